This is an optimization exercise on Yosys and OpenROAD, whose aim is small area and a short achievable clock period, not a production implementation.
RTL that was checked went through simulation tests only; none was proved equivalent to the original.
The runs stand in the order in which they began. Some may have run side by side, so a run need not build on the results above it, and the first need not be the original design.
Some runs may be left out. An edit can pass the tests and still lose a function that they never use.
No functional check of the RTL was part of runs 2 to 5, 10, 12 to 16, 18 to 22, 25 to 32, 34, 47 and 48.

## flow/config.mk

```make
export PLATFORM = sky130hd
export DESIGN_NAME = lab4_2
export DESIGN_NICKNAME = lab4_2
export VERILOG_FILES = /design/flow/design.v
export SDC_FILE = /design/flow/constraint.sdc
export NUM_CORES = 4
export LEC_CHECK = 0
export CAP_MARGIN = 20
export CORE_MARGIN = 2
export CORE_UTILIZATION = 40
export SLEW_MARGIN = 20
```

## flow/design.v

```verilog
`timescale 1ns / 1ps
module lab4_2( 
              input wire      mode,
              input wire[2:0] opCode,
              input wire[3:0] value,
              input clk,
              input reset,
              output reg[9:0] result,
              output reg cacheFull,
              output reg invalidOp,
              output reg overflow);
		reg[9:0] p0;
		reg[9:0] p1;
		reg[5:0] i;
		reg[5:0] j;
		reg[5:0] size;
		reg[3:0] bits;
		reg[5:0] offset;
		reg[2:0] ops [0:31];
		reg[3:0] vals [0:31];
		always @(posedge clk or posedge reset) begin
			if (reset == 1) begin
				for (j = 0; j < 32; j = j + 1) begin
					ops[j] = 0; vals[j] = 0; i=0; cacheFull = 0;
					size = 0; offset = 0; p0 = 0; p1 = 0; result = 0;
				end
				invalidOp = 0; overflow = 0;
			end else begin
				if (mode == 0) begin  
					overflow = 0;
					if (opCode == 3'b011 || opCode == 3'b111) begin
						invalidOp = 1;
					end else begin
						invalidOp = 0;
						if (size == 32) begin
							cacheFull = 1;
						end else begin
							ops[size[4:0]] = opCode;
							vals[size[4:0]] = value;
							size = size + 1;
						end
					end
				end else begin  
					invalidOp = 0;
					if (ops[i[4:0]] == 3'b000) begin  
						result = p0 + vals[i[4:0]];
						if (p0 + vals[i[4:0]] >= 1024) overflow = 1;
						else overflow = 0;
					end else if (ops[i[4:0]] == 3'b001) begin  
						result = p0 + p1 + vals[i[4:0]];
						if (p0 + p1 + vals[i[4:0]] >= 1024) overflow = 1;
						else overflow = 0;
					end else if (ops[i[4:0]] == 3'b010) begin  
						result = p0 * p1 + vals[i[4:0]];
						if (p0 * p1 + vals[i[4:0]] >= 1024) overflow = 1;
						else overflow = 0;
					end else if (ops[i[4:0]] == 3'b100) begin  
						bits = 0;
						for (j = 0; j < 10; j = j + 1) begin
							if (p0[j] == 1) bits = bits + 1;
						end
						result = bits;
						overflow = 0;
					end else if (ops[i[4:0]] == 3'b101) begin  
						for (j = 0; j < 10; j = j + 1) begin
							result[j] = p0[9 - j];
						end
						overflow = 0;
					end else if (ops[i[4:0]] == 3'b110) begin  
						offset = vals[i[4:0]];
					end else begin  
					end
					if (ops[i[4:0]] != 3'b110) begin 
						p1 = p0;
						p0 = result;
					end
					i = i + 1; 
					if (i == size) i = offset;
				end
			end
		end
endmodule
```

## flow/constraint.sdc

```tcl
create_clock -name core_clock -period 8.0 [get_ports {clk}]
set_input_delay 1.6000 -clock core_clock [delete_from_list [all_inputs] [get_ports {clk}]]
set_output_delay 1.6000 -clock core_clock [all_outputs]
set_load 0.01 [all_outputs]
```

## flow/run.sh

```bash
#!/bin/bash
# synth_recipe.tcl (not shown) runs the flow's synth.tcl, then flattens the netlist and writes it again
# the make line also repeats each setting of config.mk as NAME=value (left out here)
make -C /OpenROAD-flow-scripts/flow DESIGN_CONFIG=/design/flow/config.mk WORK_HOME=/design/flow/orfs CLKGATE_MAP_FILE= SYNTH_SCRIPT=/design/flow/synth_recipe.tcl finish
```

==> summary.txt, run 1 <==
Run status:
- The flow ran to the end and the layout has no timing, DRC or antenna violations.

Final layout:
- The final non-filler cell area is between 20000 and 25000 um2.
- Summing all flip-flop and latch instances after layout gives a little under 7000 um2.
- The area growth from synthesis to layout is 9.37%.
- The final-stage net count is around 2000.
- In the final layout, the share of cells above drive strength 1 is 0.193.
- Leaving out filler cells and counting taps, the final layout contains between 2000 and 2500.
- In the final layout, the multi-input gates occupy between 10000 and 15000 um2.
- The fill cell instance count of the final layout is about 4500.

STA:
- For the final database, setup skew stands at roughly 23 ps.
- The total count of hold-check failures in the final report is 0.
- The worst hold-check slack is 484 ps.
- Derived from the worst setup path, the maximum achievable clock frequency is approximately 150 MHz.
- The number of max-slew violations in the final report is 0.
- Dividing the final minimum period by the clock period gives 0.855.
- In this run the tightest slew margin relative to its limit is 0.227.
- Setup violations remaining at the end of the flow were counted as 0.
- The clock period could shrink to 6840 ps.
- The actual slew at the worst max-slew pin is 1150 ps.
- The summed negative setup slack over all endpoints is 0 ps.
- Setup repair after global routing left no endpoint under its margin.

Synth:
- In this run, synthesis inferred 0 flip-flops with an integrated enable.
- In this run the cell area of the synthesized design comes to 19400 um2.
- The synthesized design spends more area on one cell type than any other, namely sky130_fd_sc_hd__dfrtp_1.
- Synthesis instantiated 97 different standard cells from the library.
- After synthesis, the cell types taking the most area are sky130_fd_sc_hd__dfrtp_1 35%, sky130_fd_sc_hd__mux2_2 14%, sky130_fd_sc_hd__fa_1 7.5%, sky130_fd_sc_hd__ha_1 7.2%, sky130_fd_sc_hd__nand2_1 2.9%.
- In the synthesized netlist the dominant register cell turns out to be sky130_fd_sc_hd__dfrtp_1.
- The instance count of the mapped netlist is approximately 1900.
- Yosys printed 3 warnings.
- In this run, synthesis produced a sequential element count of ~280.
- The sequential area share after synthesis is 0.355.
- The share of Yosys cell area claimed by the top area cell type is 0.355.
- The per-instance average area after synthesis is between 10 and 15 um2.
- Counting flops with an async set or reset pin after synthesis yields a share of 1.00.

Flow run:
- The number of max-capacitance violations reported is 0.

Critical path:
- The worst setup path is of the flop to flop kind.
- For the worst flop-to-flop path, the logic depth is 22.
- The endpoint of the most critical register-to-register path is overflow.
- The worst setup path is launched from a flop.
- At the worst endpoint, the arrival time is roughly 7300 ps.
- The setup slack of the worst register-to-register path is between 1000 and 1500 ps.
- The reg-to-reg startpoint is i[4].
- STA classifies the critical path endpoint as a flop.
- The slowest stage of the critical path is the sky130_fd_sc_hd__dfrtp_2 cell.
- Traced cell by cell, the critical path runs through buf_4 > nor2b_1 > a22o_1 > a22oi_1 > o21ai_0 > nor4_1 > a41oi_1 > ha_1 > ha_1 > fa_1 > ha_1 > inv_1 > fa_1 > nor2b_1 > o31a_1 > o2111ai_1 > nand3b_1 > nand2_1 > a311oi_1 > nand3_1 > nor4b_2 > a311oi_1.
- Of all nets on the critical path, the largest fanout is 47.
- At the worst endpoint, the required time is 8490 ps.
- The biggest cell delay along the critical path is around 790 ps.
- The most frequent cell on the critical path is sky130_fd_sc_hd__ha_1.

Floorplanning:
- The core footprint is roughly 48000 um2.
- The number of top-level pins is 23.
- The floorplan step set the die height to 224 um.
- The floorplan step defined a die boundary enclosing about 50000 um2.
- The number of rows in the core area is 80.
- The starting utilization of the core area is 0.405.
- The overall die width is around 220 um.

Global routing:
- The via count of the first global-routing pass is about 15000.
- The wire length of the first global-routing pass is around 94000 um.
- Across every metal layer, demand over resource in global routing totals 0.243.
- Entering global routing, the biggest net connects between 150 and 200 pins.
- The final global-route overflow total is 0.
- The number of antenna violations at the first check in global routing was 0.

Route:
- The routed wire length per instance is roughly 24 um.
- The first routing iteration left 1532 violations.
- Summing over every cut layer, the via total after detailed routing is about 15000.
- The count of unresolved DRC violations after routing is 0.
- In this run the remaining antenna-violating nets after routing total 0.
- The routed design has between 60000 and 70000 um of wire.
- Before antenna repair, the detailed router went through 5 iterations.
- The per-cell via count in the routed design is slightly above 6.

Placed design:
- In this run the tool buffered the top-level ports with 22 buffer cells.
- The post-place instance area is 20100 um2.
- The number of cells after detailed placement is 2436.
- The detailed placement HPWL is around 43000 um.
- The congestion estimate from routability-driven global placement came to 0.934.

Clock tree:
- Counting along the longest clock path gives a buffer depth of 3.
- The number of buffers inserted for hold repair after clock tree synthesis is 0.
- The post-cts repair resize count is 0.
- The clock sink count is 275.
- In this run the clock root is driven by a sky130_fd_sc_hd__clkbuf_16.
- The maximum level of the CTS H-tree is 1.
- The post-CTS setup-driven buffer insertion count is 0.
- TritonCTS created 31 clock buffers.
- The later pin in the worst-skew pair is clocked with a latency of approximately 600 ps.
- TritonCTS built the clock tree.
- After clock tree synthesis, the clock-pin slew on the worst setup and hold paths is around 60 ps.

Worst hold path:
- The class of the tightest hold or removal check is flop to flop.
- The end of the worst hold path is offset[3].
- The start point of the worst min-delay path is offset[3].
- The worst hold path passes through 2 cells.
==> cells by family after synthesis <==
group,after synthesis,share of synthesized area
and+or+nand+nor,459,0.120
buffers and inverters,285,0.0590
xor gates and xnor gates,52,0.0254
DFF,275,0.355
adders and majority gates,184,0.147
muxes,270,0.157
AOI/OAI and AO/OA,380,0.137
==> registers in the layout (all words and copies together), names as in the netlist, 6 cells and up <==
| register | cells |
|---|---|
| i | 6 |
| vals | 128 |
| result | 10 |
| ops | 96 |
| p1 | 10 |
| p0 | 10 |
| offset | 6 |
| size | 6 |
==> cell usage after synthesis, drive strengths merged (8+ instances only) <==
| library cell | instances |
|---|---|
| a211oi | 13 |
| a21o | 17 |
| a21oi | 71 |
| a221oi | 10 |
| a22o | 12 |
| a22oi | 29 |
| a31oi | 22 |
| a32oi | 13 |
| and2 | 52 |
| and3 | 16 |
| buf | 41 |
| clkbuf | 97 |
| dfrtp | 275 |
| fa | 73 |
| ha | 111 |
| inv | 146 |
| mux2 | 247 |
| mux2i | 22 |
| nand2 | 152 |
| nand2b | 8 |
| nand3 | 37 |
| nand4 | 17 |
| nor2 | 81 |
| nor2b | 17 |
| nor3 | 21 |
| nor3b | 8 |
| nor4 | 10 |
| o2111ai | 10 |
| o211ai | 11 |
| o21ai | 80 |
| o22ai | 8 |
| o31a | 8 |
| xnor2 | 32 |
| xor2 | 18 |
==> worst max-delay path, delay by kind of cell, from the launching register on <==
kind	cells	cell delay, ps
buffers and inverters	2	640
AO/OA/AOI/OAI	8	2190
adder cells (fa/ha/maj)	5	1680
AND/OR/NAND/NOR	7	1430
flip-flops	1	790
==> cells in the final DEF (no fill, tap or decap), types with 31 or more instances in the layout <==
cell	Yosys	routed
sky130_fd_sc_hd__mux2_2	241	241
sky130_fd_sc_hd__nand2_1	152	152
sky130_fd_sc_hd__dfrtp_1	275	272
sky130_fd_sc_hd__fa_1	73	73
sky130_fd_sc_hd__buf_4	5	31
sky130_fd_sc_hd__inv_1	145	144
sky130_fd_sc_hd__o21ai_0	60	60
sky130_fd_sc_hd__ha_1	111	111
sky130_fd_sc_hd__xnor2_1	31	31
sky130_fd_sc_hd__nand3_1	37	37
sky130_fd_sc_hd__a21oi_1	67	67
sky130_fd_sc_hd__clkbuf_16	0	31
sky130_fd_sc_hd__and2_1	52	52
sky130_fd_sc_hd__nor2_1	79	78
==> cell type report <==
cell class	count	share of cell area
antenna	1	0.000118
clock buffer	44	0.0422
clock inverter	13	0.00991
inverter	147	0.0262
multi-input combinational	1345	0.537
sequential	275	0.325
tap	615	0.0363
timing repair buffer	55	0.0236
==> how the worst max path moves through the flow <==
stage / start / endpoint / slack (ps) / cells past startpoint
after floorplan: i[0] / overflow / 1950 / 27
after global placement: i[4] / overflow / 1480 / 21
after detailed placement: i[4] / overflow / 1320 / 21
after CTS: i[4] / overflow / 1270 / 21
after global routing: i[4] / overflow / 700 / 21
final: i[4] / overflow / 1160 / 22
==> per-layer routing <==
layer,vias up,track usage,wire length [um]
met4,0,0.0699,1760
met1,7790,0.360,28000
li1,6654,-,-
met2,563,0.368,26600
met3,113,0.0388,4230
met5,-,0,0
==> per-stage QoR <==
stage | worst slack, ps | util
floorplan | 1950 | -
global placement | 1480 | 0.419
global route | 697 | 0.443
finish | 1160 | 0.443
detailed placement | 1320 | 0.419
CTS | 1270 | 0.443
Power of run 1 is not shown: default switching activity piles up to over one toggle a cycle in this logic, so the estimate is an artifact.
==> run 2, diff against run 1 <==
==> flow/design.v (replaced) <==
`timescale 1ns / 1ps
module lab4_2( 
              input wire      mode,
              input wire[2:0] opCode,
              input wire[3:0] value,
              input clk,
              input reset,
              output reg[9:0] result,
              output reg cacheFull,
              output reg invalidOp,
              output reg overflow);
	reg [9:0] p1;
	reg [5:0] i;
	reg [5:0] size;
	reg [3:0] offset;
	reg [2:0] ops  [0:31];
	reg [3:0] vals [0:31];
	wire load_ok = ~mode & ~(opCode[1] & opCode[0]) & ~size[5];
	always @(posedge clk) begin
		if (load_ok) begin
			ops[size[4:0]]  <= opCode;
			vals[size[4:0]] <= value;
		end
	end
	wire       valid = size[5] | (i[4:0] < size[4:0]);
	wire [2:0] op = valid ? ops[i[4:0]]  : 3'b000;
	wire [3:0] v  = valid ? vals[i[4:0]] : 4'b0000;
	wire is_add2 = (op == 3'b001);
	wire is_fma  = (op == 3'b010);
	wire is_setr = (op == 3'b110);
	wire [19:0] prod = result * p1;
	wire [11:0] addend = is_fma ? prod[11:0] : ({2'b00, result} + (is_add2 ? {2'b00, p1} : 12'd0));
	wire [12:0] sum = {1'b0, addend} + {9'd0, v};
	wire        ovf = sum[12] | sum[11] | sum[10] | (is_fma & (|prod[19:12]));
	reg [3:0] popc;
	integer k;
	always @(*) begin
		popc = 4'd0;
		for (k = 0; k < 10; k = k + 1) popc = popc + result[k];
	end
	wire [9:0] brev = {result[0], result[1], result[2], result[3], result[4],
	                   result[5], result[6], result[7], result[8], result[9]};
	wire [9:0] res_new = op[2] ? (op[0] ? brev : {6'd0, popc}) : sum[9:0];
	wire       ovf_new = op[2] ? 1'b0 : ovf;
	wire [3:0] off_new = is_setr ? v : offset;
	wire [5:0] i_inc = i + 6'd1;
	wire [5:0] i_new = (i_inc == size) ? {2'b00, off_new} : i_inc;
	always @(posedge clk or posedge reset) begin
		if (reset) begin
			result <= 10'd0; p1 <= 10'd0; i <= 6'd0; size <= 6'd0; offset <= 4'd0;
			cacheFull <= 1'b0; invalidOp <= 1'b0; overflow <= 1'b0;
		end else if (~mode) begin
			overflow <= 1'b0;
			invalidOp <= opCode[1] & opCode[0];
			if (~(opCode[1] & opCode[0])) begin
				if (size[5]) cacheFull <= 1'b1;
				else size <= size + 6'd1;
			end
		end else begin
			invalidOp <= 1'b0;
			offset <= off_new;
			i <= i_new;
			if (!is_setr) begin
				result <= res_new;
				overflow <= ovf_new;
				p1 <= result;
			end
		end
	end
endmodule
==> run 2 against run 1 <==
  * Sequential share of layout area increased by 13 points
  * Count of clock-buffer cells in the layout decreased by 14
  * Clock skew shrank 6.7 ps
  * Die area is 20% lower
  * Sequential cell count decreased by 12
  * Critical endpoint unchanged
  * Largest cell class is now registers
==> summary.txt, run 2 <==
Critical path:
- The critical path launch point type is a flop.
- The cell count of the worst reg-to-reg path is 20.
- Setup slack on the worst reg-to-reg path comes out at between 1000 and 1500 ps.
- At the worst endpoint, the required time is approximately 8500 ps.
- For this run, the slowest stage of the critical path takes between 800 and 900 ps.
- Traced cell by cell, the critical path runs through buf_4 > nor2_1 > a22oi_1 > nand3b_1 > a21oi_1 > o21ai_1 > nor3_1 > and2_1 > ha_1 > inv_1 > fa_1 > nand2b_1 > a211oi_1 > o21ai_0 > a21oi_1 > xor2_1 > nand3_1 > mux2_4 > o21a_1 > o31ai_2.
- The buffering stage count on the worst path with inverters included is 2.
- The arrival time at the worst endpoint is 7370 ps.
- The most numerous cell type found on the critical path is sky130_fd_sc_hd__a21oi_1.
- The critical path is of the flop to flop type.
- The peak fanout along the critical path is 27.
- The critical path runs through a total of 20 cells.
- STA classifies the critical path endpoint as a flop.
- The reg-to-reg startpoint is i[0].
- The endpoint identified for the worst register-to-register timing path is overflow.
- The master of the slowest instance on the critical path is sky130_fd_sc_hd__dfrtp_2.
- The kind of cell adding the most delay to the critical path is compound AO/OA/AOI/OAI gates.

STA:
- Setup violations remaining at the end of the flow were counted as 0.
- The post-route fraction of the period consumed by the critical path is 0.864.
- Setup total negative slack on the finished layout was measured at 0 ps.
- Subtracting the final worst setup slack from the clock period gives between 6000 and 7000 ps.
- The total count of hold-check failures in the final report is 0.
- Derived from the worst setup path, the maximum achievable clock frequency is roughly 140 MHz.
- Setup repair after global routing left no endpoint under its margin.
- The number of max-slew violations in the final report is 0.
- The actual slew at the worst max-slew pin is between 1000 and 1500 ps.
- The clock tree skew after final layout is ~17 ps.
- The worst slew margin relative to its limit is 0.277.

Clock tree:
- The clock insertion delay at the later pin of the skew report is 550 ps.
- TritonCTS created 27 clock buffers.
- The TritonCTS clock tree is yes.
- Once the clock tree was built, the resizer swapped 0 gates to a different size.
- Buffers inserted to repair hold after CTS numbered 0.
- In this run the number of H-tree levels came out at 1.
- The clock sink count is approximately 260.
- The CTS clock-pin slew for the worst setup and hold paths is about 60 ps.
- The clock root buffer is sky130_fd_sc_hd__clkbuf_16.
- Post-CTS timing repair inserted 0 buffers for setup.
- The buffer levels on the longest clock path is 3.

Synth:
- Counting instances in the post-synthesis netlist gives the leading cell types as 224 x sky130_fd_sc_hd__edfxtp_1, 112 x sky130_fd_sc_hd__inv_1, 103 x sky130_fd_sc_hd__nand2_1.
- The cell with the most instances after synthesis is sky130_fd_sc_hd__edfxtp_1.
- The share of the Yosys chip area taken by registers is 0.498.
- Of all cell types, the one taking the most synthesized area is sky130_fd_sc_hd__edfxtp_1.
- Each instance of the synthesized netlist takes up on average ~13 um2.
- Of the post-synthesis cell area, the dominant cell type holds 0.434.
- In the post-synthesis netlist, the biggest area contributors are sky130_fd_sc_hd__edfxtp_1 43%, sky130_fd_sc_hd__fa_1 9.1%, sky130_fd_sc_hd__mux4_2 7.7%, sky130_fd_sc_hd__ha_1 6.5%, sky130_fd_sc_hd__dfrtp_1 6.3%.
- The post-synth design cell area is 15500 um2.
- After synthesis, the netlist uses approximately 70 different library cells.
- Synthesis produced 1212 cells.
- The flop and latch count out of synthesis is 263.
- In this run, synthesis inferred 224 flip-flops with an integrated enable.
- In the synthesized netlist the dominant register cell turns out to be sky130_fd_sc_hd__edfxtp_1.
- The yosys synthesis warning count is 1.
- The async set or reset register ratio after synthesis is 0.148.

Route:
- After detailed routing, the number of vias per cell comes to approximately 5.4.
- The pre-antenna-repair detailed-routing pass consisted of 5 iterations.
- The routed design has 37000 um of wire.
- The number of routed nets with antenna violations is 0.
- The count of unresolved DRC violations after routing is 0.
- For this block, the via count after detailed routing is about 9500.
- The routed wire length per instance is 21.1 um.
- The initial detailed-routing violation count is 671.

Worst hold path:
- The end of the worst hold path is cacheFull.
- In this run the worst hold path is classified as flop to flop.
- The start point of the worst min-delay path is cacheFull.
- The number of cells traversed by the worst hold path is 1.

Placed design:
- The number of buffers inserted by port buffering is 22.
- The global placer's final weighted congestion is approximately 0.87.
- The detailed placement HPWL is roughly 26000 um.

Final layout:
- Leaving out fill and tap cells, the most frequent cells in the layout are 224 x sky130_fd_sc_hd__edfxtp_1, 111 x sky130_fd_sc_hd__inv_1, 103 x sky130_fd_sc_hd__nand2_1, 81 x sky130_fd_sc_hd__ha_1, 73 x sky130_fd_sc_hd__nor2_1.
- 0 antenna diodes ended up in the layout.
- The final-stage net count is roughly 1400.
- The area taken by flip-flops and latches is roughly 7700 um2.
- The most common cell after layout, fill and taps aside is sky130_fd_sc_hd__edfxtp_1.
- Of the cells placed in the final design, the portion with a size suffix greater than 1 is 0.105.
- The multi-input combinational cell area is roughly 7100 um2.
- The register with the most flip-flops in the layout has about 130 of them.
- Counting the fill cells in the layout gives roughly 3500.
- From synthesis to final layout, the design area changed by 9.75%.

Floorplanning:
- The initial utilization of the core area, before any placement, comes to 0.402.
- The overall die width is about 200 um.
- Pin placement for this block handled 23 I/O pins.
- The floorplan has 72 rows.
- The floorplan step set the die height to between 200 and 250 um.
- The area of the die is between 40000 and 50000 um2.
- The core footprint is between 30000 and 40000 um2.

Global routing:
- The via count of the first global-routing pass is 9764.
- The number of antenna violations at the first check in global routing was 0.
- The wire length of the first global-routing pass is 57900 um.
- Entering global routing, the biggest net connects 47 pins.
- The global router's overall resource usage is 0.186.
- The final global-route overflow total is 0.

Run status:
- The run finished with no timing, DRC or antenna violations.

Flow run:
- The tool flagged a number of max-cap violations equal to 0.
[run 2: cell count changes after synthesis, sizes merged, moves of 30 or more]
cell | before | now
mux2 | 247 | 4
dfrtp | 275 | 39
edfxtp | 0 | 224
clkbuf | 97 | 34
mux4 | 1 | 53
nand2 | 152 | 104
o21ai | 80 | 44
inv | 146 | 113
ha | 111 | 81
[run 2: worst max path at each step]
| stage | start | slack, ps | end |
|---|---|---|---|
| 2_1_floorplan | result[0] | 2490 | overflow |
| 3_3_place_gp | i[0] | 1150 | overflow |
| 3_5_place_dp | i[0] | 1090 | result[5] |
| 4_1_cts | i[0] | 1070 | result[5] |
| 5_1_grt | i[0] | 480 | overflow |
| 6_report | i[0] | 1090 | overflow |
[run 2: worst register-to-register path, delay by kind of cell (launching register included)]
kind                       cells  cell delay [ps]
adders and majority gates      2              620
muxes                          1              310
AOI/OAI and AO/OA              8             2340
xor gates and xnor gates       1              340
buffers and inverters          2              580
and+or+nand+nor                6             1760
DFF                            1              890
[run 2: cells by family after synthesis]
| group | share of synthesized area |
|---|---|
| flops | 0.498 |
| simple gates | 0.104 |
| compound gates | 0.0722 |
| buf+inv | 0.0441 |
| xor+xnor | 0.0158 |
| mux | 0.110 |
| fa+ha+maj | 0.156 |
[run 2: area by class of cell]
class	instances	share of cell area
Timing Repair Buffer	32	0.0165
Sequential cell	263	0.454
Multi-Input combinational cell	781	0.418
Clock inverter	16	0.00869
Tap cell	518	0.0381
Clock buffer	30	0.0404
Inverter	113	0.0250
[run 2: per-stage QoR]
stage          instance area, um2  cells  setup WS, ps  utilization  hold WS [ps]
6_report                    17000   1753          1090        0.442           457
5_1_grt                     17000   1753           477        0.442           490
4_1_cts                     17000   1753          1070        0.442           466
3_5_place_dp                16200   1707          1090        0.420           454
3_3_place_gp                16200   1707          1150        0.420           448
2_1_floorplan               15500   1212          2490            -           475
[run 2: metal layers]
metal / up-vias / share of wire / GRT usage
li1: 4356 / - / -
met1: 4834 / 0.44 / 0.250
met2: 239 / 0.49 / 0.314
met3: 57 / 0.045 / 0.0268
met4: 0 / 0.028 / 0.0579
met5: - / 0 / 0
Power of run 2 is left out for the same reason.
==> run 3, diff against run 2 <==
--- a/flow/config.mk
+++ b/flow/config.mk
@@ -5,7 +5,9 @@
 export SDC_FILE = /design/flow/constraint.sdc
 export NUM_CORES = 4
 export LEC_CHECK = 0
+export ABC_CLOCK_PERIOD_IN_PS = 3500
 export CAP_MARGIN = 20
 export CORE_MARGIN = 2
 export CORE_UTILIZATION = 40
+export SETUP_SLACK_MARGIN = 4.5
 export SLEW_MARGIN = 20
==> run 3 against run 2 <==
  * Register-to-register slack improved by 1500 ps
  * Design area increased by 7.7%
  * Count of clock-buffer cells in the layout up 3
  * Maximum frequency up 28%
  * Non-clock buffer count grew 57
  * Largest cell class is now multi-input gates
  * Area after synthesis unchanged
  * Highest routed layer unchanged
  * Critical path depth stayed put
  * Hold slack gained 25 ps
  * Via count is 2.4% higher
  * Utilization up 3.4 points
  * Sequential cell count stayed put
==> summary.txt, run 3 <==
Run status:
- The run finished with no timing, DRC or antenna violations.

Global routing:
- The via count of the first global-routing pass came to between 10000 and 15000.
- Entering global routing, the biggest net connects 40 pins.
- The first global-routing pass estimated 59100 um of wire.
- The number of antenna violations at the first check in global routing is 0.
- The final global-route overflow total is 0.
- Across every metal layer, demand over resource in global routing totals 0.189.

STA:
- The post-route fraction of the period consumed by the critical path is 0.674.
- The final critical path time including I/O delays and setup is around 5400 ps.
- After layout, the worst setup slack is about 2600 ps.
- Based on the critical path, the design can be clocked at up to 185 MHz.
- The number of max-slew violations in the final report is 0.
- The worst slew margin relative to its limit is 0.383.
- The total count of hold-check failures in the final report is 0.
- Setup repair after global routing could not meet its margin everywhere.
- The actual slew at the worst max-slew pin is a little over 900 ps.
- In the final timing run, aggregate negative setup slack is 0 ps.
- Setup violations remaining at the end of the flow were counted as 0.
- The clock tree skew after final layout is roughly 24 ps.
- The tightest hold path in the finished design has a slack of ~480 ps.

Floorplanning:
- In this run the vertical extent of the chip is around 200 um.
- The starting utilization of the core area is 0.402.
- The number of top-level pins is 23.
- The total area inside the core boundary comes to roughly 38000 um2.
- From left edge to right edge, the die measures approximately 200 um.
- The die covers approximately 40000 um2.
- The floorplan has a little over 70 rows.

Clock tree:
- In this run the number of H-tree levels came out at 1.
- The CTS clock-pin slew for the worst setup and hold paths is approximately 60 ps.
- After clock tree synthesis, the flow added hold-fix buffers numbering 0.
- The TritonCTS clock tree is yes.
- The clock root buffer is sky130_fd_sc_hd__clkbuf_16.
- The clock sink count is approximately 260.
- The clock buffer count from CTS is 28.
- The buffer levels on the longest clock path is 3.
- The clock reaches the later pin of the worst-skew pair after 540 ps.

Synth:
- The per-instance average area after synthesis is ~13 um2.
- The number of distinct library cells after synthesis is 72.
- Of all flip-flops after synthesis, the portion carrying an async set or reset was 0.148.
- The share of Yosys cell area claimed by the top area cell type is 0.434.
- In the synthesized netlist, the number of instances is 1212.
- The count of flip-flops with a built-in enable after synthesis is between 200 and 250.
- The post-synth design cell area is ~15000 um2.
- For this run, the register share of the synthesized area comes to 0.498.
- The commonest cells after synthesis are 224 x sky130_fd_sc_hd__edfxtp_1, 112 x sky130_fd_sc_hd__inv_1, 103 x sky130_fd_sc_hd__nand2_1.
- In the post-synthesis netlist, the cell with the most instances is sky130_fd_sc_hd__edfxtp_1.
- By area the synthesized netlist is led by sky130_fd_sc_hd__edfxtp_1 43%, sky130_fd_sc_hd__fa_1 9.1%, sky130_fd_sc_hd__mux4_2 7.7%, sky130_fd_sc_hd__ha_1 6.5%, sky130_fd_sc_hd__dfrtp_1 6.3%.
- The flip-flop cell with the highest count after synthesis is sky130_fd_sc_hd__edfxtp_1.
- The yosys synthesis warning count is 1.
- The cell type contributing the most total cell area after synthesis is sky130_fd_sc_hd__edfxtp_1.
- The flop and latch count out of synthesis is approximately 260.

Route:
- Across all layers, the routed design uses just under 10000 vias.
- The per-cell via count in the routed design is between 5 and 6.
- The number of routed nets with antenna violations is 0.
- The initial detailed-routing violation count is between 700 and 800.
- In the routed design, unresolved DRC markers number 0.
- The total detailed-routing wirelength is ~38000 um.
- Dividing the detail-routed wire length by the instance count gives around 21 um.
- The number of detailed-routing iterations run before antenna repair is 5.

Final layout:
- The multi-input combinational cell area is ~7800 um2.
- The library cell used most frequently in the layout, excluding fill and tap cells, is sky130_fd_sc_hd__edfxtp_1.
- The repair_antennas step left the layout with diodes totalling 0.
- Fill cells in the final layout number between 3000 and 4000.
- The library cells used most frequently in the layout, excluding fill and tap cells, are 224 x sky130_fd_sc_hd__edfxtp_1, 108 x sky130_fd_sc_hd__inv_1, 95 x sky130_fd_sc_hd__nand2_1, 69 x sky130_fd_sc_hd__ha_1.
- In the final layout, the share of cells above drive strength 1 is 0.238.
- After routing the design area is between 15000 and 20000 um2.
- The area growth from synthesis to layout is 18.1%.
- The flip-flop count of the largest register after layout is 128.
- In the final design database the tool counted 1437 nets.
- The area taken by flip-flops and latches is between 7000 and 8000 um2.

Critical path:
- For the worst setup path, the data required time is between 8000 and 9000 ps.
- In this design, the stage delay of the slowest critical-path cell is 530 ps.
- The most frequent cell on the critical path is sky130_fd_sc_hd__fa_1.
- The worst setup path is launched from a flop.
- The setup slack of the worst register-to-register path is between 2000 and 3000 ps.
- The worst register-to-register path has a depth of 20.
- The type of destination of the critical path is a flop.
- The worst setup path is of the flop to flop kind.
- Among cell families on the critical path, the largest total delay comes from adder cells.
- Traced cell by cell, the critical path runs through and2_4 > fa_1 > inv_1 > fa_1 > inv_1 > fa_1 > fa_1 > inv_1 > fa_1 > inv_1 > ha_2 > a21o_1 > and2_4 > a221oi_2 > o22ai_1 > or3_1 > nor2_1 > o211ai_1 > o311ai_2 > o31ai_2.
- Of all nets on the critical path, the largest fanout is 11.
- The endpoint of the most critical register-to-register path is overflow.
- The reg-to-reg startpoint is p1[6].
- The arrival time at the worst endpoint is approximately 5800 ps.
- The buffering stage count on the worst path with inverters included is 4.
- The master of the slowest instance on the critical path is sky130_fd_sc_hd__fa_1.

Placed design:
- The placed instances occupy a cell area of approximately 16000 um2.
- OpenSTA, run right after detailed placement, puts the worst setup slack at approximately 2400 ps.
- The detailed placement HPWL is ~25000 um.
- The global placer's final weighted congestion is between 0.8 and 0.9.
- In this run the tool buffered the top-level ports with 22 buffer cells.

Worst hold path:
- Counting instances, the worst hold path has a depth of 1.
- In this run the most critical hold path is launched from cacheFull.
- The class of the tightest hold or removal check is flop to flop.
- The end of the worst hold path is cacheFull.

Flow run:
- The number of max-capacitance violations reported is 0.
run 3: cell counts after synthesis:
Identical to the previous run, type by type.
run 3: metal layers:
metal	GRT usage	vias up	part of all wire
met5	0	-	0
li1	-	4482	-
met3	0.0227	42	0.042
met2	0.322	211	0.50
met4	0.0426	0	0.015
met1	0.260	4974	0.45
run 3: area by class of cell:
| class | instances | area share |
|---|---|---|
| flip-flops and latches | 263 | 0.424 |
| clock inverters | 17 | 0.00513 |
| well taps | 518 | 0.0354 |
| clock buffers | 33 | 0.0405 |
| repair buffers | 89 | 0.0454 |
| multi-input cells | 781 | 0.426 |
| inverters | 113 | 0.0232 |
run 3: worst max path at each step:
stage,start,to,slack (ps),cells past startpoint
2_1_floorplan,result[5],overflow,2970,21
3_3_place_gp,p1[6],overflow,2480,20
3_5_place_dp,i[1],overflow,2360,20
4_1_cts,result[3],overflow,2630,20
5_1_grt,result[3],overflow,2430,20
6_report,p1[6],overflow,2600,20
run 3: timing repair:
item | in CTS | in global routing
gates resized for setup | 107 | 59
gates cloned | 0 | 0
buffers inserted | 27 | 32
setup endpoints to repair | 257 | 212
pin swaps | 8 | 18
run 3: stage by stage:
| stage | instances | util |
|---|---|---|
| CTS | 1782 | 0.462 |
| global placement | 1705 | 0.424 |
| global route | 1814 | 0.475 |
| detailed placement | 1705 | 0.424 |
| floorplan | 1212 | - |
| finish | 1814 | 0.475 |
run 3: kinds of logic after synthesis:
logic type / after synthesis / synth area share
adders and majority gates: 151 / 0.156
xor gates and xnor gates: 28 / 0.0158
DFF: 263 / 0.498
buffers and inverters: 168 / 0.0441
and+or+nand+nor: 328 / 0.104
muxes: 103 / 0.110
AOI/OAI and AO/OA: 171 / 0.0722
Power of run 3 is left out for the same reason.
==> run 4, diff against run 3 <==
--- a/flow/design.v
+++ b/flow/design.v
@@ -28,15 +28,42 @@
 	wire is_add2 = (op == 3'b001);
 	wire is_fma  = (op == 3'b010);
 	wire is_setr = (op == 3'b110);
-	wire [19:0] prod = result * p1;
-	wire [11:0] addend = is_fma ? prod[11:0] : ({2'b00, result} + (is_add2 ? {2'b00, p1} : 12'd0));
-	wire [12:0] sum = {1'b0, addend} + {9'd0, v};
-	wire        ovf = sum[12] | sum[11] | sum[10] | (is_fma & (|prod[19:12]));
+	wire [10:0] a11 = {1'b0, result};
+	wire [11:0] b12 = {2'b00, p1};
+	reg  [10:0] rows [0:5];
+	reg  [10:0] negs;
+	integer k, w;
+	reg one, two, neg, bm;
+	reg [10:0] mg;
+	always @(*) begin
+		negs = 11'd0;
+		for (k = 0; k < 6; k = k + 1) begin
+			bm = (k == 0) ? 1'b0 : b12[2*k-1];
+			one = b12[2*k] ^ bm;
+			two = (b12[2*k+1] & ~b12[2*k] & ~bm) | (~b12[2*k+1] & b12[2*k] & bm);
+			neg = b12[2*k+1];
+			mg = one ? a11 : two ? {a11[9:0], 1'b0} : 11'd0;
+			mg = (mg ^ {11{neg}}) << (2*k);
+			rows[k] = mg;
+			negs[2*k] = neg;
+		end
+	end
+	wire [10:0] tf = rows[0] + rows[1] + rows[2] + rows[3] + rows[4] + rows[5] + negs + {7'd0, v};
+	reg big;
+	integer m;
+	always @(*) begin
+		big = 1'b0;
+		for (m = 1; m < 10; m = m + 1)
+			big = big | ((|(result >> m)) & (|(p1 >> (10 - m))));
+	end
+	wire [11:0] sadd = {2'b00, result} + (is_add2 ? {2'b00, p1} : 12'd0) + {8'd0, v};
+	wire [9:0]  sum = is_fma ? tf[9:0] : sadd[9:0];
+	wire        ovf = is_fma ? (big | tf[10]) : (sadd[11] | sadd[10]);
 	reg [3:0] popc;
-	integer k;
+	integer q;
 	always @(*) begin
 		popc = 4'd0;
-		for (k = 0; k < 10; k = k + 1) popc = popc + result[k];
+		for (q = 0; q < 10; q = q + 1) popc = popc + result[q];
 	end
 	wire [9:0] brev = {result[0], result[1], result[2], result[3], result[4],
 	                   result[5], result[6], result[7], result[8], result[9]};
==> flow/config.mk (replaced) <==
export PLATFORM = sky130hd
export DESIGN_NAME = lab4_2
export DESIGN_NICKNAME = lab4_2
export VERILOG_FILES = /design/flow/design.v
export SDC_FILE = /design/flow/constraint.sdc
export NUM_CORES = 4
export LEC_CHECK = 0
export CAP_MARGIN = 20
export CORE_MARGIN = 2
export CORE_UTILIZATION = 40
export SETUP_SLACK_MARGIN = 5
export SLEW_MARGIN = 20
==> run 4 against run 3 <==
  * Still clean
  * Routed wire length decreased by 1.4%
  * First-iteration DRC count increased by 16%
  * Count of clock-buffer cells in the layout unchanged
  * Critical endpoint unchanged
==> summary.txt, run 4 <==
Run status:
- The flow ran to the end and the layout has no timing, DRC or antenna violations.

Synth:
- The yosys synthesis warning count is 2.
- The commonest cells after synthesis are 224 x sky130_fd_sc_hd__edfxtp_1, 79 x sky130_fd_sc_hd__nand2_1, 73 x sky130_fd_sc_hd__nor2_1.
- sky130_fd_sc_hd__edfxtp_1 takes more of the synthesized area than any other cell.
- sky130_fd_sc_hd__edfxtp_1 is the most common cell in the netlist.
- The synthesized design contains 263 register bits.
- The per-instance average area after synthesis is about 13 um2.
- The count of flip-flops with a built-in enable after synthesis is 224.
- Synthesis instantiated 62 different standard cells from the library.
- The cell area that synthesis handed to floorplanning was between 10000 and 15000 um2.
- Of the post-synthesis cell area, the dominant cell type holds 0.487.
- By area the synthesized netlist is led by sky130_fd_sc_hd__edfxtp_1 49%, sky130_fd_sc_hd__mux4_2 8.3%, sky130_fd_sc_hd__dfrtp_1 7.1%, sky130_fd_sc_hd__ha_1 4.5%, sky130_fd_sc_hd__fa_1 4.2%.
- The most used flip-flop cell after synthesis is sky130_fd_sc_hd__edfxtp_1.
- The async set or reset register ratio after synthesis is 0.148.
- Synthesis produced a netlist whose cell count is 1047.
- The sequential area share after synthesis is 0.558.

Final layout:
- The proportion of layout cells with a drive suffix above 1 is 0.293.
- The register with the most flip-flops in the layout has roughly 130 of them.
- After the last flow step, the layout net total stands at around 1200.
- The most common cell after layout, fill and taps aside is sky130_fd_sc_hd__edfxtp_1.
- 0 antenna diodes ended up in the layout.
- Relative to the synthesized area, the layout overhead comes to 24.1%.
- The library cells used most frequently in the layout, excluding fill and tap cells, are 224 x sky130_fd_sc_hd__edfxtp_1, 74 x sky130_fd_sc_hd__nand2_1, 66 x sky130_fd_sc_hd__buf_4, 53 x sky130_fd_sc_hd__inv_1.
- The final standard cell count with taps included and fillers excluded is between 1500 and 2000.

Floorplanning:
- For this design the top-level I/O count stands at 23.
- The area of the die is 36000 um2.
- From left edge to right edge, the die measures roughly 190 um.
- The core footprint is 34300 um2.
- The starting utilization of the core area is 0.403.
- The number of rows in the core area is slightly below 70.
- The y dimension of the die is approximately 190 um.

Clock tree:
- The later pin in the worst-skew pair is clocked with a latency of 560 ps.
- The TritonCTS clock tree is yes.
- The maximum level of the CTS H-tree is 1.
- The clock buffer count from CTS is 29.
- The clock passes through at most 3 buffers.
- The CTS clock-pin slew for the worst setup and hold paths is 70 ps.
- In this run, post-CTS hold repair placed 0 buffers.
- The cell sitting at the root of the clock tree is a sky130_fd_sc_hd__clkbuf_16.
- Counting every sink on the clock net gives ~260.

Global routing:
- The global router's overall resource usage is 0.209.
- The first global-routing pass estimated 56100 um of wire.
- The largest net degree at the start of global routing is 40.
- The via count of the first global-routing pass is 8935.
- The number of antenna violations at the first check in global routing came to 0.
- Global routing finished with a remaining overflow of 0.

Critical path:
- The most critical setup path has its startpoint at i[0].
- The critical path launch point type is a flop.
- Counting buffers and inverters, the worst setup path is 20 cells deep.
- The slowest stage of the critical path belongs to the cell sky130_fd_sc_hd__mux4_2.
- The capture point of the critical path is overflow.
- The category of the most critical setup path is flop to flop.
- The buffering stage count on the worst path with inverters included is 5.
- The required arrival time at the worst endpoint is around 8400 ps.
- The setup slack of the worst register-to-register path is between 3000 and 4000 ps.
- The reg-to-reg startpoint is i[0].
- For the worst setup path, the data arrival time is 5350 ps.
- Among cell families on the critical path, the largest total delay comes from adder cells.
- Walking the worst path, the cells encountered are buf_12 > buf_12 > mux4_2 > mux4_2 > a22o_4 > fa_1 > inv_1 > fa_1 > inv_2 > ha_4 > ha_4 > a21o_1 > a211oi_2 > nor2_2 > o41ai_2 > buf_4 > nor3b_2 > o21ai_1 > nand4_1 > o211ai_1.
- In this run the worst path has a maximum fanout of 5.
- The endpoint identified for the worst register-to-register timing path is overflow.
- The worst register-to-register path has a depth of 20.
- The worst setup path is captured at a flop.
- In this design, the stage delay of the slowest critical-path cell is between 500 and 600 ps.

STA:
- The actual slew at the worst max-slew pin is around 900 ps.
- The summed negative setup slack over all endpoints is 0 ps.
- Counting I/O delays and the setup requirement, the final critical path takes 4920 ps.
- Setup violations remaining at the end of the flow were counted as 0.
- The number of max-slew violations in the final report is 0.
- The clock tree skew after final layout is between 20 and 25 ps.
- Final hold analysis gives a worst-case slack of roughly 450 ps.
- Dividing the final minimum period by the clock period gives 0.615.
- The total count of hold-check failures in the final report is 0.
- The worst pin sits at a relative slew slack of 0.402.
- Setup repair after global routing could not meet its margin everywhere.
- The upper clock frequency limit is roughly 200 MHz.

Route:
- The pre-antenna-repair detailed-routing pass consisted of 8 iterations.
- Dividing the detail-routed wire length by the instance count gives between 20 and 25 um.
- In this run the remaining antenna-violating nets after routing total 0.
- Detailed routing inserted a total of 9128 vias.
- The count of unresolved DRC violations after routing is 0.
- In the routed layout, each cell is associated on average with a via count of about 5.6.
- The total detailed-routing wirelength is roughly 38000 um.
- After the first detailed-routing iteration, the DRC count stood at 834.

Worst hold path:
- In this run the worst hold path is classified as flop to flop.

Placed design:
- Detailed placement ended at an HPWL of 22200 um.
- The number of cells after detailed placement is 1469.
- The number of buffers inserted by port buffering is 22.
- The global placer's final weighted congestion is about 0.86.

Flow run:
- The number of max-capacitance violations reported is 0.
-- run 4: changes by cell type after synthesis, sizes merged, moves of 10 or more --
cell	previous run	this run
ha	81	50
fa	70	29
o21ai	44	57
nand2	104	80
clkbuf	34	44
mux2i	46	31
a21oi	45	56
nand3	25	14
inv	113	62
a22oi	10	20
xor2	10	35
and2	73	2
-- run 4: final cells by class --
type	count	area (um2)
fill	2897	17100
sequential	263	7730
multi-input combinational	656	6200
timing repair buffer	136	1440
clock buffer	33	741
tap	455	569
inverter	62	241
clock inverter	21	216
-- run 4: stage by stage --
step                      worst slack [ps]  instance area (um2)   util
final                                 3080                17100  0.500
after global routing                  2960                17100  0.500
after CTS                             3110                16800  0.489
after detailed placement              2130                14500  0.423
after global placement                2280                14500  0.423
after floorplan                       3110                14000      -
-- run 4: cells by family (layout without fill, tap and decap cells) --
group                      after synthesis  in the layout  synth area share
xor gates and xnor gates                58             58            0.0378
muxes                                   86             86             0.109
AOI/OAI and AO/OA                      196            196            0.0888
DFF                                    263            263             0.558
buffers and inverters                  130            252            0.0407
adders and majority gates               79             79            0.0873
and+or+nand+nor                        235            237            0.0791
-- run 4: worst min-delay path by stage --
stage,from,to,slack (ps),depth (start not counted)
floorplan,offset[3],offset[3],450,2
detailed placement,cacheFull,cacheFull,450,1
global route,cacheFull,cacheFull,490,1
global placement,cacheFull,cacheFull,450,1
CTS,cacheFull,cacheFull,450,1
finish,cacheFull,cacheFull,450,1
-- run 4: worst reg2reg max path, delay by kind of cell (launching register included) --
family	cells	cell delay, ps
AOI/OAI and AO/OA	6	1060
adders and majority gates	4	1340
buffers and inverters	5	560
DFF	1	470
muxes	2	1040
and+or+nand+nor	3	320
-- run 4: what timing repair did --
action                                  4_1_cts  5_1_grt
endpoints found under the setup margin      270      257
gates resized for setup                     195       46
gates cloned                                  5        0
pin swaps                                    35       30
setup buffers                                70       28
-- run 4: metal layers --
layer / wire [um] / vias up / global-route usage
met3: 2040 / 86 / 0.0295
met5: 0 / - / 0
met4: 1440 / 0 / 0.0799
li1: - / 4125 / -
met1: 15800 / 4629 / 0.278
met2: 18400 / 288 / 0.349
Power of run 4 is left out for the same reason.
==> run 5, diff against run 4 <==
--- a/flow/config.mk
+++ b/flow/config.mk
@@ -5,6 +5,7 @@
 export SDC_FILE = /design/flow/constraint.sdc
 export NUM_CORES = 4
 export LEC_CHECK = 0
+export ABC_CLOCK_PERIOD_IN_PS = 2500
 export CAP_MARGIN = 20
 export CORE_MARGIN = 2
 export CORE_UTILIZATION = 40
==> run 5 against run 4 <==
  * Still clean on timing, DRC and antenna
  * Clock skew is the same
  * Hold slack is the same
  * Critical path depth did not move
  * Maximum frequency stayed put
  * Synthesized cell count stayed put
  * Routed wire length unchanged
  * First-iteration DRC count stayed put
  * Sequential cell count unchanged
  * Critical endpoint unchanged
==> summary.txt, run 5 <==
Synth:
- The synthesized design contains ~220 enable-type register cells.
- The cell type contributing the most total cell area after synthesis is sky130_fd_sc_hd__edfxtp_1.
- The post-synth design cell area is roughly 14000 um2.
- Synthesis inferred about 260 register bits.
- The per-instance average area after synthesis is ~13 um2.
- For this run, the number of Yosys warnings is 2.
- For this run, asynchronously set or reset flops after synthesis account for 0.148.
- By area the synthesized netlist is led by sky130_fd_sc_hd__edfxtp_1 49%, sky130_fd_sc_hd__mux4_2 8.3%, sky130_fd_sc_hd__dfrtp_1 7.1%, sky130_fd_sc_hd__ha_1 4.5%, sky130_fd_sc_hd__fa_1 4.2%.
- The cell with the most instances after synthesis is sky130_fd_sc_hd__edfxtp_1.
- Of the synthesized area, sequential elements account for 0.558.
- The instance count of the mapped netlist is between 1000 and 1500.
- The flip-flop cell with the highest count after synthesis is sky130_fd_sc_hd__edfxtp_1.
- Sorting the synthesized cells by how often they occur yields 224 x sky130_fd_sc_hd__edfxtp_1, 79 x sky130_fd_sc_hd__nand2_1, 73 x sky130_fd_sc_hd__nor2_1.
- Of the post-synthesis cell area, the dominant cell type holds 0.487.
- The number of distinct library cells after synthesis is 62.

STA:
- The actual slew at the worst max-slew pin is between 800 and 900 ps.
- The clock tree skew after final layout is around 22 ps.
- Setup repair after global routing could not meet its margin everywhere.
- Final hold analysis gives a worst-case slack of roughly 450 ps.
- The summed negative setup slack over all endpoints is 0 ps.
- The upper clock frequency limit is 203 MHz.
- The number of max-slew violations in the final report is 0.
- The worst slew margin relative to its limit is 0.402.
- Setup violations remaining at the end of the flow were counted as 0.
- The worst path in the final design needs a cycle of slightly below 5000 ps, including I/O delays and setup.
- The total count of hold-check failures in the final report is 0.
- The post-route fraction of the period consumed by the critical path is 0.615.

Clock tree:
- The clock net in this run drives a total of 263 sinks.
- Clock latency on the worst-skew pair, taken at its later pin, is about 560 ps.
- TritonCTS built the clock tree.
- The cell sitting at the root of the clock tree is a sky130_fd_sc_hd__clkbuf_16.
- The CTS clock-pin slew for the worst setup and hold paths is roughly 70 ps.
- The clock buffer count from CTS is 29.
- In this run the deepest clock path goes through 3 buffers.
- The maximum level of the CTS H-tree is 1.

Flow run:
- The tool flagged a number of max-cap violations equal to 0.

Final layout:
- The area growth from synthesis to layout is 24.1%.
- The fill cell instance count of the final layout is around 2900.
- Leaving out fill and tap cells, the most frequent cell in the layout is sky130_fd_sc_hd__edfxtp_1.
- At the end of the flow, the number of nets in the layout was ~1200.
- The library cells used most frequently in the layout, excluding fill and tap cells, are 224 x sky130_fd_sc_hd__edfxtp_1, 74 x sky130_fd_sc_hd__nand2_1, 66 x sky130_fd_sc_hd__buf_4, 53 x sky130_fd_sc_hd__inv_1.
- 0 antenna diodes ended up in the layout.
- The flip-flop count of the largest register after layout is approximately 130.
- In the final layout, the share of cells above drive strength 1 is 0.293.
- After the flow finishes, the layout carries non-filler instances totaling 1626.

Global routing:
- The total overflow left after global routing is 0.
- The first global-routing pass estimated roughly 56000 um of wire.
- The largest net degree at the start of global routing is 40.
- The number of antenna violations at the first check in global routing is 0.
- The via count of the first global-routing pass was between 8000 and 9000.
- The global router's overall resource usage is 0.209.

Critical path:
- The startpoint of the worst setup timing path is i[0].
- The critical path is of the flop to flop type.
- The peak fanout along the critical path is 5.
- In this run the register-to-register setup slack is roughly 3100 ps.
- In this design, the largest share of critical-path delay is due to adder cells.
- On the critical path, the stage with the largest delay is an instance of sky130_fd_sc_hd__mux4_2.
- The arrival time at the worst endpoint is between 5000 and 6000 ps.
- The buffering stage count on the worst path with inverters included is 5.
- STA classifies the critical path endpoint as a flop.
- The cell count of the worst reg-to-reg path is 20.
- STA classifies the critical path startpoint as a flop.
- In this design, the stage delay of the slowest critical-path cell is about 540 ps.
- The endpoint of the most critical register-to-register path is overflow.
- Walking the worst path, the cells encountered are buf_12 > buf_12 > mux4_2 > mux4_2 > a22o_4 > fa_1 > inv_1 > fa_1 > inv_2 > ha_4 > ha_4 > a21o_1 > a211oi_2 > nor2_2 > o41ai_2 > buf_4 > nor3b_2 > o21ai_1 > nand4_1 > o211ai_1.
- The startpoint identified for the worst register-to-register timing path is i[0].
- Data on the critical path is required at its endpoint by 8430 ps.

Route:
- For this run, design rule violations remaining after detail routing come to 0.
- The total detailed-routing wirelength is 37600 um.
- The number of routed nets with antenna violations is 0.
- The initial detailed-routing violation count is 834.
- Using the TritonRoute via totals, the vias-per-cell ratio works out to 5.61.
- The number of detailed-routing iterations run before antenna repair is 8.
- The routed via count is 9128.
- Dividing the detail-routed wire length by the instance count gives ~23 um.

Floorplanning:
- The overall die width is about 190 um.
- The die is 190 um tall.
- The floorplan step defined a die boundary enclosing 36000 um2.
- The number of top-level pins is 23.
- The initial utilization of the core area, before any placement, comes to 0.403.
- After floorplanning, the core was divided into between 60 and 70 placement rows.
- The core footprint is 34300 um2.

Worst hold path:
- The tightest min-delay check is of the flop to flop type.
- Counting instances, the worst hold path has a depth of 1.
- The end of the worst hold path is cacheFull.
- The start point of the worst min-delay path is cacheFull.

Placed design:
- The number of buffers inserted by port buffering is 22.
- Detailed placement ended at an HPWL of roughly 22000 um.
- Routability-driven placement finished with a final weighted congestion of between 0.8 and 0.9.
- After detailed placement, the design holds a cell count of 1469.

Run status:
- The flow ran to the end and the layout has no timing, DRC or antenna violations.
[run 5: cell counts in the layout (fill, tap and decap cells not counted)]
Identical to the previous run, type by type.
[run 5: layer usage]
| metal | up-vias | wire length, um | global-route usage |
|---|---|---|---|
| met3 | 86 | 2040 | 0.0295 |
| met2 | 288 | 18400 | 0.349 |
| met4 | 0 | 1440 | 0.0799 |
| li1 | 4125 | - | - |
| met5 | - | 0 | 0 |
| met1 | 4629 | 15800 | 0.278 |
[run 5: how the worst max path moves through the flow]
stage | cells after the start | end | slack, ps
4_1_cts | 20 | overflow | 3110
5_1_grt | 20 | overflow | 2960
3_3_place_gp | 21 | overflow | 2280
3_5_place_dp | 21 | overflow | 2130
6_report | 20 | overflow | 3080
2_1_floorplan | 21 | overflow | 3110
[run 5: kinds of logic after synthesis]
kind of cell	synth area share
fa+ha+maj	0.0873
simple gates	0.0791
mux	0.109
flops	0.558
buf+inv	0.0407
xor+xnor	0.0378
compound gates	0.0888
[run 5: stage by stage]
step	worst slack, ps	util	cell area [um2]
CTS	3110	0.489	16800
global placement	2280	0.423	14500
floorplan	3110	-	14000
detailed placement	2130	0.423	14500
global route	2960	0.500	17100
finish	3080	0.500	17100
[run 5: cell type report]
type | instances | area [um2] | share of cell area
clock buffer | 33 | 741 | 0.0432
clock inverter | 21 | 216 | 0.0126
inverter | 62 | 241 | 0.0141
multi-input combinational | 656 | 6200 | 0.362
sequential | 263 | 7730 | 0.451
tap | 455 | 569 | 0.0332
timing repair buffer | 136 | 1440 | 0.0837
[run 5: worst reg2reg max path, cell delays in order (launching register included)]
cell and delay [ps]:
sky130_fd_sc_hd__dfrtp_4 470, sky130_fd_sc_hd__buf_12 150, sky130_fd_sc_hd__buf_12 130, sky130_fd_sc_hd__mux4_2 500, sky130_fd_sc_hd__mux4_2 540, sky130_fd_sc_hd__a22o_4 280
sky130_fd_sc_hd__fa_1 500, sky130_fd_sc_hd__inv_1 50, sky130_fd_sc_hd__fa_1 540, sky130_fd_sc_hd__inv_2 40, sky130_fd_sc_hd__ha_4 150, sky130_fd_sc_hd__ha_4 150
sky130_fd_sc_hd__a21o_1 180, sky130_fd_sc_hd__a211oi_2 200, sky130_fd_sc_hd__nor2_2 70, sky130_fd_sc_hd__o41ai_2 220, sky130_fd_sc_hd__buf_4 190, sky130_fd_sc_hd__nor3b_2 160
sky130_fd_sc_hd__o21ai_1 90, sky130_fd_sc_hd__nand4_1 90, sky130_fd_sc_hd__o211ai_1 90
[run 5: timing repair]
item | 4_1_cts | 5_1_grt
pin swaps | 35 | 30
resized for setup | 195 | 46
hold buffers | 0 | 0
setup buffers | 70 | 28
setup endpoints to repair | 270 | 257
gates cloned | 5 | 0
Power of run 5 is left out for the same reason.
==> run 6, diff against run 5 <==
==> flow/design.v (replaced) <==
`timescale 1ns / 1ps
module lab4_2( 
              input wire      mode,
              input wire[2:0] opCode,
              input wire[3:0] value,
              input clk,
              input reset,
              output reg[9:0] result,
              output reg cacheFull,
              output reg invalidOp,
              output reg overflow);
	reg [9:0] p1;
	reg [5:0] i;
	reg [5:0] size;
	reg [3:0] offset;
	reg [2:0] ops  [0:31];
	reg [3:0] vals [0:31];
	reg [2:0] op;
	reg [3:0] v;
	wire in_ok   = ~(opCode[1] & opCode[0]);
	wire load_ok = ~mode & in_ok & ~size[5];
	always @(posedge clk) begin
		if (load_ok) begin
			ops[size[4:0]]  <= opCode;
			vals[size[4:0]] <= value;
		end
	end
	wire is_add2 = ~op[2] & op[0];
	wire is_fma  = ~op[2] & op[1];
	wire is_setr = op[2] & op[1];
	wire [11:0] sadd = {2'b00, result} + (is_add2 ? {2'b00, p1} : 12'd0) + {8'd0, v};
	wire [10:0] a11 = {1'b0, result};
	wire [11:0] b12 = {2'b00, p1};
	reg  [10:0] rows [0:5];
	reg  [10:0] negs;
	integer k;
	reg one, two, neg, bm;
	reg [10:0] mg;
	always @(*) begin
		negs = 11'd0;
		for (k = 0; k < 6; k = k + 1) begin
			bm = (k == 0) ? 1'b0 : b12[2*k-1];
			one = b12[2*k] ^ bm;
			two = (b12[2*k+1] & ~b12[2*k] & ~bm) | (~b12[2*k+1] & b12[2*k] & bm);
			neg = b12[2*k+1];
			mg = one ? a11 : two ? {a11[9:0], 1'b0} : 11'd0;
			rows[k] = (mg ^ {11{neg}}) << (2*k);
			negs[2*k] = neg;
		end
	end
	wire [10:0] tf = rows[0] + rows[1] + rows[2] + rows[3] + rows[4] + rows[5] + negs + {7'd0, v};
	reg big;
	integer m;
	always @(*) begin
		big = 1'b0;
		for (m = 1; m < 10; m = m + 1)
			big = big | ((|(result >> m)) & (|(p1 >> (10 - m))));
	end
	reg [3:0] popc;
	integer q;
	always @(*) begin
		popc = 4'd0;
		for (q = 0; q < 10; q = q + 1) popc = popc + result[q];
	end
	wire [9:0] brev = {result[0], result[1], result[2], result[3], result[4],
	                   result[5], result[6], result[7], result[8], result[9]};
	wire [9:0] res_new = op[2] ? (op[0] ? brev : {6'd0, popc}) :
	                     is_fma ? tf[9:0] : sadd[9:0];
	wire       ovf_new = ~op[2] & (is_fma ? (big | tf[10]) : (sadd[11] | sadd[10]));
	wire [3:0] off_new = is_setr ? v : offset;
	wire [5:0] i_inc = i + 6'd1;
	wire [5:0] i_new = (i_inc == size) ? {2'b00, off_new} : i_inc;
	wire       f_valid = size[5] | (i_new[4:0] < size[4:0]);
	wire [2:0] f_op = f_valid ? ops[i_new[4:0]]  : 3'b000;
	wire [3:0] f_v  = f_valid ? vals[i_new[4:0]] : 4'b0000;
	always @(posedge clk or posedge reset) begin
		if (reset) begin
			result <= 10'd0; p1 <= 10'd0; i <= 6'd0; size <= 6'd0; offset <= 4'd0;
			cacheFull <= 1'b0; invalidOp <= 1'b0; overflow <= 1'b0;
			op <= 3'b000; v <= 4'b0000;
		end else if (~mode) begin
			overflow <= 1'b0;
			invalidOp <= ~in_ok;
			if (in_ok) begin
				if (size[5]) cacheFull <= 1'b1;
				else size <= size + 6'd1;
			end
			if (load_ok && i[4:0] == size[4:0]) begin
				op <= opCode;
				v <= value;
			end
		end else begin
			invalidOp <= 1'b0;
			offset <= off_new;
			i <= i_new;
			op <= f_op;
			v <= f_v;
			if (!is_setr) begin
				result <= res_new;
				overflow <= ovf_new;
				p1 <= result;
			end
		end
	end
endmodule
--- a/flow/config.mk
+++ b/flow/config.mk
@@ -5,7 +5,6 @@
 export SDC_FILE = /design/flow/constraint.sdc
 export NUM_CORES = 4
 export LEC_CHECK = 0
-export ABC_CLOCK_PERIOD_IN_PS = 2500
 export CAP_MARGIN = 20
 export CORE_MARGIN = 2
 export CORE_UTILIZATION = 40
==> run 6 against run 5 <==
  * Area after synthesis grew 6.4%
  * Die area is 6.2% higher
  * Hold slack improved by 44 ps
  * Largest cell class unchanged
==> summary.txt, run 6 <==
Global routing:
- Summed over all layers, the global routing overflow is 0.
- The via count of the first global-routing pass came to around 11000.
- The wire length of the first global-routing pass is between 60000 and 70000 um.
- Entering global routing, the biggest net connects 47 pins.
- Across every metal layer, demand over resource in global routing totals 0.234.
- The number of antenna violations at the first check in global routing is 0.

Critical path:
- The worst setup path is launched from a flop.
- The most critical setup path has its startpoint at p1[1].
- The endpoint identified for the worst register-to-register timing path is result[9].
- For this run, the slowest stage of the critical path takes approximately 530 ps.
- The arrival time at the worst endpoint is between 4000 and 5000 ps.
- The worst register-to-register path begins at p1[1].
- The type of destination of the critical path is a flop.
- The worst setup path is of the flop to flop kind.
- The setup slack of the worst register-to-register path is roughly 4000 ps.
- The buffering stage count on the worst path with inverters included is 5.
- The master of the slowest instance on the critical path is sky130_fd_sc_hd__fa_1.
- At the worst endpoint, the required time is roughly 8400 ps.
- The kind of cell adding the most delay to the critical path is adder cells.
- The cell count of the worst reg-to-reg path is 20.
- In this run the worst setup path terminates at result[9].
- Of all nets on the critical path, the largest fanout is 6.
- The signal on the critical path passes through buf_12 > clkinv_8 > ha_4 > buf_6 > o31ai_4 > fa_1 > inv_1 > fa_1 > inv_2 > ha_4 > fa_2 > a21oi_2 > o21bai_2 > a21oi_2 > nor2_1 > nor2_1 > xor2_1 > nand2_1 > o21ai_1 > o22ai_1.
- The number of cells on the critical path is 20.

Clock tree:
- CTS built an H-tree with a depth of 1.
- For the worst-skew pair, the clock arrives at the later sink with an insertion delay of about 560 ps.
- TritonCTS created 29 clock buffers.
- The tree built by TritonCTS fans out to 270 sinks.
- After clock tree synthesis, the flow added hold-fix buffers numbering 0.
- The TritonCTS clock tree is yes.
- The buffer levels on the longest clock path is 3.
- After clock tree synthesis, the clock-pin slew on the worst setup and hold paths is approximately 60 ps.
- The clock root buffer is sky130_fd_sc_hd__clkbuf_16.

STA:
- The post-route fraction of the period consumed by the critical path is 0.497.
- The final critical path time including I/O delays and setup is 3980 ps.
- The upper clock frequency limit is between 200 and 300 MHz.
- Setup repair after global routing could not meet its margin everywhere.
- The number of setup violations in the final report is 0.
- The total count of hold-check failures in the final report is 0.
- For the pin with the worst max-slew slack, the measured transition is about 750 ps.
- For the final routed database, the setup TNS stands at 0 ps.
- The number of max-slew violations in the final report was 0.
- On the final layout, the worst clock skew is between 15 and 20 ps.
- The worst slew margin relative to its limit is 0.501.

Floorplanning:
- The initialized floorplan defines 70 standard-cell rows.
- The core region is roughly 36000 um2.
- For this design the top-level I/O count stands at 23.
- The y dimension of the die is ~200 um.
- The overall die width is between 150 and 200 um.
- The die covers 38300 um2.
- For this configuration, the core starts out at a cell density of 0.403.

Synth:
- The post-synth design cell area is around 15000 um2.
- Yosys attributes the largest share of cell area to sky130_fd_sc_hd__edfxtp_1 46%, sky130_fd_sc_hd__dfrtp_1 7.8%, sky130_fd_sc_hd__ha_1 4.2%, sky130_fd_sc_hd__fa_1 4.0%, sky130_fd_sc_hd__nand2_1 3.3%.
- The count of flip-flops with a built-in enable after synthesis is approximately 220.
- Of all flip-flops after synthesis, the portion carrying an async set or reset was 0.170.
- Synthesis produced a netlist whose cell count is 1247.
- After synthesis the netlist holds a flip-flop and latch count of between 200 and 300.
- The flip-flop cell with the highest count after synthesis is sky130_fd_sc_hd__edfxtp_1.
- The share of Yosys cell area claimed by the top area cell type is 0.458.
- A synthesized cell averages ~12 um2.
- By count the netlist is led by 224 x sky130_fd_sc_hd__edfxtp_1, 129 x sky130_fd_sc_hd__nand2_1, 69 x sky130_fd_sc_hd__a21oi_1.
- The cell type contributing the most total cell area after synthesis is sky130_fd_sc_hd__edfxtp_1.
- For this run, the number of Yosys warnings is 2.
- Synthesis instantiated 75 different standard cells from the library.
- The cell with the most instances after synthesis is sky130_fd_sc_hd__edfxtp_1.
- The share of the Yosys chip area taken by registers is 0.536.

Final layout:
- The net count of the finished layout is between 1000 and 1500.
- In the final layout, the share of cells above drive strength 1 is 0.300.
- Across the whole layout, storage elements account for ~7900 um2.
- The multi-input combinational cell area is about 7200 um2.
- For this run, the share of the core covered by cells in the final layout is 0.519.
- The area growth from synthesis to layout is 28.7%.
- The top cell types in the final layout, fill and taps aside, are 224 x sky130_fd_sc_hd__edfxtp_1, 120 x sky130_fd_sc_hd__nand2_1, 108 x sky130_fd_sc_hd__buf_4, 58 x sky130_fd_sc_hd__a21oi_1, 49 x sky130_fd_sc_hd__inv_1.
- The flip-flop count of the largest register after layout is about 130.
- The fill cell instance count of the final layout is 3091.
- The number of antenna diodes in the final layout is 0.
- The library cell used most frequently in the layout, excluding fill and tap cells, is sky130_fd_sc_hd__edfxtp_1.

Placed design:
- The global placer's final weighted congestion is 0.909.
- The wire-length estimate of the detail-placed layout is 26200 um.
- The count of buffers added on input and output ports is 22.

Route:
- The first detailed-routing pass ran for 6 iterations.
- In this run, the number of DRC markers left after iteration 0 of detailed routing was approximately 1200.
- In the routed design, unresolved DRC markers number 0.
- The number of routed nets with antenna violations is 0.
- The routed wire length per instance is 24.1 um.
- The per-cell via count in the routed design is roughly 5.9.
- The routed design has 45200 um of wire.
- The routed layout has ~11000 vias.

Worst hold path:
- The class of the tightest hold or removal check is flop to flop.

Run status:
- The flow ran to the end and the layout has no timing, DRC or antenna violations.

Flow run:
- The number of max-capacitance violations reported is 0.
[run 6: cell count changes in the layout (fill, tap and decap cells not counted), moves of 20 or more]
cell                       previous run  this run
sky130_fd_sc_hd__nand2_1             74       120
sky130_fd_sc_hd__a21boi_0             0        24
sky130_fd_sc_hd__mux4_2              51         4
sky130_fd_sc_hd__mux2_2               4        24
sky130_fd_sc_hd__buf_4               66       108
[run 6: worst min path at each step]
stage / depth (start not counted) / slack (ps) / to / startpoint
2_1_floorplan: 2 / 450 / offset[0] / offset[0]
3_3_place_gp: 2 / 470 / offset[3] / offset[3]
3_5_place_dp: 2 / 480 / offset[3] / offset[3]
4_1_cts: 2 / 500 / offset[3] / offset[3]
5_1_grt: 1 / 540 / offset[2] / offset[2]
6_report: 2 / 490 / offset[3] / offset[3]
[run 6: cells by family (layout without fill, tap and decap cells)]
logic type / Yosys count / count (layout) / share of synthesized area
flip-flops: 270 / 270 / 0.536
adder cells (fa/ha/maj): 78 / 78 / 0.0812
multiplexers: 76 / 76 / 0.0581
AO/OA/AOI/OAI: 302 / 303 / 0.142
buffers and inverters: 145 / 299 / 0.0427
XOR/XNOR: 66 / 66 / 0.0419
AND/OR/NAND/NOR: 310 / 312 / 0.0984
[run 6: layout make-up]
type,count,share of cell area
Clock inverter,21,0.00979
Timing Repair Buffer,178,0.105
Multi-Input combinational cell,835,0.380
Timing Repair inverter,1,0.000463
Sequential cell,270,0.419
Inverter,67,0.0163
Tap cell,468,0.0310
Clock buffer,32,0.0390
[run 6: stage by stage]
| stage | area (um2) | hold WS, ps | instances | worst slack, ps |
|---|---|---|---|---|
| finish | 18900 | 491 | 1872 | 4020 |
| global route | 18900 | 542 | 1872 | 3830 |
| CTS | 18200 | 499 | 1829 | 4080 |
| detailed placement | 15600 | 484 | 1674 | 2970 |
| global placement | 15600 | 467 | 1674 | 3080 |
| floorplan | 15200 | 450 | 1247 | 4080 |
[run 6: timing repair]
action,4_1_cts,5_1_grt
gates cloned,12,3
setup buffers,90,40
endpoints found under the setup margin,271,140
pin swaps,45,51
endpoints found under the hold margin,0,0
gates resized for setup,212,59
[run 6: layer usage]
layer  wire length (um)  part of all wire  vias to the layer above  track usage
li1                   -                 -                     4912            -
met1              18400              0.41                     5460        0.318
met2              22000              0.49                      529        0.396
met3               3330             0.074                      106       0.0266
met4               1480             0.033                        0       0.0679
met5                  0                 0                        -            0
Power of run 6 is left out for the same reason.
==> run 7, diff against run 6 <==
--- a/flow/config.mk
+++ b/flow/config.mk
@@ -8,5 +8,5 @@
 export CAP_MARGIN = 20
 export CORE_MARGIN = 2
 export CORE_UTILIZATION = 40
-export SETUP_SLACK_MARGIN = 5
+export SETUP_SLACK_MARGIN = 3.5
 export SLEW_MARGIN = 20
==> run 7 against run 6 <==
  * Cell count fell by 6.8%
  * Maximum frequency fell by 6.1%
  * Register-to-register slack got worse by 260 ps
  * Still clean on timing, DRC and antenna
  * Area after synthesis did not move
  * Non-clock buffer count fell by 126
  * Critical path depth fell by 6
  * Sequential share of layout area rose by 5.9 points
  * Worst setup slack got worse by 260 ps
  * Clock skew rose by 36 ps
  * Utilization fell by 6.6 points
==> summary.txt, run 7 <==
Run status:
- The run finished with no timing, DRC or antenna violations.

Synth:
- After synthesis, the share of cell area in mux cells is 0.0581.
- By area the synthesized netlist is led by sky130_fd_sc_hd__edfxtp_1 46%, sky130_fd_sc_hd__dfrtp_1 7.8%, sky130_fd_sc_hd__ha_1 4.2%, sky130_fd_sc_hd__fa_1 4.0%, sky130_fd_sc_hd__nand2_1 3.3%.
- For this run, the number of Yosys warnings is 2.
- The cell type contributing the most total cell area after synthesis is sky130_fd_sc_hd__edfxtp_1.
- The instance count of the mapped netlist is 1247.
- In the synthesized netlist the dominant register cell turns out to be sky130_fd_sc_hd__edfxtp_1.
- The cell with the most instances after synthesis is sky130_fd_sc_hd__edfxtp_1.
- The flop and latch count out of synthesis is 270.
- The synthesized-area fraction occupied by xor and xnor cells is 0.0419.
- The post-synth design cell area is 14700 um2.
- The synthesized-area fraction occupied by adder cells is 0.0812.
- The compound-gate portion of the synthesized area was 0.142.
- After synthesis, the netlist uses 75 different library cells.
- For this run, asynchronously set or reset flops after synthesis account for 0.170.
- The share of the Yosys chip area taken by registers is 0.536.
- The dominant combinational cell family by area after synthesis is compound AO/OA/AOI/OAI gates.
- Of the post-synthesis cell area, the dominant cell type holds 0.458.
- Ranked by instance count, the synthesized netlist is headed by 224 x sky130_fd_sc_hd__edfxtp_1, 129 x sky130_fd_sc_hd__nand2_1, 69 x sky130_fd_sc_hd__a21oi_1.
- The simple-gate area share of the yosys netlist is 0.0984.
- The per-instance average area after synthesis is 11.8 um2.
- The count of flip-flops with a built-in enable after synthesis is 224.

Critical path:
- The kind of cell adding the most delay to the critical path is adder cells.
- The largest individual stage delay along the critical path comes from the cell sky130_fd_sc_hd__dfrtp_1.
- Data on the critical path is required at its endpoint by approximately 8500 ps.
- The critical path is of the flop to flop type.
- For this run, the slowest stage of the critical path takes approximately 650 ps.
- Data on the critical path arrives at its endpoint at around 4700 ps.
- The peak fanout along the critical path is 9.
- Walking the worst path, the cells encountered are inv_1 > o21ai_0 > a211oi_1 > a21oi_1 > fa_1 > fa_1 > fa_1 > xor2_1 > xnor2_1 > xnor2_1 > xnor2_1 > xnor2_1 > xnor2_1 > a211oi_1.
- The critical path launch point type is a flop.
- By instance count, the cell type seen most on the critical path is sky130_fd_sc_hd__xnor2_1.
- The type of destination of the critical path is a flop.
- The buffering stage count on the worst path with inverters included is 1.

Clock tree:
- TritonCTS built the clock tree.
- In this run the deepest clock path goes through 3 buffers.
- The later pin in the worst-skew pair is clocked with a latency of 600 ps.
- The clock root buffer is sky130_fd_sc_hd__clkbuf_16.
- The clock sink count is 270.
- The clock buffer count from CTS is 30.
- The maximum level of the CTS H-tree is 1.
- The CTS clock-pin slew for the worst setup and hold paths is about 70 ps.

Final layout:
- In the final layout, flip-flops and latches occupy slightly below 8000 um2.
- 0 antenna diodes ended up in the layout.
- The multi-input combinational cell area is 6260 um2.
- The final standard cell count with taps included and fillers excluded is about 1700.
- The fill cell instance count of the final layout is between 3000 and 4000.
- The top cell types in the final layout, fill and taps aside, are 224 x sky130_fd_sc_hd__edfxtp_1, 128 x sky130_fd_sc_hd__nand2_1, 67 x sky130_fd_sc_hd__a21oi_1, 61 x sky130_fd_sc_hd__inv_1, 57 x sky130_fd_sc_hd__nor2_1.
- The most common cell after layout, fill and taps aside is sky130_fd_sc_hd__edfxtp_1.
- In the final design database the tool counted approximately 1300 nets.
- From synthesis to final layout, the design area changed by 12.4%.
- The register with the most flip-flops in the layout has between 100 and 150 of them.
- The proportion of layout cells with a drive suffix above 1 is 0.116.

Floorplanning:
- For this design the top-level I/O count stands at 23.
- The core footprint is about 36000 um2.
- The die covers roughly 38000 um2.
- From bottom edge to top edge, the die measures 196 um.
- The number of rows in the core area is 70.
- The starting utilization of the core area is 0.403.
- The overall die width is 196 um.

Placed design:
- Once placement completed, the tool counted placed cells totaling 1678.
- In this run the tool buffered the top-level ports with 22 buffer cells.
- The detailed placement HPWL is ~27000 um.
- The congestion estimate from routability-driven global placement came to 0.931.

STA:
- The actual slew at the worst max-slew pin is between 900 and 1000 ps.
- Subtracting the final worst setup slack from the clock period gives approximately 4200 ps.
- The total count of hold-check failures in the final report is 0.
- The clock tree skew after final layout is approximately 53 ps.
- The number of max-slew violations in the final report is 0.
- Setup repair after global routing left no endpoint under its margin.
- On the final layout, the worst hold slack is 487 ps.
- The summed negative setup slack over all endpoints is 0 ps.
- Dividing the final minimum period by the clock period gives 0.529.
- The number of setup violations in the final report is 0.
- The worst slew margin relative to its limit is 0.380.
- The upper clock frequency limit is around 240 MHz.

Global routing:
- The final global-route overflow total is 0.
- Entering global routing, the biggest net connects 47 pins.
- The via count of the first global-routing pass came to between 9000 and 10000.
- For this run, the total global-route usage over all layers was measured as 0.208.
- The number of antenna violations at the first check in global routing is 1.
- The first global-routing pass estimated roughly 61000 um of wire.

Flow run:
- The number of max-capacitance violations reported is 0.

Worst hold path:
- The min-delay analysis places its worst path in the category flop to flop.

Route:
- The per-cell via count in the routed design is 5.79.
- The total detailed-routing wirelength is 39700 um.
- For this block, the via count after detailed routing is about 10000.
- In this run, the number of DRC markers left after iteration 0 of detailed routing was 942.
- After detailed routing, the average wire length per cell comes to roughly 23 um.
- The number of routed nets with antenna violations is 0.
- The count of unresolved DRC violations after routing is 0.
- Before antenna repair, the detailed router went through 7 iterations.
run 7: cell type report:
class | count | share of cell area
clock buffer | 31 | 0.0457
clock inverter | 23 | 0.0180
inverter | 67 | 0.0161
multi-input combinational | 833 | 0.379
sequential | 270 | 0.478
tap | 468 | 0.0355
timing repair buffer | 52 | 0.0274
run 7: kinds of logic after synthesis:
kind of cell	Yosys count
and+or+nand+nor	310
muxes	76
DFF	270
adders and majority gates	78
AOI/OAI and AO/OA	302
xor gates and xnor gates	66
buffers and inverters	145
run 7: metal layers:
metal,global-route usage,vias up,part of all wire
li1,-,4625,-
met3,0.0311,102,0.065
met2,0.336,385,0.46
met1,0.284,4979,0.43
met5,0,-,0.00018
met4,0.0859,2,0.045
run 7: stage by stage:
step / setup slack (ps) / area [um2] / util
floorplan: 3500 / 14700 / -
global placement: 2850 / 15300 / 0.419
detailed placement: 2790 / 15300 / 0.419
CTS: 3470 / 16400 / 0.450
global route: 3510 / 16500 / 0.453
finish: 3770 / 16500 / 0.453
run 7: repair_timing:
| action | in CTS | in global routing |
|---|---|---|
| hold buffers | 0 | 0 |
| cloned | 1 | 0 |
| pin swaps | 1 | 1 |
| buffers inserted | 1 | 10 |
| resized for setup | 17 | 16 |
| endpoints found under the setup margin | 13 | 11 |
run 7: final timing paths:
check	slack, ps	to	cells past startpoint	start
worst min-delay path	490	offset[0]	2	offset[0]
max in group asynchronous	5840	p1[1]	2	reset
worst min register to register	490	offset[0]	2	offset[0]
min in group asynchronous	1510	v[1]	2	reset
worst max register to register	3770	overflow	14	result[6]
worst max-delay path	3770	overflow	14	result[6]
run 7: worst register-to-register path: cells and delay by family, from the launching register on:
| family | cells | cell delay [ps] |
|---|---|---|
| DFF | 1 | 650 |
| adders and majority gates | 3 | 1460 |
| xor gates and xnor gates | 6 | 960 |
| buffers and inverters | 1 | 290 |
| AOI/OAI and AO/OA | 4 | 780 |
Power of run 7 is left out for the same reason.
==> run 8, diff against run 7 <==
--- a/flow/config.mk
+++ b/flow/config.mk
@@ -8,5 +8,6 @@
 export CAP_MARGIN = 20
 export CORE_MARGIN = 2
 export CORE_UTILIZATION = 40
+export CTS_BUF_LIST = sky130_fd_sc_hd__clkbuf_4 sky130_fd_sc_hd__clkbuf_8
 export SETUP_SLACK_MARGIN = 3.5
 export SLEW_MARGIN = 20
==> run 8 against run 7 <==
  * First-iteration DRC count is 18% higher
  * Critical endpoint unchanged
  * Via count is 0.74% higher
  * Critical path depth stayed put
  * Clock skew is 16 ps lower
  * Synthesized cell count stayed put
  * Hold slack better by 1.5 ps
  * Area after synthesis stayed put
==> summary.txt, run 8 <==
Floorplanning:
- For this configuration, the core starts out at a cell density of 0.403.
- After floorplanning, the core was divided into 70 placement rows.
- The overall die width is 196 um.
- The core footprint is about 36000 um2.
- The area of the die is about 38000 um2.
- The y dimension of the die is 196 um.
- Pin placement for this block handled 23 I/O pins.

Clock tree:
- The buffer levels on the longest clock path is 3.
- Buffers inserted during clock tree synthesis total 46.
- Clock tree synthesis selected as its root buffer the cell sky130_fd_sc_hd__clkbuf_8.
- TritonCTS built the clock tree.
- The H-tree was split into 2 levels.
- The clock reaches the later pin of the worst-skew pair after between 500 and 600 ps.
- The clock sink count is 270.
- The number of buffers inserted for hold repair after clock tree synthesis is 0.
- The CTS clock-pin slew for the worst setup and hold paths is ~60 ps.

Synth:
- The async set or reset register ratio after synthesis is 0.170.
- A synthesized cell averages between 10 and 15 um2.
- The flop and latch count out of synthesis is between 200 and 300.
- The number of distinct library cells after synthesis is 75.
- The cell type contributing the most total cell area after synthesis is sky130_fd_sc_hd__edfxtp_1.
- Yosys printed 2 warnings.
- The cell count after synthesis came out at between 1000 and 1500.
- The share of the Yosys chip area taken by registers is 0.536.
- The share of Yosys cell area claimed by the top area cell type is 0.458.
- The commonest cells after synthesis are 224 x sky130_fd_sc_hd__edfxtp_1, 129 x sky130_fd_sc_hd__nand2_1, 69 x sky130_fd_sc_hd__a21oi_1.
- Yosys mapped a number of flops with a built-in enable equal to around 220.
- The post-synth design cell area is 14700 um2.
- In the synthesized netlist the dominant register cell turns out to be sky130_fd_sc_hd__edfxtp_1.
- By instance count, the leading cell after synthesis is sky130_fd_sc_hd__edfxtp_1.
- Sorting the synthesized cells by area gives the leading types as sky130_fd_sc_hd__edfxtp_1 46%, sky130_fd_sc_hd__dfrtp_1 7.8%, sky130_fd_sc_hd__ha_1 4.2%, sky130_fd_sc_hd__fa_1 4.0%, sky130_fd_sc_hd__nand2_1 3.3%.

STA:
- The total count of hold-check failures in the final report is 0.
- Setup repair after global routing left no endpoint under its margin.
- The number of max-slew violations in the final report is 0.
- On the final layout, the worst hold slack is 489 ps.
- The worst slew margin relative to its limit is 0.395.
- The clock tree skew after final layout is approximately 37 ps.
- Setup violations remaining at the end of the flow were counted as 0.
- At the pin with the least slew margin, the transition time is 908 ps.
- The final critical path time including I/O delays and setup is 4250 ps.
- The summed negative setup slack over all endpoints is 0 ps.
- The post-route fraction of the period consumed by the critical path is 0.531.
- The upper clock frequency limit is ~240 MHz.
- The worst setup margin is ~3800 ps.

Global routing:
- The number of antenna violations at the first check in global routing is 0.
- The via count of the first global-routing pass is 10000.
- The wire length of the first global-routing pass is 61200 um.
- The final global-route overflow total is 0.
- The global router's overall resource usage is 0.211.
- The largest net degree at the start of global routing is between 40 and 50.

Final layout:
- Leaving out fill and tap cells, the most frequent cells in the layout are 224 x sky130_fd_sc_hd__edfxtp_1, 128 x sky130_fd_sc_hd__nand2_1, 68 x sky130_fd_sc_hd__a21oi_1, 61 x sky130_fd_sc_hd__inv_1, 57 x sky130_fd_sc_hd__nor2_1.
- The most common cell after layout, fill and taps aside is sky130_fd_sc_hd__edfxtp_1.
- The final-stage net count is approximately 1400.
- Relative to the synthesized area, the layout overhead comes to 11.2%.
- Of the cells placed in the final design, the portion with a size suffix greater than 1 is 0.130.
- The flip-flop count of the largest register after layout is around 130.
- The count of inserted antenna diode cells is 0.

Worst hold path:
- The worst hold path belongs to the class flop to flop.
- The number of cells traversed by the worst hold path is 2.
- The end of the worst hold path is offset[0].
- The start point of the worst min-delay path is offset[0].

Critical path:
- In this design, the critical path's most frequently occurring cell is sky130_fd_sc_hd__xnor2_1.
- On the critical path, the stage with the largest delay is an instance of sky130_fd_sc_hd__dfrtp_1.
- In this run the register-to-register setup slack is approximately 3800 ps.
- In this run the worst setup path begins at result[6].
- The worst setup path is captured at a flop.
- The startpoint identified for the worst register-to-register timing path is result[6].
- The arrival time at the worst endpoint is 4730 ps.
- Counting cells, the worst reg-to-reg path comes to 14.
- The worst setup path is of the flop to flop kind.
- The critical path launch point type is a flop.
- Traced cell by cell, the critical path runs through inv_1 > o21ai_0 > a211oi_1 > a21oi_1 > fa_1 > fa_1 > fa_1 > xor2_1 > xnor2_1 > xnor2_1 > xnor2_1 > xnor2_1 > xnor2_1 > a211oi_1.
- Of all nets on the critical path, the largest fanout is 9.
- The biggest cell delay along the critical path is approximately 640 ps.
- The endpoint of the most critical register-to-register path is overflow.
- The required arrival time at the worst endpoint is roughly 8500 ps.

Flow run:
- The number of max-capacitance violations reported is 0.

Route:
- After detailed routing, the number of vias per cell comes to 5.74.
- The routed wire length per instance is 22.6 um.
- The total detailed-routing wirelength is around 40000 um.
- The number of detailed-routing iterations run before antenna repair is 5.
- The initial detailed-routing violation count is around 1100.
- The detail route stage leaves a number of antenna-violating nets equal to 0.
- The routed via count is approximately 10000.
- The count of unresolved DRC violations after routing is 0.

Placed design:
- Input and output buffers added on the ports amount to 22.
- The detailed placement HPWL is roughly 27000 um.
- OpenSTA, run right after detailed placement, puts the worst setup slack at around 2800 ps.
- The congestion estimate from routability-driven global placement came to between 0.9 and 1.

Run status:
- The run finished with no timing, DRC or antenna violations.
run 8: per-stage QoR:
step | std cells | util | area, um2
CTS | 1765 | 0.446 | 16200
floorplan | 1247 | - | 14700
detailed placement | 1678 | 0.419 | 15300
global route | 1772 | 0.449 | 16300
finish | 1772 | 0.449 | 16300
global placement | 1678 | 0.419 | 15300
run 8: kinds of logic after synthesis:
kind of cell	after synthesis	share of synthesized area
and+or+nand+nor	310	0.0984
buffers and inverters	145	0.0427
muxes	76	0.0581
xor gates and xnor gates	66	0.0419
adders and majority gates	78	0.0812
AOI/OAI and AO/OA	302	0.142
DFF	270	0.536
run 8: repair_timing:
action / CTS / global route
resized for setup: 16 / 15
buffers inserted: 1 / 7
pin swaps: 1 / 1
endpoints found under the setup margin: 13 / 11
cloned: 1 / 0
run 8: area by class of cell:
| cell class | count | area (um2) |
|---|---|---|
| clock buffers | 58 | 723 |
| multi-input cells | 833 | 6260 |
| repair buffers | 49 | 430 |
| fillers | 3369 | 20100 |
| clock inverters | 27 | 190 |
| flip-flops and latches | 270 | 7890 |
| well taps | 468 | 586 |
| inverters | 67 | 265 |
run 8: worst max-delay path by stage:
stage	end	slack, ps	depth (start not counted)
floorplan	result[8]	3500	20
global placement	result[8]	2850	17
detailed placement	result[8]	2790	17
CTS	result[8]	3510	18
global route	overflow	3480	14
finish	overflow	3750	14
run 8: metal layers:
metal	GRT usage	wire length, um
met1	0.284	17100
met2	0.335	18500
met3	0.0344	2570
met4	0.0988	1790
met5	0	0
run 8: critical path, delay by kind of cell (launching register included):
kind / cells / cell delay, ps
flip-flops: 1 / 640
adder cells (fa/ha/maj): 3 / 1460
AO/OA/AOI/OAI: 4 / 780
buffers and inverters: 1 / 280
XOR/XNOR: 6 / 990
Power of run 8 is left out for the same reason.
==> run 9, diff against run 8 <==
--- a/flow/config.mk
+++ b/flow/config.mk
@@ -8,6 +8,5 @@
 export CAP_MARGIN = 20
 export CORE_MARGIN = 2
 export CORE_UTILIZATION = 40
-export CTS_BUF_LIST = sky130_fd_sc_hd__clkbuf_4 sky130_fd_sc_hd__clkbuf_8
-export SETUP_SLACK_MARGIN = 3.5
+export SETUP_SLACK_MARGIN = 2.5
 export SLEW_MARGIN = 20
==> run 9 against run 8 <==
  * Worst setup slack got worse by 880 ps
  * Global-route usage is 0.59 points lower
  * Register-to-register slack worse by 880 ps
  * Routed wire length decreased by 1.7%
  * Critical path depth fell by 1
  * Clock skew rose by 11 ps
  * Die area stayed put
  * Count of clock-buffer cells in the layout shrank 23
  * Cell count down 2.1%
==> summary.txt, run 9 <==
Synth:
- The instance count of the mapped netlist is approximately 1200.
- For this run, the register share of the synthesized area comes to 0.536.
- After synthesis, the cell types taking the most area are sky130_fd_sc_hd__edfxtp_1 46%, sky130_fd_sc_hd__dfrtp_1 7.8%, sky130_fd_sc_hd__ha_1 4.2%, sky130_fd_sc_hd__fa_1 4.0%, sky130_fd_sc_hd__nand2_1 3.3%.
- Yosys mapped the design onto between 70 and 80 distinct sky130hd cell types.
- The async set or reset register ratio after synthesis is 0.170.
- The share of Yosys cell area claimed by the top area cell type is 0.458.
- The post-synth design cell area is approximately 15000 um2.
- The biggest area contributor in the post-synthesis netlist is sky130_fd_sc_hd__edfxtp_1.
- After synthesis the netlist holds a flip-flop and latch count of 270.
- The yosys synthesis warning count is 2.
- The flip-flop cell with the highest count after synthesis is sky130_fd_sc_hd__edfxtp_1.
- Counting instances in the post-synthesis netlist gives the leading cell types as 224 x sky130_fd_sc_hd__edfxtp_1, 129 x sky130_fd_sc_hd__nand2_1, 69 x sky130_fd_sc_hd__a21oi_1.
- The average instance in the mapped netlist occupies ~12 um2.
- Counting flops with a built-in enable in the synthesized netlist gives around 220.
- sky130_fd_sc_hd__edfxtp_1 is the most common cell in the netlist.

STA:
- The number of setup violations in the final report is 0.
- On the final layout, the worst hold slack is 504 ps.
- The clock period could shrink to ~5100 ps.
- For the pin with the worst max-slew slack, the measured transition is between 800 and 900 ps.
- The summed negative setup slack over all endpoints is 0 ps.
- The upper clock frequency limit is 195 MHz.
- The total count of hold-check failures in the final report is 0.
- The number of max-slew violations in the final report is 0.
- The worst slew margin relative to its limit is 0.395.
- Setup repair after global routing left no endpoint under its margin.
- Clock skew on the completed layout was measured at around 48 ps.
- The post-route fraction of the period consumed by the critical path is 0.641.

Global routing:
- The largest net degree at the start of global routing is slightly below 60.
- Summed over all layers, the global routing overflow is 0.
- The first global-routing pass estimated about 60000 um of wire.
- The global router's overall resource usage is 0.205.
- The via count of the first global-routing pass is around 9800.
- The number of antenna violations at the first check in global routing is 0.

Final layout:
- The library cells used most frequently in the layout, excluding fill and tap cells, are 224 x sky130_fd_sc_hd__edfxtp_1, 128 x sky130_fd_sc_hd__nand2_1, 69 x sky130_fd_sc_hd__a21oi_1, 63 x sky130_fd_sc_hd__inv_1, 57 x sky130_fd_sc_hd__nor2_1.
- The count of inserted antenna diode cells is 0.
- After filler insertion, the fill cell instance count of the layout stands at 3341.
- The library cell used most frequently in the layout, excluding fill and tap cells, is sky130_fd_sc_hd__edfxtp_1.
- In the final layout, the share of cells above drive strength 1 is 0.0877.
- The register with the most flip-flops in the layout has between 100 and 150 of them.
- Compared with the post-synthesis result, the final layout area differs by 10.6%.
- Excluding fillers, the count of instances in the completed layout stands at between 1500 and 2000.
- The final-stage net count is around 1300.

Critical path:
- The required arrival time at the worst endpoint is ~8500 ps.
- The master of the slowest instance on the critical path is sky130_fd_sc_hd__ha_1.
- Traced cell by cell, the critical path runs through ha_1 > xor2_1 > nor3_4 > o211ai_4 > o21ai_4 > nand2_2 > inv_2 > ha_1 > and3_1 > a221oi_1 > o21ai_1 > nor2b_1 > nor4_1.
- The arrival time at the worst endpoint is approximately 5600 ps.
- Counting stages on the worst path, the most repeated cell is sky130_fd_sc_hd__ha_1.
- The critical path launch point type is a flop.
- The peak fanout along the critical path is 26.
- The type of destination of the critical path is a flop.
- The critical path is of the flop to flop type.
- For this run, the slowest stage of the critical path takes ~770 ps.

Route:
- In the routed design, unresolved DRC markers number 0.
- In the final routed layout, each cell accounts on average for 22.7 um.
- Using the TritonRoute via totals, the vias-per-cell ratio works out to 5.81.
- The initial detailed-routing violation count is around 1000.
- Once detail routing completed, the nets flagged for antenna violations numbered 0.
- The total detailed-routing wirelength is about 39000 um.
- The number of detailed-routing iterations run before antenna repair is 5.
- The routed via count is 10100.

Floorplanning:
- For this configuration, the core starts out at a cell density of 0.403.
- In this run the core area contains 70 standard-cell rows.
- The number of top-level pins is 23.
- In this run the standard cell core region covers 36400 um2.
- The floorplan step set the die height to around 200 um.
- The overall die width is 196 um.
- The area of the die is around 38000 um2.

Run status:
- The run finished with no timing, DRC or antenna violations.

Placed design:
- The number of cells after detailed placement is ~1700.
- Detailed placement finished with a half-perimeter wire length of 26800 um.
- Input and output buffers added on the ports amount to 22.
- At the end of routability-driven placement, the weighted congestion stood at 0.903.

Clock tree:
- After clock tree synthesis, the clock-pin slew on the worst setup and hold paths is 60 ps.
- At the later pin of the worst-skew pair, clock insertion delay measures about 600 ps.
- CTS saw 270 sinks.
- CTS built an H-tree with a depth of 1.
- The cell sitting at the root of the clock tree is a sky130_fd_sc_hd__clkbuf_16.
- TritonCTS built the clock tree.
- The clock passes through at most 3 buffers.
- The number of clock buffers added by TritonCTS is 30.

Worst hold path:
- The class of the tightest hold or removal check is flop to flop.

Flow run:
- Max-cap violations in this run came to 0.
-- run 9: cell count changes in the layout (fill, tap and decap cells not counted), moves of 3 or more --
| cell | delta |
|---|---|
| sky130_fd_sc_hd__dfrtp_1 | +8 |
| sky130_fd_sc_hd__clkbuf_4 | -12 |
| sky130_fd_sc_hd__clkinv_2 | -3 |
| sky130_fd_sc_hd__dfrtp_2 | -7 |
| sky130_fd_sc_hd__clkinv_1 | -4 |
| sky130_fd_sc_hd__clkbuf_16 | +30 |
| sky130_fd_sc_hd__buf_4 | -6 |
| sky130_fd_sc_hd__clkbuf_1 | +5 |
| sky130_fd_sc_hd__clkbuf_8 | -46 |
-- run 9: kinds of logic after synthesis --
kind of cell / synth area share
AO/OA/AOI/OAI: 0.142
XOR/XNOR: 0.0419
adder cells (fa/ha/maj): 0.0812
buffers and inverters: 0.0427
flip-flops: 0.536
multiplexers: 0.0581
AND/OR/NAND/NOR: 0.0984
-- run 9: area by class of cell --
cell class,count,area [um2],area share
well taps,468,586,0.0360
flip-flops and latches,270,7880,0.485
multi-input cells,832,6190,0.381
repair buffers,42,370,0.0228
inverters,67,251,0.0155
clock inverters,20,196,0.0121
clock buffers,35,769,0.0474
-- run 9: metal layers --
| metal | vias up | part of all wire | track usage |
|---|---|---|---|
| met5 | - | 0 | 0 |
| met4 | 0 | 0.040 | 0.0735 |
| met3 | 91 | 0.066 | 0.0327 |
| met2 | 381 | 0.48 | 0.338 |
| met1 | 4983 | 0.42 | 0.276 |
| li1 | 4614 | - | - |
-- run 9: what timing repair did --
item,in CTS,in global routing
hold buffers,0,0
endpoints found under the setup margin,0,3
setup buffers,0,0
endpoints found under the hold margin,0,0
gates resized for setup,0,2
-- run 9: metrics by stage --
stage               instance area [um2]  setup WS (ps)   util
finish                            16200           2870  0.446
global placement                  15300           2700  0.419
global route                      16200           2550  0.446
CTS                               16200           2580  0.446
floorplan                         14700           3320      -
detailed placement                15300           2620  0.419
-- run 9: final timing paths --
check	startpoint	endpoint	slack, ps	cells after the start
worst max-delay path	i[0]	op[0]	2870	13
worst min-delay path	offset[0]	offset[0]	500	2
worst max register to register	i[0]	op[0]	2870	13
worst min register to register	offset[0]	offset[0]	500	2
max in group asynchronous	reset	p1[1]	5950	3
min in group asynchronous	reset	v[3]	1540	3
-- run 9: worst max-delay path: cells and delay by family (launching register included) --
family	cells	cell delay [ps]
AO/OA/AOI/OAI	4	1250
XOR/XNOR	1	210
adder cells (fa/ha/maj)	2	1120
buffers and inverters	1	640
flip-flops	1	480
AND/OR/NAND/NOR	5	1340
Power of run 9 is left out for the same reason.
==> run 10, diff against run 9 <==
--- a/flow/design.v
+++ b/flow/design.v
@@ -10,7 +10,8 @@
               output reg invalidOp,
               output reg overflow);
 	reg [9:0] p1;
-	reg [5:0] i;
+	reg [5:0] j;
+	reg       w;
 	reg [5:0] size;
 	reg [3:0] offset;
 	reg [2:0] ops  [0:31];
@@ -29,8 +30,8 @@
 	wire is_fma  = ~op[2] & op[1];
 	wire is_setr = op[2] & op[1];
 	wire [11:0] sadd = {2'b00, result} + (is_add2 ? {2'b00, p1} : 12'd0) + {8'd0, v};
-	wire [10:0] a11 = {1'b0, result};
-	wire [11:0] b12 = {2'b00, p1};
+	wire [10:0] a11 = {1'b0, p1};
+	wire [11:0] b12 = {2'b00, result};
 	reg  [10:0] rows [0:5];
 	reg  [10:0] negs;
 	integer k;
@@ -68,14 +69,18 @@
 	                     is_fma ? tf[9:0] : sadd[9:0];
 	wire       ovf_new = ~op[2] & (is_fma ? (big | tf[10]) : (sadd[11] | sadd[10]));
 	wire [3:0] off_new = is_setr ? v : offset;
-	wire [5:0] i_inc = i + 6'd1;
-	wire [5:0] i_new = (i_inc == size) ? {2'b00, off_new} : i_inc;
-	wire       f_valid = size[5] | (i_new[4:0] < size[4:0]);
+	wire [5:0] i_new = w ? {2'b00, off_new} : j;
+	wire       off_lt = size[5] | ({1'b0, off_new} < size[4:0]);
+	wire       j_lt   = size[5] | (j[4:0] < size[4:0]);
+	wire       f_valid = w ? off_lt : j_lt;
 	wire [2:0] f_op = f_valid ? ops[i_new[4:0]]  : 3'b000;
 	wire [3:0] f_v  = f_valid ? vals[i_new[4:0]] : 4'b0000;
+	wire [5:0] j_new = i_new + 6'd1;
+	wire       w_new = w ? ({2'b00, off_new} + 6'd1 == size) : (j + 6'd1 == size);
+	wire [5:0] s_inc = size + 6'd1;
 	always @(posedge clk or posedge reset) begin
 		if (reset) begin
-			result <= 10'd0; p1 <= 10'd0; i <= 6'd0; size <= 6'd0; offset <= 4'd0;
+			result <= 10'd0; p1 <= 10'd0; j <= 6'd1; w <= 1'b0; size <= 6'd0; offset <= 4'd0;
 			cacheFull <= 1'b0; invalidOp <= 1'b0; overflow <= 1'b0;
 			op <= 3'b000; v <= 4'b0000;
 		end else if (~mode) begin
@@ -83,16 +88,20 @@
 			invalidOp <= ~in_ok;
 			if (in_ok) begin
 				if (size[5]) cacheFull <= 1'b1;
-				else size <= size + 6'd1;
+				else begin
+					size <= s_inc;
+					w <= (j == s_inc);
+				end
 			end
-			if (load_ok && i[4:0] == size[4:0]) begin
+			if (load_ok && j[4:0] == s_inc[4:0]) begin
 				op <= opCode;
 				v <= value;
 			end
 		end else begin
 			invalidOp <= 1'b0;
 			offset <= off_new;
-			i <= i_new;
+			j <= j_new;
+			w <= w_new;
 			op <= f_op;
 			v <= f_v;
 			if (!is_setr) begin
--- a/flow/config.mk
+++ b/flow/config.mk
@@ -8,5 +8,5 @@
 export CAP_MARGIN = 20
 export CORE_MARGIN = 2
 export CORE_UTILIZATION = 40
-export SETUP_SLACK_MARGIN = 2.5
+export SETUP_SLACK_MARGIN = 3.5
 export SLEW_MARGIN = 20
==> run 10 against run 9 <==
  * Routed wire length down 1.7%
  * Sequential cell count up 1
  * Clock skew down 40 ps
  * Still clean
  * Critical path depth up 4
  * Die area up 0.40%
  * Via count up 3.8%
==> summary.txt, run 10 <==
Clock tree:
- Clock tree synthesis selected as its root buffer the cell sky130_fd_sc_hd__clkbuf_16.
- The clock buffer count from CTS is 30.
- CTS built an H-tree with a depth of 1.
- The CTS clock-pin slew for the worst setup and hold paths is approximately 60 ps.
- At the later pin of the worst-skew pair, clock insertion delay measures roughly 580 ps.
- Counting every sink on the clock net gives approximately 270.
- TritonCTS built the clock tree.
- The buffer levels on the longest clock path is 3.
- The number of buffers inserted for hold repair after clock tree synthesis is 0.

Global routing:
- After global routing the overflow that remains totals 0.
- The via count of the first global-routing pass was just over 10000.
- The largest net degree at the start of global routing is between 70 and 80.
- The number of antenna violations at the first check in global routing is 0.
- For this run, the total global-route usage over all layers was measured as 0.201.
- The first global-routing pass estimated between 50000 and 60000 um of wire.

STA:
- After routing, the total negative slack on setup checks comes to 0 ps.
- The worst slew margin relative to its limit is 0.367.
- The actual slew at the worst max-slew pin is 950 ps.
- Derived from the worst setup path, the maximum achievable clock frequency is roughly 230 MHz.
- The worst path in the final design needs a cycle of between 4000 and 5000 ps, including I/O delays and setup.
- The post-route fraction of the period consumed by the critical path is 0.549.
- The total count of hold-check failures in the final report came to 0.
- The clock tree skew after final layout is about 7.9 ps.
- Setup repair after global routing could not meet its margin everywhere.
- The number of setup violations in the final report is 0.
- The number of max-slew violations in the final report is 0.

Floorplanning:
- In this run the core area contains 70 standard-cell rows.
- The y dimension of the die is a little under 200 um.
- After floorplanning, the core was sized to cover 36400 um2.
- The die is between 150 and 200 um wide.
- The die covers around 38000 um2.
- Pin placement for this block handled 23 I/O pins.
- The starting utilization of the core area is 0.405.

Route:
- The routed design uses 2260 um of met3 wire.
- The number of routed nets with antenna violations is 0.
- Summed over all layers, the routed wires come to just under 40000 um.
- The routed design uses about 18000 um of met2 wire.
- The first detailed-routing pass took 5 iterations.
- The first routing iteration left between 800 and 900 violations.
- Detailed routing inserted a total of ~10000 vias.
- The uppermost signal routing layer after detailed routing is met4.
- Dividing the detail-routed via count by the number of cells gives 5.58.
- The count of unresolved DRC violations after routing is 0.
- The wire length on met1 is ~17000 um.
- Dividing the detail-routed wire length by the instance count gives 20.6 um.

Critical path:
- The setup slack of the worst register-to-register path is 3610 ps.
- The arrival time at the worst endpoint is roughly 4900 ps.
- The biggest cell delay along the critical path is approximately 590 ps.
- The most frequent cell on the critical path is sky130_fd_sc_hd__fa_1.
- For the worst setup path, the data required time is 8480 ps.
- Together, buffers and inverters on the worst path number 5.
- The kind of cell with the highest combined delay along the critical path is adder cells.
- The critical path launch point type is a flop.
- The critical path goes through buf_12 > inv_4 > ha_4 > buf_4 > nand2_1 > o31ai_1 > fa_1 > inv_1 > fa_1 > inv_1 > fa_1 > ha_4 > o21a_1 > o41a_1 > xnor2_2 > nor3_2 > o32ai_2.
- STA classifies the critical path endpoint as a flop.
- The peak fanout along the critical path is 16.
- The category of the most critical setup path is flop to flop.
- The largest individual stage delay along the critical path comes from the cell sky130_fd_sc_hd__fa_1.

Final layout:
- In the final design database the tool counted between 1000 and 1500 nets.
- Of the cells placed in the final design, the portion with a size suffix greater than 1 is 0.104.
- The area taken by flip-flops and latches is 7920 um2.
- The final non-filler cell area is around 17000 um2.
- The number of antenna diodes in the final layout is 0.
- Relative to the synthesized area, the layout overhead comes to 12.7%.
- In the final layout, the multi-input gates occupy 6360 um2.
- The fill cell instance count of the final layout is 3380.
- Leaving out fill and tap cells, the most frequent cells in the layout are 244 x sky130_fd_sc_hd__nand2_1, 224 x sky130_fd_sc_hd__edfxtp_1, 100 x sky130_fd_sc_hd__a21oi_1, 76 x sky130_fd_sc_hd__nor2_1, 74 x sky130_fd_sc_hd__nand3_1.
- The most common cell after layout, fill and taps aside is sky130_fd_sc_hd__nand2_1.
- The register with the most flip-flops in the layout has about 130 of them.

Flow run:
- The number of max-capacitance violations reported is 0.

Placed design:
- The global placer's final weighted congestion is a little under 0.9.
- The detailed placement HPWL is about 25000 um.
- The post-place instance area is ~15000 um2.
- Input and output buffers added on the ports amount to 22.

Synth:
- The sequential area share after synthesis is 0.536.
- The number of distinct library cells after synthesis is 72.
- The share of synthesized area in the top cell type comes to 0.456.
- The per-instance average area after synthesis is about 11 um2.
- The instance count of the mapped netlist is around 1400.
- The cell type contributing the most total cell area after synthesis is sky130_fd_sc_hd__edfxtp_1.
- In this run, synthesis inferred ~220 flip-flops with an integrated enable.
- Among all cell types in the netlist, the one instantiated most often is sky130_fd_sc_hd__nand2_1.
- Sorting the synthesized cells by how often they occur yields 244 x sky130_fd_sc_hd__nand2_1, 224 x sky130_fd_sc_hd__edfxtp_1, 103 x sky130_fd_sc_hd__a21oi_1.
- By area the synthesized netlist is led by sky130_fd_sc_hd__edfxtp_1 46%, sky130_fd_sc_hd__dfrtp_1 7.8%, sky130_fd_sc_hd__nand2_1 6.2%, sky130_fd_sc_hd__ha_1 4.8%, sky130_fd_sc_hd__fa_1 3.9%.
- The flop and latch count out of synthesis is approximately 270.
- The yosys synthesis warning count is 2.
- The async set or reset register ratio after synthesis is 0.173.
- The most used flip-flop cell after synthesis is sky130_fd_sc_hd__edfxtp_1.
- The cell area that synthesis handed to floorplanning was between 10000 and 15000 um2.

Run status:
- The flow ran to the end and the layout has no timing, DRC or antenna violations.

Worst hold path:
- The class of the tightest hold or removal check is flop to flop.
-- run 10: final cells by class --
| cell class | count | share of cell area |
|---|---|---|
| repair buffers | 62 | 0.0340 |
| clock buffers | 41 | 0.0488 |
| inverters | 66 | 0.0160 |
| well taps | 468 | 0.0352 |
| flip-flops and latches | 271 | 0.476 |
| multi-input cells | 951 | 0.382 |
| clock inverters | 14 | 0.00722 |
-- run 10: worst paths after layout --
kind                              to      start  cells past startpoint
min in group asynchronous  result[3]      reset                      3
setup / recovery            overflow  result[3]                     17
max in group asynchronous  result[1]      reset                      3
setup reg to reg            overflow  result[3]                     17
hold / removal             cacheFull  cacheFull                      1
hold reg to reg            cacheFull  cacheFull                      1
-- run 10: cell families after synthesis --
group | Yosys count | share of synthesized area
adders and majority gates | 86 | 0.0877
AOI/OAI and AO/OA | 242 | 0.103
xor gates and xnor gates | 75 | 0.0455
and+or+nand+nor | 510 | 0.157
buffers and inverters | 152 | 0.0458
DFF | 271 | 0.536
muxes | 38 | 0.0263
-- run 10: stage by stage --
| step | std cells | setup WS, ps | utilization | hold WS [ps] |
|---|---|---|---|---|
| CTS | 1856 | 3510 | 0.448 | 476 |
| finish | 1873 | 3610 | 0.456 | 462 |
| floorplan | 1374 | 3520 | - | 441 |
| global route | 1873 | 3420 | 0.456 | 496 |
| global placement | 1797 | 2990 | 0.420 | 457 |
| detailed placement | 1797 | 2790 | 0.420 | 464 |
-- run 10: repair_timing --
item,CTS,global route
endpoints found under the setup margin,4,2
cloned,0,1
pin swaps,0,15
setup buffers,4,16
resized for setup,16,33
-- run 10: routing by layer --
| layer | track usage | vias up |
|---|---|---|
| met5 | 0 | - |
| met2 | 0.332 | 349 |
| li1 | - | 4908 |
| met3 | 0.0256 | 75 |
| met4 | 0.0626 | 0 |
| met1 | 0.277 | 5119 |
Power of run 10 is left out for the same reason.
==> run 11, diff against run 10 <==
--- a/flow/design.v
+++ b/flow/design.v
@@ -10,8 +10,7 @@
               output reg invalidOp,
               output reg overflow);
 	reg [9:0] p1;
-	reg [5:0] j;
-	reg       w;
+	reg [5:0] i;
 	reg [5:0] size;
 	reg [3:0] offset;
 	reg [2:0] ops  [0:31];
@@ -30,8 +29,8 @@
 	wire is_fma  = ~op[2] & op[1];
 	wire is_setr = op[2] & op[1];
 	wire [11:0] sadd = {2'b00, result} + (is_add2 ? {2'b00, p1} : 12'd0) + {8'd0, v};
-	wire [10:0] a11 = {1'b0, p1};
-	wire [11:0] b12 = {2'b00, result};
+	wire [10:0] a11 = {1'b0, result};
+	wire [11:0] b12 = {2'b00, p1};
 	reg  [10:0] rows [0:5];
 	reg  [10:0] negs;
 	integer k;
@@ -69,18 +68,14 @@
 	                     is_fma ? tf[9:0] : sadd[9:0];
 	wire       ovf_new = ~op[2] & (is_fma ? (big | tf[10]) : (sadd[11] | sadd[10]));
 	wire [3:0] off_new = is_setr ? v : offset;
-	wire [5:0] i_new = w ? {2'b00, off_new} : j;
-	wire       off_lt = size[5] | ({1'b0, off_new} < size[4:0]);
-	wire       j_lt   = size[5] | (j[4:0] < size[4:0]);
-	wire       f_valid = w ? off_lt : j_lt;
+	wire [5:0] i_inc = i + 6'd1;
+	wire [5:0] i_new = (i_inc == size) ? {2'b00, off_new} : i_inc;
+	wire       f_valid = size[5] | (i_new[4:0] < size[4:0]);
 	wire [2:0] f_op = f_valid ? ops[i_new[4:0]]  : 3'b000;
 	wire [3:0] f_v  = f_valid ? vals[i_new[4:0]] : 4'b0000;
-	wire [5:0] j_new = i_new + 6'd1;
-	wire       w_new = w ? ({2'b00, off_new} + 6'd1 == size) : (j + 6'd1 == size);
-	wire [5:0] s_inc = size + 6'd1;
 	always @(posedge clk or posedge reset) begin
 		if (reset) begin
-			result <= 10'd0; p1 <= 10'd0; j <= 6'd1; w <= 1'b0; size <= 6'd0; offset <= 4'd0;
+			result <= 10'd0; p1 <= 10'd0; i <= 6'd0; size <= 6'd0; offset <= 4'd0;
 			cacheFull <= 1'b0; invalidOp <= 1'b0; overflow <= 1'b0;
 			op <= 3'b000; v <= 4'b0000;
 		end else if (~mode) begin
@@ -88,20 +83,16 @@
 			invalidOp <= ~in_ok;
 			if (in_ok) begin
 				if (size[5]) cacheFull <= 1'b1;
-				else begin
-					size <= s_inc;
-					w <= (j == s_inc);
-				end
+				else size <= size + 6'd1;
 			end
-			if (load_ok && j[4:0] == s_inc[4:0]) begin
+			if (load_ok && i[4:0] == size[4:0]) begin
 				op <= opCode;
 				v <= value;
 			end
 		end else begin
 			invalidOp <= 1'b0;
 			offset <= off_new;
-			j <= j_new;
-			w <= w_new;
+			i <= i_new;
 			op <= f_op;
 			v <= f_v;
 			if (!is_setr) begin
--- a/flow/config.mk
+++ b/flow/config.mk
@@ -8,5 +8,8 @@
 export CAP_MARGIN = 20
 export CORE_MARGIN = 2
 export CORE_UTILIZATION = 40
+export CTS_BUF_LIST = sky130_fd_sc_hd__clkbuf_8
+export CTS_CLUSTER_DIAMETER = 100
+export CTS_CLUSTER_SIZE = 16
 export SETUP_SLACK_MARGIN = 3.5
 export SLEW_MARGIN = 20
==> run 11 against run 10 <==
  * Count of clock-buffer cells in the layout is 20 lower
  * Cell count fell by 7.8%
  * Synthesized cell count decreased by 9.2%
  * Hold slack improved by 36 ps
  * Die area decreased by 0.40%
  * Critical endpoint unchanged
  * Utilization decreased by 2.2 points
  * Clock skew grew 24 ps
  * First-iteration DRC count grew 12%
  * Maximum frequency up 2.7%
  * Register-to-register slack improved by 120 ps
  * Still clean on timing, DRC and antenna
  * Highest routed layer is now met5
==> summary.txt, run 11 <==
Run status:
- The flow ran to the end and the layout has no timing, DRC or antenna violations.

Clock tree:
- The root buffer cell chosen for the clock tree is sky130_fd_sc_hd__clkbuf_8.
- The clock buffer count from CTS is 21.
- The maximum level of the CTS H-tree is 1.
- The clock insertion delay at the later pin of the skew report is 560 ps.
- In this run, post-CTS hold repair placed 0 buffers.
- TritonCTS built the clock tree.
- CTS saw 270 sinks.
- In this run the deepest clock path goes through 3 buffers.
- Clock-pin slew was measured on the worst setup and hold paths at 120 ps.

Global routing:
- The global router's overall resource usage is 0.206.
- The wire length of the first global-routing pass is about 60000 um.
- Entering global routing, the biggest net connects 47 pins.
- The via count of the first global-routing pass came to 9744.
- The number of antenna violations at the first check in global routing is 1.
- Global routing finished with a remaining overflow of 0.

Route:
- In this run the remaining antenna-violating nets after routing total 0.
- Using the TritonRoute via totals, the vias-per-cell ratio works out to just under 6.
- The routed wire length per instance is around 23 um.
- The first detailed-routing pass took 5 iterations.
- The routed via count is ~10000.
- The count of unresolved DRC violations after routing is 0.
- The total detailed-routing wirelength is approximately 39000 um.
- The initial detailed-routing violation count is ~1000.

Final layout:
- Once layout is done, the placed cells without fillers occupy between 15000 and 20000 um2.
- The count of inserted antenna diode cells is 0.
- The proportion of layout cells with a drive suffix above 1 is 0.0993.
- The multi-input combinational cell area is 6260 um2.
- The most common cell after layout, fill and taps aside is sky130_fd_sc_hd__edfxtp_1.
- The layout has between 3000 and 4000 filler cells.
- The register with the most flip-flops in the layout has roughly 130 of them.
- Across the whole layout, storage elements account for around 7900 um2.
- From synthesis to final layout, the design area changed by 7.69%.
- The final-stage net count is 1333.
- The top cell types in the final layout, fill and taps aside, are 224 x sky130_fd_sc_hd__edfxtp_1, 128 x sky130_fd_sc_hd__nand2_1, 75 x sky130_fd_sc_hd__inv_1, 68 x sky130_fd_sc_hd__a21oi_1, 57 x sky130_fd_sc_hd__nor2_1.

Critical path:
- Walking the worst path, the cells encountered are inv_1 > ha_2 > a211oi_1 > a21oi_1 > fa_1 > fa_1 > fa_1 > xor2_1 > xnor2_1 > xnor2_1 > xnor2_1 > xnor2_1 > xnor2_1 > a211oi_1.
- The master of the slowest instance on the critical path is sky130_fd_sc_hd__dfrtp_1.
- At the worst endpoint, the arrival time is 4750 ps.
- For this run, the slowest stage of the critical path takes 580 ps.
- The setup slack of the worst register-to-register path is 3730 ps.
- The kind of cell with the highest combined delay along the critical path is adder cells.
- The category of the most critical setup path is flop to flop.
- STA classifies the critical path endpoint as a flop.
- STA classifies the critical path startpoint as a flop.
- The buffering stage count on the worst path with inverters included is 1.
- At the worst endpoint, the required time is 8480 ps.
- The most frequent cell on the critical path is sky130_fd_sc_hd__xnor2_1.
- The peak fanout along the critical path is 13.

Placed design:
- The number of buffers inserted by port buffering is 22.
- At the end of routability-driven placement, the weighted congestion stood at ~0.93.
- The wire-length estimate of the detail-placed layout is 26700 um.
- The post-place instance area is about 15000 um2.

STA:
- The total count of hold-check failures in the final report is 0.
- For the pin with the worst max-slew slack, the measured transition is 922 ps.
- Setup repair after global routing could not meet its margin everywhere.
- For this run, the top clock speed supported by timing is around 230 MHz.
- The number of max-slew violations in the final report is 0.
- The number of setup violations in the final report is 0.
- For the final database, setup skew stands at around 32 ps.
- Adding up every negative setup slack in the final design gives 0 ps.
- Subtracting the final worst setup slack from the clock period gives about 4300 ps.
- The post-route fraction of the period consumed by the critical path is 0.534.
- Headroom to the max-slew limit came out at 0.385.

Floorplanning:
- The core footprint is 36400 um2.
- The initialized floorplan defines 70 standard-cell rows.
- The area of the die is 38300 um2.
- The overall die width is ~200 um.
- The y dimension of the die is between 150 and 200 um.
- The starting utilization of the core area is 0.403.
- 23 I/O pins were placed.

Synth:
- The most used flip-flop cell after synthesis is sky130_fd_sc_hd__edfxtp_1.
- The async set or reset register ratio after synthesis is 0.170.
- Counting every instance in the synthesized netlist gives approximately 1200.
- By instance count, the leading cell after synthesis is sky130_fd_sc_hd__edfxtp_1.
- Dividing the synthesized area by the synthesized cell count gives 11.8 um2.
- Counting distinct cell types in the post-synthesis netlist gives 75.
- Of the post-synthesis cell area, the dominant cell type holds 0.458.
- The synthesized design contains 224 enable-type register cells.
- Yosys attributes the largest share of cell area to sky130_fd_sc_hd__edfxtp_1 46%, sky130_fd_sc_hd__dfrtp_1 7.8%, sky130_fd_sc_hd__ha_1 4.2%, sky130_fd_sc_hd__fa_1 4.0%, sky130_fd_sc_hd__nand2_1 3.3%.
- By count the netlist is led by 224 x sky130_fd_sc_hd__edfxtp_1, 129 x sky130_fd_sc_hd__nand2_1, 69 x sky130_fd_sc_hd__a21oi_1.
- The sequential area share after synthesis is 0.536.
- The yosys synthesis warning count is 2.
- The cell type contributing the most total cell area after synthesis is sky130_fd_sc_hd__edfxtp_1.
- The post-synth design cell area is around 15000 um2.
- In this run, synthesis produced a sequential element count of 270.

Flow run:
- The number of max-capacitance violations reported is 0.

Worst hold path:
- The class of the tightest hold or removal check is flop to flop.
==> run 11: changes by cell type after synthesis, moves of 10 or more <==
cell,previous run,this run
sky130_fd_sc_hd__buf_2,29,14
sky130_fd_sc_hd__mux2i_1,32,47
sky130_fd_sc_hd__o21ai_0,41,52
sky130_fd_sc_hd__nand2_1,244,129
sky130_fd_sc_hd__a211oi_1,7,30
sky130_fd_sc_hd__nand3_1,74,31
sky130_fd_sc_hd__nor2_1,76,57
sky130_fd_sc_hd__a21boi_0,1,24
sky130_fd_sc_hd__nand4_1,17,7
sky130_fd_sc_hd__mux2_2,6,24
sky130_fd_sc_hd__a21oi_1,103,69
sky130_fd_sc_hd__a311oi_1,3,17
sky130_fd_sc_hd__a21o_1,4,14
sky130_fd_sc_hd__xnor2_1,48,32
==> run 11: cell type report <==
type | count | share of cell area
Clock buffer | 21 | 0.0183
Clock inverter | 16 | 0.00467
Inverter | 67 | 0.0168
Multi-Input combinational cell | 833 | 0.396
Sequential cell | 270 | 0.499
Tap cell | 468 | 0.0370
Timing Repair Buffer | 52 | 0.0286
==> run 11: timing repair <==
item,4_1_cts,5_1_grt
gates cloned,1,0
hold endpoints to repair,0,0
gates resized for setup,17,16
pin swaps,1,1
setup buffers,1,10
setup endpoints to repair,13,11
==> run 11: metal layers <==
layer,up-vias,wire (um),track usage
li1,4608,-,-
met1,4908,16900,0.283
met2,371,18100,0.328
met3,95,2520,0.0303
met4,2,1760,0.0873
met5,-,10,0
==> run 11: stage by stage <==
stage               hold slack, ps  utilization  worst slack [ps]  std cells
finish                         498        0.434              3730       1727
floorplan                      450            -              3500       1247
global placement               469        0.419              2850       1678
global route                   533        0.434              3490       1727
CTS                            501        0.431              3520       1717
detailed placement             478        0.419              2790       1678
==> run 11: worst reg2reg max path, delay by kind of cell (launching register included) <==
kind                     cells  cell delay [ps]
adder cells (fa/ha/maj)      4             1950
XOR/XNOR                     6             1010
flip-flops                   1              580
AO/OA/AOI/OAI                3              490
buffers and inverters        1              170
==> run 11: kinds of logic after synthesis <==
group                    after synthesis  synth area share
AO/OA/AOI/OAI                        302             0.142
multiplexers                          76            0.0581
XOR/XNOR                              66            0.0419
buffers and inverters                145            0.0427
adder cells (fa/ha/maj)               78            0.0812
flip-flops                           270             0.536
AND/OR/NAND/NOR                      310            0.0984
==> run 11: final timing paths <==
| kind | end | start | cells past startpoint |
|---|---|---|---|
| min in group asynchronous | p1[2] | reset | 2 |
| worst min-delay path | offset[0] | offset[0] | 2 |
| max in group asynchronous | p1[1] | reset | 2 |
| worst min register to register | offset[0] | offset[0] | 2 |
| worst max register to register | overflow | p1[4] | 14 |
| worst max-delay path | overflow | p1[4] | 14 |
Power of run 11 is left out for the same reason.
==> run 12, diff against run 11 <==
--- a/flow/design.v
+++ b/flow/design.v
@@ -10,13 +10,15 @@
               output reg invalidOp,
               output reg overflow);
 	reg [9:0] p1;
-	reg [5:0] i;
+	reg [5:0] j;
+	reg       w;
 	reg [5:0] size;
 	reg [3:0] offset;
 	reg [2:0] ops  [0:31];
 	reg [3:0] vals [0:31];
 	reg [2:0] op;
 	reg [3:0] v;
+	reg       is_setr;	 
 	wire in_ok   = ~(opCode[1] & opCode[0]);
 	wire load_ok = ~mode & in_ok & ~size[5];
 	always @(posedge clk) begin
@@ -27,10 +29,9 @@
 	end
 	wire is_add2 = ~op[2] & op[0];
 	wire is_fma  = ~op[2] & op[1];
-	wire is_setr = op[2] & op[1];
 	wire [11:0] sadd = {2'b00, result} + (is_add2 ? {2'b00, p1} : 12'd0) + {8'd0, v};
-	wire [10:0] a11 = {1'b0, result};
-	wire [11:0] b12 = {2'b00, p1};
+	wire [10:0] a11 = {1'b0, p1};
+	wire [11:0] b12 = {2'b00, result};
 	reg  [10:0] rows [0:5];
 	reg  [10:0] negs;
 	integer k;
@@ -68,33 +69,43 @@
 	                     is_fma ? tf[9:0] : sadd[9:0];
 	wire       ovf_new = ~op[2] & (is_fma ? (big | tf[10]) : (sadd[11] | sadd[10]));
 	wire [3:0] off_new = is_setr ? v : offset;
-	wire [5:0] i_inc = i + 6'd1;
-	wire [5:0] i_new = (i_inc == size) ? {2'b00, off_new} : i_inc;
-	wire       f_valid = size[5] | (i_new[4:0] < size[4:0]);
+	wire [5:0] i_new = w ? {2'b00, off_new} : j;
+	wire       off_lt = size[5] | ({1'b0, off_new} < size[4:0]);
+	wire       j_lt   = size[5] | (j[4:0] < size[4:0]);
+	wire       f_valid = w ? off_lt : j_lt;
 	wire [2:0] f_op = f_valid ? ops[i_new[4:0]]  : 3'b000;
 	wire [3:0] f_v  = f_valid ? vals[i_new[4:0]] : 4'b0000;
+	wire [5:0] j_new = i_new + 6'd1;
+	wire       w_new = w ? ({2'b00, off_new} + 6'd1 == size) : (j + 6'd1 == size);
+	wire [5:0] s_inc = size + 6'd1;
 	always @(posedge clk or posedge reset) begin
 		if (reset) begin
-			result <= 10'd0; p1 <= 10'd0; i <= 6'd0; size <= 6'd0; offset <= 4'd0;
+			result <= 10'd0; p1 <= 10'd0; j <= 6'd1; w <= 1'b0; size <= 6'd0; offset <= 4'd0;
 			cacheFull <= 1'b0; invalidOp <= 1'b0; overflow <= 1'b0;
-			op <= 3'b000; v <= 4'b0000;
+			op <= 3'b000; v <= 4'b0000; is_setr <= 1'b0;
 		end else if (~mode) begin
 			overflow <= 1'b0;
 			invalidOp <= ~in_ok;
 			if (in_ok) begin
 				if (size[5]) cacheFull <= 1'b1;
-				else size <= size + 6'd1;
+				else begin
+					size <= s_inc;
+					w <= (j == s_inc);
+				end
 			end
-			if (load_ok && i[4:0] == size[4:0]) begin
+			if (load_ok && j[4:0] == s_inc[4:0]) begin
 				op <= opCode;
 				v <= value;
+				is_setr <= opCode[2] & opCode[1];
 			end
 		end else begin
 			invalidOp <= 1'b0;
 			offset <= off_new;
-			i <= i_new;
+			j <= j_new;
+			w <= w_new;
 			op <= f_op;
 			v <= f_v;
+			is_setr <= f_op[2] & f_op[1];
 			if (!is_setr) begin
 				result <= res_new;
 				overflow <= ovf_new;
--- a/flow/config.mk
+++ b/flow/config.mk
@@ -8,8 +8,8 @@
 export CAP_MARGIN = 20
 export CORE_MARGIN = 2
 export CORE_UTILIZATION = 40
-export CTS_BUF_LIST = sky130_fd_sc_hd__clkbuf_8
+export CTS_BUF_LIST = sky130_fd_sc_hd__clkbuf_16
 export CTS_CLUSTER_DIAMETER = 100
-export CTS_CLUSTER_SIZE = 16
+export CTS_CLUSTER_SIZE = 22
 export SETUP_SLACK_MARGIN = 3.5
 export SLEW_MARGIN = 20
==> run 12 against run 11 <==
  * Area after synthesis grew 0.47%
  * Design area is 1.7% higher
  * First-iteration DRC count is 17% lower
  * Cell count is 3.8% lower
  * Hold slack got worse by 13 ps
  * Critical path type unchanged
  * Largest cell class unchanged
  * Highest routed layer is now met4
==> summary.txt, run 12 <==
Run status:
- The flow ran to the end and the layout has no timing, DRC or antenna violations.

Floorplanning:
- The initial utilization of the core area, before any placement, comes to 0.405.
- The number of top-level pins is 23.
- The die covers 38500 um2.
- The die is about 200 um wide.
- The floorplan step defined a core boundary enclosing around 36000 um2.
- From bottom edge to top edge, the die measures 196 um.
- The floorplan has 70 rows.

Final layout:
- The most common cell after layout, fill and taps aside is sky130_fd_sc_hd__edfxtp_1.
- The flip-flop count of the largest register after layout is about 130.
- The area growth from synthesis to layout is 9.04%.
- Of the cells placed in the final design, the portion with a size suffix greater than 1 is 0.108.
- In the layout the commonest cells are 224 x sky130_fd_sc_hd__edfxtp_1, 84 x sky130_fd_sc_hd__nor2_1, 77 x sky130_fd_sc_hd__a21oi_1, 74 x sky130_fd_sc_hd__inv_1, 69 x sky130_fd_sc_hd__nand2_1.
- At the end of the flow, the number of nets in the layout was about 1300.
- The count of inserted antenna diode cells is 0.

Critical path:
- The cell that appears most often on the critical path is sky130_fd_sc_hd__xnor2_1.
- Of all nets on the critical path, the largest fanout is 20.
- The arrival time at the worst endpoint is around 4800 ps.
- The worst setup path is of the flop to flop kind.
- The master of the slowest instance on the critical path is sky130_fd_sc_hd__dfrtp_4.
- For this run, the slowest stage of the critical path takes 610 ps.
- The critical path launch point type is a flop.
- Walking the worst path, the cells encountered are inv_1 > ha_1 > o31ai_1 > ha_1 > inv_1 > fa_1 > fa_1 > xnor2_1 > xnor2_1 > xnor2_1 > xnor2_1 > xnor3_1 > nand4bb_1 > nand3_1.
- The required arrival time at the worst endpoint is between 8000 and 9000 ps.
- The type of destination of the critical path is a flop.

Synth:
- Yosys mapped a number of flops with a built-in enable equal to ~220.
- The flop and latch count out of synthesis is approximately 270.
- Ranked by instance count, the synthesized netlist is headed by 224 x sky130_fd_sc_hd__edfxtp_1, 84 x sky130_fd_sc_hd__nor2_1, 79 x sky130_fd_sc_hd__a21oi_1.
- Yosys instantiated no cell more often than sky130_fd_sc_hd__edfxtp_1.
- The async set or reset register ratio after synthesis is 0.176.
- The yosys synthesis warning count is 2.
- The post-synth design cell area is approximately 15000 um2.
- A synthesized cell averages ~12 um2.
- The number of distinct library cells after synthesis is 72.
- By area the synthesized netlist is led by sky130_fd_sc_hd__edfxtp_1 46%, sky130_fd_sc_hd__dfrtp_1 8.0%, sky130_fd_sc_hd__mux4_2 6.6%, sky130_fd_sc_hd__ha_1 4.8%, sky130_fd_sc_hd__fa_1 3.9%.
- The instance count of the mapped netlist is 1190.
- The share of synthesized area in the top cell type comes to 0.456.
- The synthesized design spends more area on one cell type than any other, namely sky130_fd_sc_hd__edfxtp_1.
- The flip-flop cell with the highest count after synthesis is sky130_fd_sc_hd__edfxtp_1.
- Of the synthesized area, sequential elements account for 0.537.

STA:
- Setup repair after global routing could not meet its margin everywhere.
- Setup violations remaining at the end of the flow were counted as 0.
- The post-route fraction of the period consumed by the critical path is 0.541.
- The actual slew at the worst max-slew pin is 898 ps.
- The worst slew margin relative to its limit is 0.402.
- The summed negative setup slack over all endpoints is 0 ps.
- The final critical path time including I/O delays and setup is approximately 4300 ps.
- The total count of hold-check failures in the final report is 0.
- The clock tree skew after final layout is about 22 ps.
- The number of max-slew violations in the final report is 0.
- The upper clock frequency limit is 231 MHz.

Worst hold path:
- The tightest min-delay check is of the flop to flop type.

Route:
- The first TritonRoute pass finished after 7 iterations.
- The detailed router placed between 9000 and 10000 vias in this run.
- In the routed design, unresolved DRC markers number 0.
- The per-cell via count in the routed design is 5.66.
- The first routing iteration left between 800 and 900 violations.
- The number of routed nets with antenna violations is 0.
- The routed design has between 30000 and 40000 um of wire.
- The routed wire length per instance is approximately 22 um.

Placed design:
- The detailed placement HPWL is about 24000 um.
- During placement, the flow inserted port buffers numbering 22.
- At the end of routability-driven placement, the weighted congestion stood at ~0.89.

Clock tree:
- The clock buffer count from CTS is 17.
- CTS built an H-tree with a depth of 1.
- In this run, post-CTS hold repair placed 0 buffers.
- The clock net in this run drives a total of 272 sinks.
- The buffer levels on the longest clock path is 3.
- After clock tree synthesis, the clock-pin slew on the worst setup and hold paths is around 90 ps.
- The clock root buffer is sky130_fd_sc_hd__clkbuf_16.
- For the worst-skew pair, the clock arrives at the later sink with an insertion delay of 520 ps.
- TritonCTS built the clock tree.

Global routing:
- For this run, the total global-route usage over all layers was measured as 0.188.
- The first global-routing pass estimated 55800 um of wire.
- The via count of the first global-routing pass is 9332.
- For this run the aggregate overflow at the end of global routing stands at 0.
- Entering global routing, the biggest net connects 49 pins.
- The number of antenna violations at the first check in global routing came to 0.

Flow run:
- Max-cap violations in this run came to 0.
[run 12: cell count changes after synthesis, sizes merged, moves of 17 or more]
cell | before | now
nor2 | 59 | 84
mux2 | 24 | 4
mux4 | 4 | 43
xnor2 | 33 | 50
a21boi | 24 | 2
nand2 | 130 | 69
[run 12: kinds of logic (layout without fill, tap and decap cells)]
family          Yosys count  after routing  synth area share
fa+ha+maj                86             86            0.0876
simple gates            267            267            0.0849
compound gates          249            249             0.107
xor+xnor                 74             74            0.0448
buf+inv                 152            155            0.0401
mux                      90             90            0.0989
flops                   272            272             0.537
[run 12: final cells by class]
class / count / area (um2)
clock buffer: 17 / 425
clock inverter: 13 / 105
fill: 3329 / 20300
inverter: 75 / 293
multi-input combinational: 766 / 6300
sequential: 272 / 7950
tap: 468 / 586
timing repair buffer: 50 / 440
[run 12: final timing paths]
kind	start	end	slack, ps	cells after the start
worst max register to register	result[7]	overflow	3670	14
worst max-delay path	result[7]	overflow	3670	14
worst min register to register	cacheFull	cacheFull	480	1
worst min-delay path	cacheFull	cacheFull	480	1
max in group asynchronous	reset	result[7]	5890	3
min in group asynchronous	reset	result[3]	1580	3
[run 12: routing by layer]
layer / wire [um] / global-route usage / part of all wire / vias up
met3: 1690 / 0.0260 / 0.047 / 63
met2: 17500 / 0.316 / 0.48 / 254
li1: - / - / - / 4364
met1: 15700 / 0.250 / 0.43 / 4716
met4: 1330 / 0.0690 / 0.037 / 0
met5: 0 / 0 / 0 / -
[run 12: worst max-delay path, delay by kind of cell, from the launching register on]
kind / cells / cell delay [ps]
XOR/XNOR: 5 / 1080
adder cells (fa/ha/maj): 4 / 1530
buffers and inverters: 2 / 430
AND/OR/NAND/NOR: 2 / 270
flip-flops: 1 / 610
AO/OA/AOI/OAI: 1 / 340
[run 12: metrics by stage]
| stage | std cells | setup slack (ps) | utilization | cell area [um2] | hold WS, ps |
|---|---|---|---|---|---|
| after detailed placement | 1620 | 3000 | 0.423 | 15400 | 466 |
| after global routing | 1661 | 3480 | 0.442 | 16100 | 502 |
| after global placement | 1620 | 3090 | 0.423 | 15400 | 469 |
| after floorplan | 1190 | 3510 | - | 14800 | 449 |
| after CTS | 1652 | 3520 | 0.439 | 16000 | 487 |
| final | 1661 | 3670 | 0.442 | 16100 | 484 |
[run 12: repair_timing]
| item | in CTS | in global routing |
|---|---|---|
| endpoints found under the setup margin | 6 | 7 |
| resized for setup | 13 | 15 |
| pin swaps | 0 | 2 |
| setup buffers | 2 | 9 |
Power of run 12 is left out for the same reason.
==> run 13, diff against run 12 <==
--- a/flow/config.mk
+++ b/flow/config.mk
@@ -11,5 +11,5 @@
 export CTS_BUF_LIST = sky130_fd_sc_hd__clkbuf_16
 export CTS_CLUSTER_DIAMETER = 100
 export CTS_CLUSTER_SIZE = 22
-export SETUP_SLACK_MARGIN = 3.5
+export SETUP_SLACK_MARGIN = 4.2
 export SLEW_MARGIN = 20
==> run 13 against run 12 <==
  * Synthesized cell count unchanged
  * Register-to-register slack gained 160 ps
  * Count of clock-buffer cells in the layout stayed put
==> summary.txt, run 13 <==
Run status:
- The flow ran to the end and the layout has no timing, DRC or antenna violations.

Placed design:
- The post-place instance area is ~15000 um2.
- The global placer's final weighted congestion is roughly 0.89.
- The number of buffers inserted by port buffering is 22.
- The detailed placement HPWL is about 24000 um.

Global routing:
- The final global-route overflow total is 0.
- The number of antenna violations at the first check in global routing is 0.
- The first global-routing pass estimated between 50000 and 60000 um of wire.
- The via count of the first global-routing pass is approximately 9200.
- For this run, the total global-route usage over all layers was measured as 0.190.
- The largest net degree at the start of global routing is 49.

STA:
- The total count of hold-check failures in the final report is 0.
- The worst slew margin relative to its limit is 0.344.
- The clock tree skew after final layout is between 15 and 20 ps.
- The actual slew at the worst max-slew pin is between 900 and 1000 ps.
- The post-route fraction of the period consumed by the critical path is 0.521.
- The summed negative setup slack over all endpoints is 0 ps.
- The number of max-slew violations in the final report is 0.
- The final critical path time including I/O delays and setup is between 4000 and 5000 ps.
- Timing would allow up to ~240 MHz.
- Setup violations remaining at the end of the flow were counted as 0.
- Setup repair after global routing could not meet its margin everywhere.

Final layout:
- The library cell used most frequently in the layout, excluding fill and tap cells, is sky130_fd_sc_hd__edfxtp_1.
- In the layout the commonest cells are 224 x sky130_fd_sc_hd__edfxtp_1, 73 x sky130_fd_sc_hd__a21oi_1, 70 x sky130_fd_sc_hd__inv_1, 66 x sky130_fd_sc_hd__nand2_1, 55 x sky130_fd_sc_hd__o21ai_0.
- The area growth from synthesis to layout is 12.5%.
- The flip-flop count of the largest register after layout is between 100 and 150.
- The utilization after layout is 0.456.
- The count of inserted antenna diode cells is 0.
- Of the cells placed in the final design, the portion with a size suffix greater than 1 is 0.173.
- The final non-filler cell area is 16600 um2.
- The final-stage net count is roughly 1300.

Route:
- The routed via count is roughly 9400.
- The per-cell via count in the routed design is approximately 5.6.
- In the routed design, unresolved DRC markers number 0.
- After detailed routing, the average wire length per cell comes to approximately 22 um.
- The initial detailed-routing violation count is a little over 700.
- The routed design has around 36000 um of wire.
- The first detailed-routing pass took 6 iterations.
- The detail route stage leaves a number of antenna-violating nets equal to 0.

Worst hold path:
- The class of the tightest hold or removal check is flop to flop.

Critical path:
- The peak fanout along the critical path is 3.
- For the worst setup path, the data required time is approximately 8400 ps.
- The master of the slowest instance on the critical path is sky130_fd_sc_hd__fa_1.
- Walking the worst path, the cells encountered are inv_8 > ha_4 > buf_6 > and3_4 > a21oi_4 > xnor2_2 > fa_1 > inv_2 > fa_1 > inv_2 > ha_4 > fa_2 > a21o_1 > a21oi_2 > o21bai_1 > a21oi_2 > xnor2_1 > mux2i_1 > o31ai_1.
- The critical path in this run is classified as flop to flop.
- The arrival time at the worst endpoint is roughly 4600 ps.
- The biggest cell delay along the critical path is 550 ps.
- The setup slack of the worst register-to-register path is 3830 ps.
- The worst setup path is launched from a flop.
- STA classifies the critical path endpoint as a flop.

Synth:
- In the synthesized netlist, the cells that appear most often are 224 x sky130_fd_sc_hd__edfxtp_1, 84 x sky130_fd_sc_hd__nor2_1, 79 x sky130_fd_sc_hd__a21oi_1.
- The synthesized design contains between 200 and 250 enable-type register cells.
- The post-synth design cell area is 14800 um2.
- The instance count of the mapped netlist is 1190.
- Among all flip-flop cells after synthesis, the most frequent one is sky130_fd_sc_hd__edfxtp_1.
- For this run, the number of Yosys warnings is 2.
- The cell type contributing the most total cell area after synthesis is sky130_fd_sc_hd__edfxtp_1.
- Synthesis inferred ~270 register bits.
- Averaged over all synthesized cells, the footprint is around 12 um2.
- The number of different library cells used by synthesis comes to 72.
- Counting flops with an async set or reset pin after synthesis yields a share of 0.176.
- The share of synthesized area in the top cell type comes to 0.456.
- After synthesis, the cell types taking the most area are sky130_fd_sc_hd__edfxtp_1 46%, sky130_fd_sc_hd__dfrtp_1 8.0%, sky130_fd_sc_hd__mux4_2 6.6%, sky130_fd_sc_hd__ha_1 4.8%, sky130_fd_sc_hd__fa_1 3.9%.
- The cell with the most instances after synthesis is sky130_fd_sc_hd__edfxtp_1.
- The share of the Yosys chip area taken by registers is 0.537.

Floorplanning:
- The y dimension of the die is 196 um.
- The floorplan step defined a die boundary enclosing 38500 um2.
- The initial utilization of the core area, before any placement, comes to 0.405.
- The overall die width is ~200 um.
- The number of top-level pins is 23.
- In this run the core area contains 70 standard-cell rows.
- The floorplan step defined a core boundary enclosing 36400 um2.

Clock tree:
- The TritonCTS clock tree is yes.
- The number of clock buffers added by TritonCTS is 17.
- The maximum level of the CTS H-tree is 1.
- The buffer levels on the longest clock path is 3.
- At the later pin of the worst-skew pair, clock insertion delay measures around 520 ps.
- CTS saw 272 sinks.
- After clock tree synthesis, the clock-pin slew on the worst setup and hold paths is about 100 ps.
- The clock root buffer is sky130_fd_sc_hd__clkbuf_16.

Flow run:
- Across the run, the number of max-cap violations was 0.
[run 13: cell counts after synthesis]
Identical to the previous run, type by type.
[run 13: path summary, 6_finish.rpt]
kind | to | startpoint | depth (start not counted)
setup reg to reg | result[9] | result[0] | 19
hold / removal | cacheFull | cacheFull | 1
max in group asynchronous | result[2] | reset | 3
min in group asynchronous | overflow | reset | 3
hold reg to reg | cacheFull | cacheFull | 1
setup / recovery | result[9] | result[0] | 19
[run 13: cell type report]
class	instances	area, um2
Multi-Input combinational cell	766	6630
Inverter	75	314
Fill cell	3277	19800
Clock buffer	17	425
Tap cell	468	586
Clock inverter	13	106
Sequential cell	272	7960
Timing Repair Buffer	63	583
[run 13: kinds of logic (layout without fill, tap and decap cells)]
| group | Yosys count | count (layout) | share of synthesized area |
|---|---|---|---|
| DFF | 272 | 272 | 0.537 |
| and+or+nand+nor | 267 | 267 | 0.0849 |
| AOI/OAI and AO/OA | 249 | 249 | 0.107 |
| buffers and inverters | 152 | 168 | 0.0401 |
| muxes | 90 | 90 | 0.0989 |
| adders and majority gates | 86 | 86 | 0.0876 |
| xor gates and xnor gates | 74 | 74 | 0.0448 |
[run 13: repair_timing]
| action | 4_1_cts | 5_1_grt |
|---|---|---|
| pin swaps | 16 | 22 |
| setup buffers | 19 | 4 |
| endpoints found under the setup margin | 110 | 238 |
| gates resized for setup | 49 | 51 |
| hold buffers | 0 | 0 |
[run 13: through the flow]
stage               setup WS (ps)  std cells  hold WS, ps
floorplan                    3930       1190          449
global placement             3380       1621          469
detailed placement           3310       1621          483
CTS                          3820       1670          502
global route                 3670       1674          518
finish                       3830       1674          494
[run 13: worst max-delay path, delay by kind of cell (launching register included)]
kind	cells	cell delay (ps)
fa+ha+maj	5	1860
compound gates	6	850
flops	1	520
xor+xnor	2	290
buf+inv	4	260
simple gates	1	190
mux	1	90
[run 13: per-layer routing]
layer / part of all wire / GRT usage / vias to the layer above / wire length [um]
met4: 0.029 / 0.0513 / 0 / 1040
met2: 0.50 / 0.325 / 265 / 18100
met5: 0 / 0 / - / 0
met1: 0.43 / 0.257 / 4671 / 15600
met3: 0.048 / 0.0232 / 60 / 1750
li1: - / - / 4398 / -
Power of run 13 is left out for the same reason.
==> run 14, diff against run 13 <==
--- a/flow/design.v
+++ b/flow/design.v
@@ -30,26 +30,8 @@
 	wire is_add2 = ~op[2] & op[0];
 	wire is_fma  = ~op[2] & op[1];
 	wire [11:0] sadd = {2'b00, result} + (is_add2 ? {2'b00, p1} : 12'd0) + {8'd0, v};
-	wire [10:0] a11 = {1'b0, p1};
-	wire [11:0] b12 = {2'b00, result};
-	reg  [10:0] rows [0:5];
-	reg  [10:0] negs;
-	integer k;
-	reg one, two, neg, bm;
-	reg [10:0] mg;
-	always @(*) begin
-		negs = 11'd0;
-		for (k = 0; k < 6; k = k + 1) begin
-			bm = (k == 0) ? 1'b0 : b12[2*k-1];
-			one = b12[2*k] ^ bm;
-			two = (b12[2*k+1] & ~b12[2*k] & ~bm) | (~b12[2*k+1] & b12[2*k] & bm);
-			neg = b12[2*k+1];
-			mg = one ? a11 : two ? {a11[9:0], 1'b0} : 11'd0;
-			rows[k] = (mg ^ {11{neg}}) << (2*k);
-			negs[2*k] = neg;
-		end
-	end
-	wire [10:0] tf = rows[0] + rows[1] + rows[2] + rows[3] + rows[4] + rows[5] + negs + {7'd0, v};
+	wire [10:0] tf;
+	l42_mac mac (.a(result), .b(p1), .v(v), .t(tf));
 	reg big;
 	integer m;
 	always @(*) begin
@@ -114,3 +96,169 @@
 		end
 	end
 endmodule
+module l42_mac(input wire [9:0] a, input wire [9:0] b, input wire [3:0] v, output wire [10:0] t);
+	wire [11:0] ae = {2'b00, a};
+	wire [10:0] bb = {1'b0, b};
+	wire one0 = ae[0] ^ 1'b0;
+	wire two0 = (ae[1] & ~ae[0] & ~1'b0) | (~ae[1] & ae[0] & 1'b0);
+	wire neg0 = ae[1];
+	wire pp0_0 = ((one0 & bb[0]) | (two0 & 1'b0)) ^ neg0;
+	wire pp0_1 = ((one0 & bb[1]) | (two0 & bb[0])) ^ neg0;
+	wire pp0_2 = ((one0 & bb[2]) | (two0 & bb[1])) ^ neg0;
+	wire pp0_3 = ((one0 & bb[3]) | (two0 & bb[2])) ^ neg0;
+	wire pp0_4 = ((one0 & bb[4]) | (two0 & bb[3])) ^ neg0;
+	wire pp0_5 = ((one0 & bb[5]) | (two0 & bb[4])) ^ neg0;
+	wire pp0_6 = ((one0 & bb[6]) | (two0 & bb[5])) ^ neg0;
+	wire pp0_7 = ((one0 & bb[7]) | (two0 & bb[6])) ^ neg0;
+	wire pp0_8 = ((one0 & bb[8]) | (two0 & bb[7])) ^ neg0;
+	wire pp0_9 = ((one0 & bb[9]) | (two0 & bb[8])) ^ neg0;
+	wire pp0_10 = ((one0 & bb[10]) | (two0 & bb[9])) ^ neg0;
+	wire one1 = ae[2] ^ ae[1];
+	wire two1 = (ae[3] & ~ae[2] & ~ae[1]) | (~ae[3] & ae[2] & ae[1]);
+	wire neg1 = ae[3];
+	wire pp1_2 = ((one1 & bb[0]) | (two1 & 1'b0)) ^ neg1;
+	wire pp1_3 = ((one1 & bb[1]) | (two1 & bb[0])) ^ neg1;
+	wire pp1_4 = ((one1 & bb[2]) | (two1 & bb[1])) ^ neg1;
+	wire pp1_5 = ((one1 & bb[3]) | (two1 & bb[2])) ^ neg1;
+	wire pp1_6 = ((one1 & bb[4]) | (two1 & bb[3])) ^ neg1;
+	wire pp1_7 = ((one1 & bb[5]) | (two1 & bb[4])) ^ neg1;
+	wire pp1_8 = ((one1 & bb[6]) | (two1 & bb[5])) ^ neg1;
+	wire pp1_9 = ((one1 & bb[7]) | (two1 & bb[6])) ^ neg1;
+	wire pp1_10 = ((one1 & bb[8]) | (two1 & bb[7])) ^ neg1;
+	wire one2 = ae[4] ^ ae[3];
+	wire two2 = (ae[5] & ~ae[4] & ~ae[3]) | (~ae[5] & ae[4] & ae[3]);
+	wire neg2 = ae[5];
+	wire pp2_4 = ((one2 & bb[0]) | (two2 & 1'b0)) ^ neg2;
+	wire pp2_5 = ((one2 & bb[1]) | (two2 & bb[0])) ^ neg2;
+	wire pp2_6 = ((one2 & bb[2]) | (two2 & bb[1])) ^ neg2;
+	wire pp2_7 = ((one2 & bb[3]) | (two2 & bb[2])) ^ neg2;
+	wire pp2_8 = ((one2 & bb[4]) | (two2 & bb[3])) ^ neg2;
+	wire pp2_9 = ((one2 & bb[5]) | (two2 & bb[4])) ^ neg2;
+	wire pp2_10 = ((one2 & bb[6]) | (two2 & bb[5])) ^ neg2;
+	wire one3 = ae[6] ^ ae[5];
+	wire two3 = (ae[7] & ~ae[6] & ~ae[5]) | (~ae[7] & ae[6] & ae[5]);
+	wire neg3 = ae[7];
+	wire pp3_6 = ((one3 & bb[0]) | (two3 & 1'b0)) ^ neg3;
+	wire pp3_7 = ((one3 & bb[1]) | (two3 & bb[0])) ^ neg3;
+	wire pp3_8 = ((one3 & bb[2]) | (two3 & bb[1])) ^ neg3;
+	wire pp3_9 = ((one3 & bb[3]) | (two3 & bb[2])) ^ neg3;
+	wire pp3_10 = ((one3 & bb[4]) | (two3 & bb[3])) ^ neg3;
+	wire one4 = ae[8] ^ ae[7];
+	wire two4 = (ae[9] & ~ae[8] & ~ae[7]) | (~ae[9] & ae[8] & ae[7]);
+	wire neg4 = ae[9];
+	wire pp4_8 = ((one4 & bb[0]) | (two4 & 1'b0)) ^ neg4;
+	wire pp4_9 = ((one4 & bb[1]) | (two4 & bb[0])) ^ neg4;
+	wire pp4_10 = ((one4 & bb[2]) | (two4 & bb[1])) ^ neg4;
+	wire one5 = ae[10] ^ ae[9];
+	wire two5 = (ae[11] & ~ae[10] & ~ae[9]) | (~ae[11] & ae[10] & ae[9]);
+	wire neg5 = ae[11];
+	wire pp5_10 = ((one5 & bb[0]) | (two5 & 1'b0)) ^ neg5;
+	wire s0 = pp0_6 ^ pp1_6;
+	wire c0 = pp0_6 & pp1_6;
+	wire s1 = pp0_7 ^ pp1_7;
+	wire c1 = pp0_7 & pp1_7;
+	wire s2 = pp0_8 ^ pp1_8 ^ pp2_8;
+	wire c2 = (pp0_8 & pp1_8) | (pp0_8 & pp2_8) | (pp1_8 & pp2_8);
+	wire s3 = pp3_8 ^ pp4_8;
+	wire c3 = pp3_8 & pp4_8;
+	wire s4 = pp0_9 ^ pp1_9 ^ pp2_9;
+	wire c4 = (pp0_9 & pp1_9) | (pp0_9 & pp2_9) | (pp1_9 & pp2_9);
+	wire s5 = pp3_9 ^ pp4_9;
+	wire c5 = pp3_9 & pp4_9;
+	wire s6 = pp0_10 ^ pp1_10 ^ pp2_10;
+	wire c6 = (pp0_10 & pp1_10) | (pp0_10 & pp2_10) | (pp1_10 & pp2_10);
+	wire s7 = pp3_10 ^ pp4_10 ^ pp5_10;
+	wire c7 = (pp3_10 & pp4_10) | (pp3_10 & pp5_10) | (pp4_10 & pp5_10);
+	wire s8 = pp0_2 ^ pp1_2;
+	wire c8 = pp0_2 & pp1_2;
+	wire s9 = pp0_3 ^ pp1_3;
+	wire c9 = pp0_3 & pp1_3;
+	wire s10 = pp0_4 ^ pp1_4 ^ pp2_4;
+	wire c10 = (pp0_4 & pp1_4) | (pp0_4 & pp2_4) | (pp1_4 & pp2_4);
+	wire s11 = pp0_5 ^ pp1_5;
+	wire c11 = pp0_5 & pp1_5;
+	wire s12 = s0 ^ pp2_6 ^ pp3_6;
+	wire c12 = (s0 & pp2_6) | (s0 & pp3_6) | (pp2_6 & pp3_6);
+	wire s13 = s1 ^ pp2_7 ^ pp3_7;
+	wire c13 = (s1 & pp2_7) | (s1 & pp3_7) | (pp2_7 & pp3_7);
+	wire s14 = s2 ^ s3 ^ neg4;
+	wire c14 = (s2 & s3) | (s2 & neg4) | (s3 & neg4);
+	wire s15 = s4 ^ s5 ^ c2;
+	wire c15 = (s4 & s5) | (s4 & c2) | (s5 & c2);
+	wire s16 = s6 ^ s7 ^ c4;
+	wire c16 = (s6 & s7) | (s6 & c4) | (s7 & c4);
+	wire s17 = pp0_0 ^ neg0;
+	wire c17 = pp0_0 & neg0;
+	wire s18 = pp0_1 ^ v[1];
+	wire c18 = pp0_1 & v[1];
+	wire s19 = s8 ^ neg1 ^ v[2];
+	wire c19 = (s8 & neg1) | (s8 & v[2]) | (neg1 & v[2]);
+	wire s20 = s9 ^ v[3] ^ c8;
+	wire c20 = (s9 & v[3]) | (s9 & c8) | (v[3] & c8);
+	wire s21 = s10 ^ neg2 ^ c9;
+	wire c21 = (s10 & neg2) | (s10 & c9) | (neg2 & c9);
+	wire s22 = s11 ^ pp2_5 ^ c10;
+	wire c22 = (s11 & pp2_5) | (s11 & c10) | (pp2_5 & c10);
+	wire s23 = s12 ^ neg3 ^ c11;
+	wire c23 = (s12 & neg3) | (s12 & c11) | (neg3 & c11);
+	wire s24 = s13 ^ c0 ^ c12;
+	wire c24 = (s13 & c0) | (s13 & c12) | (c0 & c12);
+	wire s25 = s14 ^ c1 ^ c13;
+	wire c25 = (s14 & c1) | (s14 & c13) | (c1 & c13);
+	wire s26 = s15 ^ c3 ^ c14;
+	wire c26 = (s15 & c3) | (s15 & c14) | (c3 & c14);
+	wire s27 = s16 ^ c5 ^ c15;
+	wire c27 = (s16 & c5) | (s16 & c15) | (c5 & c15);
+	wire [10:0] x = {s27, s26, s25, s24, s23, s22, s21, s20, s19, s18, s17};
+	wire [10:0] y = {c26, c25, c24, c23, c22, c21, c20, c19, c18, c17, v[0]};
+	l42_add11 add (.x(x), .y(y), .s(t));
+endmodule
+module l42_add11(input wire [10:0] x, input wire [10:0] y, output wire [10:0] s);
+	wire [10:0] g0 = x & y;
+	wire [10:0] p0 = x ^ y;
+	wire g1_1 = g0[1] | (p0[1] & g0[0]);
+	wire p1_1 = p0[1] & p0[0];
+	wire g1_3 = g0[3] | (p0[3] & g0[2]);
+	wire p1_3 = p0[3] & p0[2];
+	wire g1_5 = g0[5] | (p0[5] & g0[4]);
+	wire p1_5 = p0[5] & p0[4];
+	wire g1_7 = g0[7] | (p0[7] & g0[6]);
+	wire p1_7 = p0[7] & p0[6];
+	wire g1_9 = g0[9] | (p0[9] & g0[8]);
+	wire p1_9 = p0[9] & p0[8];
+	wire g2_2 = g0[2] | (p0[2] & g1_1);
+	wire p2_2 = p0[2] & p1_1;
+	wire g2_3 = g1_3 | (p1_3 & g1_1);
+	wire p2_3 = p1_3 & p1_1;
+	wire g2_6 = g0[6] | (p0[6] & g1_5);
+	wire p2_6 = p0[6] & p1_5;
+	wire g2_7 = g1_7 | (p1_7 & g1_5);
+	wire p2_7 = p1_7 & p1_5;
+	wire g2_10 = g0[10] | (p0[10] & g1_9);
+	wire p2_10 = p0[10] & p1_9;
+	wire g3_4 = g0[4] | (p0[4] & g2_3);
+	wire p3_4 = p0[4] & p2_3;
+	wire g3_5 = g1_5 | (p1_5 & g2_3);
+	wire p3_5 = p1_5 & p2_3;
+	wire g3_6 = g2_6 | (p2_6 & g2_3);
+	wire p3_6 = p2_6 & p2_3;
+	wire g3_7 = g2_7 | (p2_7 & g2_3);
+	wire p3_7 = p2_7 & p2_3;
+	wire g4_8 = g0[8] | (p0[8] & g3_7);
+	wire p4_8 = p0[8] & p3_7;
+	wire g4_9 = g1_9 | (p1_9 & g3_7);
+	wire p4_9 = p1_9 & p3_7;
+	wire g4_10 = g2_10 | (p2_10 & g3_7);
+	wire p4_10 = p2_10 & p3_7;
+	assign s[0] = p0[0];
+	assign s[1] = p0[1] ^ g0[0];
+	assign s[2] = p0[2] ^ g1_1;
+	assign s[3] = p0[3] ^ g2_2;
+	assign s[4] = p0[4] ^ g2_3;
+	assign s[5] = p0[5] ^ g3_4;
+	assign s[6] = p0[6] ^ g3_5;
+	assign s[7] = p0[7] ^ g3_6;
+	assign s[8] = p0[8] ^ g3_7;
+	assign s[9] = p0[9] ^ g4_8;
+	assign s[10] = p0[10] ^ g4_9;
+endmodule
--- a/flow/config.mk
+++ b/flow/config.mk
@@ -11,5 +11,5 @@
 export CTS_BUF_LIST = sky130_fd_sc_hd__clkbuf_16
 export CTS_CLUSTER_DIAMETER = 100
 export CTS_CLUSTER_SIZE = 22
-export SETUP_SLACK_MARGIN = 4.2
+export SETUP_SLACK_MARGIN = 3.5
 export SLEW_MARGIN = 20
==> run 14 against run 13 <==
  * Non-clock buffer count up 7
  * Critical path depth unchanged
  * Utilization down 0.47 points
  * Cell count up 5.1%
  * Design area down 0.32%
  * Hold slack worse by 14 ps
  * Clock skew up 26 ps
  * Critical path type unchanged
==> summary.txt, run 14 <==
Run status:
- The run finished with no timing, DRC or antenna violations.

Clock tree:
- The clock insertion delay at the later pin of the skew report is 550 ps.
- The clock root buffer is sky130_fd_sc_hd__clkbuf_16.
- The TritonCTS clock tree is yes.
- Clock-pin slew was measured on the worst setup and hold paths at approximately 80 ps.
- The buffer levels on the longest clock path is 3.
- The clock sink count is between 200 and 300.
- Clock tree synthesis inserted a total of 18 buffers.
- CTS built an H-tree with a depth of 1.

Route:
- The met3 wire length is roughly 2300 um.
- The initial detailed-routing violation count is between 800 and 900.
- The uppermost signal routing layer after detailed routing is met4.
- The routed via count is between 10000 and 15000.
- The routed design has about 39000 um of wire.
- The met2 wire length is between 15000 and 20000 um.
- In this run the remaining antenna-violating nets after routing total 0.
- The routed wire length per instance is approximately 22 um.
- The count of unresolved DRC violations after routing is 0.
- The number of detailed-routing iterations run before antenna repair is 5.
- The wire length on met1 is approximately 18000 um.
- The per-cell via count in the routed design is just under 6.

Worst hold path:
- The worst hold path begins at cacheFull.
- The worst hold path belongs to the class flop to flop.
- The number of cells traversed by the worst hold path is 1.
- The worst hold path terminates at cacheFull.

STA:
- The total count of hold-check failures in the final report is 0.
- The post-route fraction of the period consumed by the critical path is 0.549.
- In the final timing run, aggregate negative setup slack is 0 ps.
- The final critical path time including I/O delays and setup is 4390 ps.
- The number of max-slew violations in the final report is 0.
- The number of setup violations in the final report is 0.
- Setup repair after global routing could not meet its margin everywhere.
- The worst slew margin relative to its limit is 0.318.
- The upper clock frequency limit is roughly 230 MHz.
- The worst hold-check slack is between 400 and 500 ps.
- For the pin with the worst max-slew slack, the measured transition is roughly 1000 ps.
- On the final layout, the worst clock skew is roughly 45 ps.

Global routing:
- The largest net degree at the start of global routing is between 50 and 60.
- The final global-route overflow total is 0.
- The via count of the first global-routing pass was 9854.
- The number of antenna violations at the first check in global routing is 0.
- For this run, the total global-route usage over all layers was measured as 0.203.
- The wire length of the first global-routing pass is ~60000 um.

Final layout:
- The fill cell instance count of the final layout is around 3300.
- After routing the design area is 16500 um2.
- The area taken by flip-flops and latches is 7950 um2.
- Summing all multi-input logic gate instances after layout gives about 6500 um2.
- The flip-flop count of the largest register after layout is 128.
- In the layout the commonest cells are 224 x sky130_fd_sc_hd__edfxtp_1, 124 x sky130_fd_sc_hd__nand2_1, 84 x sky130_fd_sc_hd__mux2i_1, 77 x sky130_fd_sc_hd__inv_1, 76 x sky130_fd_sc_hd__nor2_1.
- Excluding fillers, the count of instances in the completed layout stands at between 1500 and 2000.
- Leaving out fill and tap cells, the most frequent cell in the layout is sky130_fd_sc_hd__edfxtp_1.
- The count of inserted antenna diode cells is 0.
- The area growth from synthesis to layout is 10.7%.
- The proportion of layout cells with a drive suffix above 1 is 0.117.
- For this run, the post-layout net count is between 1000 and 1500.

Floorplanning:
- The overall die width is 197 um.
- The y dimension of the die is just under 200 um.
- For this configuration, the core starts out at a cell density of 0.407.
- The core footprint is ~37000 um2.
- The number of top-level pins is 23.
- The die covers around 39000 um2.
- The number of rows in the core area is 70.

Placed design:
- The post-place instance area is 15600 um2.
- The number of buffers inserted by port buffering is 22.
- The detailed placement HPWL is between 20000 and 30000 um.
- After detailed placement, the design holds a cell count of about 1700.
- The global placer's final weighted congestion is ~0.90.

Synth:
- The commonest cells after synthesis are 224 x sky130_fd_sc_hd__edfxtp_1, 125 x sky130_fd_sc_hd__nand2_1, 84 x sky130_fd_sc_hd__mux2i_1.
- The biggest area contributor in the post-synthesis netlist is sky130_fd_sc_hd__edfxtp_1.
- A synthesized cell averages 11.7 um2.
- Synthesis inferred about 270 register bits.
- The count of flip-flops with a built-in enable after synthesis is approximately 220.
- The most used flip-flop cell after synthesis is sky130_fd_sc_hd__edfxtp_1.
- The cell with the most instances after synthesis is sky130_fd_sc_hd__edfxtp_1.
- The post-synth design cell area is ~15000 um2.
- The sequential area share after synthesis is 0.530.
- Of the post-synthesis cell area, the dominant cell type holds 0.450.
- The instance count of the mapped netlist is 1275.
- By area the synthesized netlist is led by sky130_fd_sc_hd__edfxtp_1 45%, sky130_fd_sc_hd__dfrtp_1 7.9%, sky130_fd_sc_hd__mux2i_1 5.6%, sky130_fd_sc_hd__ha_1 4.7%, sky130_fd_sc_hd__fa_1 4.0%.
- The netlist uses 75 different library cells.
- The yosys synthesis warning count is 1.
- Counting flops with an async set or reset pin after synthesis yields a share of 0.176.

Critical path:
- The type of destination of the critical path is a flop.
- Traced cell by cell, the critical path runs through inv_8 > ha_4 > buf_6 > buf_4 > a311oi_2 > ha_1 > inv_1 > fa_1 > inv_1 > fa_1 > ha_4 > inv_1 > a211oi_2 > or2_4 > fa_2 > nand2_1 > o31ai_1 > a21oi_1 > o21ai_1.
- The peak fanout along the critical path is 7.
- The critical path is of the flop to flop type.
- The critical path contains buffers and inverters numbering 6 combined.
- Data on the critical path arrives at its endpoint at ~4800 ps.
- The endpoint of the most critical register-to-register path is result[8].
- The master of the slowest instance on the critical path is sky130_fd_sc_hd__dfrtp_4.
- The critical path launch point type is a flop.
- The required arrival time at the worst endpoint is 8370 ps.
- Grouping stages by cell kind, the critical path spends the most delay in adder cells.
- The startpoint identified for the worst register-to-register timing path is result[1].
- Measured in cells, the most critical reg-to-reg path has a length of 19.
- Among the stages of the critical path, the cell type that occurs most often is sky130_fd_sc_hd__inv_1.
- The setup check on the worst reg-to-reg path leaves a slack of 3610 ps.
- The biggest cell delay along the critical path is 510 ps.

Flow run:
- The number of max-capacitance violations reported is 0.
[run 14: worst max path at each step]
stage / startpoint / cells after the start / endpoint
4_1_cts: result[6] / 17 / result[8]
3_5_place_dp: result[5] / 17 / result[8]
6_report: result[1] / 19 / result[8]
2_1_floorplan: result[1] / 22 / result[9]
5_1_grt: result[1] / 20 / result[8]
3_3_place_gp: result[5] / 17 / result[8]
[run 14: cells by family (layout without fill, tap and decap cells)]
kind of cell / count (synthesis) / after routing / synth area share
simple gates: 311 / 311 / 0.0933
compound gates: 277 / 277 / 0.126
flops: 272 / 272 / 0.530
buf+inv: 167 / 183 / 0.0478
mux: 103 / 103 / 0.0801
fa+ha+maj: 86 / 86 / 0.0871
xor+xnor: 59 / 59 / 0.0355
[run 14: layout make-up]
cell class / count / share of cell area
timing repair buffer: 70 / 0.0358
inverter: 81 / 0.0199
clock inverter: 14 / 0.00794
multi-input combinational: 836 / 0.393
clock buffer: 18 / 0.0272
sequential: 272 / 0.481
tap: 468 / 0.0354
[run 14: timing repair]
| item | 4_1_cts | 5_1_grt |
|---|---|---|
| buffers inserted | 11 | 22 |
| hold buffers | 0 | 0 |
| pin swaps | 1 | 12 |
| gates resized for setup | 16 | 27 |
| endpoints found under the setup margin | 6 | 3 |
[run 14: per-stage QoR]
stage               utilization  setup WS, ps
global route              0.451          3370
floorplan                     -          3500
finish                    0.451          3610
CTS                       0.443          3510
global placement          0.424          2860
detailed placement        0.424          2750
[run 14: per-layer routing]
metal	up-vias	global-route usage
met4	0	0.0663
met3	81	0.0237
met2	382	0.322
met5	-	0
met1	5047	0.290
li1	4687	-
Power of run 14 is left out for the same reason.
==> run 15, diff against run 14 <==
--- a/flow/config.mk
+++ b/flow/config.mk
@@ -13,3 +13,5 @@
 export CTS_CLUSTER_SIZE = 22
 export SETUP_SLACK_MARGIN = 3.5
 export SLEW_MARGIN = 20
+export SYNTH_HIERARCHICAL = 1
+export SYNTH_MINIMUM_KEEP_SIZE = 0
==> run 15 against run 14 <==
  * Sequential cell count did not move
  * Global-route usage fell by 2.0 points
  * Count of clock-buffer cells in the layout is the same
  * Via count down 7.5%
  * Design area decreased by 1.2%
  * Critical path depth unchanged
  * Cell count down 5.7%
  * Register-to-register slack got worse by 380 ps
  * Maximum frequency is 7.9% lower
  * Routed wire length is 11% lower
  * Non-clock buffer count decreased by 2
  * Largest cell class unchanged
==> summary.txt, run 15 <==
STA:
- Clock skew on the completed layout was measured at roughly 22 ps.
- The total count of hold-check failures in the final report is 0.
- Setup repair after global routing could not meet its margin everywhere.
- The number of setup violations in the final report is 0.
- The post-route fraction of the period consumed by the critical path is 0.596.
- In the final timing run, aggregate negative setup slack is 0 ps.
- The worst slew margin relative to its limit is 0.393.
- The number of max-slew violations in the final report was 0.
- The upper clock frequency limit is roughly 210 MHz.
- The worst path needs between 4000 and 5000 ps of the cycle, external delays included.
- At the pin with the least slew margin, the transition time is just over 900 ps.

Final layout:
- The final-stage net count is roughly 1300.
- The filler cells instantiated in the layout total 3285.
- The number of antenna diodes in the final layout is 0.
- Leaving out fill and tap cells, the most frequent cells in the layout are 224 x sky130_fd_sc_hd__edfxtp_1, 86 x sky130_fd_sc_hd__nand2_1, 76 x sky130_fd_sc_hd__nor2_1, 71 x sky130_fd_sc_hd__inv_1, 59 x sky130_fd_sc_hd__a21oi_1.
- The most common cell after layout, fill and taps aside is sky130_fd_sc_hd__edfxtp_1.
- The flip-flop count of the largest register after layout is 128.
- The proportion of layout cells with a drive suffix above 1 is 0.155.
- The area growth from synthesis to layout is 10.3%.

Synth:
- In the synthesized netlist, the cells that appear most often are 224 x sky130_fd_sc_hd__edfxtp_1, 86 x sky130_fd_sc_hd__nand2_1, 78 x sky130_fd_sc_hd__nor2_1.
- The synthesized-area fraction occupied by adder cells is 0.0910.
- In the post-synthesis netlist, the biggest area contributors are sky130_fd_sc_hd__edfxtp_1 45%, sky130_fd_sc_hd__dfrtp_1 7.9%, sky130_fd_sc_hd__mux4_2 7.0%, sky130_fd_sc_hd__ha_1 4.3%, sky130_fd_sc_hd__fa_1 4.1%.
- The synthesized netlist occupies a cell area of ~15000 um2.
- Of the total synthesized cell area, the portion taken by AND, OR, NAND and NOR gates is 0.0895.
- In the post-synthesis netlist, the cell with the most instances is sky130_fd_sc_hd__edfxtp_1.
- The compound-gate portion of the synthesized area is 0.0987.
- In this run, synthesis inferred about 220 flip-flops with an integrated enable.
- Among all flip-flop cells after synthesis, the most frequent one is sky130_fd_sc_hd__edfxtp_1.
- The flop and latch count out of synthesis is roughly 270.
- During synthesis, Yosys emitted a total of 7 warnings.
- Of the total synthesized cell area, the portion taken by XOR and XNOR cells is 0.0327.
- For this run, asynchronously set or reset flops after synthesis account for 0.176.
- The dominant combinational cell family by area after synthesis is multiplexers.
- The instance count of the mapped netlist is between 1000 and 1500.
- The per-instance average area after synthesis is 12.7 um2.
- After synthesis, the share of cell area in mux cells is 0.113.
- In this run, distinct cell masters in the synthesized netlist total between 70 and 80.
- The sequential area share after synthesis is 0.535.
- The share of synthesized area in the top cell type comes to 0.454.
- The cell type contributing the most total cell area after synthesis is sky130_fd_sc_hd__edfxtp_1.

Clock tree:
- For the worst-skew pair, the clock arrives at the later sink with an insertion delay of roughly 500 ps.
- The clock sink count is 272.
- The maximum level of the CTS H-tree is 1.
- The clock buffer count from CTS is 16.
- The clock root buffer is sky130_fd_sc_hd__clkbuf_16.
- Hold repair after CTS inserted 0 buffers.
- The buffer levels on the longest clock path is 3.
- The CTS clock-pin slew for the worst setup and hold paths is around 90 ps.
- The TritonCTS clock tree is yes.

Global routing:
- The wire length of the first global-routing pass is roughly 54000 um.
- The via count of the first global-routing pass is 9171.
- Entering global routing, the biggest net connects 60 pins.
- The layer carrying the most global-route usage is met2.
- The global router's overall resource usage is 0.182.
- The number of antenna violations at the first check in global routing was 0.
- In the global route stage, met3 resource usage came out at 0.0180.
- In the global route stage, met2 resource usage came out at 0.302.
- The final global-route overflow total is 0.
- For met1 alone, demand over resource in global routing was 0.259.

Critical path:
- The worst setup path is of the flop to flop kind.
- The critical path launch point type is a flop.
- The type of destination of the critical path is a flop.
- The peak fanout along the critical path is 4.
- The arrival time at the worst endpoint is between 5000 and 6000 ps.
- Data on the critical path is required at its endpoint by around 8400 ps.

Placed design:
- The detailed placement HPWL is ~22000 um.
- The global placer's final weighted congestion is 0.841.
- The number of buffers inserted by port buffering is 22.

Floorplanning:
- In this run the count of I/O pins placed on the die edge is 23.
- The floorplan has 70 rows.
- The y dimension of the die is roughly 200 um.
- The initial utilization of the core area, before any placement, comes to 0.406.
- After floorplanning, the core was sized to cover roughly 37000 um2.
- The overall die width is 197 um.
- The area of the die is about 39000 um2.

Route:
- The routed wire length per instance is 21.1 um.
- The initial detailed-routing violation count is about 840.
- The total detailed-routing wirelength is between 30000 and 40000 um.
- The per-cell via count in the routed design is about 5.7.
- Wire segments on met3 add up to 1870 um in the final route.
- After detailed routing, the number of remaining DRC violations is 0.
- The routed via count is between 9000 and 10000.
- The wire length on met1 is 15600 um.
- The uppermost signal routing layer after detailed routing is met4.
- The first TritonRoute pass finished after 5 iterations.
- The number of routed nets with antenna violations is 0.
- The met2 wire length is roughly 17000 um.

Worst hold path:
- The tightest min-delay check is of the flop to flop type.

Flow run:
- The number of max-capacitance violations reported is 0.

Run status:
- The flow ran to the end and the layout has no timing, DRC or antenna violations.
## run 15: worst max-delay path, cell delays in order, from the launching register on
cell and delay, ps:
sky130_fd_sc_hd__dfrtp_4 490, sky130_fd_sc_hd__buf_2 170, sky130_fd_sc_hd__and3_1 150, sky130_fd_sc_hd__o21ai_1 160, sky130_fd_sc_hd__o221ai_2 120, sky130_fd_sc_hd__fa_1 510
sky130_fd_sc_hd__inv_1 50, sky130_fd_sc_hd__fa_1 490, sky130_fd_sc_hd__inv_1 50, sky130_fd_sc_hd__fa_1 520, sky130_fd_sc_hd__inv_1 70, sky130_fd_sc_hd__ha_1 190
sky130_fd_sc_hd__or3_4 410, sky130_fd_sc_hd__nor4_4 170, sky130_fd_sc_hd__nor3_2 90, sky130_fd_sc_hd__a2111oi_2 320, sky130_fd_sc_hd__o221ai_1 180, sky130_fd_sc_hd__a211oi_2 280
sky130_fd_sc_hd__o31a_1 180, sky130_fd_sc_hd__a211oi_2 40
## run 15: kinds of logic (layout without fill, tap and decap cells)
| family | count (synthesis) | in the layout |
|---|---|---|
| compound gates | 221 | 221 |
| mux | 106 | 106 |
| xor+xnor | 53 | 53 |
| simple gates | 282 | 282 |
| flops | 272 | 272 |
| fa+ha+maj | 92 | 92 |
| buf+inv | 139 | 165 |
## run 15: path summary, 6_finish.rpt
kind	startpoint	endpoint	slack, ps	depth (start not counted)
hold / removal	cacheFull	cacheFull	480	1
max in group asynchronous	reset	result[3]	5870	3
hold reg to reg	cacheFull	cacheFull	480	1
setup / recovery	result[3]	overflow	3230	19
setup reg to reg	result[3]	overflow	3230	19
min in group asynchronous	reset	cacheFull	1600	3
## run 15: final cells by class
type                    count  area (um2)  area share
clock buffers              18         450      0.0276
clock inverters             7        31.3     0.00191
inverters                  72         275      0.0168
multi-input cells         754        6420       0.393
well taps                 468         586      0.0358
repair buffers             68         631      0.0386
flip-flops and latches    272        7960       0.487
## run 15: stage by stage
stage / instances / utilization / worst slack [ps] / instance area (um2) / hold slack, ps
after global routing: 1659 / 0.448 / 2980 / 16300 / 511
after CTS: 1638 / 0.440 / 3140 / 16100 / 495
final: 1659 / 0.448 / 3230 / 16300 / 479
after global placement: 1606 / 0.423 / 2690 / 15400 / 478
after detailed placement: 1606 / 0.423 / 2570 / 15400 / 474
after floorplan: 1165 / - / 3340 / 14800 / 469
## run 15: what timing repair did
| action | 4_1_cts | 5_1_grt |
|---|---|---|
| endpoints found under the hold margin | 0 | 0 |
| pin swaps | 0 | 21 |
| resized for setup | 10 | 38 |
| endpoints found under the setup margin | 3 | 3 |
| setup buffers | 7 | 21 |
## run 15: Yosys stat by module (local to each module, per instance)
module	flip-flops and latches	cells	cell area, um2	times used
l42_add11	0	52	418	1
l42_mac	0	269	1850	1
lab4_2	272	844	12600	1
Power of run 15 is not shown: the default activity estimate is doubtful for this run.
==> run 16, diff against run 15 <==
==> flow/design.v: back to that of run 12 <==
==> flow/flow/run.sh (new file) <==
#!/bin/bash
# Standard layout, with sizing free to change a cell's footprint (the platform
# default restricts resizing to cells of the same footprint).
set -euo pipefail
bash standard.sh MATCH_CELL_FOOTPRINT=0 finish > standard.log 2>&1
==> flow/standard.sh (new file) <==
#!/bin/bash
# synth_recipe.tcl (not shown) runs the flow's synth.tcl, then flattens the netlist and writes it again
# the make line also repeats each setting of config.mk as NAME=value (left out here)
make -C /OpenROAD-flow-scripts/flow DESIGN_CONFIG=/design/flow/config.mk WORK_HOME=/design/flow/orfs CLKGATE_MAP_FILE= SYNTH_SCRIPT=/design/flow/synth_recipe.tcl "${@:-finish}"
--- a/flow/config.mk
+++ b/flow/config.mk
@@ -13,5 +13,3 @@
 export CTS_CLUSTER_SIZE = 22
 export SETUP_SLACK_MARGIN = 3.5
 export SLEW_MARGIN = 20
-export SYNTH_HIERARCHICAL = 1
-export SYNTH_MINIMUM_KEEP_SIZE = 0
removed: flow/run.sh
==> run 16 against run 15 <==
  * Still clean
  * Routed wire length rose by 2.9%
  * Largest cell class unchanged
  * Area after synthesis fell by 0.42%
  * Die area fell by 0.42%
  * Critical path depth fell by 5
  * Utilization fell by 0.56 points
  * First-iteration DRC count fell by 11%
  * Count of clock-buffer cells in the layout fell by 1
==> summary.txt, run 16 <==
STA:
- The worst slew margin relative to its limit is 0.383.
- The summed negative setup slack over all endpoints is 0 ps.
- The number of setup violations in the final report is 0.
- Dividing the final minimum period by the clock period gives 0.546.
- The actual slew at the worst max-slew pin is a little over 900 ps.
- The number of max-slew violations in the final report is 0.
- The total count of hold-check failures in the final report came to 0.
- The upper clock frequency limit is approximately 230 MHz.
- For the finished layout, the period the worst path requires is ~4400 ps.
- The clock tree skew after final layout is around 18 ps.
- Setup repair after global routing could not meet its margin everywhere.

Final layout:
- After routing the design area is about 16000 um2.
- In the layout the commonest cells are 224 x sky130_fd_sc_hd__edfxtp_1, 84 x sky130_fd_sc_hd__nor2_1, 78 x sky130_fd_sc_hd__a21oi_1, 75 x sky130_fd_sc_hd__inv_1, 69 x sky130_fd_sc_hd__nand2_1.
- The flip-flop count of the largest register after layout is roughly 130.
- The count of inserted antenna diode cells is 0.
- The area growth from synthesis to layout is 9.10%.
- The final-stage net count is 1284.
- The fill cell instance count of the final layout is 3345.
- The most common cell after layout, fill and taps aside is sky130_fd_sc_hd__edfxtp_1.
- The proportion of layout cells with a drive suffix above 1 is 0.109.

Synth:
- The synthesized design contains 224 enable-type register cells.
- Yosys attributes the largest share of cell area to sky130_fd_sc_hd__edfxtp_1 46%, sky130_fd_sc_hd__dfrtp_1 8.0%, sky130_fd_sc_hd__mux4_2 6.6%, sky130_fd_sc_hd__ha_1 4.8%, sky130_fd_sc_hd__fa_1 3.9%.
- Of the synthesized area, sequential elements account for 0.537.
- By count the netlist is led by 224 x sky130_fd_sc_hd__edfxtp_1, 84 x sky130_fd_sc_hd__nor2_1, 79 x sky130_fd_sc_hd__a21oi_1.
- In this run the cell area of the synthesized design comes to around 15000 um2.
- Counting flops and latches in the post-synthesis netlist gives roughly 270.
- Of the post-synthesis cell area, the dominant cell type holds 0.456.
- In the post-synthesis netlist, the cell with the most instances is sky130_fd_sc_hd__edfxtp_1.
- Summed over all instances, the cell type with the most area after synthesis is sky130_fd_sc_hd__edfxtp_1.
- Among all flip-flop cells after synthesis, the most frequent one is sky130_fd_sc_hd__edfxtp_1.
- The per-instance average area after synthesis is about 12 um2.
- The number of distinct library cells after synthesis is just over 70.
- After technology mapping, the gate count stands at 1190.
- The yosys synthesis warning count is 2.
- The async set or reset register ratio after synthesis is 0.176.

Critical path:
- For this run, the slowest stage of the critical path takes approximately 650 ps.
- At the worst endpoint, the arrival time is just under 5000 ps.
- The buffering stage count on the worst path with inverters included is 2.
- The critical path launch point type is a flop.
- The category of the most critical setup path is flop to flop.
- In this run the worst path has a maximum fanout of 20.
- The critical path goes through inv_1 > ha_1 > o31ai_1 > ha_1 > inv_1 > fa_1 > fa_1 > xnor2_1 > xnor2_1 > xnor2_1 > xnor2_1 > xnor3_1 > nand4bb_1 > nand3_1.
- On the critical path, the stage with the largest delay is an instance of sky130_fd_sc_hd__dfrtp_2.
- STA puts the critical path data required time at 8440 ps.
- In this design, the largest share of critical-path delay is due to adder cells.
- The worst setup path is captured at a flop.
- Counting stages on the worst path, the most repeated cell is sky130_fd_sc_hd__xnor2_1.

Clock tree:
- The clock insertion delay at the later pin of the skew report is approximately 500 ps.
- The clock root buffer is sky130_fd_sc_hd__clkbuf_16.
- The clock sink count is roughly 270.
- Buffers inserted during clock tree synthesis total 17.
- The CTS clock-pin slew for the worst setup and hold paths is 100 ps.
- CTS built an H-tree with a depth of 1.
- The buffer levels on the longest clock path is 3.
- The TritonCTS clock tree is yes.

Floorplanning:
- The area of the die is just under 40000 um2.
- The total area inside the core boundary comes to 36400 um2.
- The starting utilization of the core area is 0.405.
- The floorplan step set the die width to between 150 and 200 um.
- The number of top-level pins is 23.
- The y dimension of the die is approximately 200 um.
- The number of rows in the core area is 70.

Placed design:
- Buffers placed on the I/O ports in this run total 22.
- At the end of routability-driven placement, the weighted congestion stood at 0.885.
- The post-place instance area is around 15000 um2.
- The detailed placement HPWL is about 24000 um.

Route:
- The per-cell via count in the routed design is roughly 5.7.
- After the first detailed-routing iteration, the DRC count stood at around 750.
- The count of nets left with antenna violations once routing finished came out at 0.
- The routed wire length per instance is 21.7 um.
- The final layout contains routed wiring with a total length of ~36000 um.
- The count of unresolved DRC violations after routing is 0.
- The first detailed-routing pass took 5 iterations.
- The routed via count is around 9500.

Global routing:
- The wire length of the first global-routing pass is between 50000 and 60000 um.
- The largest net degree at the start of global routing is 49.
- The via count of the first global-routing pass is 9305.
- For this run, the total global-route usage over all layers was measured as 0.189.
- The final global-route overflow total is 0.
- The number of antenna violations at the first check in global routing is 0.

Run status:
- The run finished with no timing, DRC or antenna violations.

Worst hold path:
- The class of the tightest hold or removal check is flop to flop.

Flow run:
- The number of max-capacitance violations reported is 0.
run 16: path summary, 6_finish.rpt:
kind	start	to	slack, ps	cells after the start
setup / recovery	result[7]	overflow	3630	14
hold / removal	cacheFull	cacheFull	480	1
setup reg to reg	result[7]	overflow	3630	14
hold reg to reg	cacheFull	cacheFull	480	1
max in group asynchronous	reset	result[4]	5880	3
min in group asynchronous	reset	p1[4]	1570	3
run 16: layer usage:
metal,track usage,wire length (um),share of wire,up-vias
met3,0.0206,1590,0.044,58
met5,0,0,0,-
li1,-,-,-,4383
met1,0.254,15700,0.44,4746
met2,0.321,17700,0.49,272
met4,0.0617,1150,0.032,0
run 16: worst register-to-register path, cell delays in order (launching register included):
cell	delay (ps)
sky130_fd_sc_hd__dfrtp_2	650
sky130_fd_sc_hd__inv_1	310
sky130_fd_sc_hd__ha_1	430
sky130_fd_sc_hd__o31ai_1	340
sky130_fd_sc_hd__ha_1	300
sky130_fd_sc_hd__inv_1	70
sky130_fd_sc_hd__fa_1	430
sky130_fd_sc_hd__fa_1	440
sky130_fd_sc_hd__xnor2_1	180
sky130_fd_sc_hd__xnor2_1	150
sky130_fd_sc_hd__xnor2_1	160
sky130_fd_sc_hd__xnor2_1	140
sky130_fd_sc_hd__xnor3_1	440
sky130_fd_sc_hd__nand4bb_1	190
sky130_fd_sc_hd__nand3_1	80
run 16: repair_timing:
item                                    in CTS  in global routing
hold buffers                                 0                  0
gates cloned                                 0                  0
endpoints found under the setup margin       7                  6
buffers inserted                             5                 11
resized for setup                           10                 12
hold endpoints to repair                     0                  0
pin swaps                                    0                  1
run 16: cell families (layout without fill, tap and decap cells):
family | Yosys count | in the layout | share of synthesized area
AOI/OAI and AO/OA | 249 | 249 | 0.107
xor gates and xnor gates | 74 | 74 | 0.0448
adders and majority gates | 86 | 86 | 0.0876
buffers and inverters | 152 | 161 | 0.0401
DFF | 272 | 272 | 0.537
muxes | 90 | 90 | 0.0989
and+or+nand+nor | 267 | 267 | 0.0849
run 16: metrics by stage:
step | setup slack (ps) | hold WS (ps) | cells | utilization
2_1_floorplan | 3500 | 449 | 1190 | -
3_3_place_gp | 2950 | 441 | 1621 | 0.423
3_5_place_dp | 2900 | 459 | 1621 | 0.423
4_1_cts | 3510 | 485 | 1656 | 0.439
5_1_grt | 3370 | 504 | 1667 | 0.442
6_report | 3630 | 485 | 1667 | 0.442
run 16: cell type report:
cell class / count / area (um2) / share of cell area
clock inverter: 13 / 83.8 / 0.00520
sequential: 272 / 7940 / 0.493
timing repair buffer: 56 / 479 / 0.0298
clock buffer: 17 / 425 / 0.0264
tap: 468 / 586 / 0.0364
multi-input combinational: 766 / 6290 / 0.391
inverter: 75 / 295 / 0.0183
Power of run 16 is not shown: default switching activity piles up to over one toggle a cycle in this logic, so the estimate is an artifact.
==> run 17, diff against run 16 <==
==> flow/design.v: back to that of run 6 <==
==> flow/run.sh (new file) <==
#!/bin/bash
# synth_recipe.tcl (not shown) runs the flow's synth.tcl, then flattens the netlist and writes it again
# the make line also repeats each setting of config.mk as NAME=value (left out here)
make -C /OpenROAD-flow-scripts/flow DESIGN_CONFIG=/design/flow/config.mk WORK_HOME=/design/flow/orfs CLKGATE_MAP_FILE= SYNTH_SCRIPT=/design/flow/synth_recipe.tcl finish
removed: flow/flow/run.sh
removed: flow/standard.sh
==> run 17 against run 16 <==
  * Still clean
  * Count of clock-buffer cells in the layout stayed put
  * Worst setup slack better by 82 ps
  * First-iteration DRC count is 26% higher
  * Global-route usage is 1.6 points higher
  * Routed wire length is 8.6% higher
  * Sequential share of layout area is 0.25 points higher
  * Largest cell class unchanged
  * Highest routed layer unchanged
==> summary.txt, run 17 <==
Run status:
- The run finished with no timing, DRC or antenna violations.

Clock tree:
- CTS saw 270 sinks.
- The number of clock buffers added by TritonCTS is 17.
- The later pin in the worst-skew pair is clocked with a latency of ~500 ps.
- The maximum level of the CTS H-tree is 1.
- TritonCTS built the clock tree.
- The clock root buffer is sky130_fd_sc_hd__clkbuf_16.
- The buffer levels on the longest clock path is 3.
- The CTS clock-pin slew for the worst setup and hold paths is 90 ps.

Placed design:
- The detailed placement HPWL is between 20000 and 30000 um.
- In this run the tool buffered the top-level ports with 22 buffer cells.
- At the end of routability-driven placement, the weighted congestion stood at 0.931.

Critical path:
- The number of buffers and inverters on the critical path is 3.
- The worst setup path is launched from a flop.
- In this run the worst setup path begins at result[1].
- The most frequent cell on the critical path is sky130_fd_sc_hd__a21oi_1.
- The type of destination of the critical path is a flop.
- The number of cells on the critical path is 18.
- For this run, the slowest stage of the critical path takes roughly 580 ps.
- The category of the most critical setup path is flop to flop.
- Measured in cells, the most critical reg-to-reg path has a length of 18.
- The setup slack of the worst register-to-register path is approximately 3700 ps.
- The peak fanout along the critical path is 11.
- Walking the worst path, the cells encountered are buf_4 > a21oi_1 > nor2_1 > o31ai_2 > fa_1 > inv_1 > fa_1 > inv_1 > ha_1 > ha_1 > a21o_1 > a21oi_1 > o21bai_1 > a21oi_2 > xnor2_1 > nor2_1 > a2111oi_1 > a21oi_1.
- The endpoint of the most critical register-to-register path is result[8].
- The required arrival time at the worst endpoint is approximately 8400 ps.
- The slowest stage of the critical path belongs to the cell sky130_fd_sc_hd__dfrtp_2.
- The reg-to-reg startpoint is result[1].
- The arrival time at the worst endpoint is 4660 ps.
- Among cell families on the critical path, the largest total delay comes from adder cells.
- The capture point of the critical path is result[8].

Synth:
- The count of flip-flops with a built-in enable after synthesis is about 220.
- Sorting the synthesized cells by how often they occur yields 224 x sky130_fd_sc_hd__edfxtp_1, 129 x sky130_fd_sc_hd__nand2_1, 69 x sky130_fd_sc_hd__a21oi_1.
- The number of distinct library cells after synthesis is 75.
- Synthesis produced between 1000 and 1500 cells.
- The compound-gate portion of the synthesized area is 0.142.
- Of the total synthesized cell area, the portion taken by AND, OR, NAND and NOR gates is 0.0984.
- The mux share of post-synthesis cell area is 0.0581.
- The Yosys step of the flow raised 2 warnings.
- After synthesis, the share of flip-flops with an asynchronous set or reset is 0.170.
- Dividing the synthesized area by the synthesized cell count gives between 10 and 15 um2.
- Yosys attributes the largest share of cell area to sky130_fd_sc_hd__edfxtp_1 46%, sky130_fd_sc_hd__dfrtp_1 7.8%, sky130_fd_sc_hd__ha_1 4.2%, sky130_fd_sc_hd__fa_1 4.0%, sky130_fd_sc_hd__nand2_1 3.3%.
- The cell with the most instances after synthesis is sky130_fd_sc_hd__edfxtp_1.
- The sequential area share after synthesis is 0.536.
- After synthesis the cells add up to ~15000 um2.
- The flip-flop cell with the highest count after synthesis is sky130_fd_sc_hd__edfxtp_1.
- The share of Yosys cell area claimed by the top area cell type is 0.458.
- Of the total synthesized cell area, the portion taken by XOR and XNOR cells is 0.0419.
- The cell type contributing the most total cell area after synthesis is sky130_fd_sc_hd__edfxtp_1.
- The flop and latch count out of synthesis is 270.
- After synthesis, the largest family of logic cells by area is compound AO/OA/AOI/OAI gates.
- Of the total synthesized cell area, the portion taken by full adders, half adders and majority gates is 0.0812.

STA:
- The worst slew margin relative to its limit is 0.384.
- The number of max-slew violations in the final report is 0.
- Setup violations remaining at the end of the flow were counted as 0.
- Dividing the final minimum period by the clock period gives 0.536.
- Based on the critical path, the design can be clocked at up to 233 MHz.
- For the final database, setup skew stands at approximately 18 ps.
- The summed negative setup slack over all endpoints is 0 ps.
- The clock period could shrink to ~4300 ps.
- Setup repair after global routing could not meet its margin everywhere.
- The total count of hold-check failures in the final report is 0.
- For the pin with the worst max-slew slack, the measured transition is between 900 and 1000 ps.

Route:
- The number of detailed-routing iterations run before antenna repair is 5.
- The total detailed-routing wirelength is ~39000 um.
- The count of unresolved DRC violations after routing is 0.
- The per-cell via count in the routed design is ~5.8.
- The number of routed nets with antenna violations is 0.
- The routed wire length per instance is 22.9 um.
- The initial detailed-routing violation count is 946.
- Summing over every cut layer, the via total after detailed routing is ~10000.

Floorplanning:
- From bottom edge to top edge, the die measures approximately 200 um.
- The overall die width is about 200 um.
- The core region is 36400 um2.
- Pin placement for this block handled 23 I/O pins.
- In this run the core area contains 70 standard-cell rows.
- The starting utilization of the core area is 0.403.
- The die covers ~38000 um2.

Global routing:
- The via count of the first global-routing pass is 9700.
- Entering global routing, the biggest net connects 47 pins.
- The wire length of the first global-routing pass is 60000 um.
- The number of antenna violations at the first check in global routing is 0.
- For this run, the total global-route usage over all layers was measured as 0.205.
- The final global-route overflow total is 0.

Final layout:
- The final-stage net count is 1324.
- Of the cells placed in the final design, the portion with a size suffix greater than 1 is 0.0939.
- The most common cell after layout, fill and taps aside is sky130_fd_sc_hd__edfxtp_1.
- The area growth from synthesis to layout is 8.36%.
- The count of inserted antenna diode cells is 0.
- The library cells used most frequently in the layout, excluding fill and tap cells, are 224 x sky130_fd_sc_hd__edfxtp_1, 128 x sky130_fd_sc_hd__nand2_1, 69 x sky130_fd_sc_hd__inv_1, 67 x sky130_fd_sc_hd__a21oi_1, 57 x sky130_fd_sc_hd__nor2_1.
- The register with the most flip-flops in the layout has about 130 of them.

Flow run:
- Across the run, the number of max-cap violations was 0.

Worst hold path:
- The min-delay analysis places its worst path in the category flop to flop.
-- run 17: layout make-up --
cell class / count / area, um2
multi-input combinational: 833 / 6270
inverter: 67 / 265
fill: 3372 / 20500
tap: 468 / 586
timing repair buffer: 47 / 415
sequential: 270 / 7890
clock buffer: 17 / 425
clock inverter: 12 / 73.8
-- run 17: how the worst min path moves through the flow --
stage                    from         to  slack (ps)  cells after the start
floorplan           offset[0]  offset[0]         450                      2
global placement    offset[3]  offset[3]         470                      2
detailed placement  offset[0]  offset[0]         480                      2
CTS                 offset[0]  offset[0]         500                      2
global route        offset[2]  offset[2]         530                      1
finish              offset[0]  offset[0]         490                      2
-- run 17: cells by family after synthesis --
logic type / Yosys count
xor gates and xnor gates: 66
DFF: 270
adders and majority gates: 78
AOI/OAI and AO/OA: 302
and+or+nand+nor: 310
buffers and inverters: 145
muxes: 76
-- run 17: tightest hold or removal path, cell delays in order, from the launching register on --
cell and delay [ps]:
sky130_fd_sc_hd__dfrtp_1 350, sky130_fd_sc_hd__nand2_1 50, sky130_fd_sc_hd__o21ai_0 60
-- run 17: metrics by stage --
step                      cells  instance area (um2)  hold slack (ps)  utilization  setup WS (ps)
after floorplan            1247                14700              450            -           3500
after global placement     1678                15300              469        0.419           2850
after detailed placement   1678                15300              478        0.419           2790
after CTS                  1708                15800              495        0.434           3450
after global routing       1714                15900              527        0.437           3420
final                      1714                15900              491        0.437           3710
-- run 17: layer usage --
layer,up-vias,wire length (um),global-route usage
met4,0,1840,0.0909
met1,4901,16900,0.281
met5,-,0,0
met3,98,2460,0.0296
met2,369,18000,0.326
li1,4595,-,-
-- run 17: what timing repair did --
action | CTS | global route
resized for setup | 13 | 19
hold buffers | 0 | 0
buffers inserted | 0 | 6
pin swaps | 1 | 1
setup endpoints to repair | 13 | 12
gates cloned | 1 | 0
Power of run 17 is left out for the same reason.
## Run 18: large edit since run 17, in outline
flow/design.v: 105 -> 276 lines; modules unchanged: 0
  lab4_2: edited, 104 -> 103 lines, not shown
  l42_fin: new, 6 lines
  l42_mac: new, 117 lines, not shown
  l42_add11: new, 49 lines, not shown
==> module l42_fin as of run 18 <==
module l42_fin(input wire sel, input wire [10:0] t, input wire big,
               input wire [9:0] o_res, input wire o_ovf,
               output wire [9:0] res, output wire ovf);
	assign res = sel ? t[9:0] : o_res;
	assign ovf = sel ? (big | t[10]) : o_ovf;
endmodule
--- a/flow/config.mk
+++ b/flow/config.mk
@@ -11,5 +11,7 @@
 export CTS_BUF_LIST = sky130_fd_sc_hd__clkbuf_16
 export CTS_CLUSTER_DIAMETER = 100
 export CTS_CLUSTER_SIZE = 22
-export SETUP_SLACK_MARGIN = 3.5
+export SETUP_SLACK_MARGIN = 4.0
 export SLEW_MARGIN = 20
+export SYNTH_HIERARCHICAL = 1
+export SYNTH_MINIMUM_KEEP_SIZE = 0
==> run 18 against run 17 <==
  * Highest routed layer is now met5
  * Synthesized cell count decreased by 6.4%
  * Die area increased by 1.5%
  * Sequential share of layout area decreased by 1.2 points
  * Global-route usage fell by 1.7 points
  * Critical path depth shrank 3
  * Sequential cell count up 2
  * Utilization is 1.2 points higher
  * Count of clock-buffer cells in the layout is 1 higher
  * Design area grew 3.4%
==> summary.txt, run 18 <==
STA:
- The upper clock frequency limit is around 240 MHz.
- The summed negative setup slack over all endpoints is 0 ps.
- The total count of hold-check failures in the final report is 0.
- Clock skew on the completed layout was measured at around 24 ps.
- Setup repair after global routing could not meet its margin everywhere.
- The actual slew at the worst max-slew pin is approximately 1000 ps.
- The number of max-slew violations in the final report is 0.
- Headroom to the max-slew limit came out at 0.331.
- The worst setup margin is a little under 4000 ps.
- The clock period could shrink to 4090 ps.
- Setup violations remaining at the end of the flow were counted as 0.
- The tightest hold path in the finished design has a slack of 521 ps.
- Of the available clock period, the critical path in the final layout requires 0.511.

Route:
- The routed wire length per instance is about 22 um.
- In the routed design, unresolved DRC markers number 0.
- The total detailed-routing wirelength is 35900 um.
- The routed via count is 9501.
- In the routed layout, each cell is associated on average with a via count of about 5.7.
- The detailed router finished its first iteration with 860 violations.
- The number of detailed-routing iterations run before antenna repair is 4.
- The count of nets left with antenna violations once routing finished came out at 0.

Final layout:
- Excluding fillers, the count of instances in the completed layout stands at roughly 1700.
- The finished cells cover 16500 um2.
- For this run, the share of the core covered by cells in the final layout is 0.449.
- The proportion of layout cells with a drive suffix above 1 is 0.162.
- The area taken by flip-flops and latches is between 7000 and 8000 um2.
- The multi-input combinational cell area is between 6000 and 7000 um2.
- The area growth from synthesis to layout is 10.4%.
- The final-stage net count is around 1300.
- The most common cell after layout, fill and taps aside is sky130_fd_sc_hd__edfxtp_1.
- In the layout the commonest cells are 224 x sky130_fd_sc_hd__edfxtp_1, 91 x sky130_fd_sc_hd__nand2_1, 69 x sky130_fd_sc_hd__inv_1, 67 x sky130_fd_sc_hd__nor2_1, 49 x sky130_fd_sc_hd__mux2i_1.
- The register with the most flip-flops in the layout has between 100 and 150 of them.
- The count of inserted antenna diode cells is 0.
- The fill cell instance count of the final layout is roughly 3300.

Critical path:
- STA classifies the critical path endpoint as a flop.
- Data on the critical path is required at its endpoint by around 8400 ps.
- The peak fanout along the critical path is 6.
- The arrival time at the worst endpoint is about 4500 ps.
- The worst setup path is launched from a flop.
- By startpoint and endpoint, the worst setup path is classified as flop to flop.
- The reg-to-reg startpoint is result[2].
- The most critical setup path has its startpoint at result[2].

Synth:
- Ranked by total cell area, the synthesized netlist is headed by sky130_fd_sc_hd__edfxtp_1 45%, sky130_fd_sc_hd__dfrtp_1 7.9%, sky130_fd_sc_hd__ha_1 4.3%, sky130_fd_sc_hd__fa_1 4.0%, sky130_fd_sc_hd__mux4_2 3.9%.
- The flop and latch count out of synthesis is ~270.
- In the post-synthesis netlist, the cell with the most instances is sky130_fd_sc_hd__edfxtp_1.
- The cell type contributing the most total cell area after synthesis is sky130_fd_sc_hd__edfxtp_1.
- The sequential area share after synthesis is 0.532.
- The instance count of the mapped netlist is roughly 1200.
- The number of distinct library cells after synthesis is 74.
- The per-instance average area after synthesis is between 10 and 15 um2.
- For this run, the number of Yosys warnings is 7.
- The synthesized design contains about 220 enable-type register cells.
- In the synthesized netlist the dominant register cell turns out to be sky130_fd_sc_hd__edfxtp_1.
- Sorting the synthesized cells by how often they occur yields 224 x sky130_fd_sc_hd__edfxtp_1, 91 x sky130_fd_sc_hd__nand2_1, 87 x sky130_fd_sc_hd__nor2_1.
- In this run the cell area of the synthesized design comes to about 15000 um2.
- The async set or reset register ratio after synthesis is 0.176.
- The share of Yosys cell area claimed by the top area cell type is 0.451.

Placed design:
- The congestion estimate from routability-driven global placement came to roughly 0.86.
- Before CTS, the worst setup slack after placement is about 3300 ps.
- Summing all placed instances gives a cell area of 15500 um2.
- Once detailed placement completed, the half-perimeter wirelength came to ~23000 um.
- The number of cells after detailed placement is approximately 1600.
- During placement, the flow inserted port buffers numbering 22.

Flow run:
- The number of max-capacitance violations reported is 0.

Global routing:
- The first global-routing pass estimated 56200 um of wire.
- The number of antenna violations at the first check in global routing came to 1.
- The final global-route overflow total is 0.
- The global router's overall resource usage is 0.188.
- Entering global routing, the biggest net connects 57 pins.
- The via count of the first global-routing pass was approximately 9000.

Worst hold path:
- The class of the tightest hold or removal check is flop to flop.
- The start point of the worst min-delay path is j[0].

Floorplanning:
- The number of rows in the core area is 70.
- The y dimension of the die is roughly 200 um.
- The overall die width is just under 200 um.
- The core footprint is around 37000 um2.
- The number of top-level pins is 23.
- The starting utilization of the core area is 0.406.
- The floorplan step defined a die boundary enclosing about 40000 um2.

Clock tree:
- TritonCTS built the clock tree.
- The clock insertion delay at the later pin of the skew report is slightly above 500 ps.
- The CTS clock-pin slew for the worst setup and hold paths is ~90 ps.
- The number of buffers inserted for hold repair after clock tree synthesis is 0.
- The clock root buffer is sky130_fd_sc_hd__clkbuf_16.
- The maximum level of the CTS H-tree is 1.
- The clock sink count is ~270.
- Clock tree synthesis inserted a total of 18 buffers.
- In this run the deepest clock path goes through 3 buffers.

Run status:
- The run finished with no timing, DRC or antenna violations.
[run 18: changes by cell type after synthesis, moves of 18 or more]
cell | before | now
sky130_fd_sc_hd__a21oi_1 | 69 | 51
sky130_fd_sc_hd__mux4_2 | 4 | 26
sky130_fd_sc_hd__nor2_1 | 57 | 87
sky130_fd_sc_hd__a21boi_0 | 24 | 2
sky130_fd_sc_hd__nand2_1 | 129 | 91
sky130_fd_sc_hd__a211oi_1 | 30 | 11
[run 18: path summary, 6_finish.rpt]
| check | endpoint | slack (ps) | depth (start not counted) |
|---|---|---|---|
| worst max-delay path | result[8] | 3910 | 15 |
| worst min-delay path | j[0] | 520 | 2 |
| worst max register to register | result[8] | 3910 | 15 |
| worst min register to register | j[0] | 520 | 2 |
| max in group asynchronous | result[7] | 5840 | 3 |
| min in group asynchronous | size[4] | 1610 | 3 |
[run 18: area by class of cell]
cell class                 instances  share of cell area
sequential                       272               0.483
tap                              468              0.0356
clock buffer                      18              0.0274
inverter                          65              0.0160
clock inverter                    14             0.00714
multi-input combinational        761               0.396
timing repair buffer              60              0.0343
[run 18: cell families after synthesis]
group,count (synthesis),share of synthesized area
DFF,272,0.532
AOI/OAI and AO/OA,220,0.0978
muxes,122,0.119
adders and majority gates,92,0.0904
xor gates and xnor gates,52,0.0315
buffers and inverters,134,0.0460
and+or+nand+nor,275,0.0836
[run 18: worst max-delay path: stages (launching register included)]
cell and delay, ps:
sky130_fd_sc_hd__dfrtp_4 530, sky130_fd_sc_hd__buf_6 150, sky130_fd_sc_hd__maj3_2 320, sky130_fd_sc_hd__o22ai_2 160, sky130_fd_sc_hd__a21oi_1 60, sky130_fd_sc_hd__ha_1 280, sky130_fd_sc_hd__inv_1 50, sky130_fd_sc_hd__fa_2 550
sky130_fd_sc_hd__inv_1 60, sky130_fd_sc_hd__fa_1 550, sky130_fd_sc_hd__ha_4 190, sky130_fd_sc_hd__nor2_2 40, sky130_fd_sc_hd__and3_4 170, sky130_fd_sc_hd__a21oi_2 140, sky130_fd_sc_hd__fa_2 450, sky130_fd_sc_hd__mux2_4 260
[run 18: per-layer routing]
| layer | global-route usage | part of all wire | vias to the layer above |
|---|---|---|---|
| met1 | 0.291 | 0.48 | 4825 |
| met2 | 0.284 | 0.45 | 279 |
| met5 | 0 | 0.00039 | - |
| met4 | 0.0382 | 0.021 | 2 |
| li1 | - | - | 4351 |
| met3 | 0.0251 | 0.048 | 44 |
[run 18: modules after synthesis, one instance, submodules excluded]
module	cells inside	times used
lab4_2	837	1
l42_add11	52	1
l42_fin	14	1
l42_mac	264	1
[run 18: repair_timing]
item | in CTS | in global routing
gates resized for setup | 26 | 43
setup endpoints to repair | 9 | 119
buffers inserted | 11 | 10
pin swaps | 5 | 10
Power of run 18 is left out for the same reason.
==> run 19, diff against run 18 <==
--- a/flow/design.v
+++ b/flow/design.v
@@ -21,12 +21,20 @@
 	reg       is_setr;	 
 	wire in_ok   = ~(opCode[1] & opCode[0]);
 	wire load_ok = ~mode & in_ok & ~size[5];
-	always @(posedge clk) begin
-		if (load_ok) begin
-			ops[size[4:0]]  <= opCode;
-			vals[size[4:0]] <= value;
-		end
-	end
+	wire [31:0] dec = 32'd1 << size[4:0];
+	wire [31:0] wen;
+	l42_wen wdec (.ld(load_ok), .dec(dec), .en(wen));
+	genvar e;
+	generate
+		for (e = 0; e < 32; e = e + 1) begin : wr
+			always @(posedge clk) begin
+				if (wen[e]) begin
+					ops[e]  <= opCode;
+					vals[e] <= value;
+				end
+			end
+		end
+	endgenerate
 	wire is_add2 = ~op[2] & op[0];
 	wire is_fma  = ~op[2] & op[1];
 	wire [11:0] sadd = {2'b00, result} + (is_add2 ? {2'b00, p1} : 12'd0) + {8'd0, v};
@@ -58,8 +66,16 @@
 	wire       off_lt = size[5] | ({1'b0, off_new} < size[4:0]);
 	wire       j_lt   = size[5] | (j[4:0] < size[4:0]);
 	wire       f_valid = w ? off_lt : j_lt;
-	wire [2:0] f_op = f_valid ? ops[i_new[4:0]]  : 3'b000;
-	wire [3:0] f_v  = f_valid ? vals[i_new[4:0]] : 4'b0000;
+	wire [223:0] flat;
+	generate
+		for (e = 0; e < 32; e = e + 1) begin : rd
+			assign flat[7*e +: 7] = {ops[e], vals[e]};
+		end
+	endgenerate
+	wire [6:0] rdq;
+	l42_rd rdm (.m(flat), .idx(i_new[4:0]), .q(rdq));
+	wire [2:0] f_op = f_valid ? rdq[6:4] : 3'b000;
+	wire [3:0] f_v  = f_valid ? rdq[3:0] : 4'b0000;
 	wire [5:0] j_new = i_new + 6'd1;
 	wire       w_new = w ? ({2'b00, off_new} + 6'd1 == size) : (j + 6'd1 == size);
 	wire [5:0] s_inc = size + 6'd1;
@@ -101,6 +117,28 @@
 			if (!is_setr) p1 <= result;
 		end
 	end
+endmodule
+module l42_wen(input wire ld, input wire [31:0] dec, output wire [31:0] en);
+	assign en = dec & {32{ld}};
+endmodule
+module l42_rd(input wire [223:0] m, input wire [4:0] idx, output wire [6:0] q);
+	genvar b, g;
+	generate
+		for (b = 0; b < 7; b = b + 1) begin : rb
+			wire [7:0] l1;
+			wire [1:0] l2;
+			for (g = 0; g < 8; g = g + 1) begin : grp
+				l42_m4 m1 (.d({m[7*(4*g+3)+b], m[7*(4*g+2)+b], m[7*(4*g+1)+b], m[7*(4*g)+b]}),
+				           .s(idx[1:0]), .y(l1[g]));
+			end
+			l42_m4 m2a (.d(l1[3:0]), .s(idx[3:2]), .y(l2[0]));
+			l42_m4 m2b (.d(l1[7:4]), .s(idx[3:2]), .y(l2[1]));
+			assign q[b] = idx[4] ? l2[1] : l2[0];
+		end
+	endgenerate
+endmodule
+module l42_m4(input wire [3:0] d, input wire [1:0] s, output wire y);
+	assign y = d[s];
 endmodule
 module l42_fin(input wire sel, input wire [10:0] t, input wire big,
                input wire [9:0] o_res, input wire o_ovf,
==> run 19 against run 18 <==
  * Maximum frequency decreased by 1.4%
  * Non-clock buffer count is 14 higher
  * Routed wire length is 3.7% lower
  * Clock skew up 13 ps
  * Synthesized cell count shrank 4.6%
  * Sequential share of layout area is 0.79 points lower
==> summary.txt, run 19 <==
Run status:
- The run finished with no timing, DRC or antenna violations.

Critical path:
- The peak fanout along the critical path is 6.
- For the worst setup path, the data required time is ~8400 ps.
- The critical path is of the flop to flop type.
- Together, buffers and inverters on the worst path number 1.
- In this run the number of cells on the critical path is 15.
- The biggest cell delay along the critical path is 530 ps.
- The worst register-to-register path ends at overflow.
- The reg-to-reg startpoint is result[3].
- Across all register-to-register paths, the minimum setup slack is between 3000 and 4000 ps.
- For the worst flop-to-flop path, the logic depth is 15.
- The signal on the critical path passes through buf_6 > maj3_2 > o221ai_4 > fa_1 > fa_2 > xor2_1 > xnor2_1 > xnor3_1 > xnor2_2 > xor2_2 > or3_4 > nor4_4 > nor3_2 > nor2_1 > a21oi_1.
- Data arrives at the worst endpoint at around 4600 ps.
- The largest individual stage delay along the critical path comes from the cell sky130_fd_sc_hd__dfrtp_4.
- The kind of cell adding the most delay to the critical path is adder cells.
- The type of destination of the critical path is a flop.
- STA classifies the critical path startpoint as a flop.

Floorplanning:
- The overall die width is approximately 200 um.
- The y dimension of the die is about 200 um.
- After floorplanning, the core was sized to cover 36700 um2.
- The floorplan has 70 rows.
- The number of top-level pins is 23.
- The die covers 38800 um2.
- The starting utilization of the core area is 0.406.

Synth:
- Of the total synthesized cell area, the portion taken by XOR and XNOR cells is 0.0309.
- The synthesized netlist contains 71 unique library cells.
- By count the netlist is led by 224 x sky130_fd_sc_hd__edfxtp_1, 89 x sky130_fd_sc_hd__nand2_1, 70 x sky130_fd_sc_hd__mux4_2.
- The dominant combinational cell family by area after synthesis is multiplexers.
- The mux share of post-synthesis cell area is 0.139.
- In this run, synthesis produced a sequential element count of between 200 and 300.
- After synthesis the cells add up to about 15000 um2.
- The share of synthesized area in the top cell type comes to 0.451.
- The simple-gate area share of the yosys netlist is 0.0968.
- Of the synthesized area, sequential elements account for 0.532.
- Yosys mapped a number of flops with a built-in enable equal to around 220.
- By area the synthesized netlist is led by sky130_fd_sc_hd__edfxtp_1 45%, sky130_fd_sc_hd__mux4_2 11%, sky130_fd_sc_hd__dfrtp_1 7.9%, sky130_fd_sc_hd__ha_1 4.4%, sky130_fd_sc_hd__fa_1 4.0%.
- After technology mapping, the gate count stands at about 1100.
- The synthesized-area fraction occupied by adder cells is 0.0922.
- A synthesized cell averages around 13 um2.
- The most used flip-flop cell after synthesis is sky130_fd_sc_hd__edfxtp_1.
- The compound-gate portion of the synthesized area is 0.0774.
- For this run, the number of Yosys warnings is 9.
- The async set or reset register ratio after synthesis is 0.176.
- The most common cell in the synthesized netlist is sky130_fd_sc_hd__edfxtp_1.
- The synthesized design spends more area on one cell type than any other, namely sky130_fd_sc_hd__edfxtp_1.

Worst hold path:
- The number of cells traversed by the worst hold path is 1.
- The end of the worst hold path is cacheFull.
- The tightest min-delay check is of the flop to flop type.
- The start point of the worst min-delay path is cacheFull.

Final layout:
- The area growth from synthesis to layout is 12.5%.
- The proportion of layout cells with a drive suffix above 1 is 0.228.
- In the layout the commonest cells are 224 x sky130_fd_sc_hd__edfxtp_1, 88 x sky130_fd_sc_hd__nand2_1, 73 x sky130_fd_sc_hd__inv_1, 70 x sky130_fd_sc_hd__mux4_2, 58 x sky130_fd_sc_hd__nor2_1.
- The flip-flop count of the largest register after layout is ~130.
- The most common cell after layout, fill and taps aside is sky130_fd_sc_hd__edfxtp_1.
- 0 antenna diodes ended up in the layout.
- The final-stage net count is between 1000 and 1500.

Clock tree:
- The later pin in the worst-skew pair is clocked with a latency of just over 500 ps.
- Clock-pin slew was measured on the worst setup and hold paths at 100 ps.
- The clock root buffer is sky130_fd_sc_hd__clkbuf_16.
- For this design, the sink count on the clock tree is between 200 and 300.
- In this run, CTS created clock tree buffers numbering 16.
- In this run the number of H-tree levels came out at 1.
- The TritonCTS clock tree is yes.
- The buffer levels on the longest clock path is 3.

STA:
- The worst slew margin relative to its limit is 0.396.
- Based on the critical path, the design can be clocked at up to ~240 MHz.
- The number of max-slew violations in the final report came to 0.
- The summed negative setup slack over all endpoints is 0 ps.
- The smallest clock period supported by the final layout is computed as 4150 ps.
- The actual slew at the worst max-slew pin is 905 ps.
- The post-route fraction of the period consumed by the critical path is 0.519.
- For the final database, setup skew stands at 37.0 ps.
- The total count of hold-check failures in the final report came to 0.
- Setup repair after global routing could not meet its margin everywhere.
- The number of setup violations in the final report is 0.

Route:
- The met2 wire length is 17200 um.
- After detailed routing, the average wire length per cell comes to ~21 um.
- For this block, the routed nets add up to ~35000 um of wire.
- The wire length on met1 is between 15000 and 20000 um.
- The routed via count is between 9000 and 10000.
- The per-cell via count in the routed design is 5.55.
- The routed design uses roughly 1200 um of met3 wire.
- The number of detailed-routing iterations run before antenna repair is 5.
- The number of routed nets with antenna violations is 0.
- In the routed design, unresolved DRC markers number 0.
- The initial detailed-routing violation count is 658.
- The uppermost signal routing layer after detailed routing is met4.

Global routing:
- The global router's overall resource usage is 0.180.
- The wire length of the first global-routing pass is 53800 um.
- The via count of the first global-routing pass came to roughly 8900.
- The number of antenna violations at the first check in global routing is 0.
- The largest net degree at the start of global routing is 58.
- The final global-route overflow total is 0.

Placed design:
- The global placer's final weighted congestion is roughly 0.82.
- The count of buffers added on input and output ports is 22.
- After legalization and detailed placement, the total HPWL measured roughly 22000 um.

Flow run:
- The number of max-capacitance violations reported is 0.
## run 19: metrics by stage
step / instances / instance area (um2) / hold WS, ps / utilization / worst slack (ps)
3_5_place_dp: 1569 / 15700 / 523 / 0.427 / 3310
5_1_grt: 1634 / 16800 / 554 / 0.457 / 3760
2_1_floorplan: 1113 / 15000 / 477 / - / 3870
6_report: 1634 / 16800 / 518 / 0.457 / 3850
3_3_place_gp: 1569 / 15700 / 515 / 0.427 / 3400
4_1_cts: 1612 / 16400 / 540 / 0.446 / 3900
## run 19: how the worst max path moves through the flow
| stage | end | slack, ps | from |
|---|---|---|---|
| floorplan | is_setr | 3870 | is_setr |
| global placement | result[9] | 3400 | result[3] |
| detailed placement | result[9] | 3310 | result[3] |
| CTS | result[9] | 3900 | result[2] |
| global route | overflow | 3760 | result[3] |
| finish | overflow | 3850 | result[3] |
## run 19: final cells by class
class / instances / area, um2
fillers: 3209 / 19900
clock inverters: 11 / 53.8
flip-flops and latches: 272 / 7970
inverters: 71 / 273
well taps: 468 / 586
clock buffers: 17 / 425
multi-input cells: 721 / 6780
repair buffers: 74 / 676
## run 19: per-layer routing
layer,global-route usage,vias up
met1,0.254,4614
li1,-,4239
met4,0.0345,0
met2,0.305,169
met5,0,-
met3,0.0186,42
## run 19: timing repair
item                                    in CTS  in global routing
pin swaps                                    3                 29
gates resized for setup                     28                 61
cloned                                       0                  0
setup buffers                               15                 22
hold buffers                                 0                  0
endpoints found under the setup margin      17                 13
## run 19: modules after synthesis (local to each module, per instance), excerpt
module,cells,times used,flip-flops and latches
l42_rd,8,1,0
lab4_2,670,1,272
l42_add11,52,1,0
l42_wen,35,1,0
l42_fin,14,1,0
l42_m4,1,70,0
## run 19: kinds of logic after synthesis
| logic type | count (synthesis) |
|---|---|
| flip-flops | 272 |
| AND/OR/NAND/NOR | 288 |
| AO/OA/AOI/OAI | 178 |
| XOR/XNOR | 51 |
| adder cells (fa/ha/maj) | 94 |
| buffers and inverters | 120 |
| multiplexers | 110 |
## run 19: worst register-to-register path, stage by stage (launching register included)
cell and delay [ps]:
sky130_fd_sc_hd__dfrtp_4 530, sky130_fd_sc_hd__buf_6 130, sky130_fd_sc_hd__maj3_2 310, sky130_fd_sc_hd__o221ai_4 240
sky130_fd_sc_hd__fa_1 490, sky130_fd_sc_hd__fa_2 350, sky130_fd_sc_hd__xor2_1 180, sky130_fd_sc_hd__xnor2_1 140
sky130_fd_sc_hd__xnor3_1 290, sky130_fd_sc_hd__xnor2_2 170, sky130_fd_sc_hd__xor2_2 170, sky130_fd_sc_hd__or3_4 430
sky130_fd_sc_hd__nor4_4 280, sky130_fd_sc_hd__nor3_2 80, sky130_fd_sc_hd__nor2_1 140, sky130_fd_sc_hd__a21oi_1 90
Power of run 19 is left out for the same reason.
==> run 20, diff against run 19 <==
--- a/flow/config.mk
+++ b/flow/config.mk
@@ -11,7 +11,7 @@
 export CTS_BUF_LIST = sky130_fd_sc_hd__clkbuf_16
 export CTS_CLUSTER_DIAMETER = 100
 export CTS_CLUSTER_SIZE = 22
-export SETUP_SLACK_MARGIN = 4.0
+export SETUP_SLACK_MARGIN = 4.5
 export SLEW_MARGIN = 20
 export SYNTH_HIERARCHICAL = 1
 export SYNTH_MINIMUM_KEEP_SIZE = 0
==> run 20 against run 19 <==
  * Clock skew down 28 ps
  * Critical path type unchanged
  * Global-route usage down 0.24 points
  * Non-clock buffer count up 3
  * Hold slack gained 16 ps
  * Area after synthesis unchanged
  * Register-to-register slack improved by 180 ps
==> summary.txt, run 20 <==
Run status:
- The flow ran to the end and the layout has no timing, DRC or antenna violations.

STA:
- Counting I/O delays and the setup requirement, the final critical path takes 3970 ps.
- Headroom to the max-slew limit came out at 0.372.
- The summed negative setup slack over all endpoints is 0 ps.
- The upper clock frequency limit is about 250 MHz.
- Dividing the final minimum period by the clock period gives 0.496.
- The total count of hold-check failures in the final report came to 0.
- The actual slew at the worst max-slew pin is between 900 and 1000 ps.
- The number of max-slew violations in the final report is 0.
- The worst setup margin is between 4000 and 5000 ps.
- The worst hold-check slack is approximately 530 ps.
- Clock skew on the completed layout was measured at between 8 and 9 ps.
- Setup violations remaining at the end of the flow were counted as 0.
- Setup repair after global routing could not meet its margin everywhere.

Clock tree:
- The buffer levels on the longest clock path is 3.
- TritonCTS built the clock tree.
- The CTS clock-pin slew for the worst setup and hold paths is 90 ps.
- The maximum level of the CTS H-tree is 1.
- The clock sink count is approximately 270.
- The clock root buffer is sky130_fd_sc_hd__clkbuf_16.
- The clock insertion delay at the later pin of the skew report is approximately 500 ps.
- Buffers inserted during clock tree synthesis total 16.

Placed design:
- In this run the tool buffered the top-level ports with 22 buffer cells.
- The detailed placement HPWL is 22000 um.
- Counting tap cells, the placed design contains a total of roughly 1600 instances.
- OpenSTA, run right after detailed placement, puts the worst setup slack at 3410 ps.
- Routability-driven placement finished with a final weighted congestion of ~0.86.
- The post-place instance area is ~16000 um2.

Synth:
- The compound-gate portion of the synthesized area is 0.0774.
- Counting instances in the post-synthesis netlist gives the leading cell types as 224 x sky130_fd_sc_hd__edfxtp_1, 89 x sky130_fd_sc_hd__nand2_1, 70 x sky130_fd_sc_hd__mux4_2.
- Counting distinct cell types in the post-synthesis netlist gives between 70 and 80.
- The post-synth design cell area is between 10000 and 15000 um2.
- The synthesized-area fraction occupied by xor and xnor cells is 0.0309.
- Of the total synthesized cell area, the portion taken by AND, OR, NAND and NOR gates is 0.0968.
- Synthesis handed over a netlist of around 1100 instances.
- Ranked by total cell area, the synthesized netlist is headed by sky130_fd_sc_hd__edfxtp_1 45%, sky130_fd_sc_hd__mux4_2 11%, sky130_fd_sc_hd__dfrtp_1 7.9%, sky130_fd_sc_hd__ha_1 4.4%, sky130_fd_sc_hd__fa_1 4.0%.
- The cell with the most instances after synthesis is sky130_fd_sc_hd__edfxtp_1.
- The synthesized-area fraction occupied by adder cells is 0.0922.
- The yosys synthesis warning count is 9.
- Synthesis inferred ~270 register bits.
- Of the synthesized area, sequential elements account for 0.532.
- In the synthesized netlist the async set-or-reset flop fraction comes to 0.176.
- The count of flip-flops with a built-in enable after synthesis is between 200 and 250.
- The per-instance average area after synthesis is roughly 13 um2.
- After synthesis, the share of cell area in mux cells is 0.139.
- The dominant combinational cell family by area after synthesis is multiplexers.
- The share of Yosys cell area claimed by the top area cell type is 0.451.
- In the synthesized netlist the dominant register cell turns out to be sky130_fd_sc_hd__edfxtp_1.
- The cell type contributing the most total cell area after synthesis is sky130_fd_sc_hd__edfxtp_1.

Final layout:
- From synthesis to final layout, the design area changed by 13.0%.
- The proportion of layout cells with a drive suffix above 1 is 0.240.
- The most common cell after layout, fill and taps aside is sky130_fd_sc_hd__edfxtp_1.
- In the layout the commonest cells are 224 x sky130_fd_sc_hd__edfxtp_1, 88 x sky130_fd_sc_hd__nand2_1, 70 x sky130_fd_sc_hd__mux4_2, 68 x sky130_fd_sc_hd__inv_1, 59 x sky130_fd_sc_hd__nor2_1.
- The final non-filler cell area is roughly 17000 um2.
- The final-stage net count is ~1300.
- The finished layout holds around 1600 standard cells, fillers aside.
- The utilization after layout is 0.459.
- The number of antenna diodes in the final layout is 0.
- The flip-flop count of the largest register after layout is ~130.

Route:
- The initial detailed-routing violation count is about 760.
- The number of detailed-routing iterations run before antenna repair is 5.
- The number of routed nets with antenna violations is 0.
- The routed layout has around 9100 vias.
- The per-cell via count in the routed design is 5.56.
- For this run, design rule violations remaining after detail routing come to 0.
- After detailed routing, the total wire length is roughly 34000 um.
- Dividing the detail-routed wire length by the instance count gives 20.8 um.

Global routing:
- The largest net degree at the start of global routing is 58.
- The via count of the first global-routing pass came to about 9000.
- The global router's overall resource usage is 0.178.
- The first global-routing pass estimated 53400 um of wire.
- The number of antenna violations at the first check in global routing is 0.
- The final global-route overflow total is 0.

Worst hold path:
- The tightest min-delay check is of the flop to flop type.

Floorplanning:
- In this run the standard cell core region covers 36700 um2.
- The number of rows in the core area is 70.
- For this configuration, the core starts out at a cell density of 0.406.
- During I/O placement, the number of pins put on the boundary was 23.
- The area of the die is ~39000 um2.
- The overall die width is 197 um.
- In this run the vertical extent of the chip is approximately 200 um.

Flow run:
- Across the run, the number of max-cap violations was 0.

Critical path:
- STA puts the critical path data required time at about 8400 ps.
- The type of destination of the critical path is a flop.
- The worst setup path is launched from a flop.
- The critical path is of the flop to flop type.
- The arrival time at the worst endpoint is between 4000 and 5000 ps.
- The peak fanout along the critical path is 5.
-- run 20: cell counts after synthesis --
Identical to the previous run, type by type.
-- run 20: layout make-up --
cell class                      count  area [um2]
Clock buffer                       17         425
Clock inverter                     11        51.3
Fill cell                        3216       19900
Inverter                           71         270
Multi-Input combinational cell    721        6790
Sequential cell                   272        7970
Tap cell                          468         586
Timing Repair Buffer               77         752
-- run 20: per-module statistics from Yosys, one instance, submodules excluded --
module     times used  cell area (um2)  cells
l42_add11           1              418     52
lab4_2              1            10600    670
l42_fin             1              166     14
l42_rd              1              116      8
l42_m4             70             22.5      1
l42_mac             1             1770    264
l42_wen             1              255     35
-- run 20: worst paths after layout --
kind | cells past startpoint | startpoint | slack [ps] | end
max | 18 | result[2] | 4030 | overflow
min | 1 | cacheFull | 530 | cacheFull
max reg2reg | 18 | result[2] | 4030 | overflow
min reg2reg | 1 | cacheFull | 530 | cacheFull
max in group asynchronous | 3 | reset | 5820 | result[7]
min in group asynchronous | 3 | reset | 1640 | result[2]
-- run 20: critical path, cell delays in order, from the launching register on --
cell	delay, ps
sky130_fd_sc_hd__dfrtp_4	480
sky130_fd_sc_hd__clkinvlp_4	140
sky130_fd_sc_hd__buf_6	130
sky130_fd_sc_hd__and3_4	160
sky130_fd_sc_hd__o21ai_2	110
sky130_fd_sc_hd__o221ai_2	110
sky130_fd_sc_hd__fa_1	560
sky130_fd_sc_hd__inv_1	50
sky130_fd_sc_hd__fa_1	480
sky130_fd_sc_hd__inv_1	50
sky130_fd_sc_hd__fa_1	500
sky130_fd_sc_hd__inv_2	50
sky130_fd_sc_hd__ha_2	310
sky130_fd_sc_hd__a21boi_4	200
sky130_fd_sc_hd__nand3_2	80
sky130_fd_sc_hd__o221ai_2	190
sky130_fd_sc_hd__nor3_2	70
sky130_fd_sc_hd__nor2_1	110
sky130_fd_sc_hd__a21oi_1	70
-- run 20: timing repair --
item | in CTS | in global routing
gates cloned | 0 | 1
pin swaps | 31 | 16
setup endpoints to repair | 248 | 244
setup buffers | 31 | 8
hold buffers | 0 | 0
resized for setup | 59 | 26
-- run 20: cells by family after synthesis --
logic type | Yosys count
flip-flops | 272
adder cells (fa/ha/maj) | 94
AO/OA/AOI/OAI | 178
AND/OR/NAND/NOR | 288
multiplexers | 110
XOR/XNOR | 51
buffers and inverters | 120
-- run 20: per-layer routing --
| metal | global-route usage | part of all wire | vias up |
|---|---|---|---|
| met5 | 0 | 0 | - |
| met4 | 0.0434 | 0.020 | 0 |
| met3 | 0.0164 | 0.029 | 42 |
| met2 | 0.310 | 0.50 | 153 |
| met1 | 0.241 | 0.45 | 4663 |
| li1 | - | - | 4239 |
Power of run 20 is left out for the same reason.
==> run 21, diff against run 20 <==
--- a/flow/design.v
+++ b/flow/design.v
@@ -152,57 +152,93 @@
 	wire one0 = ae[0] ^ 1'b0;
 	wire two0 = (ae[1] & ~ae[0] & ~1'b0) | (~ae[1] & ae[0] & 1'b0);
 	wire neg0 = ae[1];
-	wire pp0_0 = ((one0 & bb[0]) | (two0 & 1'b0)) ^ neg0;
-	wire pp0_1 = ((one0 & bb[1]) | (two0 & bb[0])) ^ neg0;
-	wire pp0_2 = ((one0 & bb[2]) | (two0 & bb[1])) ^ neg0;
-	wire pp0_3 = ((one0 & bb[3]) | (two0 & bb[2])) ^ neg0;
-	wire pp0_4 = ((one0 & bb[4]) | (two0 & bb[3])) ^ neg0;
-	wire pp0_5 = ((one0 & bb[5]) | (two0 & bb[4])) ^ neg0;
-	wire pp0_6 = ((one0 & bb[6]) | (two0 & bb[5])) ^ neg0;
-	wire pp0_7 = ((one0 & bb[7]) | (two0 & bb[6])) ^ neg0;
-	wire pp0_8 = ((one0 & bb[8]) | (two0 & bb[7])) ^ neg0;
-	wire pp0_9 = ((one0 & bb[9]) | (two0 & bb[8])) ^ neg0;
-	wire pp0_10 = ((one0 & bb[10]) | (two0 & bb[9])) ^ neg0;
+	wire pp0_0;
+	l42_pp upp0_0 (.one(one0), .two(two0), .neg(neg0), .x1(bb[0]), .x0(1'b0), .y(pp0_0));
+	wire pp0_1;
+	l42_pp upp0_1 (.one(one0), .two(two0), .neg(neg0), .x1(bb[1]), .x0(bb[0]), .y(pp0_1));
+	wire pp0_2;
+	l42_pp upp0_2 (.one(one0), .two(two0), .neg(neg0), .x1(bb[2]), .x0(bb[1]), .y(pp0_2));
+	wire pp0_3;
+	l42_pp upp0_3 (.one(one0), .two(two0), .neg(neg0), .x1(bb[3]), .x0(bb[2]), .y(pp0_3));
+	wire pp0_4;
+	l42_pp upp0_4 (.one(one0), .two(two0), .neg(neg0), .x1(bb[4]), .x0(bb[3]), .y(pp0_4));
+	wire pp0_5;
+	l42_pp upp0_5 (.one(one0), .two(two0), .neg(neg0), .x1(bb[5]), .x0(bb[4]), .y(pp0_5));
+	wire pp0_6;
+	l42_pp upp0_6 (.one(one0), .two(two0), .neg(neg0), .x1(bb[6]), .x0(bb[5]), .y(pp0_6));
+	wire pp0_7;
+	l42_pp upp0_7 (.one(one0), .two(two0), .neg(neg0), .x1(bb[7]), .x0(bb[6]), .y(pp0_7));
+	wire pp0_8;
+	l42_pp upp0_8 (.one(one0), .two(two0), .neg(neg0), .x1(bb[8]), .x0(bb[7]), .y(pp0_8));
+	wire pp0_9;
+	l42_pp upp0_9 (.one(one0), .two(two0), .neg(neg0), .x1(bb[9]), .x0(bb[8]), .y(pp0_9));
+	wire pp0_10;
+	l42_pp upp0_10 (.one(one0), .two(two0), .neg(neg0), .x1(bb[10]), .x0(bb[9]), .y(pp0_10));
 	wire one1 = ae[2] ^ ae[1];
 	wire two1 = (ae[3] & ~ae[2] & ~ae[1]) | (~ae[3] & ae[2] & ae[1]);
 	wire neg1 = ae[3];
-	wire pp1_2 = ((one1 & bb[0]) | (two1 & 1'b0)) ^ neg1;
-	wire pp1_3 = ((one1 & bb[1]) | (two1 & bb[0])) ^ neg1;
-	wire pp1_4 = ((one1 & bb[2]) | (two1 & bb[1])) ^ neg1;
-	wire pp1_5 = ((one1 & bb[3]) | (two1 & bb[2])) ^ neg1;
-	wire pp1_6 = ((one1 & bb[4]) | (two1 & bb[3])) ^ neg1;
-	wire pp1_7 = ((one1 & bb[5]) | (two1 & bb[4])) ^ neg1;
-	wire pp1_8 = ((one1 & bb[6]) | (two1 & bb[5])) ^ neg1;
-	wire pp1_9 = ((one1 & bb[7]) | (two1 & bb[6])) ^ neg1;
-	wire pp1_10 = ((one1 & bb[8]) | (two1 & bb[7])) ^ neg1;
+	wire pp1_2;
+	l42_pp upp1_2 (.one(one1), .two(two1), .neg(neg1), .x1(bb[0]), .x0(1'b0), .y(pp1_2));
+	wire pp1_3;
+	l42_pp upp1_3 (.one(one1), .two(two1), .neg(neg1), .x1(bb[1]), .x0(bb[0]), .y(pp1_3));
+	wire pp1_4;
+	l42_pp upp1_4 (.one(one1), .two(two1), .neg(neg1), .x1(bb[2]), .x0(bb[1]), .y(pp1_4));
+	wire pp1_5;
+	l42_pp upp1_5 (.one(one1), .two(two1), .neg(neg1), .x1(bb[3]), .x0(bb[2]), .y(pp1_5));
+	wire pp1_6;
+	l42_pp upp1_6 (.one(one1), .two(two1), .neg(neg1), .x1(bb[4]), .x0(bb[3]), .y(pp1_6));
+	wire pp1_7;
+	l42_pp upp1_7 (.one(one1), .two(two1), .neg(neg1), .x1(bb[5]), .x0(bb[4]), .y(pp1_7));
+	wire pp1_8;
+	l42_pp upp1_8 (.one(one1), .two(two1), .neg(neg1), .x1(bb[6]), .x0(bb[5]), .y(pp1_8));
+	wire pp1_9;
+	l42_pp upp1_9 (.one(one1), .two(two1), .neg(neg1), .x1(bb[7]), .x0(bb[6]), .y(pp1_9));
+	wire pp1_10;
+	l42_pp upp1_10 (.one(one1), .two(two1), .neg(neg1), .x1(bb[8]), .x0(bb[7]), .y(pp1_10));
 	wire one2 = ae[4] ^ ae[3];
 	wire two2 = (ae[5] & ~ae[4] & ~ae[3]) | (~ae[5] & ae[4] & ae[3]);
 	wire neg2 = ae[5];
-	wire pp2_4 = ((one2 & bb[0]) | (two2 & 1'b0)) ^ neg2;
-	wire pp2_5 = ((one2 & bb[1]) | (two2 & bb[0])) ^ neg2;
-	wire pp2_6 = ((one2 & bb[2]) | (two2 & bb[1])) ^ neg2;
-	wire pp2_7 = ((one2 & bb[3]) | (two2 & bb[2])) ^ neg2;
-	wire pp2_8 = ((one2 & bb[4]) | (two2 & bb[3])) ^ neg2;
-	wire pp2_9 = ((one2 & bb[5]) | (two2 & bb[4])) ^ neg2;
-	wire pp2_10 = ((one2 & bb[6]) | (two2 & bb[5])) ^ neg2;
+	wire pp2_4;
+	l42_pp upp2_4 (.one(one2), .two(two2), .neg(neg2), .x1(bb[0]), .x0(1'b0), .y(pp2_4));
+	wire pp2_5;
+	l42_pp upp2_5 (.one(one2), .two(two2), .neg(neg2), .x1(bb[1]), .x0(bb[0]), .y(pp2_5));
+	wire pp2_6;
+	l42_pp upp2_6 (.one(one2), .two(two2), .neg(neg2), .x1(bb[2]), .x0(bb[1]), .y(pp2_6));
+	wire pp2_7;
+	l42_pp upp2_7 (.one(one2), .two(two2), .neg(neg2), .x1(bb[3]), .x0(bb[2]), .y(pp2_7));
+	wire pp2_8;
+	l42_pp upp2_8 (.one(one2), .two(two2), .neg(neg2), .x1(bb[4]), .x0(bb[3]), .y(pp2_8));
+	wire pp2_9;
+	l42_pp upp2_9 (.one(one2), .two(two2), .neg(neg2), .x1(bb[5]), .x0(bb[4]), .y(pp2_9));
+	wire pp2_10;
+	l42_pp upp2_10 (.one(one2), .two(two2), .neg(neg2), .x1(bb[6]), .x0(bb[5]), .y(pp2_10));
 	wire one3 = ae[6] ^ ae[5];
 	wire two3 = (ae[7] & ~ae[6] & ~ae[5]) | (~ae[7] & ae[6] & ae[5]);
 	wire neg3 = ae[7];
-	wire pp3_6 = ((one3 & bb[0]) | (two3 & 1'b0)) ^ neg3;
-	wire pp3_7 = ((one3 & bb[1]) | (two3 & bb[0])) ^ neg3;
-	wire pp3_8 = ((one3 & bb[2]) | (two3 & bb[1])) ^ neg3;
-	wire pp3_9 = ((one3 & bb[3]) | (two3 & bb[2])) ^ neg3;
-	wire pp3_10 = ((one3 & bb[4]) | (two3 & bb[3])) ^ neg3;
+	wire pp3_6;
+	l42_pp upp3_6 (.one(one3), .two(two3), .neg(neg3), .x1(bb[0]), .x0(1'b0), .y(pp3_6));
+	wire pp3_7;
+	l42_pp upp3_7 (.one(one3), .two(two3), .neg(neg3), .x1(bb[1]), .x0(bb[0]), .y(pp3_7));
+	wire pp3_8;
+	l42_pp upp3_8 (.one(one3), .two(two3), .neg(neg3), .x1(bb[2]), .x0(bb[1]), .y(pp3_8));
+	wire pp3_9;
+	l42_pp upp3_9 (.one(one3), .two(two3), .neg(neg3), .x1(bb[3]), .x0(bb[2]), .y(pp3_9));
+	wire pp3_10;
+	l42_pp upp3_10 (.one(one3), .two(two3), .neg(neg3), .x1(bb[4]), .x0(bb[3]), .y(pp3_10));
 	wire one4 = ae[8] ^ ae[7];
 	wire two4 = (ae[9] & ~ae[8] & ~ae[7]) | (~ae[9] & ae[8] & ae[7]);
 	wire neg4 = ae[9];
-	wire pp4_8 = ((one4 & bb[0]) | (two4 & 1'b0)) ^ neg4;
-	wire pp4_9 = ((one4 & bb[1]) | (two4 & bb[0])) ^ neg4;
-	wire pp4_10 = ((one4 & bb[2]) | (two4 & bb[1])) ^ neg4;
+	wire pp4_8;
+	l42_pp upp4_8 (.one(one4), .two(two4), .neg(neg4), .x1(bb[0]), .x0(1'b0), .y(pp4_8));
+	wire pp4_9;
+	l42_pp upp4_9 (.one(one4), .two(two4), .neg(neg4), .x1(bb[1]), .x0(bb[0]), .y(pp4_9));
+	wire pp4_10;
+	l42_pp upp4_10 (.one(one4), .two(two4), .neg(neg4), .x1(bb[2]), .x0(bb[1]), .y(pp4_10));
 	wire one5 = ae[10] ^ ae[9];
 	wire two5 = (ae[11] & ~ae[10] & ~ae[9]) | (~ae[11] & ae[10] & ae[9]);
 	wire neg5 = ae[11];
-	wire pp5_10 = ((one5 & bb[0]) | (two5 & 1'b0)) ^ neg5;
+	wire pp5_10;
+	l42_pp upp5_10 (.one(one5), .two(two5), .neg(neg5), .x1(bb[0]), .x0(1'b0), .y(pp5_10));
 	wire s0 = pp0_6 ^ pp1_6;
 	wire c0 = pp0_6 & pp1_6;
 	wire s1 = pp0_7 ^ pp1_7;
@@ -312,3 +348,6 @@
 	assign s[9] = p0[9] ^ g4_8;
 	assign s[10] = p0[10] ^ g4_9;
 endmodule
+module l42_pp(input wire one, input wire two, input wire neg, input wire x1, input wire x0, output wire y);
+	assign y = ((one & x1) | (two & x0)) ^ neg;
+endmodule
--- a/flow/config.mk
+++ b/flow/config.mk
@@ -11,7 +11,7 @@
 export CTS_BUF_LIST = sky130_fd_sc_hd__clkbuf_16
 export CTS_CLUSTER_DIAMETER = 100
 export CTS_CLUSTER_SIZE = 22
-export SETUP_SLACK_MARGIN = 4.5
+export SETUP_SLACK_MARGIN = 4.0
 export SLEW_MARGIN = 20
 export SYNTH_HIERARCHICAL = 1
 export SYNTH_MINIMUM_KEEP_SIZE = 0
==> run 21 against run 20 <==
  * Maximum frequency shrank 5.0%
  * Utilization down 0.26 points
  * Register-to-register slack worse by 210 ps
  * Area after synthesis shrank 1.7%
  * Routed wire length decreased by 2.6%
  * Cell count shrank 5.3%
  * Via count down 7.5%
  * Critical path depth decreased by 3
  * Critical endpoint is now result[8]
  * Largest cell class unchanged
  * Highest routed layer unchanged
==> summary.txt, run 21 <==
Run status:
- The run finished with no timing, DRC or antenna violations.

Route:
- Dividing the detail-routed wire length by the instance count gives ~21 um.
- The count of unresolved DRC violations after routing is 0.
- The number of routed nets with antenna violations is 0.
- The wire length on met1 is approximately 15000 um.
- The routed design uses 1130 um of met3 wire.
- The per-cell via count in the routed design is 5.43.
- Signal routing reaches up to met4.
- Summed over all nets, wire length on met2 after detailed routing comes to 16300 um.
- The total detailed-routing wirelength is roughly 33000 um.
- The number of detailed-routing iterations run before antenna repair is 5.
- The first routing iteration left 543 violations.
- Detailed routing inserted a total of ~8400 vias.

Final layout:
- The most common cell after layout, fill and taps aside is sky130_fd_sc_hd__edfxtp_1.
- The register with the most flip-flops in the layout has about 130 of them.
- In the final layout, the share of cells above drive strength 1 is 0.268.
- The layout has approximately 3200 filler cells.
- The final-stage net count is ~1200.
- In the layout the commonest cells are 224 x sky130_fd_sc_hd__edfxtp_1, 74 x sky130_fd_sc_hd__inv_1, 70 x sky130_fd_sc_hd__mux4_2, 58 x sky130_fd_sc_hd__xnor2_1, 50 x sky130_fd_sc_hd__nor2_1.
- The area growth from synthesis to layout is 13.2%.
- The count of inserted antenna diode cells is 0.

Floorplanning:
- From left edge to right edge, the die measures between 150 and 200 um.
- The core footprint is 36300 um2.
- The area of the die is about 38000 um2.
- The starting utilization of the core area is 0.403.
- The die is just under 200 um tall.
- The number of top-level pins is 23.
- The initialized floorplan defines 70 standard-cell rows.

Synth:
- The number of distinct library cells after synthesis is 64.
- Averaged over all synthesized cells, the footprint is between 10 and 15 um2.
- Ranked by total cell area, the synthesized netlist is headed by sky130_fd_sc_hd__edfxtp_1 46%, sky130_fd_sc_hd__mux4_2 11%, sky130_fd_sc_hd__dfrtp_1 8.0%, sky130_fd_sc_hd__ha_1 4.5%, sky130_fd_sc_hd__fa_1 4.1%.
- Yosys instantiated no cell more often than sky130_fd_sc_hd__edfxtp_1.
- The share of Yosys cell area claimed by the top area cell type is 0.459.
- The flop and latch count out of synthesis is roughly 270.
- The synthesized design spends more area on one cell type than any other, namely sky130_fd_sc_hd__edfxtp_1.
- In the synthesized netlist the dominant register cell turns out to be sky130_fd_sc_hd__edfxtp_1.
- The Yosys step of the flow raised 9 warnings.
- The commonest cells after synthesis are 224 x sky130_fd_sc_hd__edfxtp_1, 71 x sky130_fd_sc_hd__inv_1, 70 x sky130_fd_sc_hd__mux4_2.
- Summing every instance area after synthesis gives 14600 um2.
- The count of flip-flops with a built-in enable after synthesis is 224.
- In the synthesized netlist, the number of instances is 1001.
- The share of the Yosys chip area taken by registers is 0.541.
- Of all flip-flops after synthesis, the portion carrying an async set or reset was 0.176.

Global routing:
- The layer flagged by global routing as most heavily used is met2.
- The via count of the first global-routing pass is approximately 8500.
- For met2 alone, demand over resource in global routing was 0.298.
- In the global route stage, overall resource usage came out at 0.176.
- For met1 alone, demand over resource in global routing was 0.254.
- The largest net degree at the start of global routing is 60.
- The final global-route overflow total is 0.
- The number of antenna violations at the first check in global routing was 0.
- The wire length of the first global-routing pass is slightly above 50000 um.
- In the global route stage, met3 resource usage came out at 0.0162.

Clock tree:
- Counting the buffers created by CTS gives 16.
- The clock insertion delay at the later pin of the skew report is roughly 520 ps.
- The maximum level of the CTS H-tree is 1.
- The cell sitting at the root of the clock tree is a sky130_fd_sc_hd__clkbuf_16.
- The clock sink count is roughly 270.
- The clock passes through at most 3 buffers.
- After clock tree synthesis, the clock-pin slew on the worst setup and hold paths is roughly 100 ps.
- TritonCTS built the clock tree.
- After clock tree synthesis, the flow added hold-fix buffers numbering 0.

Critical path:
- The setup path with the least slack is of type flop to flop.
- The master of the slowest instance on the critical path is sky130_fd_sc_hd__dfrtp_4.
- The kind of cell adding the most delay to the critical path is adder cells.
- The required arrival time at the worst endpoint is between 8000 and 9000 ps.
- The worst setup path is launched from a flop.
- The type of destination of the critical path is a flop.
- The peak fanout along the critical path is 6.
- The biggest cell delay along the critical path is around 530 ps.
- Data arrives at the worst endpoint at 4570 ps.
- The most frequent cell on the critical path is sky130_fd_sc_hd__fa_1.
- Walking the worst path, the cells encountered are or3_4 > o21ai_4 > buf_4 > buf_6 > a22oi_2 > xnor2_2 > fa_1 > fa_1 > ha_1 > o211ai_2 > a21o_1 > and3_4 > a21oi_4 > fa_2 > mux2_4.
- Across all register-to-register paths, the minimum setup slack is roughly 3800 ps.
- Together, buffers and inverters on the worst path number 2.

STA:
- The final critical path time including I/O delays and setup is ~4200 ps.
- The total count of hold-check failures in the final report was 0.
- On the final layout, the worst clock skew is 24.1 ps.
- The actual slew at the worst max-slew pin is slightly above 900 ps.
- In the finished design, the share of the clock period the worst path needs comes to 0.522.
- Setup violations remaining at the end of the flow were counted as 0.
- The number of max-slew violations in the final report is 0.
- Setup repair after global routing could not meet its margin everywhere.
- The summed negative setup slack over all endpoints is 0 ps.
- For this run, the top clock speed supported by timing is 240 MHz.
- In this run the tightest slew margin relative to its limit is 0.378.

Flow run:
- The tool flagged a number of max-cap violations equal to 0.

Placed design:
- Input and output buffers added on the ports amount to 22.
- The global placer's final weighted congestion is about 0.80.
- The detailed placement HPWL is 21200 um.

Worst hold path:
- The tightest min-delay check is of the flop to flop type.
-- run 21: cell count changes after synthesis, moves of 11 or more --
cell,change
sky130_fd_sc_hd__a21oi_1,-21
sky130_fd_sc_hd__nand3_1,-12
sky130_fd_sc_hd__nand2_1,-40
sky130_fd_sc_hd__xnor2_1,+31
sky130_fd_sc_hd__o21ai_0,-18
sky130_fd_sc_hd__maj3_1,-11
sky130_fd_sc_hd__clkbuf_1,-21
sky130_fd_sc_hd__a22oi_2,+36
-- run 21: layout make-up --
type	count	area (um2)	area share
flip-flops and latches	272	7960	0.480
inverters	72	273	0.0164
clock inverters	12	66.3	0.00400
clock buffers	16	400	0.0241
multi-input cells	640	6650	0.401
repair buffers	70	652	0.0393
well taps	468	586	0.0353
-- run 21: per-stage QoR --
step                setup WS (ps)  std cells  hold WS [ps]  cell area, um2  utilization
floorplan                    3910       1009           489           14800            -
global placement             3300       1489           507           15600        0.429
detailed placement           3230       1489           522           15600        0.429
CTS                          3740       1540           535           16400        0.451
global route                 3660       1550           553           16600        0.456
finish                       3830       1550           532           16600        0.456
-- run 21: worst reg2reg max path: stages (launching register included) --
cell	delay, ps
sky130_fd_sc_hd__dfrtp_4	530
sky130_fd_sc_hd__or3_4	350
sky130_fd_sc_hd__o21ai_4	120
sky130_fd_sc_hd__buf_4	170
sky130_fd_sc_hd__buf_6	100
sky130_fd_sc_hd__a22oi_2	70
sky130_fd_sc_hd__xnor2_2	180
sky130_fd_sc_hd__fa_1	500
sky130_fd_sc_hd__fa_1	440
sky130_fd_sc_hd__ha_1	310
sky130_fd_sc_hd__o211ai_2	70
sky130_fd_sc_hd__a21o_1	190
sky130_fd_sc_hd__and3_4	170
sky130_fd_sc_hd__a21oi_4	120
sky130_fd_sc_hd__fa_2	490
sky130_fd_sc_hd__mux2_4	270
-- run 21: logic make-up after synthesis --
group | count (synthesis) | synth area share
multiplexers | 109 | 0.141
flip-flops | 272 | 0.541
XOR/XNOR | 80 | 0.0497
AND/OR/NAND/NOR | 210 | 0.0741
buffers and inverters | 97 | 0.0272
other | 1 | 0.000256
adder cells (fa/ha/maj) | 83 | 0.0863
AO/OA/AOI/OAI | 149 | 0.0805
-- run 21: path summary, 6_finish.rpt --
path | depth (start not counted) | start | end
max | 15 | result[1] | result[8]
min | 2 | j[0] | j[0]
max reg2reg | 15 | result[1] | result[8]
min reg2reg | 2 | j[0] | j[0]
max in group asynchronous | 3 | reset | result[7]
min in group asynchronous | 3 | reset | invalidOp
-- run 21: repair_timing --
item,4_1_cts,5_1_grt
setup endpoints to repair,16,13
endpoints found under the hold margin,0,0
gates resized for setup,25,25
cloned,0,0
pin swaps,9,16
setup buffers,23,10
Power of run 21 is left out for the same reason.
==> run 22, diff against run 21 <==
--- a/flow/config.mk
+++ b/flow/config.mk
@@ -11,7 +11,7 @@
 export CTS_BUF_LIST = sky130_fd_sc_hd__clkbuf_16
 export CTS_CLUSTER_DIAMETER = 100
 export CTS_CLUSTER_SIZE = 22
-export SETUP_SLACK_MARGIN = 4.0
+export SETUP_SLACK_MARGIN = 4.5
 export SLEW_MARGIN = 20
 export SYNTH_HIERARCHICAL = 1
 export SYNTH_MINIMUM_KEEP_SIZE = 0
==> run 22 against run 21 <==
  * Sequential cell count did not move
  * Hold slack got worse by 9.9 ps
  * Worst setup slack better by 25 ps
  * Utilization increased by 0.82 points
  * Area after synthesis is the same
  * Non-clock buffer count increased by 23
  * Largest cell class unchanged
  * Clock skew fell by 7.3 ps
  * Die area is the same
  * Still clean on timing, DRC and antenna
==> summary.txt, run 22 <==
Run status:
- The flow ran to the end and the layout has no timing, DRC or antenna violations.

Global routing:
- For this run, the total global-route usage over all layers was measured as 0.175.
- The final global-route overflow total is 0.
- The largest net degree at the start of global routing is 60.
- The number of antenna violations at the first check in global routing is 0.
- The via count of the first global-routing pass is between 8000 and 9000.
- The wire length of the first global-routing pass is between 50000 and 60000 um.

Final layout:
- The library cells used most frequently in the layout, excluding fill and tap cells, are 224 x sky130_fd_sc_hd__edfxtp_1, 70 x sky130_fd_sc_hd__mux4_2, 64 x sky130_fd_sc_hd__inv_1, 59 x sky130_fd_sc_hd__xnor2_1, 56 x sky130_fd_sc_hd__buf_4.
- The final-stage net count is between 1000 and 1500.
- The utilization after layout is 0.464.
- The number of antenna diodes in the final layout is 0.
- Relative to the synthesized area, the layout overhead comes to 15.2%.
- After the flow finishes, the layout carries non-filler instances totaling between 1500 and 2000.
- The final non-filler cell area is about 17000 um2.
- The most common cell after layout, fill and taps aside is sky130_fd_sc_hd__edfxtp_1.
- In the final layout, the share of cells above drive strength 1 is 0.302.
- The register with the most flip-flops in the layout has around 130 of them.
- The fill cell instance count of the final layout is about 3200.

Synth:
- Counting every instance in the synthesized netlist gives 1001.
- The sequential area share after synthesis is 0.541.
- Yosys mapped a number of flops with a built-in enable equal to around 220.
- Of all flip-flops after synthesis, the portion carrying an async set or reset was 0.176.
- The cell type contributing the most total cell area after synthesis is sky130_fd_sc_hd__edfxtp_1.
- In the post-synthesis netlist, the cell with the most instances is sky130_fd_sc_hd__edfxtp_1.
- In this run, synthesis produced a sequential element count of about 270.
- The average instance in the mapped netlist occupies roughly 15 um2.
- The share of Yosys cell area claimed by the top area cell type is 0.459.
- The number of distinct library cells after synthesis is 64.
- Ranked by total cell area, the synthesized netlist is headed by sky130_fd_sc_hd__edfxtp_1 46%, sky130_fd_sc_hd__mux4_2 11%, sky130_fd_sc_hd__dfrtp_1 8.0%, sky130_fd_sc_hd__ha_1 4.5%, sky130_fd_sc_hd__fa_1 4.1%.
- The synthesized netlist occupies a cell area of about 15000 um2.
- Among all flip-flop cells after synthesis, the most frequent one is sky130_fd_sc_hd__edfxtp_1.
- By count the netlist is led by 224 x sky130_fd_sc_hd__edfxtp_1, 71 x sky130_fd_sc_hd__inv_1, 70 x sky130_fd_sc_hd__mux4_2.
- For this run, the number of Yosys warnings is 9.

Critical path:
- The critical path runs through a total of 16 cells.
- The kind of cell adding the most delay to the critical path is adder cells.
- In this run the worst path has a maximum fanout of 6.
- The master of the slowest instance on the critical path is sky130_fd_sc_hd__fa_2.
- The critical path launch point type is a flop.
- The setup slack of the worst register-to-register path is 3850 ps.
- In this design, the stage delay of the slowest critical-path cell is 560 ps.
- The arrival time at the worst endpoint is ~4500 ps.
- In this run the worst setup path begins at result[1].
- The reg-to-reg startpoint is result[1].
- The required arrival time at the worst endpoint is 8390 ps.
- The endpoint of the most critical register-to-register path is result[9].
- The critical path goes through or3_4 > o21ai_4 > buf_6 > a22oi_2 > xnor2_1 > ha_1 > inv_2 > fa_1 > inv_2 > fa_2 > ha_4 > o21ai_4 > a21oi_4 > fa_2 > xor2_2 > mux2_4.
- STA classifies the critical path endpoint as a flop.
- Following the worst setup path forward leads to its endpoint at result[9].
- The cell count of the worst reg-to-reg path is 16.
- The buffering stage count on the worst path with inverters included is 3.
- The critical path is of the flop to flop type.

Clock tree:
- The CTS clock-pin slew for the worst setup and hold paths is roughly 90 ps.
- The number of hold buffers added after CTS was 0.
- Counting every sink on the clock net gives ~270.
- The maximum level of the CTS H-tree is 1.
- The later pin in the worst-skew pair is clocked with a latency of between 500 and 600 ps.
- The clock passes through at most 3 buffers.
- TritonCTS created 17 clock buffers.
- The tree is rooted in a sky130_fd_sc_hd__clkbuf_16.
- TritonCTS built the clock tree.

Route:
- The total detailed-routing wirelength is approximately 33000 um.
- The detailed router placed around 8600 vias in this run.
- The routed wire length per instance is about 21 um.
- For this block, the initial DRC count from the detailed router was about 600.
- Once detail routing completed, the nets flagged for antenna violations numbered 0.
- In the routed design, unresolved DRC markers number 0.
- After detailed routing, the number of vias per cell comes to 5.47.
- For this run, the detailed router's first-pass iteration total came to 5.

Floorplanning:
- The floorplan step defined a die boundary enclosing about 38000 um2.
- 23 I/O pins were placed.
- After floorplanning, the core was divided into 70 placement rows.
- The region available for standard cell placement spans between 30000 and 40000 um2.
- The overall die width is slightly below 200 um.
- The floorplan step set the die height to slightly below 200 um.
- For this configuration, the core starts out at a cell density of 0.403.

STA:
- The summed negative setup slack over all endpoints is 0 ps.
- The number of max-slew violations in the final report is 0.
- The total count of hold-check failures in the final report is 0.
- The upper clock frequency limit is between 200 and 250 MHz.
- The clock tree skew after final layout is ~17 ps.
- Counting I/O delays and the setup requirement, the final critical path takes 4150 ps.
- Setup repair after global routing could not meet its margin everywhere.
- Headroom to the max-slew limit came out at 0.417.
- The post-route fraction of the period consumed by the critical path is 0.519.
- At the pin with the least slew margin, the transition time is a little under 900 ps.
- Setup violations remaining at the end of the flow were counted as 0.

Placed design:
- The global placer's final weighted congestion is roughly 0.81.
- During placement, the flow inserted port buffers numbering 22.
- After detailed placement, the total cell area comes to between 15000 and 20000 um2.
- After legalization and detailed placement, the total HPWL measured ~21000 um.
- The number of cells after detailed placement is about 1500.

Worst hold path:
- The tightest min-delay check is of the flop to flop type.

Flow run:
- The tool flagged a number of max-cap violations equal to 0.
[run 22: cell count changes in the layout (fill, tap and decap cells not counted), sizes merged]
cell	change
buf	+23
clkinv	-2
inv	-3
clkbuf	+1
and2	+1
[run 22: how the worst min path moves through the flow]
stage | from | endpoint | cells past startpoint
3_5_place_dp | offset[1] | offset[1] | 2
2_1_floorplan | offset[1] | offset[1] | 2
3_3_place_gp | offset[1] | offset[1] | 2
5_1_grt | cacheFull | cacheFull | 1
6_report | cacheFull | cacheFull | 1
4_1_cts | cacheFull | cacheFull | 1
[run 22: cell families (layout without fill, tap and decap cells)]
kind of cell	Yosys count	count (layout)	synth area share
AOI/OAI and AO/OA	149	149	0.0805
xor gates and xnor gates	80	80	0.0497
adders and majority gates	83	83	0.0863
buffers and inverters	97	189	0.0272
DFF	272	272	0.541
muxes	109	109	0.141
other	1	9	0.000256
and+or+nand+nor	210	211	0.0741
[run 22: per-stage QoR]
stage	setup slack, ps	hold slack [ps]
after CTS	3880	544
final	3850	522
after global placement	3280	510
after detailed placement	3200	524
after floorplan	3920	489
after global routing	3680	558
[run 22: layout make-up]
type | instances | area (um2) | area share
clock buffers | 17 | 425 | 0.0252
clock inverters | 7 | 60.1 | 0.00356
inverters | 72 | 273 | 0.0162
multi-input cells | 641 | 6740 | 0.399
flip-flops and latches | 272 | 7960 | 0.472
well taps | 468 | 586 | 0.0347
repair buffers | 93 | 837 | 0.0496
[run 22: modules after synthesis (local to each module, per instance)]
module,cells inside,times used,area (um2),flops+latches
l42_add11,52,1,418,0
l42_fin,14,1,166,0
l42_m4,1,70,22.5,0
l42_mac,75,1,699,0
l42_pp,2,36,21.3,0
l42_rd,8,1,116,0
l42_wen,35,1,255,0
lab4_2,675,1,10700,272
[run 22: per-layer routing]
metal  vias to the layer above  wire length [um]  track usage
li1                       3943                 -            -
met1                      4465             15200        0.248
met2                       159             16600        0.301
met3                        26              1090       0.0187
met4                         0               373       0.0229
met5                         -                 0            0
[run 22: what timing repair did]
| item | CTS | global route |
|---|---|---|
| setup buffers | 42 | 16 |
| pin swaps | 23 | 22 |
| gates resized for setup | 50 | 29 |
| cloned | 0 | 1 |
| setup endpoints to repair | 244 | 230 |
Power of run 22 is left out for the same reason.
## Run 23: large edit since run 22, in outline
flow/design.v: 353 -> 350 lines; modules unchanged: 6
  lab4_2: edited, 119 -> 135 lines, not shown
  l42_mac: edited, 153 -> 134 lines, not shown
--- a/flow/config.mk
+++ b/flow/config.mk
@@ -11,7 +11,7 @@
 export CTS_BUF_LIST = sky130_fd_sc_hd__clkbuf_16
 export CTS_CLUSTER_DIAMETER = 100
 export CTS_CLUSTER_SIZE = 22
-export SETUP_SLACK_MARGIN = 4.5
+export SETUP_SLACK_MARGIN = 4.6
 export SLEW_MARGIN = 20
 export SYNTH_HIERARCHICAL = 1
 export SYNTH_MINIMUM_KEEP_SIZE = 0
==> run 23 against run 22 <==
  * Register-to-register slack improved by 340 ps
  * Largest cell class unchanged
  * Worst setup slack improved by 340 ps
  * Clock skew rose by 0.94 ps
  * Synthesized cell count rose by 2.1%
  * Area after synthesis rose by 2.0%
  * Design area rose by 1.6%
  * Hold slack improved by 11 ps
  * Count of clock-buffer cells in the layout fell by 1
  * Critical path type unchanged
  * Cell count rose by 1.1%
  * Still clean
==> summary.txt, run 23 <==
Final layout:
- The repair_antennas step left the layout with diodes totalling 0.
- The final non-filler cell area is approximately 17000 um2.
- The top cell types in the final layout, fill and taps aside, are 224 x sky130_fd_sc_hd__edfxtp_1, 70 x sky130_fd_sc_hd__mux4_2, 62 x sky130_fd_sc_hd__inv_1, 59 x sky130_fd_sc_hd__xnor2_1, 56 x sky130_fd_sc_hd__buf_4.
- The layout has approximately 3200 filler cells.
- In the final design database the tool counted 1213 nets.
- The area growth from synthesis to layout is 14.7%.
- Registers take ~8000 um2.
- The flip-flop count of the largest register after layout is approximately 130.
- The multi-input combinational cell area is 6760 um2.
- The most common cell after layout, fill and taps aside is sky130_fd_sc_hd__edfxtp_1.
- In the final layout, the share of cells above drive strength 1 is 0.315.

Synth:
- The instance count of the mapped netlist is around 1000.
- The cell with the most instances after synthesis is sky130_fd_sc_hd__edfxtp_1.
- Yosys printed 9 warnings.
- Ranked by total cell area, the synthesized netlist is headed by sky130_fd_sc_hd__edfxtp_1 45%, sky130_fd_sc_hd__mux4_2 11%, sky130_fd_sc_hd__dfrtp_1 9.4%, sky130_fd_sc_hd__ha_1 4.9%, sky130_fd_sc_hd__fa_1 4.0%.
- The number of distinct library cells after synthesis is between 60 and 70.
- The per-instance average area after synthesis is around 15 um2.
- The share of Yosys cell area claimed by the top area cell type is 0.450.
- The synthesized netlist occupies a cell area of 14900 um2.
- In this run, synthesis produced a sequential element count of around 280.
- The async set or reset register ratio after synthesis is 0.203.
- Among all flip-flop cells after synthesis, the most frequent one is sky130_fd_sc_hd__edfxtp_1.
- The share of the Yosys chip area taken by registers is 0.546.
- The cell type contributing the most total cell area after synthesis is sky130_fd_sc_hd__edfxtp_1.
- The count of flip-flops with a built-in enable after synthesis is approximately 220.
- Ranked by instance count, the synthesized netlist is headed by 224 x sky130_fd_sc_hd__edfxtp_1, 70 x sky130_fd_sc_hd__mux4_2, 69 x sky130_fd_sc_hd__inv_1.

Placed design:
- Buffers placed on the I/O ports in this run total 22.
- The post-place instance area is ~16000 um2.
- At the end of routability-driven placement, the weighted congestion stood at approximately 0.8.
- The detailed placement HPWL is 23100 um.

Clock tree:
- The clock root buffer is sky130_fd_sc_hd__clkbuf_16.
- TritonCTS built the clock tree.
- The tree built by TritonCTS fans out to ~280 sinks.
- Clock latency on the worst-skew pair, taken at its later pin, is between 500 and 600 ps.
- The number of clock buffers added by TritonCTS is 16.
- The maximum level of the CTS H-tree is 1.
- The buffer levels on the longest clock path is 3.
- The number of buffers inserted for hold repair after clock tree synthesis is 0.
- The CTS clock-pin slew for the worst setup and hold paths is roughly 100 ps.

Critical path:
- The setup slack of the worst register-to-register path is 4190 ps.
- Along the worst path, the maximum fanout reaches 6.
- The endpoint of the most critical register-to-register path is result[8].
- STA classifies the critical path startpoint as a flop.
- The reg-to-reg startpoint is p1[0].
- For the worst setup path, the data required time is 8400 ps.
- For the worst flop-to-flop path, the logic depth is 12.
- The category of the most critical setup path is flop to flop.
- STA puts the critical path data arrival time at between 4000 and 5000 ps.
- The worst setup path is captured at a flop.

Worst hold path:
- The tightest min-delay check is of the flop to flop type.
- The worst hold path terminates at p1[2].
- The number of cells traversed by the worst hold path is 2.
- The worst hold path begins at p1[2].

Floorplanning:
- The floorplan step defined a die boundary enclosing 38900 um2.
- The starting utilization of the core area is 0.407.
- For this design the top-level I/O count stands at 23.
- The y dimension of the die is 197 um.
- Measured along the x axis, the die boundary spans about 200 um.
- The initialized floorplan defines 70 standard-cell rows.
- The core footprint is roughly 37000 um2.

Global routing:
- Across every metal layer, demand over resource in global routing totals 0.192.
- The number of antenna violations at the first check in global routing is 0.
- The via count of the first global-routing pass is between 9000 and 10000.
- Entering global routing, the biggest net connects 59 pins.
- The first global-routing pass estimated 56700 um of wire.
- Summed over all layers, the global routing overflow is 0.

STA:
- For the pin with the worst max-slew slack, the measured transition is between 1000 and 1500 ps.
- The worst hold-check slack is approximately 530 ps.
- Setup total negative slack on the finished layout was measured at 0 ps.
- The clock tree skew after final layout is between 15 and 20 ps.
- The upper clock frequency limit is 262 MHz.
- Setup repair after global routing could not meet its margin everywhere.
- The post-route fraction of the period consumed by the critical path is 0.476.
- The final critical path time including I/O delays and setup is roughly 3800 ps.
- Setup violations remaining at the end of the flow were counted as 0.
- The number of max-slew violations in the final report is 0.
- The total count of hold-check failures in the final report is 0.
- The worst slew margin relative to its limit is 0.253.

Route:
- Wires add up to 37100 um.
- Using the TritonRoute via totals, the vias-per-cell ratio works out to around 5.6.
- The initial detailed-routing violation count is between 700 and 800.
- Dividing the detail-routed wire length by the instance count gives approximately 23 um.
- After detailed routing, the number of remaining DRC violations is 0.
- The routed via count is between 8000 and 9000.
- For this run, the detailed router's first-pass iteration total came to 5.
- Once detail routing completed, the nets flagged for antenna violations numbered 0.

Flow run:
- The number of max-capacitance violations reported is 0.

Run status:
- The flow ran to the end and the layout has no timing, DRC or antenna violations.
[run 23: cell types whose count changed after synthesis, sizes merged, moves of 5 or more]
cell / change
dfrtp: +9
ha: +5
nand2: +7
nor2: +6
nor3: +5
[run 23: cell families after synthesis]
group,count (synthesis),synth area share
other,1,0.000251
XOR/XNOR,78,0.0466
buffers and inverters,96,0.0265
multiplexers,111,0.139
AO/OA/AOI/OAI,147,0.0775
AND/OR/NAND/NOR,220,0.0754
flip-flops,281,0.546
adder cells (fa/ha/maj),88,0.0888
[run 23: through the flow]
step,cells,utilization,setup WS [ps]
finish,1587,0.467,4190
global route,1587,0.467,4070
CTS,1566,0.456,4180
detailed placement,1503,0.431,3880
global placement,1503,0.431,3890
floorplan,1027,-,3980
[run 23: how the worst max path moves through the flow]
| stage | startpoint | endpoint | cells past startpoint |
|---|---|---|---|
| 4_1_cts | result[4] | result[8] | 12 |
| 2_1_floorplan | is_setr | is_setr | 8 |
| 3_3_place_gp | opCode[0] | ops[5][2] | 5 |
| 6_report | p1[0] | result[8] | 12 |
| 3_5_place_dp | opCode[0] | vals[13][1] | 5 |
| 5_1_grt | result[4] | overflow | 13 |
[run 23: final cells by class]
class / instances / share of cell area
clock buffers: 16 / 0.0234
clock inverters: 6 / 0.00226
inverters: 71 / 0.0161
multi-input cells: 651 / 0.394
flip-flops and latches: 281 / 0.479
well taps: 468 / 0.0342
repair buffers: 94 / 0.0511
[run 23: per-layer routing]
layer  track usage  vias to the layer above  share of wire
met2         0.299                      303           0.46
met4        0.0465                        0          0.023
met5             0                        -              0
met3        0.0230                       51          0.055
met1         0.289                     4525           0.46
li1              -                     4006              -
[run 23: modules after synthesis, one instance, submodules excluded]
module | cell area, um2 | flip-flops and latches | cells
l42_add11 | 418 | 0 | 52
l42_wen | 255 | 0 | 35
l42_fin | 166 | 0 | 14
lab4_2 | 11100 | 281 | 714
l42_mac | 593 | 0 | 59
l42_m4 | 22.5 | 0 | 1
l42_pp | 21.3 | 0 | 2
l42_rd | 116 | 0 | 8
[run 23: critical path, stage by stage, from the launching register on]
cell                       delay, ps
sky130_fd_sc_hd__dfrtp_4         530
sky130_fd_sc_hd__buf_12          150
sky130_fd_sc_hd__a22oi_2         220
sky130_fd_sc_hd__xnor2_2         100
sky130_fd_sc_hd__fa_1            580
sky130_fd_sc_hd__fa_1            470
sky130_fd_sc_hd__ha_4            290
sky130_fd_sc_hd__o211ai_2         60
sky130_fd_sc_hd__a21o_1          220
sky130_fd_sc_hd__and3_4          190
sky130_fd_sc_hd__a21oi_4         120
sky130_fd_sc_hd__fa_2            490
sky130_fd_sc_hd__mux2_4          270
[run 23: timing repair]
item / CTS / global route
setup buffers: 41 / 19
pin swaps: 14 / 42
setup endpoints to repair: 246 / 167
cloned: 0 / 2
resized for setup: 38 / 56
Power of run 23 is left out for the same reason.
==> run 24, diff against run 23 <==
--- a/flow/config.mk
+++ b/flow/config.mk
@@ -11,7 +11,7 @@
 export CTS_BUF_LIST = sky130_fd_sc_hd__clkbuf_16
 export CTS_CLUSTER_DIAMETER = 100
 export CTS_CLUSTER_SIZE = 22
-export SETUP_SLACK_MARGIN = 4.6
+export SETUP_SLACK_MARGIN = 4.0
 export SLEW_MARGIN = 20
 export SYNTH_HIERARCHICAL = 1
 export SYNTH_MINIMUM_KEEP_SIZE = 0
==> run 24 against run 23 <==
  * Still clean on timing, DRC and antenna
  * Die area unchanged
  * First-iteration DRC count down 14%
  * Sequential share of layout area up 1.6 points
  * Global-route usage down 0.79 points
  * Routed wire length down 6.5%
  * Count of clock-buffer cells in the layout up 1
  * Design area down 3.4%
  * Sequential cell count unchanged
  * Worst setup slack worse by 32 ps
  * Cell count down 1.6%
==> summary.txt, run 24 <==
Run status:
- The flow ran to the end and the layout has no timing, DRC or antenna violations.

Route:
- After detailed routing, the average wire length per cell comes to 22.2 um.
- In the routed design, unresolved DRC markers number 0.
- In this run the remaining antenna-violating nets after routing total 0.
- Across all layers, the routed design uses 8623 vias.
- The pre-antenna-repair detailed-routing pass consisted of 5 iterations.
- The detailed router finished its first iteration with ~670 violations.
- The total detailed-routing wirelength is 34700 um.
- Dividing the detail-routed via count by the number of cells gives ~5.5.

STA:
- The number of max-slew violations in the final report is 0.
- The total count of hold-check failures in the final report is 0.
- On the final layout, the worst hold slack is 516 ps.
- Setup violations remaining at the end of the flow were counted as 0.
- Setup repair after global routing could not meet its margin everywhere.
- For the final database, setup skew stands at about 14 ps.
- The summed negative setup slack over all endpoints is 0 ps.
- The post-route fraction of the period consumed by the critical path is 0.480.
- The actual slew at the worst max-slew pin is 1060 ps.
- The worst slew margin relative to its limit is 0.292.
- The final critical path time including I/O delays and setup is 3840 ps.
- The upper clock frequency limit is about 260 MHz.

Critical path:
- The worst register-to-register path has a depth of 14.
- The setup slack of the worst register-to-register path is 4160 ps.
- The required arrival time at the worst endpoint is ~8400 ps.
- The peak fanout along the critical path is 4.
- The worst setup path is captured at a flop.
- The kind of cell adding the most delay to the critical path is adder cells.
- The critical path is of the flop to flop type.
- The slowest stage of the critical path is the sky130_fd_sc_hd__dfrtp_4 cell.
- The critical path launch point type is a flop.
- Counting both buffers and inverters, the worst setup path holds a total of 3.
- Data arrives at the worst endpoint at 4230 ps.
- The number of cells on the critical path is 14.
- In this design, the stage delay of the slowest critical-path cell is roughly 510 ps.
- Traced cell by cell, the critical path runs through buf_4 > a22oi_2 > xnor2_1 > ha_1 > inv_1 > fa_1 > inv_1 > fa_1 > ha_2 > nor2_2 > and3_4 > a21oi_1 > fa_2 > mux2_4.

Synth:
- The flip-flop cell with the highest count after synthesis is sky130_fd_sc_hd__edfxtp_1.
- In this run the cell area of the synthesized design comes to approximately 15000 um2.
- The synthesized design contains ~220 enable-type register cells.
- Of all flip-flops after synthesis, the portion carrying an async set or reset was 0.203.
- Ranked by instance count, the synthesized netlist is headed by 224 x sky130_fd_sc_hd__edfxtp_1, 70 x sky130_fd_sc_hd__mux4_2, 69 x sky130_fd_sc_hd__inv_1.
- The yosys synthesis warning count is 9.
- Of the post-synthesis cell area, the dominant cell type holds 0.450.
- By area the synthesized netlist is led by sky130_fd_sc_hd__edfxtp_1 45%, sky130_fd_sc_hd__mux4_2 11%, sky130_fd_sc_hd__dfrtp_1 9.4%, sky130_fd_sc_hd__ha_1 4.9%, sky130_fd_sc_hd__fa_1 4.0%.
- The per-instance average area after synthesis is roughly 15 um2.
- The cell type contributing the most total cell area after synthesis is sky130_fd_sc_hd__edfxtp_1.
- The number of distinct library cells after synthesis is 62.
- In this run, synthesis produced a sequential element count of roughly 280.
- For this run, the register share of the synthesized area comes to 0.546.
- The instance count of the mapped netlist is 1022.
- The cell with the most instances after synthesis is sky130_fd_sc_hd__edfxtp_1.

Final layout:
- In the layout the commonest cells are 224 x sky130_fd_sc_hd__edfxtp_1, 77 x sky130_fd_sc_hd__inv_1, 70 x sky130_fd_sc_hd__mux4_2, 63 x sky130_fd_sc_hd__xnor2_1, 56 x sky130_fd_sc_hd__ha_1.
- The most common cell after layout, fill and taps aside is sky130_fd_sc_hd__edfxtp_1.
- 0 antenna diodes ended up in the layout.
- The flip-flop count of the largest register after layout is about 130.
- The area growth from synthesis to layout is 10.8%.
- In the final layout, the share of cells above drive strength 1 is 0.253.
- The final-stage net count is approximately 1200.
- The fill cell instance count of the final layout is 3260.

Flow run:
- Across the run, the number of max-cap violations was 0.

Floorplanning:
- The number of top-level pins is 23.
- The starting utilization of the core area is 0.407.
- The area of the die is approximately 39000 um2.
- The overall die width is 197 um.
- The floorplan has 70 rows.
- The core footprint is approximately 37000 um2.
- The y dimension of the die is ~200 um.

Clock tree:
- The later pin in the worst-skew pair is clocked with a latency of about 510 ps.
- The CTS clock-pin slew for the worst setup and hold paths is around 90 ps.
- The clock root buffer is sky130_fd_sc_hd__clkbuf_16.
- The clock buffer count from CTS is 17.
- TritonCTS built the clock tree.
- The maximum level of the CTS H-tree is 1.
- Buffers inserted to repair hold after CTS numbered 0.
- The buffer levels on the longest clock path is 3.
- CTS saw roughly 280 sinks.

Global routing:
- In the global route stage, overall resource usage came out at 0.184.
- The final global-route overflow total is 0.
- The largest net degree at the start of global routing is slightly below 60.
- The first global-routing pass estimated ~55000 um of wire.
- The number of antenna violations at the first check in global routing was 0.
- The via count of the first global-routing pass came to slightly below 9000.

Worst hold path:
- The number of cells traversed by the worst hold path is 1.
- The tightest min-delay check is of the flop to flop type.

Placed design:
- The number of buffers inserted by port buffering is 22.
- Routability-driven placement finished with a final weighted congestion of approximately 0.80.
- The detailed placement HPWL is 22900 um.
run 24: final timing paths:
path,endpoint,from
worst max-delay path,result[8],p1[0]
worst min-delay path,cacheFull,cacheFull
worst max register to register,result[8],p1[0]
worst min register to register,cacheFull,cacheFull
max in group asynchronous,result[6],reset
min in group asynchronous,invalidOp,reset
run 24: final cells by class:
| class | instances | area [um2] | share of cell area |
|---|---|---|---|
| Clock buffer | 17 | 425 | 0.0257 |
| Multi-Input combinational cell | 650 | 6510 | 0.393 |
| Timing Repair Buffer | 61 | 494 | 0.0299 |
| Inverter | 71 | 267 | 0.0161 |
| Clock inverter | 13 | 76.3 | 0.00461 |
| Sequential cell | 281 | 8190 | 0.495 |
| Tap cell | 468 | 586 | 0.0354 |
run 24: what timing repair did:
item,4_1_cts,5_1_grt
gates cloned,0,0
resized for setup,18,23
endpoints found under the setup margin,5,4
setup buffers,6,19
pin swaps,0,5
run 24: logic make-up after synthesis:
kind of cell	count (synthesis)	synth area share
xor+xnor	78	0.0466
fa+ha+maj	88	0.0888
simple gates	220	0.0754
compound gates	147	0.0775
mux	111	0.139
buf+inv	96	0.0265
other cells	1	0.000251
flops	281	0.546
run 24: per-layer routing:
metal | wire (um) | vias up | track usage | share of wire
met5 | 0 | - | 0 | 0
met4 | 548 | 0 | 0.0304 | 0.016
met3 | 1300 | 37 | 0.0174 | 0.038
met2 | 16800 | 190 | 0.303 | 0.48
met1 | 16100 | 4462 | 0.271 | 0.46
li1 | - | 3934 | - | -
run 24: per-stage QoR:
step           utilization  cell area, um2  setup WS [ps]  cells
2_1_floorplan            -           15000           3980   1027
3_3_place_gp         0.429           15800           3610   1506
3_5_place_dp         0.430           15800           3570   1506
4_1_cts              0.445           16300           3940   1542
5_1_grt              0.451           16600           3970   1561
6_report             0.451           16600           4160   1561
run 24: Yosys stat by module (local to each module, per instance):
module	flops+latches	times used	cells inside	cell area [um2]
l42_wen	0	1	35	255
l42_mac	0	1	59	593
l42_rd	0	1	8	116
lab4_2	281	1	714	11100
l42_pp	0	35	2	21.3
l42_add11	0	1	52	418
l42_m4	0	70	1	22.5
l42_fin	0	1	14	166
run 24: worst register-to-register path, cell delays in order (launching register included):
cell and delay, ps:
sky130_fd_sc_hd__dfrtp_4 510, sky130_fd_sc_hd__buf_4 150, sky130_fd_sc_hd__a22oi_2 180, sky130_fd_sc_hd__xnor2_1 100, sky130_fd_sc_hd__ha_1 290, sky130_fd_sc_hd__inv_1 50
sky130_fd_sc_hd__fa_1 470, sky130_fd_sc_hd__inv_1 50, sky130_fd_sc_hd__fa_1 510, sky130_fd_sc_hd__ha_2 230, sky130_fd_sc_hd__nor2_2 60, sky130_fd_sc_hd__and3_4 190
sky130_fd_sc_hd__a21oi_1 160, sky130_fd_sc_hd__fa_2 490, sky130_fd_sc_hd__mux2_4 270
Power of run 24 is left out for the same reason.
==> run 25, diff against run 24 <==
--- a/flow/design.v
+++ b/flow/design.v
@@ -59,12 +59,10 @@
 		for (m = 1; m < 10; m = m + 1)
 			big = big | ((|(result >> m)) & (|(p1 >> (10 - m))));
 	end
-	reg [3:0] popc;
-	integer q;
-	always @(*) begin
-		popc = 4'd0;
-		for (q = 0; q < 10; q = q + 1) popc = popc + result[q];
-	end
+	wire [2:0] pc_lo, pc_hi;
+	l42_pc5 pcl (.x(result[4:0]), .n(pc_lo));
+	l42_pc5 pch (.x(result[9:5]), .n(pc_hi));
+	wire [3:0] popc = pc_lo + pc_hi;
 	wire [9:0] brev = {result[0], result[1], result[2], result[3], result[4],
 	                   result[5], result[6], result[7], result[8], result[9]};
 	wire       fsel = mode & is_fma;
@@ -162,6 +160,18 @@
 	assign res = sel ? t[9:0] : o_res;
 	assign ovf = sel ? (big | t[10]) : o_ovf;
 endmodule
+module l42_pc5(input wire [4:0] x, output reg [2:0] n);
+	always @(*) begin
+		case (x)
+			5'd0: n = 3'd0;
+			5'd1, 5'd2, 5'd4, 5'd8, 5'd16: n = 3'd1;
+			5'd3, 5'd5, 5'd6, 5'd9, 5'd10, 5'd12, 5'd17, 5'd18, 5'd20, 5'd24: n = 3'd2;
+			5'd7, 5'd11, 5'd13, 5'd14, 5'd19, 5'd21, 5'd22, 5'd25, 5'd26, 5'd28: n = 3'd3;
+			5'd31: n = 3'd5;
+			default: n = 3'd4;
+		endcase
+	end
+endmodule
 module l42_mac(input wire [9:0] a, input wire [9:0] b, input wire [4:1] e_one,
                input wire [4:0] e_two, input wire [3:0] v, output wire [10:0] t);
 	wire [10:0] aa = {1'b0, a};
@@ -334,17 +344,20 @@
 	wire g4_10 = g2_10 | (p2_10 & g3_7);
 	wire p4_10 = p2_10 & p3_7;
 	assign s[0] = p0[0];
-	assign s[1] = p0[1] ^ g0[0];
-	assign s[2] = p0[2] ^ g1_1;
-	assign s[3] = p0[3] ^ g2_2;
-	assign s[4] = p0[4] ^ g2_3;
-	assign s[5] = p0[5] ^ g3_4;
-	assign s[6] = p0[6] ^ g3_5;
-	assign s[7] = p0[7] ^ g3_6;
-	assign s[8] = p0[8] ^ g3_7;
-	assign s[9] = p0[9] ^ g4_8;
-	assign s[10] = p0[10] ^ g4_9;
+	l42_x2 ux1 (.a(p0[1]), .b(g0[0]), .y(s[1]));
+	l42_x2 ux2 (.a(p0[2]), .b(g1_1), .y(s[2]));
+	l42_x2 ux3 (.a(p0[3]), .b(g2_2), .y(s[3]));
+	l42_x2 ux4 (.a(p0[4]), .b(g2_3), .y(s[4]));
+	l42_x2 ux5 (.a(p0[5]), .b(g3_4), .y(s[5]));
+	l42_x2 ux6 (.a(p0[6]), .b(g3_5), .y(s[6]));
+	l42_x2 ux7 (.a(p0[7]), .b(g3_6), .y(s[7]));
+	l42_x2 ux8 (.a(p0[8]), .b(g3_7), .y(s[8]));
+	l42_x2 ux9 (.a(p0[9]), .b(g4_8), .y(s[9]));
+	l42_x2 ux10 (.a(p0[10]), .b(g4_9), .y(s[10]));
 endmodule
 module l42_pp(input wire one, input wire two, input wire neg, input wire x1, input wire x0, output wire y);
 	assign y = ((one & x1) | (two & x0)) ^ neg;
 endmodule
+module l42_x2(input wire a, input wire b, output wire y);
+	assign y = a ^ b;
+endmodule
==> run 25 against run 24 <==
  * Hold slack better by 6.6 ps
  * Critical path depth unchanged
  * Maximum frequency up 1.0%
  * Routed wire length up 4.7%
  * Non-clock buffer count down 5
  * Via count up 3.2%
  * Die area up 1.7%
  * Worst setup slack better by 39 ps
==> summary.txt, run 25 <==
Run status:
- The run finished with no timing, DRC or antenna violations.

Final layout:
- The proportion of layout cells with a drive suffix above 1 is 0.226.
- In the layout the commonest cells are 224 x sky130_fd_sc_hd__edfxtp_1, 74 x sky130_fd_sc_hd__inv_1, 72 x sky130_fd_sc_hd__nor2_1, 70 x sky130_fd_sc_hd__mux4_2, 66 x sky130_fd_sc_hd__ha_1.
- The multi-input combinational cell area is about 6700 um2.
- After filler insertion, the fill cell instance count of the layout stands at around 3400.
- The library cell used most frequently in the layout, excluding fill and tap cells, is sky130_fd_sc_hd__edfxtp_1.
- After routing the design area is 16700 um2.
- The final-stage net count is about 1200.
- The area taken by flip-flops and latches is roughly 8200 um2.
- Relative to the synthesized area, the layout overhead comes to 9.91%.
- The count of inserted antenna diode cells is 0.
- The register with the most flip-flops in the layout has 128 of them.

Critical path:
- The endpoint of the most critical register-to-register path is result[9].
- Measured in cells, the most critical reg-to-reg path has a length of 14.
- The capture point of the critical path is result[9].
- Traced cell by cell, the critical path runs through a22oi_2 > xnor2_1 > ha_1 > inv_1 > fa_1 > fa_1 > inv_1 > ha_2 > and2_4 > a221oi_4 > o21ai_2 > a21o_1 > xor2_1 > mux2_2.
- Data on the critical path is required at its endpoint by approximately 8400 ps.
- Broken down by cell family, the worst path's largest delay share belongs to adder cells.
- STA puts the critical path data arrival time at about 4200 ps.
- The reg-to-reg startpoint is result[6].
- The critical path launch point type is a flop.
- Of all nets on the critical path, the largest fanout is 14.
- The buffering stage count on the worst path with inverters included is 2.
- The number of cells on the critical path is 14.
- The worst setup path is captured at a flop.
- The setup slack of the worst register-to-register path is 4190 ps.
- The master of the slowest instance on the critical path is sky130_fd_sc_hd__dfrtp_4.
- In this design, the stage delay of the slowest critical-path cell is roughly 600 ps.
- The critical path starts at result[6].
- The category of the most critical setup path is flop to flop.

Clock tree:
- The number of hold buffers added after CTS was 0.
- For this design, the sink count on the clock tree is roughly 280.
- The maximum level of the CTS H-tree is 1.
- The clock buffer count from CTS is 16.
- The cell sitting at the root of the clock tree is a sky130_fd_sc_hd__clkbuf_16.
- The clock insertion delay at the later pin of the skew report is slightly above 500 ps.
- The TritonCTS clock tree is yes.
- The buffer levels on the longest clock path is 3.
- Clock-pin slew was measured on the worst setup and hold paths at about 100 ps.

Route:
- The number of detailed-routing iterations run before antenna repair is 4.
- In this run the remaining antenna-violating nets after routing total 0.
- Across all layers, the routed design uses approximately 8900 vias.
- The count of unresolved DRC violations after routing is 0.
- Dividing the detail-routed wire length by the instance count gives approximately 22 um.
- The per-cell via count in the routed design is 5.40.
- The final layout contains routed wiring with a total length of 36300 um.
- The uppermost signal routing layer after detailed routing is met4.
- The met3 wire length is about 1700 um.
- After detailed routing, the met2 layer carries roughly 18000 um of wire.
- The initial detailed-routing violation count is between 700 and 800.
- For this block, wires on met1 add up to about 16000 um.

Synth:
- The share of synthesized area in the top cell type comes to 0.442.
- The most common cell in the synthesized netlist is sky130_fd_sc_hd__edfxtp_1.
- The cell area that synthesis handed to floorplanning was 15200 um2.
- The sequential area share after synthesis is 0.536.
- The async set or reset register ratio after synthesis is 0.203.
- The flop and latch count out of synthesis is 281.
- In this run the mean area of a mapped cell was roughly 14 um2.
- The synthesized design spends more area on one cell type than any other, namely sky130_fd_sc_hd__edfxtp_1.
- The synthesized netlist contains 72 unique library cells.
- In this run, synthesis inferred between 200 and 250 flip-flops with an integrated enable.
- The yosys synthesis warning count is 10.
- Ranked by total cell area, the synthesized netlist is headed by sky130_fd_sc_hd__edfxtp_1 44%, sky130_fd_sc_hd__mux4_2 10%, sky130_fd_sc_hd__dfrtp_1 9.2%, sky130_fd_sc_hd__ha_1 5.5%, sky130_fd_sc_hd__xnor2_1 3.7%.
- The most used flip-flop cell after synthesis is sky130_fd_sc_hd__edfxtp_1.
- The commonest cells after synthesis are 224 x sky130_fd_sc_hd__edfxtp_1, 73 x sky130_fd_sc_hd__nor2_1, 70 x sky130_fd_sc_hd__mux4_2.
- Synthesis handed over a netlist of 1078 instances.

STA:
- The routed design could run at a clock period as short as roughly 3800 ps.
- The worst slew margin relative to its limit is 0.269.
- The total count of hold-check failures in the final report is 0.
- The summed negative setup slack over all endpoints is 0 ps.
- The number of max-slew violations in the final report came to 0.
- The clock tree skew after final layout is between 30 and 40 ps.
- Of the available clock period, the critical path in the final layout requires 0.476.
- Setup violations remaining at the end of the flow were counted as 0.
- Hold timing on the final database bottoms out at a slack of about 520 ps.
- Static timing analysis puts the maximum clock frequency at 263 MHz.
- The actual slew at the worst max-slew pin is 1100 ps.
- Setup repair after global routing left no endpoint under its margin.

Global routing:
- The number of antenna violations at the first check in global routing was 0.
- The global router's overall resource usage is 0.189.
- The final global-route overflow total is 0.
- The via count of the first global-routing pass is 9040.
- The first global-routing pass estimated between 50000 and 60000 um of wire.
- The largest net degree at the start of global routing is 59.

Floorplanning:
- The overall die width is 199 um.
- The number of rows in the core area is 71.
- The number of top-level pins is 23.
- The area of the die is between 30000 and 40000 um2.
- The y dimension of the die is roughly 200 um.
- The starting utilization of the core area is 0.405.
- The core footprint is approximately 38000 um2.

Placed design:
- Detailed placement ended at an HPWL of between 20000 and 25000 um.
- Routability-driven placement finished with a final weighted congestion of slightly above 0.8.
- Once placement finished, the instance area stood at between 15000 and 20000 um2.
- In this run the tool buffered the top-level ports with 22 buffer cells.

Worst hold path:
- The path class of the tightest hold or removal check is flop to flop.

Flow run:
- The number of max-capacitance violations reported is 0.
-- run 25: cell types whose count changed after synthesis, moves of 7 or more --
cell / before / now
sky130_fd_sc_hd__ha_1: 58 / 67
sky130_fd_sc_hd__nand2_1: 55 / 64
sky130_fd_sc_hd__xor2_1: 12 / 19
sky130_fd_sc_hd__nor2_1: 57 / 73
sky130_fd_sc_hd__fa_1: 30 / 21
sky130_fd_sc_hd__o2111ai_1: 0 / 7
sky130_fd_sc_hd__a21oi_1: 31 / 41
sky130_fd_sc_hd__o22ai_1: 11 / 1
sky130_fd_sc_hd__o31ai_1: 1 / 9
-- run 25: Yosys stat by module (local to each module, per instance), excerpt --
module,cells,area [um2],copies in the design
l42_mac,59,593,1
l42_fin,14,166,1
l42_m4,1,22.5,70
l42_rd,8,116,1
l42_pc5,23,185,2
l42_wen,35,255,1
l42_pp,2,21.3,35
lab4_2,727,11000,1
-- run 25: logic make-up (layout without fill, tap and decap cells) --
kind of cell | count (synthesis) | count (layout) | share of synthesized area
multiplexers | 107 | 107 | 0.135
AO/OA/AOI/OAI | 163 | 163 | 0.0828
XOR/XNOR | 86 | 86 | 0.0509
buffers and inverters | 99 | 151 | 0.0279
flip-flops | 281 | 281 | 0.536
adder cells (fa/ha/maj) | 88 | 88 | 0.0828
AND/OR/NAND/NOR | 253 | 253 | 0.0840
other | 1 | 6 | 0.000247
-- run 25: layer usage --
| layer | up-vias | track usage |
|---|---|---|
| met5 | - | 0 |
| met2 | 227 | 0.324 |
| li1 | 4132 | - |
| met4 | 0 | 0.0401 |
| met1 | 4495 | 0.259 |
| met3 | 42 | 0.0220 |
-- run 25: area by class of cell --
type / count / area share
sequential: 281 / 0.490
inverter: 67 / 0.0150
multi-input combinational: 703 / 0.402
clock inverter: 12 / 0.00344
tap: 511 / 0.0383
clock buffer: 16 / 0.0240
timing repair buffer: 56 / 0.0280
-- run 25: worst min path at each step --
stage	start	end	slack, ps	cells after the start
after global placement	p1[4]	p1[4]	490	2
after global routing	p1[4]	p1[4]	560	2
after detailed placement	p1[4]	p1[4]	500	2
after CTS	p1[4]	p1[4]	520	2
after floorplan	p1[4]	p1[4]	460	2
final	p1[4]	p1[4]	520	2
-- run 25: timing repair --
action / CTS / global route
resized for setup: 10 / 19
setup endpoints to repair: 4 / 10
setup buffers: 0 / 17
pin swaps: 0 / 1
-- run 25: metrics by stage --
step	util	cells	setup WS, ps
2_1_floorplan	-	1083	3980
3_3_place_gp	0.427	1601	3760
3_5_place_dp	0.427	1601	3710
4_1_cts	0.440	1629	4000
5_1_grt	0.445	1646	4000
6_report	0.445	1646	4190
Power of run 25 is left out for the same reason.
==> run 26, diff against run 25 <==
--- a/flow/design.v
+++ b/flow/design.v
@@ -33,9 +33,8 @@
 	reg       is_setr;	 
 	wire in_ok   = ~(opCode[1] & opCode[0]);
 	wire load_ok = ~mode & in_ok & ~size[5];
-	wire [31:0] dec = 32'd1 << size[4:0];
 	wire [31:0] wen;
-	l42_wen wdec (.ld(load_ok), .dec(dec), .en(wen));
+	l42_wen wdec (.ld(load_ok), .sz(size[4:0]), .en(wen));
 	genvar e;
 	generate
 		for (e = 0; e < 32; e = e + 1) begin : wr
@@ -132,8 +131,20 @@
 		end
 	end
 endmodule
-module l42_wen(input wire ld, input wire [31:0] dec, output wire [31:0] en);
-	assign en = dec & {32{ld}};
+module l42_wen(input wire ld, input wire [4:0] sz, output wire [31:0] en);
+	wire [3:0] grp = 4'd1 << sz[4:3];
+	wire [7:0] low = 8'd1 << sz[2:0];
+	wire [3:0] lg;
+	l42_and4 ga (.a(grp), .b(ld), .y(lg));
+	genvar k;
+	generate
+		for (k = 0; k < 32; k = k + 1) begin : en_k
+			assign en[k] = lg[k / 8] & low[k % 8];
+		end
+	endgenerate
+endmodule
+module l42_and4(input wire [3:0] a, input wire b, output wire [3:0] y);
+	assign y = a & {4{b}};
 endmodule
 module l42_rd(input wire [223:0] m, input wire [4:0] idx, output wire [6:0] q);
 	genvar b, g;
==> run 26 against run 25 <==
  * Die area is essentially flat
  * Non-clock buffer count unchanged
  * Count of clock-buffer cells in the layout is 1 higher
  * Critical path type unchanged
  * Critical endpoint unchanged
==> summary.txt, run 26 <==
STA:
- At the pin with the least slew margin, the transition time is 1090 ps.
- Setup repair after global routing could not meet its margin everywhere.
- For the final database, setup skew stands at around 22 ps.
- The summed negative setup slack over all endpoints is 0 ps.
- The total count of hold-check failures in the final report was 0.
- The number of max-slew violations in the final report is 0.
- The worst setup margin is between 4000 and 5000 ps.
- The number of setup violations in the final report is 0.
- The worst hold-check slack is 523 ps.
- The worst slew margin relative to its limit is 0.271.
- In the finished design, the share of the clock period the worst path needs comes to 0.489.
- The final critical path time including I/O delays and setup is between 3000 and 4000 ps.
- The upper clock frequency limit is 256 MHz.

Final layout:
- The sequential cells in the finished layout cover a total of 8180 um2.
- The register with the most flip-flops in the layout has between 100 and 150 of them.
- The fill cell instance count of the final layout is about 3400.
- The final standard cell count with taps included and fillers excluded is between 1500 and 2000.
- The proportion of layout cells with a drive suffix above 1 is 0.231.
- The final non-filler cell area is between 15000 and 20000 um2.
- Leaving out fill and tap cells, the most frequent cell in the layout is sky130_fd_sc_hd__edfxtp_1.
- The final-stage net count is 1159.
- The area growth from synthesis to layout is 9.77%.
- The multi-input combinational cell area is ~6700 um2.
- For this run, the share of the core covered by cells in the final layout is 0.444.
- Leaving out fill and tap cells, the most frequent cells in the layout are 224 x sky130_fd_sc_hd__edfxtp_1, 70 x sky130_fd_sc_hd__mux4_2, 62 x sky130_fd_sc_hd__xnor2_1, 62 x sky130_fd_sc_hd__ha_1, 60 x sky130_fd_sc_hd__inv_1.
- 0 antenna diodes ended up in the layout.

Clock tree:
- The CTS clock-pin slew for the worst setup and hold paths is around 100 ps.
- The number of buffers inserted for hold repair after clock tree synthesis is 0.
- The buffer levels on the longest clock path is 3.
- The clock root buffer is sky130_fd_sc_hd__clkbuf_16.
- TritonCTS created 17 clock buffers.
- TritonCTS built the clock tree.
- The clock sink count is roughly 280.
- The clock insertion delay at the later pin of the skew report is approximately 500 ps.
- The maximum level of the CTS H-tree is 1.

Global routing:
- After global routing the overflow that remains totals 0.
- Entering global routing, the biggest net connects between 50 and 60 pins.
- The number of antenna violations at the first check in global routing is 0.
- The global router's overall resource usage is 0.172.
- The via count of the first global-routing pass came to between 8000 and 9000.
- The wire length of the first global-routing pass is around 52000 um.

Synth:
- The share of synthesized area in the top cell type comes to 0.442.
- A synthesized cell averages roughly 15 um2.
- After synthesis, the netlist uses 87 different library cells.
- For this run, the number of Yosys warnings is 10.
- By count the netlist is led by 224 x sky130_fd_sc_hd__edfxtp_1, 70 x sky130_fd_sc_hd__mux4_2, 62 x sky130_fd_sc_hd__ha_1, 62 x sky130_fd_sc_hd__xnor2_1.
- After synthesis, the cell types taking the most area are sky130_fd_sc_hd__edfxtp_1 44%, sky130_fd_sc_hd__mux4_2 10%, sky130_fd_sc_hd__dfrtp_1 9.2%, sky130_fd_sc_hd__ha_1 5.1%, sky130_fd_sc_hd__xnor2_1 3.6%.
- The cell with the most instances after synthesis is sky130_fd_sc_hd__edfxtp_1.
- The post-synth design cell area is between 15000 and 20000 um2.
- The synthesized design contains approximately 220 enable-type register cells.
- In this run, synthesis produced a sequential element count of 281.
- Counting every instance in the synthesized netlist gives ~1000.
- The sequential area share after synthesis is 0.536.
- Of all flip-flops after synthesis, the portion carrying an async set or reset was 0.203.
- sky130_fd_sc_hd__edfxtp_1 takes more of the synthesized area than any other cell.
- The flip-flop cell with the highest count after synthesis is sky130_fd_sc_hd__edfxtp_1.

Route:
- Dividing the detail-routed wire length by the instance count gives about 21 um.
- The per-cell via count in the routed design is between 5 and 6.
- For this block, the via count after detailed routing is roughly 8700.
- The first routing iteration left roughly 580 violations.
- The first detailed-routing pass ran for 7 iterations.
- The total detailed-routing wirelength is 33100 um.
- The detail route stage leaves a number of antenna-violating nets equal to 0.
- The count of unresolved DRC violations after routing is 0.

Floorplanning:
- After floorplanning, the core was divided into slightly above 70 placement rows.
- From left edge to right edge, the die measures 199 um.
- The initial utilization of the core area, before any placement, comes to 0.405.
- Pin placement for this block handled 23 I/O pins.
- From bottom edge to top edge, the die measures about 200 um.
- The floorplan step defined a die boundary enclosing about 40000 um2.
- The core footprint is ~38000 um2.

Critical path:
- The critical path starts at p1[0].
- The worst setup path is launched from a flop.
- The reg-to-reg startpoint is p1[0].
- The cell count of the worst reg-to-reg path is 14.
- The type of destination of the critical path is a flop.
- In this run the worst path has a maximum fanout of 11.
- The arrival time at the worst endpoint is between 4000 and 5000 ps.
- STA puts the critical path data required time at between 8000 and 9000 ps.
- The category of the most critical setup path is flop to flop.

Placed design:
- The setup slack after placement is between 3000 and 4000 ps.
- The post-place instance area is approximately 16000 um2.
- After legalization and detailed placement, the total HPWL measured about 22000 um.
- The number of buffers inserted by port buffering is 22.
- The global placer's final weighted congestion is 0.821.
- The number of cells after detailed placement is around 1500.

Worst hold path:
- The number of cells traversed by the worst hold path is 2.
- The start point of the worst min-delay path is j[0].
- The worst hold path belongs to the class flop to flop.

Flow run:
- The number of max-capacitance violations reported is 0.

Run status:
- The run finished with no timing, DRC or antenna violations.
run 26: worst max-delay path, cell delays in order (launching register included):
cell and delay [ps]:
sky130_fd_sc_hd__dfrtp_4 570, sky130_fd_sc_hd__a22oi_2 230, sky130_fd_sc_hd__xnor2_1 150, sky130_fd_sc_hd__ha_1 250, sky130_fd_sc_hd__inv_1 70, sky130_fd_sc_hd__fa_1 440, sky130_fd_sc_hd__fa_1 550, sky130_fd_sc_hd__inv_1 40
sky130_fd_sc_hd__ha_1 320, sky130_fd_sc_hd__and2_4 180, sky130_fd_sc_hd__a221oi_2 270, sky130_fd_sc_hd__o21ai_2 110, sky130_fd_sc_hd__a21o_1 200, sky130_fd_sc_hd__xor2_1 170, sky130_fd_sc_hd__mux2_2 260
run 26: path summary, 6_finish.rpt:
kind | endpoint | slack (ps)
worst max register to register | result[9] | 4090
min in group asynchronous | j[2] | 1620
worst max-delay path | result[9] | 4090
worst min register to register | j[0] | 520
worst min-delay path | j[0] | 520
max in group asynchronous | result[7] | 5780
run 26: Yosys stat by module (local to each module, per instance):
module / area, um2 / flip-flops and latches / copies in the design / cells
lab4_2: 10800 / 281 / 1 / 658
l42_mac: 593 / 0 / 1 / 59
l42_wen: 458 / 0 / 1 / 45
l42_add11: 303 / 0 / 1 / 39
l42_pc5: 185 / 0 / 2 / 23
l42_fin: 166 / 0 / 1 / 14
l42_rd: 116 / 0 / 1 / 8
l42_and4: 25.0 / 0 / 1 / 4
l42_m4: 22.5 / 0 / 70 / 1
l42_pp: 21.3 / 0 / 35 / 2
l42_x2: 8.76 / 0 / 10 / 1
run 26: cell type report:
type / count / share of cell area
flip-flops and latches: 281 / 0.490
repair buffers: 56 / 0.0287
multi-input cells: 653 / 0.401
clock inverters: 8 / 0.00307
clock buffers: 17 / 0.0255
well taps: 511 / 0.0383
inverters: 57 / 0.0128
run 26: repair_timing:
action,CTS,global route
endpoints found under the hold margin,0,0
gates resized for setup,10,16
buffers inserted,0,13
setup endpoints to repair,12,31
run 26: logic make-up (layout without fill, tap and decap cells):
| logic type | count (synthesis) | count (layout) | share of synthesized area |
|---|---|---|---|
| flops | 281 | 281 | 0.536 |
| xor+xnor | 87 | 87 | 0.0515 |
| simple gates | 198 | 198 | 0.0808 |
| compound gates | 173 | 173 | 0.0890 |
| buf+inv | 94 | 138 | 0.0287 |
| other cells | 1 | 6 | 0.000247 |
| mux | 106 | 106 | 0.135 |
| fa+ha+maj | 83 | 83 | 0.0787 |
run 26: per-layer routing:
layer / global-route usage / vias up / share of wire
li1: - / 4025 / -
met1: 0.233 / 4497 / 0.45
met2: 0.308 / 168 / 0.51
met3: 0.0164 / 28 / 0.034
met4: 0.0252 / 0 / 0.012
met5: 0 / - / 0
Power of run 26 is left out for the same reason.
==> run 27, diff against run 26 <==
--- a/flow/design.v
+++ b/flow/design.v
@@ -9,6 +9,7 @@
               output reg cacheFull,
               output reg invalidOp,
               output reg overflow);
+	reg [9:0] ra;
 	reg [9:0] p1;
 	reg [4:1] p1_one;
 	reg [4:0] p1_two;
@@ -50,7 +51,7 @@
 	wire is_fma  = ~op[2] & op[1];
 	wire [11:0] sadd = {2'b00, result} + (is_add2 ? {2'b00, p1} : 12'd0) + {8'd0, v};
 	wire [10:0] tf;
-	l42_mac mac (.a(result), .b(p1), .e_one(p1_one), .e_two(p1_two), .v(v), .t(tf));
+	l42_mac mac (.a(ra), .b(p1), .e_one(p1_one), .e_two(p1_two), .v(v), .t(tf));
 	reg big;
 	integer m;
 	always @(*) begin
@@ -70,6 +71,9 @@
 	wire [9:0] res_d;
 	wire       ovf_d;
 	l42_fin fin (.sel(fsel), .t(tf), .big(big), .o_res(oth_res), .o_ovf(oth_ovf), .res(res_d), .ovf(ovf_d));
+	wire [9:0] ra_d;
+	wire       ra_unused;
+	l42_fin fina (.sel(fsel), .t(tf), .big(big), .o_res(oth_res), .o_ovf(oth_ovf), .res(ra_d), .ovf(ra_unused));
 	wire [3:0] off_new = is_setr ? v : offset;
 	wire [5:0] i_new = w ? {2'b00, off_new} : j;
 	wire       off_lt = size[5] | ({1'b0, off_new} < size[4:0]);
@@ -90,9 +94,10 @@
 	wire [5:0] s_inc = size + 6'd1;
 	always @(posedge clk or posedge reset) begin
 		if (reset) begin
-			result <= 10'd0; overflow <= 1'b0;
+			result <= 10'd0; ra <= 10'd0; overflow <= 1'b0;
 		end else begin
 			result <= res_d;
+			ra <= ra_d;
 			overflow <= ovf_d;
 		end
 	end
--- a/flow/config.mk
+++ b/flow/config.mk
@@ -11,7 +11,7 @@
 export CTS_BUF_LIST = sky130_fd_sc_hd__clkbuf_16
 export CTS_CLUSTER_DIAMETER = 100
 export CTS_CLUSTER_SIZE = 22
-export SETUP_SLACK_MARGIN = 4.0
+export SETUP_SLACK_MARGIN = 4.2
 export SLEW_MARGIN = 20
 export SYNTH_HIERARCHICAL = 1
 export SYNTH_MINIMUM_KEEP_SIZE = 0
==> run 27 against run 26 <==
  * Highest routed layer unchanged
  * Die area is 3.8% higher
  * Design area rose by 4.2%
  * Still clean on timing, DRC and antenna
  * Routed wire length is 7.8% higher
  * Sequential cell count increased by 10
==> summary.txt, run 27 <==
Route:
- The number of detailed-routing iterations run before antenna repair is 5.
- The detailed router placed about 9200 vias in this run.
- Using the TritonRoute via totals, the vias-per-cell ratio works out to roughly 5.6.
- The routed wire length per instance is approximately 22 um.
- The total detailed-routing wirelength is between 30000 and 40000 um.
- The number of routed nets with antenna violations is 0.
- After the first detailed-routing iteration, the DRC count stood at approximately 650.
- The count of unresolved DRC violations after routing is 0.

STA:
- The actual slew at the worst max-slew pin is 1050 ps.
- The total count of hold-check failures in the final report is 0.
- The number of max-slew violations in the final report is 0.
- The clock tree skew after final layout is 29.1 ps.
- Timing would allow up to approximately 270 MHz.
- In this run the tightest slew margin relative to its limit is 0.301.
- The worst hold-check slack is roughly 530 ps.
- The smallest clock period supported by the final layout is computed as around 3700 ps.
- Setup repair after global routing could not meet its margin everywhere.
- In the final timing run, aggregate negative setup slack is 0 ps.
- The number of setup violations in the final report is 0.
- The post-route fraction of the period consumed by the critical path is 0.460.

Placed design:
- The post-place instance area is approximately 17000 um2.
- The wire-length estimate of the detail-placed layout is between 20000 and 25000 um.
- The number of buffers inserted by port buffering is 22.
- The congestion estimate from routability-driven global placement came to 0.829.

Critical path:
- The required arrival time at the worst endpoint is about 8400 ps.
- The category of the most critical setup path is flop to flop.
- Along the worst path, the maximum fanout reaches 4.
- The critical path launch point type is a flop.
- The type of destination of the critical path is a flop.
- The arrival time at the worst endpoint is approximately 4000 ps.
- In this run the register-to-register setup slack is roughly 4300 ps.

Clock tree:
- In this run the deepest clock path goes through 3 buffers.
- The root buffer cell chosen for the clock tree is sky130_fd_sc_hd__clkbuf_16.
- The clock sink count is 291.
- The clock insertion delay at the later pin of the skew report is 520 ps.
- The CTS clock-pin slew for the worst setup and hold paths is 90 ps.
- The number of hold buffers added after CTS was 0.
- TritonCTS built the clock tree.
- In this run, CTS created clock tree buffers numbering 17.
- The maximum level of the CTS H-tree is 1.

Floorplanning:
- The die is between 200 and 250 um tall.
- In this run the horizontal extent of the chip is slightly above 200 um.
- The core footprint is 38800 um2.
- The area of the die is roughly 41000 um2.
- Pin placement for this block handled 23 I/O pins.
- The number of rows in the core area is 72.
- The initial utilization of the core area, before any placement, comes to 0.407.

Final layout:
- Leaving out fill and tap cells, the most frequent cell in the layout is sky130_fd_sc_hd__edfxtp_1.
- With fillers left out, the area of the finished cells amounts to 17400 um2.
- From synthesis to final layout, the design area changed by 10.1%.
- The utilization after layout is 0.448.
- The final-stage net count is 1220.
- Leaving out fill and tap cells, the most frequent cells in the layout are 224 x sky130_fd_sc_hd__edfxtp_1, 70 x sky130_fd_sc_hd__mux4_2, 68 x sky130_fd_sc_hd__inv_1, 58 x sky130_fd_sc_hd__ha_1, 54 x sky130_fd_sc_hd__xnor2_1.
- The flip-flop count of the largest register after layout is 128.
- The number of antenna diodes in the final layout is 0.
- In the final layout, the share of cells above drive strength 1 is 0.233.

Worst hold path:
- The class of the tightest hold or removal check is flop to flop.

Synth:
- The post-synth design cell area is about 16000 um2.
- The yosys synthesis warning count is 10.
- Synthesis produced approximately 1100 cells.
- The per-instance average area after synthesis is about 15 um2.

Global routing:
- Across every metal layer, demand over resource in global routing totals 0.175.
- The via count of the first global-routing pass is 9085.
- The number of antenna violations at the first check in global routing is 0.
- Entering global routing, the biggest net connects roughly 70 pins.
- The final global-route overflow total is 0.
- The first global-routing pass estimated about 56000 um of wire.

Run status:
- The flow ran to the end and the layout has no timing, DRC or antenna violations.

Flow run:
- The number of max-capacitance violations reported is 0.
## run 27: changes by cell type in the layout (fill, tap and decap cells not counted), moves of 6 or more
cell	change
sky130_fd_sc_hd__nor3b_1	+7
sky130_fd_sc_hd__mux2_4	+8
sky130_fd_sc_hd__a211oi_1	+6
sky130_fd_sc_hd__inv_1	+8
sky130_fd_sc_hd__nor2_1	+6
sky130_fd_sc_hd__xnor2_1	-8
sky130_fd_sc_hd__o21ai_0	+6
sky130_fd_sc_hd__o211ai_1	+6
sky130_fd_sc_hd__dfrtp_1	+9
## run 27: cell type report
type / instances / area, um2
tap: 518 / 648
timing repair buffer: 58 / 497
clock inverter: 7 / 70.1
fill: 3434 / 21400
timing repair inverter: 1 / 7.51
sequential: 291 / 8430
multi-input combinational: 690 / 7050
inverter: 68 / 259
clock buffer: 17 / 425
## run 27: what timing repair did
action | CTS | global route
setup endpoints to repair | 43 | 30
gates resized for setup | 30 | 10
endpoints found under the hold margin | 0 | 0
buffers inserted | 11 | 11
cloned | 1 | 0
pin swaps | 4 | 17
## run 27: worst max-delay path, stage by stage (launching register included)
cell	delay (ps)
sky130_fd_sc_hd__dfrtp_4	530
sky130_fd_sc_hd__a22oi_2	210
sky130_fd_sc_hd__xnor2_1	130
sky130_fd_sc_hd__ha_1	240
sky130_fd_sc_hd__inv_1	70
sky130_fd_sc_hd__fa_1	440
sky130_fd_sc_hd__fa_1	520
sky130_fd_sc_hd__inv_2	50
sky130_fd_sc_hd__ha_4	230
sky130_fd_sc_hd__and2_4	170
sky130_fd_sc_hd__a221oi_4	290
sky130_fd_sc_hd__o21ai_2	100
sky130_fd_sc_hd__a21o_1	180
sky130_fd_sc_hd__xor2_1	160
sky130_fd_sc_hd__mux2_2	260
## run 27: final timing paths
path,endpoint,depth (start not counted),from
worst min register to register,p1[4],2,p1[4]
min in group asynchronous,invalidOp,3,reset
worst max register to register,ra[9],14,p1[0]
worst min-delay path,p1[4],2,p1[4]
worst max-delay path,ra[9],14,p1[0]
max in group asynchronous,p1[0],3,reset
## run 27: metrics by stage
stage          instances  setup WS (ps)
2_1_floorplan       1089           3990
5_1_grt             1650           4110
6_report            1650           4320
4_1_cts             1639           4210
3_3_place_gp        1603           3700
3_5_place_dp        1603           3550
## run 27: per-layer routing
layer / wire (um) / track usage / vias up / share of wire
met3: 1490 / 0.0199 / 32 / 0.042
met2: 17500 / 0.294 / 184 / 0.49
met5: 0 / 0 / - / 0
met4: 594 / 0.0344 / 0 / 0.017
met1: 16100 / 0.248 / 4712 / 0.45
li1: - / - / 4247 / -
Power of run 27 is left out for the same reason.
==> run 28, diff against run 27 <==
--- a/flow/design.v
+++ b/flow/design.v
@@ -34,15 +34,23 @@
 	reg       is_setr;	 
 	wire in_ok   = ~(opCode[1] & opCode[0]);
 	wire load_ok = ~mode & in_ok & ~size[5];
+	reg       pend;
+	reg [2:0] pend_op;
+	reg [3:0] pend_v;
+	wire [4:0] pw = size[4:0] - 5'd1;
+	always @(posedge clk) begin
+		pend_op <= opCode;
+		pend_v <= value;
+	end
 	wire [31:0] wen;
-	l42_wen wdec (.ld(load_ok), .sz(size[4:0]), .en(wen));
+	l42_wen wdec (.ld(pend), .sz(pw), .en(wen));
 	genvar e;
 	generate
 		for (e = 0; e < 32; e = e + 1) begin : wr
 			always @(posedge clk) begin
 				if (wen[e]) begin
-					ops[e]  <= opCode;
-					vals[e] <= value;
+					ops[e]  <= pend_op;
+					vals[e] <= pend_v;
 				end
 			end
 		end
@@ -87,15 +95,17 @@
 	endgenerate
 	wire [6:0] rdq;
 	l42_rd rdm (.m(flat), .idx(i_new[4:0]), .q(rdq));
-	wire [2:0] f_op = f_valid ? rdq[6:4] : 3'b000;
-	wire [3:0] f_v  = f_valid ? rdq[3:0] : 4'b0000;
+	wire       f_byp = pend & (w ? ({1'b0, off_new} == pw) : (j[4:0] == pw));
+	wire [2:0] f_op = f_byp ? pend_op : f_valid ? rdq[6:4] : 3'b000;
+	wire [3:0] f_v  = f_byp ? pend_v  : f_valid ? rdq[3:0] : 4'b0000;
 	wire [5:0] j_new = i_new + 6'd1;
 	wire       w_new = w ? ({2'b00, off_new} + 6'd1 == size) : (j + 6'd1 == size);
 	wire [5:0] s_inc = size + 6'd1;
 	always @(posedge clk or posedge reset) begin
 		if (reset) begin
-			result <= 10'd0; ra <= 10'd0; overflow <= 1'b0;
+			result <= 10'd0; ra <= 10'd0; overflow <= 1'b0; pend <= 1'b0;
 		end else begin
+			pend <= load_ok;
 			result <= res_d;
 			ra <= ra_d;
 			overflow <= ovf_d;
--- a/flow/config.mk
+++ b/flow/config.mk
@@ -11,7 +11,7 @@
 export CTS_BUF_LIST = sky130_fd_sc_hd__clkbuf_16
 export CTS_CLUSTER_DIAMETER = 100
 export CTS_CLUSTER_SIZE = 22
-export SETUP_SLACK_MARGIN = 4.2
+export SETUP_SLACK_MARGIN = 4.3
 export SLEW_MARGIN = 20
 export SYNTH_HIERARCHICAL = 1
 export SYNTH_MINIMUM_KEEP_SIZE = 0
==> run 28 against run 27 <==
  * Sequential cell count increased by 8
  * Critical endpoint is now result[9]
  * Clock skew decreased by 13 ps
  * First-iteration DRC count increased by 29%
  * Hold slack got worse by 7.5 ps
  * Synthesized cell count increased by 1.7%
  * Largest cell class unchanged
==> summary.txt, run 28 <==
Final layout:
- The flip-flop count of the largest register after layout is between 100 and 150.
- The area growth from synthesis to layout is 10.8%.
- The net count of the finished layout is around 1200.
- Leaving out fill and tap cells, the most frequent cells in the layout are 224 x sky130_fd_sc_hd__edfxtp_1, 70 x sky130_fd_sc_hd__inv_1, 70 x sky130_fd_sc_hd__mux4_2, 64 x sky130_fd_sc_hd__xnor2_1, 58 x sky130_fd_sc_hd__ha_1.
- The most common cell after layout, fill and taps aside is sky130_fd_sc_hd__edfxtp_1.
- The final non-filler cell area is ~18000 um2.
- The proportion of layout cells with a drive suffix above 1 is 0.246.
- 0 antenna diodes ended up in the layout.

Placed design:
- The post-place instance area is 16900 um2.
- The detailed placement HPWL is around 23000 um.
- The congestion estimate from routability-driven global placement came to 0.809.
- The number of buffers inserted by port buffering is 22.

Clock tree:
- TritonCTS built the clock tree.
- After clock tree synthesis, the clock-pin slew on the worst setup and hold paths is roughly 90 ps.
- The maximum level of the CTS H-tree is 1.
- The clock insertion delay at the later pin of the skew report is 520 ps.
- Counting the buffers created by CTS gives 18.
- The number of buffers inserted for hold repair after clock tree synthesis is 0.
- The buffer levels on the longest clock path is 3.
- The tree built by TritonCTS fans out to 299 sinks.
- The clock root buffer is sky130_fd_sc_hd__clkbuf_16.

Route:
- The initial detailed-routing violation count is about 830.
- The pre-antenna-repair detailed-routing pass consisted of 6 iterations.
- For this block, the via count after detailed routing is 9284.
- Wires add up to 35700 um.
- The number of routed nets with antenna violations is 0.
- The count of unresolved DRC violations after routing is 0.
- The routed wire length per instance is around 21 um.
- The per-cell via count in the routed design is about 5.5.

Synth:
- The Yosys step of the flow raised 10 warnings.
- The post-synth design cell area is roughly 16000 um2.
- In the synthesized netlist, the number of instances is ~1100.
- In this run the mean area of a mapped cell was ~15 um2.

Floorplanning:
- The area of the die is approximately 42000 um2.
- In this run the horizontal extent of the chip is 205 um.
- After floorplanning, the core was divided into 73 placement rows.
- The number of top-level pins is 23.
- For this configuration, the core starts out at a cell density of 0.406.
- The die is between 200 and 250 um tall.
- The core footprint is approximately 40000 um2.

STA:
- Measured against its own limit, the worst slew margin works out to 0.389.
- The number of max-slew violations in the final report is 0.
- The summed negative setup slack over all endpoints is 0 ps.
- The clock tree skew after final layout is between 15 and 20 ps.
- The total count of hold-check failures in the final report is 0.
- Setup violations remaining at the end of the flow were counted as 0.
- The worst hold-check slack is ~530 ps.
- For the pin with the worst max-slew slack, the measured transition is roughly 910 ps.
- The post-route fraction of the period consumed by the critical path is 0.466.
- For the finished layout, the period the worst path requires is around 3700 ps.
- For this run, the top clock speed supported by timing is 268 MHz.
- Setup repair after global routing could not meet its margin everywhere.

Flow run:
- Across the run, the number of max-cap violations was 0.

Global routing:
- The first global-routing pass estimated 56600 um of wire.
- Entering global routing, the biggest net connects 69 pins.
- The via count of the first global-routing pass came to a little over 9000.
- For this run the aggregate overflow at the end of global routing stands at 0.
- The number of antenna violations at the first check in global routing is 0.
- The global router's overall resource usage is 0.175.

Worst hold path:
- The class of the tightest hold or removal check is flop to flop.

Critical path:
- Data on the critical path is required at its endpoint by between 8000 and 9000 ps.
- For the worst setup path, the data arrival time is 4150 ps.
- In this run the worst path has a maximum fanout of 5.
- STA classifies the critical path endpoint as a flop.
- The critical path is of the flop to flop type.
- The critical path launch point type is a flop.

Run status:
- The run finished with no timing, DRC or antenna violations.
-- run 28: per-layer routing --
layer	up-vias	wire (um)	GRT usage
met1	4754	16800	0.259
li1	4303	-	-
met4	0	577	0.0339
met5	-	0	0
met3	34	1600	0.0207
met2	193	16600	0.280
-- run 28: cell type report --
cell class	count	area, um2
Clock buffer	18	450
Clock inverter	14	111
Fill cell	3519	21900
Inverter	66	248
Multi-Input combinational cell	702	7290
Sequential cell	299	8610
Tap cell	525	657
Timing Repair Buffer	51	490
-- run 28: what timing repair did --
| item | 4_1_cts | 5_1_grt |
|---|---|---|
| setup buffers | 14 | 1 |
| pin swaps | 22 | 6 |
| resized for setup | 40 | 9 |
| endpoints found under the setup margin | 19 | 20 |
-- run 28: path summary, 6_finish.rpt --
check	from	to	slack, ps	depth (start not counted)
worst max-delay path	p1[0]	result[9]	4270	14
worst min-delay path	cacheFull	cacheFull	530	1
worst max register to register	p1[0]	result[9]	4270	14
worst min register to register	cacheFull	cacheFull	530	1
max in group asynchronous	reset	p1[1]	5640	3
min in group asynchronous	reset	size[2]	1650	3
-- run 28: through the flow --
step | setup WS, ps | std cells | util
global placement | 3770 | 1626 | 0.426
detailed placement | 3760 | 1626 | 0.426
CTS | 4310 | 1672 | 0.447
finish | 4270 | 1675 | 0.450
floorplan | 3710 | 1107 | -
global route | 4160 | 1675 | 0.450
-- run 28: critical path: stages, from the launching register on --
cell	delay, ps
sky130_fd_sc_hd__dfrtp_4	550
sky130_fd_sc_hd__a22oi_2	200
sky130_fd_sc_hd__xnor2_1	100
sky130_fd_sc_hd__ha_1	280
sky130_fd_sc_hd__inv_2	40
sky130_fd_sc_hd__fa_1	470
sky130_fd_sc_hd__fa_1	530
sky130_fd_sc_hd__inv_2	50
sky130_fd_sc_hd__ha_4	240
sky130_fd_sc_hd__buf_12	120
sky130_fd_sc_hd__a221oi_4	300
sky130_fd_sc_hd__o21ai_2	110
sky130_fd_sc_hd__a21o_1	200
sky130_fd_sc_hd__xor2_2	170
sky130_fd_sc_hd__mux2_2	270
Power of run 28 is left out for the same reason.
==> run 29, diff against run 28 <==
--- a/flow/config.mk
+++ b/flow/config.mk
@@ -7,7 +7,7 @@
 export LEC_CHECK = 0
 export CAP_MARGIN = 20
 export CORE_MARGIN = 2
-export CORE_UTILIZATION = 40
+export CORE_UTILIZATION = 55
 export CTS_BUF_LIST = sky130_fd_sc_hd__clkbuf_16
 export CTS_CLUSTER_DIAMETER = 100
 export CTS_CLUSTER_SIZE = 22
==> run 29 against run 28 <==
  * Still clean on timing, DRC and antenna
  * Global-route usage grew 6.1 points
  * Maximum frequency shrank 1.9%
  * Design area down 1.2%
  * Cell count fell by 8.1%
  * Highest routed layer unchanged
==> summary.txt, run 29 <==
Run status:
- The run finished with no timing, DRC or antenna violations.

Global routing:
- The number of antenna violations at the first check in global routing is 1.
- For this run, global-route usage on met3 was measured as 0.0235.
- The via count of the first global-routing pass is 9340.
- The layer flagged by global routing as most heavily used is met2.
- Entering global routing, the biggest net connects slightly below 70 pins.
- The final global-route overflow total is 0.
- The met2 demand-to-capacity share in global routing is 0.394.
- The global router's overall resource usage is 0.237.
- The wire length of the first global-routing pass is roughly 55000 um.
- The routing usage on met1 is 0.344.

STA:
- Based on the critical path, the design can be clocked at up to about 260 MHz.
- The number of max-slew violations in the final report is 0.
- The summed negative setup slack over all endpoints is 0 ps.
- In the finished design, the share of the clock period the worst path needs comes to 0.475.
- The total count of hold-check failures in the final report came to 0.
- The final critical path time including I/O delays and setup is roughly 3800 ps.
- The number of setup violations in the final report is 0.
- Setup repair after global routing could not meet its margin everywhere.
- At the pin with the least slew margin, the transition time is 972 ps.
- After layout, the worst setup slack is 4200 ps.
- The worst slew margin relative to its limit is 0.350.
- The clock arrives with roughly 19 ps of skew.

Final layout:
- The number of antenna diodes in the final layout is 0.
- From synthesis to final layout, the design area changed by 9.47%.
- The register with the most flip-flops in the layout has 128 of them.
- In the layout the commonest cells are 224 x sky130_fd_sc_hd__edfxtp_1, 70 x sky130_fd_sc_hd__inv_1, 70 x sky130_fd_sc_hd__mux4_2, 63 x sky130_fd_sc_hd__xnor2_1, 60 x sky130_fd_sc_hd__ha_1.
- Summing all non-filler instances in the final layout gives an area of approximately 18000 um2.
- The proportion of layout cells with a drive suffix above 1 is 0.242.
- The most common cell after layout, fill and taps aside is sky130_fd_sc_hd__edfxtp_1.
- At the end of the flow, the number of nets in the layout was 1238.

Synth:
- For this run, the number of Yosys warnings is 10.
- The post-synth design cell area is roughly 16000 um2.
- The instance count of the mapped netlist is about 1100.
- The average instance in the mapped netlist occupies 14.6 um2.

Clock tree:
- In this run, CTS created clock tree buffers numbering 18.
- The CTS clock-pin slew for the worst setup and hold paths is around 90 ps.
- For the worst-skew pair, the clock arrives at the later sink with an insertion delay of 530 ps.
- TritonCTS built the clock tree.
- For this design, the sink count on the clock tree is between 200 and 300.
- The maximum level of the CTS H-tree is 1.
- The buffer levels on the longest clock path is 3.
- The cell sitting at the root of the clock tree is a sky130_fd_sc_hd__clkbuf_16.

Worst hold path:
- The start point of the worst min-delay path is cacheFull.
- The worst hold path belongs to the class flop to flop.

Placed design:
- Summed over all nets, the half-perimeter wirelength after detailed placement is 23500 um.
- The global placer's final weighted congestion is between 0.8 and 0.9.
- The number of buffers inserted by port buffering is 22.
- The setup slack after placement is 3730 ps.
- After detailed placement, the total cell area comes to approximately 17000 um2.

Floorplanning:
- The starting utilization of the core area is 0.560.
- The number of rows in the core area is 62.
- The die covers a little over 30000 um2.
- The overall die width is roughly 180 um.
- After floorplanning, the core was sized to cover between 20000 and 30000 um2.
- The y dimension of the die is approximately 180 um.
- The number of top-level pins is 23.

Critical path:
- The peak fanout along the critical path is 5.
- The setup slack of the worst register-to-register path is approximately 4200 ps.
- STA classifies the critical path startpoint as a flop.
- STA classifies the critical path endpoint as a flop.
- Broken down by cell family, the worst path's largest delay share belongs to adder cells.
- The buffering stage count on the worst path with inverters included is 2.
- The worst setup path is of the flop to flop kind.
- STA puts the critical path data arrival time at roughly 4200 ps.
- The signal on the critical path passes through a22oi_2 > xnor2_1 > ha_1 > inv_2 > fa_1 > fa_1 > inv_2 > ha_4 > and2_4 > a221oi_4 > o21ai_2 > a21o_1 > xor2_2 > mux2_4.
- Tracing the worst setup path back leads to its startpoint at p1[0].
- At the worst endpoint, the required time is about 8400 ps.
- For this design, the slowest cell found on the critical path is sky130_fd_sc_hd__dfrtp_4.
- The biggest cell delay along the critical path is between 500 and 600 ps.
- The reg-to-reg startpoint is p1[0].

Route:
- Summed over all layers, the routed wires come to roughly 36000 um.
- The per-cell via count in the routed design is roughly 6.
- The number of detailed-routing iterations run before antenna repair is 5.
- For this block, the initial DRC count from the detailed router was slightly below 800.
- The routed via count is 9273.
- In the routed design, unresolved DRC markers number 0.
- After detailed routing, the average wire length per cell comes to around 23 um.
- The number of routed nets with antenna violations is 0.

Flow run:
- The number of max-capacitance violations reported is 0.
-- run 29: layer usage --
| layer | up-vias | share of wire |
|---|---|---|
| met5 | - | 0 |
| met4 | 0 | 0.017 |
| met3 | 33 | 0.041 |
| met2 | 204 | 0.49 |
| met1 | 4731 | 0.45 |
| li1 | 4305 | - |
-- run 29: layout make-up --
cell class | count | area (um2)
clock inverters | 14 | 104
inverters | 66 | 251
clock buffers | 18 | 450
repair buffers | 56 | 504
well taps | 384 | 480
fillers | 2227 | 11100
repair inverters | 1 | 5.00
multi-input cells | 702 | 7250
flip-flops and latches | 299 | 8600
-- run 29: path summary, 6_finish.rpt --
check,end,cells past startpoint
min in group asynchronous,cacheFull,3
hold reg to reg,cacheFull,1
hold / removal,cacheFull,1
max in group asynchronous,p1[1],3
setup reg to reg,ra[9],14
setup / recovery,ra[9],14
-- run 29: repair_timing --
action                                 in CTS  in global routing
hold buffers                                0                  0
cloned                                      0                  1
pin swaps                                   8                 12
setup endpoints to repair                  17                 14
gates resized for setup                    33                 12
buffers inserted                           16                  1
endpoints found under the hold margin       0                  0
-- run 29: per-stage QoR --
step | cells | utilization | hold slack (ps)
finish | 1540 | 0.613 | 484
global route | 1540 | 0.613 | 509
CTS | 1538 | 0.611 | 492
detailed placement | 1490 | 0.583 | 469
global placement | 1490 | 0.583 | 473
floorplan | 1107 | - | 465
Power of run 29 is left out for the same reason.
==> run 30, diff against run 29 <==
--- a/flow/design.v
+++ b/flow/design.v
@@ -9,7 +9,6 @@
               output reg cacheFull,
               output reg invalidOp,
               output reg overflow);
-	reg [9:0] ra;
 	reg [9:0] p1;
 	reg [4:1] p1_one;
 	reg [4:0] p1_two;
@@ -34,23 +33,16 @@
 	reg       is_setr;	 
 	wire in_ok   = ~(opCode[1] & opCode[0]);
 	wire load_ok = ~mode & in_ok & ~size[5];
-	reg       pend;
-	reg [2:0] pend_op;
-	reg [3:0] pend_v;
-	wire [4:0] pw = size[4:0] - 5'd1;
-	always @(posedge clk) begin
-		pend_op <= opCode;
-		pend_v <= value;
-	end
+	wire [31:0] dec = 32'd1 << size[4:0];
 	wire [31:0] wen;
-	l42_wen wdec (.ld(pend), .sz(pw), .en(wen));
+	l42_wen wdec (.ld(load_ok), .dec(dec), .en(wen));
 	genvar e;
 	generate
 		for (e = 0; e < 32; e = e + 1) begin : wr
 			always @(posedge clk) begin
 				if (wen[e]) begin
-					ops[e]  <= pend_op;
-					vals[e] <= pend_v;
+					ops[e]  <= opCode;
+					vals[e] <= value;
 				end
 			end
 		end
@@ -59,7 +51,7 @@
 	wire is_fma  = ~op[2] & op[1];
 	wire [11:0] sadd = {2'b00, result} + (is_add2 ? {2'b00, p1} : 12'd0) + {8'd0, v};
 	wire [10:0] tf;
-	l42_mac mac (.a(ra), .b(p1), .e_one(p1_one), .e_two(p1_two), .v(v), .t(tf));
+	l42_mac mac (.a(result), .b(p1), .e_one(p1_one), .e_two(p1_two), .v(v), .t(tf));
 	reg big;
 	integer m;
 	always @(*) begin
@@ -79,9 +71,6 @@
 	wire [9:0] res_d;
 	wire       ovf_d;
 	l42_fin fin (.sel(fsel), .t(tf), .big(big), .o_res(oth_res), .o_ovf(oth_ovf), .res(res_d), .ovf(ovf_d));
-	wire [9:0] ra_d;
-	wire       ra_unused;
-	l42_fin fina (.sel(fsel), .t(tf), .big(big), .o_res(oth_res), .o_ovf(oth_ovf), .res(ra_d), .ovf(ra_unused));
 	wire [3:0] off_new = is_setr ? v : offset;
 	wire [5:0] i_new = w ? {2'b00, off_new} : j;
 	wire       off_lt = size[5] | ({1'b0, off_new} < size[4:0]);
@@ -95,19 +84,17 @@
 	endgenerate
 	wire [6:0] rdq;
 	l42_rd rdm (.m(flat), .idx(i_new[4:0]), .q(rdq));
-	wire       f_byp = pend & (w ? ({1'b0, off_new} == pw) : (j[4:0] == pw));
-	wire [2:0] f_op = f_byp ? pend_op : f_valid ? rdq[6:4] : 3'b000;
-	wire [3:0] f_v  = f_byp ? pend_v  : f_valid ? rdq[3:0] : 4'b0000;
+	wire [2:0] f_op = f_valid ? rdq[6:4] : 3'b000;
+	wire [3:0] f_v  = f_valid ? rdq[3:0] : 4'b0000;
 	wire [5:0] j_new = i_new + 6'd1;
-	wire       w_new = w ? ({2'b00, off_new} + 6'd1 == size) : (j + 6'd1 == size);
+	wire [5:0] s_dec = size - 6'd1;
+	wire       w_new = w ? ({2'b00, off_new} == s_dec) : (j == s_dec);
 	wire [5:0] s_inc = size + 6'd1;
 	always @(posedge clk or posedge reset) begin
 		if (reset) begin
-			result <= 10'd0; ra <= 10'd0; overflow <= 1'b0; pend <= 1'b0;
+			result <= 10'd0; overflow <= 1'b0;
 		end else begin
-			pend <= load_ok;
 			result <= res_d;
-			ra <= ra_d;
 			overflow <= ovf_d;
 		end
 	end
@@ -146,20 +133,8 @@
 		end
 	end
 endmodule
-module l42_wen(input wire ld, input wire [4:0] sz, output wire [31:0] en);
-	wire [3:0] grp = 4'd1 << sz[4:3];
-	wire [7:0] low = 8'd1 << sz[2:0];
-	wire [3:0] lg;
-	l42_and4 ga (.a(grp), .b(ld), .y(lg));
-	genvar k;
-	generate
-		for (k = 0; k < 32; k = k + 1) begin : en_k
-			assign en[k] = lg[k / 8] & low[k % 8];
-		end
-	endgenerate
-endmodule
-module l42_and4(input wire [3:0] a, input wire b, output wire [3:0] y);
-	assign y = a & {4{b}};
+module l42_wen(input wire ld, input wire [31:0] dec, output wire [31:0] en);
+	assign en = dec & {32{ld}};
 endmodule
 module l42_rd(input wire [223:0] m, input wire [4:0] idx, output wire [6:0] q);
 	genvar b, g;
--- a/flow/config.mk
+++ b/flow/config.mk
@@ -7,11 +7,11 @@
 export LEC_CHECK = 0
 export CAP_MARGIN = 20
 export CORE_MARGIN = 2
-export CORE_UTILIZATION = 55
+export CORE_UTILIZATION = 40
 export CTS_BUF_LIST = sky130_fd_sc_hd__clkbuf_16
 export CTS_CLUSTER_DIAMETER = 100
 export CTS_CLUSTER_SIZE = 22
-export SETUP_SLACK_MARGIN = 4.3
+export SETUP_SLACK_MARGIN = 4.0
 export SLEW_MARGIN = 20
 export SYNTH_HIERARCHICAL = 1
 export SYNTH_MINIMUM_KEEP_SIZE = 0
==> run 30 against run 29 <==
  * Still clean on timing, DRC and antenna
  * Critical path depth stayed put
  * Cell count rose by 6.1%
  * Hold slack gained 7.1 ps
  * Sequential cell count decreased by 18
  * Register-to-register slack worse by 120 ps
  * Worst setup slack got worse by 120 ps
  * Synthesized cell count decreased by 2.8%
==> summary.txt, run 30 <==
STA:
- The worst setup margin is ~4100 ps.
- Setup repair after global routing could not meet its margin everywhere.
- The clock tree skew after final layout is roughly 23 ps.
- The post-route fraction of the period consumed by the critical path is 0.490.
- The summed negative setup slack over all endpoints is 0 ps.
- The worst slew margin relative to its limit is 0.393.
- Setup violations remaining at the end of the flow were counted as 0.
- The actual slew at the worst max-slew pin is 910 ps.
- The number of max-slew violations in the final report is 0.
- The total count of hold-check failures in the final report is 0.
- The smallest clock period supported by the final layout is computed as between 3000 and 4000 ps.
- Timing would allow up to roughly 260 MHz.

Critical path:
- In this run the worst setup path begins at result[4].
- The largest single stage delay on the critical path is around 620 ps.
- The cell count of the worst reg-to-reg path is 14.
- The setup slack of the worst register-to-register path is 4080 ps.
- The buffering stage count on the worst path with inverters included is 2.
- The worst setup path is captured at a flop.
- At the worst endpoint, the required time is 8400 ps.
- The peak fanout along the critical path is 19.
- The largest individual stage delay along the critical path comes from the cell sky130_fd_sc_hd__dfrtp_4.
- The critical path runs through a total of 14 cells.
- The critical path launch point type is a flop.
- On the critical path the largest part of the delay comes from adder cells.
- In this run the critical register-to-register path is launched from result[4].
- At the worst endpoint, the arrival time is ~4300 ps.
- Traced cell by cell, the critical path runs through a22oi_2 > xnor2_1 > ha_1 > inv_1 > fa_1 > fa_1 > inv_1 > ha_1 > and2_4 > a221oi_2 > o21ai_2 > a21o_1 > xor2_1 > mux2_2.
- The endpoint identified for the worst register-to-register timing path is result[9].
- The capture point of the critical path is result[9].
- The setup path with the least slack is of type flop to flop.

Final layout:
- In the layout the commonest cells are 224 x sky130_fd_sc_hd__edfxtp_1, 71 x sky130_fd_sc_hd__nor2_1, 70 x sky130_fd_sc_hd__mux4_2, 68 x sky130_fd_sc_hd__inv_1, 66 x sky130_fd_sc_hd__ha_1.
- The final-stage net count is 1214.
- The proportion of layout cells with a drive suffix above 1 is 0.225.
- The library cell used most frequently in the layout, excluding fill and tap cells, is sky130_fd_sc_hd__edfxtp_1.
- Relative to the synthesized area, the layout overhead comes to 9.95%.
- The register with the most flip-flops in the layout has roughly 130 of them.
- 0 antenna diodes ended up in the layout.

Clock tree:
- The clock buffer count from CTS is 17.
- In this run, post-CTS repair resized a total of 16 instances.
- Post-CTS timing repair inserted 0 buffers for setup.
- The TritonCTS clock tree is yes.
- The maximum level of the CTS H-tree is 1.
- The longest clock path from root to sink contains 3 buffers.
- The clock root buffer is sky130_fd_sc_hd__clkbuf_16.
- The CTS clock-pin slew for the worst setup and hold paths is 90 ps.
- The number of buffers inserted for hold repair after clock tree synthesis is 0.
- The clock sink count is ~280.
- The clock insertion delay at the later pin of the skew report is between 500 and 600 ps.

Global routing:
- The global router's overall resource usage is 0.179.
- The largest net degree at the start of global routing is 59.
- The number of antenna violations at the first check in global routing was 0.
- The wire length of the first global-routing pass is about 53000 um.
- The final global-route overflow total is 0.
- The via count of the first global-routing pass is just under 9000.

Route:
- The per-cell via count in the routed design is 5.42.
- The pre-antenna-repair detailed-routing pass consisted of 5 iterations.
- The initial detailed-routing violation count is just under 700.
- The routed wire length per instance is between 20 and 25 um.
- The total detailed-routing wirelength is around 35000 um.
- In this run the remaining antenna-violating nets after routing total 0.
- The count of unresolved DRC violations after routing is 0.
- The detailed router placed 8850 vias in this run.

Worst hold path:
- In this run the most critical hold path is launched from offset[0].
- In this run the worst hold path is classified as flop to flop.

Placed design:
- The detailed placement HPWL is 22600 um.
- At the placement stage, the worst setup path has a slack of approximately 3500 ps.
- During placement, the flow inserted port buffers numbering 22.
- Routability-driven placement finished with a final weighted congestion of around 0.8.

Floorplanning:
- The number of top-level pins is 23.
- The die is between 150 and 200 um tall.
- The die covers just under 40000 um2.
- In this run the horizontal extent of the chip is around 200 um.
- The starting utilization of the core area is 0.405.
- The core footprint is 37500 um2.
- The floorplan has 71 rows.

Flow run:
- The number of max-capacitance violations reported is 0.

Synth:
- After synthesis the cells add up to around 15000 um2.
- After synthesis the netlist holds a flip-flop and latch count of 281.
- The synthesized design spends more area on one cell type than any other, namely sky130_fd_sc_hd__edfxtp_1.
- The sequential area share after synthesis is 0.537.
- The count of flip-flops with a built-in enable after synthesis is 224.
- The commonest cells after synthesis are 224 x sky130_fd_sc_hd__edfxtp_1, 71 x sky130_fd_sc_hd__nor2_1, 70 x sky130_fd_sc_hd__mux4_2.
- The per-instance average area after synthesis is approximately 14 um2.
- The most used flip-flop cell after synthesis is sky130_fd_sc_hd__edfxtp_1.
- Yosys attributes the largest share of cell area to sky130_fd_sc_hd__edfxtp_1 44%, sky130_fd_sc_hd__mux4_2 10%, sky130_fd_sc_hd__dfrtp_1 9.2%, sky130_fd_sc_hd__ha_1 5.4%, sky130_fd_sc_hd__xnor2_1 3.5%.
- The yosys synthesis warning count is 10.
- The cell with the most instances after synthesis is sky130_fd_sc_hd__edfxtp_1.
- The number of distinct library cells after synthesis is 75.
- The instance count of the mapped netlist is 1071.
- In the synthesized netlist the async set-or-reset flop fraction comes to 0.203.
- The share of Yosys cell area claimed by the top area cell type is 0.443.

Run status:
- The flow ran to the end and the layout has no timing, DRC or antenna violations.
run 30: changes by cell type in the layout (fill, tap and decap cells not counted), sizes merged, moves of 10 or more:
cell,before,now
and2,16,42
and4b,12,0
and4bb,11,0
dfrtp,67,56
mux2,38,28
nor2,46,74
run 30: cells by family after synthesis:
kind of cell               count (synthesis)  share of synthesized area
buffers and inverters                     98                     0.0279
muxes                                    104                      0.133
adders and majority gates                 87                     0.0821
AOI/OAI and AO/OA                        169                     0.0876
xor gates and xnor gates                  82                     0.0482
and+or+nand+nor                          249                     0.0836
other                                      1                   0.000247
DFF                                      281                      0.537
run 30: how the worst min path moves through the flow:
stage	end	slack [ps]	cells after the start
2_1_floorplan	offset[0]	450	2
3_3_place_gp	offset[0]	470	2
3_5_place_dp	offset[0]	470	2
4_1_cts	offset[0]	490	2
5_1_grt	offset[0]	540	2
6_report	offset[0]	490	2
run 30: worst reg2reg max path, stage by stage, from the launching register on:
cell,delay (ps)
sky130_fd_sc_hd__dfrtp_4,620
sky130_fd_sc_hd__a22oi_2,180
sky130_fd_sc_hd__xnor2_1,140
sky130_fd_sc_hd__ha_1,250
sky130_fd_sc_hd__inv_1,70
sky130_fd_sc_hd__fa_1,460
sky130_fd_sc_hd__fa_1,560
sky130_fd_sc_hd__inv_1,40
sky130_fd_sc_hd__ha_1,320
sky130_fd_sc_hd__and2_4,180
sky130_fd_sc_hd__a221oi_2,260
sky130_fd_sc_hd__o21ai_2,110
sky130_fd_sc_hd__a21o_1,190
sky130_fd_sc_hd__xor2_1,180
sky130_fd_sc_hd__mux2_2,270
run 30: layout make-up:
class | count | area [um2]
clock buffer | 17 | 425
clock inverter | 8 | 76.3
fill | 3368 | 20800
inverter | 66 | 248
multi-input combinational | 699 | 6670
sequential | 281 | 8180
tap | 511 | 639
timing repair buffer | 52 | 442
run 30: through the flow:
stage | hold WS, ps | util | area, um2 | std cells
finish | 491 | 0.445 | 16700 | 1634
global route | 539 | 0.445 | 16700 | 1634
CTS | 492 | 0.441 | 16500 | 1618
detailed placement | 471 | 0.427 | 16000 | 1592
global placement | 465 | 0.427 | 16000 | 1592
floorplan | 449 | - | 15200 | 1076
run 30: Yosys stat by module, one instance, submodules excluded:
module,times used,cells inside
l42_fin,1,14
lab4_2,1,720
l42_pp,35,2
l42_rd,1,8
l42_m4,70,1
l42_pc5,2,23
l42_wen,1,35
l42_x2,10,1
l42_mac,1,59
l42_add11,1,39
run 30: per-layer routing:
| metal | global-route usage | wire (um) | part of all wire | up-vias |
|---|---|---|---|---|
| met5 | 0 | 0 | 0 | - |
| met4 | 0.0246 | 336 | 0.0096 | 0 |
| met3 | 0.0203 | 1560 | 0.045 | 24 |
| met2 | 0.299 | 17000 | 0.48 | 196 |
| met1 | 0.259 | 16200 | 0.46 | 4514 |
| li1 | - | - | - | 4116 |
Power of run 30 is left out for the same reason.
==> run 31, diff against run 30 <==
--- a/flow/design.v
+++ b/flow/design.v
@@ -50,8 +50,8 @@
 	wire is_add2 = ~op[2] & op[0];
 	wire is_fma  = ~op[2] & op[1];
 	wire [11:0] sadd = {2'b00, result} + (is_add2 ? {2'b00, p1} : 12'd0) + {8'd0, v};
-	wire [10:0] tf;
-	l42_mac mac (.a(result), .b(p1), .e_one(p1_one), .e_two(p1_two), .v(v), .t(tf));
+	wire [10:0] fp, fc;
+	l42_mac mac (.a(result), .b(p1), .e_one(p1_one), .e_two(p1_two), .v(v), .p(fp), .c(fc));
 	reg big;
 	integer m;
 	always @(*) begin
@@ -70,7 +70,7 @@
 	wire       oth_ovf = mode & (is_setr ? overflow : (~op[2] & (sadd[11] | sadd[10])));
 	wire [9:0] res_d;
 	wire       ovf_d;
-	l42_fin fin (.sel(fsel), .t(tf), .big(big), .o_res(oth_res), .o_ovf(oth_ovf), .res(res_d), .ovf(ovf_d));
+	l42_fin fin (.sel(fsel), .p(fp), .c(fc), .big(big), .o_res(oth_res), .o_ovf(oth_ovf), .res(res_d), .ovf(ovf_d));
 	wire [3:0] off_new = is_setr ? v : offset;
 	wire [5:0] i_new = w ? {2'b00, off_new} : j;
 	wire       off_lt = size[5] | ({1'b0, off_new} < size[4:0]);
@@ -155,11 +155,21 @@
 module l42_m4(input wire [3:0] d, input wire [1:0] s, output wire y);
 	assign y = d[s];
 endmodule
-module l42_fin(input wire sel, input wire [10:0] t, input wire big,
+module l42_fin(input wire sel, input wire [10:0] p, input wire [10:0] c, input wire big,
                input wire [9:0] o_res, input wire o_ovf,
                output wire [9:0] res, output wire ovf);
-	assign res = sel ? t[9:0] : o_res;
-	assign ovf = sel ? (big | t[10]) : o_ovf;
+	wire [10:0] a0, a1;
+	assign a0[9:0] = sel ? p[9:0] : o_res;
+	assign a1[9:0] = sel ? ~p[9:0] : o_res;
+	assign a0[10] = sel ? (big | p[10]) : o_ovf;
+	assign a1[10] = sel ? (big | ~p[10]) : o_ovf;
+	wire [10:0] y;
+	l42_cmux cm (.c(c), .a0(a0), .a1(a1), .y(y));
+	assign res = y[9:0];
+	assign ovf = y[10];
+endmodule
+module l42_cmux(input wire [10:0] c, input wire [10:0] a0, input wire [10:0] a1, output wire [10:0] y);
+	assign y = (c & a1) | (~c & a0);
 endmodule
 module l42_pc5(input wire [4:0] x, output reg [2:0] n);
 	always @(*) begin
@@ -174,7 +184,7 @@
 	end
 endmodule
 module l42_mac(input wire [9:0] a, input wire [9:0] b, input wire [4:1] e_one,
-               input wire [4:0] e_two, input wire [3:0] v, output wire [10:0] t);
+               input wire [4:0] e_two, input wire [3:0] v, output wire [10:0] p, output wire [10:0] c);
 	wire [10:0] aa = {1'b0, a};
 	wire pp0_0;
 	l42_pp upp0_0 (.one(b[0]), .two(e_two[0]), .neg(b[1]), .x1(aa[0]), .x0(1'b0), .y(pp0_0));
@@ -305,9 +315,9 @@
 	wire c27 = (s16 & c5) | (s16 & c15) | (c5 & c15);
 	wire [10:0] x = {s27, s26, s25, s24, s23, s22, s21, s20, s19, s18, s17};
 	wire [10:0] y = {c26, c25, c24, c23, c22, c21, c20, c19, c18, c17, v[0]};
-	l42_add11 add (.x(x), .y(y), .s(t));
+	l42_add11 add (.x(x), .y(y), .p(p), .c(c));
 endmodule
-module l42_add11(input wire [10:0] x, input wire [10:0] y, output wire [10:0] s);
+module l42_add11(input wire [10:0] x, input wire [10:0] y, output wire [10:0] p, output wire [10:0] c);
 	wire [10:0] g0 = x & y;
 	wire [10:0] p0 = x ^ y;
 	wire g1_1 = g0[1] | (p0[1] & g0[0]);
@@ -344,21 +354,19 @@
 	wire p4_9 = p1_9 & p3_7;
 	wire g4_10 = g2_10 | (p2_10 & g3_7);
 	wire p4_10 = p2_10 & p3_7;
-	assign s[0] = p0[0];
-	l42_x2 ux1 (.a(p0[1]), .b(g0[0]), .y(s[1]));
-	l42_x2 ux2 (.a(p0[2]), .b(g1_1), .y(s[2]));
-	l42_x2 ux3 (.a(p0[3]), .b(g2_2), .y(s[3]));
-	l42_x2 ux4 (.a(p0[4]), .b(g2_3), .y(s[4]));
-	l42_x2 ux5 (.a(p0[5]), .b(g3_4), .y(s[5]));
-	l42_x2 ux6 (.a(p0[6]), .b(g3_5), .y(s[6]));
-	l42_x2 ux7 (.a(p0[7]), .b(g3_6), .y(s[7]));
-	l42_x2 ux8 (.a(p0[8]), .b(g3_7), .y(s[8]));
-	l42_x2 ux9 (.a(p0[9]), .b(g4_8), .y(s[9]));
-	l42_x2 ux10 (.a(p0[10]), .b(g4_9), .y(s[10]));
+	assign p = p0;
+	assign c[0] = 1'b0;
+	assign c[1] = g0[0];
+	assign c[2] = g1_1;
+	assign c[3] = g2_2;
+	assign c[4] = g2_3;
+	assign c[5] = g3_4;
+	assign c[6] = g3_5;
+	assign c[7] = g3_6;
+	assign c[8] = g3_7;
+	assign c[9] = g4_8;
+	assign c[10] = g4_9;
 endmodule
 module l42_pp(input wire one, input wire two, input wire neg, input wire x1, input wire x0, output wire y);
 	assign y = ((one & x1) | (two & x0)) ^ neg;
 endmodule
-module l42_x2(input wire a, input wire b, output wire y);
-	assign y = a ^ b;
-endmodule
==> run 31 against run 30 <==
  * Clock skew up 22 ps
  * Hold slack better by 23 ps
  * Largest cell class unchanged
  * Still clean on timing, DRC and antenna
  * Global-route usage down 0.30 points
  * Critical endpoint is now overflow
  * Via count up 3.5%
==> summary.txt, run 31 <==
Run status:
- The run finished with no timing, DRC or antenna violations.

Synth:
- The compound-gate portion of the synthesized area is 0.0923.
- The flip-flop cell with the highest count after synthesis is sky130_fd_sc_hd__edfxtp_1.
- The commonest cells after synthesis are 224 x sky130_fd_sc_hd__edfxtp_1, 84 x sky130_fd_sc_hd__nand2_1, 70 x sky130_fd_sc_hd__mux4_2.
- The synthesized design spends more area on one cell type than any other, namely sky130_fd_sc_hd__edfxtp_1.
- The synthesized-area fraction occupied by adder cells is 0.0810.
- The Yosys step of the flow raised 10 warnings.
- By area the synthesized netlist is led by sky130_fd_sc_hd__edfxtp_1 44%, sky130_fd_sc_hd__mux4_2 10%, sky130_fd_sc_hd__dfrtp_1 9.1%, sky130_fd_sc_hd__ha_1 5.4%, sky130_fd_sc_hd__xnor2_1 3.5%.
- The flop and latch count out of synthesis is approximately 280.
- The sequential area share after synthesis is 0.530.
- The instance count of the mapped netlist is about 1100.
- After synthesis, the share of flip-flops with an asynchronous set or reset is 0.203.
- Of the total synthesized cell area, the portion taken by AND, OR, NAND and NOR gates is 0.0852.
- Yosys instantiated no cell more often than sky130_fd_sc_hd__edfxtp_1.
- The per-instance average area after synthesis is ~14 um2.
- After synthesis, the largest family of logic cells by area is multiplexers.
- In this run, synthesis inferred 224 flip-flops with an integrated enable.
- The portion of synthesized area spent on multiplexers is 0.135.
- The post-synth design cell area is 15400 um2.
- The share of Yosys cell area claimed by the top area cell type is 0.437.
- Of the total synthesized cell area, the portion taken by XOR and XNOR cells is 0.0436.
- The netlist uses 79 different library cells.

Critical path:
- The critical path launch point type is a flop.
- The worst register-to-register path begins at result[4].
- The biggest cell delay along the critical path is between 600 and 700 ps.
- Walking the worst path, the cells encountered are a22oi_2 > xnor2_1 > ha_1 > inv_1 > fa_1 > fa_1 > inv_1 > ha_1 > and2_4 > nand3_1 > o211a_1 > nor3_1 > mux2_4.
- Of all nets on the critical path, the largest fanout is 20.
- The required arrival time at the worst endpoint is about 8400 ps.
- The cell count of the worst reg-to-reg path is 13.
- The worst register-to-register path ends at overflow.
- The arrival time at the worst endpoint is ~4200 ps.
- The worst setup path is captured at a flop.
- The setup slack of the worst register-to-register path is 4190 ps.
- The critical path is of the flop to flop type.
- The slowest stage of the critical path is the sky130_fd_sc_hd__dfrtp_4 cell.

Global routing:
- The largest net degree at the start of global routing is 60.
- The number of antenna violations at the first check in global routing is 0.
- The via count of the first global-routing pass is slightly above 9000.
- The wire length of the first global-routing pass is 55300 um.
- Global routing finished with a remaining overflow of 0.
- The global router's overall resource usage is 0.176.

STA:
- The actual slew at the worst max-slew pin is around 910 ps.
- Between clock sinks in the finished design, the worst skew comes to 45.0 ps.
- Setup repair after global routing could not meet its margin everywhere.
- The worst slew margin relative to its limit is 0.390.
- The upper clock frequency limit is between 200 and 300 MHz.
- The final critical path time including I/O delays and setup is around 3800 ps.
- The number of max-slew violations in the final report came to 0.
- The worst setup margin is around 4200 ps.
- The total count of hold-check failures in the final report came to 0.
- Of the available clock period, the critical path in the final layout requires 0.476.
- The summed negative setup slack over all endpoints is 0 ps.
- Setup violations remaining at the end of the flow were counted as 0.

Final layout:
- The count of inserted antenna diode cells is 0.
- The register with the most flip-flops in the layout has 128 of them.
- The fill cell instance count of the final layout is approximately 3400.
- The final-stage net count is 1235.
- With fillers left out, the area of the finished cells amounts to ~17000 um2.
- The area taken by flip-flops and latches is ~8000 um2.
- The area growth from synthesis to layout is 9.09%.
- In the layout the commonest cells are 224 x sky130_fd_sc_hd__edfxtp_1, 84 x sky130_fd_sc_hd__nand2_1, 71 x sky130_fd_sc_hd__inv_1, 70 x sky130_fd_sc_hd__mux4_2, 66 x sky130_fd_sc_hd__ha_1.
- The proportion of layout cells with a drive suffix above 1 is 0.219.
- The library cell used most frequently in the layout, excluding fill and tap cells, is sky130_fd_sc_hd__edfxtp_1.
- The multi-input combinational cell area is 6780 um2.

Clock tree:
- CTS built an H-tree with a depth of 1.
- Clock-pin slew was measured on the worst setup and hold paths at about 100 ps.
- The TritonCTS clock tree is yes.
- For this design, the CTS-stage hold fixing added 0 buffers.
- In this run the clock root is driven by a sky130_fd_sc_hd__clkbuf_16.
- Clock latency on the worst-skew pair, taken at its later pin, is 530 ps.
- The tree built by TritonCTS fans out to around 280 sinks.
- No sink is reached through more buffers than the 3 on the longest clock path.
- The clock buffer count from CTS is 17.

Route:
- The first TritonRoute pass finished after 5 iterations.
- The number of routed nets with antenna violations is 0.
- Dividing the detail-routed wire length by the instance count gives about 21 um.
- The routed via count is between 9000 and 10000.
- In the routed design, unresolved DRC markers number 0.
- The initial detailed-routing violation count is ~740.
- For this block, the routed nets add up to 35100 um of wire.
- Dividing the detail-routed via count by the number of cells gives 5.53.

Worst hold path:
- Along the worst hold path, the cell count comes to 1.
- In this run the most critical hold path is launched from cacheFull.
- The class of the tightest hold or removal check is flop to flop.
- For hold timing, the worst endpoint is cacheFull.

Placed design:
- The number of buffers inserted by port buffering is 22.
- Summing all placed instances gives a cell area of 16200 um2.
- The wire-length estimate of the detail-placed layout is around 24000 um.
- At the end of routability-driven placement, the weighted congestion stood at 0.824.
- Timing analysis after detailed placement gives a worst setup slack of approximately 3800 ps.

Flow run:
- The number of max-capacitance violations reported is 0.

Floorplanning:
- For this configuration, the core starts out at a cell density of 0.407.
- The number of top-level pins is 23.
- The area of the die is about 40000 um2.
- The core footprint is 37800 um2.
- The overall die width is 200 um.
- Row generation in the floorplan step produced 71 rows.
- The floorplan step set the die height to ~200 um.
-- run 31: cell types whose count changed after synthesis, moves of 5 or more --
cell | previous run | this run
sky130_fd_sc_hd__a211oi_1 | 10 | 1
sky130_fd_sc_hd__a2bb2oi_1 | 0 | 5
sky130_fd_sc_hd__buf_4 | 1 | 11
sky130_fd_sc_hd__nand2_1 | 62 | 84
sky130_fd_sc_hd__nand2b_1 | 5 | 13
sky130_fd_sc_hd__nor2_1 | 71 | 64
sky130_fd_sc_hd__nor3_1 | 21 | 9
sky130_fd_sc_hd__o21ai_0 | 26 | 39
sky130_fd_sc_hd__xor2_1 | 21 | 12
-- run 31: critical path: cells and delay by family (launching register included) --
kind            cells  cell delay [ps]
fa+ha+maj           4             1550
flops               1              620
simple gates        3              540
compound gates      2              400
mux                 1              320
xor+xnor            1              140
buf+inv             2              110
-- run 31: per-module statistics from Yosys (local to each module, per instance) --
module | cells | copies in the design | cell area (um2) | flops+latches
l42_fin | 46 | 1 | 243 | 0
l42_pp | 2 | 35 | 21.3 | 0
l42_rd | 8 | 1 | 116 | 0
l42_wen | 35 | 1 | 255 | 0
l42_pc5 | 23 | 2 | 185 | 0
l42_m4 | 1 | 70 | 22.5 | 0
l42_cmux | 11 | 1 | 165 | 0
lab4_2 | 709 | 1 | 10900 | 281
l42_mac | 59 | 1 | 593 | 0
l42_add11 | 49 | 1 | 374 | 0
-- run 31: how the worst max path moves through the flow --
stage	cells past startpoint	endpoint	start	slack [ps]
6_report	13	overflow	result[4]	4190
5_1_grt	13	overflow	result[4]	3950
4_1_cts	13	result[9]	op[2]	3980
2_1_floorplan	7	op[1]	is_setr	3880
3_3_place_gp	13	overflow	result[7]	3860
3_5_place_dp	13	result[9]	op[2]	3790
-- run 31: final cells by class --
type                            count  share of cell area
Clock buffer                       17              0.0254
Clock inverter                     10             0.00380
Inverter                           67              0.0150
Multi-Input combinational cell    721               0.404
Sequential cell                   281               0.487
Tap cell                          511              0.0381
Timing Repair Buffer               50              0.0261
-- run 31: per-stage QoR --
step,std cells,hold slack [ps],utilization
after floorplan,1108,457,-
after global placement,1624,486,0.429
after global routing,1657,558,0.444
after CTS,1651,532,0.443
after detailed placement,1624,498,0.429
final,1657,514,0.444
-- run 31: metal layers --
layer,wire (um),global-route usage,up-vias
li1,-,-,4184
met1,16200,0.258,4680
met2,16500,0.285,262
met3,1830,0.0223,34
met4,580,0.0333,0
met5,0,0,-
-- run 31: what timing repair did --
item                                    in CTS  in global routing
endpoints found under the hold margin        0                  0
pin swaps                                    0                  0
buffers inserted                             0                  6
gates resized for setup                      8                 15
endpoints found under the setup margin       9                  6
Power of run 31 is not shown: the default activity estimate is doubtful for this run.
==> run 32, diff against run 31 <==
--- a/flow/config.mk
+++ b/flow/config.mk
@@ -11,7 +11,7 @@
 export CTS_BUF_LIST = sky130_fd_sc_hd__clkbuf_16
 export CTS_CLUSTER_DIAMETER = 100
 export CTS_CLUSTER_SIZE = 22
-export SETUP_SLACK_MARGIN = 4.0
+export SETUP_SLACK_MARGIN = 4.4
 export SLEW_MARGIN = 20
 export SYNTH_HIERARCHICAL = 1
 export SYNTH_MINIMUM_KEEP_SIZE = 0
==> run 32 against run 31 <==
  * Area after synthesis unchanged
  * Critical path depth fell by 7
  * Register-to-register slack improved by 200 ps
==> summary.txt, run 32 <==
Clock tree:
- The TritonCTS clock tree is yes.
- In this run the deepest clock path goes through 3 buffers.
- The clock sink count is around 280.
- Clock tree synthesis inserted a total of 16 buffers.
- Clock tree synthesis selected as its root buffer the cell sky130_fd_sc_hd__clkbuf_16.
- The maximum level of the CTS H-tree is 1.
- After clock tree synthesis, the clock-pin slew on the worst setup and hold paths is roughly 100 ps.
- The clock insertion delay at the later pin of the skew report is around 520 ps.

Run status:
- The flow ran to the end and the layout has no timing, DRC or antenna violations.

Floorplanning:
- The number of top-level pins is 23.
- The number of rows in the core area is 71.
- After floorplanning, the core was sized to cover between 30000 and 40000 um2.
- For this configuration, the core starts out at a cell density of 0.407.
- The area of the die is roughly 40000 um2.
- The y dimension of the die is 200 um.
- The die is 200 um wide.

STA:
- The upper clock frequency limit is 274 MHz.
- The number of max-slew violations in the final report was 0.
- The worst setup margin is 4350 ps.
- The clock arrives with ~23 ps of skew.
- The summed negative setup slack over all endpoints is 0 ps.
- The number of setup violations in the final report is 0.
- The total count of hold-check failures in the final report came to 0.
- The smallest clock period supported by the final layout is computed as ~3700 ps.
- At the pin with the least slew margin, the transition time is about 990 ps.
- The worst slew margin relative to its limit is 0.341.
- The post-route fraction of the period consumed by the critical path is 0.457.
- Setup repair after global routing could not meet its margin everywhere.

Critical path:
- The endpoint of the most critical register-to-register path is result[9].
- The critical path contains buffers and inverters numbering 2 combined.
- The biggest cell delay along the critical path is approximately 800 ps.
- The most frequent cell on the critical path is sky130_fd_sc_hd__nand2_1.
- At the worst endpoint, the arrival time is about 3900 ps.
- The reg-to-reg startpoint is p1[0].
- The critical path launch point type is an input port.
- The worst setup path is of the input port to flop kind.
- The type of destination of the critical path is a flop.
- Measured in cells, the most critical reg-to-reg path has a length of 13.
- At the worst endpoint, the required time is just over 8000 ps.
- The signal on the critical path passes through clkdlybuf4s50_1 > buf_4 > nand2_1 > nand2_1 > nor2_2 > and2_2.
- The critical path crosses 6 cells after its start point.
- The kind of cell with the highest combined delay along the critical path is simple AND/OR/NAND/NOR gates.
- For flop-to-flop paths, the worst setup slack is 4390 ps.
- The largest individual stage delay along the critical path comes from the cell sky130_fd_sc_hd__nor2_2.
- The peak fanout along the critical path is 35.

Placed design:
- Input and output buffers added on the ports amount to 22.
- The detailed placement HPWL is 23800 um.
- The global placer's final weighted congestion is ~0.79.
- Timing analysis after detailed placement gives a worst setup slack of about 3700 ps.

Final layout:
- In the layout the commonest cells are 224 x sky130_fd_sc_hd__edfxtp_1, 84 x sky130_fd_sc_hd__nand2_1, 72 x sky130_fd_sc_hd__inv_1, 70 x sky130_fd_sc_hd__mux4_2, 64 x sky130_fd_sc_hd__nor2_1.
- The fill cell instance count of the final layout is between 3000 and 4000.
- Leaving out fill and tap cells, the most frequent cell in the layout is sky130_fd_sc_hd__edfxtp_1.
- The proportion of layout cells with a drive suffix above 1 is 0.254.
- The flip-flop count of the largest register after layout is between 100 and 150.
- The count of inserted antenna diode cells is 0.
- The area growth from synthesis to layout is 11.1%.
- The net count of the finished layout is 1257.

Synth:
- The flop and latch count out of synthesis is around 280.
- After synthesis, the netlist uses between 70 and 80 different library cells.
- In the post-synthesis netlist, the cell with the most instances is sky130_fd_sc_hd__edfxtp_1.
- The share of Yosys cell area claimed by the top area cell type is 0.437.
- The cell type contributing the most total cell area after synthesis is sky130_fd_sc_hd__edfxtp_1.
- The async set or reset register ratio after synthesis is 0.203.
- The per-instance average area after synthesis is roughly 14 um2.
- The share of the Yosys chip area taken by registers is 0.530.
- Sorting the synthesized cells by area gives the leading types as sky130_fd_sc_hd__edfxtp_1 44%, sky130_fd_sc_hd__mux4_2 10%, sky130_fd_sc_hd__dfrtp_1 9.1%, sky130_fd_sc_hd__ha_1 5.4%, sky130_fd_sc_hd__xnor2_1 3.5%.
- The instance count of the mapped netlist is approximately 1100.
- Among all flip-flop cells after synthesis, the most frequent one is sky130_fd_sc_hd__edfxtp_1.
- The commonest cells after synthesis are 224 x sky130_fd_sc_hd__edfxtp_1, 84 x sky130_fd_sc_hd__nand2_1, 70 x sky130_fd_sc_hd__mux4_2.
- The post-synth design cell area is between 15000 and 20000 um2.
- For this run, the number of Yosys warnings is 10.
- The synthesized design contains 224 enable-type register cells.

Route:
- The routed wire length per instance is around 23 um.
- The number of routed nets with antenna violations is 0.
- The initial detailed-routing violation count is 833.
- The count of unresolved DRC violations after routing is 0.
- The per-cell via count in the routed design is between 5 and 6.
- The total detailed-routing wirelength is between 30000 and 40000 um.
- The detailed router placed 9408 vias in this run.
- The number of detailed-routing iterations run before antenna repair is 7.

Flow run:
- The number of max-capacitance violations reported is 0.

Worst hold path:
- The class of the tightest hold or removal check is flop to flop.
- The start point of the worst min-delay path is offset[0].
- The end of the worst hold path is offset[0].
- Counting instances, the worst hold path has a depth of 2.

Global routing:
- The first global-routing pass estimated ~58000 um of wire.
- After global routing the overflow that remains totals 0.
- The number of antenna violations at the first check in global routing is 0.
- The via count of the first global-routing pass is between 9000 and 10000.
- The global router's overall resource usage is 0.189.
- The largest net degree at the start of global routing is 60.
## run 32: cell counts after synthesis
No cell type changed its count.
## run 32: layer usage
metal  part of all wire  track usage
met1               0.43        0.264
met2               0.49        0.316
met4              0.027       0.0514
met5                  0            0
met3              0.050       0.0194
## run 32: what timing repair did
| item | in CTS | in global routing |
|---|---|---|
| endpoints found under the hold margin | 0 | 0 |
| hold buffers | 0 | 0 |
| pin swaps | 15 | 3 |
| endpoints found under the setup margin | 17 | 26 |
| setup buffers | 40 | 0 |
| gates cloned | 0 | 1 |
| gates resized for setup | 36 | 7 |
## run 32: per-stage QoR
stage	cells	instance area [um2]	hold WS, ps	utilization
finish	1681	17100	527	0.453
global route	1681	17100	547	0.453
CTS	1680	17100	529	0.452
detailed placement	1612	16100	500	0.428
global placement	1612	16100	499	0.428
floorplan	1108	15500	457	-
## run 32: cells by family after synthesis
| logic type | share of synthesized area |
|---|---|
| other | 0.000488 |
| adders and majority gates | 0.0810 |
| xor gates and xnor gates | 0.0436 |
| AOI/OAI and AO/OA | 0.0923 |
| buffers and inverters | 0.0320 |
| DFF | 0.530 |
| and+or+nand+nor | 0.0852 |
| muxes | 0.135 |
## run 32: worst max path at each step
stage               startpoint           to  slack, ps
global route             p1[0]    result[9]       4290
finish               opCode[0]  vals[17][0]       4350
floorplan              is_setr        op[1]       3880
detailed placement           w        op[1]       3670
CTS                  result[5]    result[5]       4390
global placement             w        op[1]       3700
## run 32: final cells by class
type,instances,area [um2],area share
clock buffer,17,425,0.0249
clock inverter,11,53.8,0.00315
inverter,67,251,0.0147
multi-input combinational,722,6900,0.404
sequential,281,8210,0.481
tap,511,639,0.0374
timing repair buffer,72,604,0.0354
## run 32: Yosys stat by module (local to each module, per instance), excerpt
module / cell area, um2 / copies in the design
l42_add11: 374 / 1
l42_cmux: 165 / 1
l42_fin: 243 / 1
l42_m4: 22.5 / 70
l42_mac: 593 / 1
l42_pc5: 185 / 2
l42_pp: 21.3 / 35
l42_rd: 116 / 1
lab4_2: 10900 / 1
## run 32: tightest hold or removal path: cells and delay by family, from the launching register on
kind	cells	cell delay, ps
and+or+nand+nor	1	50
AOI/OAI and AO/OA	1	60
DFF	1	390
Power of run 32 is left out: the tool's default activity adds up to more than one toggle a clock period on the data nets, which glitch-free logic cannot reach.
==> run 33, diff against run 32 <==
--- a/flow/design.v
+++ b/flow/design.v
@@ -33,9 +33,8 @@
 	reg       is_setr;	 
 	wire in_ok   = ~(opCode[1] & opCode[0]);
 	wire load_ok = ~mode & in_ok & ~size[5];
-	wire [31:0] dec = 32'd1 << size[4:0];
 	wire [31:0] wen;
-	l42_wen wdec (.ld(load_ok), .dec(dec), .en(wen));
+	l42_wen wdec (.ld(load_ok), .sz(size[4:0]), .en(wen));
 	genvar e;
 	generate
 		for (e = 0; e < 32; e = e + 1) begin : wr
@@ -133,8 +132,18 @@
 		end
 	end
 endmodule
-module l42_wen(input wire ld, input wire [31:0] dec, output wire [31:0] en);
-	assign en = dec & {32{ld}};
+module l42_wen(input wire ld, input wire [4:0] sz, output wire [31:0] en);
+	wire [3:0] grp = 4'd1 << sz[4:3];
+	wire [7:0] low = 8'd1 << sz[2:0];
+	wire [3:0] lg;
+	l42_and4 ga (.a(grp), .b(ld), .y(lg));
+	l42_and32 gb (.a({{8{lg[3]}}, {8{lg[2]}}, {8{lg[1]}}, {8{lg[0]}}}), .b({4{low}}), .y(en));
+endmodule
+module l42_and4(input wire [3:0] a, input wire b, output wire [3:0] y);
+	assign y = a & {4{b}};
+endmodule
+module l42_and32(input wire [31:0] a, input wire [31:0] b, output wire [31:0] y);
+	assign y = a & b;
 endmodule
 module l42_rd(input wire [223:0] m, input wire [4:0] idx, output wire [6:0] q);
 	genvar b, g;
--- a/flow/config.mk
+++ b/flow/config.mk
@@ -11,7 +11,7 @@
 export CTS_BUF_LIST = sky130_fd_sc_hd__clkbuf_16
 export CTS_CLUSTER_DIAMETER = 100
 export CTS_CLUSTER_SIZE = 22
-export SETUP_SLACK_MARGIN = 4.4
+export SETUP_SLACK_MARGIN = 4.7
 export SLEW_MARGIN = 20
 export SYNTH_HIERARCHICAL = 1
 export SYNTH_MINIMUM_KEEP_SIZE = 0
==> run 33 against run 32 <==
  * Still clean
  * Highest routed layer unchanged
  * Critical endpoint is now result[9]
  * Critical path depth is 7 higher
  * Maximum frequency is 1.6% higher
  * Critical path type is now flop to flop
  * Die area is 0.59% lower
  * Utilization is 1.4 points higher
  * Area after synthesis is 0.60% lower
  * Clock skew is 6.2 ps lower
  * Sequential cell count stayed put
==> summary.txt, run 33 <==
Synth:
- The yosys synthesis warning count is 10.
- The flop and latch count out of synthesis is ~280.
- The per-instance average area after synthesis is about 14 um2.
- By count the netlist is led by 224 x sky130_fd_sc_hd__edfxtp_1, 72 x sky130_fd_sc_hd__nand2_1, 70 x sky130_fd_sc_hd__inv_1, 70 x sky130_fd_sc_hd__mux4_2, 62 x sky130_fd_sc_hd__xnor2_1.
- Yosys mapped a number of flops with a built-in enable equal to between 200 and 250.
- The share of Yosys cell area claimed by the top area cell type is 0.440.
- By area the synthesized netlist is led by sky130_fd_sc_hd__edfxtp_1 44%, sky130_fd_sc_hd__mux4_2 10%, sky130_fd_sc_hd__dfrtp_1 9.2%, sky130_fd_sc_hd__ha_1 5.0%, sky130_fd_sc_hd__xnor2_1 3.6%.
- The async set or reset register ratio after synthesis is 0.203.
- The post-synth design cell area is 15300 um2.
- Among all cell types in the netlist, the one instantiated most often is sky130_fd_sc_hd__edfxtp_1.
- The instance count of the mapped netlist is around 1100.

Critical path:
- For this run, the slowest stage of the critical path takes roughly 550 ps.
- Traced cell by cell, the critical path runs through a22oi_2 > xnor2_1 > ha_1 > inv_1 > fa_1 > fa_1 > inv_2 > ha_4 > and2_4 > a221oi_4 > o21ai_2 > a21o_1 > mux2_4.
- The most numerous cell type found on the critical path is sky130_fd_sc_hd__fa_1.
- The worst setup path is captured at a flop.
- By startpoint and endpoint, the worst setup path is classified as flop to flop.
- The master of the slowest instance on the critical path is sky130_fd_sc_hd__dfrtp_4.
- On the critical path the largest part of the delay comes from adder cells.
- The critical path launch point type is a flop.
- In this run the worst path has a maximum fanout of 6.
- The critical path contains buffers and inverters numbering 2 combined.

STA:
- The final critical path time including I/O delays and setup is ~3600 ps.
- The total count of hold-check failures in the final report was 0.
- The clock arrives with 16.5 ps of skew.
- Setup violations remaining at the end of the flow were counted as 0.
- Setup repair after global routing could not meet its margin everywhere.
- In this run the tightest slew margin relative to its limit is 0.243.
- For the pin with the worst max-slew slack, the measured transition is about 1100 ps.
- For the final routed database, the setup TNS stands at 0 ps.
- The worst setup margin is ~4400 ps.

Route:
- In the detailed route, the total length drawn on met3 is 1780 um.
- The routed design has ~37000 um of wire.
- For this run, the detailed router's first-pass iteration total came to 5.
- The uppermost signal routing layer after detailed routing is met4.
- The detailed router finished its first iteration with a little under 800 violations.
- The wire length on met1 is 16400 um.
- The final route contains between 9000 and 10000 vias.
- Wire segments on met2 add up to between 15000 and 20000 um in the final route.
- The number of routed nets with antenna violations is 0.

Floorplanning:
- The number of top-level pins is 23.
- The overall die width is around 200 um.
- For this configuration, the core starts out at a cell density of 0.406.
- The core footprint is around 38000 um2.
- The y dimension of the die is 200 um.
- The floorplan step defined a die boundary enclosing 39800 um2.

Flow run:
- Across the run, the number of max-cap violations was 0.

Placed design:
- The global placer's final weighted congestion is 0.793.
- Port buffering added 22 buffers.
- The detailed placement HPWL is around 23000 um.
- The number of cells after detailed placement is 1596.

Clock tree:
- The clock buffer count from CTS is 17.
- Buffers added to address setup during post-CTS repair amount to 43.
- The CTS clock-pin slew for the worst setup and hold paths is about 100 ps.
- Once the clock tree was built, the resizer swapped 93 gates to a different size.
- The clock reaches the later pin of the worst-skew pair after ~500 ps.
- TritonCTS built the clock tree.
- Buffers inserted to repair hold after CTS numbered 0.
- CTS built an H-tree with a depth of 1.
- The tree is rooted in a sky130_fd_sc_hd__clkbuf_16.

Final layout:
- For this run, the number of standard cells in the final layout without fillers is between 1500 and 2000.
- The flip-flop count of the largest register after layout is between 100 and 150.
- Fill cells in the final layout number roughly 3400.
- 0 antenna diodes ended up in the layout.
- The final-stage net count is ~1300.
- Summing all non-filler instances in the final layout gives an area of between 15000 and 20000 um2.

Global routing:
- The routing usage on met1 is 0.263.
- The via count of the first global-routing pass is a little over 9000.
- The number of antenna violations at the first check in global routing was 0.
- The global router's overall resource usage is 0.187.

Run status:
- The flow ran to the end and the layout has no timing, DRC or antenna violations.

Worst hold path:
- The class of the tightest hold or removal check is flop to flop.
==> run 33: cell count changes in the layout (fill, tap and decap cells not counted), moves of 9 or more <==
cell / delta
sky130_fd_sc_hd__buf_6: +10
sky130_fd_sc_hd__buf_4: +13
sky130_fd_sc_hd__ha_1: -12
sky130_fd_sc_hd__o21ai_0: -11
sky130_fd_sc_hd__nand2_1: -13
sky130_fd_sc_hd__a21oi_1: -9
sky130_fd_sc_hd__nor2_1: -24
==> run 33: cells by family (layout without fill, tap and decap cells) <==
logic type	Yosys count	count (layout)	synth area share
other cells	2	7	0.000491
buf+inv	110	198	0.0340
fa+ha+maj	82	82	0.0774
simple gates	238	239	0.0812
mux	113	113	0.139
xor+xnor	74	74	0.0433
compound gates	182	182	0.0911
flops	281	281	0.533
==> run 33: cell type report <==
| class | count | area, um2 | share of cell area |
|---|---|---|---|
| tap | 511 | 639 | 0.0364 |
| clock buffer | 17 | 425 | 0.0242 |
| sequential | 281 | 8220 | 0.467 |
| inverter | 71 | 274 | 0.0156 |
| clock inverter | 9 | 85.1 | 0.00484 |
| multi-input combinational | 697 | 6990 | 0.398 |
| timing repair buffer | 101 | 953 | 0.0542 |
==> run 33: final timing paths <==
| kind | slack [ps] | endpoint | cells past startpoint | startpoint |
|---|---|---|---|---|
| min in group asynchronous | 1630 | j[3] | 3 | reset |
| hold / removal | 500 | cacheFull | 1 | cacheFull |
| hold reg to reg | 500 | cacheFull | 1 | cacheFull |
| setup reg to reg | 4400 | result[9] | 13 | p1[0] |
| setup / recovery | 4400 | result[9] | 13 | p1[0] |
| max in group asynchronous | 5770 | p1[1] | 3 | reset |
==> run 33: modules after synthesis (local to each module, per instance), a selection <==
| module | cell area [um2] | cells inside | flip-flops and latches |
|---|---|---|---|
| l42_and32 | 200 | 32 | 0 |
| l42_cmux | 165 | 11 | 0 |
| l42_fin | 243 | 46 | 0 |
| l42_m4 | 22.5 | 1 | 0 |
| l42_mac | 593 | 59 | 0 |
| l42_pc5 | 185 | 23 | 0 |
==> run 33: worst reg2reg max path: stages (launching register included) <==
cell and delay, ps:
sky130_fd_sc_hd__dfrtp_4 550, sky130_fd_sc_hd__a22oi_2 220, sky130_fd_sc_hd__xnor2_1 140, sky130_fd_sc_hd__ha_1 240, sky130_fd_sc_hd__inv_1 60, sky130_fd_sc_hd__fa_1 430
sky130_fd_sc_hd__fa_1 540, sky130_fd_sc_hd__inv_2 50, sky130_fd_sc_hd__ha_4 230, sky130_fd_sc_hd__and2_4 160, sky130_fd_sc_hd__a221oi_4 270, sky130_fd_sc_hd__o21ai_2 100
sky130_fd_sc_hd__a21o_1 210, sky130_fd_sc_hd__mux2_4 300
Power of run 33 is left out for the same reason.
==> run 34, diff against run 33 <==
--- a/flow/design.v
+++ b/flow/design.v
@@ -33,15 +33,23 @@
 	reg       is_setr;	 
 	wire in_ok   = ~(opCode[1] & opCode[0]);
 	wire load_ok = ~mode & in_ok & ~size[5];
+	reg       pend;
+	reg [2:0] pend_op;
+	reg [3:0] pend_v;
+	wire [4:0] pw = size[4:0] - 5'd1;
+	always @(posedge clk) begin
+		pend_op <= opCode;
+		pend_v <= value;
+	end
 	wire [31:0] wen;
-	l42_wen wdec (.ld(load_ok), .sz(size[4:0]), .en(wen));
+	l42_wen wdec (.ld(pend), .sz(pw), .en(wen));
 	genvar e;
 	generate
 		for (e = 0; e < 32; e = e + 1) begin : wr
 			always @(posedge clk) begin
 				if (wen[e]) begin
-					ops[e]  <= opCode;
-					vals[e] <= value;
+					ops[e]  <= pend_op;
+					vals[e] <= pend_v;
 				end
 			end
 		end
@@ -83,16 +91,18 @@
 	endgenerate
 	wire [6:0] rdq;
 	l42_rd rdm (.m(flat), .idx(i_new[4:0]), .q(rdq));
-	wire [2:0] f_op = f_valid ? rdq[6:4] : 3'b000;
-	wire [3:0] f_v  = f_valid ? rdq[3:0] : 4'b0000;
+	wire       f_byp = pend & (w ? ({1'b0, off_new} == pw) : (j[4:0] == pw));
+	wire [2:0] f_op = f_byp ? pend_op : f_valid ? rdq[6:4] : 3'b000;
+	wire [3:0] f_v  = f_byp ? pend_v  : f_valid ? rdq[3:0] : 4'b0000;
 	wire [5:0] j_new = i_new + 6'd1;
 	wire [5:0] s_dec = size - 6'd1;
 	wire       w_new = w ? ({2'b00, off_new} == s_dec) : (j == s_dec);
 	wire [5:0] s_inc = size + 6'd1;
 	always @(posedge clk or posedge reset) begin
 		if (reset) begin
-			result <= 10'd0; overflow <= 1'b0;
+			result <= 10'd0; overflow <= 1'b0; pend <= 1'b0;
 		end else begin
+			pend <= load_ok;
 			result <= res_d;
 			overflow <= ovf_d;
 		end
--- a/flow/config.mk
+++ b/flow/config.mk
@@ -11,7 +11,7 @@
 export CTS_BUF_LIST = sky130_fd_sc_hd__clkbuf_16
 export CTS_CLUSTER_DIAMETER = 100
 export CTS_CLUSTER_SIZE = 22
-export SETUP_SLACK_MARGIN = 4.7
+export SETUP_SLACK_MARGIN = 4.4
 export SLEW_MARGIN = 20
 export SYNTH_HIERARCHICAL = 1
 export SYNTH_MINIMUM_KEEP_SIZE = 0
==> run 34 against run 33 <==
  * Sequential cell count up 8
  * Count of clock-buffer cells in the layout unchanged
  * Maximum frequency down 0.75%
  * Critical path depth unchanged
  * Utilization down 1.6 points
  * Critical path type unchanged
  * Still clean
  * First-iteration DRC count up 13%
  * Non-clock buffer count down 25
  * Critical endpoint is now overflow
  * Worst setup slack worse by 27 ps
==> summary.txt, run 34 <==
Critical path:
- The master of the slowest instance on the critical path is sky130_fd_sc_hd__dfrtp_4.
- The peak fanout along the critical path is 6.
- In this design, the stage delay of the slowest critical-path cell is about 550 ps.
- The critical path launch point type is a flop.
- By startpoint and endpoint, the worst setup path is classified as flop to flop.
- Data arrives at the worst endpoint at approximately 4000 ps.
- The worst setup path is captured at a flop.
- Broken down by cell family, the worst path's largest delay share belongs to adder cells.
- Data on the critical path is required at its endpoint by about 8400 ps.
- The buffering stage count on the worst path with inverters included is 2.
- The critical path goes through a22oi_2 > xnor2_1 > ha_1 > inv_2 > fa_1 > fa_1 > inv_2 > ha_4 > and2_4 > nand3_2 > o211a_1 > nor3_2 > mux2_4.

Synth:
- The cell type contributing the most total cell area after synthesis is sky130_fd_sc_hd__edfxtp_1.
- The flip-flop cell with the highest count after synthesis is sky130_fd_sc_hd__edfxtp_1.
- After synthesis, the most frequently instantiated cells are 224 x sky130_fd_sc_hd__edfxtp_1, 79 x sky130_fd_sc_hd__nand2_1, 70 x sky130_fd_sc_hd__mux4_2.
- The yosys synthesis warning count is 10.
- Yosys instantiated no cell more often than sky130_fd_sc_hd__edfxtp_1.
- The count of flip-flops with a built-in enable after synthesis is 224.
- The number of distinct library cells after synthesis is 80.
- Yosys attributes the largest share of cell area to sky130_fd_sc_hd__edfxtp_1 43%, sky130_fd_sc_hd__mux4_2 10%, sky130_fd_sc_hd__dfrtp_1 9.2%, sky130_fd_sc_hd__ha_1 4.9%, sky130_fd_sc_hd__xnor2_1 3.4%.
- The cell count after synthesis came out at around 1100.
- The per-instance average area after synthesis is around 14 um2.
- The share of the Yosys chip area taken by registers is 0.535.
- Synthesis inferred around 290 register bits.
- Counting flops with an async set or reset pin after synthesis yields a share of 0.201.
- The post-synth design cell area is 15600 um2.
- The share of Yosys cell area claimed by the top area cell type is 0.432.

Placed design:
- Buffers placed on the I/O ports in this run total 22.
- The detailed placement HPWL is 23300 um.
- The global placer's final weighted congestion is 0.847.

Final layout:
- The fill cell instance count of the final layout is approximately 3400.
- The multi-input combinational cells in the finished layout cover a total of around 7000 um2.
- From synthesis to final layout, the design area changed by 11.6%.
- The flip-flop count of the largest register after layout is 128.
- Of the cells placed in the final design, the portion with a size suffix greater than 1 is 0.244.
- At the end of the flow, the number of nets in the layout was 1251.
- Summing all flip-flop and latch instances after layout gives 8380 um2.
- Leaving out fill and tap cells, the most frequent cells in the layout are 224 x sky130_fd_sc_hd__edfxtp_1, 79 x sky130_fd_sc_hd__nand2_1, 70 x sky130_fd_sc_hd__mux4_2, 69 x sky130_fd_sc_hd__inv_1, 59 x sky130_fd_sc_hd__xnor2_1.
- Leaving out fill and tap cells, the most frequent cell in the layout is sky130_fd_sc_hd__edfxtp_1.
- For this run, the share of the core covered by cells in the final layout is 0.451.
- 0 antenna diodes ended up in the layout.

STA:
- The post-route fraction of the period consumed by the critical path is 0.453.
- The clock tree skew after final layout is roughly 33 ps.
- The number of max-slew violations in the final report is 0.
- Setup repair after global routing could not meet its margin everywhere.
- The total count of hold-check failures in the final report is 0.
- The worst slew margin relative to its limit is 0.474.
- Counting I/O delays and the setup requirement, the final critical path takes between 3000 and 4000 ps.
- The number of setup violations in the final report is 0.
- At the pin with the least slew margin, the transition time is around 800 ps.
- For this run, the top clock speed supported by timing is between 200 and 300 MHz.
- The summed negative setup slack over all endpoints is 0 ps.

Clock tree:
- TritonCTS built the clock tree.
- Clock-pin slew was measured on the worst setup and hold paths at ~100 ps.
- After clock tree synthesis, the flow added hold-fix buffers numbering 0.
- The clock root buffer is sky130_fd_sc_hd__clkbuf_16.
- The maximum level of the CTS H-tree is 1.
- The buffer levels on the longest clock path is 3.
- The clock buffer count from CTS is 17.
- The later pin in the worst-skew pair is clocked with a latency of between 500 and 600 ps.
- Clock tree synthesis found a total of about 290 sinks.

Route:
- For this run, the detailed router's first-pass iteration total came to 5.
- For this block, the initial DRC count from the detailed router was a little under 900.
- Using the TritonRoute via totals, the vias-per-cell ratio works out to 5.49.
- The total detailed-routing wirelength is between 30000 and 40000 um.
- After detailed routing, the number of remaining DRC violations is 0.
- The routed wire length per instance is 21.4 um.
- The number of routed nets with antenna violations is 0.
- The routed layout has ~9300 vias.

Global routing:
- For this run, the total global-route usage over all layers was measured as 0.179.
- The wire length of the first global-routing pass is 56100 um.
- The number of antenna violations at the first check in global routing is 0.
- The final global-route overflow total is 0.
- The via count of the first global-routing pass was 9285.
- Entering global routing, the biggest net connects approximately 60 pins.

Floorplanning:
- The initial utilization of the core area, before any placement, comes to 0.404.
- The number of rows in the core area is between 70 and 80.
- The die is ~200 um tall.
- The number of top-level pins is 23.
- The overall die width is 201 um.
- The total area inside the core boundary comes to around 39000 um2.
- The area of the die is about 40000 um2.

Run status:
- The run finished with no timing, DRC or antenna violations.

Worst hold path:
- In this run the worst hold path is classified as flop to flop.

Flow run:
- The number of max-capacitance violations reported is 0.
run 34: cell types whose count changed after synthesis, moves of 5 or more:
cell                       change
sky130_fd_sc_hd__inv_1         -8
sky130_fd_sc_hd__dfxtp_1       +7
sky130_fd_sc_hd__a221o_1       +7
sky130_fd_sc_hd__buf_2         -5
sky130_fd_sc_hd__a31oi_1       -5
sky130_fd_sc_hd__nand2_1       +7
sky130_fd_sc_hd__a211oi_1      +7
sky130_fd_sc_hd__nor2_1       +10
sky130_fd_sc_hd__o22ai_1       -5
run 34: area by class of cell:
cell class	instances	area share
sequential	289	0.482
multi-input combinational	710	0.400
timing repair buffer	76	0.0382
tap	518	0.0373
clock buffer	17	0.0245
inverter	65	0.0140
clock inverter	13	0.00396
run 34: path summary, 6_finish.rpt:
check	to	slack [ps]	start	depth (start not counted)
max	overflow	4380	p1[0]	13
min	cacheFull	470	cacheFull	1
max reg2reg	overflow	4380	p1[0]	13
min reg2reg	cacheFull	470	cacheFull	1
max in group asynchronous	p1_two[0]	5760	reset	3
min in group asynchronous	size[3]	1630	reset	3
run 34: metrics by stage:
| step | area, um2 | cells | hold WS (ps) | setup WS [ps] |
|---|---|---|---|---|
| 6_report | 17400 | 1688 | 470 | 4380 |
| 5_1_grt | 17400 | 1688 | 500 | 4260 |
| 4_1_cts | 17300 | 1687 | 470 | 4370 |
| 3_5_place_dp | 16400 | 1616 | 448 | 3690 |
| 3_3_place_gp | 16400 | 1616 | 446 | 3700 |
| 2_1_floorplan | 15700 | 1102 | 465 | 3760 |
run 34: cell families after synthesis:
family | after synthesis | share of synthesized area
buffers and inverters | 103 | 0.0336
adders and majority gates | 82 | 0.0761
other | 2 | 0.000483
DFF | 289 | 0.535
muxes | 108 | 0.134
xor gates and xnor gates | 72 | 0.0425
AOI/OAI and AO/OA | 183 | 0.0923
and+or+nand+nor | 258 | 0.0861
run 34: layer usage:
metal | GRT usage | routed length, um | part of all wire
met5 | 0 | 0 | 0
met4 | 0.0376 | 643 | 0.018
met3 | 0.0224 | 1540 | 0.043
met2 | 0.285 | 16800 | 0.47
met1 | 0.266 | 17100 | 0.47
run 34: worst register-to-register path, delay by kind of cell (launching register included):
kind	cells	cell delay [ps]
muxes	1	320
xor gates and xnor gates	1	90
and+or+nand+nor	3	470
DFF	1	550
AOI/OAI and AO/OA	2	460
adders and majority gates	4	1550
buffers and inverters	2	90
run 34: timing repair:
action	in CTS	in global routing
setup buffers	41	1
endpoints found under the setup margin	18	17
pin swaps	16	8
gates resized for setup	33	17
Power of run 34 is left out for the same reason.
==> run 35, diff against run 34 <==
--- a/flow/design.v
+++ b/flow/design.v
@@ -33,23 +33,15 @@
 	reg       is_setr;	 
 	wire in_ok   = ~(opCode[1] & opCode[0]);
 	wire load_ok = ~mode & in_ok & ~size[5];
-	reg       pend;
-	reg [2:0] pend_op;
-	reg [3:0] pend_v;
-	wire [4:0] pw = size[4:0] - 5'd1;
-	always @(posedge clk) begin
-		pend_op <= opCode;
-		pend_v <= value;
-	end
 	wire [31:0] wen;
-	l42_wen wdec (.ld(pend), .sz(pw), .en(wen));
+	l42_wen wdec (.ld(load_ok), .sz(size[4:0]), .en(wen));
 	genvar e;
 	generate
 		for (e = 0; e < 32; e = e + 1) begin : wr
 			always @(posedge clk) begin
 				if (wen[e]) begin
-					ops[e]  <= pend_op;
-					vals[e] <= pend_v;
+					ops[e]  <= opCode;
+					vals[e] <= value;
 				end
 			end
 		end
@@ -91,18 +83,16 @@
 	endgenerate
 	wire [6:0] rdq;
 	l42_rd rdm (.m(flat), .idx(i_new[4:0]), .q(rdq));
-	wire       f_byp = pend & (w ? ({1'b0, off_new} == pw) : (j[4:0] == pw));
-	wire [2:0] f_op = f_byp ? pend_op : f_valid ? rdq[6:4] : 3'b000;
-	wire [3:0] f_v  = f_byp ? pend_v  : f_valid ? rdq[3:0] : 4'b0000;
+	wire [2:0] f_op = f_valid ? rdq[6:4] : 3'b000;
+	wire [3:0] f_v  = f_valid ? rdq[3:0] : 4'b0000;
 	wire [5:0] j_new = i_new + 6'd1;
 	wire [5:0] s_dec = size - 6'd1;
 	wire       w_new = w ? ({2'b00, off_new} == s_dec) : (j == s_dec);
 	wire [5:0] s_inc = size + 6'd1;
 	always @(posedge clk or posedge reset) begin
 		if (reset) begin
-			result <= 10'd0; overflow <= 1'b0; pend <= 1'b0;
+			result <= 10'd0; overflow <= 1'b0;
 		end else begin
-			pend <= load_ok;
 			result <= res_d;
 			overflow <= ovf_d;
 		end
--- a/flow/config.mk
+++ b/flow/config.mk
@@ -11,7 +11,7 @@
 export CTS_BUF_LIST = sky130_fd_sc_hd__clkbuf_16
 export CTS_CLUSTER_DIAMETER = 100
 export CTS_CLUSTER_SIZE = 22
-export SETUP_SLACK_MARGIN = 4.4
+export SETUP_SLACK_MARGIN = 4.2
 export SLEW_MARGIN = 20
 export SYNTH_HIERARCHICAL = 1
 export SYNTH_MINIMUM_KEEP_SIZE = 0
==> run 35 against run 34 <==
  * Register-to-register slack worse by 50 ps
  * Critical path depth increased by 1
  * Highest routed layer unchanged
  * Maximum frequency down 1.4%
  * Area after synthesis is 1.8% lower
  * Critical path type unchanged
  * Routed wire length decreased by 6.1%
  * Die area shrank 1.7%
  * Clock skew fell by 19 ps
  * Via count fell by 4.6%
==> summary.txt, run 35 <==
Critical path:
- The arrival time at the worst endpoint is 4050 ps.
- The setup slack of the worst register-to-register path is 4330 ps.
- In this run the worst path has a maximum fanout of 5.
- In this design, the stage delay of the slowest critical-path cell is about 480 ps.
- The critical path launch point type is a flop.
- STA puts the critical path data required time at roughly 8400 ps.
- The master of the slowest instance on the critical path is sky130_fd_sc_hd__fa_1.
- The cell count of the worst reg-to-reg path is 14.
- The category of the most critical setup path is flop to flop.
- The reg-to-reg startpoint is p1_one[1].
- The worst setup path is captured at a flop.
- Walking the worst path, the cells encountered are buf_4 > a22oi_2 > xnor2_1 > ha_1 > inv_1 > fa_1 > inv_1 > fa_1 > ha_4 > and2_4 > nand3_2 > o211a_1 > nor3_4 > mux2_4.
- The startpoint of the worst setup timing path is p1_one[1].

Synth:
- The share of the Yosys chip area taken by registers is 0.533.
- The share of synthesized area in the top cell type comes to 0.440.
- The largest total area in the synthesized netlist belongs to sky130_fd_sc_hd__edfxtp_1.
- The number of distinct library cells after synthesis is between 70 and 80.
- For this run, asynchronously set or reset flops after synthesis account for 0.203.
- Each instance of the synthesized netlist takes up on average approximately 14 um2.
- The instance count of the mapped netlist is roughly 1100.
- The flop and latch count out of synthesis is around 280.
- The yosys synthesis warning count is 10.
- The cell with the most instances after synthesis is sky130_fd_sc_hd__edfxtp_1.
- In this run the cell area of the synthesized design comes to approximately 15000 um2.
- Sorting the synthesized cells by how often they occur yields 224 x sky130_fd_sc_hd__edfxtp_1, 72 x sky130_fd_sc_hd__nand2_1, 70 x sky130_fd_sc_hd__inv_1, 70 x sky130_fd_sc_hd__mux4_2, 62 x sky130_fd_sc_hd__xnor2_1.
- By area the synthesized netlist is led by sky130_fd_sc_hd__edfxtp_1 44%, sky130_fd_sc_hd__mux4_2 10%, sky130_fd_sc_hd__dfrtp_1 9.2%, sky130_fd_sc_hd__ha_1 5.0%, sky130_fd_sc_hd__xnor2_1 3.6%.
- In this run, synthesis inferred approximately 220 flip-flops with an integrated enable.
- In the synthesized netlist the dominant register cell turns out to be sky130_fd_sc_hd__edfxtp_1.

Global routing:
- Across every metal layer, demand over resource in global routing totals 0.176.
- The wire length of the first global-routing pass is between 50000 and 60000 um.
- The final global-route overflow total is 0.
- Entering global routing, the biggest net connects 59 pins.
- The via count of the first global-routing pass is between 8000 and 9000.
- The number of antenna violations at the first check in global routing is 0.

Final layout:
- The register with the most flip-flops in the layout has approximately 130 of them.
- The library cell used most frequently in the layout, excluding fill and tap cells, is sky130_fd_sc_hd__edfxtp_1.
- The final-stage net count is between 1000 and 1500.
- In the layout the commonest cells are 224 x sky130_fd_sc_hd__edfxtp_1, 79 x sky130_fd_sc_hd__inv_1, 72 x sky130_fd_sc_hd__nand2_1, 70 x sky130_fd_sc_hd__mux4_2, 60 x sky130_fd_sc_hd__xnor2_1.
- The count of inserted antenna diode cells is 0.
- After filler insertion, the fill cell instance count of the layout stands at around 3400.
- The area growth from synthesis to layout is 11.0%.
- Of the cells placed in the final design, the portion with a size suffix greater than 1 is 0.226.

Placed design:
- The global placer's final weighted congestion is between 0.8 and 0.9.
- Input and output buffers added on the ports amount to 22.
- After legalization and detailed placement, the total HPWL measured approximately 22000 um.

STA:
- The total count of hold-check failures in the final report was 0.
- The number of max-slew violations in the final report came to 0.
- The upper clock frequency limit is roughly 270 MHz.
- The final critical path time including I/O delays and setup is around 3700 ps.
- In this run the tightest slew margin relative to its limit is 0.383.
- Setup repair after global routing left no endpoint under its margin.
- The actual slew at the worst max-slew pin is approximately 920 ps.
- The clock tree skew after final layout is ~15 ps.
- The number of setup violations in the final report is 0.
- The summed negative setup slack over all endpoints is 0 ps.
- In the finished design, the share of the clock period the worst path needs comes to 0.459.

Floorplanning:
- The starting utilization of the core area is 0.406.
- The core footprint is 37700 um2.
- The floorplan step set the die width to ~200 um.
- The number of rows in the core area is just over 70.
- The die covers ~40000 um2.
- Measured along the y axis, the die boundary spans 200 um.
- For this design the top-level I/O count stands at 23.

Route:
- The routed layout has approximately 8800 vias.
- The per-cell via count in the routed design is around 5.3.
- The initial detailed-routing violation count is approximately 610.
- For this block, the routed nets add up to around 34000 um of wire.
- The number of detailed-routing iterations run before antenna repair is 5.
- After detailed routing, the average wire length per cell comes to about 20 um.
- After detailed routing, the number of remaining DRC violations is 0.
- The number of routed nets with antenna violations is 0.

Clock tree:
- The clock root buffer is sky130_fd_sc_hd__clkbuf_16.
- The clock insertion delay at the later pin of the skew report is 500 ps.
- TritonCTS built the clock tree.
- The number of buffers inserted for hold repair after clock tree synthesis is 0.
- After clock tree synthesis, the clock-pin slew on the worst setup and hold paths is 90 ps.
- In this run the deepest clock path goes through 3 buffers.
- Counting every sink on the clock net gives between 200 and 300.
- The maximum level of the CTS H-tree is 1.
- Clock tree synthesis inserted a total of 17 buffers.

Worst hold path:
- The tightest min-delay check is of the flop to flop type.
- The start point of the worst min-delay path is cacheFull.
- The number of cells traversed by the worst hold path is 1.

Run status:
- The flow ran to the end and the layout has no timing, DRC or antenna violations.

Flow run:
- Max-cap violations in this run came to 0.
==> run 35: cell types whose count changed after synthesis, sizes merged, moves of 7 or more <==
cell    before  now
inv         64   71
a221o        7    0
a211oi       8    1
nand2       79   72
dfxtp        7    0
nor2        50   40
==> run 35: metrics by stage <==
stage                     hold slack, ps  std cells  setup WS (ps)  cell area, um2  utilization
after floorplan                      464       1087           4010           15300            -
after global placement               441       1595           3150           16100        0.426
after detailed placement             449       1595           3120           16000        0.426
after CTS                            470       1640           4200           16700        0.445
after global routing                 481       1657           4220           17000        0.451
final                                465       1657           4330           17000        0.451
==> run 35: repair_timing <==
item,in CTS,in global routing
gates resized for setup,33,20
setup buffers,16,17
pin swaps,0,14
setup endpoints to repair,243,96
==> run 35: cell type report <==
cell class / count / area (um2) / share of cell area
tap: 511 / 639 / 0.0377
clock buffer: 17 / 425 / 0.0251
sequential: 281 / 8200 / 0.483
timing repair buffer: 69 / 577 / 0.0340
inverter: 71 / 267 / 0.0157
clock inverter: 12 / 70.1 / 0.00413
multi-input combinational: 696 / 6800 / 0.400
==> run 35: Yosys stat by module, one instance, submodules excluded, excerpt <==
module | cells | flip-flops and latches | area [um2] | times used
l42_rd | 8 | 0 | 116 | 1
l42_m4 | 1 | 0 | 22.5 | 70
lab4_2 | 675 | 281 | 10800 | 1
l42_fin | 46 | 0 | 243 | 1
l42_and32 | 32 | 0 | 200 | 1
l42_wen | 12 | 0 | 87.6 | 1
==> run 35: worst paths after layout <==
| kind | end |
|---|---|
| max in group asynchronous | result[6] |
| min in group asynchronous | invalidOp |
| hold reg to reg | cacheFull |
| hold / removal | cacheFull |
| setup / recovery | overflow |
| setup reg to reg | overflow |
==> run 35: critical path: cells and delay by family, from the launching register on <==
kind	cells	cell delay (ps)
fa+ha+maj	4	1550
xor+xnor	1	90
buf+inv	3	260
simple gates	3	430
compound gates	2	450
flops	1	470
mux	1	320
==> run 35: kinds of logic (layout without fill, tap and decap cells) <==
family / after synthesis / after routing / synth area share
DFF: 281 / 281 / 0.533
and+or+nand+nor: 238 / 238 / 0.0812
AOI/OAI and AO/OA: 182 / 182 / 0.0911
muxes: 113 / 113 / 0.139
buffers and inverters: 110 / 169 / 0.0340
adders and majority gates: 82 / 82 / 0.0774
xor gates and xnor gates: 74 / 74 / 0.0433
other: 2 / 7 / 0.000491
==> run 35: layer usage <==
layer  up-vias  part of all wire  track usage  routed length (um)
met4         0             0.022       0.0420                 733
met2       164              0.48        0.292               16400
li1       4158                 -            -                   -
met5         -                 0            0                   0
met3        39             0.032       0.0159                1100
met1      4480              0.46        0.251               15800
Power of run 35 is left out for the same reason.
==> run 36, diff against run 35 <==
--- a/flow/config.mk
+++ b/flow/config.mk
@@ -11,7 +11,7 @@
 export CTS_BUF_LIST = sky130_fd_sc_hd__clkbuf_16
 export CTS_CLUSTER_DIAMETER = 100
 export CTS_CLUSTER_SIZE = 22
-export SETUP_SLACK_MARGIN = 4.2
+export SETUP_SLACK_MARGIN = 4.4
 export SLEW_MARGIN = 20
 export SYNTH_HIERARCHICAL = 1
 export SYNTH_MINIMUM_KEEP_SIZE = 0
==> run 36 against run 35 <==
  * Still clean
  * Sequential cell count unchanged
  * Clock skew increased by 1.5 ps
  * Hold slack improved by 48 ps
  * Register-to-register slack improved by 40 ps
  * Global-route usage increased by 1.2 points
  * Maximum frequency increased by 1.2%
  * Design area increased by 0.77%
  * Die area unchanged
  * Via count increased by 3.1%
  * Count of clock-buffer cells in the layout unchanged
==> summary.txt, run 36 <==
Synth:
- Of all cell types, the one taking the most synthesized area is sky130_fd_sc_hd__edfxtp_1.
- The count of flip-flops with a built-in enable after synthesis is between 200 and 250.
- The commonest cells after synthesis are 224 x sky130_fd_sc_hd__edfxtp_1, 72 x sky130_fd_sc_hd__nand2_1, 70 x sky130_fd_sc_hd__inv_1, 70 x sky130_fd_sc_hd__mux4_2, 62 x sky130_fd_sc_hd__xnor2_1.
- The share of Yosys cell area claimed by the top area cell type is 0.440.
- Synthesis inferred 281 register bits.
- Ranked by total cell area, the synthesized netlist is headed by sky130_fd_sc_hd__edfxtp_1 44%, sky130_fd_sc_hd__mux4_2 10%, sky130_fd_sc_hd__dfrtp_1 9.2%, sky130_fd_sc_hd__ha_1 5.0%, sky130_fd_sc_hd__xnor2_1 3.6%.
- Among all cell types in the netlist, the one instantiated most often is sky130_fd_sc_hd__edfxtp_1.
- The async set or reset register ratio after synthesis is 0.203.
- Counting every instance in the synthesized netlist gives around 1100.
- The per-instance average area after synthesis is approximately 14 um2.
- The post-synth design cell area is between 15000 and 20000 um2.
- The yosys synthesis warning count is 10.
- For this run, the register share of the synthesized area comes to 0.533.
- Among all flip-flop cells after synthesis, the most frequent one is sky130_fd_sc_hd__edfxtp_1.
- The number of distinct library cells after synthesis is 75.

Critical path:
- The arrival time at the worst endpoint is 4020 ps.
- The setup path with the least slack is of type flop to flop.
- The slowest stage of the critical path is the sky130_fd_sc_hd__dfrtp_4 cell.
- STA classifies the critical path endpoint as a flop.
- Across all register-to-register paths, the minimum setup slack is approximately 4400 ps.
- Traced cell by cell, the critical path runs through buf_4 > xnor2_1 > fa_1 > fa_1 > inv_1 > fa_1 > inv_1 > ha_4 > nor3_2 > nor3_4 > mux2_4.
- The required arrival time at the worst endpoint is around 8400 ps.
- The endpoint identified for the worst register-to-register timing path is overflow.
- The startpoint identified for the worst register-to-register timing path is p1[1].
- The peak fanout along the critical path is 11.
- The cell count of the worst reg-to-reg path is 11.
- Among the stages of the critical path, the cell type that occurs most often is sky130_fd_sc_hd__fa_1.
- The largest single stage delay on the critical path is roughly 580 ps.
- The critical path launch point type is a flop.

Clock tree:
- The number of buffers inserted for hold repair after clock tree synthesis is 0.
- TritonCTS built the clock tree.
- The clock buffer count from CTS is 17.
- The buffer levels on the longest clock path is 3.
- The clock sink count is roughly 280.
- The cell sitting at the root of the clock tree is a sky130_fd_sc_hd__clkbuf_16.
- For the worst-skew pair, the clock arrives at the later sink with an insertion delay of a little over 500 ps.
- The CTS clock-pin slew for the worst setup and hold paths is ~100 ps.
- CTS built an H-tree with a depth of 1.

Final layout:
- The register with the most flip-flops in the layout has roughly 130 of them.
- Leaving out fill and tap cells, the most frequent cell in the layout is sky130_fd_sc_hd__edfxtp_1.
- After the last flow step, the layout net total stands at 1243.
- The proportion of layout cells with a drive suffix above 1 is 0.250.
- Compared with the post-synthesis result, the final layout area differs by 11.9%.
- In the layout the commonest cells are 224 x sky130_fd_sc_hd__edfxtp_1, 72 x sky130_fd_sc_hd__nand2_1, 70 x sky130_fd_sc_hd__mux4_2, 69 x sky130_fd_sc_hd__inv_1, 61 x sky130_fd_sc_hd__xnor2_1.
- The fill cell instance count of the final layout is between 3000 and 4000.
- The utilization after layout is 0.454.

Floorplanning:
- The overall die width is ~200 um.
- The die covers approximately 40000 um2.
- The number of rows in the core area is between 70 and 80.
- In this run the count of I/O pins placed on the die edge is 23.
- The starting utilization of the core area is 0.406.
- The y dimension of the die is approximately 200 um.
- The core footprint is around 38000 um2.

STA:
- The worst hold-check slack is 513 ps.
- The clock arrives with between 15 and 20 ps of skew.
- The upper clock frequency limit is 275 MHz.
- The worst slew margin relative to its limit is 0.249.
- Setup repair after global routing could not meet its margin everywhere.
- Dividing the final minimum period by the clock period gives 0.454.
- The number of setup violations in the final report is 0.
- In the final timing run, aggregate negative setup slack is 0 ps.
- The total count of hold-check failures in the final report is 0.
- The actual slew at the worst max-slew pin is 1120 ps.
- The number of max-slew violations in the final report is 0.
- Subtracting the final worst setup slack from the clock period gives approximately 3600 ps.

Placed design:
- The number of buffers inserted by port buffering is 22.
- After legalization and detailed placement, the total HPWL measured roughly 23000 um.
- The congestion estimate from routability-driven global placement came to 0.838.

Route:
- After detailed routing, the total wire length is between 30000 and 40000 um.
- Detailed routing inserted a total of slightly above 9000 vias.
- In the final routed layout, each cell accounts on average for 21.8 um.
- The per-cell via count in the routed design is 5.46.
- In this run, the number of DRC markers left after iteration 0 of detailed routing was roughly 800.
- The number of routed nets with antenna violations is 0.
- The number of detailed-routing iterations run before antenna repair is 5.
- For this run, design rule violations remaining after detail routing come to 0.

Global routing:
- The largest net degree at the start of global routing is 59.
- The number of antenna violations at the first check in global routing is 0.
- The final global-route overflow total is 0.
- The via count of the first global-routing pass came to around 9200.
- The wire length of the first global-routing pass is between 50000 and 60000 um.
- Across every metal layer, demand over resource in global routing totals 0.188.

Worst hold path:
- The worst hold path terminates at cacheFull.
- The path class of the tightest hold or removal check is flop to flop.
- In this run the most critical hold path is launched from cacheFull.
- The number of cells traversed by the worst hold path is 1.

Flow run:
- Max-cap violations in this run came to 0.

Run status:
- The flow ran to the end and the layout has no timing, DRC or antenna violations.
-- run 36: worst max-delay path: cells and delay by family, from the launching register on --
family	cells	cell delay [ps]
XOR/XNOR	1	210
adder cells (fa/ha/maj)	4	1780
multiplexers	1	300
AND/OR/NAND/NOR	2	330
flip-flops	1	580
buffers and inverters	3	310
-- run 36: layout make-up --
class                           count  area, um2  area share
Sequential cell                   281       8210       0.480
Multi-Input combinational cell    697       6810       0.398
Timing Repair Buffer               83        692      0.0405
Tap cell                          511        639      0.0374
Clock buffer                       17        425      0.0249
Inverter                           71        267      0.0156
Clock inverter                      8       57.6     0.00336
Antenna cell                        2       5.00    0.000293
-- run 36: how the worst max path moves through the flow --
stage              start    endpoint
2_1_floorplan    is_setr     is_setr
3_3_place_gp        mode  ops[21][2]
3_5_place_dp        mode  ops[24][2]
4_1_cts        result[4]    overflow
5_1_grt            p1[1]    overflow
6_report           p1[1]    overflow
-- run 36: kinds of logic after synthesis --
| logic type | synth area share |
|---|---|
| XOR/XNOR | 0.0433 |
| AO/OA/AOI/OAI | 0.0911 |
| buffers and inverters | 0.0340 |
| multiplexers | 0.139 |
| other | 0.000491 |
| flip-flops | 0.533 |
| adder cells (fa/ha/maj) | 0.0774 |
| AND/OR/NAND/NOR | 0.0812 |
-- run 36: metrics by stage --
stage | area (um2) | cells | setup slack, ps
2_1_floorplan | 15400 | 1087 | 4010
3_3_place_gp | 16100 | 1595 | 3520
3_5_place_dp | 16100 | 1595 | 3400
4_1_cts | 17000 | 1658 | 4370
5_1_grt | 17100 | 1668 | 4280
6_report | 17100 | 1670 | 4370
-- run 36: modules after synthesis, one instance, submodules excluded --
module | flip-flops and latches | cells
lab4_2 | 281 | 675
l42_mac | 0 | 59
l42_add11 | 0 | 49
l42_fin | 0 | 46
l42_and32 | 0 | 32
l42_pc5 | 0 | 23
l42_cmux | 0 | 11
l42_rd | 0 | 8
l42_wen | 0 | 12
l42_and4 | 0 | 4
l42_m4 | 0 | 1
l42_pp | 0 | 2
-- run 36: metal layers --
| metal | track usage | wire (um) |
|---|---|---|
| met1 | 0.260 | 16400 |
| met2 | 0.308 | 17400 |
| met4 | 0.0477 | 832 |
| met5 | 0 | 0 |
| met3 | 0.0316 | 1840 |
-- run 36: repair_timing --
action,4_1_cts,5_1_grt
setup buffers,37,10
gates resized for setup,37,19
gates cloned,1,0
setup endpoints to repair,241,229
pin swaps,17,8
Power of run 36 is left out for the same reason.
==> run 37, diff against run 36 <==
--- a/flow/config.mk
+++ b/flow/config.mk
@@ -15,3 +15,4 @@
 export SLEW_MARGIN = 20
 export SYNTH_HIERARCHICAL = 1
 export SYNTH_MINIMUM_KEEP_SIZE = 0
+export TNS_END_PERCENT = 10
==> run 37 against run 36 <==
  * Global-route usage decreased by 1.3 points
  * First-iteration DRC count decreased by 25%
  * Utilization increased by 0.12 points
  * Largest cell class unchanged
==> summary.txt, run 37 <==
Run status:
- The run finished with no timing, DRC or antenna violations.

Final layout:
- The multi-input combinational cell area is between 6000 and 7000 um2.
- Of the cells placed in the final design, the portion with a size suffix greater than 1 is 0.236.
- The flip-flop count of the largest register after layout is 128.
- The fill cell instance count of the final layout is around 3400.
- The utilization after layout is 0.455.
- The most common cell after layout, fill and taps aside is sky130_fd_sc_hd__edfxtp_1.
- The library cells used most frequently in the layout, excluding fill and tap cells, are 224 x sky130_fd_sc_hd__edfxtp_1, 75 x sky130_fd_sc_hd__inv_1, 72 x sky130_fd_sc_hd__nand2_1, 70 x sky130_fd_sc_hd__mux4_2, 61 x sky130_fd_sc_hd__xnor2_1.
- The repair_antennas step left the layout with diodes totalling 0.
- Registers take between 8000 and 9000 um2.
- The final-stage net count is roughly 1200.
- Once layout is complete, the cells apart from fillers number 1668.
- The area growth from synthesis to layout is 12.2%.

Synth:
- Summing every instance area after synthesis gives around 15000 um2.
- The share of Yosys cell area claimed by the top area cell type is 0.440.
- The number of different library cells used by synthesis comes to 75.
- After synthesis, the cell types taking the most area are sky130_fd_sc_hd__edfxtp_1 44%, sky130_fd_sc_hd__mux4_2 10%, sky130_fd_sc_hd__dfrtp_1 9.2%, sky130_fd_sc_hd__ha_1 5.0%, sky130_fd_sc_hd__xnor2_1 3.6%.
- The sequential area share after synthesis is 0.533.
- sky130_fd_sc_hd__edfxtp_1 takes more of the synthesized area than any other cell.
- The per-instance average area after synthesis is between 10 and 15 um2.
- Yosys printed 10 warnings.
- The count of flip-flops with a built-in enable after synthesis is ~220.
- After synthesis, the most frequently instantiated cells are 224 x sky130_fd_sc_hd__edfxtp_1, 72 x sky130_fd_sc_hd__nand2_1, 70 x sky130_fd_sc_hd__inv_1, 70 x sky130_fd_sc_hd__mux4_2, 62 x sky130_fd_sc_hd__xnor2_1.
- Synthesis produced a netlist whose cell count is ~1100.
- The cell with the most instances after synthesis is sky130_fd_sc_hd__edfxtp_1.
- Counting flops with an async set or reset pin after synthesis yields a share of 0.203.
- The flip-flop cell with the highest count after synthesis is sky130_fd_sc_hd__edfxtp_1.
- Counting flops and latches in the post-synthesis netlist gives 281.

Global routing:
- The first global-routing pass estimated approximately 53000 um of wire.
- The global router's overall resource usage is 0.175.
- The number of antenna violations at the first check in global routing is 0.
- Entering global routing, the biggest net connects 59 pins.
- The final global-route overflow total is 0.
- The via count of the first global-routing pass is 8678.

Critical path:
- The critical path goes through a22oi_2 > xnor2_1 > ha_1 > inv_1 > fa_1 > inv_1 > fa_1 > ha_4 > and2_4 > nand3_4 > o211a_1 > nor3_2 > mux2_4.
- STA classifies the critical path endpoint as a flop.
- The peak fanout along the critical path is 6.
- The reg-to-reg startpoint is result[6].
- The category of the most critical setup path is flop to flop.
- Counting both buffers and inverters, the worst setup path holds a total of 2.
- STA classifies the critical path startpoint as a flop.
- The worst register-to-register path has a depth of 13.
- The largest individual stage delay along the critical path comes from the cell sky130_fd_sc_hd__dfrtp_4.
- In this run the register-to-register setup slack is roughly 4400 ps.
- The required arrival time at the worst endpoint is 8390 ps.
- On the worst path, the slowest cell contributes a delay of around 540 ps.
- The endpoint identified for the worst register-to-register timing path is overflow.
- Among cell families on the critical path, the largest total delay comes from adder cells.
- STA puts the critical path data arrival time at between 4000 and 5000 ps.

Floorplanning:
- The area of the die is approximately 40000 um2.
- The die is roughly 200 um wide.
- The core footprint is 37700 um2.
- The number of rows in the core area is 71.
- The starting utilization of the core area is 0.406.
- The die is roughly 200 um tall.
- During I/O placement, the number of pins put on the boundary was 23.

Worst hold path:
- The worst hold path begins at cacheFull.
- The class of the tightest hold or removal check is flop to flop.
- The path with the worst hold slack has its endpoint at cacheFull.
- The number of cells traversed by the worst hold path is 1.

STA:
- Setup violations remaining at the end of the flow were counted as 0.
- The worst setup margin is approximately 4400 ps.
- For the final database, setup skew stands at approximately 15 ps.
- Subtracting the final worst setup slack from the clock period gives 3620 ps.
- The total count of hold-check failures in the final report came to 0.
- The number of max-slew violations in the final report is 0.
- The upper clock frequency limit is 276 MHz.
- At the pin with the least slew margin, the transition time is around 950 ps.
- In this run the tightest slew margin relative to its limit is 0.365.
- Of the available clock period, the critical path in the final layout requires 0.453.
- Setup repair after global routing could not meet its margin everywhere.
- For the final routed database, the setup TNS stands at 0 ps.

Clock tree:
- The TritonCTS clock tree is yes.
- The tree is rooted in a sky130_fd_sc_hd__clkbuf_16.
- After clock tree synthesis, the clock-pin slew on the worst setup and hold paths is 90 ps.
- The tree built by TritonCTS fans out to 281 sinks.
- The clock reaches the later pin of the worst-skew pair after slightly above 500 ps.
- The maximum level of the CTS H-tree is 1.
- The buffer levels on the longest clock path is 3.
- Clock tree synthesis inserted a total of 17 buffers.

Placed design:
- The number of cells after detailed placement is ~1600.
- The setup slack after placement is 3640 ps.
- The wire-length estimate of the detail-placed layout is ~22000 um.
- The global placer's final weighted congestion is roughly 0.83.
- Port buffering added 22 buffers.

Route:
- The routed via count is ~8900.
- The total detailed-routing wirelength is about 35000 um.
- After detailed routing, the number of remaining DRC violations is 0.
- The number of routed nets with antenna violations is 0.
- In this run, the number of DRC markers left after iteration 0 of detailed routing was roughly 600.
- In the final routed layout, each cell accounts on average for between 20 and 25 um.
- The number of detailed-routing iterations run before antenna repair is 5.
- Dividing the detail-routed via count by the number of cells gives about 5.3.

Flow run:
- The tool flagged a number of max-cap violations equal to 0.
## run 37: cell counts after synthesis
Identical to the previous run, type by type.
## run 37: final cells by class
cell class,instances,area share
clock buffers,17,0.0248
clock inverters,13,0.00430
inverters,71,0.0155
multi-input cells,696,0.396
flip-flops and latches,281,0.478
well taps,511,0.0373
repair buffers,79,0.0443
## run 37: per-module statistics from Yosys, one instance, submodules excluded, a selection
| module | copies in the design | flip-flops and latches | cell area [um2] | cells |
|---|---|---|---|---|
| l42_add11 | 1 | 0 | 374 | 49 |
| l42_rd | 1 | 0 | 116 | 8 |
| l42_fin | 1 | 0 | 243 | 46 |
| l42_pp | 35 | 0 | 21.3 | 2 |
| l42_and32 | 1 | 0 | 200 | 32 |
| l42_m4 | 70 | 0 | 22.5 | 1 |
| l42_mac | 1 | 0 | 593 | 59 |
| l42_pc5 | 2 | 0 | 185 | 23 |
| l42_cmux | 1 | 0 | 165 | 11 |
## run 37: worst max path at each step
stage | slack [ps] | from | depth (start not counted) | to
2_1_floorplan | 4010 | is_setr | 8 | is_setr
3_3_place_gp | 3690 | mode | 7 | result[9]
3_5_place_dp | 3640 | mode | 7 | result[9]
4_1_cts | 4290 | result[8] | 11 | overflow
5_1_grt | 4280 | result[9] | 13 | overflow
6_report | 4380 | result[6] | 13 | overflow
## run 37: logic make-up (layout without fill, tap and decap cells)
logic type / count (synthesis) / count (layout) / share of synthesized area
buffers and inverters: 110 / 180 / 0.0340
muxes: 113 / 113 / 0.139
adders and majority gates: 82 / 82 / 0.0774
AOI/OAI and AO/OA: 182 / 182 / 0.0911
DFF: 281 / 281 / 0.533
xor gates and xnor gates: 74 / 74 / 0.0433
other: 2 / 7 / 0.000491
and+or+nand+nor: 238 / 238 / 0.0812
## run 37: per-stage QoR
stage	instance area, um2	hold WS, ps
after floorplan	15300	464
after global routing	17100	495
final	17100	462
after detailed placement	16100	447
after global placement	16100	443
after CTS	16900	468
## run 37: routing by layer
layer / vias to the layer above / GRT usage / share of wire
li1: 4180 / - / -
met1: 4534 / 0.244 / 0.45
met2: 144 / 0.298 / 0.50
met3: 33 / 0.0189 / 0.035
met4: 0 / 0.0316 / 0.017
met5: - / 0 / 0
## run 37: timing repair
action,4_1_cts,5_1_grt
gates cloned,1,1
hold buffers,0,0
pin swaps,14,17
setup buffers,22,15
setup endpoints to repair,244,209
gates resized for setup,40,20
Power of run 37 is left out for the same reason.
==> run 38, diff against run 37 <==
--- a/flow/config.mk
+++ b/flow/config.mk
@@ -11,8 +11,7 @@
 export CTS_BUF_LIST = sky130_fd_sc_hd__clkbuf_16
 export CTS_CLUSTER_DIAMETER = 100
 export CTS_CLUSTER_SIZE = 22
-export SETUP_SLACK_MARGIN = 4.4
+export SETUP_SLACK_MARGIN = 4.5
 export SLEW_MARGIN = 20
 export SYNTH_HIERARCHICAL = 1
 export SYNTH_MINIMUM_KEEP_SIZE = 0
-export TNS_END_PERCENT = 10
==> run 38 against run 37 <==
  * Still clean on timing, DRC and antenna
  * Register-to-register slack is essentially flat
  * Cell count about the same
  * Hold slack improved by 39 ps
  * Design area fell by 0.17%
  * Die area unchanged
  * Global-route usage rose by 1.3 points
  * Sequential cell count unchanged
  * Synthesized cell count unchanged
  * First-iteration DRC count rose by 46%
  * Critical path type unchanged
  * Critical endpoint unchanged
==> summary.txt, run 38 <==
Floorplanning:
- The core footprint is ~38000 um2.
- The floorplan step defined a die boundary enclosing 39800 um2.
- The overall die width is roughly 200 um.
- The y dimension of the die is about 200 um.
- The number of top-level pins is 23.

Final layout:
- Fill cells in the final layout number ~3400.
- The most common cell after layout, fill and taps aside is sky130_fd_sc_hd__edfxtp_1.
- The count of inserted antenna diode cells is 0.
- The proportion of layout cells with a drive suffix above 1 is 0.270.
- Leaving out fill and tap cells, the most frequent cells in the layout are 224 x sky130_fd_sc_hd__edfxtp_1, 72 x sky130_fd_sc_hd__inv_1, 72 x sky130_fd_sc_hd__nand2_1, 70 x sky130_fd_sc_hd__mux4_2, 62 x sky130_fd_sc_hd__xnor2_1.
- The final non-filler cell area is approximately 17000 um2.
- The multi-input combinational cell area is 6820 um2.
- For this run, the post-layout net count is 1241.
- The area growth from synthesis to layout is 12.0%.
- The area taken by flip-flops and latches is slightly above 8000 um2.
- The count of cells in the finished layout, fillers not included, comes to approximately 1700.

Clock tree:
- The number of clock buffers added by TritonCTS is 17.
- In this run the number of H-tree levels came out at 1.
- Post-CTS timing repair inserted 32 buffers for setup.
- Clock-pin slew was measured on the worst setup and hold paths at 100 ps.
- The number of buffers inserted for hold repair after clock tree synthesis is 0.
- In this run, post-CTS repair resized a total of between 40 and 50 instances.
- The TritonCTS clock tree is yes.

STA:
- The post-route fraction of the period consumed by the critical path is 0.451.
- Across all hold checks on the routed design, the worst slack comes to ~500 ps.
- Setup repair after global routing could not meet its margin everywhere.
- The summed negative setup slack over all endpoints is 0 ps.
- The number of setup violations in the final report is 0.
- The number of max-slew violations in the final report was 0.
- The upper clock frequency limit is approximately 280 MHz.
- The actual slew at the worst max-slew pin is ~1100 ps.
- The worst slew margin relative to its limit is 0.272.
- The worst path meets setup with 4390 ps of slack.
- The total count of hold-check failures in the final report is 0.

Synth:
- The per-instance average area after synthesis is 14.1 um2.
- Yosys attributes the largest share of cell area to sky130_fd_sc_hd__edfxtp_1 44%, sky130_fd_sc_hd__mux4_2 10%, sky130_fd_sc_hd__dfrtp_1 9.2%, sky130_fd_sc_hd__ha_1 5.0%, sky130_fd_sc_hd__xnor2_1 3.6%.
- The synthesized design spends more area on one cell type than any other, namely sky130_fd_sc_hd__edfxtp_1.
- sky130_fd_sc_hd__edfxtp_1 is the most common cell in the netlist.
- By count the netlist is led by 224 x sky130_fd_sc_hd__edfxtp_1, 72 x sky130_fd_sc_hd__nand2_1, 70 x sky130_fd_sc_hd__inv_1, 70 x sky130_fd_sc_hd__mux4_2, 62 x sky130_fd_sc_hd__xnor2_1.
- In the synthesized netlist, the number of instances is approximately 1100.
- The mapped netlist covers approximately 15000 um2.

Critical path:
- Data on the critical path is required at its endpoint by roughly 8400 ps.
- The critical path goes through a22oi_2 > xnor2_1 > ha_1 > inv_1 > fa_1 > fa_1 > inv_2 > ha_4 > and2_4 > nand3_2 > o211a_1 > nor3_2 > mux2_4.
- The endpoint identified for the worst register-to-register timing path is overflow.
- The worst setup path is launched from a flop.
- STA puts the critical path data arrival time at ~4000 ps.
- The worst register-to-register path has a depth of 13.
- The biggest cell delay along the critical path is about 550 ps.
- The worst register-to-register path begins at p1_two[0].
- The master of the slowest instance on the critical path is sky130_fd_sc_hd__dfrtp_4.
- The buffering stage count on the worst path with inverters included is 2.
- Of all nets on the critical path, the largest fanout is 7.
- Grouping stages by cell kind, the critical path spends the most delay in adder cells.

Worst hold path:
- The worst hold path terminates at cacheFull.
- The class of the tightest hold or removal check is flop to flop.
- The number of cells traversed by the worst hold path is 1.

Route:
- Summed over all layers, the routed wires come to between 30000 and 40000 um.
- The detailed router placed roughly 9100 vias in this run.
- The number of routed nets with antenna violations is 0.
- The number of detailed-routing iterations run before antenna repair is 5.
- The routed wire length per instance is 21.6 um.
- The count of unresolved DRC violations after routing is 0.
- Using the TritonRoute via totals, the vias-per-cell ratio works out to about 5.5.

Placed design:
- The global placer's final weighted congestion is around 0.80.
- OpenSTA, run right after detailed placement, puts the worst setup slack at between 3000 and 4000 ps.
- The number of buffers inserted by port buffering is 22.

Run status:
- The run finished with no timing, DRC or antenna violations.

Global routing:
- The largest net degree at the start of global routing is between 50 and 60.
- The final global-route overflow total is 0.
- The number of antenna violations at the first check in global routing was 0.

Flow run:
- The tool flagged a number of max-cap violations equal to 0.
-- run 38: cells by family (layout without fill, tap and decap cells) --
family | count (synthesis) | count (layout) | share of synthesized area
XOR/XNOR | 74 | 74 | 0.0433
other | 2 | 7 | 0.000491
AND/OR/NAND/NOR | 238 | 238 | 0.0812
multiplexers | 113 | 113 | 0.139
AO/OA/AOI/OAI | 182 | 182 | 0.0911
flip-flops | 281 | 281 | 0.533
adder cells (fa/ha/maj) | 82 | 82 | 0.0774
buffers and inverters | 110 | 179 | 0.0340
-- run 38: final cells by class --
cell class                      count  area share
Clock buffer                       17      0.0249
Clock inverter                      9     0.00336
Inverter                           71      0.0156
Multi-Input combinational cell    696       0.398
Sequential cell                   281       0.480
Tap cell                          511      0.0373
Timing Repair Buffer               82      0.0407
-- run 38: how the worst max path moves through the flow --
stage | from | to | depth (start not counted)
2_1_floorplan | is_setr | is_setr | 8
3_3_place_gp | mode | ops[21][2] | 6
3_5_place_dp | mode | vals[5][3] | 6
4_1_cts | result[6] | overflow | 13
5_1_grt | p1_two[0] | overflow | 13
6_report | p1_two[0] | overflow | 13
-- run 38: routing by layer --
metal / track usage / routed length (um) / part of all wire / vias up
met1: 0.268 / 16600 / 0.46 / 4660
met2: 0.310 / 17300 / 0.48 / 246
met5: 0 / 0 / 0 / -
met4: 0.0384 / 570 / 0.016 / 0
li1: - / - / - / 4181
met3: 0.0216 / 1670 / 0.046 / 36
-- run 38: modules after synthesis (local to each module, per instance) --
module | cell area (um2) | copies in the design | cells | flops+latches
l42_m4 | 22.5 | 70 | 1 | 0
l42_mac | 593 | 1 | 59 | 0
l42_and4 | 25.0 | 1 | 4 | 0
l42_add11 | 374 | 1 | 49 | 0
l42_wen | 87.6 | 1 | 12 | 0
l42_pc5 | 185 | 2 | 23 | 0
lab4_2 | 10800 | 1 | 675 | 281
l42_and32 | 200 | 1 | 32 | 0
l42_pp | 21.3 | 35 | 2 | 0
l42_fin | 243 | 1 | 46 | 0
l42_cmux | 165 | 1 | 11 | 0
l42_rd | 116 | 1 | 8 | 0
-- run 38: worst reg2reg max path: stages (launching register included) --
cell and delay, ps:
sky130_fd_sc_hd__dfrtp_4 550, sky130_fd_sc_hd__a22oi_2 180, sky130_fd_sc_hd__xnor2_1 140, sky130_fd_sc_hd__ha_1 250, sky130_fd_sc_hd__inv_1 70, sky130_fd_sc_hd__fa_1 430
sky130_fd_sc_hd__fa_1 520, sky130_fd_sc_hd__inv_2 50, sky130_fd_sc_hd__ha_4 280, sky130_fd_sc_hd__and2_4 160, sky130_fd_sc_hd__nand3_2 90, sky130_fd_sc_hd__o211a_1 230
sky130_fd_sc_hd__nor3_2 220, sky130_fd_sc_hd__mux2_4 320
Power of run 38 is left out for the same reason.
==> run 39, diff against run 38 <==
--- a/flow/config.mk
+++ b/flow/config.mk
@@ -7,11 +7,11 @@
 export LEC_CHECK = 0
 export CAP_MARGIN = 20
 export CORE_MARGIN = 2
-export CORE_UTILIZATION = 40
+export CORE_UTILIZATION = 50
 export CTS_BUF_LIST = sky130_fd_sc_hd__clkbuf_16
 export CTS_CLUSTER_DIAMETER = 100
 export CTS_CLUSTER_SIZE = 22
-export SETUP_SLACK_MARGIN = 4.5
+export SETUP_SLACK_MARGIN = 4.4
 export SLEW_MARGIN = 20
 export SYNTH_HIERARCHICAL = 1
 export SYNTH_MINIMUM_KEEP_SIZE = 0
==> run 39 against run 38 <==
  * Still clean on timing, DRC and antenna
  * Sequential share of layout area rose by 0.28 points
  * Routed wire length grew 0.99%
  * Register-to-register slack better by 40 ps
  * Via count is 1.2% higher
  * Sequential cell count is the same
  * Global-route usage grew 4.6 points
  * Synthesized cell count is the same
  * Hold slack worse by 6.8 ps
  * Critical path depth did not move
  * Worst setup slack improved by 43 ps
==> summary.txt, run 39 <==
Critical path:
- The setup slack of the worst register-to-register path is ~4400 ps.
- The critical path is of the flop to flop type.
- The critical path launch point type is a flop.
- The most frequent cell on the critical path is sky130_fd_sc_hd__fa_1.
- The biggest cell delay along the critical path is roughly 550 ps.
- The arrival time at the worst endpoint is between 3000 and 4000 ps.
- Walking the worst path, the cells encountered are a22oi_2 > xnor2_1 > ha_1 > inv_1 > fa_1 > fa_1 > inv_2 > ha_4 > buf_4 > a221oi_4 > o21ai_2 > a21o_1 > mux2_4.
- The worst register-to-register path begins at p1[0].
- The endpoint of the most critical register-to-register path is result[9].
- The number of buffers and inverters on the critical path is 3.
- The required arrival time at the worst endpoint is approximately 8400 ps.
- The kind of cell adding the most delay to the critical path is adder cells.
- Measured in cells, the most critical reg-to-reg path has a length of 13.
- The peak fanout along the critical path is 6.
- The master of the slowest instance on the critical path is sky130_fd_sc_hd__dfrtp_4.
- The type of destination of the critical path is a flop.

Final layout:
- The proportion of layout cells with a drive suffix above 1 is 0.245.
- The top cell types in the final layout, fill and taps aside, are 224 x sky130_fd_sc_hd__edfxtp_1, 74 x sky130_fd_sc_hd__inv_1, 72 x sky130_fd_sc_hd__nand2_1, 70 x sky130_fd_sc_hd__mux4_2, 59 x sky130_fd_sc_hd__xnor2_1.
- The final-stage net count is 1241.
- The final standard cell count with taps included and fillers excluded is between 1500 and 2000.
- Leaving out fill and tap cells, the most frequent cell in the layout is sky130_fd_sc_hd__edfxtp_1.
- The count of inserted antenna diode cells is 0.
- The area growth from synthesis to layout is 11.2%.
- The fill cell instance count of the final layout is between 2000 and 2500.
- The register with the most flip-flops in the layout has 128 of them.

Route:
- Dividing the detail-routed wire length by the instance count gives ~23 um.
- The number of routed nets with antenna violations is 0.
- The first detailed-routing pass ran for 5 iterations.
- The per-cell via count in the routed design is approximately 6.
- The routed via count is approximately 9200.
- The initial detailed-routing violation count is ~830.
- In the routed design, unresolved DRC markers number 0.
- The total detailed-routing wirelength is 36400 um.

Synth:
- The instance count of the mapped netlist is roughly 1100.
- The post-synth design cell area is around 15000 um2.
- The async set or reset register ratio after synthesis is 0.203.
- Among all flip-flop cells after synthesis, the most frequent one is sky130_fd_sc_hd__edfxtp_1.
- The most common cell in the synthesized netlist is sky130_fd_sc_hd__edfxtp_1.
- The yosys synthesis warning count is 10.
- Of the synthesized area, sequential elements account for 0.533.
- The cell type contributing the most total cell area after synthesis is sky130_fd_sc_hd__edfxtp_1.
- The share of Yosys cell area claimed by the top area cell type is 0.440.
- A synthesized cell averages approximately 14 um2.
- The count of flip-flops with a built-in enable after synthesis is between 200 and 250.
- The flop and latch count out of synthesis is 281.
- Sorting the synthesized cells by area gives the leading types as sky130_fd_sc_hd__edfxtp_1 44%, sky130_fd_sc_hd__mux4_2 10%, sky130_fd_sc_hd__dfrtp_1 9.2%, sky130_fd_sc_hd__ha_1 5.0%, sky130_fd_sc_hd__xnor2_1 3.6%.
- The commonest cells after synthesis are 224 x sky130_fd_sc_hd__edfxtp_1, 72 x sky130_fd_sc_hd__nand2_1, 70 x sky130_fd_sc_hd__inv_1, 70 x sky130_fd_sc_hd__mux4_2, 62 x sky130_fd_sc_hd__xnor2_1.
- The number of distinct library cells after synthesis is between 70 and 80.

Clock tree:
- In this run the clock root is driven by a sky130_fd_sc_hd__clkbuf_16.
- After clock tree synthesis, the clock-pin slew on the worst setup and hold paths is about 90 ps.
- In this run, CTS created clock tree buffers numbering 17.
- In this run the number of H-tree levels came out at 1.
- Counting along the longest clock path gives a buffer depth of 3.
- The TritonCTS clock tree is yes.
- At the later pin of the worst-skew pair, clock insertion delay measures slightly above 500 ps.
- For this design, the CTS-stage hold fixing added 0 buffers.
- CTS saw ~280 sinks.

STA:
- Setup violations remaining at the end of the flow were counted as 0.
- The summed negative setup slack over all endpoints is 0 ps.
- The total count of hold-check failures in the final report is 0.
- The upper clock frequency limit is about 280 MHz.
- The number of max-slew violations in the final report is 0.
- Setup repair after global routing could not meet its margin everywhere.
- Of the available clock period, the critical path in the final layout requires 0.446.
- The clock tree skew after final layout is just over 30 ps.
- The routed design could run at a clock period as short as roughly 3600 ps.
- The worst slew margin relative to its limit is 0.351.
- The actual slew at the worst max-slew pin is between 900 and 1000 ps.

Floorplanning:
- The die is between 150 and 200 um tall.
- The starting utilization of the core area is 0.504.
- The area of the die is roughly 32000 um2.
- The number of rows in the core area is 64.
- During I/O placement, the number of pins put on the boundary was 23.
- The overall die width is 179 um.
- The core region is slightly above 30000 um2.

Flow run:
- The number of max-capacitance violations reported is 0.

Global routing:
- The first global-routing pass estimated around 55000 um of wire.
- The global router's overall resource usage is 0.233.
- Entering global routing, the biggest net connects 59 pins.
- The number of antenna violations at the first check in global routing came to 1.
- The via count of the first global-routing pass was approximately 9000.
- The final global-route overflow total is 0.

Placed design:
- In this run, placement finished with an instance count of 1481.
- Buffers placed on the I/O ports in this run total 22.
- The HPWL after detailed placement is 23200 um.
- The global placer's final weighted congestion is about 0.8.

Worst hold path:
- The class of the tightest hold or removal check is flop to flop.
- In this run the most critical hold path is launched from cacheFull.
- The number of cells traversed by the worst hold path is 1.
- For hold timing, the worst endpoint is cacheFull.

Run status:
- The flow ran to the end and the layout has no timing, DRC or antenna violations.
## run 39: cell counts after synthesis
Identical to the previous run, type by type.
## run 39: cells by family (layout without fill, tap and decap cells)
family / count (synthesis) / count (layout) / share of synthesized area
compound gates: 182 / 182 / 0.0911
fa+ha+maj: 82 / 82 / 0.0774
flops: 281 / 281 / 0.533
mux: 113 / 113 / 0.139
other cells: 2 / 7 / 0.000491
simple gates: 238 / 238 / 0.0812
buf+inv: 110 / 182 / 0.0340
xor+xnor: 74 / 74 / 0.0433
## run 39: worst max-delay path by stage
stage | start | endpoint | cells past startpoint | slack, ps
after floorplan | is_setr | is_setr | 8 | 4010
after global routing | mode | result[9] | 7 | 4310
final | p1[0] | result[9] | 13 | 4430
after CTS | p1[0] | overflow | 13 | 4400
after detailed placement | mode | result[9] | 7 | 3640
after global placement | mode | result[9] | 7 | 3680
## run 39: repair_timing
| item | 4_1_cts | 5_1_grt |
|---|---|---|
| pin swaps | 15 | 11 |
| buffers inserted | 27 | 18 |
| resized for setup | 33 | 21 |
| setup endpoints to repair | 231 | 235 |
| hold endpoints to repair | 0 | 0 |
## run 39: worst register-to-register path: cells and delay by family (launching register included)
family                     cells  cell delay, ps
xor gates and xnor gates       1              90
DFF                            1             550
buffers and inverters          3             270
adders and majority gates      4            1450
muxes                          1             290
AOI/OAI and AO/OA              4             790
## run 39: metrics by stage
stage	util	hold WS [ps]	worst slack (ps)	instance area (um2)
2_1_floorplan	-	464	4010	15400
3_3_place_gp	0.525	464	3680	15900
3_5_place_dp	0.526	459	3640	15900
4_1_cts	0.553	494	4400	16800
5_1_grt	0.560	500	4310	17000
6_report	0.560	494	4430	17000
## run 39: layout make-up
class / instances / area (um2) / area share
clock buffers: 17 / 425 / 0.0250
clock inverters: 12 / 91.3 / 0.00537
inverters: 71 / 267 / 0.0157
multi-input cells: 696 / 6830 / 0.402
flip-flops and latches: 281 / 8210 / 0.483
well taps: 396 / 495 / 0.0291
repair buffers: 82 / 684 / 0.0403
## run 39: Yosys stat by module (local to each module, per instance), a selection
| module | flip-flops and latches | area, um2 | copies in the design | cells |
|---|---|---|---|---|
| l42_add11 | 0 | 374 | 1 | 49 |
| l42_and32 | 0 | 200 | 1 | 32 |
| l42_cmux | 0 | 165 | 1 | 11 |
| l42_m4 | 0 | 22.5 | 70 | 1 |
| l42_pp | 0 | 21.3 | 35 | 2 |
| l42_rd | 0 | 116 | 1 | 8 |
| l42_wen | 0 | 87.6 | 1 | 12 |
## run 39: metal layers
layer  global-route usage  part of all wire  vias up
met5                    0                 0        -
met2                0.386              0.48      258
met3               0.0254             0.050       43
li1                     -                 -     4187
met1                0.334              0.45     4743
met4               0.0525             0.021        0
Power of run 39 is left out for the same reason.
==> run 40, diff against run 39 <==
--- a/flow/config.mk
+++ b/flow/config.mk
@@ -7,7 +7,7 @@
 export LEC_CHECK = 0
 export CAP_MARGIN = 20
 export CORE_MARGIN = 2
-export CORE_UTILIZATION = 50
+export CORE_UTILIZATION = 60
 export CTS_BUF_LIST = sky130_fd_sc_hd__clkbuf_16
 export CTS_CLUSTER_DIAMETER = 100
 export CTS_CLUSTER_SIZE = 22
==> run 40 against run 39 <==
  * Still clean
  * Synthesized cell count is the same
  * Sequential cell count stayed put
  * Via count shrank 1.9%
  * Critical path depth unchanged
  * Critical path type unchanged
==> summary.txt, run 40 <==
Run status:
- The flow ran to the end and the layout has no timing, DRC or antenna violations.

STA:
- The worst setup margin is about 4400 ps.
- The upper clock frequency limit is around 280 MHz.
- The summed negative setup slack over all endpoints is 0 ps.
- The worst path needs 3580 ps of the cycle, external delays included.
- The actual slew at the worst max-slew pin is approximately 1100 ps.
- Setup violations remaining at the end of the flow were counted as 0.
- Dividing the final minimum period by the clock period gives 0.447.
- Clock skew on the completed layout was measured at 13.5 ps.
- The number of max-slew violations in the final report came to 0.
- The total count of hold-check failures in the final report is 0.
- Setup repair after global routing could not meet its margin everywhere.
- The worst slew margin relative to its limit is 0.229.

Floorplanning:
- The total area inside the core boundary comes to about 25000 um2.
- The overall die width is about 160 um.
- From bottom edge to top edge, the die measures 164 um.
- For this configuration, the core starts out at a cell density of 0.609.
- Row generation in the floorplan step produced 58 rows.
- The floorplan step defined a die boundary enclosing between 20000 and 30000 um2.
- The number of top-level pins is 23.

Final layout:
- The proportion of layout cells with a drive suffix above 1 is 0.246.
- The utilization after layout is 0.670.
- The final-stage net count is between 1000 and 1500.
- The flip-flop count of the largest register after layout is about 130.
- Leaving out filler cells and counting taps, the final layout contains ~1500.
- The most common cell after layout, fill and taps aside is sky130_fd_sc_hd__edfxtp_1.
- The area growth from synthesis to layout is 10.0%.
- The fill cell instance count of the final layout is 1786.
- In the layout the commonest cells are 224 x sky130_fd_sc_hd__edfxtp_1, 72 x sky130_fd_sc_hd__nand2_1, 70 x sky130_fd_sc_hd__mux4_2, 67 x sky130_fd_sc_hd__inv_1, 61 x sky130_fd_sc_hd__xnor2_1.

Critical path:
- Among all stages on the critical path, the largest delay is contributed by sky130_fd_sc_hd__dfrtp_4.
- The arrival time at the worst endpoint is between 3000 and 4000 ps.
- The critical path goes through a22oi_2 > xnor2_1 > ha_1 > inv_2 > fa_1 > inv_2 > fa_1 > ha_4 > and2_4 > a221oi_4 > o21ai_2 > a21o_1 > mux2_4.
- The required arrival time at the worst endpoint is 8400 ps.
- The critical path launch point type is a flop.
- The category of the most critical setup path is flop to flop.
- The critical path contains buffers and inverters numbering 2 combined.
- For this run, the slowest stage of the critical path takes around 540 ps.
- On the critical path the largest part of the delay comes from adder cells.
- Along the worst path, the maximum fanout reaches 6.
- The type of destination of the critical path is a flop.

Synth:
- In this run, synthesis produced a sequential element count of around 280.
- The per-instance average area after synthesis is between 10 and 15 um2.
- In the synthesized netlist the dominant register cell turns out to be sky130_fd_sc_hd__edfxtp_1.
- The async set or reset register ratio after synthesis is 0.203.
- Ranked by total cell area, the synthesized netlist is headed by sky130_fd_sc_hd__edfxtp_1 44%, sky130_fd_sc_hd__mux4_2 10%, sky130_fd_sc_hd__dfrtp_1 9.2%, sky130_fd_sc_hd__ha_1 5.0%, sky130_fd_sc_hd__xnor2_1 3.6%.
- The sequential area share after synthesis is 0.533.
- The number of distinct library cells after synthesis is 75.
- The instance count of the mapped netlist is approximately 1100.
- The cell type contributing the most total cell area after synthesis is sky130_fd_sc_hd__edfxtp_1.
- The Yosys step of the flow raised 10 warnings.
- The count of flip-flops with a built-in enable after synthesis is about 220.
- The most common cell in the synthesized netlist is sky130_fd_sc_hd__edfxtp_1.
- The cell area that synthesis handed to floorplanning was roughly 15000 um2.
- By count the netlist is led by 224 x sky130_fd_sc_hd__edfxtp_1, 72 x sky130_fd_sc_hd__nand2_1, 70 x sky130_fd_sc_hd__inv_1, 70 x sky130_fd_sc_hd__mux4_2, 62 x sky130_fd_sc_hd__xnor2_1.
- The share of Yosys cell area claimed by the top area cell type is 0.440.

Route:
- The first routing iteration left between 900 and 1000 violations.
- The total detailed-routing wirelength is 35000 um.
- After detailed routing, the average wire length per cell comes to approximately 24 um.
- The final route contains around 9100 vias.
- After detailed routing, the number of remaining DRC violations is 0.
- After detailed routing, the number of vias per cell comes to 6.12.
- The number of detailed-routing iterations run before antenna repair is 5.
- The number of routed nets with antenna violations is 0.

Global routing:
- The via count of the first global-routing pass came to roughly 9000.
- The first global-routing pass estimated around 54000 um of wire.
- Global routing finished with a remaining overflow of 0.
- Entering global routing, the biggest net connects 59 pins.
- Across every metal layer, demand over resource in global routing totals 0.272.
- The number of antenna violations at the first check in global routing is 0.

Clock tree:
- The clock sink count is ~280.
- In this run the number of H-tree levels came out at 1.
- TritonCTS built the clock tree.
- The tree is rooted in a sky130_fd_sc_hd__clkbuf_16.
- Clock tree synthesis inserted a total of 17 buffers.
- Clock-pin slew was measured on the worst setup and hold paths at approximately 90 ps.
- For the worst-skew pair, the clock arrives at the later sink with an insertion delay of 510 ps.
- The clock passes through at most 3 buffers.

Placed design:
- Port buffering added 22 buffers.
- Detailed placement ended at an HPWL of about 23000 um.
- The setup slack after placement is 3680 ps.
- The number of cells after detailed placement is between 1000 and 1500.
- Routability-driven placement finished with a final weighted congestion of roughly 0.82.

Worst hold path:
- The class of the tightest hold or removal check is flop to flop.

Flow run:
- The number of max-capacitance violations reported is 0.
## run 40: cell counts after synthesis
Identical to the previous run, type by type.
## run 40: path summary, 6_finish.rpt
kind	from	endpoint	slack, ps	depth (start not counted)
worst max-delay path	result[6]	result[9]	4420	13
worst min-delay path	offset[0]	offset[0]	520	2
worst max register to register	result[6]	result[9]	4420	13
worst min register to register	offset[0]	offset[0]	520	2
max in group asynchronous	reset	p1_two[0]	5780	3
min in group asynchronous	reset	j[4]	1610	3
## run 40: cells by family (layout without fill, tap and decap cells)
kind of cell / Yosys count / count (layout) / share of synthesized area
XOR/XNOR: 74 / 74 / 0.0433
buffers and inverters: 110 / 171 / 0.0340
AND/OR/NAND/NOR: 238 / 238 / 0.0812
AO/OA/AOI/OAI: 182 / 182 / 0.0911
multiplexers: 113 / 113 / 0.139
flip-flops: 281 / 281 / 0.533
other: 2 / 9 / 0.000491
adder cells (fa/ha/maj): 82 / 82 / 0.0774
## run 40: worst reg2reg max path, cell delays in order (launching register included)
cell and delay [ps]:
sky130_fd_sc_hd__dfrtp_4 540, sky130_fd_sc_hd__a22oi_2 220, sky130_fd_sc_hd__xnor2_1 90, sky130_fd_sc_hd__ha_1 290, sky130_fd_sc_hd__inv_2 40, sky130_fd_sc_hd__fa_1 490, sky130_fd_sc_hd__inv_2 50, sky130_fd_sc_hd__fa_1 530
sky130_fd_sc_hd__ha_4 220, sky130_fd_sc_hd__and2_4 170, sky130_fd_sc_hd__a221oi_4 270, sky130_fd_sc_hd__o21ai_2 110, sky130_fd_sc_hd__a21o_1 180, sky130_fd_sc_hd__mux2_4 290
## run 40: area by class of cell
class,instances,area [um2],area share
flip-flops and latches,281,8210,0.488
multi-input cells,696,6790,0.404
clock buffers,17,425,0.0253
inverters,71,267,0.0158
diodes,2,5.00,0.000297
well taps,330,413,0.0245
repair buffers,76,633,0.0376
clock inverters,7,77.6,0.00461
## run 40: timing repair
| action | 4_1_cts | 5_1_grt |
|---|---|---|
| setup buffers | 32 | 7 |
| resized for setup | 30 | 23 |
| hold buffers | 0 | 0 |
| gates cloned | 0 | 0 |
| setup endpoints to repair | 150 | 150 |
| pin swaps | 17 | 10 |
## run 40: metrics by stage
stage	area [um2]	hold slack, ps
after floorplan	15400	464
after global placement	15900	489
after detailed placement	15900	504
after CTS	16700	526
after global routing	16800	564
final	16800	521
## run 40: layer usage
metal  share of wire  up-vias  track usage
li1                -     4166            -
met1            0.44     4558        0.394
met2            0.47      271        0.437
met3           0.054       63       0.0356
met4           0.032        0       0.0770
met5               0        -            0
Power of run 40 is left out for the same reason.
==> run 41, diff against run 40 <==
--- a/flow/config.mk
+++ b/flow/config.mk
@@ -11,7 +11,7 @@
 export CTS_BUF_LIST = sky130_fd_sc_hd__clkbuf_16
 export CTS_CLUSTER_DIAMETER = 100
 export CTS_CLUSTER_SIZE = 22
-export SETUP_SLACK_MARGIN = 4.4
+export SETUP_SLACK_MARGIN = 4.5
 export SLEW_MARGIN = 20
 export SYNTH_HIERARCHICAL = 1
 export SYNTH_MINIMUM_KEEP_SIZE = 0
==> run 41 against run 40 <==
  * Still clean on timing, DRC and antenna
  * Synthesized cell count is the same
  * Area after synthesis unchanged
  * Die area unchanged
  * Hold slack better by 1.7 ps
  * Critical path type unchanged
  * Register-to-register slack hardly changed
  * Critical path depth is 1 lower
  * Non-clock buffer count is 1 lower
  * Count of clock-buffer cells in the layout did not move
==> summary.txt, run 41 <==
Global routing:
- The number of antenna violations at the first check in global routing was 0.
- For this run, the total global-route usage over all layers was measured as 0.281.
- The wire length of the first global-routing pass is between 50000 and 60000 um.
- The largest net degree at the start of global routing is 59.

Final layout:
- The number of ordinary inverters in the final layout is 71.
- The register with the most flip-flops in the layout has around 130 of them.
- The multi-input combinational cell area is about 7000 um2.
- The number of clock buffers in the layout is 17.
- The final non-filler cell area is about 17000 um2.
- The number of antenna diodes in the final layout is 0.
- Across the whole layout, storage elements account for ~8200 um2.
- The final-stage net count is ~1200.
- Registers represent a cell area share of 0.486.
- The fraction of final cell area spent on clock buffers and inverters in this run is 0.0297.
- Leaving out the clock tree, the finished layout contains a buffer count of 75.
- The non-clock buffering overhead in the final layout is 0.0378.
- The most common cell after layout, fill and taps aside is sky130_fd_sc_hd__edfxtp_1.
- The count of cells in the finished layout, fillers not included, comes to between 1000 and 1500.
- The largest cell class by area is registers.

Critical path:
- The reg-to-reg startpoint is result[6].
- STA classifies the critical path startpoint as a flop.
- The type of destination of the critical path is a flop.
- The biggest cell delay along the critical path is approximately 540 ps.
- The critical path in this run is classified as flop to flop.
- Walking the worst path, the cells encountered are buf_6 > a22oi_2 > xnor2_2 > fa_1 > inv_1 > fa_1 > fa_1 > inv_2 > ha_4 > nor2_1 > nor3_4 > mux2_4.
- The kind of cell with the highest combined delay along the critical path is adder cells.
- The master of the slowest instance on the critical path is sky130_fd_sc_hd__dfrtp_4.
- The peak fanout along the critical path is 6.
- The buffering stage count on the worst path with inverters included is 3.

Run status:
- The run finished with no timing, DRC or antenna violations.

STA:
- Dividing the final minimum period by the clock period gives 0.448.
- The clock tree skew after final layout is 25.4 ps.
- Setup repair after global routing could not meet its margin everywhere.
- For the final routed database, the setup TNS stands at 0 ps.
- The number of max-slew violations in the final report is 0.
- The total count of hold-check failures in the final report is 0.
- The worst setup margin is approximately 4400 ps.
- The worst slew margin relative to its limit is 0.323.
- At the pin with the least slew margin, the transition time is 1010 ps.
- The worst hold-check slack is ~520 ps.
- The number of setup violations in the final report is 0.

Route:
- After detailed routing, the average wire length per cell comes to between 20 and 25 um.
- Once detail routing completed, the nets flagged for antenna violations numbered 0.
- The count of unresolved DRC violations after routing is 0.
- The initial detailed-routing violation count is 1013.
- For this block, the routed nets add up to 36800 um of wire.

Clock tree:
- The clock insertion delay at the later pin of the skew report is between 500 and 600 ps.
- CTS built an H-tree with a depth of 1.
- In this run the deepest clock path goes through 3 buffers.
- The number of buffers inserted for hold repair after clock tree synthesis is 0.
- After clock tree synthesis, the clock-pin slew on the worst setup and hold paths is 90 ps.
- The TritonCTS clock tree is yes.

Floorplanning:
- The area of the die is about 27000 um2.
- Measured along the y axis, the die boundary spans ~160 um.
- For this configuration, the core starts out at a cell density of 0.609.
- The floorplan step defined a core boundary enclosing between 20000 and 30000 um2.
- The number of top-level pins is 23.

Synth:
- Counting distinct cell types in the post-synthesis netlist gives 75.
- The sequential area share after synthesis is 0.533.
- Synthesis inferred between 200 and 300 register bits.
- The async set or reset register ratio after synthesis is 0.203.
- The yosys synthesis warning count is 10.
- By area the synthesized netlist is led by sky130_fd_sc_hd__edfxtp_1 44%, sky130_fd_sc_hd__mux4_2 10%, sky130_fd_sc_hd__dfrtp_1 9.2%, sky130_fd_sc_hd__ha_1 5.0%, sky130_fd_sc_hd__xnor2_1 3.6%.
- Summing every instance area after synthesis gives 15300 um2.
- The flip-flop cell with the highest count after synthesis is sky130_fd_sc_hd__edfxtp_1.
- The cell type contributing the most total cell area after synthesis is sky130_fd_sc_hd__edfxtp_1.
- The share of Yosys cell area claimed by the top area cell type is 0.440.

Placed design:
- The global placer's final weighted congestion is ~0.86.
- Detailed placement finished with a half-perimeter wire length of 23100 um.

Worst hold path:
- The path class of the tightest hold or removal check is flop to flop.

Flow run:
- The number of max-capacitance violations reported is 0.
==> run 41: changes by cell type in the layout (fill, tap and decap cells not counted), sizes merged <==
cell | before | now
nand2b | 13 | 14
buf | 54 | 52
bufinv | 1 | 0
clkbuf | 17 | 18
diode | 2 | 0
a21oi | 36 | 37
inv | 75 | 82
==> run 41: worst register-to-register path: stages, from the launching register on <==
cell	delay, ps
sky130_fd_sc_hd__dfrtp_4	540
sky130_fd_sc_hd__buf_6	150
sky130_fd_sc_hd__a22oi_2	180
sky130_fd_sc_hd__xnor2_2	120
sky130_fd_sc_hd__fa_1	520
sky130_fd_sc_hd__inv_1	50
sky130_fd_sc_hd__fa_1	490
sky130_fd_sc_hd__fa_1	510
sky130_fd_sc_hd__inv_2	60
sky130_fd_sc_hd__ha_4	270
sky130_fd_sc_hd__nor2_1	60
sky130_fd_sc_hd__nor3_4	210
sky130_fd_sc_hd__mux2_4	310
==> run 41: path summary, 6_finish.rpt <==
| path | to | slack (ps) | cells past startpoint |
|---|---|---|---|
| min in group asynchronous | j[1] | 1640 | 3 |
| worst min register to register | offset[0] | 520 | 2 |
| worst max register to register | overflow | 4420 | 12 |
| worst max-delay path | overflow | 4420 | 12 |
| worst min-delay path | offset[0] | 520 | 2 |
| max in group asynchronous | p1[1] | 5730 | 3 |
==> run 41: per-module statistics from Yosys (local to each module, per instance), excerpt <==
module | cell area [um2] | flops+latches | copies in the design | cells
l42_add11 | 374 | 0 | 1 | 49
l42_mac | 593 | 0 | 1 | 59
l42_and4 | 25.0 | 0 | 1 | 4
l42_m4 | 22.5 | 0 | 70 | 1
l42_and32 | 200 | 0 | 1 | 32
l42_pc5 | 185 | 0 | 2 | 23
l42_wen | 87.6 | 0 | 1 | 12
l42_cmux | 165 | 0 | 1 | 11
l42_rd | 116 | 0 | 1 | 8
lab4_2 | 10800 | 281 | 1 | 675
==> run 41: per-layer routing <==
metal  global-route usage  part of all wire  routed length (um)
met5                    0                 0                   0
met4               0.0714             0.029                1050
met3               0.0363             0.064                2360
met2                0.450              0.48               17600
met1                0.414              0.43               15800
==> run 41: repair_timing <==
action / CTS / global route
setup buffers: 28 / 12
gates resized for setup: 39 / 45
cloned: 1 / 1
pin swaps: 14 / 25
setup endpoints to repair: 244 / 186
==> run 41: logic make-up (layout without fill, tap and decap cells) <==
group / Yosys count / after routing / share of synthesized area
and+or+nand+nor: 238 / 239 / 0.0812
xor gates and xnor gates: 74 / 74 / 0.0433
AOI/OAI and AO/OA: 182 / 183 / 0.0911
muxes: 113 / 113 / 0.139
adders and majority gates: 82 / 82 / 0.0774
other: 2 / 7 / 0.000491
DFF: 281 / 281 / 0.533
buffers and inverters: 110 / 176 / 0.0340
Power of run 41 is left out for the same reason.
==> run 42, diff against run 41 <==
--- a/flow/config.mk
+++ b/flow/config.mk
@@ -7,7 +7,7 @@
 export LEC_CHECK = 0
 export CAP_MARGIN = 20
 export CORE_MARGIN = 2
-export CORE_UTILIZATION = 60
+export CORE_UTILIZATION = 70
 export CTS_BUF_LIST = sky130_fd_sc_hd__clkbuf_16
 export CTS_CLUSTER_DIAMETER = 100
 export CTS_CLUSTER_SIZE = 22
==> run 42 against run 41 <==
  * Hold slack worse by 63 ps
  * Sequential cell count unchanged
  * Global-route usage up 3.2 points
  * Synthesized cell count unchanged
  * Via count down 1.2%
  * Largest cell class unchanged
  * First-iteration DRC count down 20%
  * Utilization up 10 points
  * Routed wire length down 6.0%
  * Sequential share of layout area up 0.53 points
  * Cell count down 3.7%
==> summary.txt, run 42 <==
Run status:
- The run finished with no timing, DRC or antenna violations.

Clock tree:
- The clock insertion delay at the later pin of the skew report is roughly 500 ps.
- In this run, CTS created clock tree buffers numbering 16.
- The maximum level of the CTS H-tree is 1.
- The number of buffers inserted for hold repair after clock tree synthesis is 0.
- The buffer levels on the longest clock path is 3.
- The TritonCTS clock tree is yes.
- After clock tree synthesis, the clock-pin slew on the worst setup and hold paths is ~100 ps.
- The tree is rooted in a sky130_fd_sc_hd__clkbuf_16.
- The clock sink count is ~280.

Critical path:
- The worst register-to-register path ends at overflow.
- The setup slack of the worst register-to-register path is about 4400 ps.
- Along the worst path, the maximum fanout reaches 6.
- The required arrival time at the worst endpoint is between 8000 and 9000 ps.
- The critical path launch point type is a flop.
- The critical path in this run is classified as flop to flop.
- The worst register-to-register path has a depth of 12.
- In this run the critical register-to-register path is launched from p1[0].
- At the worst endpoint, the arrival time is 4010 ps.
- The type of destination of the critical path is a flop.

STA:
- The summed negative setup slack over all endpoints is 0 ps.
- The actual slew at the worst max-slew pin is 1070 ps.
- In the finished design, the share of the clock period the worst path needs comes to 0.451.
- Counting I/O delays and the setup requirement, the final critical path takes 3610 ps.
- The worst slew margin relative to its limit is 0.286.
- The worst setup margin is 4390 ps.
- The number of max-slew violations in the final report is 0.
- Setup violations remaining at the end of the flow were counted as 0.
- Setup repair after global routing could not meet its margin everywhere.
- The clock tree skew after final layout is approximately 24 ps.
- The total count of hold-check failures in the final report was 0.
- Derived from the worst setup path, the maximum achievable clock frequency is 277 MHz.

Floorplanning:
- The number of rows in the core area is between 50 and 60.
- The floorplan step set the die width to around 150 um.
- The starting utilization of the core area is 0.707.
- Pin placement for this block handled 23 I/O pins.
- In this run the vertical extent of the chip is between 150 and 200 um.
- In this run the standard cell core region covers around 22000 um2.
- The area of the die is ~23000 um2.

Route:
- The routed via count is 9222.
- The per-cell via count in the routed design is around 6.4.
- The initial detailed-routing violation count is between 800 and 900.
- For this run, the detailed router's first-pass iteration total came to 5.
- After detailed routing, the total wire length is 34600 um.
- The routed wire length per instance is 24.2 um.
- The number of routed nets with antenna violations is 0.
- The count of unresolved DRC violations after routing is 0.

Synth:
- The flip-flop cell with the highest count after synthesis is sky130_fd_sc_hd__edfxtp_1.
- The cell type contributing the most total cell area after synthesis is sky130_fd_sc_hd__edfxtp_1.
- Each instance of the synthesized netlist takes up on average 14.1 um2.
- In the synthesized netlist the async set-or-reset flop fraction comes to 0.203.
- The flop and latch count out of synthesis is roughly 280.
- The commonest cells after synthesis are 224 x sky130_fd_sc_hd__edfxtp_1, 72 x sky130_fd_sc_hd__nand2_1, 70 x sky130_fd_sc_hd__inv_1, 70 x sky130_fd_sc_hd__mux4_2, 62 x sky130_fd_sc_hd__xnor2_1.
- The cell with the most instances after synthesis is sky130_fd_sc_hd__edfxtp_1.
- After synthesis the cells add up to 15300 um2.
- The sequential area share after synthesis is 0.533.
- The synthesized netlist contains 75 unique library cells.
- The instance count of the mapped netlist is 1082.
- Ranked by total cell area, the synthesized netlist is headed by sky130_fd_sc_hd__edfxtp_1 44%, sky130_fd_sc_hd__mux4_2 10%, sky130_fd_sc_hd__dfrtp_1 9.2%, sky130_fd_sc_hd__ha_1 5.0%, sky130_fd_sc_hd__xnor2_1 3.6%.
- For this run, the number of Yosys warnings is 10.
- The count of flip-flops with a built-in enable after synthesis is 224.
- The share of synthesized area in the top cell type comes to 0.440.

Placed design:
- The number of cells after detailed placement is 1364.
- The congestion estimate from routability-driven global placement came to approximately 0.83.
- OpenSTA, run right after detailed placement, puts the worst setup slack at about 3500 ps.
- Summed over all nets, the half-perimeter wirelength after detailed placement is 21800 um.
- Port buffering added 22 buffers.

Flow run:
- The number of max-capacitance violations reported is 0.

Final layout:
- The most common cell after layout, fill and taps aside is sky130_fd_sc_hd__edfxtp_1.
- Relative to the synthesized area, the layout overhead comes to 9.44%.
- The top cell types in the final layout, fill and taps aside, are 224 x sky130_fd_sc_hd__edfxtp_1, 78 x sky130_fd_sc_hd__inv_1, 72 x sky130_fd_sc_hd__nand2_1, 70 x sky130_fd_sc_hd__mux4_2, 60 x sky130_fd_sc_hd__xnor2_1.
- The repair_antennas step left the layout with diodes totalling 0.
- The register with the most flip-flops in the layout has ~130 of them.
- The finished layout holds approximately 1400 standard cells, fillers aside.
- The net count of the finished layout is about 1200.
- Of the cells placed in the final design, the portion with a size suffix greater than 1 is 0.257.

Worst hold path:
- The end of the worst hold path is cacheFull.
- Counting instances, the worst hold path has a depth of 1.
- The class of the tightest hold or removal check is flop to flop.
- The start point of the worst min-delay path is cacheFull.

Global routing:
- The first global-routing pass estimated between 50000 and 60000 um of wire.
- In the global route stage, overall resource usage came out at 0.313.
- The number of antenna violations at the first check in global routing came to 0.
- The via count of the first global-routing pass is approximately 8700.
- The largest net degree at the start of global routing is 59.
- The total overflow left after global routing is 0.
-- run 42: routing by layer --
metal,global-route usage,vias up,share of wire
li1,-,4175,-
met1,0.466,4616,0.43
met2,0.509,377,0.48
met3,0.0332,54,0.068
met4,0.0727,0,0.031
met5,0,-,0
-- run 42: worst max-delay path by stage --
stage	cells after the start	from	slack (ps)	end
final	12	p1[0]	4390	overflow
after CTS	13	result[6]	4370	overflow
after floorplan	8	is_setr	4010	is_setr
after detailed placement	5	mode	3540	ops[24][2]
after global placement	6	mode	3560	result[9]
after global routing	13	p1[0]	4280	overflow
-- run 42: final cells by class --
class | instances | area [um2]
Tap cell | 280 | 350
Clock inverter | 11 | 43.8
Fill cell | 1320 | 4890
Sequential cell | 281 | 8220
Inverter | 71 | 267
Timing Repair Buffer | 74 | 628
Multi-Input combinational cell | 696 | 6800
Clock buffer | 17 | 425
-- run 42: cell families after synthesis --
| logic type | synth area share |
|---|---|
| flip-flops | 0.533 |
| AND/OR/NAND/NOR | 0.0812 |
| AO/OA/AOI/OAI | 0.0911 |
| multiplexers | 0.139 |
| buffers and inverters | 0.0340 |
| adder cells (fa/ha/maj) | 0.0774 |
| XOR/XNOR | 0.0433 |
| other | 0.000491 |
-- run 42: critical path, cell delays in order (launching register included) --
cell                      delay (ps)
sky130_fd_sc_hd__dfrtp_4         560
sky130_fd_sc_hd__a22oi_2         210
sky130_fd_sc_hd__xnor2_1         170
sky130_fd_sc_hd__fa_1            490
sky130_fd_sc_hd__fa_1            540
sky130_fd_sc_hd__inv_1            70
sky130_fd_sc_hd__fa_1            480
sky130_fd_sc_hd__inv_1            70
sky130_fd_sc_hd__ha_2            190
sky130_fd_sc_hd__nor2_1           50
sky130_fd_sc_hd__o211a_1         130
sky130_fd_sc_hd__nor3_2          230
sky130_fd_sc_hd__mux2_4          320
-- run 42: per-stage QoR --
stage	hold WS (ps)	utilization	instance area [um2]
2_1_floorplan	464	-	15400
6_report	460	0.774	16700
4_1_cts	466	0.765	16500
3_3_place_gp	444	0.731	15800
5_1_grt	506	0.774	16700
3_5_place_dp	444	0.731	15800
-- run 42: Yosys stat by module, one instance, submodules excluded, a selection --
module,cell area [um2],cells
lab4_2,10800,675
l42_mac,593,59
l42_add11,374,49
l42_fin,243,46
l42_and4,25.0,4
l42_m4,22.5,1
l42_pp,21.3,2
-- run 42: what timing repair did --
| action | 4_1_cts | 5_1_grt |
|---|---|---|
| buffers inserted | 24 | 14 |
| resized for setup | 36 | 43 |
| pin swaps | 12 | 10 |
| endpoints found under the setup margin | 247 | 180 |
Power of run 42 is left out for the same reason.
==> run 43, diff against run 42 <==
--- a/flow/config.mk
+++ b/flow/config.mk
@@ -7,7 +7,7 @@
 export LEC_CHECK = 0
 export CAP_MARGIN = 20
 export CORE_MARGIN = 2
-export CORE_UTILIZATION = 70
+export CORE_UTILIZATION = 50
 export CTS_BUF_LIST = sky130_fd_sc_hd__clkbuf_16
 export CTS_CLUSTER_DIAMETER = 100
 export CTS_CLUSTER_SIZE = 22
==> run 43 against run 42 <==
  * Cell count up 7.8%
  * Largest cell class unchanged
  * Global-route usage fell by 7.8 points
  * Utilization down 22 points
  * Critical path type unchanged
==> summary.txt, run 43 <==
Run status:
- The run finished with no timing, DRC or antenna violations.

Critical path:
- At the worst endpoint, the arrival time is around 4000 ps.
- The peak fanout along the critical path is 4.
- The worst setup path is captured at a flop.
- STA classifies the critical path startpoint as a flop.
- The category of the most critical setup path is flop to flop.
- The required arrival time at the worst endpoint is 8400 ps.

Placed design:
- The number of buffers inserted by port buffering is 22.
- The wire-length estimate of the detail-placed layout is roughly 23000 um.
- The setup slack after placement is ~3700 ps.
- The global placer's final weighted congestion is a little over 0.8.

Final layout:
- The most common cell after layout, fill and taps aside is sky130_fd_sc_hd__edfxtp_1.
- The count of inserted antenna diode cells is 0.
- The register with the most flip-flops in the layout has about 130 of them.
- The fill cell instance count of the final layout is 2500.
- The proportion of layout cells with a drive suffix above 1 is 0.260.
- The area taken by flip-flops and latches is around 8000 um2.
- The multi-input combinational cell area is around 6800 um2.
- The final-stage net count is 1232.
- Once layout is complete, the utilization of the core stands at 0.557.
- The area growth from synthesis to layout is 10.5%.
- In the layout the commonest cells are 224 x sky130_fd_sc_hd__edfxtp_1, 72 x sky130_fd_sc_hd__nand2_1, 70 x sky130_fd_sc_hd__mux4_2, 68 x sky130_fd_sc_hd__inv_1, 61 x sky130_fd_sc_hd__xnor2_1.

Route:
- The number of detailed-routing iterations run before antenna repair is 5.
- For this block, the routed nets add up to around 37000 um of wire.
- For this run, design rule violations remaining after detail routing come to 0.
- The number of routed nets with antenna violations is 0.
- Dividing the detail-routed wire length by the instance count gives 23.8 um.
- Summing over every cut layer, the via total after detailed routing is 9130.
- The initial detailed-routing violation count is between 600 and 700.
- The per-cell via count in the routed design is ~5.9.

Synth:
- The per-instance average area after synthesis is ~14 um2.
- The netlist uses 75 different library cells.
- The flop and latch count out of synthesis is between 200 and 300.
- The share of synthesized area in the top cell type comes to 0.440.
- The post-synth design cell area is between 15000 and 20000 um2.
- The async set or reset register ratio after synthesis is 0.203.
- In this run, synthesis inferred between 200 and 250 flip-flops with an integrated enable.
- The yosys synthesis warning count is 10.
- The flip-flop cell with the highest count after synthesis is sky130_fd_sc_hd__edfxtp_1.
- The sequential area share after synthesis is 0.533.
- By count the netlist is led by 224 x sky130_fd_sc_hd__edfxtp_1, 72 x sky130_fd_sc_hd__nand2_1, 70 x sky130_fd_sc_hd__inv_1, 70 x sky130_fd_sc_hd__mux4_2, 62 x sky130_fd_sc_hd__xnor2_1.
- The cell with the most instances after synthesis is sky130_fd_sc_hd__edfxtp_1.
- In the post-synthesis netlist, the biggest area contributors are sky130_fd_sc_hd__edfxtp_1 44%, sky130_fd_sc_hd__mux4_2 10%, sky130_fd_sc_hd__dfrtp_1 9.2%, sky130_fd_sc_hd__ha_1 5.0%, sky130_fd_sc_hd__xnor2_1 3.6%.
- Summed over all instances, the cell type with the most area after synthesis is sky130_fd_sc_hd__edfxtp_1.
- The instance count of the mapped netlist is between 1000 and 1500.

Floorplanning:
- The overall die width is roughly 180 um.
- Pin placement for this block handled 23 I/O pins.
- The initial utilization of the core area, before any placement, comes to 0.504.
- After floorplanning, the core was sized to cover 30300 um2.
- Row generation in the floorplan step produced 64 rows.
- The die covers 32000 um2.
- The y dimension of the die is 179 um.

STA:
- The worst slew margin relative to its limit is 0.274.
- The number of max-slew violations in the final report is 0.
- Setup repair after global routing could not meet its margin everywhere.
- The clock arrives with 13.1 ps of skew.
- On the final layout, the worst hold slack is roughly 500 ps.
- Once routing completed, OpenROAD measured the worst setup slack at 4420 ps.
- The summed negative setup slack over all endpoints is 0 ps.
- The total count of hold-check failures in the final report is 0.
- The post-route fraction of the period consumed by the critical path is 0.447.
- For this run, the top clock speed supported by timing is 279 MHz.
- The clock period could shrink to around 3600 ps.
- Setup violations remaining at the end of the flow were counted as 0.
- For the pin with the worst max-slew slack, the measured transition is around 1100 ps.

Global routing:
- The via count of the first global-routing pass is 8913.
- The wire length of the first global-routing pass is approximately 56000 um.
- The number of antenna violations at the first check in global routing is 0.
- The total overflow left after global routing is 0.
- In the global route stage, overall resource usage came out at 0.235.
- The largest net degree at the start of global routing is 59.

Clock tree:
- Clock-pin slew was measured on the worst setup and hold paths at roughly 90 ps.
- The clock root buffer is sky130_fd_sc_hd__clkbuf_16.
- The TritonCTS clock tree is yes.
- In this run the number of H-tree levels came out at 1.
- Counting every sink on the clock net gives between 200 and 300.
- The clock buffer count from CTS is 17.
- The clock insertion delay at the later pin of the skew report is about 500 ps.
- The buffer levels on the longest clock path is 3.

Flow run:
- Across the run, the number of max-cap violations was 0.

Worst hold path:
- The class of the tightest hold or removal check is flop to flop.
run 43: cell counts after synthesis:
Identical to the previous run, type by type.
run 43: repair_timing:
item                       4_1_cts  5_1_grt
buffers inserted                25       13
setup endpoints to repair      245      105
gates resized for setup         41       36
pin swaps                       12        5
hold buffers                     0        0
run 43: cell type report:
cell class / count / area share
Sequential cell: 281 / 0.486
Multi-Input combinational cell: 696 / 0.404
Timing Repair Buffer: 73 / 0.0367
Tap cell: 396 / 0.0293
Clock buffer: 17 / 0.0252
Inverter: 71 / 0.0158
Clock inverter: 7 / 0.00311
run 43: worst paths after layout:
check                      startpoint         to  slack, ps  cells after the start
max reg2reg                 result[7]   overflow       4420                     12
max                         result[7]   overflow       4420                     12
min in group asynchronous       reset       j[1]       1620                      3
max in group asynchronous       reset  result[2]       5760                      3
min reg2reg                 cacheFull  cacheFull        500                      1
min                         cacheFull  cacheFull        500                      1
run 43: layer usage:
metal	global-route usage	routed length (um)
met1	0.342	16300
met4	0.0610	962
met5	0	0
met2	0.380	17400
met3	0.0248	1960
run 43: per-stage QoR:
step / instance area (um2) / instances
finish: 16900 / 1541
global route: 16900 / 1541
CTS: 16700 / 1528
detailed placement: 15900 / 1479
global placement: 15900 / 1479
floorplan: 15400 / 1087
run 43: cell families (layout without fill, tap and decap cells):
group | Yosys count | in the layout | synth area share
flip-flops | 281 | 281 | 0.533
adder cells (fa/ha/maj) | 82 | 82 | 0.0774
other | 2 | 7 | 0.000491
XOR/XNOR | 74 | 74 | 0.0433
multiplexers | 113 | 113 | 0.139
buffers and inverters | 110 | 168 | 0.0340
AND/OR/NAND/NOR | 238 | 238 | 0.0812
AO/OA/AOI/OAI | 182 | 182 | 0.0911
run 43: critical path, cell delays in order, from the launching register on:
cell	delay (ps)
sky130_fd_sc_hd__dfrtp_4	530
sky130_fd_sc_hd__buf_4	160
sky130_fd_sc_hd__a22oi_2	190
sky130_fd_sc_hd__xnor2_2	90
sky130_fd_sc_hd__fa_1	510
sky130_fd_sc_hd__inv_1	50
sky130_fd_sc_hd__fa_1	460
sky130_fd_sc_hd__fa_1	560
sky130_fd_sc_hd__inv_2	60
sky130_fd_sc_hd__ha_4	270
sky130_fd_sc_hd__nor2_1	60
sky130_fd_sc_hd__nor3_4	210
sky130_fd_sc_hd__mux2_4	310
run 43: modules after synthesis (local to each module, per instance), a selection:
module | area (um2) | copies in the design | cells
l42_and4 | 25.0 | 1 | 4
l42_pc5 | 185 | 2 | 23
l42_pp | 21.3 | 35 | 2
l42_wen | 87.6 | 1 | 12
l42_m4 | 22.5 | 70 | 1
l42_add11 | 374 | 1 | 49
l42_cmux | 165 | 1 | 11
Power of run 43 is left out for the same reason.
==> run 44, diff against run 43 <==
--- a/flow/config.mk
+++ b/flow/config.mk
@@ -11,7 +11,7 @@
 export CTS_BUF_LIST = sky130_fd_sc_hd__clkbuf_16
 export CTS_CLUSTER_DIAMETER = 100
 export CTS_CLUSTER_SIZE = 22
-export SETUP_SLACK_MARGIN = 4.5
+export SETUP_SLACK_MARGIN = 4.6
 export SLEW_MARGIN = 20
 export SYNTH_HIERARCHICAL = 1
 export SYNTH_MINIMUM_KEEP_SIZE = 0
==> run 44 against run 43 <==
  * Via count rose by 0.35%
  * Highest routed layer unchanged
  * Synthesized cell count did not move
  * Cell count rose by 0.84%
==> summary.txt, run 44 <==
Run status:
- The run finished with no timing, DRC or antenna violations.

Critical path:
- The peak fanout along the critical path is 5.
- The kind of cell adding the most delay to the critical path is adder cells.
- The type of destination of the critical path is a flop.
- Following the worst setup path forward leads to its endpoint at overflow.
- The number of cells on the critical path is 12.
- The arrival time at the worst endpoint is between 3000 and 4000 ps.
- Together, buffers and inverters on the worst path number 3.
- The endpoint of the most critical register-to-register path is overflow.
- For the worst flop-to-flop path, the logic depth is 12.
- The worst setup path is launched from a flop.
- The required arrival time at the worst endpoint is ~8400 ps.
- The worst register-to-register path has a setup slack of roughly 4400 ps.
- The worst setup path is of the flop to flop kind.
- The most critical setup path has its startpoint at result[4].
- In this design, the stage delay of the slowest critical-path cell is about 550 ps.
- In this design, the critical path's most frequently occurring cell is sky130_fd_sc_hd__fa_1.
- The reg-to-reg startpoint is result[4].
- The critical path goes through buf_6 > a22oi_2 > xnor2_2 > fa_1 > fa_1 > inv_1 > fa_1 > inv_1 > ha_4 > nor3_2 > nor3_2 > mux2_4.
- The slowest stage of the critical path is the sky130_fd_sc_hd__dfrtp_4 cell.

Final layout:
- The proportion of layout cells with a drive suffix above 1 is 0.277.
- The top cell types in the final layout, fill and taps aside, are 224 x sky130_fd_sc_hd__edfxtp_1, 71 x sky130_fd_sc_hd__nand2_1, 70 x sky130_fd_sc_hd__mux4_2, 68 x sky130_fd_sc_hd__inv_1, 58 x sky130_fd_sc_hd__xnor2_1.
- The final-stage net count is roughly 1200.
- The library cell used most frequently in the layout, excluding fill and tap cells, is sky130_fd_sc_hd__edfxtp_1.
- The layout has between 2000 and 2500 filler cells.
- The flip-flop count of the largest register after layout is 128.
- The multi-input combinational cells in the finished layout cover a total of approximately 7000 um2.
- Relative to the synthesized area, the layout overhead comes to 12.0%.
- Summing all flip-flop and latch instances after layout gives 8210 um2.

Global routing:
- The total overflow left after global routing is 0.
- Entering global routing, the biggest net connects 59 pins.
- The number of antenna violations at the first check in global routing is 0.
- The global router's overall resource usage is 0.234.
- The via count of the first global-routing pass is between 8000 and 9000.
- The wire length of the first global-routing pass is 55500 um.

Clock tree:
- The maximum level of the CTS H-tree is 1.
- TritonCTS created 17 clock buffers.
- Clock latency on the worst-skew pair, taken at its later pin, is ~500 ps.
- TritonCTS built the clock tree.
- The clock passes through at most 3 buffers.
- The tree is rooted in a sky130_fd_sc_hd__clkbuf_16.
- The clock sink count is between 200 and 300.
- The number of hold buffers added after CTS was 0.
- The CTS clock-pin slew for the worst setup and hold paths is about 100 ps.

Synth:
- The number of distinct library cells after synthesis is 75.
- The instance count of the mapped netlist is 1082.
- By area the synthesized netlist is led by sky130_fd_sc_hd__edfxtp_1 44%, sky130_fd_sc_hd__mux4_2 10%, sky130_fd_sc_hd__dfrtp_1 9.2%, sky130_fd_sc_hd__ha_1 5.0%, sky130_fd_sc_hd__xnor2_1 3.6%.
- After synthesis the cells add up to between 15000 and 20000 um2.
- The per-instance average area after synthesis is about 14 um2.
- The flop and latch count out of synthesis is between 200 and 300.
- The synthesized design contains 224 enable-type register cells.
- Sorting the synthesized cells by how often they occur yields 224 x sky130_fd_sc_hd__edfxtp_1, 72 x sky130_fd_sc_hd__nand2_1, 70 x sky130_fd_sc_hd__inv_1, 70 x sky130_fd_sc_hd__mux4_2, 62 x sky130_fd_sc_hd__xnor2_1.
- The compound-gate portion of the synthesized area was 0.0911.
- The synthesized-area fraction occupied by xor and xnor cells is 0.0433.
- The sequential area share after synthesis is 0.533.
- sky130_fd_sc_hd__edfxtp_1 is the most common cell in the netlist.
- The yosys synthesis warning count is 10.
- Of the post-synthesis cell area, the dominant cell type holds 0.440.
- The synthesized-area fraction occupied by adder cells is 0.0774.
- The cell type contributing the most total cell area after synthesis is sky130_fd_sc_hd__edfxtp_1.
- After synthesis, the share of flip-flops with an asynchronous set or reset is 0.203.
- The flip-flop cell with the highest count after synthesis is sky130_fd_sc_hd__edfxtp_1.
- The mux share of post-synthesis cell area is 0.139.
- Of the total synthesized cell area, the portion taken by AND, OR, NAND and NOR gates is 0.0812.
- After synthesis, the largest family of logic cells by area is multiplexers.

Floorplanning:
- The floorplan has 64 rows.
- The number of top-level pins is 23.
- The area of the die is ~32000 um2.
- The starting utilization of the core area is 0.504.
- The y dimension of the die is between 150 and 200 um.
- The overall die width is about 180 um.
- The floorplan step defined a core boundary enclosing between 30000 and 40000 um2.

STA:
- The worst slew margin relative to its limit is 0.191.
- The upper clock frequency limit is ~280 MHz.
- The clock tree skew after final layout is about 23 ps.
- The clock period could shrink to about 3600 ps.
- The total count of hold-check failures in the final report is 0.
- The number of setup violations in the final report is 0.
- The summed negative setup slack over all endpoints is 0 ps.
- Setup repair after global routing could not meet its margin everywhere.
- Of the available clock period, the critical path in the final layout requires 0.449.
- The actual slew at the worst max-slew pin is 1210 ps.
- The number of max-slew violations in the final report is 0.

Placed design:
- In this run the tool buffered the top-level ports with 22 buffer cells.
- The global placer's final weighted congestion is around 0.81.
- The detailed placement HPWL is ~23000 um.

Worst hold path:
- The class of the tightest hold or removal check is flop to flop.

Route:
- After detailed routing, the number of vias per cell comes to 5.90.
- For this run, design rule violations remaining after detail routing come to 0.
- Summing over every cut layer, the via total after detailed routing is about 9200.
- The routed wire length per instance is approximately 24 um.
- The first detailed-routing pass ran for 5 iterations.
- The total detailed-routing wirelength is around 37000 um.
- In this run the remaining antenna-violating nets after routing total 0.
- After the first detailed-routing iteration, the DRC count stood at ~630.

Flow run:
- The number of max-capacitance violations reported is 0.
run 44: cell types whose count changed in the layout (fill, tap and decap cells not counted), sizes merged:
cell          before  now
clkinv             1    0
diode              0    1
dlymetal6s2s       0    1
buf               53   63
inv               76   78
clkinvlp           1    0
nand2b            13   14
run 44: layout make-up:
| cell class | instances | share of cell area |
|---|---|---|
| sequential | 281 | 0.479 |
| multi-input combinational | 697 | 0.403 |
| timing repair buffer | 84 | 0.0452 |
| tap | 396 | 0.0289 |
| clock buffer | 17 | 0.0248 |
| inverter | 71 | 0.0156 |
| clock inverter | 7 | 0.00321 |
| antenna | 1 | 0.000146 |
run 44: per-module statistics from Yosys (local to each module, per instance), excerpt:
module	area (um2)	copies in the design	cells inside	flip-flops and latches
lab4_2	10800	1	675	281
l42_add11	374	1	49	0
l42_fin	243	1	46	0
l42_and32	200	1	32	0
l42_wen	87.6	1	12	0
l42_m4	22.5	70	1	0
run 44: worst min path at each step:
| stage | startpoint | endpoint | slack (ps) | cells past startpoint |
|---|---|---|---|---|
| global route | cacheFull | cacheFull | 520 | 1 |
| CTS | cacheFull | cacheFull | 500 | 1 |
| finish | cacheFull | cacheFull | 480 | 1 |
| global placement | cacheFull | cacheFull | 480 | 1 |
| floorplan | p1[4] | p1[4] | 460 | 2 |
| detailed placement | cacheFull | cacheFull | 470 | 1 |
run 44: stage by stage:
stage / cell area (um2) / cells / setup slack, ps / hold WS (ps) / utilization
global route: 17100 / 1553 / 4300 / 520 / 0.564
floorplan: 15400 / 1087 / 4010 / 464 / -
finish: 17100 / 1554 / 4410 / 483 / 0.564
global placement: 16000 / 1481 / 3690 / 480 / 0.526
detailed placement: 16000 / 1481 / 3630 / 468 / 0.526
CTS: 16900 / 1543 / 4370 / 502 / 0.556
run 44: logic make-up (layout without fill, tap and decap cells):
group	Yosys count	in the layout
flops	281	281
simple gates	238	239
compound gates	182	182
mux	113	113
buf+inv	110	179
fa+ha+maj	82	82
xor+xnor	74	74
other cells	2	8
run 44: per-layer routing:
metal  share of wire  vias to the layer above  track usage
li1                -                     4192            -
met1            0.45                     4648        0.339
met2            0.48                      274        0.377
met3           0.044                       48       0.0263
met4           0.025                        0       0.0647
met5               0                        -            0
run 44: what timing repair did:
item / 4_1_cts / 5_1_grt
buffers inserted: 38 / 9
gates resized for setup: 56 / 49
cloned: 0 / 1
pin swaps: 18 / 17
endpoints found under the setup margin: 252 / 244
Power of run 44 is left out for the same reason.
==> run 45, diff against run 44 <==
--- a/flow/config.mk
+++ b/flow/config.mk
@@ -9,9 +9,9 @@
 export CORE_MARGIN = 2
 export CORE_UTILIZATION = 50
 export CTS_BUF_LIST = sky130_fd_sc_hd__clkbuf_16
-export CTS_CLUSTER_DIAMETER = 100
-export CTS_CLUSTER_SIZE = 22
-export SETUP_SLACK_MARGIN = 4.6
+export CTS_CLUSTER_DIAMETER = 120
+export CTS_CLUSTER_SIZE = 28
+export SETUP_SLACK_MARGIN = 4.5
 export SLEW_MARGIN = 20
 export SYNTH_HIERARCHICAL = 1
 export SYNTH_MINIMUM_KEEP_SIZE = 0
==> run 45 against run 44 <==
  * Maximum frequency increased by 0.43%
  * Critical endpoint unchanged
  * Non-clock buffer count shrank 15
  * Count of clock-buffer cells in the layout decreased by 2
==> summary.txt, run 45 <==
Clock tree:
- The TritonCTS clock tree is yes.
- The clock sink count is 281.
- The maximum level of the CTS H-tree is 1.
- The clock passes through at most 3 buffers.
- Clock latency on the worst-skew pair, taken at its later pin, is 510 ps.
- The number of buffers inserted for hold repair after clock tree synthesis is 0.
- The CTS clock-pin slew for the worst setup and hold paths is between 100 and 150 ps.
- Clock tree synthesis selected as its root buffer the cell sky130_fd_sc_hd__clkbuf_16.
- The number of clock buffers added by TritonCTS is 14.

Route:
- The pre-antenna-repair detailed-routing pass consisted of 6 iterations.
- The per-cell via count in the routed design is 5.91.
- After detailed routing, the average wire length per cell comes to between 20 and 25 um.
- Summing over every cut layer, the via total after detailed routing is 9080.
- In this run, the number of DRC markers left after iteration 0 of detailed routing was slightly above 600.
- The count of unresolved DRC violations after routing is 0.
- The number of routed nets with antenna violations is 0.
- Summed over all layers, the routed wires come to 36700 um.

Synth:
- The count of flip-flops with a built-in enable after synthesis is around 220.
- In the synthesized netlist the async set-or-reset flop fraction comes to 0.203.
- During synthesis, Yosys emitted a total of 10 warnings.
- Yosys instantiated no cell more often than sky130_fd_sc_hd__edfxtp_1.
- The share of synthesized area in the top cell type comes to 0.440.
- Of the synthesized area, sequential elements account for 0.533.
- The flip-flop cell with the highest count after synthesis is sky130_fd_sc_hd__edfxtp_1.
- In the synthesized netlist, the cells that appear most often are 224 x sky130_fd_sc_hd__edfxtp_1, 72 x sky130_fd_sc_hd__nand2_1, 70 x sky130_fd_sc_hd__inv_1, 70 x sky130_fd_sc_hd__mux4_2, 62 x sky130_fd_sc_hd__xnor2_1.
- In this run the cell area of the synthesized design comes to between 15000 and 20000 um2.
- A synthesized cell averages between 10 and 15 um2.
- The instance count of the mapped netlist is 1082.
- The cell type contributing the most total cell area after synthesis is sky130_fd_sc_hd__edfxtp_1.
- The flop and latch count out of synthesis is approximately 280.
- The number of distinct library cells after synthesis is 75.
- By area the synthesized netlist is led by sky130_fd_sc_hd__edfxtp_1 44%, sky130_fd_sc_hd__mux4_2 10%, sky130_fd_sc_hd__dfrtp_1 9.2%, sky130_fd_sc_hd__ha_1 5.0%, sky130_fd_sc_hd__xnor2_1 3.6%.

Worst hold path:
- The min-delay analysis places its worst path in the category flop to flop.

STA:
- Setup repair after global routing could not meet its margin everywhere.
- The number of max-slew violations in the final report came to 0.
- The worst setup margin is between 4000 and 5000 ps.
- At the pin with the least slew margin, the transition time is ~1100 ps.
- Of the available clock period, the critical path in the final layout requires 0.447.
- The total count of hold-check failures in the final report is 0.
- For the final database, setup skew stands at 47.8 ps.
- The worst slew margin relative to its limit is 0.266.
- After layout, the minimum clock period comes to between 3000 and 4000 ps.
- The number of setup violations in the final report is 0.
- Based on the critical path, the design can be clocked at up to 280 MHz.
- The summed negative setup slack over all endpoints is 0 ps.

Critical path:
- The critical path launch point type is a flop.
- The setup slack of the worst register-to-register path is roughly 4400 ps.
- Along the worst path, the maximum fanout reaches 6.
- The required arrival time at the worst endpoint is 8400 ps.
- The cell count of the worst reg-to-reg path is 13.
- The capture point of the critical path is overflow.
- The category of the most critical setup path is flop to flop.
- In this run the critical register-to-register path is captured at overflow.
- The type of destination of the critical path is a flop.
- The worst register-to-register path begins at p1[0].
- For the worst setup path, the data arrival time is slightly below 4000 ps.
- The startpoint of the worst setup timing path is p1[0].

Floorplanning:
- The overall die width is roughly 180 um.
- The area of the die is ~32000 um2.
- After floorplanning, the core was sized to cover between 30000 and 40000 um2.
- The number of top-level pins is 23.
- The die is roughly 180 um tall.
- The initial utilization of the core area, before any placement, comes to 0.504.
- The number of rows in the core area is between 60 and 70.

Global routing:
- In the global route stage, overall resource usage came out at 0.237.
- Entering global routing, the biggest net connects between 50 and 60 pins.
- The number of antenna violations at the first check in global routing is 0.
- The first global-routing pass estimated roughly 56000 um of wire.
- The via count of the first global-routing pass is ~9000.
- The final global-route overflow total is 0.

Final layout:
- After routing the design area is between 15000 and 20000 um2.
- In the final layout, the share of cells above drive strength 1 is 0.259.
- The library cells used most frequently in the layout, excluding fill and tap cells, are 224 x sky130_fd_sc_hd__edfxtp_1, 72 x sky130_fd_sc_hd__inv_1, 72 x sky130_fd_sc_hd__nand2_1, 70 x sky130_fd_sc_hd__mux4_2, 59 x sky130_fd_sc_hd__xnor2_1.
- The most common cell after layout, fill and taps aside is sky130_fd_sc_hd__edfxtp_1.
- The register with the most flip-flops in the layout has between 100 and 150 of them.
- The final-stage net count is between 1000 and 1500.
- The number of antenna diodes in the final layout is 0.
- The area growth from synthesis to layout is 10.3%.

Placed design:
- The number of buffers inserted by port buffering is 22.
- The setup slack after placement is roughly 3700 ps.
- The global placer's final weighted congestion is a little over 0.8.
- After detailed placement, the total cell area comes to ~16000 um2.
- The detailed placement HPWL is 23300 um.

Flow run:
- The number of max-capacitance violations reported is 0.

Run status:
- The flow ran to the end and the layout has no timing, DRC or antenna violations.
==> run 45: cell counts after synthesis <==
Identical to the previous run, type by type.
==> run 45: worst min-delay path by stage <==
stage / start / end / slack [ps] / depth (start not counted)
2_1_floorplan: p1[4] / p1[4] / 460 / 2
3_3_place_gp: cacheFull / cacheFull / 470 / 1
3_5_place_dp: cacheFull / cacheFull / 480 / 1
4_1_cts: cacheFull / cacheFull / 520 / 1
5_1_grt: cacheFull / cacheFull / 540 / 1
6_report: cacheFull / cacheFull / 500 / 1
==> run 45: kinds of logic after synthesis <==
group,after synthesis,synth area share
buffers and inverters,110,0.0340
AND/OR/NAND/NOR,238,0.0812
XOR/XNOR,74,0.0433
AO/OA/AOI/OAI,182,0.0911
other,2,0.000491
adder cells (fa/ha/maj),82,0.0774
flip-flops,281,0.533
multiplexers,113,0.139
==> run 45: cell type report <==
class                      instances  area [um2]
multi-input combinational        696        6850
clock buffer                      15         375
timing repair buffer              69         594
clock inverter                     9        73.8
sequential                       281        8210
tap                              396         495
inverter                          71         267
fill                            2502       13500
==> run 45: modules after synthesis (local to each module, per instance), excerpt <==
module    copies in the design  area, um2  cells
l42_and4                     1       25.0      4
l42_cmux                     1        165     11
l42_fin                      1        243     46
l42_m4                      70       22.5      1
l42_mac                      1        593     59
l42_pc5                      2        185     23
l42_pp                      35       21.3      2
l42_rd                       1        116      8
lab4_2                       1      10800    675
==> run 45: layer usage <==
layer,GRT usage,wire [um],share of wire,vias to the layer above
met5,0,0,0,-
li1,-,-,-,4158
met4,0.0637,845,0.023,0
met3,0.0267,1800,0.049,38
met2,0.386,17500,0.48,248
met1,0.341,16500,0.45,4636
==> run 45: critical path: stages (launching register included) <==
cell and delay, ps:
sky130_fd_sc_hd__dfrtp_4 570, sky130_fd_sc_hd__a22oi_2 190, sky130_fd_sc_hd__xnor2_1 140, sky130_fd_sc_hd__ha_1 250
sky130_fd_sc_hd__inv_1 60, sky130_fd_sc_hd__fa_1 420, sky130_fd_sc_hd__fa_1 510, sky130_fd_sc_hd__inv_2 60
sky130_fd_sc_hd__ha_4 290, sky130_fd_sc_hd__and2_4 160, sky130_fd_sc_hd__nand3_2 90, sky130_fd_sc_hd__o211a_1 260
sky130_fd_sc_hd__nor3_4 150, sky130_fd_sc_hd__mux2_4 310
==> run 45: repair_timing <==
| item | CTS | global route |
|---|---|---|
| pin swaps | 12 | 16 |
| endpoints found under the setup margin | 245 | 238 |
| hold endpoints to repair | 0 | 0 |
| buffers inserted | 27 | 7 |
| gates resized for setup | 46 | 38 |
==> run 45: metrics by stage <==
step / hold WS [ps] / instances / utilization
finish: 498 / 1537 / 0.556
global route: 542 / 1537 / 0.556
CTS: 518 / 1530 / 0.550
detailed placement: 479 / 1479 / 0.525
global placement: 472 / 1479 / 0.525
floorplan: 464 / 1087 / -
Power of run 45 is left out for the same reason.
==> run 46, diff against run 45 <==
--- a/flow/config.mk
+++ b/flow/config.mk
@@ -8,9 +8,9 @@
 export CAP_MARGIN = 20
 export CORE_MARGIN = 2
 export CORE_UTILIZATION = 50
-export CTS_BUF_LIST = sky130_fd_sc_hd__clkbuf_16
-export CTS_CLUSTER_DIAMETER = 120
-export CTS_CLUSTER_SIZE = 28
+export CTS_BUF_LIST = sky130_fd_sc_hd__clkbuf_8 sky130_fd_sc_hd__clkbuf_16
+export CTS_CLUSTER_DIAMETER = 80
+export CTS_CLUSTER_SIZE = 14
 export SETUP_SLACK_MARGIN = 4.5
 export SLEW_MARGIN = 20
 export SYNTH_HIERARCHICAL = 1
==> run 46 against run 45 <==
  * Still clean on timing, DRC and antenna
  * First-iteration DRC count up 18%
  * Design area up 1.3%
  * Die area unchanged
  * Non-clock buffer count down 2
  * Maximum frequency down 0.33%
  * Hold slack worse by 7.5 ps
  * Via count up 0.55%
  * Synthesized cell count unchanged
  * Critical path type unchanged
==> summary.txt, run 46 <==
Run status:
- The flow ran to the end and the layout has no timing, DRC or antenna violations.

Floorplanning:
- After floorplanning, the core was divided into 64 placement rows.
- The starting utilization of the core area is 0.504.
- The die covers ~32000 um2.
- 23 I/O pins were placed.
- The overall die width is 179 um.
- The core footprint is just over 30000 um2.
- From bottom edge to top edge, the die measures between 150 and 200 um.

Synth:
- The yosys synthesis warning count is 10.
- Yosys attributes the largest share of cell area to sky130_fd_sc_hd__edfxtp_1 44%, sky130_fd_sc_hd__mux4_2 10%, sky130_fd_sc_hd__dfrtp_1 9.2%, sky130_fd_sc_hd__ha_1 5.0%, sky130_fd_sc_hd__xnor2_1 3.6%.
- The cell type contributing the most total cell area after synthesis is sky130_fd_sc_hd__edfxtp_1.
- The per-instance average area after synthesis is approximately 14 um2.
- After synthesis, the share of cell area in mux cells is 0.139.
- The number of distinct library cells after synthesis is 75.
- The synthesized-area fraction occupied by adder cells is 0.0774.
- The count of flip-flops with a built-in enable after synthesis is 224.
- The compound-gate portion of the synthesized area is 0.0911.
- The async set or reset register ratio after synthesis is 0.203.
- Of the total synthesized cell area, the portion taken by AND, OR, NAND and NOR gates is 0.0812.
- The share of synthesized area in the top cell type comes to 0.440.
- The cell area that synthesis handed to floorplanning was around 15000 um2.
- After technology mapping, the gate count stands at about 1100.
- The cell with the most instances after synthesis is sky130_fd_sc_hd__edfxtp_1.
- The synthesized-area fraction occupied by xor and xnor cells is 0.0433.
- The flop and latch count out of synthesis is approximately 280.
- The sequential area share after synthesis is 0.533.
- Ranked by instance count, the synthesized netlist is headed by 224 x sky130_fd_sc_hd__edfxtp_1, 72 x sky130_fd_sc_hd__nand2_1, 70 x sky130_fd_sc_hd__inv_1, 70 x sky130_fd_sc_hd__mux4_2, 62 x sky130_fd_sc_hd__xnor2_1.
- The flip-flop cell with the highest count after synthesis is sky130_fd_sc_hd__edfxtp_1.
- After synthesis, the largest family of logic cells by area is multiplexers.

STA:
- The worst hold-check slack is between 400 and 500 ps.
- The final critical path time including I/O delays and setup is approximately 3600 ps.
- The worst slew margin relative to its limit is 0.233.
- The actual slew at the worst max-slew pin is about 1100 ps.
- The number of max-slew violations in the final report is 0.
- Setup violations remaining at the end of the flow were counted as 0.
- Derived from the worst setup path, the maximum achievable clock frequency is around 280 MHz.
- The summed negative setup slack over all endpoints is 0 ps.
- Setup repair after global routing could not meet its margin everywhere.
- The post-route fraction of the period consumed by the critical path is 0.448.
- Across the routed clock network, the largest skew measured is 13.6 ps.
- The total count of hold-check failures in the final report came to 0.

Final layout:
- Of the cells placed in the final design, the portion with a size suffix greater than 1 is 0.260.
- The sequential cells in the finished layout cover a total of approximately 8000 um2.
- The most common cell after layout, fill and taps aside is sky130_fd_sc_hd__edfxtp_1.
- The count of inserted antenna diode cells is 0.
- The area growth from synthesis to layout is 11.8%.
- The library cells used most frequently in the layout, excluding fill and tap cells, are 224 x sky130_fd_sc_hd__edfxtp_1, 81 x sky130_fd_sc_hd__inv_1, 72 x sky130_fd_sc_hd__nand2_1, 70 x sky130_fd_sc_hd__mux4_2, 60 x sky130_fd_sc_hd__xnor2_1.
- The multi-input combinational cell area is around 6800 um2.
- Fill cells in the final layout number between 2000 and 2500.
- Once layout is complete, the utilization of the core stands at 0.563.
- The final standard cell count with taps included and fillers excluded is roughly 1600.
- The final-stage net count is about 1200.
- The flip-flop count of the largest register after layout is 128.

Critical path:
- The cell count of the worst reg-to-reg path is 13.
- The startpoint identified for the worst register-to-register timing path is p1[0].
- The endpoint of the most critical register-to-register path is overflow.
- The required arrival time at the worst endpoint is around 8400 ps.
- The biggest cell delay along the critical path is approximately 550 ps.
- The critical path crosses 13 cells after its start point.
- In this design, the largest share of critical-path delay is due to adder cells.
- At the worst endpoint, the arrival time is ~4000 ps.
- The master of the slowest instance on the critical path is sky130_fd_sc_hd__dfrtp_4.
- Across all register-to-register paths, the minimum setup slack is ~4400 ps.
- In this run the worst path has a maximum fanout of 6.
- The type of destination of the critical path is a flop.
- Walking the worst path, the cells encountered are a22oi_2 > xnor2_1 > ha_1 > inv_1 > fa_1 > fa_1 > inv_2 > ha_4 > and2_4 > nand3_2 > o211a_1 > nor3_4 > mux2_4.
- The category of the most critical setup path is flop to flop.
- The most frequent cell on the critical path is sky130_fd_sc_hd__fa_1.
- The critical path launch point type is a flop.
- The buffering stage count on the worst path with inverters included is 2.

Route:
- In this run, the number of DRC markers left after iteration 0 of detailed routing was 729.
- The routed layout has roughly 9000 vias.
- In the final routed layout, each cell accounts on average for between 20 and 25 um.
- The number of detailed-routing iterations run before antenna repair is 5.
- The total detailed-routing wirelength is ~37000 um.
- In this run the remaining antenna-violating nets after routing total 0.
- After detailed routing, the number of vias per cell comes to between 5 and 6.
- For this run, design rule violations remaining after detail routing come to 0.

Clock tree:
- The tree is rooted in a sky130_fd_sc_hd__clkbuf_16.
- The clock sink count is between 200 and 300.
- Counting along the longest clock path gives a buffer depth of 3.
- The maximum level of the CTS H-tree is 1.
- The TritonCTS clock tree is yes.
- The clock insertion delay at the later pin of the skew report is 520 ps.
- The clock buffer count from CTS is 24.
- Clock-pin slew was measured on the worst setup and hold paths at roughly 70 ps.
- The number of buffers inserted for hold repair after clock tree synthesis is 0.

Worst hold path:
- The end of the worst hold path is cacheFull.
- The number of cells traversed by the worst hold path is 1.
- The worst hold path begins at cacheFull.
- The path class of the tightest hold or removal check is flop to flop.

Global routing:
- The via count of the first global-routing pass was 9053.
- The number of antenna violations at the first check in global routing is 0.
- The largest net degree at the start of global routing is 59.
- For this run the aggregate overflow at the end of global routing stands at 0.
- The first global-routing pass estimated around 57000 um of wire.
- The global router's overall resource usage is 0.239.

Placed design:
- Counting tap cells, the placed design contains a total of about 1500 instances.
- The number of buffers inserted by port buffering is 22.
- Routability-driven placement finished with a final weighted congestion of a little over 0.8.
- The detailed placement HPWL is roughly 23000 um.

Flow run:
- The tool flagged a number of max-cap violations equal to 0.
[run 46: kinds of logic after synthesis]
group	Yosys count
flops	281
simple gates	238
compound gates	182
mux	113
buf+inv	110
fa+ha+maj	82
xor+xnor	74
other cells	2
[run 46: metal layers]
metal	vias to the layer above	track usage	part of all wire
met5	-	0	0
met4	0	0.0698	0.025
met3	46	0.0297	0.062
met2	310	0.384	0.47
met1	4590	0.344	0.44
li1	4184	-	-
[run 46: metrics by stage]
stage / area, um2 / setup slack [ps]
2_1_floorplan: 15400 / 4010
3_3_place_gp: 15900 / 3700
3_5_place_dp: 15900 / 3670
4_1_cts: 16900 / 4340
5_1_grt: 17100 / 4310
6_report: 17100 / 4410
[run 46: modules after synthesis (local to each module, per instance)]
module / times used / flip-flops and latches / area (um2) / cells inside
lab4_2: 1 / 281 / 10800 / 675
l42_wen: 1 / 0 / 87.6 / 12
l42_fin: 1 / 0 / 243 / 46
l42_pp: 35 / 0 / 21.3 / 2
l42_cmux: 1 / 0 / 165 / 11
l42_m4: 70 / 0 / 22.5 / 1
l42_pc5: 2 / 0 / 185 / 23
l42_add11: 1 / 0 / 374 / 49
l42_rd: 1 / 0 / 116 / 8
l42_and32: 1 / 0 / 200 / 32
l42_and4: 1 / 0 / 25.0 / 4
l42_mac: 1 / 0 / 593 / 59
[run 46: area by class of cell]
class                           instances  share of cell area
Sequential cell                       281               0.480
Multi-Input combinational cell        696               0.400
Clock buffer                           25              0.0366
Timing Repair Buffer                   67              0.0337
Tap cell                              396              0.0290
Inverter                               71              0.0156
Clock inverter                         19             0.00469
[run 46: how the worst max path moves through the flow]
stage | slack, ps | startpoint | end
after floorplan | 4010 | is_setr | is_setr
after global placement | 3700 | mode | result[9]
after detailed placement | 3670 | mode | result[9]
after CTS | 4340 | p1[0] | overflow
after global routing | 4310 | result[4] | overflow
final | 4410 | p1[0] | overflow
[run 46: repair_timing]
item | CTS | global route
gates resized for setup | 42 | 37
cloned | 0 | 0
buffers inserted | 25 | 7
pin swaps | 12 | 7
endpoints found under the hold margin | 0 | 0
setup endpoints to repair | 245 | 219
Power of run 46 is left out for the same reason.
## Run 47: large edit since run 46, in outline
flow/design.v: 381 -> 383 lines; modules unchanged: 9
  lab4_2: edited, 133 -> 135 lines, not shown
  l42_mac: edited, 134 -> 134 lines, not shown
  l42_pp: edited, 3 -> 3 lines
==> module l42_pp as of run 47 <==
module l42_pp(input wire one, input wire two, input wire negn, input wire x1, input wire x0, output wire y);
	assign y = ~(((one & x1) | (two & x0)) ^ negn);
endmodule
--- a/flow/config.mk
+++ b/flow/config.mk
@@ -8,9 +8,9 @@
 export CAP_MARGIN = 20
 export CORE_MARGIN = 2
 export CORE_UTILIZATION = 50
-export CTS_BUF_LIST = sky130_fd_sc_hd__clkbuf_8 sky130_fd_sc_hd__clkbuf_16
-export CTS_CLUSTER_DIAMETER = 80
-export CTS_CLUSTER_SIZE = 14
+export CTS_BUF_LIST = sky130_fd_sc_hd__clkbuf_16
+export CTS_CLUSTER_DIAMETER = 100
+export CTS_CLUSTER_SIZE = 22
 export SETUP_SLACK_MARGIN = 4.5
 export SLEW_MARGIN = 20
 export SYNTH_HIERARCHICAL = 1
==> run 47 against run 46 <==
  * Die area up 1.0%
  * First-iteration DRC count is 25% higher
  * Non-clock buffer count rose by 10
  * Synthesized cell count up 3.0%
  * Critical path depth is 1 lower
  * Cell count rose by 1.4%
  * Area after synthesis up 1.1%
  * Via count is 3.8% higher
  * Worst setup slack worse by 85 ps
  * Register-to-register slack got worse by 90 ps
  * Count of clock-buffer cells in the layout shrank 6
  * Still clean
==> summary.txt, run 47 <==
Placed design:
- The number of buffers inserted by port buffering is 22.
- The post-place instance area is between 15000 and 20000 um2.
- Once placement completed, the tool counted placed cells totaling about 1500.
- The congestion estimate from routability-driven global placement came to 0.814.
- The detailed placement HPWL is between 20000 and 25000 um.

Clock tree:
- Post-CTS repair changed the size of 43 cells.
- Clock-pin slew was measured on the worst setup and hold paths at 90 ps.
- The TritonCTS clock tree is yes.
- The clock insertion delay at the later pin of the skew report is between 500 and 600 ps.
- The clock root buffer is sky130_fd_sc_hd__clkbuf_16.
- In this run the deepest clock path goes through 3 buffers.
- The number of hold buffers added after CTS was 0.
- The maximum level of the CTS H-tree is 1.
- The clock sink count is 286.
- Post-CTS timing repair inserted 36 buffers for setup.
- Clock tree synthesis inserted a total of 18 buffers.

Floorplanning:
- In this run the core area contains 64 standard-cell rows.
- The overall die width is approximately 180 um.
- The core footprint is roughly 30000 um2.
- The die is about 180 um tall.
- The starting utilization of the core area is 0.506.
- The number of top-level pins is 23.
- The die covers 32300 um2.

Final layout:
- The area growth from synthesis to layout is 11.6%.
- The flip-flop count of the largest register after layout is roughly 130.
- The multi-input combinational cell area is around 7000 um2.
- Measured on the finished design, the core utilization comes to 0.565.
- The proportion of layout cells with a drive suffix above 1 is 0.244.
- In the final design database the tool counted 1267 nets.
- The area taken by flip-flops and latches is 8340 um2.
- The count of inserted antenna diode cells is 0.
- The final standard cell count with taps included and fillers excluded is ~1600.
- The final non-filler cell area is around 17000 um2.
- The most common cell after layout, fill and taps aside is sky130_fd_sc_hd__edfxtp_1.
- Counting the fill cells in the layout gives roughly 2500.
- In the layout the commonest cells are 224 x sky130_fd_sc_hd__edfxtp_1, 83 x sky130_fd_sc_hd__nand2_1, 72 x sky130_fd_sc_hd__inv_1, 70 x sky130_fd_sc_hd__mux4_2, 54 x sky130_fd_sc_hd__ha_1.

Synth:
- sky130_fd_sc_hd__edfxtp_1 is the most common cell in the netlist.
- The per-instance average area after synthesis is 13.9 um2.
- The yosys synthesis warning count is 10.
- Of the post-synthesis cell area, the dominant cell type holds 0.435.
- The number of distinct library cells after synthesis is between 70 and 80.
- The instance count of the mapped netlist is about 1100.
- The cell type contributing the most total cell area after synthesis is sky130_fd_sc_hd__edfxtp_1.
- For this run, the leading register cell type out of synthesis is sky130_fd_sc_hd__edfxtp_1.
- The flop and latch count out of synthesis is between 200 and 300.
- By area the synthesized netlist is led by sky130_fd_sc_hd__edfxtp_1 44%, sky130_fd_sc_hd__mux4_2 10%, sky130_fd_sc_hd__dfrtp_1 9.1%, sky130_fd_sc_hd__ha_1 4.9%, sky130_fd_sc_hd__a22oi_2 2.8%.
- The sequential area share after synthesis is 0.536.
- Yosys mapped a number of flops with a built-in enable equal to around 220.
- Ranked by instance count, the synthesized netlist is headed by 224 x sky130_fd_sc_hd__edfxtp_1, 83 x sky130_fd_sc_hd__nand2_1, 74 x sky130_fd_sc_hd__inv_1.
- The post-synth design cell area is between 15000 and 20000 um2.
- Of all flip-flops after synthesis, the portion carrying an async set or reset was 0.217.

STA:
- The final critical path time including I/O delays and setup is about 3700 ps.
- For the pin with the worst max-slew slack, the measured transition is about 1100 ps.
- The summed negative setup slack over all endpoints is 0 ps.
- The total count of hold-check failures in the final report was 0.
- The clock tree skew after final layout is 18.2 ps.
- For this run, the top clock speed supported by timing is 272 MHz.
- Setup repair after global routing could not meet its margin everywhere.
- The worst slew margin relative to its limit is 0.250.
- The post-route fraction of the period consumed by the critical path is 0.459.
- The number of setup violations in the final report is 0.
- The number of max-slew violations in the final report came to 0.

Global routing:
- The global router's overall resource usage is 0.234.
- The final global-route overflow total is 0.
- The first global-routing pass estimated ~58000 um of wire.
- The met3 track demand over resource is 0.0239.
- The via count of the first global-routing pass is about 9500.
- The routing usage on met1 is 0.318.
- For met2 alone, demand over resource in global routing was 0.408.
- met2 is the most crowded layer.
- The number of antenna violations at the first check in global routing came to 0.
- Entering global routing, the biggest net connects 63 pins.

Critical path:
- Across all register-to-register paths, the minimum setup slack is about 4300 ps.
- Of all nets on the critical path, the largest fanout is 4.
- For the worst setup path, the data required time is roughly 8400 ps.
- The type of destination of the critical path is a flop.
- The critical path in this run is classified as flop to flop.
- The worst register-to-register path has a depth of 12.
- STA classifies the critical path startpoint as a flop.
- The arrival time at the worst endpoint is just over 4000 ps.

Flow run:
- The number of max-capacitance violations reported is 0.

Route:
- The first routing iteration left 909 violations.
- The total detailed-routing wirelength is between 30000 and 40000 um.
- The number of routed nets with antenna violations is 0.
- The first detailed-routing pass ran for 5 iterations.
- Summing over every cut layer, the via total after detailed routing is ~9500.
- In the final routed layout, each cell accounts on average for approximately 24 um.
- After detailed routing, the number of remaining DRC violations is 0.
- The per-cell via count in the routed design is about 6.

Worst hold path:
- The class of the tightest hold or removal check is flop to flop.
- The worst hold path was traced through 2 stages.

Run status:
- The flow ran to the end and the layout has no timing, DRC or antenna violations.
-- run 47: cell count changes after synthesis, sizes merged, moves of 4 or more --
cell | before | now
a211oi | 1 | 6
a21oi | 36 | 46
buf | 27 | 21
clkbuf | 12 | 20
dfstp | 1 | 6
inv | 71 | 75
mux2 | 29 | 23
mux2i | 14 | 10
nand2 | 72 | 83
nor3 | 11 | 18
o311ai | 0 | 5
xnor2 | 62 | 22
xor2 | 11 | 46
-- run 47: final timing paths --
path | start | to
max | result[5] | overflow
min | j[0] | j[0]
max reg2reg | result[5] | overflow
min reg2reg | j[0] | j[0]
max in group asynchronous | reset | p1[0]
min in group asynchronous | reset | p1_one[2]
-- run 47: per-stage QoR --
| step | setup slack, ps | hold WS, ps |
|---|---|---|
| after detailed placement | 3700 | 514 |
| after floorplan | 3960 | 455 |
| after CTS | 4300 | 526 |
| after global routing | 4190 | 556 |
| final | 4330 | 525 |
| after global placement | 3720 | 484 |
-- run 47: worst max-delay path, stage by stage (launching register included) --
cell,delay [ps]
sky130_fd_sc_hd__dfrtp_4,530
sky130_fd_sc_hd__buf_4,180
sky130_fd_sc_hd__a22oi_2,160
sky130_fd_sc_hd__xor2_1,230
sky130_fd_sc_hd__fa_1,440
sky130_fd_sc_hd__inv_1,90
sky130_fd_sc_hd__fa_1,430
sky130_fd_sc_hd__fa_1,550
sky130_fd_sc_hd__inv_1,60
sky130_fd_sc_hd__ha_4,280
sky130_fd_sc_hd__nor2_1,70
sky130_fd_sc_hd__nor3_4,230
sky130_fd_sc_hd__mux2_4,320
-- run 47: metal layers --
layer  vias up  wire, um
met5         -         0
met4         0      1130
met3        64      1550
met2       264     19000
met1      4855     16200
li1       4295         -
-- run 47: Yosys stat by module (local to each module, per instance) --
module	times used	flip-flops and latches	cells inside
lab4_2	1	286	703
l42_mac	1	0	63
l42_add11	1	0	49
l42_fin	1	0	46
l42_and32	1	0	32
l42_pc5	2	0	23
l42_cmux	1	0	11
l42_rd	1	0	8
l42_wen	1	0	12
l42_and4	1	0	4
l42_m4	70	0	1
l42_pp	35	0	2
-- run 47: area by class of cell --
type,instances,area share
Sequential cell,286,0.484
Multi-Input combinational cell,717,0.401
Timing Repair Buffer,77,0.0398
Tap cell,396,0.0287
Clock buffer,19,0.0276
Inverter,75,0.0163
Clock inverter,7,0.00348
-- run 47: kinds of logic after synthesis --
| kind of cell | count (synthesis) | synth area share |
|---|---|---|
| muxes | 103 | 0.130 |
| AOI/OAI and AO/OA | 196 | 0.0948 |
| and+or+nand+nor | 260 | 0.0867 |
| buffers and inverters | 116 | 0.0347 |
| xor gates and xnor gates | 69 | 0.0400 |
| adders and majority gates | 82 | 0.0766 |
| other | 2 | 0.000486 |
| DFF | 286 | 0.536 |
Power of run 47 is left out for the same reason.
==> run 48, diff against run 47 <==
--- a/flow/config.mk
+++ b/flow/config.mk
@@ -11,7 +11,7 @@
 export CTS_BUF_LIST = sky130_fd_sc_hd__clkbuf_16
 export CTS_CLUSTER_DIAMETER = 100
 export CTS_CLUSTER_SIZE = 22
-export SETUP_SLACK_MARGIN = 4.5
+export SETUP_SLACK_MARGIN = 4.65
 export SLEW_MARGIN = 20
 export SYNTH_HIERARCHICAL = 1
 export SYNTH_MINIMUM_KEEP_SIZE = 0
==> run 48 against run 47 <==
  * Still clean
  * First-iteration DRC count is 17% lower
  * Non-clock buffer count grew 12
  * Critical path depth rose by 1
  * Count of clock-buffer cells in the layout did not move
  * Hold slack worse by 51 ps
  * Utilization increased by 0.98 points
  * Sequential cell count unchanged
  * Sequential share of layout area down 0.78 points
  * Routed wire length about the same
  * Synthesized cell count stayed put
==> summary.txt, run 48 <==
Run status:
- The flow ran to the end and the layout has no timing, DRC or antenna violations.

Critical path:
- For this run, the slowest stage of the critical path takes roughly 560 ps.
- Of all nets on the critical path, the largest fanout is 6.
- STA puts the critical path data required time at roughly 8400 ps.
- Walking the worst path, the cells encountered are a22oi_2 > xor2_1 > ha_1 > inv_1 > fa_1 > fa_1 > inv_2 > ha_4 > and2_4 > a221oi_4 > o21ai_2 > a21o_1 > mux2_4.
- STA classifies the critical path endpoint as a flop.
- The arrival time at the worst endpoint is slightly above 4000 ps.
- The most frequent cell on the critical path is sky130_fd_sc_hd__fa_1.
- The master of the slowest instance on the critical path is sky130_fd_sc_hd__dfrtp_4.
- The critical path launch point type is a flop.
- The setup path with the least slack is of type flop to flop.

Route:
- In this run the remaining antenna-violating nets after routing total 0.
- The routed wire length per instance is ~24 um.
- The met3 wire length is between 1500 and 2000 um.
- Dividing the detail-routed via count by the number of cells gives 6.03.
- After the first detailed-routing iteration, the DRC count stood at approximately 750.
- The wire length on met1 is about 16000 um.
- The detailed router used layers up to and including met4.
- The number of detailed-routing iterations run before antenna repair is 5.
- The final layout contains routed wiring with a total length of about 38000 um.
- In the routed design, unresolved DRC markers number 0.
- The routed via count is 9582.
- The met2 wire length is ~19000 um.

Synth:
- The flip-flop cell with the highest count after synthesis is sky130_fd_sc_hd__edfxtp_1.
- The cell with the most instances after synthesis is sky130_fd_sc_hd__edfxtp_1.
- The netlist uses 73 different library cells.
- After synthesis, the cell types taking the most area are sky130_fd_sc_hd__edfxtp_1 44%, sky130_fd_sc_hd__mux4_2 10%, sky130_fd_sc_hd__dfrtp_1 9.1%, sky130_fd_sc_hd__ha_1 4.9%, sky130_fd_sc_hd__a22oi_2 2.8%.
- The post-synth design cell area is between 15000 and 20000 um2.
- Counting flops with a built-in enable in the synthesized netlist gives 224.
- The async set or reset register ratio after synthesis is 0.217.
- The yosys synthesis warning count is 10.
- The per-instance average area after synthesis is 13.9 um2.
- The share of the Yosys chip area taken by registers is 0.536.
- By count the netlist is led by 224 x sky130_fd_sc_hd__edfxtp_1, 83 x sky130_fd_sc_hd__nand2_1, 74 x sky130_fd_sc_hd__inv_1.
- The instance count of the mapped netlist is between 1000 and 1500.
- The share of Yosys cell area claimed by the top area cell type is 0.435.
- The cell type contributing the most total cell area after synthesis is sky130_fd_sc_hd__edfxtp_1.
- Counting flops and latches in the post-synthesis netlist gives ~290.

Final layout:
- The area growth from synthesis to layout is 13.6%.
- In the final layout, the share of cells above drive strength 1 is 0.285.
- The layout has around 2500 filler cells.
- The flip-flop count of the largest register after layout is around 130.
- The count of inserted antenna diode cells is 0.
- The final-stage net count is 1279.
- In the layout the commonest cells are 224 x sky130_fd_sc_hd__edfxtp_1, 82 x sky130_fd_sc_hd__nand2_1, 70 x sky130_fd_sc_hd__mux4_2, 69 x sky130_fd_sc_hd__inv_1, 50 x sky130_fd_sc_hd__ha_1.
- The library cell used most frequently in the layout, excluding fill and tap cells, is sky130_fd_sc_hd__edfxtp_1.

Clock tree:
- TritonCTS created 18 clock buffers.
- Clock tree synthesis found a total of 286 sinks.
- The TritonCTS clock tree is yes.
- Hold repair after CTS inserted 0 buffers.
- The CTS clock-pin slew for the worst setup and hold paths is about 100 ps.
- In this run the deepest clock path goes through 3 buffers.
- The clock root buffer is sky130_fd_sc_hd__clkbuf_16.
- The maximum level of the CTS H-tree is 1.
- Clock latency on the worst-skew pair, taken at its later pin, is a little over 500 ps.

Floorplanning:
- From left edge to right edge, the die measures 180 um.
- In this run the vertical extent of the chip is approximately 180 um.
- After floorplanning, the core was sized to cover just over 30000 um2.
- The floorplan step defined a die boundary enclosing around 32000 um2.
- The initial utilization of the core area, before any placement, comes to 0.506.
- Pin placement for this block handled 23 I/O pins.
- The number of rows in the core area is 64.

Global routing:
- The via count of the first global-routing pass came to ~9500.
- For this run, the total global-route usage over all layers was measured as 0.230.
- The number of antenna violations at the first check in global routing is 0.
- The first global-routing pass estimated roughly 57000 um of wire.
- For this run the aggregate overflow at the end of global routing stands at 0.
- Entering global routing, the biggest net connects between 60 and 70 pins.

Placed design:
- At the end of routability-driven placement, the weighted congestion stood at 0.820.
- The detailed placement HPWL is roughly 24000 um.
- In this run the tool buffered the top-level ports with 22 buffer cells.

STA:
- The actual slew at the worst max-slew pin is between 1000 and 1500 ps.
- The number of max-slew violations in the final report is 0.
- Setup violations remaining at the end of the flow were counted as 0.
- Of the available clock period, the critical path in the final layout requires 0.453.
- The final critical path time including I/O delays and setup is approximately 3600 ps.
- Clock skew on the completed layout was measured at 15.4 ps.
- The summed negative setup slack over all endpoints is 0 ps.
- Setup repair after global routing could not meet its margin everywhere.
- The total count of hold-check failures in the final report is 0.
- The worst slew margin relative to its limit is 0.310.
- Derived from the worst setup path, the maximum achievable clock frequency is ~280 MHz.

Flow run:
- The tool flagged a number of max-cap violations equal to 0.

Worst hold path:
- In this run the worst hold path is classified as flop to flop.
==> run 48: cell types whose count changed in the layout (fill, tap and decap cells not counted), moves of 3 or more <==
cell / before / now
sky130_fd_sc_hd__and2_1: 39 / 12
sky130_fd_sc_hd__and2_2: 7 / 33
sky130_fd_sc_hd__buf_6: 2 / 8
sky130_fd_sc_hd__clkdlybuf4s50_1: 21 / 17
sky130_fd_sc_hd__ha_1: 54 / 50
sky130_fd_sc_hd__dfrtp_2: 10 / 7
sky130_fd_sc_hd__dfrtp_4: 9 / 12
sky130_fd_sc_hd__ha_4: 7 / 10
sky130_fd_sc_hd__inv_1: 72 / 69
sky130_fd_sc_hd__inv_2: 4 / 7
==> run 48: final timing paths <==
path / start / endpoint / slack [ps] / depth (start not counted)
setup / recovery: p1[0] / result[9] / 4370 / 13
setup reg to reg: p1[0] / result[9] / 4370 / 13
max in group asynchronous: reset / p1[0] / 5600 / 3
hold / removal: cacheFull / cacheFull / 470 / 1
hold reg to reg: cacheFull / cacheFull / 470 / 1
min in group asynchronous: reset / result[5] / 1680 / 3
==> run 48: cell families after synthesis <==
family / after synthesis / share of synthesized area
flops: 286 / 0.536
simple gates: 260 / 0.0867
compound gates: 196 / 0.0948
buf+inv: 116 / 0.0347
mux: 103 / 0.130
fa+ha+maj: 82 / 0.0766
xor+xnor: 69 / 0.0400
other cells: 2 / 0.000486
==> run 48: what timing repair did <==
item | CTS | global route
setup buffers | 45 | 6
cloned | 0 | 2
gates resized for setup | 98 | 36
pin swaps | 29 | 32
endpoints found under the setup margin | 280 | 176
==> run 48: worst max-delay path: cells and delay by family, from the launching register on <==
| kind | cells | cell delay [ps] |
|---|---|---|
| XOR/XNOR | 1 | 160 |
| multiplexers | 1 | 300 |
| AND/OR/NAND/NOR | 1 | 170 |
| flip-flops | 1 | 560 |
| adder cells (fa/ha/maj) | 4 | 1420 |
| AO/OA/AOI/OAI | 4 | 790 |
| buffers and inverters | 2 | 120 |
==> run 48: layout make-up <==
type	count	area (um2)	area share
clock inverters	7	57.6	0.00328
inverters	75	282	0.0160
flip-flops and latches	286	8350	0.476
multi-input cells	717	7010	0.400
well taps	396	495	0.0282
repair buffers	89	877	0.0500
clock buffers	19	475	0.0271
==> run 48: through the flow <==
step	hold slack (ps)	worst slack, ps	cells	util	instance area [um2]
global route	528	4250	1589	0.575	17500
floorplan	455	3960	1119	-	15500
detailed placement	455	3240	1509	0.527	16100
global placement	490	3380	1509	0.528	16100
finish	473	4370	1589	0.575	17500
CTS	473	4310	1580	0.566	17300
==> run 48: layer usage <==
metal	up-vias	GRT usage
met4	0	0.0699
met2	282	0.398
met3	69	0.0249
li1	4321	-
met1	4910	0.306
met5	-	0
Power of run 48 is left out for the same reason.

-- port drivers added, routing unchanged --
How much do the figures lean on ideal ports? The routed layouts below were timed once more, with nothing changed but the port constraints. Step 1 assumes that a clkbuf_16 drives the clock port and a buf_2 every other input. Step 2 moves the port delays by t, midway between the first and last clock arrival at a register: inputs arrive t later, outputs are due t later. That takes back most of the time a late clock gives input paths. Slacks: ideal ports / drivers / drivers and shift; pairs: ideal ports / drivers.
| run | shift t [ns] | slack for setup (ns) | hold slack, ns | cell pins on the clock port's net |
|---|---|---|---|---|
| run 1 | 0.646 | 1.159 / 1.159 / 1.159 | 0.484 / 0.484 / 0.484 | 1 |
| run 2 | 0.589 | 1.091 / 1.091 / 1.091 | 0.457 / 0.457 / 0.457 | 1 |
| run 3 | 0.575 | 2.604 / 2.604 / 2.604 | 0.482 / 0.482 / 0.482 | 1 |
| run 4 | 0.597 | 3.079 / 3.079 / 3.079 | 0.447 / 0.447 / 0.447 | 1 |
| run 5 | 0.597 | 3.079 / 3.079 / 3.079 | 0.447 / 0.447 / 0.447 | 1 |
| run 6 | 0.603 | 4.025 / 4.025 / 4.025 | 0.491 / 0.491 / 0.491 | 1 |
| run 7 | 0.621 | 3.766 / 3.766 / 3.223 | 0.487 / 0.487 / 0.487 | 1 |
| run 8 | 0.621 | 3.752 / 3.752 / 3.236 | 0.489 / 0.489 / 0.489 | 1 |
| run 9 | 0.621 | 2.873 / 2.873 / 2.873 | 0.504 / 0.504 / 0.504 | 1 |
| run 10 | 0.629 | 3.610 / 3.610 / 3.379 | 0.462 / 0.462 / 0.462 | 1 |
| run 11 | 0.592 | 3.725 / 3.725 / 3.231 | 0.498 / 0.498 / 0.498 | 1 |
| run 12 | 0.555 | 3.671 / 3.671 / 3.182 | 0.484 / 0.484 / 0.484 | 1 |
| run 13 | 0.557 | 3.831 / 3.831 / 3.653 | 0.494 / 0.494 / 0.494 | 1 |
| run 14 | 0.580 | 3.608 / 3.608 / 3.312 | 0.480 / 0.480 / 0.480 | 1 |
| run 15 | 0.542 | 3.230 / 3.230 / 3.230 | 0.479 / 0.479 / 0.479 | 1 |
| run 16 | 0.549 | 3.629 / 3.629 / 3.370 | 0.485 / 0.485 / 0.485 | 1 |
| run 17 | 0.545 | 3.711 / 3.711 / 3.279 | 0.491 / 0.491 / 0.491 | 1 |
| run 18 | 0.553 | 3.910 / 3.910 / 3.500 | 0.521 / 0.521 / 0.521 | 1 |
| run 19 | 0.540 | 3.852 / 3.852 / 3.852 | 0.518 / 0.518 / 0.518 | 1 |
| run 20 | 0.542 | 4.034 / 4.034 / 4.034 | 0.534 / 0.534 / 0.534 | 1 |
| run 21 | 0.555 | 3.826 / 3.826 / 3.826 | 0.532 / 0.532 / 0.532 | 1 |
| run 22 | 0.550 | 3.851 / 3.851 / 3.851 | 0.522 / 0.522 / 0.522 | 1 |
| run 23 | 0.554 | 4.189 / 4.189 / 4.122 | 0.533 / 0.533 / 0.533 | 1 |
| run 24 | 0.552 | 4.156 / 4.156 / 3.833 | 0.516 / 0.516 / 0.516 | 1 |
| run 25 | 0.550 | 4.195 / 4.195 / 3.721 | 0.522 / 0.522 / 0.522 | 1 |
| run 26 | 0.540 | 4.088 / 4.088 / 3.661 | 0.523 / 0.523 / 0.523 | 1 |
| run 27 | 0.555 | 4.324 / 4.324 / 3.899 | 0.533 / 0.533 / 0.533 | 1 |
| run 28 | 0.567 | 4.271 / 4.271 / 4.031 | 0.525 / 0.525 / 0.525 | 1 |
| run 29 | 0.576 | 4.198 / 4.198 / 3.727 | 0.484 / 0.484 / 0.484 | 1 |
| run 30 | 0.542 | 4.079 / 4.079 / 3.645 | 0.491 / 0.491 / 0.491 | 1 |
| run 31 | 0.554 | 4.192 / 4.192 / 4.176 | 0.514 / 0.514 / 0.514 | 1 |
| run 32 | 0.560 | 4.347 / 4.377 / 3.816 | 0.527 / 0.527 / 0.527 | 1 |
| run 33 | 0.553 | 4.404 / 4.404 / 4.037 | 0.505 / 0.505 / 0.505 | 1 |
| run 34 | 0.557 | 4.377 / 4.377 / 3.937 | 0.470 / 0.470 / 0.470 | 1 |
| run 35 | 0.536 | 4.326 / 4.326 / 3.911 | 0.465 / 0.465 / 0.465 | 1 |
| run 36 | 0.550 | 4.369 / 4.369 / 4.024 | 0.513 / 0.513 / 0.513 | 1 |
| run 37 | 0.550 | 4.378 / 4.378 / 3.906 | 0.462 / 0.462 / 0.462 | 1 |
| run 38 | 0.561 | 4.389 / 4.389 / 4.129 | 0.501 / 0.501 / 0.501 | 1 |
| run 39 | 0.540 | 4.433 / 4.433 / 3.929 | 0.494 / 0.494 / 0.494 | 1 |
| run 40 | 0.555 | 4.424 / 4.424 / 3.911 | 0.521 / 0.521 / 0.521 | 1 |
| run 41 | 0.550 | 4.417 / 4.417 / 3.966 | 0.522 / 0.522 / 0.522 | 1 |
| run 42 | 0.531 | 4.389 / 4.389 / 4.067 | 0.460 / 0.460 / 0.460 | 1 |
| run 43 | 0.544 | 4.421 / 4.421 / 3.954 | 0.498 / 0.498 / 0.498 | 1 |
| run 44 | 0.542 | 4.409 / 4.409 / 4.030 | 0.483 / 0.483 / 0.483 | 1 |
| run 45 | 0.534 | 4.424 / 4.424 / 3.971 | 0.498 / 0.498 / 0.498 | 1 |
| run 46 | 0.567 | 4.412 / 4.412 / 3.953 | 0.491 / 0.491 / 0.491 | 1 |
| run 47 | 0.547 | 4.327 / 4.327 / 4.076 | 0.525 / 0.525 / 0.525 | 1 |
| run 48 | 0.550 | 4.372 / 4.372 / 4.265 | 0.473 / 0.473 / 0.473 | 1 |
After both steps every run listed still meets setup and hold. For run 7, which loses most, drivers alone change the setup slack by 0.000 ns; drivers and shift together by -0.543 ns.
